From an optimization exercise on the open Yosys and OpenROAD flow, aimed at small area and a short achievable clock period; shortcuts taken in it are not production practice. Where RTL was checked, it was by simulation tests only, not by an equivalence proof against the original. Runs are listed by start time; runs that overlapped did not see each other's results, and the first one shown may already differ from the original design. The series may have gaps, and a smaller design here may also do less where the tests do not look. Function not checked in runs 2 to 6, 8 to 13, 15, 16 and 28 to 31: the RTL went through the layout flow alone.

$ cat flow/config.mk
export PLATFORM = sky130hd
export DESIGN_NAME = FPUFMAPipe
export DESIGN_NICKNAME = FPUFMAPipe
export VERILOG_FILES = /design/flow/design.v
export SDC_FILE = /design/flow/constraint.sdc
export NUM_CORES = 8
export LEC_CHECK = 0
export CAP_MARGIN = 20
export CORE_MARGIN = 2
export CORE_UTILIZATION = 45
export SLEW_MARGIN = 20
$ cat flow/constraint.sdc
create_clock -name core_clock -period 16.0 [get_ports {clock}]
set_input_delay 3.2000 -clock core_clock [delete_from_list [all_inputs] [get_ports {clock}]]
set_output_delay 3.2000 -clock core_clock [all_outputs]
set_load 0.01 [all_outputs]
$ cat flow/design.v
module FPUFMAPipe(
  input         clock,
                reset,
                io_in_valid,
                io_in_bits_ren3,
                io_in_bits_swap23,
  input  [2:0]  io_in_bits_rm,
  input  [1:0]  io_in_bits_fmaCmd,
  input  [64:0] io_in_bits_in1,
                io_in_bits_in2,
                io_in_bits_in3,
  output        io_out_valid,
  output [64:0] io_out_bits_data,
  output [4:0]  io_out_bits_exc
);
  wire [64:0] _fma_io_out;	 
  wire [4:0]  _fma_io_exceptionFlags;	 
  wire        _fma_io_validout;	 
  reg         valid;	 
  reg  [2:0]  in_rm;	 
  reg  [1:0]  in_fmaCmd;	 
  reg  [64:0] in_in1;	 
  reg  [64:0] in_in2;	 
  reg  [64:0] in_in3;	 
  reg         io_out_v;	 
  reg  [64:0] io_out_b_data;	 
  reg  [4:0]  io_out_b_exc;	 
  always @(posedge clock) begin
    valid <= io_in_valid;	 
    if (io_in_valid) begin
      in_rm <= io_in_bits_rm;	 
      in_fmaCmd <= io_in_bits_fmaCmd;	 
      in_in1 <= io_in_bits_in1;	 
      if (io_in_bits_swap23)
        in_in2 <= 65'h8000000000000000;	 
      else
        in_in2 <= io_in_bits_in2;	 
      if (io_in_bits_ren3 | io_in_bits_swap23)	 
        in_in3 <= io_in_bits_in3;	 
      else	 
        in_in3 <= (io_in_bits_in1 ^ io_in_bits_in2) & 65'h10000000000000000;	 
    end
    if (_fma_io_validout) begin	 
      io_out_b_data <= ({65{_fma_io_out[63:61] != 3'h7}} | 65'h1EFEFFFFFFFFFFFFF) & _fma_io_out;	 
      io_out_b_exc <= _fma_io_exceptionFlags;	 
    end
    if (reset)
      io_out_v <= 1'h0;	 
    else
      io_out_v <= _fma_io_validout;	 
  end  
  MulAddRecFNPipe fma (	 
    .clock             (clock),
    .reset             (reset),
    .io_validin        (valid),	 
    .io_op             (in_fmaCmd),	 
    .io_a              (in_in1),	 
    .io_b              (in_in2),	 
    .io_c              (in_in3),	 
    .io_roundingMode   (in_rm),	 
    .io_out            (_fma_io_out),
    .io_exceptionFlags (_fma_io_exceptionFlags),
    .io_validout       (_fma_io_validout)
  );
  assign io_out_valid = io_out_v;	 
  assign io_out_bits_data = io_out_b_data;	 
  assign io_out_bits_exc = io_out_b_exc;	 
endmodule
module MulAddRecFNPipe(
  input         clock,
                reset,
                io_validin,
  input  [1:0]  io_op,
  input  [64:0] io_a,
                io_b,
                io_c,
  input  [2:0]  io_roundingMode,
  output [64:0] io_out,
  output [4:0]  io_exceptionFlags,
  output        io_validout
);
  wire         _mulAddRecFNToRaw_postMul_io_invalidExc;	 
  wire         _mulAddRecFNToRaw_postMul_io_rawOut_isNaN;	 
  wire         _mulAddRecFNToRaw_postMul_io_rawOut_isInf;	 
  wire         _mulAddRecFNToRaw_postMul_io_rawOut_isZero;	 
  wire         _mulAddRecFNToRaw_postMul_io_rawOut_sign;	 
  wire [12:0]  _mulAddRecFNToRaw_postMul_io_rawOut_sExp;	 
  wire [55:0]  _mulAddRecFNToRaw_postMul_io_rawOut_sig;	 
  wire [52:0]  _mulAddRecFNToRaw_preMul_io_mulAddA;	 
  wire [52:0]  _mulAddRecFNToRaw_preMul_io_mulAddB;	 
  wire [105:0] _mulAddRecFNToRaw_preMul_io_mulAddC;	 
  wire         _mulAddRecFNToRaw_preMul_io_toPostMul_isSigNaNAny;	 
  wire         _mulAddRecFNToRaw_preMul_io_toPostMul_isNaNAOrB;	 
  wire         _mulAddRecFNToRaw_preMul_io_toPostMul_isInfA;	 
  wire         _mulAddRecFNToRaw_preMul_io_toPostMul_isZeroA;	 
  wire         _mulAddRecFNToRaw_preMul_io_toPostMul_isInfB;	 
  wire         _mulAddRecFNToRaw_preMul_io_toPostMul_isZeroB;	 
  wire         _mulAddRecFNToRaw_preMul_io_toPostMul_signProd;	 
  wire         _mulAddRecFNToRaw_preMul_io_toPostMul_isNaNC;	 
  wire         _mulAddRecFNToRaw_preMul_io_toPostMul_isInfC;	 
  wire         _mulAddRecFNToRaw_preMul_io_toPostMul_isZeroC;	 
  wire [12:0]  _mulAddRecFNToRaw_preMul_io_toPostMul_sExpSum;	 
  wire         _mulAddRecFNToRaw_preMul_io_toPostMul_doSubMags;	 
  wire         _mulAddRecFNToRaw_preMul_io_toPostMul_CIsDominant;	 
  wire [5:0]   _mulAddRecFNToRaw_preMul_io_toPostMul_CDom_CAlignDist;	 
  wire [54:0]  _mulAddRecFNToRaw_preMul_io_toPostMul_highAlignedSigC;	 
  wire         _mulAddRecFNToRaw_preMul_io_toPostMul_bit0AlignedSigC;	 
  reg          mulAddRecFNToRaw_postMul_io_fromPreMul_b_isSigNaNAny;	 
  reg          mulAddRecFNToRaw_postMul_io_fromPreMul_b_isNaNAOrB;	 
  reg          mulAddRecFNToRaw_postMul_io_fromPreMul_b_isInfA;	 
  reg          mulAddRecFNToRaw_postMul_io_fromPreMul_b_isZeroA;	 
  reg          mulAddRecFNToRaw_postMul_io_fromPreMul_b_isInfB;	 
  reg          mulAddRecFNToRaw_postMul_io_fromPreMul_b_isZeroB;	 
  reg          mulAddRecFNToRaw_postMul_io_fromPreMul_b_signProd;	 
  reg          mulAddRecFNToRaw_postMul_io_fromPreMul_b_isNaNC;	 
  reg          mulAddRecFNToRaw_postMul_io_fromPreMul_b_isInfC;	 
  reg          mulAddRecFNToRaw_postMul_io_fromPreMul_b_isZeroC;	 
  reg  [12:0]  mulAddRecFNToRaw_postMul_io_fromPreMul_b_sExpSum;	 
  reg          mulAddRecFNToRaw_postMul_io_fromPreMul_b_doSubMags;	 
  reg          mulAddRecFNToRaw_postMul_io_fromPreMul_b_CIsDominant;	 
  reg  [5:0]   mulAddRecFNToRaw_postMul_io_fromPreMul_b_CDom_CAlignDist;	 
  reg  [54:0]  mulAddRecFNToRaw_postMul_io_fromPreMul_b_highAlignedSigC;	 
  reg          mulAddRecFNToRaw_postMul_io_fromPreMul_b_bit0AlignedSigC;	 
  reg  [106:0] mulAddRecFNToRaw_postMul_io_mulAddResult_b;	 
  reg  [2:0]   mulAddRecFNToRaw_postMul_io_roundingMode_b;	 
  reg  [2:0]   roundingMode_stage0_b;	 
  reg          valid_stage0_v;	 
  reg          roundRawFNToRecFN_io_invalidExc_b;	 
  reg          roundRawFNToRecFN_io_in_b_isNaN;	 
  reg          roundRawFNToRecFN_io_in_b_isInf;	 
  reg          roundRawFNToRecFN_io_in_b_isZero;	 
  reg          roundRawFNToRecFN_io_in_b_sign;	 
  reg  [12:0]  roundRawFNToRecFN_io_in_b_sExp;	 
  reg  [55:0]  roundRawFNToRecFN_io_in_b_sig;	 
  reg  [2:0]   roundRawFNToRecFN_io_roundingMode_b;	 
  reg          roundRawFNToRecFN_io_detectTininess_b;	 
  reg          io_validout_v;	 
  always @(posedge clock) begin
    if (io_validin) begin
      mulAddRecFNToRaw_postMul_io_fromPreMul_b_isSigNaNAny <= _mulAddRecFNToRaw_preMul_io_toPostMul_isSigNaNAny;	 
      mulAddRecFNToRaw_postMul_io_fromPreMul_b_isNaNAOrB <= _mulAddRecFNToRaw_preMul_io_toPostMul_isNaNAOrB;	 
      mulAddRecFNToRaw_postMul_io_fromPreMul_b_isInfA <= _mulAddRecFNToRaw_preMul_io_toPostMul_isInfA;	 
      mulAddRecFNToRaw_postMul_io_fromPreMul_b_isZeroA <= _mulAddRecFNToRaw_preMul_io_toPostMul_isZeroA;	 
      mulAddRecFNToRaw_postMul_io_fromPreMul_b_isInfB <= _mulAddRecFNToRaw_preMul_io_toPostMul_isInfB;	 
      mulAddRecFNToRaw_postMul_io_fromPreMul_b_isZeroB <= _mulAddRecFNToRaw_preMul_io_toPostMul_isZeroB;	 
      mulAddRecFNToRaw_postMul_io_fromPreMul_b_signProd <= _mulAddRecFNToRaw_preMul_io_toPostMul_signProd;	 
      mulAddRecFNToRaw_postMul_io_fromPreMul_b_isNaNC <= _mulAddRecFNToRaw_preMul_io_toPostMul_isNaNC;	 
      mulAddRecFNToRaw_postMul_io_fromPreMul_b_isInfC <= _mulAddRecFNToRaw_preMul_io_toPostMul_isInfC;	 
      mulAddRecFNToRaw_postMul_io_fromPreMul_b_isZeroC <= _mulAddRecFNToRaw_preMul_io_toPostMul_isZeroC;	 
      mulAddRecFNToRaw_postMul_io_fromPreMul_b_sExpSum <= _mulAddRecFNToRaw_preMul_io_toPostMul_sExpSum;	 
      mulAddRecFNToRaw_postMul_io_fromPreMul_b_doSubMags <= _mulAddRecFNToRaw_preMul_io_toPostMul_doSubMags;	 
      mulAddRecFNToRaw_postMul_io_fromPreMul_b_CIsDominant <= _mulAddRecFNToRaw_preMul_io_toPostMul_CIsDominant;	 
      mulAddRecFNToRaw_postMul_io_fromPreMul_b_CDom_CAlignDist <= _mulAddRecFNToRaw_preMul_io_toPostMul_CDom_CAlignDist;	 
      mulAddRecFNToRaw_postMul_io_fromPreMul_b_highAlignedSigC <= _mulAddRecFNToRaw_preMul_io_toPostMul_highAlignedSigC;	 
      mulAddRecFNToRaw_postMul_io_fromPreMul_b_bit0AlignedSigC <= _mulAddRecFNToRaw_preMul_io_toPostMul_bit0AlignedSigC;	 
      mulAddRecFNToRaw_postMul_io_mulAddResult_b <= {1'h0, {53'h0, _mulAddRecFNToRaw_preMul_io_mulAddA} * {53'h0, _mulAddRecFNToRaw_preMul_io_mulAddB}} + {1'h0, _mulAddRecFNToRaw_preMul_io_mulAddC};	 
      mulAddRecFNToRaw_postMul_io_roundingMode_b <= io_roundingMode;	 
      roundingMode_stage0_b <= io_roundingMode;	 
    end
    if (valid_stage0_v) begin	 
      roundRawFNToRecFN_io_invalidExc_b <= _mulAddRecFNToRaw_postMul_io_invalidExc;	 
      roundRawFNToRecFN_io_in_b_isNaN <= _mulAddRecFNToRaw_postMul_io_rawOut_isNaN;	 
      roundRawFNToRecFN_io_in_b_isInf <= _mulAddRecFNToRaw_postMul_io_rawOut_isInf;	 
      roundRawFNToRecFN_io_in_b_isZero <= _mulAddRecFNToRaw_postMul_io_rawOut_isZero;	 
      roundRawFNToRecFN_io_in_b_sign <= _mulAddRecFNToRaw_postMul_io_rawOut_sign;	 
      roundRawFNToRecFN_io_in_b_sExp <= _mulAddRecFNToRaw_postMul_io_rawOut_sExp;	 
      roundRawFNToRecFN_io_in_b_sig <= _mulAddRecFNToRaw_postMul_io_rawOut_sig;	 
      roundRawFNToRecFN_io_roundingMode_b <= roundingMode_stage0_b;	 
    end
    roundRawFNToRecFN_io_detectTininess_b <= valid_stage0_v | roundRawFNToRecFN_io_detectTininess_b;	 
    if (reset) begin
      valid_stage0_v <= 1'h0;	 
      io_validout_v <= 1'h0;	 
    end
    else begin
      valid_stage0_v <= io_validin;	 
      io_validout_v <= valid_stage0_v;	 
    end
  end  
  MulAddRecFNToRaw_preMul_52 mulAddRecFNToRaw_preMul (	 
    .io_op                        (io_op),
    .io_a                         (io_a),
    .io_b                         (io_b),
    .io_c                         (io_c),
    .io_mulAddA                   (_mulAddRecFNToRaw_preMul_io_mulAddA),
    .io_mulAddB                   (_mulAddRecFNToRaw_preMul_io_mulAddB),
    .io_mulAddC                   (_mulAddRecFNToRaw_preMul_io_mulAddC),
    .io_toPostMul_isSigNaNAny     (_mulAddRecFNToRaw_preMul_io_toPostMul_isSigNaNAny),
    .io_toPostMul_isNaNAOrB       (_mulAddRecFNToRaw_preMul_io_toPostMul_isNaNAOrB),
    .io_toPostMul_isInfA          (_mulAddRecFNToRaw_preMul_io_toPostMul_isInfA),
    .io_toPostMul_isZeroA         (_mulAddRecFNToRaw_preMul_io_toPostMul_isZeroA),
    .io_toPostMul_isInfB          (_mulAddRecFNToRaw_preMul_io_toPostMul_isInfB),
    .io_toPostMul_isZeroB         (_mulAddRecFNToRaw_preMul_io_toPostMul_isZeroB),
    .io_toPostMul_signProd        (_mulAddRecFNToRaw_preMul_io_toPostMul_signProd),
    .io_toPostMul_isNaNC          (_mulAddRecFNToRaw_preMul_io_toPostMul_isNaNC),
    .io_toPostMul_isInfC          (_mulAddRecFNToRaw_preMul_io_toPostMul_isInfC),
    .io_toPostMul_isZeroC         (_mulAddRecFNToRaw_preMul_io_toPostMul_isZeroC),
    .io_toPostMul_sExpSum         (_mulAddRecFNToRaw_preMul_io_toPostMul_sExpSum),
    .io_toPostMul_doSubMags       (_mulAddRecFNToRaw_preMul_io_toPostMul_doSubMags),
    .io_toPostMul_CIsDominant     (_mulAddRecFNToRaw_preMul_io_toPostMul_CIsDominant),
    .io_toPostMul_CDom_CAlignDist (_mulAddRecFNToRaw_preMul_io_toPostMul_CDom_CAlignDist),
    .io_toPostMul_highAlignedSigC (_mulAddRecFNToRaw_preMul_io_toPostMul_highAlignedSigC),
    .io_toPostMul_bit0AlignedSigC (_mulAddRecFNToRaw_preMul_io_toPostMul_bit0AlignedSigC)
  );
  MulAddRecFNToRaw_postMul_52 mulAddRecFNToRaw_postMul (	 
    .io_fromPreMul_isSigNaNAny     (mulAddRecFNToRaw_postMul_io_fromPreMul_b_isSigNaNAny),	 
    .io_fromPreMul_isNaNAOrB       (mulAddRecFNToRaw_postMul_io_fromPreMul_b_isNaNAOrB),	 
    .io_fromPreMul_isInfA          (mulAddRecFNToRaw_postMul_io_fromPreMul_b_isInfA),	 
    .io_fromPreMul_isZeroA         (mulAddRecFNToRaw_postMul_io_fromPreMul_b_isZeroA),	 
    .io_fromPreMul_isInfB          (mulAddRecFNToRaw_postMul_io_fromPreMul_b_isInfB),	 
    .io_fromPreMul_isZeroB         (mulAddRecFNToRaw_postMul_io_fromPreMul_b_isZeroB),	 
    .io_fromPreMul_signProd        (mulAddRecFNToRaw_postMul_io_fromPreMul_b_signProd),	 
    .io_fromPreMul_isNaNC          (mulAddRecFNToRaw_postMul_io_fromPreMul_b_isNaNC),	 
    .io_fromPreMul_isInfC          (mulAddRecFNToRaw_postMul_io_fromPreMul_b_isInfC),	 
    .io_fromPreMul_isZeroC         (mulAddRecFNToRaw_postMul_io_fromPreMul_b_isZeroC),	 
    .io_fromPreMul_sExpSum         (mulAddRecFNToRaw_postMul_io_fromPreMul_b_sExpSum),	 
    .io_fromPreMul_doSubMags       (mulAddRecFNToRaw_postMul_io_fromPreMul_b_doSubMags),	 
    .io_fromPreMul_CIsDominant     (mulAddRecFNToRaw_postMul_io_fromPreMul_b_CIsDominant),	 
    .io_fromPreMul_CDom_CAlignDist (mulAddRecFNToRaw_postMul_io_fromPreMul_b_CDom_CAlignDist),	 
    .io_fromPreMul_highAlignedSigC (mulAddRecFNToRaw_postMul_io_fromPreMul_b_highAlignedSigC),	 
    .io_fromPreMul_bit0AlignedSigC (mulAddRecFNToRaw_postMul_io_fromPreMul_b_bit0AlignedSigC),	 
    .io_mulAddResult               (mulAddRecFNToRaw_postMul_io_mulAddResult_b),	 
    .io_roundingMode               (mulAddRecFNToRaw_postMul_io_roundingMode_b),	 
    .io_invalidExc                 (_mulAddRecFNToRaw_postMul_io_invalidExc),
    .io_rawOut_isNaN               (_mulAddRecFNToRaw_postMul_io_rawOut_isNaN),
    .io_rawOut_isInf               (_mulAddRecFNToRaw_postMul_io_rawOut_isInf),
    .io_rawOut_isZero              (_mulAddRecFNToRaw_postMul_io_rawOut_isZero),
    .io_rawOut_sign                (_mulAddRecFNToRaw_postMul_io_rawOut_sign),
    .io_rawOut_sExp                (_mulAddRecFNToRaw_postMul_io_rawOut_sExp),
    .io_rawOut_sig                 (_mulAddRecFNToRaw_postMul_io_rawOut_sig)
  );
  RoundRawFNToRecFN_52 roundRawFNToRecFN (	 
    .io_invalidExc     (roundRawFNToRecFN_io_invalidExc_b),	 
    .io_in_isNaN       (roundRawFNToRecFN_io_in_b_isNaN),	 
    .io_in_isInf       (roundRawFNToRecFN_io_in_b_isInf),	 
    .io_in_isZero      (roundRawFNToRecFN_io_in_b_isZero),	 
    .io_in_sign        (roundRawFNToRecFN_io_in_b_sign),	 
    .io_in_sExp        (roundRawFNToRecFN_io_in_b_sExp),	 
    .io_in_sig         (roundRawFNToRecFN_io_in_b_sig),	 
    .io_roundingMode   (roundRawFNToRecFN_io_roundingMode_b),	 
    .io_detectTininess (roundRawFNToRecFN_io_detectTininess_b),	 
    .io_out            (io_out),
    .io_exceptionFlags (io_exceptionFlags)
  );
  assign io_validout = io_validout_v;	 
endmodule
module MulAddRecFNToRaw_preMul_52(
  input  [1:0]   io_op,
  input  [64:0]  io_a,
                 io_b,
                 io_c,
  output [52:0]  io_mulAddA,
                 io_mulAddB,
  output [105:0] io_mulAddC,
  output         io_toPostMul_isSigNaNAny,
                 io_toPostMul_isNaNAOrB,
                 io_toPostMul_isInfA,
                 io_toPostMul_isZeroA,
                 io_toPostMul_isInfB,
                 io_toPostMul_isZeroB,
                 io_toPostMul_signProd,
                 io_toPostMul_isNaNC,
                 io_toPostMul_isInfC,
                 io_toPostMul_isZeroC,
  output [12:0]  io_toPostMul_sExpSum,
  output         io_toPostMul_doSubMags,
                 io_toPostMul_CIsDominant,
  output [5:0]   io_toPostMul_CDom_CAlignDist,
  output [54:0]  io_toPostMul_highAlignedSigC,
  output         io_toPostMul_bit0AlignedSigC
);
  wire         rawA_isNaN = (&(io_a[63:62])) & io_a[61];	 
  wire         rawB_isNaN = (&(io_b[63:62])) & io_b[61];	 
  wire         rawC_isNaN = (&(io_c[63:62])) & io_c[61];	 
  wire         signProd = io_a[64] ^ io_b[64] ^ io_op[1];	 
  wire [13:0]  _sExpAlignedProd_T_2 = {2'h0, io_a[63:52]} + {2'h0, io_b[63:52]} - 14'h7C8;	 
  wire         doSubMags = signProd ^ io_c[64] ^ io_op[0];	 
  wire [13:0]  _sNatCAlignDist_T_1 = _sExpAlignedProd_T_2 - {2'h0, io_c[63:52]};	 
  wire         isMinCAlign = ~(|(io_a[63:61])) | ~(|(io_b[63:61])) | $signed(_sNatCAlignDist_T_1) < 14'sh0;	 
  wire         CIsDominant = (|(io_c[63:61])) & (isMinCAlign | _sNatCAlignDist_T_1[12:0] < 13'h36);	 
  wire [7:0]   CAlignDist = isMinCAlign ? 8'h0 : _sNatCAlignDist_T_1[12:0] < 13'hA1 ? _sNatCAlignDist_T_1[7:0] : 8'hA1;	 
  wire [164:0] mainAlignedSigC = $signed($signed({doSubMags ? {1'h1, ~(|(io_c[63:61])), ~(io_c[51:0])} : {1'h0, |(io_c[63:61]), io_c[51:0]}, {111{doSubMags}}}) >>> CAlignDist);	 
  wire [64:0]  reduced4CExtra_shift = $signed(65'sh10000000000000000 >>> CAlignDist[7:2]);	 
  wire [12:0]  _GEN = {|(io_c[51:48]), |(io_c[47:44]), |(io_c[43:40]), |(io_c[39:36]), |(io_c[35:32]), |(io_c[31:28]), |(io_c[27:24]), |(io_c[23:20]), |(io_c[19:16]), |(io_c[15:12]), |(io_c[11:8]), |(io_c[7:4]), |(io_c[3:0])} & {reduced4CExtra_shift[24], reduced4CExtra_shift[25], reduced4CExtra_shift[26], reduced4CExtra_shift[27], reduced4CExtra_shift[28], reduced4CExtra_shift[29], reduced4CExtra_shift[30], reduced4CExtra_shift[31], reduced4CExtra_shift[32], reduced4CExtra_shift[33], reduced4CExtra_shift[34], reduced4CExtra_shift[35], reduced4CExtra_shift[36]};	 
  assign io_mulAddA = {|(io_a[63:61]), io_a[51:0]};	 
  assign io_mulAddB = {|(io_b[63:61]), io_b[51:0]};	 
  assign io_mulAddC = mainAlignedSigC[108:3];	 
  assign io_toPostMul_isSigNaNAny = rawA_isNaN & ~(io_a[51]) | rawB_isNaN & ~(io_b[51]) | rawC_isNaN & ~(io_c[51]);	 
  assign io_toPostMul_isNaNAOrB = rawA_isNaN | rawB_isNaN;	 
  assign io_toPostMul_isInfA = (&(io_a[63:62])) & ~(io_a[61]);	 
  assign io_toPostMul_isZeroA = ~(|(io_a[63:61]));	 
  assign io_toPostMul_isInfB = (&(io_b[63:62])) & ~(io_b[61]);	 
  assign io_toPostMul_isZeroB = ~(|(io_b[63:61]));	 
  assign io_toPostMul_signProd = signProd;	 
  assign io_toPostMul_isNaNC = rawC_isNaN;	 
  assign io_toPostMul_isInfC = (&(io_c[63:62])) & ~(io_c[61]);	 
  assign io_toPostMul_isZeroC = ~(|(io_c[63:61]));	 
  assign io_toPostMul_sExpSum = CIsDominant ? {1'h0, io_c[63:52]} : _sExpAlignedProd_T_2[12:0] - 13'h35;	 
  assign io_toPostMul_doSubMags = doSubMags;	 
  assign io_toPostMul_CIsDominant = CIsDominant;	 
  assign io_toPostMul_CDom_CAlignDist = CAlignDist[5:0];	 
  assign io_toPostMul_highAlignedSigC = mainAlignedSigC[163:109];	 
  assign io_toPostMul_bit0AlignedSigC = doSubMags ? (&(mainAlignedSigC[2:0])) & ~(|_GEN) : (|(mainAlignedSigC[2:0])) | (|_GEN);	 
endmodule
module MulAddRecFNToRaw_postMul_52(
  input          io_fromPreMul_isSigNaNAny,
                 io_fromPreMul_isNaNAOrB,
                 io_fromPreMul_isInfA,
                 io_fromPreMul_isZeroA,
                 io_fromPreMul_isInfB,
                 io_fromPreMul_isZeroB,
                 io_fromPreMul_signProd,
                 io_fromPreMul_isNaNC,
                 io_fromPreMul_isInfC,
                 io_fromPreMul_isZeroC,
  input  [12:0]  io_fromPreMul_sExpSum,
  input          io_fromPreMul_doSubMags,
                 io_fromPreMul_CIsDominant,
  input  [5:0]   io_fromPreMul_CDom_CAlignDist,
  input  [54:0]  io_fromPreMul_highAlignedSigC,
  input          io_fromPreMul_bit0AlignedSigC,
  input  [106:0] io_mulAddResult,
  input  [2:0]   io_roundingMode,
  output         io_invalidExc,
                 io_rawOut_isNaN,
                 io_rawOut_isInf,
                 io_rawOut_isZero,
                 io_rawOut_sign,
  output [12:0]  io_rawOut_sExp,
  output [55:0]  io_rawOut_sig
);
  wire         roundingMode_min = io_roundingMode == 3'h2;	 
  wire         CDom_sign = io_fromPreMul_signProd ^ io_fromPreMul_doSubMags;	 
  wire [54:0]  _sigSum_T_3 = io_mulAddResult[106] ? io_fromPreMul_highAlignedSigC + 55'h1 : io_fromPreMul_highAlignedSigC;	 
  wire [107:0] CDom_absSigSum = io_fromPreMul_doSubMags ? ~{_sigSum_T_3, io_mulAddResult[105:53]} : {1'h0, io_fromPreMul_highAlignedSigC[54:53], _sigSum_T_3[52:0], io_mulAddResult[105:54]};	 
  wire [170:0] _CDom_mainSig_T = {63'h0, CDom_absSigSum} << io_fromPreMul_CDom_CAlignDist;	 
  wire [16:0]  CDom_reduced4SigExtra_shift = $signed(17'sh10000 >>> ~(io_fromPreMul_CDom_CAlignDist[5:2]));	 
  wire [108:0] notCDom_absSigSum = _sigSum_T_3[2] ? ~{_sigSum_T_3[1:0], io_mulAddResult[105:0], io_fromPreMul_bit0AlignedSigC} : {_sigSum_T_3[1:0], io_mulAddResult[105:0], io_fromPreMul_bit0AlignedSigC} + {108'h0, io_fromPreMul_doSubMags};	 
  wire [5:0]   notCDom_normDistReduced2 =
    notCDom_absSigSum[108]
      ? 6'h0
      : (|(notCDom_absSigSum[107:106]))
          ? 6'h1
          : (|(notCDom_absSigSum[105:104]))
              ? 6'h2
              : (|(notCDom_absSigSum[103:102])) ? 6'h3 : (|(notCDom_absSigSum[101:100])) ? 6'h4 : (|(notCDom_absSigSum[99:98])) ? 6'h5 : (|(notCDom_absSigSum[97:96])) ? 6'h6 : (|(notCDom_absSigSum[95:94])) ? 6'h7 : (|(notCDom_absSigSum[93:92])) ? 6'h8 : (|(notCDom_absSigSum[91:90])) ? 6'h9 : (|(notCDom_absSigSum[89:88])) ? 6'hA : (|(notCDom_absSigSum[87:86])) ? 6'hB : (|(notCDom_absSigSum[85:84])) ? 6'hC : (|(notCDom_absSigSum[83:82])) ? 6'hD : (|(notCDom_absSigSum[81:80])) ? 6'hE : (|(notCDom_absSigSum[79:78])) ? 6'hF : (|(notCDom_absSigSum[77:76])) ? 6'h10 : (|(notCDom_absSigSum[75:74])) ? 6'h11 : (|(notCDom_absSigSum[73:72])) ? 6'h12 : (|(notCDom_absSigSum[71:70])) ? 6'h13 : (|(notCDom_absSigSum[69:68])) ? 6'h14 : (|(notCDom_absSigSum[67:66])) ? 6'h15 : (|(notCDom_absSigSum[65:64])) ? 6'h16 : (|(notCDom_absSigSum[63:62])) ? 6'h17 : (|(notCDom_absSigSum[61:60])) ? 6'h18 : (|(notCDom_absSigSum[59:58])) ? 6'h19 : (|(notCDom_absSigSum[57:56])) ? 6'h1A : (|(notCDom_absSigSum[55:54])) ? 6'h1B : (|(notCDom_absSigSum[53:52])) ? 6'h1C : (|(notCDom_absSigSum[51:50])) ? 6'h1D : (|(notCDom_absSigSum[49:48])) ? 6'h1E : (|(notCDom_absSigSum[47:46])) ? 6'h1F : (|(notCDom_absSigSum[45:44])) ? 6'h20 : (|(notCDom_absSigSum[43:42])) ? 6'h21 : (|(notCDom_absSigSum[41:40])) ? 6'h22 : (|(notCDom_absSigSum[39:38])) ? 6'h23 : (|(notCDom_absSigSum[37:36])) ? 6'h24 : (|(notCDom_absSigSum[35:34])) ? 6'h25 : (|(notCDom_absSigSum[33:32])) ? 6'h26 : (|(notCDom_absSigSum[31:30])) ? 6'h27 : (|(notCDom_absSigSum[29:28])) ? 6'h28 : (|(notCDom_absSigSum[27:26])) ? 6'h29 : (|(notCDom_absSigSum[25:24])) ? 6'h2A : (|(notCDom_absSigSum[23:22])) ? 6'h2B : (|(notCDom_absSigSum[21:20])) ? 6'h2C : (|(notCDom_absSigSum[19:18])) ? 6'h2D : (|(notCDom_absSigSum[17:16])) ? 6'h2E : (|(notCDom_absSigSum[15:14])) ? 6'h2F : (|(notCDom_absSigSum[13:12])) ? 6'h30 : (|(notCDom_absSigSum[11:10])) ? 6'h31 : (|(notCDom_absSigSum[9:8])) ? 6'h32 : (|(notCDom_absSigSum[7:6])) ? 6'h33 : (|(notCDom_absSigSum[5:4])) ? 6'h34 : (|(notCDom_absSigSum[3:2])) ? 6'h35 : 6'h36;	 
  wire [235:0] _notCDom_mainSig_T = {127'h0, notCDom_absSigSum} << {229'h0, notCDom_normDistReduced2, 1'h0};	 
  wire [32:0]  notCDom_reduced4SigExtra_shift = $signed(33'sh100000000 >>> ~(notCDom_normDistReduced2[5:1]));	 
  wire         notCDom_completeCancellation = _notCDom_mainSig_T[109:108] == 2'h0;	 
  wire         notNaN_isInfProd = io_fromPreMul_isInfA | io_fromPreMul_isInfB;	 
  wire         notNaN_isInfOut = notNaN_isInfProd | io_fromPreMul_isInfC;	 
  wire         notNaN_addZeros = (io_fromPreMul_isZeroA | io_fromPreMul_isZeroB) & io_fromPreMul_isZeroC;	 
  assign io_invalidExc = io_fromPreMul_isSigNaNAny | io_fromPreMul_isInfA & io_fromPreMul_isZeroB | io_fromPreMul_isZeroA & io_fromPreMul_isInfB | ~io_fromPreMul_isNaNAOrB & notNaN_isInfProd & io_fromPreMul_isInfC & io_fromPreMul_doSubMags;	 
  assign io_rawOut_isNaN = io_fromPreMul_isNaNAOrB | io_fromPreMul_isNaNC;	 
  assign io_rawOut_isInf = notNaN_isInfOut;	 
  assign io_rawOut_isZero = notNaN_addZeros | ~io_fromPreMul_CIsDominant & notCDom_completeCancellation;	 
  assign io_rawOut_sign = notNaN_isInfProd & io_fromPreMul_signProd | io_fromPreMul_isInfC & CDom_sign | notNaN_addZeros & ~roundingMode_min & io_fromPreMul_signProd & CDom_sign | notNaN_addZeros & roundingMode_min & (io_fromPreMul_signProd | CDom_sign) | ~notNaN_isInfOut & ~notNaN_addZeros & (io_fromPreMul_CIsDominant ? CDom_sign : notCDom_completeCancellation ? roundingMode_min : io_fromPreMul_signProd ^ _sigSum_T_3[2]);	 
  assign io_rawOut_sExp = io_fromPreMul_CIsDominant ? io_fromPreMul_sExpSum - {12'h0, io_fromPreMul_doSubMags} : io_fromPreMul_sExpSum - {6'h0, notCDom_normDistReduced2, 1'h0};	 
  assign io_rawOut_sig =
    io_fromPreMul_CIsDominant
      ? {_CDom_mainSig_T[107:53], (|(_CDom_mainSig_T[52:50])) | (|({|(CDom_absSigSum[49:46]), |(CDom_absSigSum[45:42]), |(CDom_absSigSum[41:38]), |(CDom_absSigSum[37:34]), |(CDom_absSigSum[33:30]), |(CDom_absSigSum[29:26]), |(CDom_absSigSum[25:22]), |(CDom_absSigSum[21:18]), |(CDom_absSigSum[17:14]), |(CDom_absSigSum[13:10]), |(CDom_absSigSum[9:6]), |(CDom_absSigSum[5:2]), |(CDom_absSigSum[1:0])} & {CDom_reduced4SigExtra_shift[1], CDom_reduced4SigExtra_shift[2], CDom_reduced4SigExtra_shift[3], CDom_reduced4SigExtra_shift[4], CDom_reduced4SigExtra_shift[5], CDom_reduced4SigExtra_shift[6], CDom_reduced4SigExtra_shift[7], CDom_reduced4SigExtra_shift[8], CDom_reduced4SigExtra_shift[9], CDom_reduced4SigExtra_shift[10], CDom_reduced4SigExtra_shift[11], CDom_reduced4SigExtra_shift[12], CDom_reduced4SigExtra_shift[13]})) | (io_fromPreMul_doSubMags ? io_mulAddResult[52:0] != 53'h1FFFFFFFFFFFFF : (|(io_mulAddResult[53:0])))}
      : {_notCDom_mainSig_T[109:55], (|(_notCDom_mainSig_T[54:52])) | (|({|{|(notCDom_absSigSum[51:50]), |(notCDom_absSigSum[49:48])}, |{|(notCDom_absSigSum[47:46]), |(notCDom_absSigSum[45:44])}, |{|(notCDom_absSigSum[43:42]), |(notCDom_absSigSum[41:40])}, |{|(notCDom_absSigSum[39:38]), |(notCDom_absSigSum[37:36])}, |{|(notCDom_absSigSum[35:34]), |(notCDom_absSigSum[33:32])}, |{|(notCDom_absSigSum[31:30]), |(notCDom_absSigSum[29:28])}, |{|(notCDom_absSigSum[27:26]), |(notCDom_absSigSum[25:24])}, |{|(notCDom_absSigSum[23:22]), |(notCDom_absSigSum[21:20])}, |{|(notCDom_absSigSum[19:18]), |(notCDom_absSigSum[17:16])}, |{|(notCDom_absSigSum[15:14]), |(notCDom_absSigSum[13:12])}, |{|(notCDom_absSigSum[11:10]), |(notCDom_absSigSum[9:8])}, |{|(notCDom_absSigSum[7:6]), |(notCDom_absSigSum[5:4])}, |{|(notCDom_absSigSum[3:2]), |(notCDom_absSigSum[1:0])}} & {notCDom_reduced4SigExtra_shift[1], notCDom_reduced4SigExtra_shift[2], notCDom_reduced4SigExtra_shift[3], notCDom_reduced4SigExtra_shift[4], notCDom_reduced4SigExtra_shift[5], notCDom_reduced4SigExtra_shift[6], notCDom_reduced4SigExtra_shift[7], notCDom_reduced4SigExtra_shift[8], notCDom_reduced4SigExtra_shift[9], notCDom_reduced4SigExtra_shift[10], notCDom_reduced4SigExtra_shift[11], notCDom_reduced4SigExtra_shift[12], notCDom_reduced4SigExtra_shift[13]}))};	 
endmodule
module RoundAnyRawFNToRecFN_106(
  input         io_invalidExc,
                io_in_isNaN,
                io_in_isInf,
                io_in_isZero,
                io_in_sign,
  input  [12:0] io_in_sExp,
  input  [55:0] io_in_sig,
  input  [2:0]  io_roundingMode,
  input         io_detectTininess,
  output [64:0] io_out,
  output [4:0]  io_exceptionFlags
);
  wire        roundingMode_near_even = io_roundingMode == 3'h0;	 
  wire        roundingMode_odd = io_roundingMode == 3'h6;	 
  wire        roundMagUp = io_roundingMode == 3'h2 & io_in_sign | io_roundingMode == 3'h3 & ~io_in_sign;	 
  wire [11:0] _roundMask_T_1 = ~(io_in_sExp[11:0]);	 
  wire [64:0] roundMask_shift = $signed(65'sh10000000000000000 >>> _roundMask_T_1[5:0]);	 
  wire [64:0] roundMask_shift_1 = $signed(65'sh10000000000000000 >>> _roundMask_T_1[5:0]);	 
  wire [53:0] _roundMask_T_129 = (_roundMask_T_1[11] ? (_roundMask_T_1[10] ? {~(_roundMask_T_1[9] | _roundMask_T_1[8] | _roundMask_T_1[7] | _roundMask_T_1[6] ? 51'h0 : ~{roundMask_shift[13], roundMask_shift[14], roundMask_shift[15], roundMask_shift[16], roundMask_shift[17], roundMask_shift[18], roundMask_shift[19], roundMask_shift[20], roundMask_shift[21], roundMask_shift[22], roundMask_shift[23], roundMask_shift[24], roundMask_shift[25], roundMask_shift[26], roundMask_shift[27], roundMask_shift[28], roundMask_shift[29], roundMask_shift[30], roundMask_shift[31], roundMask_shift[32], roundMask_shift[33], roundMask_shift[34], roundMask_shift[35], roundMask_shift[36], roundMask_shift[37], roundMask_shift[38], roundMask_shift[39], roundMask_shift[40], roundMask_shift[41], roundMask_shift[42], roundMask_shift[43], roundMask_shift[44], roundMask_shift[45], roundMask_shift[46], roundMask_shift[47], roundMask_shift[48], roundMask_shift[49], roundMask_shift[50], roundMask_shift[51], roundMask_shift[52], roundMask_shift[53], roundMask_shift[54], roundMask_shift[55], roundMask_shift[56], roundMask_shift[57], roundMask_shift[58], roundMask_shift[59], roundMask_shift[60], roundMask_shift[61], roundMask_shift[62], roundMask_shift[63]}), 3'h7} : {51'h0, _roundMask_T_1[9] & _roundMask_T_1[8] & _roundMask_T_1[7] & _roundMask_T_1[6] ? {roundMask_shift_1[0], roundMask_shift_1[1], roundMask_shift_1[2]} : 3'h0}) : 54'h0) | {53'h0, io_in_sig[55]};	 
  wire [54:0] _GEN = {_roundMask_T_129, 1'h1};	 
  wire [54:0] _roundedSig_T_14 = {1'h1, ~_roundMask_T_129} & _GEN;	 
  wire [54:0] _GEN_0 = io_in_sig[55:1] & _roundedSig_T_14;	 
  wire [54:0] _GEN_1 = io_in_sig[54:0] & _GEN;	 
  wire        anyRound = (|_GEN_0) | (|_GEN_1);	 
  wire        _overflow_roundMagUp_T = roundingMode_near_even | io_roundingMode == 3'h4;	 
  wire [54:0] roundedSig = _overflow_roundMagUp_T & (|_GEN_0) | roundMagUp & anyRound ? {1'h0, io_in_sig[55:2] | _roundMask_T_129} + 55'h1 & ~(roundingMode_near_even & (|_GEN_0) & ~(|_GEN_1) ? {_roundMask_T_129, 1'h1} : 55'h0) : {1'h0, io_in_sig[55:2] & ~_roundMask_T_129} | (roundingMode_odd & anyRound ? _roundedSig_T_14 : 55'h0);	 
  wire [13:0] sRoundedExp = {io_in_sExp[12], io_in_sExp} + {12'h0, roundedSig[54:53]};	 
  wire        common_totalUnderflow = $signed(sRoundedExp) < 14'sh3CE;	 
  wire        isNaNOut = io_invalidExc | io_in_isNaN;	 
  wire        commonCase = ~isNaNOut & ~io_in_isInf & ~io_in_isZero;	 
  wire        overflow = commonCase & $signed(sRoundedExp[13:10]) > 4'sh2;	 
  wire        overflow_roundMagUp = _overflow_roundMagUp_T | roundMagUp;	 
  wire        pegMinNonzeroMagOut = commonCase & common_totalUnderflow & (roundMagUp | roundingMode_odd);	 
  wire        pegMaxFiniteMagOut = overflow & ~overflow_roundMagUp;	 
  wire        notNaN_isInfOut = io_in_isInf | overflow & overflow_roundMagUp;	 
  assign io_out = {~isNaNOut & io_in_sign, sRoundedExp[11:0] & ~(io_in_isZero | common_totalUnderflow ? 12'hE00 : 12'h0) & ~(pegMinNonzeroMagOut ? 12'hC31 : 12'h0) & {1'h1, ~pegMaxFiniteMagOut, 10'h3FF} & {2'h3, ~notNaN_isInfOut, 9'h1FF} | (pegMinNonzeroMagOut ? 12'h3CE : 12'h0) | (pegMaxFiniteMagOut ? 12'hBFF : 12'h0) | (notNaN_isInfOut ? 12'hC00 : 12'h0) | (isNaNOut ? 12'hE00 : 12'h0), (isNaNOut | io_in_isZero | common_totalUnderflow ? {isNaNOut, 51'h0} : io_in_sig[55] ? roundedSig[52:1] : roundedSig[51:0]) | {52{pegMaxFiniteMagOut}}};	 
  assign io_exceptionFlags = {io_invalidExc, 1'h0, overflow, commonCase & (common_totalUnderflow | anyRound & io_in_sExp[12:11] != 2'h1 & (io_in_sig[55] ? _roundMask_T_129[1] : _roundMask_T_129[0]) & ~(io_detectTininess & ~(io_in_sig[55] ? _roundMask_T_129[2] : _roundMask_T_129[1]) & (io_in_sig[55] ? roundedSig[54] : roundedSig[53]) & (|_GEN_0) & (_overflow_roundMagUp_T & (io_in_sig[55] ? io_in_sig[2] : io_in_sig[1]) | roundMagUp & (io_in_sig[55] & io_in_sig[2] | (|(io_in_sig[1:0])))))), overflow | commonCase & (common_totalUnderflow | anyRound)};	 
endmodule
module RoundRawFNToRecFN_52(
  input         io_invalidExc,
                io_in_isNaN,
                io_in_isInf,
                io_in_isZero,
                io_in_sign,
  input  [12:0] io_in_sExp,
  input  [55:0] io_in_sig,
  input  [2:0]  io_roundingMode,
  input         io_detectTininess,
  output [64:0] io_out,
  output [4:0]  io_exceptionFlags
);
  RoundAnyRawFNToRecFN_106 roundAnyRawFNToRecFN (	 
    .io_invalidExc     (io_invalidExc),
    .io_in_isNaN       (io_in_isNaN),
    .io_in_isInf       (io_in_isInf),
    .io_in_isZero      (io_in_isZero),
    .io_in_sign        (io_in_sign),
    .io_in_sExp        (io_in_sExp),
    .io_in_sig         (io_in_sig),
    .io_roundingMode   (io_roundingMode),
    .io_detectTininess (io_detectTininess),
    .io_out            (io_out),
    .io_exceptionFlags (io_exceptionFlags)
  );
endmodule
$ cat flow/run.sh
#!/bin/bash
# synth_recipe.tcl (not shown) runs the flow's synth.tcl, then flattens the netlist and writes it again
# the make line also repeats each setting of config.mk as NAME=value (left out here)
make -C /OpenROAD-flow-scripts/flow DESIGN_CONFIG=/design/flow/config.mk WORK_HOME=/design/flow/orfs CLKGATE_MAP_FILE= SYNTH_SCRIPT=/design/flow/synth_recipe.tcl finish
==> results of run 1 <==
==> routing by layer <==
layer / GRT usage / wire (um)
met2: 0.561 / 259000
met3: 0.0491 / 41200
met4: 0.138 / 26600
met5: 0 / 69
met1: 0.456 / 226000
==> cells in the final DEF, fill, tap and decap left out, drive strengths merged, types with 272 or more instances in the layout <==
cell type,Yosys,layout
inv,2769,2776
nand2,3009,3009
and2,747,747
fa,2713,2713
buf,182,942
ha,514,514
mux2i,538,538
edfxtp,543,543
nor2,765,765
o21ai,652,652
clkdlybuf4s50,0,272
a21oi,661,661
==> sequential cells by signal, summed over array words and instances, names as in the netlist, 4 cells and up <==
name,flops
fma.roundRawFNToRecFN_io_in_b_sExp,13
in_in3,65
fma.mulAddRecFNToRaw_postMul_io_fromPreMul_b_sExpSum,13
fma.mulAddRecFNToRaw_postMul_io_fromPreMul_b_highAlignedSigC,55
io_out_b_data,65
fma.mulAddRecFNToRaw_postMul_io_fromPreMul_b_CDom_CAlignDist,6
fma.mulAddRecFNToRaw_postMul_io_mulAddResult_b,107
io_out_b_exc,4
in_in2,65
fma.roundRawFNToRecFN_io_in_b_sig,56
in_in1,65
==> layout make-up <==
class                      instances  area, um^2  area share
tap                             4180        5230      0.0332
multi-input combinational      12300      113000       0.717
sequential                       548       16400       0.104
clock inverter                    39         427     0.00271
antenna                            6        15.0   0.0000952
timing repair buffer            1214       10200      0.0646
inverter                        2772       10400      0.0661
clock buffer                      88        2010      0.0127
==> worst max-delay path by stage <==
stage	startpoint	end	slack, ns	cells after the start
final	in_in1[53]$_DFFE_PP_	flip-flop	0.47	67
after floorplan	in_in2[53]$_SDFFCE_PP0P_	flip-flop	0.64	63
after global routing	in_in1[53]$_DFFE_PP_	flip-flop	-0.07	71
after detailed placement	in_in1[53]$_DFFE_PP_	flip-flop	-0.56	67
after CTS	in_in1[53]$_DFFE_PP_	flip-flop	0.03	67
after global placement	in_in2[53]$_SDFFCE_PP0P_	flip-flop	-0.36	67
==> timing repair <==
action,in CTS,in global routing
pin swaps,9,64
buffers inserted,4,12
resized for setup,34,145
hold buffers,0,0
endpoints found under the setup margin,19,34
==> logic make-up after synthesis <==
logic type,Yosys count,share of synthesized area
simple gates,5614,0.178
buf+inv,3989,0.105
fa+ha+maj,3227,0.423
compound gates,2419,0.107
mux,694,0.0503
flops,548,0.114
xor+xnor,363,0.0221
other cells,1,0.0000261
==> stage by stage <==
| stage | cells | TNS, ns |
|---|---|---|
| finish | 21200 | 0 |
| floorplan | 16900 | 0 |
| global placement | 21000 | -2.25 |
| detailed placement | 21000 | -4.16 |
| CTS | 21100 | 0 |
| global route | 21200 | -0.353 |
==> summary.txt, run 1 <==
* Status: no timing/DRC/antenna violations
* GRT Resource Usage Total at 0.342
* Via Count at 123000
* Crit path max fanout at 6
* Nets at 20400
* P&R area growth vs syn at 9.78%
* Worst EP required at 16.52 ns
* H-tree depth at 3
* Mapped Cells at approximately 17000
* Crit end category: flip-flop
* Hold Path Stages at 0
* Placement Cell Area at 154000 um^2
* Final Cell Area at about 160000 um^2
* Primary FF master, synth: edfxtp_1
* Starting Density at 0.452
* CTS tree: done
* Worst path slowest cell: fa_1
* Synth warn at 2
* Synthesized Nets at 20300
* DR vias/cell at roughly 5.8
* Crit path max-delay family: adder cells
* Pin count of the biggest net entering global routing at about 160
* 1st-pass router iterations at 6
* Critical path class: flip-flop to flip-flop
* Worst r2r path cells at 67
* Worst-Margin Slew at 1.29 ns
* Max cap viols at 0
* Clock transition at path regs at 0.06 ns
* Worst path bufs/invs at 13
* Largest stage delay, worst path at roughly 0.60 ns
* EDFF count, synth at 543
* Layout filler cell count at 30900
* Slew Viols, Final at 0
* Post-place setup slack at -0.555 ns
* Top Ports at 276
* Post-DRT Antenna Nets at 0
* Synth top cells by count: nand2_1, inv_1, fa_1
* Post-synth cell types at 109
* Share of cells above drive strength 1 at 0.0857
* Syn_area_per_cell at 8.52 um^2
* Top post-synthesis cells by area: fa_1, edfxtp_1, nand2_1
* Post-synth ARST share at 0
* Synth area leader: fa_1
* WL final at 554000 um
* Die X at 569 um
* Seq/Total Area, Yosys at 0.114
* Fin util at 0.496
* 1st-iter DRT viols at 12000
* Vias in the first global route at 125000
* Max-slew headroom at 0.119
* Final HPWL DP at 454000 um
* HP Start: in_rm[0]$_DFFE_PP_
* Initial antenna violation count at 26
* CTS Buffer Depth at 4
* WL/cell at 26.2 um
* First-pass GRT wire length at approximately 830000 um
* Most common cell in the netlist: nand2_1
* Period utilization at 0.971
* # port buffers at 274
* Final worst path period need at 15.53 ns
* Share of the synthesized area in the top cell type at 0.378
* Row Count at 207
* Synth Register Bits at 548
* Gr ovfl total at 0
* CTS root buf: clkbuf_16
* Clk_skew at roughly 0.064 ns
* CP most frequent cell: fa_1
* Core area at 318000 um^2
* Die Y at 569 um
* Reg2Reg Setup Slack at approximately 0.47 ns
* Peak Freq at 64.4 MHz
* Hold Crit Endpoint: fma.roundingMode_stage0_b[0]$_DFFE_PP_
* WHS at 0.414 ns
* Die Area at approximately 320000 um^2
* Cell Area, Synth at around 140000 um^2
* Cts bufs inserted at 76
* Hold Fails Final Rpt at 0
* CP Data Arrival Time at between 15 and 20 ns
* Setup violators final at 0
* Worst-skew pair later-pin latency at 0.82 ns
* Critical Path Start Type: flip-flop
* Hold Crit Class: flip-flop to flip-flop
* Worst R2R Start: in_in1[53]$_DFFE_PP_
* Clock Sinks at 548
* DR DRC count at 0
* Final WS setup at 0.468 ns
* GP Congestion at approximately 1.1
Power of run 1 is left out: the tool's default activity adds up to more than one toggle a clock period on the data nets, which glitch-free logic cannot reach.
## Run 2: large edit since run 1, in outline
flow/design.v: 429 -> 6372 lines; modules unchanged: 0
  FPUFMAPipe: edited, 68 -> 225 lines
  fma_booth_tree: new, 5008 lines, shown in part
  fma_cpa: new, 903 lines, not shown
  fma_lzc_pairs: new, 198 lines
  fma_round: new, 38 lines
  removed: MulAddRecFNPipe, MulAddRecFNToRaw_preMul_52, MulAddRecFNToRaw_postMul_52, RoundAnyRawFNToRecFN_106, RoundRawFNToRecFN_52
==> module FPUFMAPipe as of run 2 <==
module FPUFMAPipe(
  input         clock,
                reset,
                io_in_valid,
                io_in_bits_ren3,
                io_in_bits_swap23,
  input  [2:0]  io_in_bits_rm,
  input  [1:0]  io_in_bits_fmaCmd,
  input  [64:0] io_in_bits_in1,
                io_in_bits_in2,
                io_in_bits_in3,
  output        io_out_valid,
  output [64:0] io_out_bits_data,
  output [4:0]  io_out_bits_exc
);
  wire [64:0] a = io_in_bits_in1;
  wire [64:0] b = io_in_bits_swap23 ? 65'h08000000000000000 : io_in_bits_in2;
  wire [64:0] c = (io_in_bits_ren3 | io_in_bits_swap23) ? io_in_bits_in3
                  : {io_in_bits_in1[64] ^ io_in_bits_in2[64], 64'h0};
  wire zA = ~(|a[63:61]);
  wire zB = ~(|b[63:61]);
  wire zC = ~(|c[63:61]);
  wire nanA = (&a[63:62]) & a[61];
  wire nanB = (&b[63:62]) & b[61];
  wire nanC = (&c[63:62]) & c[61];
  wire infA = (&a[63:62]) & ~a[61];
  wire infB = (&b[63:62]) & ~b[61];
  wire infC = (&c[63:62]) & ~c[61];
  wire signProd = a[64] ^ b[64] ^ io_in_bits_fmaCmd[1];
  wire doSub    = signProd ^ c[64] ^ io_in_bits_fmaCmd[0];
  wire [13:0] sExpAlignedProd = {2'h0, a[63:52]} + {2'h0, b[63:52]} - 14'h7C8;
  wire [13:0] sNat = sExpAlignedProd - {2'h0, c[63:52]};
  wire [12:0] sExpProd = sExpAlignedProd[12:0] - 13'h35;
  wire isSigNaNAny = nanA & ~a[51] | nanB & ~b[51] | nanC & ~c[51];
  wire isNaNAOrB   = nanA | nanB;
  wire isInfProd   = infA | infB;
  wire invalidExc  = isSigNaNAny | infA & zB | zA & infB | ~isNaNAOrB & isInfProd & infC & doSub;
  wire outIsNaN    = isNaNAOrB | nanC;
  wire isInfOut    = isInfProd | infC;
  wire addZeros    = (zA | zB) & zC;
  wire rmMin       = io_in_bits_rm == 3'h2;
  wire CDomSign    = signProd ^ doSub;
  wire signK       = isInfProd & signProd | infC & CDomSign
                     | addZeros & ~rmMin & signProd & CDomSign
                     | addZeros & rmMin & (signProd | CDomSign);
  wire signEn      = ~isInfOut & ~addZeros;
  wire [54:0] yB = {1'b0, ~zB, b[51:0], 1'b0};    
  wire [26:0] bOne, bTwo;
  wire [25:0] bNeg;
  genvar gi;
  generate
    for (gi = 0; gi < 27; gi = gi + 1) begin : booth
      wire y0 = yB[2*gi];        
      wire y1 = yB[2*gi+1];      
      wire y2 = yB[2*gi+2];      
      assign bOne[gi] = y1 ^ y0;
      assign bTwo[gi] = y2 & ~y1 & ~y0 | ~y2 & y1 & y0;
      if (gi < 26) begin : n
        assign bNeg[gi] = y2;
      end
    end
  endgenerate
  wire [52:0] sigCx = {~zC, c[51:0]} ^ {53{doSub}};
  reg         v0;
  reg  [52:0] e0_sigA;
  reg  [26:0] e0_one, e0_two;
  reg  [25:0] e0_neg;
  reg  [52:0] e0_sigCx;
  reg         e0_doSub, e0_zAB, e0_zC, e0_signProd;
  reg  [13:0] e0_sNat;
  reg  [12:0] e0_sExpProd;
  reg  [11:0] e0_expC;
  reg         e0_invalid, e0_isNaN, e0_isInf, e0_addZeros, e0_signK, e0_signEn;
  reg  [2:0]  e0_rm;
  always @(posedge clock) begin
    v0 <= io_in_valid;
    e0_sigA <= {~zA, a[51:0]};
    e0_one <= bOne;
    e0_two <= bTwo;
    e0_neg <= bNeg;
    e0_sigCx <= sigCx;
    e0_doSub <= doSub;
    e0_zAB <= zA | zB;
    e0_zC <= zC;
    e0_signProd <= signProd;
    e0_sNat <= sNat;
    e0_sExpProd <= sExpProd;
    e0_expC <= c[63:52];
    e0_invalid <= invalidExc;
    e0_isNaN <= outIsNaN;
    e0_isInf <= isInfOut;
    e0_addZeros <= addZeros;
    e0_signK <= signK;
    e0_signEn <= signEn;
    e0_rm <= io_in_bits_rm;
  end
  wire isMinCAlign = e0_zAB | e0_sNat[13];
  wire CIsDom = ~e0_zC & (isMinCAlign | e0_sNat[12:0] < 13'h36);
  wire [7:0] CAlignDist = isMinCAlign ? 8'h0 : e0_sNat[12:0] < 13'hA1 ? e0_sNat[7:0] : 8'hA1;
  wire [12:0] sExpSum = CIsDom ? {1'h0, e0_expC} : e0_sExpProd;
  wire [164:0] mainAlignedSigC = $signed({e0_doSub, e0_sigCx, {111{e0_doSub}}}) >>> CAlignDist;
  wire [64:0] reduced4CExtra_shift = $signed(65'sh10000000000000000 >>> CAlignDist[7:2]);
  wire [51:0] cFrac = e0_sigCx[51:0] ^ {52{e0_doSub}};
  wire [12:0] cGen = {|(cFrac[51:48]), |(cFrac[47:44]), |(cFrac[43:40]), |(cFrac[39:36]), |(cFrac[35:32]),
                      |(cFrac[31:28]), |(cFrac[27:24]), |(cFrac[23:20]), |(cFrac[19:16]), |(cFrac[15:12]),
                      |(cFrac[11:8]), |(cFrac[7:4]), |(cFrac[3:0])}
                   & {reduced4CExtra_shift[24], reduced4CExtra_shift[25], reduced4CExtra_shift[26],
                      reduced4CExtra_shift[27], reduced4CExtra_shift[28], reduced4CExtra_shift[29],
                      reduced4CExtra_shift[30], reduced4CExtra_shift[31], reduced4CExtra_shift[32],
                      reduced4CExtra_shift[33], reduced4CExtra_shift[34], reduced4CExtra_shift[35],
                      reduced4CExtra_shift[36]};
  wire bit0AlignedSigC = e0_doSub ? (&(mainAlignedSigC[2:0])) & ~(|cGen)
                                  : (|(mainAlignedSigC[2:0])) | (|cGen);
  wire [106:0] tr0, tr1;
  fma_booth_tree tree (
    .a(e0_sigA), .one(e0_one), .two(e0_two), .neg(e0_neg),
    .cadd(mainAlignedSigC[108:3]), .r0(tr0), .r1(tr1));
  reg          v1;
  reg  [106:0] e1_r0, e1_r1;
  reg  [54:0]  e1_high;
  reg          e1_bit0, e1_doSub, e1_CIsDom, e1_signProd;
  reg  [5:0]   e1_CAlignDist;
  reg  [12:0]  e1_sExpSum;
  reg          e1_invalid, e1_isNaN, e1_isInf, e1_addZeros, e1_signK, e1_signEn;
  reg  [2:0]   e1_rm;
  always @(posedge clock) begin
    if (reset) v1 <= 1'b0; else v1 <= v0;
    e1_r0 <= tr0;
    e1_r1 <= tr1;
    e1_high <= mainAlignedSigC[163:109];
    e1_bit0 <= bit0AlignedSigC;
    e1_doSub <= e0_doSub;
    e1_CIsDom <= CIsDom;
    e1_signProd <= e0_signProd;
    e1_CAlignDist <= CAlignDist[5:0];
    e1_sExpSum <= sExpSum;
    e1_invalid <= e0_invalid;
    e1_isNaN <= e0_isNaN;
    e1_isInf <= e0_isInf;
    e1_addZeros <= e0_addZeros;
    e1_signK <= e0_signK;
    e1_signEn <= e0_signEn;
    e1_rm <= e0_rm;
  end
  wire [105:0] sum0, sum1;
  wire c105_0, c105_1;
  fma_cpa cpa (.x(e1_r0[105:0]), .y(e1_r1[105:0]), .sum0(sum0), .sum1(sum1),
               .cout0(c105_0), .cout1(c105_1));
  wire m106 = e1_r0[106] ^ e1_r1[106];
  wire mAR106_0 = m106 ^ c105_0;
  wire mAR106_1 = m106 ^ c105_1;
  wire [54:0] T3 = e1_high + {54'h0, mAR106_0};
  wire [1:0]  T3_1 = e1_high[1:0] + {1'b0, mAR106_1};
  wire [161:0] sigSum = {T3, sum0, e1_bit0};
  wire [107:0] CDom_absSigSum = e1_doSub ? ~sigSum[161:54] : {1'h0, e1_high[54:53], sigSum[159:55]};
  wire CDom_extraSticky = e1_doSub ? sum0[52:0] != 53'h1FFFFFFFFFFFFF : (|(sum0[53:0]));
  wire nSign = T3[2];
  wire [108:0] Y = sigSum[108:0];
  wire [108:0] Yp = e1_doSub ? (e1_bit0 ? {T3_1, sum1, 1'b0} : {T3[1:0], sum0, 1'b1}) : Y;
  wire [108:0] notCDom_abs = nSign ? ~Y : Yp;
  wire [109:0] X = e1_CIsDom ? {CDom_absSigSum, 2'b00} : {1'b0, notCDom_abs};
  wire [5:0] nd;
  wire lzAny;
  fma_lzc_pairs lzc (.x({1'b0, notCDom_abs}), .nd(nd), .any(lzAny));
  wire complCanc = ~lzAny & ~(|notCDom_abs[1:0]);
  wire [6:0] sh = e1_CIsDom ? {1'b0, e1_CAlignDist} : {nd, 1'b0};
  wire e1_rmMin = e1_rm == 3'h2;
  wire rawSign = e1_signK | e1_signEn & (e1_CIsDom ? e1_signProd ^ e1_doSub
                                          : complCanc ? e1_rmMin : e1_signProd ^ nSign);
  wire rawIsZero = e1_addZeros | ~e1_CIsDom & complCanc;
  reg          v2;
  reg  [109:0] e2_X;
  reg  [6:0]   e2_sh;
  reg  [12:0]  e2_sExpSum;
  reg          e2_CIsDom, e2_doSub, e2_extraSticky;
  reg          e2_invalid, e2_isNaN, e2_isInf, e2_isZero, e2_sign;
  reg  [2:0]   e2_rm;
  always @(posedge clock) begin
    if (reset) v2 <= 1'b0; else v2 <= v1;
    e2_X <= X;
    e2_sh <= sh;
    e2_sExpSum <= e1_sExpSum;
    e2_CIsDom <= e1_CIsDom;
    e2_doSub <= e1_doSub;
    e2_extraSticky <= e1_CIsDom & CDom_extraSticky;
    e2_invalid <= e1_invalid;
    e2_isNaN <= e1_isNaN;
    e2_isInf <= e1_isInf;
    e2_isZero <= rawIsZero;
    e2_sign <= rawSign;
    e2_rm <= e1_rm;
  end
  wire [109:0] Xs = e2_X << e2_sh;
  wire [12:0] grp = {|(e2_X[51:48]), |(e2_X[47:44]), |(e2_X[43:40]), |(e2_X[39:36]), |(e2_X[35:32]),
                     |(e2_X[31:28]), |(e2_X[27:24]), |(e2_X[23:20]), |(e2_X[19:16]), |(e2_X[15:12]),
                     |(e2_X[11:8]), |(e2_X[7:4]), |(e2_X[3:0])};
  wire [4:0] shq = e2_sh[6:2];
  reg grpSticky;
  integer k;
  always @(*) begin
    grpSticky = 1'b0;
    for (k = 0; k < 13; k = k + 1)
      if ({27'h0, shq} + k <= 12) grpSticky = grpSticky | grp[k];
  end
  wire sticky = (|(Xs[54:52])) | grpSticky | e2_extraSticky;
  wire [55:0] rawSig = {Xs[109:55], sticky};
  wire [12:0] rawExp = e2_sExpSum - (e2_CIsDom ? {12'h0, e2_doSub} : {6'h0, e2_sh});
  wire [64:0] rOut;
  wire [4:0]  rExc;
  fma_round rnd (
    .io_invalidExc(e2_invalid), .io_in_isNaN(e2_isNaN), .io_in_isInf(e2_isInf),
    .io_in_isZero(e2_isZero), .io_in_sign(e2_sign), .io_in_sExp(rawExp), .io_in_sig(rawSig),
    .io_roundingMode(e2_rm), .io_out(rOut), .io_exceptionFlags(rExc));
  reg         v3;
  reg  [64:0] e3_data;
  reg  [4:0]  e3_exc;
  always @(posedge clock) begin
    if (reset) v3 <= 1'b0; else v3 <= v2;
    e3_data <= ({65{rOut[63:61] != 3'h7}} | 65'h1EFEFFFFFFFFFFFFF) & rOut;
    e3_exc <= rExc;
  end
  assign io_out_valid = v3;
  assign io_out_bits_data = e3_data;
  assign io_out_bits_exc = e3_exc;
endmodule
==> module fma_booth_tree as of run 2, first 20 of 5008 lines <==
module fma_booth_tree(
  input [52:0] a,
  input [26:0] one,
  input [26:0] two,
  input [25:0] neg,
  input [105:0] cadd,
  output [106:0] r0,
  output [106:0] r1
);
  wire pp_0_0, pp_0_1, pp_0_2, pp_0_3, pp_0_4, pp_0_5, pp_0_6, pp_0_7, pp_0_8, pp_0_9, pp_0_10, pp_0_11, pp_0_12, pp_0_13, pp_0_14, pp_0_15;
  wire pp_0_16, pp_0_17, pp_0_18, pp_0_19, pp_0_20, pp_0_21, pp_0_22, pp_0_23, pp_0_24, pp_0_25, pp_0_26, pp_0_27, pp_0_28, pp_0_29, pp_0_30, pp_0_31;
  wire pp_0_32, pp_0_33, pp_0_34, pp_0_35, pp_0_36, pp_0_37, pp_0_38, pp_0_39, pp_0_40, pp_0_41, pp_0_42, pp_0_43, pp_0_44, pp_0_45, pp_0_46, pp_0_47;
  wire pp_0_48, pp_0_49, pp_0_50, pp_0_51, pp_0_52, pp_0_53, nneg_0, pp_1_0, pp_1_1, pp_1_2, pp_1_3, pp_1_4, pp_1_5, pp_1_6, pp_1_7, pp_1_8;
  wire pp_1_9, pp_1_10, pp_1_11, pp_1_12, pp_1_13, pp_1_14, pp_1_15, pp_1_16, pp_1_17, pp_1_18, pp_1_19, pp_1_20, pp_1_21, pp_1_22, pp_1_23, pp_1_24;
  wire pp_1_25, pp_1_26, pp_1_27, pp_1_28, pp_1_29, pp_1_30, pp_1_31, pp_1_32, pp_1_33, pp_1_34, pp_1_35, pp_1_36, pp_1_37, pp_1_38, pp_1_39, pp_1_40;
  wire pp_1_41, pp_1_42, pp_1_43, pp_1_44, pp_1_45, pp_1_46, pp_1_47, pp_1_48, pp_1_49, pp_1_50, pp_1_51, pp_1_52, pp_1_53, nneg_1, pp_2_0, pp_2_1;
  wire pp_2_2, pp_2_3, pp_2_4, pp_2_5, pp_2_6, pp_2_7, pp_2_8, pp_2_9, pp_2_10, pp_2_11, pp_2_12, pp_2_13, pp_2_14, pp_2_15, pp_2_16, pp_2_17;
  wire pp_2_18, pp_2_19, pp_2_20, pp_2_21, pp_2_22, pp_2_23, pp_2_24, pp_2_25, pp_2_26, pp_2_27, pp_2_28, pp_2_29, pp_2_30, pp_2_31, pp_2_32, pp_2_33;
  wire pp_2_34, pp_2_35, pp_2_36, pp_2_37, pp_2_38, pp_2_39, pp_2_40, pp_2_41, pp_2_42, pp_2_43, pp_2_44, pp_2_45, pp_2_46, pp_2_47, pp_2_48, pp_2_49;
  wire pp_2_50, pp_2_51, pp_2_52, pp_2_53, nneg_2, pp_3_0, pp_3_1, pp_3_2, pp_3_3, pp_3_4, pp_3_5, pp_3_6, pp_3_7, pp_3_8, pp_3_9, pp_3_10;
==> module fma_lzc_pairs as of run 2 <==
module fma_lzc_pairs(
  input [109:0] x,
  output [5:0] nd,
  output any
);
  wire [63:0] v;
  assign v[0] = x[109] | x[108];
  assign v[1] = x[107] | x[106];
  assign v[2] = x[105] | x[104];
  assign v[3] = x[103] | x[102];
  assign v[4] = x[101] | x[100];
  assign v[5] = x[99] | x[98];
  assign v[6] = x[97] | x[96];
  assign v[7] = x[95] | x[94];
  assign v[8] = x[93] | x[92];
  assign v[9] = x[91] | x[90];
  assign v[10] = x[89] | x[88];
  assign v[11] = x[87] | x[86];
  assign v[12] = x[85] | x[84];
  assign v[13] = x[83] | x[82];
  assign v[14] = x[81] | x[80];
  assign v[15] = x[79] | x[78];
  assign v[16] = x[77] | x[76];
  assign v[17] = x[75] | x[74];
  assign v[18] = x[73] | x[72];
  assign v[19] = x[71] | x[70];
  assign v[20] = x[69] | x[68];
  assign v[21] = x[67] | x[66];
  assign v[22] = x[65] | x[64];
  assign v[23] = x[63] | x[62];
  assign v[24] = x[61] | x[60];
  assign v[25] = x[59] | x[58];
  assign v[26] = x[57] | x[56];
  assign v[27] = x[55] | x[54];
  assign v[28] = x[53] | x[52];
  assign v[29] = x[51] | x[50];
  assign v[30] = x[49] | x[48];
  assign v[31] = x[47] | x[46];
  assign v[32] = x[45] | x[44];
  assign v[33] = x[43] | x[42];
  assign v[34] = x[41] | x[40];
  assign v[35] = x[39] | x[38];
  assign v[36] = x[37] | x[36];
  assign v[37] = x[35] | x[34];
  assign v[38] = x[33] | x[32];
  assign v[39] = x[31] | x[30];
  assign v[40] = x[29] | x[28];
  assign v[41] = x[27] | x[26];
  assign v[42] = x[25] | x[24];
  assign v[43] = x[23] | x[22];
  assign v[44] = x[21] | x[20];
  assign v[45] = x[19] | x[18];
  assign v[46] = x[17] | x[16];
  assign v[47] = x[15] | x[14];
  assign v[48] = x[13] | x[12];
  assign v[49] = x[11] | x[10];
  assign v[50] = x[9] | x[8];
  assign v[51] = x[7] | x[6];
  assign v[52] = x[5] | x[4];
  assign v[53] = x[3] | x[2];
  assign v[54] = 1'b1;
  assign v[55] = 1'b1;
  assign v[56] = 1'b1;
  assign v[57] = 1'b1;
  assign v[58] = 1'b1;
  assign v[59] = 1'b1;
  assign v[60] = 1'b1;
  assign v[61] = 1'b1;
  assign v[62] = 1'b1;
  assign v[63] = 1'b1;
  wire z0_2_v = v[0] | v[1];
  wire z2_2_v = v[2] | v[3];
  wire z0_4_v = z0_2_v | z2_2_v;
  wire z0_4_c0 = z0_2_v ? ~v[0] : ~v[2];
  wire z4_2_v = v[4] | v[5];
  wire z6_2_v = v[6] | v[7];
  wire z4_4_v = z4_2_v | z6_2_v;
  wire z4_4_c0 = z4_2_v ? ~v[4] : ~v[6];
  wire z0_8_v = z0_4_v | z4_4_v;
  wire z0_8_c0 = z0_4_v ? ~z0_2_v : ~z4_2_v;
  wire z0_8_c1 = z0_4_v ? z0_4_c0 : z4_4_c0;
  wire z8_2_v = v[8] | v[9];
  wire z10_2_v = v[10] | v[11];
  wire z8_4_v = z8_2_v | z10_2_v;
  wire z8_4_c0 = z8_2_v ? ~v[8] : ~v[10];
  wire z12_2_v = v[12] | v[13];
  wire z14_2_v = v[14] | v[15];
  wire z12_4_v = z12_2_v | z14_2_v;
  wire z12_4_c0 = z12_2_v ? ~v[12] : ~v[14];
  wire z8_8_v = z8_4_v | z12_4_v;
  wire z8_8_c0 = z8_4_v ? ~z8_2_v : ~z12_2_v;
  wire z8_8_c1 = z8_4_v ? z8_4_c0 : z12_4_c0;
  wire z0_16_v = z0_8_v | z8_8_v;
  wire z0_16_c0 = z0_8_v ? ~z0_4_v : ~z8_4_v;
  wire z0_16_c1 = z0_8_v ? z0_8_c0 : z8_8_c0;
  wire z0_16_c2 = z0_8_v ? z0_8_c1 : z8_8_c1;
  wire z16_2_v = v[16] | v[17];
  wire z18_2_v = v[18] | v[19];
  wire z16_4_v = z16_2_v | z18_2_v;
  wire z16_4_c0 = z16_2_v ? ~v[16] : ~v[18];
  wire z20_2_v = v[20] | v[21];
  wire z22_2_v = v[22] | v[23];
  wire z20_4_v = z20_2_v | z22_2_v;
  wire z20_4_c0 = z20_2_v ? ~v[20] : ~v[22];
  wire z16_8_v = z16_4_v | z20_4_v;
  wire z16_8_c0 = z16_4_v ? ~z16_2_v : ~z20_2_v;
  wire z16_8_c1 = z16_4_v ? z16_4_c0 : z20_4_c0;
  wire z24_2_v = v[24] | v[25];
  wire z26_2_v = v[26] | v[27];
  wire z24_4_v = z24_2_v | z26_2_v;
  wire z24_4_c0 = z24_2_v ? ~v[24] : ~v[26];
  wire z28_2_v = v[28] | v[29];
  wire z30_2_v = v[30] | v[31];
  wire z28_4_v = z28_2_v | z30_2_v;
  wire z28_4_c0 = z28_2_v ? ~v[28] : ~v[30];
  wire z24_8_v = z24_4_v | z28_4_v;
  wire z24_8_c0 = z24_4_v ? ~z24_2_v : ~z28_2_v;
  wire z24_8_c1 = z24_4_v ? z24_4_c0 : z28_4_c0;
  wire z16_16_v = z16_8_v | z24_8_v;
  wire z16_16_c0 = z16_8_v ? ~z16_4_v : ~z24_4_v;
  wire z16_16_c1 = z16_8_v ? z16_8_c0 : z24_8_c0;
  wire z16_16_c2 = z16_8_v ? z16_8_c1 : z24_8_c1;
  wire z0_32_v = z0_16_v | z16_16_v;
  wire z0_32_c0 = z0_16_v ? ~z0_8_v : ~z16_8_v;
  wire z0_32_c1 = z0_16_v ? z0_16_c0 : z16_16_c0;
  wire z0_32_c2 = z0_16_v ? z0_16_c1 : z16_16_c1;
  wire z0_32_c3 = z0_16_v ? z0_16_c2 : z16_16_c2;
  wire z32_2_v = v[32] | v[33];
  wire z34_2_v = v[34] | v[35];
  wire z32_4_v = z32_2_v | z34_2_v;
  wire z32_4_c0 = z32_2_v ? ~v[32] : ~v[34];
  wire z36_2_v = v[36] | v[37];
  wire z38_2_v = v[38] | v[39];
  wire z36_4_v = z36_2_v | z38_2_v;
  wire z36_4_c0 = z36_2_v ? ~v[36] : ~v[38];
  wire z32_8_v = z32_4_v | z36_4_v;
  wire z32_8_c0 = z32_4_v ? ~z32_2_v : ~z36_2_v;
  wire z32_8_c1 = z32_4_v ? z32_4_c0 : z36_4_c0;
  wire z40_2_v = v[40] | v[41];
  wire z42_2_v = v[42] | v[43];
  wire z40_4_v = z40_2_v | z42_2_v;
  wire z40_4_c0 = z40_2_v ? ~v[40] : ~v[42];
  wire z44_2_v = v[44] | v[45];
  wire z46_2_v = v[46] | v[47];
  wire z44_4_v = z44_2_v | z46_2_v;
  wire z44_4_c0 = z44_2_v ? ~v[44] : ~v[46];
  wire z40_8_v = z40_4_v | z44_4_v;
  wire z40_8_c0 = z40_4_v ? ~z40_2_v : ~z44_2_v;
  wire z40_8_c1 = z40_4_v ? z40_4_c0 : z44_4_c0;
  wire z32_16_v = z32_8_v | z40_8_v;
  wire z32_16_c0 = z32_8_v ? ~z32_4_v : ~z40_4_v;
  wire z32_16_c1 = z32_8_v ? z32_8_c0 : z40_8_c0;
  wire z32_16_c2 = z32_8_v ? z32_8_c1 : z40_8_c1;
  wire z48_2_v = v[48] | v[49];
  wire z50_2_v = v[50] | v[51];
  wire z48_4_v = z48_2_v | z50_2_v;
  wire z48_4_c0 = z48_2_v ? ~v[48] : ~v[50];
  wire z52_2_v = v[52] | v[53];
  wire z54_2_v = v[54] | v[55];
  wire z52_4_v = z52_2_v | z54_2_v;
  wire z52_4_c0 = z52_2_v ? ~v[52] : ~v[54];
  wire z48_8_v = z48_4_v | z52_4_v;
  wire z48_8_c0 = z48_4_v ? ~z48_2_v : ~z52_2_v;
  wire z48_8_c1 = z48_4_v ? z48_4_c0 : z52_4_c0;
  wire z56_2_v = v[56] | v[57];
  wire z58_2_v = v[58] | v[59];
  wire z56_4_v = z56_2_v | z58_2_v;
  wire z56_4_c0 = z56_2_v ? ~v[56] : ~v[58];
  wire z60_2_v = v[60] | v[61];
  wire z62_2_v = v[62] | v[63];
  wire z60_4_v = z60_2_v | z62_2_v;
  wire z60_4_c0 = z60_2_v ? ~v[60] : ~v[62];
  wire z56_8_v = z56_4_v | z60_4_v;
  wire z56_8_c0 = z56_4_v ? ~z56_2_v : ~z60_2_v;
  wire z56_8_c1 = z56_4_v ? z56_4_c0 : z60_4_c0;
  wire z48_16_v = z48_8_v | z56_8_v;
  wire z48_16_c0 = z48_8_v ? ~z48_4_v : ~z56_4_v;
  wire z48_16_c1 = z48_8_v ? z48_8_c0 : z56_8_c0;
  wire z48_16_c2 = z48_8_v ? z48_8_c1 : z56_8_c1;
  wire z32_32_v = z32_16_v | z48_16_v;
  wire z32_32_c0 = z32_16_v ? ~z32_8_v : ~z48_8_v;
  wire z32_32_c1 = z32_16_v ? z32_16_c0 : z48_16_c0;
  wire z32_32_c2 = z32_16_v ? z32_16_c1 : z48_16_c1;
  wire z32_32_c3 = z32_16_v ? z32_16_c2 : z48_16_c2;
  wire z0_64_v = z0_32_v | z32_32_v;
  wire z0_64_c0 = z0_32_v ? ~z0_16_v : ~z32_16_v;
  wire z0_64_c1 = z0_32_v ? z0_32_c0 : z32_32_c0;
  wire z0_64_c2 = z0_32_v ? z0_32_c1 : z32_32_c1;
  wire z0_64_c3 = z0_32_v ? z0_32_c2 : z32_32_c2;
  wire z0_64_c4 = z0_32_v ? z0_32_c3 : z32_32_c3;
  assign nd[5] = ~z0_32_v;
  assign nd[4] = z0_64_c0;
  assign nd[3] = z0_64_c1;
  assign nd[2] = z0_64_c2;
  assign nd[1] = z0_64_c3;
  assign nd[0] = z0_64_c4;
  assign any = |v[53:0];
endmodule
==> module fma_round as of run 2 <==
module fma_round(
  input         io_invalidExc,
                io_in_isNaN,
                io_in_isInf,
                io_in_isZero,
                io_in_sign,
  input  [12:0] io_in_sExp,
  input  [55:0] io_in_sig,
  input  [2:0]  io_roundingMode,
  output [64:0] io_out,
  output [4:0]  io_exceptionFlags
);
  wire        roundingMode_near_even = io_roundingMode == 3'h0;
  wire        roundingMode_odd = io_roundingMode == 3'h6;
  wire        roundMagUp = io_roundingMode == 3'h2 & io_in_sign | io_roundingMode == 3'h3 & ~io_in_sign;
  wire [11:0] _roundMask_T_1 = ~(io_in_sExp[11:0]);
  wire [64:0] roundMask_shift = $signed(65'sh10000000000000000 >>> _roundMask_T_1[5:0]);
  wire [64:0] roundMask_shift_1 = $signed(65'sh10000000000000000 >>> _roundMask_T_1[5:0]);
  wire [53:0] _roundMask_T_129 = (_roundMask_T_1[11] ? (_roundMask_T_1[10] ? {~(_roundMask_T_1[9] | _roundMask_T_1[8] | _roundMask_T_1[7] | _roundMask_T_1[6] ? 51'h0 : ~{roundMask_shift[13], roundMask_shift[14], roundMask_shift[15], roundMask_shift[16], roundMask_shift[17], roundMask_shift[18], roundMask_shift[19], roundMask_shift[20], roundMask_shift[21], roundMask_shift[22], roundMask_shift[23], roundMask_shift[24], roundMask_shift[25], roundMask_shift[26], roundMask_shift[27], roundMask_shift[28], roundMask_shift[29], roundMask_shift[30], roundMask_shift[31], roundMask_shift[32], roundMask_shift[33], roundMask_shift[34], roundMask_shift[35], roundMask_shift[36], roundMask_shift[37], roundMask_shift[38], roundMask_shift[39], roundMask_shift[40], roundMask_shift[41], roundMask_shift[42], roundMask_shift[43], roundMask_shift[44], roundMask_shift[45], roundMask_shift[46], roundMask_shift[47], roundMask_shift[48], roundMask_shift[49], roundMask_shift[50], roundMask_shift[51], roundMask_shift[52], roundMask_shift[53], roundMask_shift[54], roundMask_shift[55], roundMask_shift[56], roundMask_shift[57], roundMask_shift[58], roundMask_shift[59], roundMask_shift[60], roundMask_shift[61], roundMask_shift[62], roundMask_shift[63]}), 3'h7} : {51'h0, _roundMask_T_1[9] & _roundMask_T_1[8] & _roundMask_T_1[7] & _roundMask_T_1[6] ? {roundMask_shift_1[0], roundMask_shift_1[1], roundMask_shift_1[2]} : 3'h0}) : 54'h0) | {53'h0, io_in_sig[55]};
  wire [54:0] _GEN = {_roundMask_T_129, 1'h1};
  wire [54:0] _roundedSig_T_14 = {1'h1, ~_roundMask_T_129} & _GEN;
  wire [54:0] _GEN_0 = io_in_sig[55:1] & _roundedSig_T_14;
  wire [54:0] _GEN_1 = io_in_sig[54:0] & _GEN;
  wire        anyRound = (|_GEN_0) | (|_GEN_1);
  wire        _overflow_roundMagUp_T = roundingMode_near_even | io_roundingMode == 3'h4;
  wire [54:0] roundedSig = _overflow_roundMagUp_T & (|_GEN_0) | roundMagUp & anyRound ? {1'h0, io_in_sig[55:2] | _roundMask_T_129} + 55'h1 & ~(roundingMode_near_even & (|_GEN_0) & ~(|_GEN_1) ? {_roundMask_T_129, 1'h1} : 55'h0) : {1'h0, io_in_sig[55:2] & ~_roundMask_T_129} | (roundingMode_odd & anyRound ? _roundedSig_T_14 : 55'h0);
  wire [13:0] sRoundedExp = {io_in_sExp[12], io_in_sExp} + {12'h0, roundedSig[54:53]};
  wire        common_totalUnderflow = $signed(sRoundedExp) < 14'sh3CE;
  wire        isNaNOut = io_invalidExc | io_in_isNaN;
  wire        commonCase = ~isNaNOut & ~io_in_isInf & ~io_in_isZero;
  wire        overflow = commonCase & $signed(sRoundedExp[13:10]) > 4'sh2;
  wire        overflow_roundMagUp = _overflow_roundMagUp_T | roundMagUp;
  wire        pegMinNonzeroMagOut = commonCase & common_totalUnderflow & (roundMagUp | roundingMode_odd);
  wire        pegMaxFiniteMagOut = overflow & ~overflow_roundMagUp;
  wire        notNaN_isInfOut = io_in_isInf | overflow & overflow_roundMagUp;
  assign io_out = {~isNaNOut & io_in_sign, sRoundedExp[11:0] & ~(io_in_isZero | common_totalUnderflow ? 12'hE00 : 12'h0) & ~(pegMinNonzeroMagOut ? 12'hC31 : 12'h0) & {1'h1, ~pegMaxFiniteMagOut, 10'h3FF} & {2'h3, ~notNaN_isInfOut, 9'h1FF} | (pegMinNonzeroMagOut ? 12'h3CE : 12'h0) | (pegMaxFiniteMagOut ? 12'hBFF : 12'h0) | (notNaN_isInfOut ? 12'hC00 : 12'h0) | (isNaNOut ? 12'hE00 : 12'h0), (isNaNOut | io_in_isZero | common_totalUnderflow ? {isNaNOut, 51'h0} : io_in_sig[55] ? roundedSig[52:1] : roundedSig[51:0]) | {52{pegMaxFiniteMagOut}}};
  assign io_exceptionFlags = {io_invalidExc, 1'h0, overflow, commonCase & (common_totalUnderflow | anyRound & io_in_sExp[12:11] != 2'h1 & (io_in_sig[55] ? _roundMask_T_129[1] : _roundMask_T_129[0]) & ~(1'b1 & ~(io_in_sig[55] ? _roundMask_T_129[2] : _roundMask_T_129[1]) & (io_in_sig[55] ? roundedSig[54] : roundedSig[53]) & (|_GEN_0) & (_overflow_roundMagUp_T & (io_in_sig[55] ? io_in_sig[2] : io_in_sig[1]) | roundMagUp & (io_in_sig[55] & io_in_sig[2] | (|(io_in_sig[1:0])))))), overflow | commonCase & (common_totalUnderflow | anyRound)};
endmodule
==> summary.txt, run 2 <==
* Largest register by flop count: e2_X
* Gr ovfl total at 0
* Largest stage delay, worst path at 0.92 ns
* Final HPWL DP at 467000 um
* Share of the synthesized area in the top cell type at 0.242
* Non-filler cells, final at 16400
* Synth warn at 1
* WL final at approximately 650000 um
* Max-slew headroom at 0.107
* GRT Resource Usage Total at 0.484
* Syn_area_per_cell at 8.71 um^2
* Hold Path Stages at 0
* Setup TNS at 0 ns
* CP most frequent cell: mux2_2
* Synth Register Bits at 753
* Pin count of the biggest net entering global routing at 79
* Peak Freq at 81.5 MHz
* Commonest non-fill, non-tap cell in the layout: a22oi_1
* Cts bufs inserted at slightly above 90
* Post-place setup slack at approximately 3.9 ns
* Post-synth ARST share at 0
* Via Count at 116000
* Critical path class: flip-flop to flip-flop
* DR vias/cell at 7.11
* DR DRC count at 0
* Endpoint of the worst register-to-register path: e3_data[16]$_DFF_P_
* CP Data Arrival Time at about 13 ns
* Top Ports at 276
* Crit path max fanout at 31
* Worst EP required at 16.70 ns
* P&R area growth vs syn at 7.47%
* Synth area leader: fa_1
* Worst r2r path cells at 32
* Clk_skew at 0.0631 ns
* Synthesized Nets at 15300
* Reg area at 15300 um^2
* Core area at around 260000 um^2
* Die Area at 264000 um^2
* Share of cells above drive strength 1 at 0.0830
* GP Congestion at between 1 and 1.5
* Setup violators final at 0
* Layout filler cell count at 24500
* Placed cell count at 16200
* Critical Path Start Type: flip-flop
* CTS tree: done
* Vias in the first global route at 117000
* Die Y at 514 um
* Post-DRT Antenna Nets at 0
* Hold Fails Final Rpt at 0
* # resized after CTS at 0
* WL/cell at between 40 and 50 um
* Crit end category: flip-flop
* Hold Crit Endpoint: e2_sExpSum[11]$_DFF_P_
* Worst path slowest cell: a21oi_1
* Worst R2R Start: e2_sh[0]$_SDFF_PN0_
* First-pass GRT wire length at 909000 um
* Post-CTS setup buffer count at 0
* Seq/Total Area, Yosys at 0.129
* Final WS setup at 3.72 ns
* Die X at 514 um
* CTS Buffer Depth at 3
* Row Count at 187
* Initial antenna violation count at 46
* Footprint of the multi-input gates at 92200 um^2
* 1st-iter DRT viols at ~18000
* Period utilization at 0.767
* Worst-skew pair later-pin latency at 0.80 ns
* Nets at approximately 15000
* Clock Sinks at 753
* Mapped Cells at 13400
* CTS Hold Bufs at 0
* Top post-synthesis cells by area: fa_1, dfxtp_1, a22oi_1
* Final worst path period need at 12.28 ns
* Synth top cells by count: a22oi_1, fa_1, inv_1
* 1st-pass router iterations at 13
* Primary FF master, synth: dfxtp_1
* Slew Viols, Final at 0
* Status: no timing/DRC/antenna violations
* Biggest regs: e2_X (110), e1_r0 (107), e1_r1 (107)
* EDFF count, synth at 0
* RSZ-0062 raised after global routing: no
* CTS root buf: clkbuf_16
* Worst-Margin Slew at 1.34 ns
* Max FFs per register at 110
* Most frequent cells in the layout: a22oi_1, fa_1, inv_1
* Hold Crit Class: flip-flop to flip-flop
* Cell Area, Synth at 117000 um^2
* Reg2Reg Setup Slack at 3.72 ns
* H-tree depth at 3
* Most common cell in the netlist: a22oi_1
* Clock transition at path regs at 0.06 ns
* HP Start: e1_sExpSum[11]$_DFF_P_
* # port buffers at 274
* Post-synth cell types at 111
* Starting Density at 0.451
* Max cap viols at 0
## run 2: cell types whose count changed after synthesis, sizes merged, moves of 95 or more
cell    before   now
xor2       111   876
o21ai      652   398
nand2     3009   737
nor2b      172    77
edfxtp     543     0
ha         514   269
nor2       765   572
a22oi       55  1419
fa        2713  1412
dfxtp        5   753
and2       747    68
inv       2769  1293
a21oi      661   507
xnor2      252   916
## run 2: worst max path at each step
stage,slack [ns],cells after the start,endpoint,from
global placement,3.65,35,e3_data[16]$_DFF_P_,e2_sh[0]$_SDFF_PN0_
detailed placement,3.85,32,e3_data[16]$_DFF_P_,e2_sh[0]$_SDFF_PN0_
CTS,3.90,32,e3_data[16]$_DFF_P_,e2_sh[0]$_SDFF_PN0_
floorplan,6.13,39,e3_data[9]$_DFF_P_,e2_sh[1]$_DFF_P_
global route,3.11,32,e3_data[16]$_DFF_P_,e2_sh[0]$_SDFF_PN0_
finish,3.72,32,e3_data[16]$_DFF_P_,e2_sh[0]$_SDFF_PN0_
## run 2: critical path, delay by kind of cell, from the launching register on
family | cells | cell delay [ns]
xor+xnor | 1 | 0.21
compound gates | 11 | 4.08
fa+ha+maj | 4 | 1.15
mux | 3 | 0.80
flops | 1 | 0.65
buf+inv | 3 | 0.68
simple gates | 10 | 4.59
## run 2: cell type report
class / count / share of cell area
clock inverters: 50 / 0.00498
diodes: 20 / 0.000399
multi-input cells: 10100 / 0.734
well taps: 3402 / 0.0339
flip-flops and latches: 753 / 0.122
repair buffers: 655 / 0.0448
clock buffers: 121 / 0.0204
inverters: 1299 / 0.0388
## run 2: kinds of logic after synthesis
group	after synthesis	share of synthesized area
AOI/OAI and AO/OA	3520	0.212
buffers and inverters	2608	0.0853
and+or+nand+nor	2412	0.101
xor gates and xnor gates	1792	0.134
adders and majority gates	1682	0.271
DFF	753	0.129
muxes	650	0.0668
other	1	0.0000321
## run 2: per-stage QoR
stage	instance area, um^2	hold WS (ns)	util
finish	126000	0.285	0.485
global route	126000	0.283	0.485
CTS	125000	0.281	0.484
detailed placement	122000	0.312	0.472
global placement	122000	0.311	0.472
floorplan	117000	0.310	-
## run 2: per-layer routing
metal  part of all wire  GRT usage  vias to the layer above
met5             0.0010     0.0126                        -
met4               0.12      0.434                       48
met3               0.13      0.190                     3656
met2               0.42      0.723                    10400
met1               0.33      0.530                    56800
li1                   -          -                    45500
Power of run 2 is left out for the same reason.
==> inputs of run 3 (changes only) <==
--- a/flow/design.v
+++ b/flow/design.v
@@ -28,9 +28,12 @@
   wire infC = (&c[63:62]) & ~c[61];
   wire signProd = a[64] ^ b[64] ^ io_in_bits_fmaCmd[1];
   wire doSub    = signProd ^ c[64] ^ io_in_bits_fmaCmd[0];
-  wire [13:0] sExpAlignedProd = {2'h0, a[63:52]} + {2'h0, b[63:52]} - 14'h7C8;
-  wire [13:0] sNat = sExpAlignedProd - {2'h0, c[63:52]};
-  wire [12:0] sExpProd = sExpAlignedProd[12:0] - 13'h35;
+  wire [13:0] sNat = {2'h0, a[63:52]} + {2'h0, b[63:52]} + {2'h3, ~c[63:52]} + 14'h3839;
+  wire [12:0] sExpProd = {1'h0, a[63:52]} + {1'h0, b[63:52]} + 13'h1803;
+  wire isMinCAlign = zA | zB | sNat[13];
+  wire bigCAlign = ~isMinCAlign & (sNat[12:0] > 13'hA0);
+  wire CIsDom = ~zC & (isMinCAlign | sNat[12:0] < 13'h36);
+  wire [12:0] sExpSum = CIsDom ? {1'h0, c[63:52]} : sExpProd;
   wire isSigNaNAny = nanA & ~a[51] | nanB & ~b[51] | nanC & ~c[51];
   wire isNaNAOrB   = nanA | nanB;
   wire isInfProd   = infA | infB;
@@ -66,10 +69,9 @@
   reg  [26:0] e0_one, e0_two;
   reg  [25:0] e0_neg;
   reg  [52:0] e0_sigCx;
-  reg         e0_doSub, e0_zAB, e0_zC, e0_signProd;
-  reg  [13:0] e0_sNat;
-  reg  [12:0] e0_sExpProd;
-  reg  [11:0] e0_expC;
+  reg         e0_doSub, e0_signProd, e0_isMin, e0_big, e0_CIsDom;
+  reg  [7:0]  e0_u;
+  reg  [12:0] e0_sExpSum;
   reg         e0_invalid, e0_isNaN, e0_isInf, e0_addZeros, e0_signK, e0_signEn;
   reg  [2:0]  e0_rm;
   always @(posedge clock) begin
@@ -80,12 +82,12 @@
     e0_neg <= bNeg;
     e0_sigCx <= sigCx;
     e0_doSub <= doSub;
-    e0_zAB <= zA | zB;
-    e0_zC <= zC;
     e0_signProd <= signProd;
-    e0_sNat <= sNat;
-    e0_sExpProd <= sExpProd;
-    e0_expC <= c[63:52];
+    e0_isMin <= isMinCAlign;
+    e0_big <= bigCAlign;
+    e0_CIsDom <= CIsDom;
+    e0_u <= sNat[7:0];
+    e0_sExpSum <= sExpSum;
     e0_invalid <= invalidExc;
     e0_isNaN <= outIsNaN;
     e0_isInf <= isInfOut;
@@ -94,11 +96,11 @@
     e0_signEn <= signEn;
     e0_rm <= io_in_bits_rm;
   end
-  wire isMinCAlign = e0_zAB | e0_sNat[13];
-  wire CIsDom = ~e0_zC & (isMinCAlign | e0_sNat[12:0] < 13'h36);
-  wire [7:0] CAlignDist = isMinCAlign ? 8'h0 : e0_sNat[12:0] < 13'hA1 ? e0_sNat[7:0] : 8'hA1;
-  wire [12:0] sExpSum = CIsDom ? {1'h0, e0_expC} : e0_sExpProd;
-  wire [164:0] mainAlignedSigC = $signed({e0_doSub, e0_sigCx, {111{e0_doSub}}}) >>> CAlignDist;
+  wire [7:0] CAlignDist = e0_isMin ? 8'h0 : e0_big ? 8'hA1 : e0_u;
+  wire [164:0] shC = $signed({e0_doSub, e0_sigCx, {111{e0_doSub}}}) >>> e0_u;
+  wire [105:0] cadd = (e0_isMin | e0_big) ? {106{e0_doSub}} : shC[108:3];
+  wire [54:0] highC = e0_isMin ? {e0_sigCx, e0_doSub, e0_doSub} : e0_big ? {55{e0_doSub}} : shC[163:109];
+  wire [2:0] lowC = e0_isMin ? {3{e0_doSub}} : e0_big ? e0_sigCx[52:50] : shC[2:0];
   wire [64:0] reduced4CExtra_shift = $signed(65'sh10000000000000000 >>> CAlignDist[7:2]);
   wire [51:0] cFrac = e0_sigCx[51:0] ^ {52{e0_doSub}};
   wire [12:0] cGen = {|(cFrac[51:48]), |(cFrac[47:44]), |(cFrac[43:40]), |(cFrac[39:36]), |(cFrac[35:32]),
@@ -109,12 +111,11 @@
                       reduced4CExtra_shift[30], reduced4CExtra_shift[31], reduced4CExtra_shift[32],
                       reduced4CExtra_shift[33], reduced4CExtra_shift[34], reduced4CExtra_shift[35],
                       reduced4CExtra_shift[36]};
-  wire bit0AlignedSigC = e0_doSub ? (&(mainAlignedSigC[2:0])) & ~(|cGen)
-                                  : (|(mainAlignedSigC[2:0])) | (|cGen);
+  wire bit0AlignedSigC = e0_doSub ? (&lowC) & ~(|cGen) : (|lowC) | (|cGen);
   wire [106:0] tr0, tr1;
   fma_booth_tree tree (
     .a(e0_sigA), .one(e0_one), .two(e0_two), .neg(e0_neg),
-    .cadd(mainAlignedSigC[108:3]), .r0(tr0), .r1(tr1));
+    .cadd(cadd), .r0(tr0), .r1(tr1));
   reg          v1;
   reg  [106:0] e1_r0, e1_r1;
   reg  [54:0]  e1_high;
@@ -127,13 +128,13 @@
     if (reset) v1 <= 1'b0; else v1 <= v0;
     e1_r0 <= tr0;
     e1_r1 <= tr1;
-    e1_high <= mainAlignedSigC[163:109];
+    e1_high <= highC;
     e1_bit0 <= bit0AlignedSigC;
     e1_doSub <= e0_doSub;
-    e1_CIsDom <= CIsDom;
+    e1_CIsDom <= e0_CIsDom;
     e1_signProd <= e0_signProd;
     e1_CAlignDist <= CAlignDist[5:0];
-    e1_sExpSum <= sExpSum;
+    e1_sExpSum <= e0_sExpSum;
     e1_invalid <= e0_invalid;
     e1_isNaN <= e0_isNaN;
     e1_isInf <= e0_isInf;
@@ -159,10 +160,12 @@
   wire [108:0] Yp = e1_doSub ? (e1_bit0 ? {T3_1, sum1, 1'b0} : {T3[1:0], sum0, 1'b1}) : Y;
   wire [108:0] notCDom_abs = nSign ? ~Y : Yp;
   wire [109:0] X = e1_CIsDom ? {CDom_absSigSum, 2'b00} : {1'b0, notCDom_abs};
-  wire [5:0] nd;
-  wire lzAny;
-  fma_lzc_pairs lzc (.x({1'b0, notCDom_abs}), .nd(nd), .any(lzAny));
-  wire complCanc = ~lzAny & ~(|notCDom_abs[1:0]);
+  wire [5:0] ndPos, ndNeg;
+  wire anyPos, anyNeg;
+  fma_lzc_pairs lzcP (.x({1'b0, Yp}), .nd(ndPos), .any(anyPos));
+  fma_lzc_pairs lzcN (.x({1'b0, ~Y}), .nd(ndNeg), .any(anyNeg));
+  wire [5:0] nd = nSign ? ndNeg : ndPos;
+  wire complCanc = nSign ? ~anyNeg & ~(|notCDom_abs[1:0]) : ~anyPos & ~(|Yp[1:0]);
   wire [6:0] sh = e1_CIsDom ? {1'b0, e1_CAlignDist} : {nd, 1'b0};
   wire e1_rmMin = e1_rm == 3'h2;
   wire rawSign = e1_signK | e1_signEn & (e1_CIsDom ? e1_signProd ^ e1_doSub
@@ -6349,24 +6352,40 @@
   wire        roundMagUp = io_roundingMode == 3'h2 & io_in_sign | io_roundingMode == 3'h3 & ~io_in_sign;
   wire [11:0] _roundMask_T_1 = ~(io_in_sExp[11:0]);
   wire [64:0] roundMask_shift = $signed(65'sh10000000000000000 >>> _roundMask_T_1[5:0]);
-  wire [64:0] roundMask_shift_1 = $signed(65'sh10000000000000000 >>> _roundMask_T_1[5:0]);
-  wire [53:0] _roundMask_T_129 = (_roundMask_T_1[11] ? (_roundMask_T_1[10] ? {~(_roundMask_T_1[9] | _roundMask_T_1[8] | _roundMask_T_1[7] | _roundMask_T_1[6] ? 51'h0 : ~{roundMask_shift[13], roundMask_shift[14], roundMask_shift[15], roundMask_shift[16], roundMask_shift[17], roundMask_shift[18], roundMask_shift[19], roundMask_shift[20], roundMask_shift[21], roundMask_shift[22], roundMask_shift[23], roundMask_shift[24], roundMask_shift[25], roundMask_shift[26], roundMask_shift[27], roundMask_shift[28], roundMask_shift[29], roundMask_shift[30], roundMask_shift[31], roundMask_shift[32], roundMask_shift[33], roundMask_shift[34], roundMask_shift[35], roundMask_shift[36], roundMask_shift[37], roundMask_shift[38], roundMask_shift[39], roundMask_shift[40], roundMask_shift[41], roundMask_shift[42], roundMask_shift[43], roundMask_shift[44], roundMask_shift[45], roundMask_shift[46], roundMask_shift[47], roundMask_shift[48], roundMask_shift[49], roundMask_shift[50], roundMask_shift[51], roundMask_shift[52], roundMask_shift[53], roundMask_shift[54], roundMask_shift[55], roundMask_shift[56], roundMask_shift[57], roundMask_shift[58], roundMask_shift[59], roundMask_shift[60], roundMask_shift[61], roundMask_shift[62], roundMask_shift[63]}), 3'h7} : {51'h0, _roundMask_T_1[9] & _roundMask_T_1[8] & _roundMask_T_1[7] & _roundMask_T_1[6] ? {roundMask_shift_1[0], roundMask_shift_1[1], roundMask_shift_1[2]} : 3'h0}) : 54'h0) | {53'h0, io_in_sig[55]};
-  wire [54:0] _GEN = {_roundMask_T_129, 1'h1};
-  wire [54:0] _roundedSig_T_14 = {1'h1, ~_roundMask_T_129} & _GEN;
-  wire [54:0] _GEN_0 = io_in_sig[55:1] & _roundedSig_T_14;
+  wire [53:0] roundMaskE = _roundMask_T_1[11] ? (_roundMask_T_1[10] ? {~(_roundMask_T_1[9] | _roundMask_T_1[8] | _roundMask_T_1[7] | _roundMask_T_1[6] ? 51'h0 : ~{roundMask_shift[13], roundMask_shift[14], roundMask_shift[15], roundMask_shift[16], roundMask_shift[17], roundMask_shift[18], roundMask_shift[19], roundMask_shift[20], roundMask_shift[21], roundMask_shift[22], roundMask_shift[23], roundMask_shift[24], roundMask_shift[25], roundMask_shift[26], roundMask_shift[27], roundMask_shift[28], roundMask_shift[29], roundMask_shift[30], roundMask_shift[31], roundMask_shift[32], roundMask_shift[33], roundMask_shift[34], roundMask_shift[35], roundMask_shift[36], roundMask_shift[37], roundMask_shift[38], roundMask_shift[39], roundMask_shift[40], roundMask_shift[41], roundMask_shift[42], roundMask_shift[43], roundMask_shift[44], roundMask_shift[45], roundMask_shift[46], roundMask_shift[47], roundMask_shift[48], roundMask_shift[49], roundMask_shift[50], roundMask_shift[51], roundMask_shift[52], roundMask_shift[53], roundMask_shift[54], roundMask_shift[55], roundMask_shift[56], roundMask_shift[57], roundMask_shift[58], roundMask_shift[59], roundMask_shift[60], roundMask_shift[61], roundMask_shift[62], roundMask_shift[63]}), 3'h7} : {51'h0, _roundMask_T_1[9] & _roundMask_T_1[8] & _roundMask_T_1[7] & _roundMask_T_1[6] ? {roundMask_shift[0], roundMask_shift[1], roundMask_shift[2]} : 3'h0}) : 54'h0;
+  wire [53:0] roundMask = roundMaskE | {53'h0, io_in_sig[55]};
+  wire [54:0] _GEN = {roundMask, 1'h1};
+  wire [54:0] roundPosMask = {1'h1, ~roundMask} & _GEN;
+  wire [54:0] _GEN_0 = io_in_sig[55:1] & roundPosMask;
   wire [54:0] _GEN_1 = io_in_sig[54:0] & _GEN;
-  wire        anyRound = (|_GEN_0) | (|_GEN_1);
+  wire        roundPosBit = |_GEN_0;
+  wire        anyRoundExtra = |_GEN_1;
+  wire        anyRound = roundPosBit | anyRoundExtra;
   wire        _overflow_roundMagUp_T = roundingMode_near_even | io_roundingMode == 3'h4;
-  wire [54:0] roundedSig = _overflow_roundMagUp_T & (|_GEN_0) | roundMagUp & anyRound ? {1'h0, io_in_sig[55:2] | _roundMask_T_129} + 55'h1 & ~(roundingMode_near_even & (|_GEN_0) & ~(|_GEN_1) ? {_roundMask_T_129, 1'h1} : 55'h0) : {1'h0, io_in_sig[55:2] & ~_roundMask_T_129} | (roundingMode_odd & anyRound ? _roundedSig_T_14 : 55'h0);
-  wire [13:0] sRoundedExp = {io_in_sExp[12], io_in_sExp} + {12'h0, roundedSig[54:53]};
-  wire        common_totalUnderflow = $signed(sRoundedExp) < 14'sh3CE;
+  wire        roundIncr = _overflow_roundMagUp_T & roundPosBit | roundMagUp & anyRound;
+  wire [54:0] incSig = {1'h0, io_in_sig[55:2] | roundMask} + 55'h1;
+  wire [54:0] roundedSig = roundIncr
+    ? incSig & ~(roundingMode_near_even & roundPosBit & ~anyRoundExtra ? _GEN : 55'h0)
+    : {1'h0, io_in_sig[55:2] & ~roundMask} | (roundingMode_odd & anyRound ? roundPosMask : 55'h0);
+  wire [13:0] sExpX = {io_in_sExp[12], io_in_sExp};
+  wire [13:0] sExpP1 = sExpX + 14'h1;
+  wire [13:0] sExpP2 = sExpX + 14'h2;
+  wire uf0 = $signed(sExpX) < 14'sh3CE;
+  wire uf1 = $signed(sExpP1) < 14'sh3CE;
+  wire uf2 = $signed(sExpP2) < 14'sh3CE;
+  wire of0 = $signed(sExpX[13:10]) > 4'sh2;
+  wire of1 = $signed(sExpP1[13:10]) > 4'sh2;
+  wire of2 = $signed(sExpP2[13:10]) > 4'sh2;
+  wire [13:0] sRoundedExp = roundedSig[54] ? sExpP2 : roundedSig[53] ? sExpP1 : sExpX;
+  wire        common_totalUnderflow = roundedSig[54] ? uf2 : roundedSig[53] ? uf1 : uf0;
+  wire        expOverflow = roundedSig[54] ? of2 : roundedSig[53] ? of1 : of0;
   wire        isNaNOut = io_invalidExc | io_in_isNaN;
   wire        commonCase = ~isNaNOut & ~io_in_isInf & ~io_in_isZero;
-  wire        overflow = commonCase & $signed(sRoundedExp[13:10]) > 4'sh2;
+  wire        overflow = commonCase & expOverflow;
   wire        overflow_roundMagUp = _overflow_roundMagUp_T | roundMagUp;
   wire        pegMinNonzeroMagOut = commonCase & common_totalUnderflow & (roundMagUp | roundingMode_odd);
   wire        pegMaxFiniteMagOut = overflow & ~overflow_roundMagUp;
   wire        notNaN_isInfOut = io_in_isInf | overflow & overflow_roundMagUp;
   assign io_out = {~isNaNOut & io_in_sign, sRoundedExp[11:0] & ~(io_in_isZero | common_totalUnderflow ? 12'hE00 : 12'h0) & ~(pegMinNonzeroMagOut ? 12'hC31 : 12'h0) & {1'h1, ~pegMaxFiniteMagOut, 10'h3FF} & {2'h3, ~notNaN_isInfOut, 9'h1FF} | (pegMinNonzeroMagOut ? 12'h3CE : 12'h0) | (pegMaxFiniteMagOut ? 12'hBFF : 12'h0) | (notNaN_isInfOut ? 12'hC00 : 12'h0) | (isNaNOut ? 12'hE00 : 12'h0), (isNaNOut | io_in_isZero | common_totalUnderflow ? {isNaNOut, 51'h0} : io_in_sig[55] ? roundedSig[52:1] : roundedSig[51:0]) | {52{pegMaxFiniteMagOut}}};
-  assign io_exceptionFlags = {io_invalidExc, 1'h0, overflow, commonCase & (common_totalUnderflow | anyRound & io_in_sExp[12:11] != 2'h1 & (io_in_sig[55] ? _roundMask_T_129[1] : _roundMask_T_129[0]) & ~(1'b1 & ~(io_in_sig[55] ? _roundMask_T_129[2] : _roundMask_T_129[1]) & (io_in_sig[55] ? roundedSig[54] : roundedSig[53]) & (|_GEN_0) & (_overflow_roundMagUp_T & (io_in_sig[55] ? io_in_sig[2] : io_in_sig[1]) | roundMagUp & (io_in_sig[55] & io_in_sig[2] | (|(io_in_sig[1:0])))))), overflow | commonCase & (common_totalUnderflow | anyRound)};
+  assign io_exceptionFlags = {io_invalidExc, 1'h0, overflow, commonCase & (common_totalUnderflow | anyRound & io_in_sExp[12:11] != 2'h1 & (io_in_sig[55] ? roundMask[1] : roundMask[0]) & ~(~(io_in_sig[55] ? roundMask[2] : roundMask[1]) & (io_in_sig[55] ? roundedSig[54] : roundedSig[53]) & roundPosBit & (_overflow_roundMagUp_T & (io_in_sig[55] ? io_in_sig[2] : io_in_sig[1]) | roundMagUp & (io_in_sig[55] & io_in_sig[2] | (|(io_in_sig[1:0])))))), overflow | commonCase & (common_totalUnderflow | anyRound)};
 endmodule
==> flow/flow/run.sh (new file) <==
#!/bin/bash
# The standard layout (standard synthesis, floorplan, placement, CTS, routing),
# with ORFS's setup repair asked to leave extra setup slack so that it upsizes and
# buffers the slowest paths. The make output goes to flow.log, and ORFS keeps each
# step's full log under orfs/logs/.
set -uo pipefail
bash standard.sh SETUP_SLACK_MARGIN=9 finish > flow.log 2>&1
==> flow/standard.sh (new file) <==
#!/bin/bash
# synth_recipe.tcl (not shown) runs the flow's synth.tcl, then flattens the netlist and writes it again
# the make line also repeats each setting of config.mk as NAME=value (left out here)
make -C /OpenROAD-flow-scripts/flow DESIGN_CONFIG=/design/flow/config.mk WORK_HOME=/design/flow/orfs CLKGATE_MAP_FILE= SYNTH_SCRIPT=/design/flow/synth_recipe.tcl "${@:-finish}"
removed: flow/run.sh
==> summary.txt, run 3 <==
* Placed cell count at 16800
* Largest stage delay, worst path at ~0.65 ns
* Pin count of the biggest net entering global routing at 125
* Worst-Margin Slew at 1.36 ns
* Cell Area, Synth at 120000 um^2
* Gr ovfl total at 0
* Clock transition at path regs at 0.06 ns
* Synth warn at 1
* # port buffers at between 200 and 300
* Synthesized Nets at 15900
* Synth Register Bits at 736
* Mapped Cells at approximately 14000
* RSZ-0062 raised after global routing: yes
* Worst-skew pair later-pin latency at 0.89 ns
* CP most frequent cell: a32oi_1
* Final worst path period need at 7.07 ns
* Fin util at 0.491
* Max FFs per register at 110
* Setup violators final at 0
* HP Start: e0_rm[1]$_DFF_P_
* CTS root buf: clkbuf_16
* Post-synth ARST share at 0
* Layout filler cell count at 25200
* Hold Crit Class: flip-flop to flip-flop
* CTS Hold Bufs at 0
* Die Area at 270000 um^2
* Via Count at between 100k and 150k
* Footprint of the multi-input gates at around 96000 um^2
* Clock Sinks at 736
* Hold Crit Endpoint: e1_rm[1]$_DFF_P_
* CTS Buffer Depth at 4
* Share of the synthesized area in the top cell type at 0.238
* Post-synthesis mux area share at 0.0670
* Worst path slowest cell: a21boi_0
* Starting Density at 0.452
* Seq/Total Area, Yosys at 0.123
* Most common cell in the netlist: fa_1
* Hold Fails Final Rpt at 0
* Crit end category: flip-flop
* H-tree depth at 3
* Nets at 15400
* Die X at 520 um
* Critical path class: flip-flop to flip-flop
* Top Ports at 276
* WL final at approximately 670000 um
* First-pass GRT wire length at 925000 um
* Period utilization at 0.442
* Status: no timing/DRC/antenna violations
* Largest register by flop count: e2_X
* 1st-pass router iterations at 12
* Row Count at 189
* P&R area growth vs syn at 8.64%
* Worst r2r path cells at 17
* Share of cells above drive strength 1 at 0.101
* Worst R2R Start: e2_sh[1]$_DFF_P_
* Cts bufs inserted at 94
* Setup TNS at 0 ns
* Crit path max fanout at 44
* Slew Viols, Final at 0
* Most frequent cells in the layout: fa_1, a22oi_1, inv_1
* DR DRC count at 0
* Final HPWL DP at 469000 um
* Critical Path Start Type: flip-flop
* Top post-synthesis cells by area: fa_1, dfxtp_1, a22oi_1
* Initial antenna violation count at roughly 40
* CP Data Arrival Time at 7.83 ns
* WL/cell at 39.2 um
* Compound-Gate Fraction of Synth Area at 0.220
* Largest family of logic cells by synthesized area: adder cells
* Reg area at between 15000 and 20000 um^2
* Synth Area in Simple Gates at 0.104
* Hold Path Stages at 0
* DR vias/cell at 7.15
* Commonest non-fill, non-tap cell in the layout: fa_1
* 1st-iter DRT viols at a little over 20000
* Post-synth cell types at 115
* EDFF count, synth at 0
* Endpoint of the worst register-to-register path: e3_data[17]$_DFF_P_
* XOR/XNOR share of the synthesized area at 0.132
* Post-DRT Antenna Nets at 0
* Biggest regs: e2_X (110), e1_r0 (107), e1_r1 (107)
* Clk_skew at 0.118 ns
* Max cap viols at 0
* Reg2Reg Setup Slack at 8.93 ns
* Worst EP required at 16.76 ns
* Syn_area_per_cell at 8.56 um^2
* Primary FF master, synth: dfxtp_1
* Synth top cells by count: fa_1, a22oi_1, inv_1
* CTS tree: done
* Peak Freq at ~140 MHz
* Vias in the first global route at 120000
* GRT Resource Usage Total at 0.478
* Adder-Cell Fraction of Synth Area at 0.268
* GP Congestion at 1.09
* Core area at 265000 um^2
* Max-slew headroom at 0.0912
* Die Y at 520 um
* WHS at 0.314 ns
* Non-filler cells, final at between 15000 and 20000
* Synth area leader: fa_1
* CP cell instances: buf_4, nand2_2, o22ai_1, o21ai_0, a32oi_1, nand4_1, a211oi_1, a31oi_1, or4_1, or2_4, a21boi_4, buf_12, a21oi_1, a32oi_1, a21boi_0, and2_1, o31ai_2
==> run 3: changes by cell type in the layout (fill, tap and decap cells not counted), sizes merged, moves of 72 or more <==
cell | previous run | this run
a21o | 74 | 146
a21oi | 507 | 656
mux2i | 449 | 303
nand2 | 737 | 843
nor2 | 572 | 662
o21ai | 398 | 631
==> run 3: final cells by class <==
type | count | area share
Multi-Input combinational cell | 10600 | 0.736
Sequential cell | 736 | 0.115
Timing Repair Buffer | 727 | 0.0507
Inverter | 1341 | 0.0387
Tap cell | 3533 | 0.0340
Clock buffer | 117 | 0.0201
Clock inverter | 51 | 0.00449
Antenna cell | 40 | 0.000769
==> run 3: logic make-up after synthesis <==
logic type	after synthesis
xor gates and xnor gates	1803
muxes	590
buffers and inverters	2700
DFF	736
and+or+nand+nor	2603
adders and majority gates	1708
AOI/OAI and AO/OA	3855
other	1
==> run 3: layer usage <==
| metal | track usage | wire (um) | up-vias |
|---|---|---|---|
| li1 | - | - | 47400 |
| met2 | 0.708 | 280000 | 11500 |
| met3 | 0.185 | 92300 | 3868 |
| met5 | 0.00860 | 365 | - |
| met4 | 0.416 | 76600 | 28 |
| met1 | 0.535 | 221000 | 59500 |
==> run 3: worst max path at each step <==
stage	startpoint	to	slack [ns]	depth (start not counted)
after floorplan	io_in_bits_swap23	e0_sExpSum[4]$_DFF_P_	8.30	28
after global placement	e2_sh[0]$_SDFF_PN0_	e3_data[6]$_DFF_P_	6.95	21
after detailed placement	e2_sh[0]$_SDFF_PN0_	e3_data[6]$_DFF_P_	7.11	21
after CTS	io_in_bits_swap23	e0_sExpSum[1]$_DFF_P_	9.00	25
after global routing	e1_r1[0]$_DFF_P_	e2_X[97]$_DFF_P_	8.88	33
final	e2_sh[1]$_DFF_P_	e3_data[17]$_DFF_P_	8.93	17
==> run 3: repair_timing <==
| action | 4_1_cts | 5_1_grt |
|---|---|---|
| pin swaps | 18 | 27 |
| cloned | 5 | 5 |
| setup buffers | 33 | 33 |
| gates resized for setup | 144 | 85 |
| setup endpoints to repair | 179 | 116 |
==> run 3: worst max-delay path, delay by kind of cell (launching register included) <==
kind	cells	cell delay, ns
AO/OA/AOI/OAI	10	3.31
flip-flops	1	0.56
buffers and inverters	2	0.88
AND/OR/NAND/NOR	5	2.23
==> run 3: per-stage QoR <==
| stage | setup WS, ns | area, um^2 |
|---|---|---|
| after global placement | 6.95 | 125000 |
| after detailed placement | 7.11 | 125000 |
| after floorplan | 8.30 | 120000 |
| after global routing | 8.88 | 130000 |
| after CTS | 9.00 | 129000 |
| final | 8.93 | 130000 |
Power of run 3 is left out for the same reason.
--- run 4: outline of the changes from run 3 ---
flow/design.v: 6391 -> 5046 lines; modules unchanged: 3
  FPUFMAPipe: edited, 228 -> 257 lines
  fma_booth_tree: edited, 5008 -> 3606 lines, shown in part
  fma_add: new, 28 lines
==> module FPUFMAPipe, changes in run 4 <==
@@ -28,12 +28,21 @@
   wire infC = (&c[63:62]) & ~c[61];
   wire signProd = a[64] ^ b[64] ^ io_in_bits_fmaCmd[1];
   wire doSub    = signProd ^ c[64] ^ io_in_bits_fmaCmd[0];
-  wire [13:0] sNat = {2'h0, a[63:52]} + {2'h0, b[63:52]} + {2'h3, ~c[63:52]} + 14'h3839;
-  wire [12:0] sExpProd = {1'h0, a[63:52]} + {1'h0, b[63:52]} + 13'h1803;
-  wire isMinCAlign = zA | zB | sNat[13];
-  wire bigCAlign = ~isMinCAlign & (sNat[12:0] > 13'hA0);
-  wire CIsDom = ~zC & (isMinCAlign | sNat[12:0] < 13'h36);
-  wire [12:0] sExpSum = CIsDom ? {1'h0, c[63:52]} : sExpProd;
+  wire [13:0] ex = {2'h0, a[63:52]};
+  wire [13:0] ey = {2'h0, b[63:52]};
+  wire [13:0] ez = {2'h3, ~c[63:52]};
+  wire [13:0] k1 = 14'h3839;
+  wire [13:0] s1 = ex ^ ey ^ ez;
+  wire [13:0] c1 = {(ex[12:0] & ey[12:0]) | (ex[12:0] & ez[12:0]) | (ey[12:0] & ez[12:0]), 1'b0};
+  wire [13:0] s2 = s1 ^ c1 ^ k1;
+  wire [13:0] c2 = {(s1[12:0] & c1[12:0]) | (s1[12:0] & k1[12:0]) | (c1[12:0] & k1[12:0]), 1'b0};
+  wire [13:0] sNat;
+  fma_add #(14) addNat (.a(s2), .b(c2), .cin(1'b0), .s(sNat));
+  wire [12:0] k2 = 13'h1803;
+  wire [12:0] s3 = ex[12:0] ^ ey[12:0] ^ k2;
+  wire [12:0] c3 = {(ex[11:0] & ey[11:0]) | (ex[11:0] & k2[11:0]) | (ey[11:0] & k2[11:0]), 1'b0};
+  wire [12:0] sExpProd;
+  fma_add #(13) addProd (.a(s3), .b(c3), .cin(1'b0), .s(sExpProd));
   wire isSigNaNAny = nanA & ~a[51] | nanB & ~b[51] | nanC & ~c[51];
   wire isNaNAOrB   = nanA | nanB;
   wire isInfProd   = infA | infB;
@@ -69,9 +78,10 @@
   reg  [26:0] e0_one, e0_two;
   reg  [25:0] e0_neg;
   reg  [52:0] e0_sigCx;
-  reg         e0_doSub, e0_signProd, e0_isMin, e0_big, e0_CIsDom;
-  reg  [7:0]  e0_u;
-  reg  [12:0] e0_sExpSum;
+  reg         e0_doSub, e0_signProd, e0_zAB, e0_zC;
+  reg  [13:0] e0_sNat;
+  reg  [12:0] e0_sExpProd;
+  reg  [11:0] e0_expC;
   reg         e0_invalid, e0_isNaN, e0_isInf, e0_addZeros, e0_signK, e0_signEn;
   reg  [2:0]  e0_rm;
   always @(posedge clock) begin
@@ -83,11 +93,11 @@
     e0_sigCx <= sigCx;
     e0_doSub <= doSub;
     e0_signProd <= signProd;
-    e0_isMin <= isMinCAlign;
-    e0_big <= bigCAlign;
-    e0_CIsDom <= CIsDom;
-    e0_u <= sNat[7:0];
-    e0_sExpSum <= sExpSum;
+    e0_zAB <= zA | zB;
+    e0_zC <= zC;
+    e0_sNat <= sNat;
+    e0_sExpProd <= sExpProd;
+    e0_expC <= c[63:52];
     e0_invalid <= invalidExc;
     e0_isNaN <= outIsNaN;
     e0_isInf <= isInfOut;
@@ -96,6 +106,11 @@
     e0_signEn <= signEn;
     e0_rm <= io_in_bits_rm;
   end
+  wire e0_isMin = e0_zAB | e0_sNat[13];
+  wire e0_big = ~e0_isMin & (e0_sNat[12:0] > 13'hA0);
+  wire e0_CIsDom = ~e0_zC & (e0_isMin | e0_sNat[12:0] < 13'h36);
+  wire [12:0] e0_sExpSum = e0_CIsDom ? {1'h0, e0_expC} : e0_sExpProd;
+  wire [7:0] e0_u = e0_sNat[7:0];
   wire [7:0] CAlignDist = e0_isMin ? 8'h0 : e0_big ? 8'hA1 : e0_u;
   wire [164:0] shC = $signed({e0_doSub, e0_sigCx, {111{e0_doSub}}}) >>> e0_u;
   wire [105:0] cadd = (e0_isMin | e0_big) ? {106{e0_doSub}} : shC[108:3];
@@ -150,8 +165,16 @@
   wire m106 = e1_r0[106] ^ e1_r1[106];
   wire mAR106_0 = m106 ^ c105_0;
   wire mAR106_1 = m106 ^ c105_1;
-  wire [54:0] T3 = e1_high + {54'h0, mAR106_0};
-  wire [1:0]  T3_1 = e1_high[1:0] + {1'b0, mAR106_1};
+  wire [54:0] hiOnes;
+  assign hiOnes[0] = 1'b1;
+  genvar hi;
+  generate
+    for (hi = 1; hi < 55; hi = hi + 1) begin : hio
+      assign hiOnes[hi] = &e1_high[hi-1:0];
+    end
+  endgenerate
+  wire [54:0] T3 = e1_high ^ (hiOnes & {55{mAR106_0}});
+  wire [1:0]  T3_1 = e1_high[1:0] ^ (hiOnes[1:0] & {2{mAR106_1}});
   wire [161:0] sigSum = {T3, sum0, e1_bit0};
   wire [107:0] CDom_absSigSum = e1_doSub ? ~sigSum[161:54] : {1'h0, e1_high[54:53], sigSum[159:55]};
   wire CDom_extraSticky = e1_doSub ? sum0[52:0] != 53'h1FFFFFFFFFFFFF : (|(sum0[53:0]));
@@ -182,7 +205,7 @@
     if (reset) v2 <= 1'b0; else v2 <= v1;
     e2_X <= X;
     e2_sh <= sh;
-    e2_sExpSum <= e1_sExpSum;
+    e2_sExpSum <= e1_sExpSum - {12'h0, e1_CIsDom & e1_doSub};
     e2_CIsDom <= e1_CIsDom;
     e2_doSub <= e1_doSub;
     e2_extraSticky <= e1_CIsDom & CDom_extraSticky;
@@ -193,7 +216,13 @@
     e2_sign <= rawSign;
     e2_rm <= e1_rm;
   end
-  wire [109:0] Xs = e2_X << e2_sh;
+  wire [109:0] xs6 = e2_sh[6] ? {e2_X[45:0], 64'h0} : e2_X;
+  wire [109:0] xs5 = e2_sh[5] ? {xs6[77:0], 32'h0} : xs6;
+  wire [109:0] xs4 = e2_sh[4] ? {xs5[93:0], 16'h0} : xs5;
+  wire [109:0] xs3 = e2_sh[3] ? {xs4[101:0], 8'h0} : xs4;
+  wire [109:0] xs2 = e2_sh[2] ? {xs3[105:0], 4'h0} : xs3;
+  wire [109:0] xs1 = e2_sh[1] ? {xs2[107:0], 2'h0} : xs2;
+  wire [109:0] Xs  = e2_sh[0] ? {xs1[108:0], 1'h0} : xs1;
   wire [12:0] grp = {|(e2_X[51:48]), |(e2_X[47:44]), |(e2_X[43:40]), |(e2_X[39:36]), |(e2_X[35:32]),
                      |(e2_X[31:28]), |(e2_X[27:24]), |(e2_X[23:20]), |(e2_X[19:16]), |(e2_X[15:12]),
                      |(e2_X[11:8]), |(e2_X[7:4]), |(e2_X[3:0])};
@@ -207,7 +236,7 @@
   end
   wire sticky = (|(Xs[54:52])) | grpSticky | e2_extraSticky;
   wire [55:0] rawSig = {Xs[109:55], sticky};
-  wire [12:0] rawExp = e2_sExpSum - (e2_CIsDom ? {12'h0, e2_doSub} : {6'h0, e2_sh});
+  wire [12:0] rawExp = e2_sExpSum - {6'h0, e2_sh & {7{~e2_CIsDom}}};
   wire [64:0] rOut;
   wire [4:0]  rExc;
   fma_round rnd (
==> module fma_booth_tree, changes in run 4, first 37 of 4417 lines <==
@@ -1777,3014 +1777,1612 @@
   assign c2 = neg[0] & pp_0_0;
   assign s3 = pp_0_1 ^ c2;
   assign c4 = pp_0_1 & c2;
-  assign s5 = neg[1] ^ pp_0_2 ^ pp_1_0;
-  assign c6 = (neg[1] & pp_0_2) | (neg[1] & pp_1_0) | (pp_0_2 & pp_1_0);
+  assign {c6, s5} = {1'b0, neg[1]} + {1'b0, pp_0_2} + {1'b0, pp_1_0};
   assign s7 = s5 ^ c4;
   assign c8 = s5 & c4;
-  assign s9 = pp_0_3 ^ pp_1_1 ^ c6;
-  assign c10 = (pp_0_3 & pp_1_1) | (pp_0_3 & c6) | (pp_1_1 & c6);
+  assign {c10, s9} = {1'b0, pp_0_3} + {1'b0, pp_1_1} + {1'b0, c6};
   assign s11 = c8 ^ s9;
   assign c12 = c8 & s9;
-  assign s13 = neg[2] ^ pp_0_4 ^ pp_1_2;
-  assign c14 = (neg[2] & pp_0_4) | (neg[2] & pp_1_2) | (pp_0_4 & pp_1_2);
-  assign s15 = pp_2_0 ^ s13 ^ c10;
-  assign c16 = (pp_2_0 & s13) | (pp_2_0 & c10) | (s13 & c10);
+  assign {c14, s13} = {1'b0, neg[2]} + {1'b0, pp_0_4} + {1'b0, pp_1_2};
+  assign {c16, s15} = {1'b0, pp_2_0} + {1'b0, s13} + {1'b0, c10};
   assign s17 = c12 ^ s15;
   assign c18 = c12 & s15;
-  assign s19 = pp_0_5 ^ pp_1_3 ^ pp_2_1;
-  assign c20 = (pp_0_5 & pp_1_3) | (pp_0_5 & pp_2_1) | (pp_1_3 & pp_2_1);
-  assign s21 = c14 ^ s19 ^ c16;
-  assign c22 = (c14 & s19) | (c14 & c16) | (s19 & c16);
+  assign {c20, s19} = {1'b0, pp_0_5} + {1'b0, pp_1_3} + {1'b0, pp_2_1};
+  assign {c22, s21} = {1'b0, c14} + {1'b0, s19} + {1'b0, c16};
   assign s23 = cadd[5] ^ c18;
   assign c24 = cadd[5] & c18;
-  assign s25 = neg[3] ^ pp_0_6 ^ pp_1_4;
-  assign c26 = (neg[3] & pp_0_6) | (neg[3] & pp_1_4) | (pp_0_6 & pp_1_4);
-  assign s27 = pp_2_2 ^ pp_3_0 ^ c20;
-  assign c28 = (pp_2_2 & pp_3_0) | (pp_2_2 & c20) | (pp_3_0 & c20);
-  assign s29 = s25 ^ s27 ^ cadd[6];
-  assign c30 = (s25 & s27) | (s25 & cadd[6]) | (s27 & cadd[6]);
+  assign {c26, s25} = {1'b0, neg[3]} + {1'b0, pp_0_6} + {1'b0, pp_1_4};
==> module fma_add as of run 4 <==
module fma_add #(parameter W = 14) (
  input  [W-1:0] a,
  input  [W-1:0] b,
  input          cin,
  output [W-1:0] s
);
  localparam L = $clog2(W);
  wire [W-1:0] g [0:L];
  wire [W-1:0] p [0:L];
  assign g[0] = (a & b) | ({{(W-1){1'b0}}, cin} & (a ^ b));
  assign p[0] = a ^ b;
  genvar l, i;
  generate
    for (l = 0; l < L; l = l + 1) begin : lev
      for (i = 0; i < W; i = i + 1) begin : bit_
        if ((i >> l) & 1) begin : comb
          localparam integer J = ((i >> l) << l) - 1;
          assign g[l+1][i] = g[l][i] | (p[l][i] & g[l][J]);
          assign p[l+1][i] = p[l][i] & p[l][J];
        end else begin : pass
          assign g[l+1][i] = g[l][i];
          assign p[l+1][i] = p[l][i];
        end
      end
    end
  endgenerate
  assign s = (a ^ b) ^ {g[L][W-2:0], cin};
endmodule
--- a/flow/flow/run.sh
+++ b/flow/flow/run.sh
@@ -4,4 +4,4 @@
 # buffers the slowest paths. The make output goes to flow.log, and ORFS keeps each
 # step's full log under orfs/logs/.
 set -uo pipefail
-bash standard.sh SETUP_SLACK_MARGIN=9 finish > flow.log 2>&1
+bash standard.sh SETUP_SLACK_MARGIN=10.5 finish > flow.log 2>&1
--- a/flow/config.mk
+++ b/flow/config.mk
@@ -5,7 +5,8 @@
 export SDC_FILE = /design/flow/constraint.sdc
 export NUM_CORES = 8
 export LEC_CHECK = 0
+export ABC_AREA = 1
 export CAP_MARGIN = 20
 export CORE_MARGIN = 2
-export CORE_UTILIZATION = 45
+export CORE_UTILIZATION = 55
 export SLEW_MARGIN = 20
==> summary.txt, run 4 <==
* Status: stopped before the end
* Fail Step: global routing (5_1_grt)
* Stop Error: [ERROR GRT-0232] Routing congestion too high. Check the congestion heatmap in the GUI.
* Synth Register Bits at around 750
* Synth area leader: fa_1
* Die X at 453 um
* Post-synth cell types at a little under 70
* Pin count of the biggest net entering global routing at 105
* # port buffers at 274
* Cts bufs inserted at slightly below 90
* Final HPWL DP at roughly 400000 um
* Clock Sinks at 752
* EDFF count, synth at 0
* Synthesized Nets at 16500
* CTS root buf: clkbuf_16
* Top Ports at 276
* Die Y at 453 um
* Primary FF master, synth: dfxtp_1
* Mapped Cells at approximately 15000
* Top post-synthesis cells by area: fa_1, dfxtp_1, xor2_1
* Starting Density at 0.554
* Syn_area_per_cell at about 7.6 um^2
* Seq/Total Area, Yosys at 0.136
* Post-synth ARST share at 0
* CTS Buffer Depth at 3
* GP Congestion at 1.12
* Cell Area, Synth at 111000 um^2
* Synth warn at 3
* Synth top cells by count: nand2_1, xor2_1, o22ai_1
* Row Count at about 160
* H-tree depth at 3
* Most common cell in the netlist: nand2_1
* Share of the synthesized area in the top cell type at 0.258
==> run 4: worst max path at each step <==
stage / end / slack (ns) / depth (start not counted)
floorplan: e0_sNat[12]$_DFF_P_ / 9.95 / 17
global placement: e3_data[61]$_DFF_P_ / 7.95 / 33
detailed placement: e3_data[63]$_DFF_P_ / 7.88 / 33
CTS: e2_X[45]$_DFF_P_ / 10.43 / 25
==> run 4: kinds of logic after synthesis <==
kind of cell | Yosys count | share of synthesized area
compound gates | 2974 | 0.159
mux | 117 | 0.0106
xor+xnor | 1661 | 0.131
flops | 752 | 0.136
buf+inv | 2606 | 0.0909
other cells | 1 | 0.0000338
simple gates | 4722 | 0.182
fa+ha+maj | 1713 | 0.290
==> run 4: timing repair <==
item / in CTS
resized for setup: 875
hold buffers: 0
endpoints found under the setup margin: 328
gates cloned: 63
setup buffers: 67
pin swaps: 40
==> run 4: stage by stage <==
stage	setup slack, ns	instances	hold slack (ns)	util	area (um^2)
detailed placement	7.88	16700	0.312	0.574	115000
floorplan	9.95	14500	0.310	-	111000
global placement	7.95	16700	0.313	0.574	115000
CTS	10.43	16900	0.326	0.616	123000
## Run 5: large edit since run 4, in outline
flow/design.v: 5046 -> 4958 lines; modules unchanged: 5
  fma_booth_tree: edited, 3606 -> 3518 lines, shown in part
==> module fma_booth_tree as of run 5, first 20 of 3518 lines <==
module fma_booth_tree(
  input [52:0] a,
  input [26:0] one,
  input [26:0] two,
  input [25:0] neg,
  input [105:0] cadd,
  output [106:0] r0,
  output [106:0] r1
);
  wire pp_0_0, pp_0_1, pp_0_2, pp_0_3, pp_0_4, pp_0_5, pp_0_6, pp_0_7, pp_0_8, pp_0_9, pp_0_10, pp_0_11, pp_0_12, pp_0_13, pp_0_14, pp_0_15;
  wire pp_0_16, pp_0_17, pp_0_18, pp_0_19, pp_0_20, pp_0_21, pp_0_22, pp_0_23, pp_0_24, pp_0_25, pp_0_26, pp_0_27, pp_0_28, pp_0_29, pp_0_30, pp_0_31;
  wire pp_0_32, pp_0_33, pp_0_34, pp_0_35, pp_0_36, pp_0_37, pp_0_38, pp_0_39, pp_0_40, pp_0_41, pp_0_42, pp_0_43, pp_0_44, pp_0_45, pp_0_46, pp_0_47;
  wire pp_0_48, pp_0_49, pp_0_50, pp_0_51, pp_0_52, pp_0_53, nneg_0, pp_1_0, pp_1_1, pp_1_2, pp_1_3, pp_1_4, pp_1_5, pp_1_6, pp_1_7, pp_1_8;
  wire pp_1_9, pp_1_10, pp_1_11, pp_1_12, pp_1_13, pp_1_14, pp_1_15, pp_1_16, pp_1_17, pp_1_18, pp_1_19, pp_1_20, pp_1_21, pp_1_22, pp_1_23, pp_1_24;
  wire pp_1_25, pp_1_26, pp_1_27, pp_1_28, pp_1_29, pp_1_30, pp_1_31, pp_1_32, pp_1_33, pp_1_34, pp_1_35, pp_1_36, pp_1_37, pp_1_38, pp_1_39, pp_1_40;
  wire pp_1_41, pp_1_42, pp_1_43, pp_1_44, pp_1_45, pp_1_46, pp_1_47, pp_1_48, pp_1_49, pp_1_50, pp_1_51, pp_1_52, pp_1_53, nneg_1, pp_2_0, pp_2_1;
  wire pp_2_2, pp_2_3, pp_2_4, pp_2_5, pp_2_6, pp_2_7, pp_2_8, pp_2_9, pp_2_10, pp_2_11, pp_2_12, pp_2_13, pp_2_14, pp_2_15, pp_2_16, pp_2_17;
  wire pp_2_18, pp_2_19, pp_2_20, pp_2_21, pp_2_22, pp_2_23, pp_2_24, pp_2_25, pp_2_26, pp_2_27, pp_2_28, pp_2_29, pp_2_30, pp_2_31, pp_2_32, pp_2_33;
  wire pp_2_34, pp_2_35, pp_2_36, pp_2_37, pp_2_38, pp_2_39, pp_2_40, pp_2_41, pp_2_42, pp_2_43, pp_2_44, pp_2_45, pp_2_46, pp_2_47, pp_2_48, pp_2_49;
  wire pp_2_50, pp_2_51, pp_2_52, pp_2_53, nneg_2, pp_3_0, pp_3_1, pp_3_2, pp_3_3, pp_3_4, pp_3_5, pp_3_6, pp_3_7, pp_3_8, pp_3_9, pp_3_10;
--- a/flow/config.mk
+++ b/flow/config.mk
@@ -7,6 +7,7 @@
 export LEC_CHECK = 0
 export ABC_AREA = 1
 export CAP_MARGIN = 20
+export CELL_PAD_IN_SITES_DETAIL_PLACEMENT = 1
 export CORE_MARGIN = 2
-export CORE_UTILIZATION = 55
+export CORE_UTILIZATION = 45
 export SLEW_MARGIN = 20
==> summary.txt, run 5 <==
* Worst path slowest cell: fa_1
* Placement Cell Area at 116000 um^2
* Die Area at approximately 250000 um^2
* Max FFs per register at 110
* Worst-Margin Slew at 1.21 ns
* Critical path class: flip-flop to flip-flop
* Starting Density at 0.452
* First-pass GRT wire length at 857000 um
* Clock Sinks at 752
* Critical path origin: e0_sNat[0]$_DFF_P_
* GRT Resource Usage Total at 0.469
* Die Y at 501 um
* Nets at around 16000
* Synth Register Bits at 752
* Post-synth ARST share at 0
* Footprint of the multi-input gates at 87700 um^2
* Crit path max fanout at 27
* # port buffers at 274
* Setup violators final at 0
* Largest stage delay, worst path at roughly 0.71 ns
* Setup TNS at 0 ns
* Peak Freq at between 150 and 200 MHz
* Top Ports at 276
* Initial antenna violation count at 32
* CP cell instances: clkbuf_16, o21ai_0, inv_1, nand2_1, o21ai_1, mux2i_1, nand2_1, o21ai_0, nand2_1, o21ai_0, nand2_1, nand2_1, a21oi_4, fa_1, fa_1, fa_1, fa_1, inv_1
* Share of cells above drive strength 1 at 0.0900
* 1st-iter DRT viols at ~17000
* CTS Hold Bufs at 0
* Worst EP required at 16.65 ns
* Hold Crit Class: flip-flop to flip-flop
* 1st-pass router iterations at 15
* Commonest non-fill, non-tap cell in the layout: nand2_1
* Row Count at 182
* Via Count at approximately 120k
* Die X at about 500 um
* CTS Buffer Depth at 3
* Top post-synthesis cells by area: fa_1, dfxtp_1, xor2_1
* Layout filler cell count at 29700
* Period utilization at 0.355
* Mapped Cells at 14600
* Reg area at 15100 um^2
* Final worst path period need at 5.68 ns
* Crit path max-delay family: adder cells
* Slew Viols, Final at 0
* Synth warn at 3
* Core area at 246000 um^2
* Seq/Total Area, Yosys at 0.135
* Share of the synthesized area in the top cell type at 0.258
* Max cap viols at 0
* Max-slew headroom at 0.195
* Post-DRT Antenna Nets at 0
* Pin count of the biggest net entering global routing at 110
* Critical Path Start Type: flip-flop
* Most frequent cells in the layout: nand2_1, xor2_1, inv_1
* Synth area leader: fa_1
* Largest register by flop count: e2_X
* RSZ-0062 raised after global routing: yes
* H-tree depth at 3
* Final HPWL DP at 426000 um
* HP Start: e0_addZeros$_DFF_P_
* WL/cell at roughly 35 um
* CP Data Arrival Time at around 6.3 ns
* Post-synth cell types at 73
* Worst-skew pair later-pin latency at 0.84 ns
* WL final at a little over 600000 um
* Final Cell Area at about 130000 um^2
* Gr ovfl total at 0
* Cell Area, Synth at between 100000 and 150000 um^2
* Biggest regs: e2_X (110), e1_r0 (107), e1_r1 (107)
* Syn_area_per_cell at 7.60 um^2
* EDFF count, synth at 0
* Vias in the first global route at 122000
* CP most frequent cell: nand2_1
* Primary FF master, synth: dfxtp_1
* GP Congestion at 1.07
* Cts bufs inserted at 94
* Synthesized Nets at 16600
* DR vias/cell at 6.79
* CTS root buf: clkbuf_16
* Most common cell in the netlist: nand2_1
* Synth top cells by count: nand2_1, xor2_1, inv_1
* Worst R2R Start: e0_sNat[0]$_DFF_P_
* Status: no timing/DRC/antenna violations
* P&R area growth vs syn at 13.1%
* Crit end category: flip-flop
* Clk_skew at 0.0921 ns
* Clock transition at path regs at 0.07 ns
* Hold Fails Final Rpt at 0
* Worst path bufs/invs at 3
* CTS tree: done
* DR DRC count at 0
run 5: cell count changes after synthesis, moves of 23 or more:
| cell | delta |
|---|---|
| inv_1 | +181 |
| nand2_1 | -125 |
| clkbuf_1 | +71 |
| xor2_1 | +69 |
| nor2_1 | +51 |
| xnor2_1 | -51 |
| a31oi_1 | +46 |
| buf_1 | -44 |
| o21ai_0 | -35 |
| o22ai_1 | -34 |
| o211ai_1 | -25 |
| nand3_1 | -24 |
| nor3_1 | +24 |
| nand4_1 | +23 |
run 5: stage by stage:
stage | worst slack (ns) | hold WS [ns] | cells | utilization
2_1_floorplan | 9.96 | 0.310 | 14600 | -
3_3_place_gp | 7.84 | 0.312 | 17300 | 0.472
3_5_place_dp | 7.76 | 0.315 | 17300 | 0.472
4_1_cts | 10.50 | 0.330 | 17600 | 0.499
5_1_grt | 10.33 | 0.335 | 17700 | 0.511
6_report | 10.32 | 0.327 | 17700 | 0.512
run 5: worst paths after layout:
kind,end,slack (ns),depth (start not counted)
max reg2reg,e1_r0[38]$_DFF_P_,10.32,18
min,e1_addZeros$_DFF_P_,0.33,0
min reg2reg,e1_addZeros$_DFF_P_,0.33,0
max,e1_r0[38]$_DFF_P_,10.32,18
run 5: cells by family after synthesis:
| family | share of synthesized area |
|---|---|
| DFF | 0.135 |
| muxes | 0.0106 |
| adders and majority gates | 0.288 |
| xor gates and xnor gates | 0.132 |
| and+or+nand+nor | 0.179 |
| buffers and inverters | 0.0964 |
| AOI/OAI and AO/OA | 0.158 |
| other | 0.0000337 |
run 5: area by class of cell:
type | count | area share
flip-flops and latches | 752 | 0.120
clock inverters | 52 | 0.00536
repair buffers | 750 | 0.0679
clock buffers | 122 | 0.0206
well taps | 3220 | 0.0320
inverters | 1698 | 0.0556
diodes | 24 | 0.000477
repair inverters | 9 | 0.000517
multi-input cells | 11100 | 0.697
run 5: worst register-to-register path, stage by stage (launching register included):
cell       delay [ns]
dfxtp_4          0.44
clkbuf_16        0.25
o21ai_0          0.14
inv_1            0.12
nand2_1          0.09
o21ai_1          0.27
mux2i_1          0.19
nand2_1          0.13
o21ai_0          0.23
nand2_1          0.12
o21ai_0          0.17
nand2_1          0.12
nand2_1          0.23
a21oi_4          0.63
fa_1             0.58
fa_1             0.48
fa_1             0.52
fa_1             0.71
inv_1            0.08
run 5: metal layers:
layer  part of all wire  global-route usage
met4               0.11               0.384
met5             0.0015             0.00560
met2               0.41               0.682
met3               0.15               0.206
met1               0.34               0.530
run 5: what timing repair did:
item                       CTS  global route
pin swaps                   39            76
buffers inserted            80            76
gates resized for setup    596           557
setup endpoints to repair  424           302
cloned                      26            23
Power of run 5 is left out for the same reason.
==> inputs of run 6 (changes only) <==
--- a/flow/config.mk
+++ b/flow/config.mk
@@ -7,7 +7,6 @@
 export LEC_CHECK = 0
 export ABC_AREA = 1
 export CAP_MARGIN = 20
-export CELL_PAD_IN_SITES_DETAIL_PLACEMENT = 1
 export CORE_MARGIN = 2
-export CORE_UTILIZATION = 45
+export CORE_UTILIZATION = 38
 export SLEW_MARGIN = 20
==> summary.txt, run 6 <==
* Status: no timing/DRC/antenna violations
* Slew Viols, Final at 0
* Most common cell in the netlist: nand2_1
* Pin count of the biggest net entering global routing at 110
* Clk_skew at 0.0923 ns
* Synth top cells by count: nand2_1, xor2_1, inv_1
* Primary FF master, synth: dfxtp_1
* # port buffers at 274
* Reg area at 15100 um^2
* Clock transition at path regs at 0.06 ns
* RSZ-0062 raised after global routing: yes
* Peak Freq at 178 MHz
* Final HPWL DP at 417000 um
* Hold Crit Class: flip-flop to flip-flop
* First-pass GRT wire length at 824000 um
* Worst path slowest cell: fa_1
* Clock Sinks at 752
* Metal-1 WL at about 210000 um
* Crit path max fanout at 27
* GP Congestion at 1.05
* Worst-skew pair later-pin latency at 0.91 ns
* Max-slew headroom at 0.134
* Top sig layer: met5
* 1st-iter DRT viols at 17200
* Biggest regs: e2_X (110), e1_r0 (107), e1_r1 (107)
* Worst EP required at 16.75 ns
* Metal2 WL at 241000 um
* CTS Hold Bufs at 0
* EDFF count, synth at 0
* Max cap viols at 0
* Fin util at 0.433
* CP most frequent cell: fa_1
* Gr ovfl total at 0
* Die Y at ~550 um
* Worst-Margin Slew at 1.28 ns
* Seq/Total Area, Yosys at 0.135
* Setup violators final at 0
* Row Count at 198
* Critical Path Start Type: flip-flop
* CTS root buf: clkbuf_16
* Starting Density at 0.382
* Mapped Cells at 14600
* Core area at slightly below 300000 um^2
* Period utilization at 0.350
* Critical path class: flip-flop to flip-flop
* Synth Register Bits at 752
* H-tree depth at 3
* WL/cell at 32.2 um
* Post-DRT Antenna Nets at 0
* Worst R2R Start: e0_sNat[0]$_DFF_P_
* Cell Area, Synth at 111000 um^2
* Largest register by flop count: e2_X
* Die X at 545 um
* Top Ports at 276
* Share of cells above drive strength 1 at 0.0899
* WL final at roughly 600000 um
* CP cell instances: clkbuf_16, o21ai_0, mux2i_1, o21ai_2, o21ai_0, mux2i_1, mux2i_2, o21ai_4, inv_1, fa_1, fa_1, fa_1, fa_1, inv_1
* GRT Resource Usage Total at 0.382
* Largest stage delay, worst path at around 0.74 ns
* Worst r2r path cells at 14
* Met3 WL at slightly above 80000 um
* Vias in the first global route at 112000
* Commonest non-fill, non-tap cell in the layout: nand2_1
* Hold Fails Final Rpt at 0
* Top post-synthesis cells by area: fa_1, dfxtp_1, xor2_1
* Footprint of the multi-input gates at 87800 um^2
* DR vias/cell at approximately 6.3
* Layout filler cell count at 29600
* Die Area at between 200000 and 300000 um^2
* Via Count at 115000
* CTS Buffer Depth at 4
* Final worst path period need at 5.61 ns
* Nets at 16300
* Hold Path Stages at 0
* 1st-pass router iterations at 12
* Share of the synthesized area in the top cell type at 0.258
* DR DRC count at 0
* Setup TNS at 0 ns
* Synth area leader: fa_1
* Syn_area_per_cell at between 7 and 8 um^2
* Initial antenna violation count at 30
* Most frequent cells in the layout: nand2_1, xor2_1, inv_1
* Critical path origin: e0_sNat[0]$_DFF_P_
* Synth warn at 3
* P&R area growth vs syn at 13.4%
* Synthesized Nets at ~17000
* CTS tree: done
* Cts bufs inserted at 97
* Max FFs per register at 110
* Post-synth ARST share at 0
* CP Data Arrival Time at 6.35 ns
* Post-synth cell types at between 70 and 80
* Crit end category: flip-flop
* HP Start: e1_invalid$_DFF_P_
## run 6: cell counts after synthesis
No cell type changed its count.
## run 6: final timing paths
check | slack [ns] | end
worst max register to register | 10.39 | e1_r0[37]$_DFF_P_
worst min register to register | 0.32 | e2_invalid$_DFF_P_
worst min-delay path | 0.32 | e2_invalid$_DFF_P_
worst max-delay path | 10.39 | e1_r0[37]$_DFF_P_
## run 6: cells by family (layout without fill, tap and decap cells)
group / Yosys count / count (layout) / synth area share
xor gates and xnor gates: 1680 / 1680 / 0.132
buffers and inverters: 2793 / 2623 / 0.0964
other: 1 / 28 / 0.0000337
muxes: 118 / 118 / 0.0106
AOI/OAI and AO/OA: 2954 / 2955 / 0.158
adders and majority gates: 1705 / 1705 / 0.288
DFF: 752 / 752 / 0.135
and+or+nand+nor: 4643 / 4655 / 0.179
## run 6: area by class of cell
type,count,area share
repair buffers,744,0.0647
clock inverters,59,0.00575
inverters,1698,0.0537
diodes,27,0.000536
multi-input cells,11100,0.696
clock buffers,116,0.0204
well taps,3900,0.0387
flip-flops and latches,752,0.120
repair inverters,6,0.000307
## run 6: per-layer routing
layer,vias up,GRT usage
met2,9516,0.552
met4,33,0.319
li1,48000,-
met1,54800,0.441
met3,2857,0.150
met5,-,0.0146
## run 6: what timing repair did
| action | 4_1_cts | 5_1_grt |
|---|---|---|
| setup buffers | 103 | 55 |
| setup endpoints to repair | 430 | 280 |
| pin swaps | 45 | 68 |
| resized for setup | 521 | 532 |
| gates cloned | 24 | 14 |
## run 6: per-stage QoR
step                setup WS [ns]  hold WS (ns)  cells  instance area (um^2)
floorplan                    9.96         0.310  14600                111000
global placement             7.69         0.310  18000                117000
detailed placement           7.81         0.312  18000                117000
CTS                         10.50         0.324  18300                124000
global route                10.42         0.326  18400                126000
finish                      10.39         0.321  18400                126000
## run 6: worst max-delay path, delay by kind of cell (launching register included)
family,cells,cell delay [ns]
adder cells (fa/ha/maj),4,2.27
AO/OA/AOI/OAI,4,1.27
multiplexers,3,0.89
buffers and inverters,3,0.59
flip-flops,1,0.40
Power of run 6 is left out for the same reason.
==> inputs of run 7 (changes only) <==
--- a/flow/design.v
+++ b/flow/design.v
@@ -37,12 +37,12 @@
   wire [13:0] s2 = s1 ^ c1 ^ k1;
   wire [13:0] c2 = {(s1[12:0] & c1[12:0]) | (s1[12:0] & k1[12:0]) | (c1[12:0] & k1[12:0]), 1'b0};
   wire [13:0] sNat;
-  fma_add #(14) addNat (.a(s2), .b(c2), .cin(1'b0), .s(sNat));
+  fma_add #(14, 4) addNat (.a(s2), .b(c2), .cin(1'b0), .s(sNat));
   wire [12:0] k2 = 13'h1803;
   wire [12:0] s3 = ex[12:0] ^ ey[12:0] ^ k2;
   wire [12:0] c3 = {(ex[11:0] & ey[11:0]) | (ex[11:0] & k2[11:0]) | (ey[11:0] & k2[11:0]), 1'b0};
   wire [12:0] sExpProd;
-  fma_add #(13) addProd (.a(s3), .b(c3), .cin(1'b0), .s(sExpProd));
+  fma_add #(13, 4) addProd (.a(s3), .b(c3), .cin(1'b0), .s(sExpProd));
   wire isSigNaNAny = nanA & ~a[51] | nanB & ~b[51] | nanC & ~c[51];
   wire isNaNAOrB   = nanA | nanB;
   wire isInfProd   = infA | infB;
@@ -4928,13 +4928,12 @@
   assign io_out = {~isNaNOut & io_in_sign, sRoundedExp[11:0] & ~(io_in_isZero | common_totalUnderflow ? 12'hE00 : 12'h0) & ~(pegMinNonzeroMagOut ? 12'hC31 : 12'h0) & {1'h1, ~pegMaxFiniteMagOut, 10'h3FF} & {2'h3, ~notNaN_isInfOut, 9'h1FF} | (pegMinNonzeroMagOut ? 12'h3CE : 12'h0) | (pegMaxFiniteMagOut ? 12'hBFF : 12'h0) | (notNaN_isInfOut ? 12'hC00 : 12'h0) | (isNaNOut ? 12'hE00 : 12'h0), (isNaNOut | io_in_isZero | common_totalUnderflow ? {isNaNOut, 51'h0} : io_in_sig[55] ? roundedSig[52:1] : roundedSig[51:0]) | {52{pegMaxFiniteMagOut}}};
   assign io_exceptionFlags = {io_invalidExc, 1'h0, overflow, commonCase & (common_totalUnderflow | anyRound & io_in_sExp[12:11] != 2'h1 & (io_in_sig[55] ? roundMask[1] : roundMask[0]) & ~(~(io_in_sig[55] ? roundMask[2] : roundMask[1]) & (io_in_sig[55] ? roundedSig[54] : roundedSig[53]) & roundPosBit & (_overflow_roundMagUp_T & (io_in_sig[55] ? io_in_sig[2] : io_in_sig[1]) | roundMagUp & (io_in_sig[55] & io_in_sig[2] | (|(io_in_sig[1:0])))))), overflow | commonCase & (common_totalUnderflow | anyRound)};
 endmodule
-module fma_add #(parameter W = 14) (
+module fma_add #(parameter W = 14, parameter L = 4) (
   input  [W-1:0] a,
   input  [W-1:0] b,
   input          cin,
   output [W-1:0] s
 );
-  localparam L = $clog2(W);
   wire [W-1:0] g [0:L];
   wire [W-1:0] p [0:L];
   assign g[0] = (a & b) | ({{(W-1){1'b0}}, cin} & (a ^ b));
==> summary.txt, run 7 <==
* Status: no timing/DRC/antenna violations
* Cell Area, Synth at 111000 um^2
* Final HPWL DP at 417000 um
* 1st-iter DRT viols at 17200
* Initial antenna violation count at 30
* Synth area leader: fa_1
* Setup violators final at 0
* Synth warn at 3
* Period utilization at 0.350
* WL/cell at about 32 um
* Max-slew headroom at 0.134
* Die X at about 550 um
* RSZ-0062 raised after global routing: yes
* # port buffers at between 200 and 300
* Reg2Reg Setup Slack at around 10 ns
* Post-DRT Antenna Nets at 0
* CTS root buf: clkbuf_16
* Clk_skew at between 0.09 and 0.1 ns
* Most frequent cells in the layout: nand2_1, xor2_1, inv_1
* Top post-synthesis cells by area: fa_1, dfxtp_1, xor2_1
* Syn_area_per_cell at roughly 7.6 um^2
* Die Area at a little under 300000 um^2
* Post-synth cell types at 73
* Synth Register Bits at ~750
* Synthesized Nets at 16600
* Worst-skew pair later-pin latency at 0.91 ns
* Final worst path period need at 5.61 ns
* GP Congestion at 1.05
* Most common cell in the netlist: nand2_1
* CTS tree: done
* Biggest regs: e2_X (110), e1_r0 (107), e1_r1 (107)
* CP Data Arrival Time at 6.35 ns
* Worst-Margin Slew at between 1 and 1.5 ns
* Largest register by flop count: e2_X
* Max cap viols at 0
* Seq/Total Area, Yosys at 0.135
* Max FFs per register at 110
* Synth top cells by count: nand2_1, xor2_1, inv_1
* Clock Sinks at 752
* Pin count of the biggest net entering global routing at 110
* DR vias/cell at 6.26
* Reg area at between 15000 and 20000 um^2
* CTS Buffer Depth at 4
* Nets at roughly 16000
* Slew Viols, Final at 0
* Top Ports at 276
* Non-filler cells, final at roughly 18000
* Critical Path Start Type: flip-flop
* Worst EP required at 16.75 ns
* Footprint of the multi-input gates at 87800 um^2
* Critical path class: flip-flop to flip-flop
* Hold Crit Class: flip-flop to flip-flop
* CTS Hold Bufs at 0
* Post-synth ARST share at 0
* Post-place setup slack at 7.81 ns
* Critical path origin: e0_sNat[0]$_DFF_P_
* P&R area growth vs syn at 13.4%
* Primary FF master, synth: dfxtp_1
* Worst Setup EP: e1_r0[37]$_DFF_P_
* Hold Fails Final Rpt at 0
* Worst r2r path cells at 14
* Share of the synthesized area in the top cell type at 0.258
* GRT Resource Usage Total at 0.382
* Row Count at 198
* Clock transition at path regs at 0.06 ns
* Setup TNS at 0 ns
* WL final at 593000 um
* DR DRC count at 0
* Gr ovfl total at 0
* First-pass GRT wire length at about 820000 um
* 1st-pass router iterations at 12
* Core area at 291000 um^2
* EDFF count, synth at 0
* Peak Freq at 178 MHz
* Crit path max fanout at 27
* Cts bufs inserted at 97
* Via Count at 115000
* Vias in the first global route at around 110k
* Placed cell count at 18000
* Final Cell Area at 126000 um^2
* Starting Density at 0.382
* Worst R2R Start: e0_sNat[0]$_DFF_P_
* Endpoint of the worst register-to-register path: e1_r0[37]$_DFF_P_
* Layout filler cell count at 29600
* Crit end category: flip-flop
* Mapped Cells at 14600
* H-tree depth at 3
* Die Y at between 500 and 600 um
* Commonest non-fill, non-tap cell in the layout: nand2_1
* Placement Cell Area at 117000 um^2
* Share of cells above drive strength 1 at 0.0899
* Final WS setup at 10.39 ns
==> run 7: final cells by class <==
type	instances	share of cell area
multi-input cells	11100	0.696
flip-flops and latches	752	0.120
repair buffers	744	0.0647
inverters	1698	0.0537
well taps	3900	0.0387
clock buffers	116	0.0204
clock inverters	59	0.00575
diodes	27	0.000536
repair inverters	6	0.000307
==> run 7: what timing repair did <==
item                       in CTS  in global routing
setup buffers                 103                 55
pin swaps                      45                 68
gates resized for setup       521                532
gates cloned                   24                 14
setup endpoints to repair     430                280
==> run 7: per-layer routing <==
layer	share of wire	wire, um	GRT usage	vias to the layer above
li1	-	-	-	48000
met1	0.35	207000	0.441	54800
met2	0.41	241000	0.552	9516
met3	0.14	80500	0.150	2857
met4	0.11	63900	0.319	33
met5	0.0013	758	0.0146	-
==> run 7: worst min path at each step <==
stage,start,to,depth (start not counted)
CTS,e1_invalid$_DFF_P_,e2_invalid$_DFF_P_,0
detailed placement,e0_rm[0]$_DFF_P_,e1_rm[0]$_DFF_P_,0
floorplan,e0_addZeros$_DFF_P_,e1_addZeros$_DFF_P_,0
global route,e0_isInf$_DFF_P_,e1_isInf$_DFF_P_,0
global placement,e0_rm[0]$_DFF_P_,e1_rm[0]$_DFF_P_,0
finish,e1_invalid$_DFF_P_,e2_invalid$_DFF_P_,0
==> run 7: logic make-up (layout without fill, tap and decap cells) <==
kind of cell,after synthesis,after routing,synth area share
simple gates,4643,4655,0.179
compound gates,2954,2955,0.158
buf+inv,2793,2623,0.0964
fa+ha+maj,1705,1705,0.288
xor+xnor,1680,1680,0.132
flops,752,752,0.135
mux,118,118,0.0106
other cells,1,28,0.0000337
==> run 7: per-stage QoR <==
| step | hold WS (ns) | util |
|---|---|---|
| 2_1_floorplan | 0.310 | - |
| 3_3_place_gp | 0.310 | 0.402 |
| 3_5_place_dp | 0.312 | 0.402 |
| 4_1_cts | 0.324 | 0.425 |
| 5_1_grt | 0.326 | 0.433 |
| 6_report | 0.321 | 0.433 |
==> run 7: critical path, stage by stage, from the launching register on <==
cell and delay (ns):
dfxtp_4 0.40, clkbuf_16 0.21, o21ai_0 0.38, mux2i_1 0.28
o21ai_2 0.30, o21ai_0 0.17, mux2i_1 0.36, mux2i_2 0.25
o21ai_4 0.42, inv_1 0.30, fa_1 0.55, fa_1 0.46
fa_1 0.52, fa_1 0.74, inv_1 0.08
Power of run 7 is left out for the same reason.
==> inputs of run 8 (changes only) <==
--- a/flow/design.v
+++ b/flow/design.v
@@ -117,10 +117,14 @@
   wire [54:0] highC = e0_isMin ? {e0_sigCx, e0_doSub, e0_doSub} : e0_big ? {55{e0_doSub}} : shC[163:109];
   wire [2:0] lowC = e0_isMin ? {3{e0_doSub}} : e0_big ? e0_sigCx[52:50] : shC[2:0];
   wire [64:0] reduced4CExtra_shift = $signed(65'sh10000000000000000 >>> CAlignDist[7:2]);
-  wire [51:0] cFrac = e0_sigCx[51:0] ^ {52{e0_doSub}};
-  wire [12:0] cGen = {|(cFrac[51:48]), |(cFrac[47:44]), |(cFrac[43:40]), |(cFrac[39:36]), |(cFrac[35:32]),
-                      |(cFrac[31:28]), |(cFrac[27:24]), |(cFrac[23:20]), |(cFrac[19:16]), |(cFrac[15:12]),
-                      |(cFrac[11:8]), |(cFrac[7:4]), |(cFrac[3:0])}
+  wire [12:0] cGrp;
+  genvar cg;
+  generate
+    for (cg = 0; cg < 13; cg = cg + 1) begin : cgrp
+      assign cGrp[cg] = e0_doSub ? ~(&e0_sigCx[4*cg+3:4*cg]) : (|e0_sigCx[4*cg+3:4*cg]);
+    end
+  endgenerate
+  wire [12:0] cGen = cGrp
                    & {reduced4CExtra_shift[24], reduced4CExtra_shift[25], reduced4CExtra_shift[26],
                       reduced4CExtra_shift[27], reduced4CExtra_shift[28], reduced4CExtra_shift[29],
                       reduced4CExtra_shift[30], reduced4CExtra_shift[31], reduced4CExtra_shift[32],
--- a/flow/flow/run.sh
+++ b/flow/flow/run.sh
@@ -4,4 +4,4 @@
 # buffers the slowest paths. The make output goes to flow.log, and ORFS keeps each
 # step's full log under orfs/logs/.
 set -uo pipefail
-bash standard.sh SETUP_SLACK_MARGIN=10.5 finish > flow.log 2>&1
+bash standard.sh SETUP_SLACK_MARGIN=10.8 finish > flow.log 2>&1
==> summary.txt, run 8 <==
* Clock Sinks at 752
* Hold Fails Final Rpt at 0
* Crit end category: flip-flop
* # port buffers at 274
* Initial antenna violation count at 44
* Peak Freq at between 150 and 200 MHz
* Final HPWL DP at between 400000 and 500000 um
* WL final at approximately 640000 um
* Cts bufs inserted at 99
* CTS root buf: clkbuf_16
* Synth top cells by count: nand2_1, xor2_1, inv_1
* Synth warn at 3
* Post-DRT Antenna Nets at 0
* Final worst path period need at 5.35 ns
* Vias in the first global route at 112000
* Gr ovfl total at 0
* Placement Cell Area at 117000 um^2
* Post-synth ARST share at 0
* Die Area at between 200000 and 300000 um^2
* Syn_area_per_cell at 7.65 um^2
* Commonest non-fill, non-tap cell in the layout: nand2_1
* 1st-iter DRT viols at 18800
* Die X at around 540 um
* Cell Area, Synth at ~110000 um^2
* Die Y at 543 um
* Top Ports at 276
* Max-slew headroom at 0.158
* Synth Register Bits at 752
* Core area at a little under 300000 um^2
* Biggest regs: e2_X (110), e1_r0 (107), e1_r1 (107)
* P&R area growth vs syn at 19.2%
* Final WS setup at 10.65 ns
* Crit path max fanout at 8
* Met3 WL at 94000 um
* Slew Viols, Final at 0
* Worst-skew pair later-pin latency at 0.91 ns
* Top post-synthesis cells by area: fa_1, dfxtp_1, xor2_1
* Top sig layer: met5
* Final Cell Area at 132000 um^2
* Metal2 WL at roughly 250000 um
* CTS Hold Bufs at 0
* CTS Buffer Depth at 4
* Share of cells above drive strength 1 at 0.123
* Critical Path Start Type: input port
* Setup violators final at 0
* First-pass GRT wire length at approximately 850000 um
* RSZ-0062 raised after global routing: yes
* Fin util at 0.454
* CP Data Arrival Time at 6.18 ns
* Hold Crit Class: flip-flop to flip-flop
* Starting Density at 0.381
* Critical path class: input port to flip-flop
* Clk_skew at around 0.097 ns
* CTS tree: done
* Metal-1 WL at 213000 um
* Pin count of the biggest net entering global routing at 95
* Post-place setup slack at between 7 and 8 ns
* Via Count at approximately 120k
* Nets at 16400
* EDFF count, synth at 0
* Seq/Total Area, Yosys at 0.136
* Max FFs per register at 110
* Post-synth cell types at 72
* Period utilization at 0.335
* Worst-Margin Slew at ~1.2 ns
* Synth area leader: fa_1
* Most common cell in the netlist: nand2_1
* Largest register by flop count: e2_X
* DR DRC count at 0
* Row Count at 198
* GP Congestion at 1.07
* Synthesized Nets at 16400
* Clock transition at path regs at 0.06 ns
* GRT Resource Usage Total at 0.403
* Primary FF master, synth: dfxtp_1
* Setup TNS at 0 ns
* H-tree depth at 3
* Max cap viols at 0
* Most frequent cells in the layout: nand2_1, xor2_1, inv_1
* Share of the synthesized area in the top cell type at 0.260
* 1st-pass router iterations at 15
* Mapped Cells at around 14000
* Status: no timing/DRC/antenna violations
* Worst EP required at 16.83 ns
* WL/cell at 34.7 um
* DR vias/cell at 6.42
-- run 8: cell types whose count changed after synthesis, sizes merged, moves of 23 or more --
cell	delta
o21ai	-47
nand2	-94
nor3	-23
inv	-38
a31oi	-28
nand3	-24
-- run 8: what timing repair did --
action	CTS	global route
gates resized for setup	993	809
cloned	57	66
setup buffers	123	155
pin swaps	114	208
hold endpoints to repair	0	0
endpoints found under the setup margin	425	289
-- run 8: worst paths after layout --
path                      start                  to  slack, ns  cells after the start
min reg2reg    e0_rm[0]$_DFF_P_    e1_rm[0]$_DFF_P_       0.33                      0
max reg2reg  e0_sNat[0]$_DFF_P_   e1_r0[71]$_DFF_P_      10.72                     20
max           io_in_bits_swap23  e0_sNat[8]$_DFF_P_      10.65                     18
min            e0_rm[0]$_DFF_P_    e1_rm[0]$_DFF_P_       0.33                      0
-- run 8: area by class of cell --
class	instances	area, um^2
timing repair inverter	20	179
clock buffer	124	2730
antenna	40	100
clock inverter	51	614
sequential	752	15200
multi-input combinational	11000	88600
fill	28900	158000
timing repair buffer	953	12300
inverter	1660	7140
tap	3900	4880
-- run 8: logic make-up after synthesis --
| group | synth area share |
|---|---|
| and+or+nand+nor | 0.175 |
| buffers and inverters | 0.0958 |
| xor gates and xnor gates | 0.134 |
| adders and majority gates | 0.290 |
| muxes | 0.0110 |
| DFF | 0.136 |
| other | 0.0000339 |
| AOI/OAI and AO/OA | 0.157 |
-- run 8: stage by stage --
| step | hold slack, ns | instances |
|---|---|---|
| after global routing | 0.329 | 18400 |
| after floorplan | 0.310 | 14400 |
| final | 0.326 | 18500 |
| after global placement | 0.311 | 17800 |
| after CTS | 0.327 | 18200 |
| after detailed placement | 0.314 | 17800 |
-- run 8: layer usage --
layer / up-vias / global-route usage
met5: - / 0.00942
met4: 63 / 0.363
met3: 3522 / 0.164
met2: 10200 / 0.576
met1: 56800 / 0.458
li1: 47900 / -
-- run 8: critical path: stages --
cell and delay, ns:
buf_12 0.11, buf_16 0.14, nor2_4 0.13, buf_12 0.15, nor2_4 0.05, fa_1 0.50
inv_2 0.05, ha_4 0.27, ha_4 0.19, a21o_1 0.16, a21oi_2 0.17, o21ai_2 0.08
a21oi_2 0.14, inv_1 0.06, a21oi_2 0.16, buf_4 0.14, fa_2 0.42, inv_1 0.06
Power of run 8 is not shown: the default activity estimate is doubtful for this run.
==> inputs of run 9 (changes only) <==
--- a/flow/design.v
+++ b/flow/design.v
@@ -207,7 +207,7 @@
   reg  [2:0]   e2_rm;
   always @(posedge clock) begin
     if (reset) v2 <= 1'b0; else v2 <= v1;
-    e2_X <= X;
+    e2_X <= sh[6] ? {X[45:0], 64'h0} : X;    
     e2_sh <= sh;
     e2_sExpSum <= e1_sExpSum - {12'h0, e1_CIsDom & e1_doSub};
     e2_CIsDom <= e1_CIsDom;
@@ -220,8 +220,7 @@
     e2_sign <= rawSign;
     e2_rm <= e1_rm;
   end
-  wire [109:0] xs6 = e2_sh[6] ? {e2_X[45:0], 64'h0} : e2_X;
-  wire [109:0] xs5 = e2_sh[5] ? {xs6[77:0], 32'h0} : xs6;
+  wire [109:0] xs5 = e2_sh[5] ? {e2_X[77:0], 32'h0} : e2_X;
   wire [109:0] xs4 = e2_sh[4] ? {xs5[93:0], 16'h0} : xs5;
   wire [109:0] xs3 = e2_sh[3] ? {xs4[101:0], 8'h0} : xs4;
   wire [109:0] xs2 = e2_sh[2] ? {xs3[105:0], 4'h0} : xs3;
@@ -230,7 +229,7 @@
   wire [12:0] grp = {|(e2_X[51:48]), |(e2_X[47:44]), |(e2_X[43:40]), |(e2_X[39:36]), |(e2_X[35:32]),
                      |(e2_X[31:28]), |(e2_X[27:24]), |(e2_X[23:20]), |(e2_X[19:16]), |(e2_X[15:12]),
                      |(e2_X[11:8]), |(e2_X[7:4]), |(e2_X[3:0])};
-  wire [4:0] shq = e2_sh[6:2];
+  wire [4:0] shq = {1'b0, e2_sh[5:2]};
   reg grpSticky;
   integer k;
   always @(*) begin
==> summary.txt, run 9 <==
* Status: no timing/DRC/antenna violations
* Largest register by flop count: e2_X
* Reg2Reg Setup Slack at 10.62 ns
* Critical Path Start Type: flip-flop
* Most common cell in the netlist: nand2_1
* Hold Crit Endpoint: e1_rm[0]$_DFF_P_
* Hold Path Stages at 0
* Worst EP required at ~17 ns
* P&R area growth vs syn at 20.1%
* XOR/XNOR share of the synthesized area at 0.133
* Die X at 547 um
* Compound-Gate Fraction of Synth Area at 0.159
* Core area at between 200000 and 300000 um^2
* RSZ-0062 raised after global routing: yes
* Synth area leader: fa_1
* Starting Density at 0.381
* Seq/Total Area, Yosys at 0.134
* Setup violators final at 0
* CP cell instances: clkinv_1, buf_12, o22ai_1, xor2_1, fa_1, fa_2, fa_2, fa_1, fa_2, fa_2, fa_2, inv_1
* Share of cells above drive strength 1 at 0.139
* CTS tree: done
* Gr ovfl total at 0
* Most frequent cells in the layout: nand2_1, xor2_1, inv_1
* Worst-Margin Slew at 1.13 ns
* Clock transition at path regs at 0.06 ns
* Via Count at around 120k
* CTS root buf: clkbuf_16
* Share of the synthesized area in the top cell type at 0.257
* Largest family of logic cells by synthesized area: adder cells
* Worst r2r path cells at 12
* Top post-synthesis cells by area: fa_1, dfxtp_1, xor2_1
* Final worst path period need at 5.38 ns
* Synthesized Nets at 16700
* Initial antenna violation count at 41
* Syn_area_per_cell at 7.58 um^2
* # port buffers at 274
* H-tree depth at 3
* Synth top cells by count: nand2_1, xor2_1, inv_1
* Biggest regs: e2_X (110), e1_r0 (107), e1_r1 (107)
* Cell Area, Synth at 112000 um^2
* HP Start: e0_rm[0]$_DFF_P_
* Crit path max fanout at 52
* Hold Crit Class: flip-flop to flip-flop
* Synth Register Bits at 752
* Post-DRT Antenna Nets at 0
* Die Area at approximately 300000 um^2
* WHS at 0.325 ns
* CP Data Arrival Time at 6.11 ns
* Post-synth ARST share at 0
* Synth warn at 3
* Final Cell Area at 134000 um^2
* GP Congestion at 1.06
* EDFF count, synth at 0
* Period utilization at 0.336
* Adder-Cell Fraction of Synth Area at 0.287
* Max cap viols at 0
* DR DRC count at 0
* Hold Fails Final Rpt at 0
* Max-slew headroom at 0.241
* Largest stage delay, worst path at 0.66 ns
* Mapped Cells at 14800
* Top Ports at between 200 and 300
* 1st-iter DRT viols at 17900
* Critical path class: flip-flop to flip-flop
* Primary FF master, synth: dfxtp_1
* CP most frequent cell: fa_2
* Worst path bufs/invs at 3
* Worst path slowest cell: fa_2
* Commonest non-fill, non-tap cell in the layout: nand2_1
* DR vias/cell at approximately 6.3
* First-pass GRT wire length at about 820000 um
* GRT Resource Usage Total at 0.378
* Die Y at 547 um
* Worst-skew pair later-pin latency at 0.91 ns
* WL final at 617000 um
* Post-synth cell types at 76
* Peak Freq at around 190 MHz
* Final HPWL DP at 408000 um
* Clock Sinks at about 750
* Vias in the first global route at 111000
* Slew Viols, Final at 0
* Post-synthesis mux area share at 0.00841
* 1st-pass router iterations at 17
* Setup TNS at 0 ns
* Pin count of the biggest net entering global routing at 79
* Crit end category: flip-flop
* Crit path max-delay family: adder cells
* Row Count at about 200
* WL/cell at 32.8 um
* Placement Cell Area at between 100000 and 150000 um^2
* CTS Buffer Depth at 4
* Synth Area in Simple Gates at 0.181
* Max FFs per register at 110
* Cts bufs inserted at 97
* Endpoint of the worst register-to-register path: e1_r0[39]$_DFF_P_
* Clk_skew at 0.117 ns
* Nets at 16700
* Worst R2R Start: e0_two[3]$_DFF_P_
==> run 9: cell count changes after synthesis, sizes merged, moves of 28 or more <==
| cell | change |
|---|---|
| o21ai | +30 |
| o221ai | -31 |
| a31oi | +32 |
| inv | +44 |
| a22oi | -31 |
| nor3 | +30 |
| nand2 | +237 |
| nor2 | +42 |
| mux2i | -28 |
| nand3 | -134 |
==> run 9: worst register-to-register path: cells and delay by family (launching register included) <==
kind,cells,cell delay [ns]
buf+inv,3,0.56
fa+ha+maj,7,3.72
xor+xnor,1,0.21
compound gates,1,0.25
flops,1,0.52
==> run 9: metal layers <==
metal | vias up | share of wire | global-route usage
met5 | - | 0.0028 | 0.0112
met4 | 75 | 0.11 | 0.312
met3 | 3414 | 0.15 | 0.166
met2 | 10300 | 0.39 | 0.538
met1 | 56300 | 0.34 | 0.436
li1 | 48700 | - | -
==> run 9: area by class of cell <==
type	count	area [um^2]
flip-flops and latches	752	15200
clock buffers	126	2700
repair buffers	1010	13400
inverters	1704	7110
clock inverters	50	638
diodes	28	70.1
multi-input cells	11200	90300
fillers	29000	159000
repair inverters	10	82.6
well taps	3919	4900
==> run 9: kinds of logic after synthesis <==
group / after synthesis
and+or+nand+nor: 4717
AOI/OAI and AO/OA: 2994
buffers and inverters: 2808
adders and majority gates: 1706
xor gates and xnor gates: 1697
DFF: 752
muxes: 94
other: 1
==> run 9: worst max path at each step <==
stage	startpoint	endpoint	cells past startpoint
floorplan	io_in_bits_ren3	e0_sNat[12]$_DFF_P_	17
global placement	e2_sh[0]$_SDFF_PN0_	e3_data[21]$_DFF_P_	28
detailed placement	e2_sh[0]$_SDFF_PN0_	e3_data[20]$_DFF_P_	28
CTS	e0_sNat[0]$_DFF_P_	e1_r0[34]$_DFF_P_	17
global route	io_in_bits_swap23	e0_sNat[11]$_DFF_P_	18
finish	e0_two[3]$_DFF_P_	e1_r0[39]$_DFF_P_	12
==> run 9: per-stage QoR <==
stage | instances | util | setup WS [ns]
6_report | 18800 | 0.458 | 10.62
5_1_grt | 18800 | 0.458 | 10.60
4_1_cts | 18500 | 0.434 | 10.66
3_5_place_dp | 18200 | 0.401 | 7.56
3_3_place_gp | 18200 | 0.401 | 7.74
2_1_floorplan | 14800 | - | 9.94
==> run 9: timing repair <==
| action | CTS | global route |
|---|---|---|
| cloned | 54 | 75 |
| pin swaps | 111 | 253 |
| hold endpoints to repair | 0 | 0 |
| setup buffers | 111 | 222 |
| hold buffers | 0 | 0 |
| gates resized for setup | 1163 | 922 |
| endpoints found under the setup margin | 387 | 326 |
Power of run 9 is not shown: default switching activity piles up to over one toggle a cycle in this logic, so the estimate is an artifact.
==> inputs of run 10 (changes only) <==
--- a/flow/design.v
+++ b/flow/design.v
@@ -36,13 +36,7 @@
   wire [13:0] c1 = {(ex[12:0] & ey[12:0]) | (ex[12:0] & ez[12:0]) | (ey[12:0] & ez[12:0]), 1'b0};
   wire [13:0] s2 = s1 ^ c1 ^ k1;
   wire [13:0] c2 = {(s1[12:0] & c1[12:0]) | (s1[12:0] & k1[12:0]) | (c1[12:0] & k1[12:0]), 1'b0};
-  wire [13:0] sNat;
-  fma_add #(14, 4) addNat (.a(s2), .b(c2), .cin(1'b0), .s(sNat));
-  wire [12:0] k2 = 13'h1803;
-  wire [12:0] s3 = ex[12:0] ^ ey[12:0] ^ k2;
-  wire [12:0] c3 = {(ex[11:0] & ey[11:0]) | (ex[11:0] & k2[11:0]) | (ey[11:0] & k2[11:0]), 1'b0};
-  wire [12:0] sExpProd;
-  fma_add #(13, 4) addProd (.a(s3), .b(c3), .cin(1'b0), .s(sExpProd));
+  wire [8:0] sNatLo = {1'b0, s2[7:0]} + {1'b0, c2[7:0]};
   wire isSigNaNAny = nanA & ~a[51] | nanB & ~b[51] | nanC & ~c[51];
   wire isNaNAOrB   = nanA | nanB;
   wire isInfProd   = infA | infB;
@@ -79,8 +73,8 @@
   reg  [25:0] e0_neg;
   reg  [52:0] e0_sigCx;
   reg         e0_doSub, e0_signProd, e0_zAB, e0_zC;
-  reg  [13:0] e0_sNat;
-  reg  [12:0] e0_sExpProd;
+  reg  [8:0]  e0_sNatLo;
+  reg  [5:0]  e0_sNatS, e0_sNatC;
   reg  [11:0] e0_expC;
   reg         e0_invalid, e0_isNaN, e0_isInf, e0_addZeros, e0_signK, e0_signEn;
   reg  [2:0]  e0_rm;
@@ -95,8 +89,9 @@
     e0_signProd <= signProd;
     e0_zAB <= zA | zB;
     e0_zC <= zC;
-    e0_sNat <= sNat;
-    e0_sExpProd <= sExpProd;
+    e0_sNatLo <= sNatLo;
+    e0_sNatS <= s2[13:8];
+    e0_sNatC <= c2[13:8];
     e0_expC <= c[63:52];
     e0_invalid <= invalidExc;
     e0_isNaN <= outIsNaN;
@@ -106,6 +101,11 @@
     e0_signEn <= signEn;
     e0_rm <= io_in_bits_rm;
   end
+  wire [5:0] sNatHi;
+  fma_add #(6, 3) addNatHi (.a(e0_sNatS), .b(e0_sNatC), .cin(e0_sNatLo[8]), .s(sNatHi));
+  wire [13:0] e0_sNat = {sNatHi, e0_sNatLo[7:0]};
+  wire [12:0] e0_sExpProd;
+  fma_add #(13, 4) addProd (.a(e0_sNat[12:0]), .b({1'b0, e0_expC} + 13'h1FCB), .cin(1'b0), .s(e0_sExpProd));
   wire e0_isMin = e0_zAB | e0_sNat[13];
   wire e0_big = ~e0_isMin & (e0_sNat[12:0] > 13'hA0);
   wire e0_CIsDom = ~e0_zC & (e0_isMin | e0_sNat[12:0] < 13'h36);
==> summary.txt, run 10 <==
* Status: no timing/DRC/antenna violations
* Biggest regs: e2_X (110), e1_r0 (107), e1_r1 (107)
* GRT Resource Usage Total at 0.380
* Gr ovfl total at 0
* RSZ-0062 raised after global routing: yes
* Synthesized Nets at ~17000
* Clk_skew at 0.0913 ns
* Critical Path Start Type: flip-flop
* Fin util at 0.449
* Die X at 546 um
* Most common cell in the netlist: nand2_1
* Via Count at 117000
* Mapped Cells at 14600
* Seq/Total Area, Yosys at 0.133
* CP Data Arrival Time at 6.66 ns
* CP cell instances: buf_4, inv_2, buf_6, o21ai_0, mux2i_1, o21ai_0, o21ai_0, nand2_4, o211ai_1, fa_2, fa_2, fa_2, fa_2, inv_4
* Post-synth cell types at 85
* Worst path slowest cell: o21ai_0
* Die Area at 298000 um^2
* 1st-pass router iterations at 11
* Syn_area_per_cell at 7.62 um^2
* Final worst path period need at 5.94 ns
* Largest register by flop count: e2_X
* Worst R2R Start: e0_sNatLo[2]$_DFF_P_
* DR DRC count at 0
* Endpoint of the worst register-to-register path: e1_r0[68]$_DFF_P_
* Max cap viols at 0
* Final Cell Area at 132000 um^2
* Share of the synthesized area in the top cell type at 0.258
* HP Start: e0_invalid$_DFF_P_
* Placement Cell Area at approximately 120000 um^2
* Post-synth ARST share at 0
* Initial antenna violation count at 27
* Share of cells above drive strength 1 at 0.152
* GP Congestion at around 1.1
* Crit path max fanout at 54
* Hold Fails Final Rpt at 0
* Crit end category: flip-flop
* Max-slew headroom at 0.121
* Clock transition at path regs at about 0.07 ns
* # port buffers at 274
* CP most frequent cell: fa_2
* First-pass GRT wire length at approximately 820000 um
* CTS tree: done
* Slew Viols, Final at 0
* Setup TNS at 0 ns
* CTS Buffer Depth at 4
* WL final at 592000 um
* P&R area growth vs syn at 17.8%
* Top post-synthesis cells by area: fa_1, dfxtp_1, xor2_1
* Crit path max-delay family: compound AO/OA/AOI/OAI gates
* Synth Register Bits at 744
* WL/cell at approximately 32 um
* Commonest non-fill, non-tap cell in the layout: nand2_1
* Row Count at 199
* Vias in the first global route at 112000
* CTS Hold Bufs at 0
* Hold Path Stages at 0
* Period utilization at 0.371
* Nets at ~17000
* Synth area leader: fa_1
* Worst-skew pair later-pin latency at 0.92 ns
* Layout filler cell count at 29100
* Cell Area, Synth at 112000 um^2
* EDFF count, synth at 0
* Pin count of the biggest net entering global routing at 111
* Core area at between 200000 and 300000 um^2
* Hold Crit Endpoint: e1_invalid$_DFF_P_
* Max FFs per register at 110
* Post-DRT Antenna Nets at 0
* Setup violators final at 0
* 1st-iter DRT viols at 17200
* Hold Crit Class: flip-flop to flip-flop
* Most frequent cells in the layout: nand2_1, xor2_1, o22ai_1
* Worst r2r path cells at 14
* Worst-Margin Slew at approximately 1.3 ns
* Worst EP required at roughly 17 ns
* Die Y at 546 um
* Worst path bufs/invs at 4
* Reg2Reg Setup Slack at 10.06 ns
* Starting Density at 0.381
* Synth top cells by count: nand2_1, xor2_1, fa_1
* CTS root buf: clkbuf_16
* Top Ports at 276
* Synth warn at 3
* H-tree depth at 3
* Critical path class: flip-flop to flip-flop
* Clock Sinks at about 740
* Cts bufs inserted at 98
* Peak Freq at 168 MHz
* DR vias/cell at 6.25
* Largest stage delay, worst path at 0.63 ns
* Primary FF master, synth: dfxtp_1
* Final HPWL DP at about 410000 um
[run 10: worst max-delay path by stage]
| stage | from | end | cells after the start |
|---|---|---|---|
| finish | e0_sNatLo[2]$_DFF_P_ | e1_r0[68]$_DFF_P_ | 14 |
| global placement | e2_sh[0]$_SDFF_PN0_ | e3_data[60]$_DFF_P_ | 36 |
| floorplan | io_in_bits_swap23 | e0_sNatLo[7]$_DFF_P_ | 13 |
| detailed placement | e2_sh[0]$_SDFF_PN0_ | e3_data[58]$_DFF_P_ | 36 |
| CTS | e0_sNatLo[8]$_DFF_P_ | e1_r0[66]$_DFF_P_ | 23 |
| global route | e0_sNatLo[8]$_DFF_P_ | e1_r0[66]$_DFF_P_ | 23 |
[run 10: layout make-up]
class                           instances  area, um^2  area share
Inverter                             1618        6480      0.0492
Clock buffer                          123        2670      0.0203
Clock inverter                         52         697     0.00530
Antenna cell                           21        52.6    0.000400
Timing Repair inverter                 15         204     0.00155
Timing Repair Buffer                  942       10500      0.0795
Sequential cell                       744       15000       0.114
Tap cell                             3919        4900      0.0373
Multi-Input combinational cell      11200       91100       0.693
[run 10: metrics by stage]
step	worst slack [ns]	instances	hold WS, ns
after global routing	10.04	18600	0.314
after detailed placement	8.20	18000	0.312
final	10.06	18600	0.313
after CTS	10.21	18500	0.313
after floorplan	10.47	14600	0.310
after global placement	7.71	18000	0.310
[run 10: kinds of logic (layout without fill, tap and decap cells)]
family / Yosys count / after routing / share of synthesized area
flip-flops: 744 / 744 / 0.133
buffers and inverters: 2715 / 2750 / 0.0952
multiplexers: 87 / 87 / 0.00780
AND/OR/NAND/NOR: 4788 / 4813 / 0.186
other: 1 / 22 / 0.0000336
XOR/XNOR: 1701 / 1701 / 0.134
adder cells (fa/ha/maj): 1695 / 1695 / 0.287
AO/OA/AOI/OAI: 2918 / 2918 / 0.158
[run 10: routing by layer]
| metal | track usage | vias to the layer above | share of wire |
|---|---|---|---|
| li1 | - | 48300 | - |
| met1 | 0.430 | 55500 | 0.34 |
| met2 | 0.553 | 9669 | 0.41 |
| met3 | 0.155 | 3141 | 0.14 |
| met4 | 0.328 | 18 | 0.11 |
| met5 | 0.00849 | - | 0.00069 |
[run 10: timing repair]
| item | in CTS | in global routing |
|---|---|---|
| pin swaps | 354 | 291 |
| setup buffers | 221 | 155 |
| gates resized for setup | 1184 | 554 |
| cloned | 55 | 15 |
| setup endpoints to repair | 443 | 365 |
Power of run 10 is left out for the same reason.
==> inputs of run 11 (changes only) <==
--- a/flow/design.v
+++ b/flow/design.v
@@ -136,7 +136,9 @@
     .a(e0_sigA), .one(e0_one), .two(e0_two), .neg(e0_neg),
     .cadd(cadd), .r0(tr0), .r1(tr1));
   reg          v1;
-  reg  [106:0] e1_r0, e1_r1;
+  reg  [106:0] e1_r0n, e1_r1n;    
+  wire [106:0] e1_r0 = ~e1_r0n;
+  wire [106:0] e1_r1 = ~e1_r1n;
   reg  [54:0]  e1_high;
   reg          e1_bit0, e1_doSub, e1_CIsDom, e1_signProd;
   reg  [5:0]   e1_CAlignDist;
@@ -145,8 +147,8 @@
   reg  [2:0]   e1_rm;
   always @(posedge clock) begin
     if (reset) v1 <= 1'b0; else v1 <= v0;
-    e1_r0 <= tr0;
-    e1_r1 <= tr1;
+    e1_r0n <= ~tr0;
+    e1_r1n <= ~tr1;
     e1_high <= highC;
     e1_bit0 <= bit0AlignedSigC;
     e1_doSub <= e0_doSub;
--- a/flow/config.mk
+++ b/flow/config.mk
@@ -9,4 +9,5 @@
 export CAP_MARGIN = 20
 export CORE_MARGIN = 2
 export CORE_UTILIZATION = 38
+export CTS_BUF_LIST = sky130_fd_sc_hd__clkbuf_4 sky130_fd_sc_hd__clkbuf_8
 export SLEW_MARGIN = 20
==> summary.txt, run 11 <==
* Status: no timing/DRC/antenna violations
* Clock Sinks at about 740
* Post-synth cell types at 69
* Max cap viols at 0
* WL/cell at 33.1 um
* 1st-iter DRT viols at roughly 17000
* CP most frequent cell: fa_2
* Adder-Cell Fraction of Synth Area at 0.287
* 1st-pass router iterations at 11
* Worst r2r path cells at 23
* Global routing's busiest layer: met2
* Final Cell Area at approximately 130000 um^2
* Initial antenna violation count at 38
* Worst-skew pair later-pin latency at about 1.1 ns
* Synthesized Nets at 16700
* CTS root buf: clkbuf_8
* CP Data Arrival Time at between 7 and 8 ns
* Final HPWL DP at 446000 um
* Endpoint of the worst register-to-register path: e1_r0n[34]$_DFF_P_
* Commonest non-fill, non-tap cell in the layout: nand2_1
* Vias in the first global route at ~110k
* Grt met3 use at 0.170
* GRT Resource Usage Total at 0.403
* Critical Path Start Type: flip-flop
* DR vias/cell at 6.22
* Worst EP required at about 17 ns
* P&R area growth vs syn at 17.5%
* Die X at ~550 um
* Met1 GRT Util at 0.482
* Final worst path period need at 6.22 ns
* Max FFs per register at 110
* Synth Area in Simple Gates at 0.187
* Via Count at 118000
* Share of the synthesized area in the top cell type at 0.258
* DR DRC count at 0
* Period utilization at 0.389
* Worst path slowest cell: o21ai_4
* Post-place setup slack at 7.97 ns
* Post-synthesis mux area share at 0.00737
* Max-slew headroom at 0.0880
* CTS Hold Bufs at 0
* Worst-Margin Slew at approximately 1.4 ns
* Hold Fails Final Rpt at 0
* Row Count at 198
* Compound-Gate Fraction of Synth Area at 0.159
* Synth area leader: fa_1
* GR Layer Usage met2 at 0.580
* Top post-synthesis cells by area: fa_1, dfxtp_1, xor2_1
* Peak Freq at around 160 MHz
* Crit end category: flip-flop
* CTS tree: done
* Post-synth ARST share at 0
* Largest stage delay, worst path at between 0.5 and 0.6 ns
* Setup violators final at 0
* Die Y at between 500 and 600 um
* RSZ-0062 raised after global routing: yes
* Placed cell count at 18200
* Syn_area_per_cell at about 7.5 um^2
* Core area at 291000 um^2
* Slew Viols, Final at 0
* Top Ports at 276
* Most frequent cells in the layout: nand2_1, xor2_1, o22ai_1
* Seq/Total Area, Yosys at 0.134
* Hold Crit Endpoint: e1_invalid$_DFF_P_
* Cts bufs inserted at ~150
* Post-DRT Antenna Nets at 0
* Critical path class: flip-flop to flip-flop
* Synth top cells by count: nand2_1, xor2_1, inv_1
* Biggest regs: e2_X (110), e1_r0n (107), e1_r1n (107)
* EDFF count, synth at 0
* Cell Area, Synth at 111000 um^2
* GP Congestion at about 1.1
* Largest family of logic cells by synthesized area: adder cells
* Nets at 16800
* CTS Buffer Depth at 4
* Final WS setup at 9.78 ns
* Clk_skew at about 0.14 ns
* Setup TNS at 0 ns
* XOR/XNOR share of the synthesized area at 0.131
* H-tree depth at 4
* Die Area at 298000 um^2
* Placement Cell Area at between 100000 and 150000 um^2
* Starting Density at 0.382
* Hold Crit Class: flip-flop to flip-flop
* Synth Register Bits at 744
* Largest register by flop count: e2_X
* Synth warn at 3
* Most common cell in the netlist: nand2_1
* Crit path max fanout at 4
* Hold Path Stages at 0
* Non-filler cells, final at 19000
* Reg2Reg Setup Slack at 9.78 ns
* Worst R2R Start: e0_sNatS[0]$_DFF_P_
* Clock transition at path regs at 0.06 ns
* Share of cells above drive strength 1 at 0.146
* First-pass GRT wire length at between 800000 and 900000 um
* Primary FF master, synth: dfxtp_1
* # port buffers at approximately 270
* Mapped Cells at 14800
* Gr ovfl total at 0
* WL final at 627000 um
* HP Start: e0_invalid$_DFF_P_
* CP cell instances: fa_2, fa_2, inv_2, nor2_2, a211oi_2, fa_1, inv_1, or4_4, nor3_4, nand2_2, buf_12, inv_16, nand2_8, buf_12, buf_12, buf_8, buf_6, o21ai_4, inv_2, fa_2, fa_2, fa_2, fa_2
* Pin count of the biggest net entering global routing at 111
## run 11: cell types whose count changed after synthesis, sizes merged, moves of 20 or more
cell / delta
nand2: +87
nor2: +59
inv: +29
o21ai: +73
nand4: -27
nor3: +20
xor2: -28
o221ai: -21
nand3: +34
## run 11: layer usage
layer	routed length (um)	vias up	share of wire
li1	-	49100	-
met1	224000	56600	0.36
met2	253000	9535	0.40
met5	531	-	0.00085
met4	59700	40	0.095
met3	90500	2766	0.14
## run 11: logic make-up (layout without fill, tap and decap cells)
kind of cell,after synthesis,in the layout
AND/OR/NAND/NOR,4942,4959
AO/OA/AOI/OAI,2972,2972
buffers and inverters,2740,2937
adder cells (fa/ha/maj),1695,1695
XOR/XNOR,1665,1665
flip-flops,744,744
multiplexers,82,82
other,1,20
## run 11: repair_timing
item | in CTS | in global routing
buffers inserted | 250 | 163
setup endpoints to repair | 455 | 366
gates cloned | 42 | 8
pin swaps | 328 | 315
resized for setup | 972 | 507
## run 11: cell type report
cell class              count  area [um^2]
diodes                     19         47.5
multi-input cells       11400        90600
well taps                3900         4880
repair buffers           1025        10500
flip-flops and latches    744        15000
fillers                 29400       160000
inverters                1643         6440
repair inverters            5         77.6
clock inverters            54          672
clock buffers             210         2700
## run 11: worst max-delay path by stage
stage	startpoint	to	slack [ns]	cells after the start
after floorplan	io_in_bits_ren3	e0_sNatLo[7]$_DFF_P_	10.48	13
after global placement	e2_sh[5]$_DFF_P_	e3_data[3]$_DFF_P_	8.03	32
after detailed placement	e2_sh[5]$_DFF_P_	e3_data[47]$_DFF_P_	7.97	32
after CTS	e0_sNatS[0]$_DFF_P_	e1_r0n[66]$_DFF_P_	9.95	19
after global routing	e0_sNatS[0]$_DFF_P_	e1_r0n[34]$_DFF_P_	9.73	23
final	e0_sNatS[0]$_DFF_P_	e1_r0n[34]$_DFF_P_	9.78	23
## run 11: metrics by stage
step,utilization,hold WS [ns]
after floorplan,-,0.310
after global placement,0.403,0.311
after detailed placement,0.403,0.314
after CTS,0.438,0.328
after global routing,0.449,0.332
final,0.449,0.327
## run 11: critical path, delay by kind of cell, from the launching register on
| kind | cells | cell delay [ns] |
|---|---|---|
| AO/OA/AOI/OAI | 2 | 0.74 |
| adder cells (fa/ha/maj) | 7 | 2.93 |
| buffers and inverters | 9 | 1.03 |
| flip-flops | 1 | 0.32 |
| AND/OR/NAND/NOR | 5 | 0.99 |
Power of run 11 is left out for the same reason.
==> inputs of run 12 (changes only) <==
--- a/flow/design.v
+++ b/flow/design.v
@@ -36,7 +36,13 @@
   wire [13:0] c1 = {(ex[12:0] & ey[12:0]) | (ex[12:0] & ez[12:0]) | (ey[12:0] & ez[12:0]), 1'b0};
   wire [13:0] s2 = s1 ^ c1 ^ k1;
   wire [13:0] c2 = {(s1[12:0] & c1[12:0]) | (s1[12:0] & k1[12:0]) | (c1[12:0] & k1[12:0]), 1'b0};
-  wire [8:0] sNatLo = {1'b0, s2[7:0]} + {1'b0, c2[7:0]};
+  wire [13:0] sNat;
+  fma_add #(14, 4) addNat (.a(s2), .b(c2), .cin(1'b0), .s(sNat));
+  wire [12:0] k2 = 13'h1803;
+  wire [12:0] s3 = ex[12:0] ^ ey[12:0] ^ k2;
+  wire [12:0] c3 = {(ex[11:0] & ey[11:0]) | (ex[11:0] & k2[11:0]) | (ey[11:0] & k2[11:0]), 1'b0};
+  wire [12:0] sExpProd;
+  fma_add #(13, 4) addProd (.a(s3), .b(c3), .cin(1'b0), .s(sExpProd));
   wire isSigNaNAny = nanA & ~a[51] | nanB & ~b[51] | nanC & ~c[51];
   wire isNaNAOrB   = nanA | nanB;
   wire isInfProd   = infA | infB;
@@ -73,8 +79,8 @@
   reg  [25:0] e0_neg;
   reg  [52:0] e0_sigCx;
   reg         e0_doSub, e0_signProd, e0_zAB, e0_zC;
-  reg  [8:0]  e0_sNatLo;
-  reg  [5:0]  e0_sNatS, e0_sNatC;
+  reg  [13:0] e0_sNat;
+  reg  [12:0] e0_sExpProd;
   reg  [11:0] e0_expC;
   reg         e0_invalid, e0_isNaN, e0_isInf, e0_addZeros, e0_signK, e0_signEn;
   reg  [2:0]  e0_rm;
@@ -89,9 +95,8 @@
     e0_signProd <= signProd;
     e0_zAB <= zA | zB;
     e0_zC <= zC;
-    e0_sNatLo <= sNatLo;
-    e0_sNatS <= s2[13:8];
-    e0_sNatC <= c2[13:8];
+    e0_sNat <= sNat;
+    e0_sExpProd <= sExpProd;
     e0_expC <= c[63:52];
     e0_invalid <= invalidExc;
     e0_isNaN <= outIsNaN;
@@ -101,11 +106,6 @@
     e0_signEn <= signEn;
     e0_rm <= io_in_bits_rm;
   end
-  wire [5:0] sNatHi;
-  fma_add #(6, 3) addNatHi (.a(e0_sNatS), .b(e0_sNatC), .cin(e0_sNatLo[8]), .s(sNatHi));
-  wire [13:0] e0_sNat = {sNatHi, e0_sNatLo[7:0]};
-  wire [12:0] e0_sExpProd;
-  fma_add #(13, 4) addProd (.a(e0_sNat[12:0]), .b({1'b0, e0_expC} + 13'h1FCB), .cin(1'b0), .s(e0_sExpProd));
   wire e0_isMin = e0_zAB | e0_sNat[13];
   wire e0_big = ~e0_isMin & (e0_sNat[12:0] > 13'hA0);
   wire e0_CIsDom = ~e0_zC & (e0_isMin | e0_sNat[12:0] < 13'h36);
@@ -136,9 +136,7 @@
     .a(e0_sigA), .one(e0_one), .two(e0_two), .neg(e0_neg),
     .cadd(cadd), .r0(tr0), .r1(tr1));
   reg          v1;
-  reg  [106:0] e1_r0n, e1_r1n;    
-  wire [106:0] e1_r0 = ~e1_r0n;
-  wire [106:0] e1_r1 = ~e1_r1n;
+  reg  [106:0] e1_r0, e1_r1;
   reg  [54:0]  e1_high;
   reg          e1_bit0, e1_doSub, e1_CIsDom, e1_signProd;
   reg  [5:0]   e1_CAlignDist;
@@ -147,8 +145,8 @@
   reg  [2:0]   e1_rm;
   always @(posedge clock) begin
     if (reset) v1 <= 1'b0; else v1 <= v0;
-    e1_r0n <= ~tr0;
-    e1_r1n <= ~tr1;
+    e1_r0 <= tr0;
+    e1_r1 <= tr1;
     e1_high <= highC;
     e1_bit0 <= bit0AlignedSigC;
     e1_doSub <= e0_doSub;
@@ -166,8 +164,9 @@
   end
   wire [105:0] sum0, sum1;
   wire c105_0, c105_1;
+  wire sumIsM1;    
   fma_cpa cpa (.x(e1_r0[105:0]), .y(e1_r1[105:0]), .sum0(sum0), .sum1(sum1),
-               .cout0(c105_0), .cout1(c105_1));
+               .cout0(c105_0), .cout1(c105_1), .pall(sumIsM1));
   wire m106 = e1_r0[106] ^ e1_r1[106];
   wire mAR106_0 = m106 ^ c105_0;
   wire mAR106_1 = m106 ^ c105_1;
@@ -194,7 +193,9 @@
   fma_lzc_pairs lzcP (.x({1'b0, Yp}), .nd(ndPos), .any(anyPos));
   fma_lzc_pairs lzcN (.x({1'b0, ~Y}), .nd(ndNeg), .any(anyNeg));
   wire [5:0] nd = nSign ? ndNeg : ndPos;
-  wire complCanc = nSign ? ~anyNeg & ~(|notCDom_abs[1:0]) : ~anyPos & ~(|Yp[1:0]);
+  wire t3IsM1 = (e1_high[1:0] == 2'h3) & ~m106 | (e1_high[1:0] == 2'h2) & m106;
+  wire signM1 = e1_high[2] ^ (e1_high[1] & e1_high[0] & m106);
+  wire complCanc = e1_bit0 & sumIsM1 & t3IsM1 & (signM1 | e1_doSub);
   wire [6:0] sh = e1_CIsDom ? {1'b0, e1_CAlignDist} : {nd, 1'b0};
   wire e1_rmMin = e1_rm == 3'h2;
   wire rawSign = e1_signK | e1_signEn & (e1_CIsDom ? e1_signProd ^ e1_doSub
@@ -3784,7 +3785,8 @@
   output [105:0] sum0,
   output [105:0] sum1,
   output cout0,
-  output cout1
+  output cout1,
+  output pall
 );
   wire [105:0] g0 = x & y;
   wire [105:0] p0 = x ^ y;
@@ -4680,6 +4682,7 @@
   assign sum1[105] = p0[105] ^ (G6_104 | P6_104);
   assign cout0 = G6_105;
   assign cout1 = G6_105 | P6_105;
+  assign pall = P6_105;
 endmodule
 module fma_lzc_pairs(
   input [109:0] x,
--- a/flow/config.mk
+++ b/flow/config.mk
@@ -9,5 +9,4 @@
 export CAP_MARGIN = 20
 export CORE_MARGIN = 2
 export CORE_UTILIZATION = 38
-export CTS_BUF_LIST = sky130_fd_sc_hd__clkbuf_4 sky130_fd_sc_hd__clkbuf_8
 export SLEW_MARGIN = 20
==> summary.txt, run 12 <==
* Via Count at 119000
* Synthesized Nets at 16800
* Die Y at 547 um
* Worst-Margin Slew at approximately 1.4 ns
* Syn_area_per_cell at 7.53 um^2
* Max cap viols at 0
* Commonest non-fill, non-tap cell in the layout: nand2_1
* Hold Crit Class: flip-flop to flip-flop
* Final HPWL DP at about 420000 um
* CTS tree: done
* EDFF count, synth at 0
* First-pass GRT wire length at between 800000 and 900000 um
* Critical path class: flip-flop to flip-flop
* Setup TNS at 0 ns
* Pin count of the biggest net entering global routing at 73
* Layout filler cell count at 29300
* Seq/Total Area, Yosys at 0.134
* Clk_skew at 0.0958 ns
* DR vias/cell at about 6.3
* Biggest regs: e2_X (110), e1_r0 (107), e1_r1 (107)
* Vias in the first global route at 113000
* GP Congestion at 1.06
* Die X at 547 um
* Synth Register Bits at 752
* Clock transition at path regs at around 0.06 ns
* Row Count at 199
* P&R area growth vs syn at 19.9%
* Reg area at 15200 um^2
* Slew Viols, Final at 0
* Hold Fails Final Rpt at 0
* Gr ovfl total at 0
* Core area at 294000 um^2
* CP most frequent cell: nand2_1
* Max-slew headroom at 0.0788
* WL final at 622000 um
* Primary FF master, synth: dfxtp_1
* Worst path slowest cell: fa_2
* Crit path max-delay family: adder cells
* CP Data Arrival Time at 6.09 ns
* Reg2Reg Setup Slack at 10.62 ns
* Cell Area, Synth at 112000 um^2
* Max FFs per register at 110
* Post-synth cell types at 78
* Critical Path Start Type: flip-flop
* Synth top cells by count: nand2_1, xor2_1, inv_1
* Worst-skew pair later-pin latency at 0.92 ns
* Mapped Cells at 14900
* Worst EP required at 16.71 ns
* CP cell instances: buf_12, clkbuf_16, nand2_1, o21ai_1, mux2i_1, nand2_1, nand2_1, nand2_1, o21ai_1, o21ai_1, mux2i_2, nand2_1, a31oi_4, fa_2, fa_2, fa_1, fa_2, inv_1
* Period utilization at 0.336
* Post-place setup slack at 7.96 ns
* Initial antenna violation count at 27
* Share of the synthesized area in the top cell type at 0.256
* RSZ-0062 raised after global routing: yes
* Synth warn at 3
* Most frequent cells in the layout: nand2_1, xor2_1, inv_1
* 1st-pass router iterations at 31
* 1st-iter DRT viols at 19100
* Setup violators final at 0
* Status: no timing/DRC/antenna violations
* GRT Resource Usage Total at 0.388
* Top post-synthesis cells by area: fa_1, dfxtp_1, xor2_1
* Top Ports at 276
* Crit path max fanout at 27
* Crit end category: flip-flop
* Share of cells above drive strength 1 at 0.132
* Final WS setup at 10.62 ns
* Largest register by flop count: e2_X
* # port buffers at 274
* Most common cell in the netlist: nand2_1
* CTS root buf: clkbuf_16
* CTS Buffer Depth at 4
* Synth area leader: fa_1
* Cts bufs inserted at 99
* Footprint of the multi-input gates at 89900 um^2
* Final worst path period need at 5.38 ns
* Post-DRT Antenna Nets at 0
* Post-synth ARST share at 0
* WL/cell at about 33 um
* Starting Density at 0.382
* Largest stage delay, worst path at 0.75 ns
* Nets at 16800
* Worst path bufs/invs at 3
* Clock Sinks at 752
* H-tree depth at 3
* Die Area at between 200000 and 300000 um^2
* DR DRC count at 0
* Peak Freq at 186 MHz
==> run 12: cell types whose count changed after synthesis, sizes merged, moves of 32 or more <==
cell	before	now
a22oi	42	7
buf	255	288
clkbuf	842	810
inv	1569	1698
nand2	2819	2616
nand3	949	1035
o21ai	801	846
o221ai	54	22
==> run 12: layer usage <==
| layer | global-route usage | vias up | share of wire |
|---|---|---|---|
| met5 | 0.0215 | - | 0.0023 |
| met4 | 0.314 | 40 | 0.11 |
| met3 | 0.162 | 3279 | 0.15 |
| met2 | 0.560 | 10000 | 0.40 |
| met1 | 0.446 | 56900 | 0.34 |
| li1 | - | 49100 | - |
==> run 12: layout make-up <==
class / count / area share
Sequential cell: 752 / 0.113
Timing Repair inverter: 16 / 0.00110
Tap cell: 3919 / 0.0365
Antenna cell: 83 / 0.00154
Inverter: 1772 / 0.0551
Timing Repair Buffer: 991 / 0.0990
Multi-Input combinational cell: 11300 / 0.668
Clock buffer: 132 / 0.0211
Clock inverter: 45 / 0.00444
==> run 12: final timing paths <==
kind | from | endpoint | depth (start not counted)
min reg2reg | e0_rm[2]$_DFF_P_ | e1_rm[2]$_DFF_P_ | 0
max | e0_sNat[0]$_DFF_P_ | e1_r0[47]$_DFF_P_ | 18
min | e0_rm[2]$_DFF_P_ | e1_rm[2]$_DFF_P_ | 0
max reg2reg | e0_sNat[0]$_DFF_P_ | e1_r0[47]$_DFF_P_ | 18
==> run 12: timing repair <==
action | 4_1_cts | 5_1_grt
cloned | 56 | 73
setup buffers | 114 | 188
hold buffers | 0 | 0
setup endpoints to repair | 436 | 331
resized for setup | 1137 | 920
pin swaps | 102 | 255
==> run 12: worst reg2reg max path: stages, from the launching register on <==
cell,delay (ns)
dfxtp_4,0.35
buf_12,0.15
clkbuf_16,0.21
nand2_1,0.07
o21ai_1,0.10
mux2i_1,0.28
nand2_1,0.10
nand2_1,0.22
nand2_1,0.10
o21ai_1,0.17
o21ai_1,0.18
mux2i_2,0.28
nand2_1,0.13
a31oi_4,0.59
fa_2,0.63
fa_2,0.36
fa_1,0.48
fa_2,0.75
inv_1,0.08
==> run 12: cells by family (layout without fill, tap and decap cells) <==
logic type / after synthesis / in the layout / share of synthesized area
AND/OR/NAND/NOR: 4851 / 4864 / 0.186
multiplexers: 108 / 108 / 0.00964
buffers and inverters: 2871 / 2956 / 0.0995
adder cells (fa/ha/maj): 1706 / 1706 / 0.286
other: 1 / 84 / 0.0000334
XOR/XNOR: 1657 / 1657 / 0.130
flip-flops: 752 / 752 / 0.134
AO/OA/AOI/OAI: 2942 / 2942 / 0.155
==> run 12: through the flow <==
stage          area [um^2]  instances   util  hold slack (ns)
2_1_floorplan       112000      14900      -            0.310
3_3_place_gp        118000      18300  0.401            0.312
3_5_place_dp        118000      18300  0.402            0.312
4_1_cts             128000      18600  0.434            0.326
5_1_grt             134000      19000  0.458            0.330
6_report            134000      19000  0.458            0.325
Power of run 12 is left out for the same reason.
==> inputs of run 13 (changes only) <==
--- a/flow/design.v
+++ b/flow/design.v
@@ -136,7 +136,9 @@
     .a(e0_sigA), .one(e0_one), .two(e0_two), .neg(e0_neg),
     .cadd(cadd), .r0(tr0), .r1(tr1));
   reg          v1;
-  reg  [106:0] e1_r0, e1_r1;
+  reg  [106:0] e1_r0n, e1_r1n;    
+  wire [106:0] e1_r0 = ~e1_r0n;
+  wire [106:0] e1_r1 = ~e1_r1n;
   reg  [54:0]  e1_high;
   reg          e1_bit0, e1_doSub, e1_CIsDom, e1_signProd;
   reg  [5:0]   e1_CAlignDist;
@@ -145,8 +147,8 @@
   reg  [2:0]   e1_rm;
   always @(posedge clock) begin
     if (reset) v1 <= 1'b0; else v1 <= v0;
-    e1_r0 <= tr0;
-    e1_r1 <= tr1;
+    e1_r0n <= ~tr0;
+    e1_r1n <= ~tr1;
     e1_high <= highC;
     e1_bit0 <= bit0AlignedSigC;
     e1_doSub <= e0_doSub;
==> summary.txt, run 13 <==
* Starting Density at 0.381
* Metal2 WL at 244000 um
* RSZ-0062 raised after global routing: yes
* Max-slew headroom at 0.0990
* DR DRC count at 0
* Hold Crit Endpoint: e1_rm[1]$_DFF_P_
* 1st-pass router iterations at 17
* Synthesized Nets at 16700
* Mapped Cells at roughly 15000
* Clock Sinks at 752
* Period utilization at 0.343
* Pin count of the biggest net entering global routing at 88
* Max FFs per register at 110
* First-pass GRT wire length at 824000 um
* CTS tree: done
* Core area at 294000 um^2
* Hold Fails Final Rpt at 0
* Post-DRT Antenna Nets at 0
* WL/cell at 32.1 um
* GP Congestion at 1.07
* Die Area at 299000 um^2
* Vias in the first global route at 112000
* Crit end category: flip-flop
* GRT Resource Usage Total at 0.380
* Initial antenna violation count at 34
* Post-synth ARST share at 0
* Placed cell count at 18200
* Status: no timing/DRC/antenna violations
* Gr ovfl total at 0
* CTS root buf: clkbuf_16
* Final HPWL DP at 414000 um
* Commonest non-fill, non-tap cell in the layout: nand2_1
* Seq/Total Area, Yosys at 0.134
* Layout filler cell count at just under 30000
* Worst EP required at 16.67 ns
* Row Count at 199
* Most frequent cells in the layout: nand2_1, xor2_1, inv_1
* Slew Viols, Final at 0
* 1st-iter DRT viols at ~17000
* Worst R2R Start: e0_sNat[0]$_DFF_P_
* Hold Crit Class: flip-flop to flip-flop
* Metal-1 WL at between 200000 and 250000 um
* Via Count at 117000
* Largest register by flop count: e2_X
* Final worst path period need at 5.49 ns
* Clock transition at path regs at approximately 0.06 ns
* Crit path max fanout at 7
* Syn_area_per_cell at roughly 7.6 um^2
* Biggest regs: e2_X (110), e1_r0n (107), e1_r1n (107)
* Post-place setup slack at between 8 and 9 ns
* Worst r2r path cells at 15
* Top Ports at 276
* Peak Freq at 182 MHz
* Most common cell in the netlist: nand2_1
* Cell Area, Synth at 112000 um^2
* Critical path class: flip-flop to flip-flop
* WL final at 604000 um
* HP Start: e0_rm[1]$_DFF_P_
* Critical Path Start Type: flip-flop
* Endpoint of the worst register-to-register path: e1_r0n[31]$_DFF_P_
* Nets at 16600
* Primary FF master, synth: dfxtp_1
* Reg2Reg Setup Slack at 10.51 ns
* H-tree depth at 3
* CP Data Arrival Time at 6.16 ns
* Clk_skew at between 0.08 and 0.09 ns
* Top sig layer: met5
* # port buffers at 274
* Die X at 547 um
* Non-filler cells, final at 18800
* Synth Register Bits at approximately 750
* CTS Hold Bufs at 0
* Synth top cells by count: nand2_1, xor2_1, inv_1
* Share of the synthesized area in the top cell type at 0.257
* Cts bufs inserted at 99
* Hold Path Stages at 0
* Setup TNS at 0 ns
* Top post-synthesis cells by area: fa_1, dfxtp_1, xor2_1
* WHS at between 0.3 and 0.4 ns
* EDFF count, synth at 0
* Setup violators final at 0
* Die Y at 547 um
* P&R area growth vs syn at 18.5%
* Synth area leader: fa_1
* Worst-Margin Slew at 1.35 ns
* Final WS setup at ~11 ns
* Max cap viols at 0
* Post-synth cell types at 78
* Synth warn at 3
* DR vias/cell at 6.23
* Met3 WL at between 80000 and 90000 um
* Worst-skew pair later-pin latency at around 0.90 ns
* CTS Buffer Depth at 4
* Share of cells above drive strength 1 at 0.133
==> run 13: cell count changes in the layout (fill, tap and decap cells not counted), sizes merged, moves of 31 or more <==
cell,previous run,this run
nor2,844,883
inv,1700,1641
clkbuf,200,165
diode,83,52
o21ai,846,726
nand3,1036,993
nand2,2624,2581
==> run 13: how the worst max path moves through the flow <==
stage,from,to,cells past startpoint
4_1_cts,e0_sNat[0]$_DFF_P_,e1_r0n[21]$_DFF_P_,19
5_1_grt,io_in_bits_swap23,e0_sNat[12]$_DFF_P_,19
3_3_place_gp,e2_sh[0]$_SDFF_PN0_,e3_data[61]$_DFF_P_,35
6_report,e0_sNat[0]$_DFF_P_,e1_r0n[31]$_DFF_P_,15
3_5_place_dp,e2_sh[0]$_SDFF_PN0_,e3_data[61]$_DFF_P_,35
2_1_floorplan,io_in_bits_ren3,e0_sNat[12]$_DFF_P_,17
==> run 13: logic make-up after synthesis <==
family / Yosys count / share of synthesized area
buffers and inverters: 2811 / 0.0982
other: 1 / 0.0000335
muxes: 106 / 0.00948
xor gates and xnor gates: 1638 / 0.128
adders and majority gates: 1706 / 0.287
AOI/OAI and AO/OA: 2940 / 0.158
DFF: 752 / 0.134
and+or+nand+nor: 4792 / 0.184
==> run 13: repair_timing <==
item                       in CTS  in global routing
resized for setup            1064                872
setup endpoints to repair     438                375
pin swaps                     119                213
gates cloned                   52                 46
setup buffers                 132                161
==> run 13: critical path: stages (launching register included) <==
cell and delay, ns:
dfxtp_4 0.35, buf_12 0.20, buf_12 0.17, clkbuf_16 0.17
o21ai_1 0.11, mux2i_2 0.28, mux2i_2 0.17, mux2i_1 0.24
o21ai_2 0.14, mux2i_1 0.26, a21oi_2 0.11, o31ai_4 1.04
fa_1 0.61, fa_2 0.36, fa_2 0.55, fa_2 0.48
==> run 13: final cells by class <==
cell class,instances,area (um^2),area share
Multi-Input combinational cell,11200,90100,0.679
Timing Repair Buffer,936,11700,0.0883
Inverter,1721,7170,0.0541
Clock buffer,121,2660,0.0201
Tap cell,3919,4900,0.0370
Sequential cell,752,15200,0.114
Antenna cell,52,130,0.000981
Timing Repair inverter,12,95.1,0.000717
Clock inverter,57,647,0.00488
==> run 13: routing by layer <==
metal / GRT usage / vias to the layer above
met1: 0.440 / 55900
met5: 0.0179 / -
met3: 0.159 / 2931
met2: 0.551 / 9577
li1: - / 48600
met4: 0.300 / 50
==> run 13: per-stage QoR <==
| stage | utilization | area, um^2 |
|---|---|---|
| after floorplan | - | 112000 |
| after global placement | 0.401 | 118000 |
| after detailed placement | 0.401 | 118000 |
| after CTS | 0.432 | 127000 |
| after global routing | 0.452 | 133000 |
| final | 0.452 | 133000 |
Power of run 13 is left out for the same reason.
==> inputs of run 14 (changes only) <==
--- a/flow/design.v
+++ b/flow/design.v
@@ -136,9 +136,7 @@
     .a(e0_sigA), .one(e0_one), .two(e0_two), .neg(e0_neg),
     .cadd(cadd), .r0(tr0), .r1(tr1));
   reg          v1;
-  reg  [106:0] e1_r0n, e1_r1n;    
-  wire [106:0] e1_r0 = ~e1_r0n;
-  wire [106:0] e1_r1 = ~e1_r1n;
+  reg  [106:0] e1_r0, e1_r1;
   reg  [54:0]  e1_high;
   reg          e1_bit0, e1_doSub, e1_CIsDom, e1_signProd;
   reg  [5:0]   e1_CAlignDist;
@@ -147,8 +145,8 @@
   reg  [2:0]   e1_rm;
   always @(posedge clock) begin
     if (reset) v1 <= 1'b0; else v1 <= v0;
-    e1_r0n <= ~tr0;
-    e1_r1n <= ~tr1;
+    e1_r0 <= tr0;
+    e1_r1 <= tr1;
     e1_high <= highC;
     e1_bit0 <= bit0AlignedSigC;
     e1_doSub <= e0_doSub;
@@ -212,7 +210,7 @@
   reg  [2:0]   e2_rm;
   always @(posedge clock) begin
     if (reset) v2 <= 1'b0; else v2 <= v1;
-    e2_X <= sh[6] ? {X[45:0], 64'h0} : X;    
+    e2_X <= X;
     e2_sh <= sh;
     e2_sExpSum <= e1_sExpSum - {12'h0, e1_CIsDom & e1_doSub};
     e2_CIsDom <= e1_CIsDom;
@@ -225,7 +223,8 @@
     e2_sign <= rawSign;
     e2_rm <= e1_rm;
   end
-  wire [109:0] xs5 = e2_sh[5] ? {e2_X[77:0], 32'h0} : e2_X;
+  wire [109:0] xs6 = e2_sh[6] ? {e2_X[45:0], 64'h0} : e2_X;
+  wire [109:0] xs5 = e2_sh[5] ? {xs6[77:0], 32'h0} : xs6;
   wire [109:0] xs4 = e2_sh[4] ? {xs5[93:0], 16'h0} : xs5;
   wire [109:0] xs3 = e2_sh[3] ? {xs4[101:0], 8'h0} : xs4;
   wire [109:0] xs2 = e2_sh[2] ? {xs3[105:0], 4'h0} : xs3;
@@ -234,7 +233,7 @@
   wire [12:0] grp = {|(e2_X[51:48]), |(e2_X[47:44]), |(e2_X[43:40]), |(e2_X[39:36]), |(e2_X[35:32]),
                      |(e2_X[31:28]), |(e2_X[27:24]), |(e2_X[23:20]), |(e2_X[19:16]), |(e2_X[15:12]),
                      |(e2_X[11:8]), |(e2_X[7:4]), |(e2_X[3:0])};
-  wire [4:0] shq = {1'b0, e2_sh[5:2]};
+  wire [4:0] shq = e2_sh[6:2];
   reg grpSticky;
   integer k;
   always @(*) begin
==> summary.txt, run 14 <==
* Status: stopped before the end
* Top post-synthesis cells by area: fa_1, dfxtp_1, xor2_1
* Share of the synthesized area in the top cell type at 0.259
* Synthesized Nets at ~16000
* CTS Buffer Depth at 4
* Seq/Total Area, Yosys at 0.136
* Syn_area_per_cell at roughly 7.6 um^2
* Mapped Cells at 14600
* Primary FF master, synth: dfxtp_1
* # port buffers at 274
* Placement Cell Area at 117000 um^2
* Fail Step: global routing (5_1_grt)
* Post-synth cell types at 72
* Synth area leader: fa_1
* H-tree depth at 3
* CTS root buf: clkbuf_16
* Pin count of the biggest net entering global routing at 90
* Die Y at 544 um
* CTS Hold Bufs at 0
* Clock Sinks at 752
* GP Congestion at 1.04
* Die X at around 540 um
* EDFF count, synth at 0
* Final HPWL DP at between 400000 and 500000 um
* Post-synth ARST share at 0
* Top Ports at 276
* Synth top cells by count: nand2_1, xor2_1, inv_1
* Stop Error: [ERROR GRT-0232] Routing congestion too high. Check the congestion heatmap in the GUI.
* Row Count at 198
* Cell Area, Synth at 111000 um^2
* Starting Density at 0.382
* Synth Register Bits at 752
* Synth warn at 3
* Cts bufs inserted at 96
* Most common cell in the netlist: nand2_1
run 14: changes by cell type after synthesis, moves of 24 or more:
| cell | change |
|---|---|
| or2_2 | -26 |
| o21ai_2 | -26 |
| buf_6 | -24 |
| inv_1 | -83 |
| o21ai_1 | +25 |
| nand2_2 | -35 |
| xor2_1 | +52 |
| nor2_1 | -68 |
| a21oi_1 | +29 |
| nand2_1 | -184 |
| clkbuf_1 | +52 |
| o21ai_0 | +31 |
| nand3_1 | +138 |
run 14: logic make-up after synthesis:
| group | count (synthesis) | share of synthesized area |
|---|---|---|
| AOI/OAI and AO/OA | 2969 | 0.160 |
| other | 1 | 0.0000338 |
| buffers and inverters | 2759 | 0.0951 |
| muxes | 101 | 0.00911 |
| adders and majority gates | 1705 | 0.289 |
| and+or+nand+nor | 4606 | 0.178 |
| xor gates and xnor gates | 1691 | 0.133 |
| DFF | 752 | 0.136 |
run 14: worst min path at each step:
| stage | startpoint | end |
|---|---|---|
| floorplan | e0_addZeros$_DFF_P_ | e1_addZeros$_DFF_P_ |
| global placement | e0_rm[2]$_DFF_P_ | e1_rm[2]$_DFF_P_ |
| detailed placement | e1_isNaN$_DFF_P_ | e2_isNaN$_DFF_P_ |
| CTS | e1_isNaN$_DFF_P_ | e2_isNaN$_DFF_P_ |
run 14: timing repair:
action,4_1_cts
buffers inserted,154
pin swaps,138
endpoints found under the setup margin,435
resized for setup,1214
gates cloned,69
run 14: stage by stage:
step / worst slack (ns) / hold WS [ns] / instances / util
3_3_place_gp: 8.36 / 0.310 / 18000 / 0.403
2_1_floorplan: 9.96 / 0.310 / 14600 / -
3_5_place_dp: 8.27 / 0.312 / 18000 / 0.403
4_1_cts: 10.58 / 0.326 / 18400 / 0.441
==> inputs of run 15 (changes only) <==
--- a/flow/design.v
+++ b/flow/design.v
@@ -164,9 +164,8 @@
   end
   wire [105:0] sum0, sum1;
   wire c105_0, c105_1;
-  wire sumIsM1;    
   fma_cpa cpa (.x(e1_r0[105:0]), .y(e1_r1[105:0]), .sum0(sum0), .sum1(sum1),
-               .cout0(c105_0), .cout1(c105_1), .pall(sumIsM1));
+               .cout0(c105_0), .cout1(c105_1));
   wire m106 = e1_r0[106] ^ e1_r1[106];
   wire mAR106_0 = m106 ^ c105_0;
   wire mAR106_1 = m106 ^ c105_1;
@@ -193,9 +192,7 @@
   fma_lzc_pairs lzcP (.x({1'b0, Yp}), .nd(ndPos), .any(anyPos));
   fma_lzc_pairs lzcN (.x({1'b0, ~Y}), .nd(ndNeg), .any(anyNeg));
   wire [5:0] nd = nSign ? ndNeg : ndPos;
-  wire t3IsM1 = (e1_high[1:0] == 2'h3) & ~m106 | (e1_high[1:0] == 2'h2) & m106;
-  wire signM1 = e1_high[2] ^ (e1_high[1] & e1_high[0] & m106);
-  wire complCanc = e1_bit0 & sumIsM1 & t3IsM1 & (signM1 | e1_doSub);
+  wire complCanc = nSign ? ~anyNeg & ~(|notCDom_abs[1:0]) : ~anyPos & ~(|Yp[1:0]);
   wire [6:0] sh = e1_CIsDom ? {1'b0, e1_CAlignDist} : {nd, 1'b0};
   wire e1_rmMin = e1_rm == 3'h2;
   wire rawSign = e1_signK | e1_signEn & (e1_CIsDom ? e1_signProd ^ e1_doSub
@@ -3786,8 +3783,7 @@
   output [105:0] sum0,
   output [105:0] sum1,
   output cout0,
-  output cout1,
-  output pall
+  output cout1
 );
   wire [105:0] g0 = x & y;
   wire [105:0] p0 = x ^ y;
@@ -4683,7 +4679,6 @@
   assign sum1[105] = p0[105] ^ (G6_104 | P6_104);
   assign cout0 = G6_105;
   assign cout1 = G6_105 | P6_105;
-  assign pall = P6_105;
 endmodule
 module fma_lzc_pairs(
   input [109:0] x,
--- a/flow/flow/run.sh
+++ b/flow/flow/run.sh
@@ -4,4 +4,4 @@
 # buffers the slowest paths. The make output goes to flow.log, and ORFS keeps each
 # step's full log under orfs/logs/.
 set -uo pipefail
-bash standard.sh SETUP_SLACK_MARGIN=10.8 finish > flow.log 2>&1
+bash standard.sh SETUP_SLACK_MARGIN=10.65 finish > flow.log 2>&1
==> summary.txt, run 15 <==
* Cts bufs inserted at a little over 100
* Max FFs per register at 110
* Core area at 290000 um^2
* Worst r2r path cells at 12
* Hold Fails Final Rpt at 0
* Compound-Gate Fraction of Synth Area at 0.157
* Top Ports at 276
* 1st-pass router iterations at 13
* # port buffers at 274
* Crit path max fanout at 15
* Synth area leader: fa_1
* Hold Crit Class: flip-flop to flip-flop
* Most common cell in the netlist: nand2_1
* Clock transition at path regs at 0.06 ns
* Pin count of the biggest net entering global routing at 98
* Gr ovfl total at 0
* Biggest regs: e2_X (110), e1_r0 (107), e1_r1 (107)
* Slew Viols, Final at 0
* Adder-Cell Fraction of Synth Area at 0.290
* Synth top cells by count: nand2_1, xor2_1, inv_1
* Synth Register Bits at around 750
* Largest register by flop count: e2_X
* Largest stage delay, worst path at 0.66 ns
* Peak Freq at 181 MHz
* Post-synth cell types at 72
* Crit end category: flip-flop
* Final worst path period need at 5.54 ns
* CP Data Arrival Time at 6.28 ns
* Metal-1 WL at about 210000 um
* CTS tree: done
* Worst-skew pair later-pin latency at 0.89 ns
* Share of the synthesized area in the top cell type at 0.260
* 1st-iter DRT viols at approximately 17000
* Post-DRT Antenna Nets at 0
* Die Y at 543 um
* Die Area at approximately 300000 um^2
* Met3 WL at 87200 um
* Commonest non-fill, non-tap cell in the layout: nand2_1
* CP cell instances: inv_4, buf_12, o22ai_1, xor2_1, fa_1, fa_1, fa_1, fa_1, fa_1, fa_1, fa_1, inv_1
* HP Start: e0_isNaN$_DFF_P_
* Final HPWL DP at 434000 um
* Critical path origin: e0_sigA[52]$_DFF_P_
* Die X at 543 um
* Critical path class: flip-flop to flip-flop
* DR vias/cell at 6.30
* Initial antenna violation count at 44
* Largest family of logic cells by synthesized area: adder cells
* Syn_area_per_cell at 7.65 um^2
* Hold Path Stages at 0
* Period utilization at 0.346
* Setup violators final at 0
* Crit path depth at 12
* Crit path max-delay family: adder cells
* Via Count at 115000
* Post-synthesis mux area share at 0.0110
* Row Count at 198
* Clock Sinks at 752
* Vias in the first global route at between 100k and 150k
* Clk_skew at 0.0927 ns
* Top sig layer: met5
* Status: no timing/DRC/antenna violations
* Max-slew headroom at 0.164
* CTS root buf: clkbuf_16
* Synth Area in Simple Gates at 0.175
* Seq/Total Area, Yosys at 0.136
* Most frequent cells in the layout: nand2_1, xor2_1, inv_1
* Max cap viols at 0
* Synth warn at 3
* Post-synth ARST share at 0
* Nets at around 16000
* Layout filler cell count at 29400
* Metal2 WL at between 200000 and 250000 um
* P&R area growth vs syn at 15.3%
* Top post-synthesis cells by area: fa_1, dfxtp_1, xor2_1
* XOR/XNOR share of the synthesized area at 0.134
* Worst path slowest cell: fa_1
* Footprint of the multi-input gates at 87400 um^2
* Setup TNS at 0 ns
* RSZ-0062 raised after global routing: yes
* H-tree depth at 3
* Critical Path Start Type: flip-flop
* Share of cells above drive strength 1 at 0.0941
* Worst-Margin Slew at 1.24 ns
* Worst EP required at 16.74 ns
* Primary FF master, synth: dfxtp_1
* Mapped Cells at roughly 14000
* Starting Density at 0.381
* DR DRC count at 0
* WL final at ~620000 um
* CTS Buffer Depth at 4
* WL/cell at 33.7 um
* CP most frequent cell: fa_1
* Reg area at 15100 um^2
* Worst R2R Start: e0_sigA[52]$_DFF_P_
* CTS Hold Bufs at 0
* GRT Resource Usage Total at 0.398
* Synthesized Nets at between 15000 and 20000
* First-pass GRT wire length at 840000 um
* Cell Area, Synth at roughly 110000 um^2
* Worst path bufs/invs at 3
* EDFF count, synth at 0
* GP Congestion at 1.08
run 15: cell families after synthesis:
group / after synthesis
simple gates: 4531
other cells: 1
buf+inv: 2746
mux: 122
xor+xnor: 1688
fa+ha+maj: 1705
flops: 752
compound gates: 2901
run 15: layout make-up:
| type | count | area share |
|---|---|---|
| antenna | 35 | 0.000687 |
| multi-input combinational | 11000 | 0.686 |
| sequential | 752 | 0.119 |
| clock inverter | 57 | 0.00611 |
| clock buffer | 127 | 0.0217 |
| inverter | 1660 | 0.0538 |
| tap | 3900 | 0.0383 |
| timing repair buffer | 770 | 0.0746 |
| timing repair inverter | 8 | 0.000540 |
run 15: worst paths after layout:
kind	to	slack (ns)
setup / recovery	e1_r0[69]$_DFF_P_	10.46
hold / removal	e1_isNaN$_DFF_P_	0.32
setup reg to reg	e1_r0[69]$_DFF_P_	10.46
hold reg to reg	e1_isNaN$_DFF_P_	0.32
run 15: what timing repair did:
item                                   CTS  global route
buffers inserted                        70            81
gates cloned                            30            35
pin swaps                               58            95
endpoints found under the hold margin    0             0
setup endpoints to repair              424           255
resized for setup                      676           668
run 15: stage by stage:
| step | hold WS (ns) | util | cells | cell area, um^2 | setup slack, ns |
|---|---|---|---|---|---|
| after global placement | 0.311 | 0.402 | 17800 | 117000 | 8.13 |
| after CTS | 0.326 | 0.426 | 18100 | 124000 | 10.57 |
| after detailed placement | 0.312 | 0.402 | 17800 | 117000 | 8.17 |
| after global routing | 0.322 | 0.439 | 18300 | 127000 | 10.40 |
| after floorplan | 0.310 | - | 14400 | 111000 | 9.96 |
| final | 0.321 | 0.440 | 18300 | 128000 | 10.46 |
run 15: per-layer routing:
layer,vias up,GRT usage
met5,-,0.00438
met4,16,0.343
met3,3002,0.160
met2,9490,0.573
met1,55200,0.458
li1,47500,-
Power of run 15 is left out for the same reason.
==> inputs of run 16 (changes only) <==
--- a/flow/design.v
+++ b/flow/design.v
@@ -192,6 +192,10 @@
   fma_lzc_pairs lzcP (.x({1'b0, Yp}), .nd(ndPos), .any(anyPos));
   fma_lzc_pairs lzcN (.x({1'b0, ~Y}), .nd(ndNeg), .any(anyNeg));
   wire [5:0] nd = nSign ? ndNeg : ndPos;
+  wire [12:0] expBase = e1_sExpSum - {12'h0, e1_CIsDom & e1_doSub};
+  wire [12:0] expPos = expBase - {6'h0, ndPos, 1'b0};
+  wire [12:0] expNeg = expBase - {6'h0, ndNeg, 1'b0};
+  wire [12:0] rawExpS2 = e1_CIsDom ? expBase : nSign ? expNeg : expPos;
   wire complCanc = nSign ? ~anyNeg & ~(|notCDom_abs[1:0]) : ~anyPos & ~(|Yp[1:0]);
   wire [6:0] sh = e1_CIsDom ? {1'b0, e1_CAlignDist} : {nd, 1'b0};
   wire e1_rmMin = e1_rm == 3'h2;
@@ -201,7 +205,7 @@
   reg          v2;
   reg  [109:0] e2_X;
   reg  [6:0]   e2_sh;
-  reg  [12:0]  e2_sExpSum;
+  reg  [12:0]  e2_rawExp;
   reg          e2_CIsDom, e2_doSub, e2_extraSticky;
   reg          e2_invalid, e2_isNaN, e2_isInf, e2_isZero, e2_sign;
   reg  [2:0]   e2_rm;
@@ -209,7 +213,7 @@
     if (reset) v2 <= 1'b0; else v2 <= v1;
     e2_X <= X;
     e2_sh <= sh;
-    e2_sExpSum <= e1_sExpSum - {12'h0, e1_CIsDom & e1_doSub};
+    e2_rawExp <= rawExpS2;
     e2_CIsDom <= e1_CIsDom;
     e2_doSub <= e1_doSub;
     e2_extraSticky <= e1_CIsDom & CDom_extraSticky;
@@ -240,7 +244,7 @@
   end
   wire sticky = (|(Xs[54:52])) | grpSticky | e2_extraSticky;
   wire [55:0] rawSig = {Xs[109:55], sticky};
-  wire [12:0] rawExp = e2_sExpSum - {6'h0, e2_sh & {7{~e2_CIsDom}}};
+  wire [12:0] rawExp = e2_rawExp;
   wire [64:0] rOut;
   wire [4:0]  rExc;
   fma_round rnd (
==> summary.txt, run 16 <==
* Status: no timing/DRC/antenna violations
* Nets at around 16000
* Most frequent cells in the layout: nand2_1, xor2_1, inv_1
* Worst EP required at 16.80 ns
* Worst r2r path cells at 40
* Critical path origin: e1_r0[18]$_DFF_P_
* Clock Sinks at around 750
* Syn_area_per_cell at ~7.6 um^2
* Peak Freq at 173 MHz
* Synth Register Bits at 751
* Max-slew headroom at 0.147
* Metal2 WL at 240000 um
* Synthesized Nets at about 16000
* Die Area at 296000 um^2
* WL/cell at 32.8 um
* Pin count of the biggest net entering global routing at 82
* Share of cells above drive strength 1 at 0.117
* Final HPWL DP at 417000 um
* GRT Resource Usage Total at 0.387
* Biggest regs: e2_X (110), e1_r0 (107), e1_r1 (107)
* Top sig layer: met5
* Worst-Margin Slew at 1.27 ns
* Worst path slowest cell: dfxtp_1
* WL final at 602000 um
* CTS tree: done
* Setup TNS at 0 ns
* Crit path max-delay family: simple AND/OR/NAND/NOR gates
* Starting Density at 0.381
* Via Count at between 100k and 150k
* Hold Crit Class: flip-flop to flip-flop
* Crit end category: flip-flop
* Met3 WL at 88100 um
* Mapped Cells at around 15000
* Worst Setup EP: e2_rawExp[12]$_DFF_P_
* DR DRC count at 0
* Largest register by flop count: e2_X
* H-tree depth at 3
* Vias in the first global route at 110000
* Worst path bufs/invs at 7
* Post-synth cell types at 70
* Setup violators final at 0
* CTS root buf: clkbuf_16
* # port buffers at 274
* Post-DRT Antenna Nets at 0
* Worst-skew pair later-pin latency at approximately 0.91 ns
* Hold Fails Final Rpt at 0
* Layout filler cell count at about 29000
* Seq/Total Area, Yosys at 0.136
* Reg2Reg Setup Slack at 10.22 ns
* Final WS setup at 10.22 ns
* Die Y at 544 um
* Largest stage delay, worst path at between 0.3 and 0.4 ns
* P&R area growth vs syn at 17.1%
* Critical Path Start Type: flip-flop
* Top Ports at 276
* Core area at 290000 um^2
* Slew Viols, Final at 0
* 1st-iter DRT viols at 17900
* Final worst path period need at 5.78 ns
* Synth area leader: fa_1
* Crit path depth at 40
* Cell Area, Synth at 111000 um^2
* DR vias/cell at 6.29
* Top post-synthesis cells by area: fa_1, dfxtp_1, xor2_1
* Metal-1 WL at 206000 um
* Period utilization at 0.361
* CTS Hold Bufs at 0
* Clock transition at path regs at 0.06 ns
* Post-synth ARST share at 0
* RSZ-0062 raised after global routing: yes
* Critical path class: flip-flop to flip-flop
* Max cap viols at 0
* EDFF count, synth at 0
* Post-place setup slack at roughly 8.3 ns
* GP Congestion at between 1 and 1.5
* Footprint of the multi-input gates at 88900 um^2
* Share of the synthesized area in the top cell type at 0.259
* Synth top cells by count: nand2_1, xor2_1, inv_1
* Worst R2R Start: e1_r0[18]$_DFF_P_
* Endpoint of the worst register-to-register path: e2_rawExp[12]$_DFF_P_
* Cts bufs inserted at 99
* Primary FF master, synth: dfxtp_1
* Row Count at 198
* CP Data Arrival Time at 6.58 ns
* Clk_skew at about 0.11 ns
* Reg area at 15200 um^2
* Max FFs per register at 110
* Most common cell in the netlist: nand2_1
* 1st-pass router iterations at 12
* Gr ovfl total at 0
* Die X at 544 um
* Commonest non-fill, non-tap cell in the layout: nand2_1
* First-pass GRT wire length at 819000 um
* Synth warn at 3
* Crit path max fanout at 5
* Initial antenna violation count at 36
* CTS Buffer Depth at 4
[run 16: cell types whose count changed in the layout (fill, tap and decap cells not counted), sizes merged, moves of 16 or more]
cell,previous run,this run
inv,1613,1585
buf,450,516
o21a,1,19
a21oi,362,378
nand3,1080,1196
nand2,2332,2316
o22ai,1443,1412
nor3,82,105
a22oi,32,13
nor2,808,739
o21ai,715,772
mux2i,122,89
xor2,1638,1618
[run 16: worst register-to-register path: cells and delay by family, from the launching register on]
family	cells	cell delay [ns]
DFF	1	0.32
and+or+nand+nor	23	3.03
adders and majority gates	3	0.67
xor gates and xnor gates	3	0.47
AOI/OAI and AO/OA	4	0.46
buffers and inverters	7	0.76
[run 16: repair_timing]
action	CTS	global route
gates resized for setup	1006	683
gates cloned	31	33
setup endpoints to repair	393	235
buffers inserted	102	120
pin swaps	110	184
[run 16: cells by family after synthesis]
logic type	after synthesis	synth area share
and+or+nand+nor	4587	0.179
AOI/OAI and AO/OA	2952	0.159
buffers and inverters	2750	0.0958
adders and majority gates	1704	0.290
xor gates and xnor gates	1671	0.132
DFF	751	0.136
muxes	89	0.00804
other	1	0.0000339
[run 16: worst min path at each step]
stage          slack (ns)             endpoint                 from  depth (start not counted)
2_1_floorplan        0.31  e1_addZeros$_DFF_P_  e0_addZeros$_DFF_P_                          0
4_1_cts              0.33     e1_rm[1]$_DFF_P_     e0_rm[1]$_DFF_P_                          0
3_3_place_gp         0.31     e1_rm[1]$_DFF_P_     e0_rm[1]$_DFF_P_                          0
5_1_grt              0.33  e1_addZeros$_DFF_P_  e0_addZeros$_DFF_P_                          0
6_report             0.33     e1_rm[1]$_DFF_P_     e0_rm[1]$_DFF_P_                          0
3_5_place_dp         0.31  e1_addZeros$_DFF_P_  e0_addZeros$_DFF_P_                          0
[run 16: area by class of cell]
class,instances,area share
repair inverters,11,0.000743
multi-input cells,11000,0.685
clock inverters,55,0.00551
inverters,1652,0.0532
well taps,3900,0.0376
diodes,31,0.000598
clock buffers,125,0.0210
flip-flops and latches,751,0.117
repair buffers,835,0.0793
[run 16: routing by layer]
layer	GRT usage	up-vias
met5	0.00925	-
met4	0.335	32
met3	0.164	2927
met2	0.548	9850
met1	0.445	54900
li1	-	47900
[run 16: stage by stage]
step / cells / cell area, um^2 / util / hold slack [ns]
floorplan: 14500 / 111000 / - / 0.310
finish: 18400 / 130000 / 0.447 / 0.326
detailed placement: 17900 / 117000 / 0.403 / 0.314
CTS: 18200 / 126000 / 0.432 / 0.328
global placement: 17900 / 117000 / 0.402 / 0.311
global route: 18300 / 130000 / 0.447 / 0.335
Power of run 16 is left out for the same reason.
==> inputs of run 17 (changes only) <==
==> flow/design.v: back to that of run 14 <==
==> flow/flow/run.sh (replaced) <==
#!/bin/bash
# The standard layout (standard synthesis, floorplan, placement, CTS, routing), with
# two changes to how ORFS repairs timing: the setup repair is asked to leave extra setup
# slack, and gate resizing may pick any drive strength (MATCH_CELL_FOOTPRINT=0) instead of
# only cells of the same width. The make output goes to flow.log, and ORFS keeps each
# step's full log under orfs/logs/.
set -uo pipefail
bash standard.sh SETUP_SLACK_MARGIN=10.65 MATCH_CELL_FOOTPRINT=0 finish > flow.log 2>&1
==> summary.txt, run 17 <==
* Status: no timing/DRC/antenna violations
* Final WS setup at 10.47 ns
* Initial antenna violation count at 40
* H-tree depth at 3
* Top Ports at 276
* Peak Freq at 181 MHz
* Clk_skew at slightly above 0.09 ns
* Die Y at 544 um
* Most frequent cells in the layout: nand2_1, xor2_1, inv_1
* Max FFs per register at 110
* Largest register by flop count: e2_X
* Synth area leader: fa_1
* Final HPWL DP at roughly 420000 um
* Critical Path Start Type: flip-flop
* Most common cell in the netlist: nand2_1
* P&R area growth vs syn at 16.0%
* Clock Sinks at 752
* Synth Register Bits at about 750
* Period utilization at 0.346
* Die Area at 296000 um^2
* Final worst path period need at 5.53 ns
* Row Count at a little under 200
* Critical path class: flip-flop to flip-flop
* Share of the synthesized area in the top cell type at 0.259
* # port buffers at 274
* Post-DRT Antenna Nets at 0
* Layout filler cell count at 29500
* EDFF count, synth at 0
* Mapped Cells at between 10000 and 15000
* CTS Buffer Depth at 4
* Share of cells above drive strength 1 at 0.104
* CTS tree: done
* Reg area at roughly 15000 um^2
* Starting Density at 0.382
* Crit end category: flip-flop
* Final Cell Area at between 100000 and 150000 um^2
* Die X at between 500 and 600 um
* HP Start: e0_signEn$_DFF_P_
* WHS at 0.325 ns
* GP Congestion at between 1 and 1.5
* CTS root buf: clkbuf_16
* Hold Fails Final Rpt at 0
* Syn_area_per_cell at 7.61 um^2
* Post-synth cell types at just over 70
* Synth top cells by count: nand2_1, xor2_1, inv_1
* Worst EP required at 16.65 ns
* DR DRC count at 0
* Footprint of the multi-input gates at 87800 um^2
* Synth warn at 3
* Commonest non-fill, non-tap cell in the layout: nand2_1
* Clock transition at path regs at around 0.060 ns
* Worst-Margin Slew at 1.30 ns
* Max-slew headroom at 0.132
* Hold Crit Class: flip-flop to flip-flop
* Setup TNS at 0 ns
* Slew Viols, Final at 0
* Cell Area, Synth at 111000 um^2
* Crit path max fanout at 29
* 1st-iter DRT viols at 18200
* First-pass GRT wire length at around 840000 um
* RSZ-0062 raised after global routing: yes
* CP Data Arrival Time at 6.19 ns
* DR vias/cell at 6.36
* Post-synth ARST share at 0
* Seq/Total Area, Yosys at 0.136
* Critical path origin: e0_neg[22]$_DFF_P_
* Biggest regs: e2_X (110), e1_r0 (107), e1_r1 (107)
* Worst R2R Start: e0_neg[22]$_DFF_P_
* Core area at 291000 um^2
* Primary FF master, synth: dfxtp_1
* Worst-skew pair later-pin latency at between 0.8 and 0.9 ns
* WL/cell at 33.1 um
* Gr ovfl total at 0
* Via Count at 117000
* Setup violators final at 0
* Vias in the first global route at 113000
* Placement Cell Area at between 100000 and 150000 um^2
* Post-place setup slack at 8.06 ns
* WL final at 612000 um
* GRT Resource Usage Total at 0.393
* 1st-pass router iterations at 23
* Top post-synthesis cells by area: fa_1, dfxtp_1, xor2_1
* Pin count of the biggest net entering global routing at between 80 and 90
* Nets at 16400
* Cts bufs inserted at 98
* Max cap viols at 0
* Synthesized Nets at 16500
run 17: changes by cell type after synthesis, sizes merged, moves of 13 or more:
cell	previous run	this run
nand3	1196	1120
nor2	735	780
nand2	2312	2350
o22ai	1412	1442
xor2	1618	1635
o21ai	772	757
a22oi	13	27
clkbuf	844	857
run 17: final timing paths:
path / endpoint / slack, ns / depth (start not counted)
max reg2reg: e1_r0[51]$_DFF_P_ / 10.47 / 12
min reg2reg: e1_signEn$_DFF_P_ / 0.32 / 0
min: e1_signEn$_DFF_P_ / 0.32 / 0
max: e1_r0[51]$_DFF_P_ / 10.47 / 12
run 17: metal layers:
layer,GRT usage,share of wire,up-vias
li1,-,-,48100
met1,0.453,0.34,55900
met2,0.569,0.41,10200
met3,0.153,0.14,3223
met4,0.331,0.11,50
met5,0.0135,0.0015,-
run 17: critical path, cell delays in order (launching register included):
cell	delay, ns
dfxtp_1	0.32
buf_6	0.36
inv_6	0.19
buf_12	0.25
xor2_1	0.24
fa_1	0.54
fa_1	0.56
fa_2	0.61
fa_1	0.46
fa_1	0.47
fa_1	0.53
fa_1	0.60
inv_1	0.16
run 17: cell families after synthesis:
| kind of cell | after synthesis | synth area share |
|---|---|---|
| xor+xnor | 1691 | 0.133 |
| mux | 101 | 0.00911 |
| simple gates | 4606 | 0.178 |
| compound gates | 2969 | 0.160 |
| other cells | 1 | 0.0000338 |
| fa+ha+maj | 1705 | 0.289 |
| buf+inv | 2759 | 0.0951 |
| flops | 752 | 0.136 |
run 17: repair_timing:
action | in CTS | in global routing
hold endpoints to repair | 0 | 0
buffers inserted | 98 | 115
cloned | 36 | 45
endpoints found under the setup margin | 434 | 312
hold buffers | 0 | 0
gates resized for setup | 925 | 595
pin swaps | 68 | 111
run 17: cell type report:
class	instances	area share
clock buffer	119	0.0208
antenna	25	0.000486
tap	3900	0.0379
multi-input combinational	11100	0.682
timing repair buffer	870	0.0816
timing repair inverter	8	0.000437
sequential	752	0.118
inverter	1660	0.0530
clock inverter	57	0.00600
run 17: through the flow:
stage / std cells / util
global route: 18500 / 0.443
CTS: 18300 / 0.429
global placement: 18000 / 0.403
finish: 18500 / 0.443
floorplan: 14600 / -
detailed placement: 18000 / 0.403
Power of run 17 is left out for the same reason.
==> inputs of run 18 (changes only) <==
==> flow/flow/run.sh (replaced) <==
#!/bin/bash
# The standard layout (standard synthesis, floorplan, placement, CTS, routing), with
# two changes: the setup repair is asked to leave extra setup slack, and the buffers
# that every input and output port gets are sky130_fd_sc_hd__buf_4 cells. The make output
# goes to flow.log, and ORFS keeps each step's full log under orfs/logs/.
set -uo pipefail
bash standard.sh SETUP_SLACK_MARGIN=10.65 "BUFFER_PORTS_ARGS=-buffer_cell sky130_fd_sc_hd__buf_4" finish > flow.log 2>&1
==> summary.txt, run 18 <==
* Primary FF master, synth: dfxtp_1
* Clk_skew at 0.0904 ns
* Row Count at 198
* Worst EP required at 16.71 ns
* Critical path class: flip-flop to flip-flop
* GRT Resource Usage Total at 0.390
* EDFF count, synth at 0
* Crit end category: flip-flop
* CTS Buffer Depth at 4
* Die Area at 296000 um^2
* HP Start: e0_addZeros$_DFF_P_
* Clock Sinks at 752
* Setup TNS at 0 ns
* Synth area leader: fa_1
* Endpoint of the worst register-to-register path: e1_r0[65]$_DFF_P_
* Top Ports at roughly 280
* CP Data Arrival Time at 6.34 ns
* GP Congestion at 1.06
* Post-synth cell types at slightly above 70
* Mapped Cells at 14600
* WL final at 614000 um
* Worst-Margin Slew at 1.39 ns
* Core area at 291000 um^2
* Starting Density at 0.382
* Hold Crit Endpoint: e1_addZeros$_DFF_P_
* Top post-synthesis cells by area: fa_1, dfxtp_1, xor2_1
* 1st-iter DRT viols at 18100
* Worst r2r path cells at 13
* CTS Hold Bufs at 0
* Most common cell in the netlist: nand2_1
* Max FFs per register at 110
* Max cap viols at 0
* H-tree depth at 3
* Synth Register Bits at 752
* Synth top cells by count: nand2_1, xor2_1, inv_1
* Die Y at 544 um
* Post-synth ARST share at 0
* Largest register by flop count: e2_X
* Hold Fails Final Rpt at 0
* DR vias/cell at 6.35
* Via Count at ~120k
* Cell Area, Synth at 111000 um^2
* Cts bufs inserted at 95
* Final worst path period need at 5.63 ns
* Final HPWL DP at 424000 um
* Seq/Total Area, Yosys at 0.136
* Worst-skew pair later-pin latency at ~0.90 ns
* First-pass GRT wire length at ~830000 um
* Critical Path Start Type: flip-flop
* Hold Crit Class: flip-flop to flip-flop
* WHS at 0.321 ns
* Setup violators final at 0
* Share of cells above drive strength 1 at 0.121
* Fin util at 0.440
* Worst R2R Start: e0_sigA[52]$_DFF_P_
* Vias in the first global route at 112000
* Status: no timing/DRC/antenna violations
* 1st-pass router iterations at 15
* Die X at between 500 and 600 um
* CTS tree: done
* CTS root buf: clkbuf_16
* RSZ-0062 raised after global routing: yes
* WL/cell at 33.3 um
* Hold Path Stages at 0
* Period utilization at 0.352
* # port buffers at 274
* Slew Viols, Final at 0
* Synthesized Nets at between 15000 and 20000
* Share of the synthesized area in the top cell type at 0.259
* Post-DRT Antenna Nets at 0
* Most frequent cells in the layout: nand2_1, xor2_1, inv_1
* Non-filler cells, final at approximately 18000
* DR DRC count at 0
* P&R area growth vs syn at 15.3%
* Synth warn at 3
* Max-slew headroom at 0.0712
* Pin count of the biggest net entering global routing at ~100
* Commonest non-fill, non-tap cell in the layout: nand2_1
* Gr ovfl total at 0
* Biggest regs: e2_X (110), e1_r0 (107), e1_r1 (107)
* Crit path max fanout at 15
* Placed cell count at 18000
* Reg2Reg Setup Slack at 10.37 ns
* Clock transition at path regs at approximately 0.070 ns
* Peak Freq at 178 MHz
* Syn_area_per_cell at 7.61 um^2
* Initial antenna violation count at 28
* Nets at 16400
==> run 18: cell counts after synthesis <==
No cell type changed its count.
==> run 18: repair_timing <==
| item | in CTS | in global routing |
|---|---|---|
| endpoints found under the setup margin | 429 | 320 |
| cloned | 30 | 49 |
| pin swaps | 59 | 109 |
| resized for setup | 769 | 645 |
| buffers inserted | 75 | 128 |
==> run 18: worst max-delay path by stage <==
stage,start,endpoint,depth (start not counted)
finish,e0_sigA[52]$_DFF_P_,e1_r0[65]$_DFF_P_,13
global route,e0_sigA[52]$_DFF_P_,e1_r0[65]$_DFF_P_,13
CTS,e0_sNat[2]$_DFF_P_,e1_r0[80]$_DFF_P_,18
detailed placement,e2_sh[0]$_SDFF_PN0_,e3_data[61]$_DFF_P_,35
global placement,e2_sh[0]$_SDFF_PN0_,e3_data[60]$_DFF_P_,35
floorplan,io_in_bits_ren3,e0_sNat[12]$_DFF_P_,17
==> run 18: worst max-delay path, cell delays in order (launching register included) <==
cell,delay (ns)
dfxtp_2,0.34
buf_12,0.20
nand2_1,0.14
xor2_2,0.96
ha_1,0.30
inv_1,0.08
fa_1,0.53
inv_1,0.05
fa_1,0.50
fa_1,0.46
fa_1,0.64
fa_2,0.51
fa_1,0.59
inv_1,0.06
==> run 18: metrics by stage <==
step	worst slack, ns	area (um^2)
global placement	8.19	116000
detailed placement	8.22	116000
finish	10.37	128000
CTS	10.54	124000
floorplan	9.96	111000
global route	10.45	128000
==> run 18: cells by family after synthesis <==
| kind of cell | share of synthesized area |
|---|---|
| other | 0.0000338 |
| flip-flops | 0.136 |
| XOR/XNOR | 0.133 |
| AND/OR/NAND/NOR | 0.178 |
| adder cells (fa/ha/maj) | 0.289 |
| AO/OA/AOI/OAI | 0.160 |
| multiplexers | 0.00911 |
| buffers and inverters | 0.0951 |
==> run 18: final cells by class <==
cell class / instances / area [um^2]
fill: 29500 / 163000
antenna: 27 / 67.6
timing repair buffer: 846 / 9730
multi-input combinational: 11100 / 87700
timing repair inverter: 14 / 123
clock buffer: 117 / 2600
clock inverter: 56 / 801
tap: 3900 / 4880
sequential: 752 / 15200
inverter: 1660 / 6910
==> run 18: per-layer routing <==
layer | vias to the layer above | track usage | part of all wire
met5 | - | 0.0214 | 0.0015
met4 | 37 | 0.328 | 0.11
met3 | 3112 | 0.144 | 0.14
met2 | 10100 | 0.566 | 0.40
met1 | 55900 | 0.455 | 0.34
li1 | 48100 | - | -
Power of run 18 is left out for the same reason.
==> inputs of run 19 (changes only) <==
==> flow/flow/run.sh (replaced) <==
#!/bin/bash
# The standard layout (standard synthesis, floorplan, placement, CTS, routing),
# with ORFS's setup repair asked to leave extra setup slack so that it upsizes and
# buffers the slowest paths. The make output goes to flow.log, and ORFS keeps each
# step's full log under orfs/logs/.
set -uo pipefail
bash standard.sh SETUP_SLACK_MARGIN=10.65 finish > flow.log 2>&1
==> summary.txt, run 19 <==
* RSZ-0062 raised after global routing: yes
* DR vias/cell at 6.36
* Hold Path Stages at 0
* Critical path class: flip-flop to flip-flop
* Clock Sinks at 752
* Endpoint of the worst register-to-register path: e1_r0[80]$_DFF_P_
* Row Count at 198
* Synth Register Bits at around 750
* Seq/Total Area, Yosys at 0.136
* Post-DRT Antenna Nets at 0
* CTS Hold Bufs at 0
* Synth top cells by count: nand2_1, xor2_1, inv_1
* Via Count at about 120k
* Footprint of the multi-input gates at between 80000 and 90000 um^2
* 1st-iter DRT viols at 17800
* Nets at 16400
* Final HPWL DP at 425000 um
* Cts bufs inserted at 95
* Post-synth ARST share at 0
* Layout filler cell count at 29400
* Gr ovfl total at 0
* Synth warn at 3
* Crit end category: flip-flop
* H-tree depth at 3
* Slew Viols, Final at 0
* Syn_area_per_cell at 7.61 um^2
* EDFF count, synth at 0
* Top post-synthesis cells by area: fa_1, dfxtp_1, xor2_1
* Post-synth cell types at 72
* Worst EP required at 16.71 ns
* Primary FF master, synth: dfxtp_1
* HP Start: e0_isNaN$_DFF_P_
* Top Ports at between 200 and 300
* GRT Resource Usage Total at 0.391
* Reg area at 15200 um^2
* Pin count of the biggest net entering global routing at 90
* Share of cells above drive strength 1 at 0.108
* Initial antenna violation count at 33
* Status: no timing/DRC/antenna violations
* Commonest non-fill, non-tap cell in the layout: nand2_1
* Synthesized Nets at around 16000
* # port buffers at 274
* Final worst path period need at 5.41 ns
* Largest register by flop count: e2_X
* Share of the synthesized area in the top cell type at 0.259
* Worst R2R Start: e0_sNat[2]$_DFF_P_
* Cell Area, Synth at 111000 um^2
* CTS tree: done
* Core area at 291000 um^2
* CTS Buffer Depth at 4
* Mapped Cells at 14600
* 1st-pass router iterations at 14
* Clock transition at path regs at 0.06 ns
* Worst r2r path cells at 18
* CP Data Arrival Time at 6.11 ns
* Max cap viols at 0
* Die Y at 544 um
* Crit path max fanout at 12
* Worst-Margin Slew at 1.35 ns
* Hold Crit Endpoint: e1_isNaN$_DFF_P_
* Setup TNS at 0 ns
* Vias in the first global route at roughly 110k
* Worst-skew pair later-pin latency at 0.89 ns
* Biggest regs: e2_X (110), e1_r0 (107), e1_r1 (107)
* Die Area at 296000 um^2
* Max FFs per register at 110
* CTS root buf: clkbuf_16
* Max-slew headroom at 0.0995
* Reg2Reg Setup Slack at 10.59 ns
* Hold Crit Class: flip-flop to flip-flop
* Period utilization at 0.338
* Synth area leader: fa_1
* Critical Path Start Type: flip-flop
* WL final at between 600000 and 700000 um
* DR DRC count at 0
* Setup violators final at 0
* P&R area growth vs syn at 16.3%
* Clk_skew at between 0.07 and 0.08 ns
* Starting Density at 0.382
* First-pass GRT wire length at 834000 um
* GP Congestion at around 1.1
* WL/cell at around 33 um
* Die X at 544 um
* Peak Freq at approximately 190 MHz
* Hold Fails Final Rpt at 0
* Most common cell in the netlist: nand2_1
* Most frequent cells in the layout: nand2_1, xor2_1, inv_1
## run 19: cells by family after synthesis
kind of cell    count (synthesis)  synth area share
xor+xnor                     1691             0.133
other cells                     1         0.0000338
fa+ha+maj                    1705             0.289
mux                           101           0.00911
buf+inv                      2759            0.0951
simple gates                 4606             0.178
compound gates               2969             0.160
flops                         752             0.136
## run 19: how the worst max path moves through the flow
stage	start	end	slack, ns	depth (start not counted)
after global placement	e2_sh[0]$_SDFF_PN0_	e3_data[61]$_DFF_P_	8.31	35
after CTS	e0_sNat[0]$_DFF_P_	e1_r0[83]$_DFF_P_	10.58	17
after global routing	io_in_bits_swap23	e0_sNat[12]$_DFF_P_	10.46	18
final	e0_sNat[2]$_DFF_P_	e1_r0[80]$_DFF_P_	10.59	18
after floorplan	io_in_bits_ren3	e0_sNat[12]$_DFF_P_	9.96	17
after detailed placement	e2_sh[0]$_SDFF_PN0_	e3_data[61]$_DFF_P_	8.34	35
## run 19: cell type report
type	instances	share of cell area
Timing Repair inverter	7	0.000417
Inverter	1660	0.0530
Tap cell	3900	0.0378
Timing Repair Buffer	887	0.0822
Sequential cell	752	0.118
Clock buffer	111	0.0198
Multi-Input combinational cell	11100	0.682
Antenna cell	22	0.000427
Clock inverter	55	0.00632
## run 19: critical path: stages (launching register included)
cell	delay, ns
dfxtp_4	0.41
buf_12	0.17
inv_4	0.08
buf_12	0.16
nand4_1	0.10
a21oi_2	0.08
o21a_1	0.20
nand2_1	0.10
buf_12	0.16
clkinvlp_4	0.16
buf_12	0.20
nand2_8	0.13
clkinv_8	0.12
a211oi_4	0.82
fa_1	0.59
fa_1	0.47
fa_1	0.53
fa_1	0.59
inv_1	0.09
## run 19: metal layers
layer / track usage / share of wire
met1: 0.447 / 0.34
met2: 0.568 / 0.40
met3: 0.153 / 0.14
met4: 0.336 / 0.11
met5: 0.0235 / 0.0016
## run 19: through the flow
| step | hold slack, ns | utilization | setup slack (ns) | cell area, um^2 | instances |
|---|---|---|---|---|---|
| after floorplan | 0.310 | - | 9.96 | 111000 | 14600 |
| after global placement | 0.310 | 0.403 | 8.31 | 117000 | 18000 |
| after detailed placement | 0.312 | 0.403 | 8.34 | 117000 | 18000 |
| after CTS | 0.326 | 0.428 | 10.58 | 124000 | 18300 |
| after global routing | 0.333 | 0.444 | 10.46 | 129000 | 18500 |
| final | 0.325 | 0.444 | 10.59 | 129000 | 18500 |
## run 19: repair_timing
action | in CTS | in global routing
gates cloned | 23 | 47
setup endpoints to repair | 376 | 305
resized for setup | 777 | 648
setup buffers | 82 | 153
pin swaps | 73 | 130
Power of run 19 is left out for the same reason.
==> inputs of run 20 (changes only) <==
==> flow/flow/run.sh (replaced) <==
#!/bin/bash
# The standard layout (standard synthesis, floorplan, placement, CTS, routing), with
# two changes: the setup repair is asked to leave extra setup slack, and the buffers
# that every input and output port gets are sky130_fd_sc_hd__buf_2 cells (smaller and
# faster than the delay cells buffer_ports picks by default). The make output goes to
# flow.log, and ORFS keeps each step's full log under orfs/logs/.
set -uo pipefail
bash standard.sh SETUP_SLACK_MARGIN=10.65 "BUFFER_PORTS_ARGS=-buffer_cell sky130_fd_sc_hd__buf_2" finish > flow.log 2>&1
==> summary.txt, run 20 <==
* Clock Sinks at approximately 750
* Crit end category: flip-flop
* Layout filler cell count at 29500
* Placed cell count at 18000
* Synth warn at 3
* Slew Viols, Final at 0
* Setup violators final at 0
* Mapped Cells at 14600
* Peak Freq at 183 MHz
* 1st-iter DRT viols at 18000
* Final HPWL DP at around 420000 um
* Cell Area, Synth at 111000 um^2
* GP Congestion at 1.06
* WHS at 0.323 ns
* Worst-skew pair later-pin latency at 0.93 ns
* Max FFs per register at 110
* WL/cell at 33.2 um
* Synth Register Bits at 752
* Synth top cells by count: nand2_1, xor2_1, inv_1
* Share of the synthesized area in the top cell type at 0.259
* Max-slew headroom at 0.157
* Hold Fails Final Rpt at 0
* Hold Crit Class: flip-flop to flip-flop
* Pin count of the biggest net entering global routing at 100
* Via Count at 118000
* Largest stage delay, worst path at just under 0.7 ns
* Biggest regs: e2_X (110), e1_r0 (107), e1_r1 (107)
* CTS Hold Bufs at 0
* EDFF count, synth at 0
* Worst r2r path cells at 17
* Critical Path Start Type: flip-flop
* Final WS setup at roughly 11 ns
* Period utilization at 0.342
* CTS root buf: clkbuf_16
* Clk_skew at 0.122 ns
* Crit path max fanout at 14
* Die Area at 296000 um^2
* CP Data Arrival Time at 6.19 ns
* Gr ovfl total at 0
* CTS tree: done
* Row Count at 198
* 1st-pass router iterations at 11
* Seq/Total Area, Yosys at 0.136
* Hold Path Stages at 0
* Synthesized Nets at ~16000
* Setup TNS at 0 ns
* DR vias/cell at 6.37
* Syn_area_per_cell at around 7.6 um^2
* Die Y at 544 um
* Commonest non-fill, non-tap cell in the layout: nand2_1
* RSZ-0062 raised after global routing: yes
* Worst EP required at 16.71 ns
* Non-filler cells, final at between 15000 and 20000
* Synth area leader: fa_1
* H-tree depth at 3
* Worst R2R Start: e0_sNat[1]$_DFF_P_
* Status: no timing/DRC/antenna violations
* WL final at roughly 610000 um
* Max cap viols at 0
* Post-place setup slack at 8.15 ns
* Final worst path period need at approximately 5.5 ns
* Worst path slowest cell: fa_2
* Nets at between 15000 and 20000
* Top Ports at 276
* HP Start: e0_isInf$_DFF_P_
* Die X at around 540 um
* GRT Resource Usage Total at 0.392
* Reg2Reg Setup Slack at 10.52 ns
* P&R area growth vs syn at 15.0%
* DR DRC count at 0
* Endpoint of the worst register-to-register path: e1_r0[70]$_DFF_P_
* Core area at 291000 um^2
* Cts bufs inserted at just under 100
* Critical path class: flip-flop to flip-flop
* Crit path max-delay family: adder cells
* Most common cell in the netlist: nand2_1
* Primary FF master, synth: dfxtp_1
* Hold Crit Endpoint: e1_isInf$_DFF_P_
* First-pass GRT wire length at 834000 um
* Post-synth cell types at 72
* Initial antenna violation count at 37
* CTS Buffer Depth at 4
* Share of cells above drive strength 1 at 0.125
* CP most frequent cell: nand2_1
* Starting Density at 0.382
* Largest register by flop count: e2_X
* Worst path bufs/invs at 4
* Vias in the first global route at 112000
* Clock transition at path regs at 0.06 ns
* Worst-Margin Slew at around 1.3 ns
* CP cell instances: buf_12, inv_6, buf_12, or2_2, o21a_1, nand2_1, o21ai_1, mux2i_1, o21ai_0, nand2_1, nand2_1, a31oi_4, fa_1, fa_1, fa_2, fa_2, inv_1
* Top post-synthesis cells by area: fa_1, dfxtp_1, xor2_1
* Most frequent cells in the layout: nand2_1, xor2_1, inv_1
* Post-synth ARST share at 0
* # port buffers at around 270
* Post-DRT Antenna Nets at 0
## run 20: worst max path at each step
stage                   startpoint                   to  slack, ns  cells after the start
6_report        e0_sNat[1]$_DFF_P_    e1_r0[70]$_DFF_P_      10.52                     17
5_1_grt         e0_two[12]$_DFF_P_    e1_r0[70]$_DFF_P_      10.51                     15
4_1_cts         e0_sNat[1]$_DFF_P_    e1_r0[68]$_DFF_P_      10.50                     16
3_5_place_dp   e2_sh[0]$_SDFF_PN0_  e3_data[52]$_DFF_P_       8.15                     33
3_3_place_gp   e2_sh[0]$_SDFF_PN0_  e3_data[51]$_DFF_P_       8.32                     33
2_1_floorplan      io_in_bits_ren3  e0_sNat[12]$_DFF_P_       9.96                     17
## run 20: area by class of cell
class | instances | area [um^2] | area share
timing repair buffer | 840 | 8970 | 0.0703
timing repair inverter | 11 | 100 | 0.000784
inverter | 1660 | 6950 | 0.0544
clock buffer | 118 | 2640 | 0.0207
clock inverter | 60 | 772 | 0.00605
antenna | 23 | 57.6 | 0.000451
multi-input combinational | 11100 | 88100 | 0.690
sequential | 752 | 15200 | 0.119
tap | 3900 | 4880 | 0.0382
## run 20: cells by family (layout without fill, tap and decap cells)
logic type / Yosys count / count (layout) / share of synthesized area
AO/OA/AOI/OAI: 2969 / 2969 / 0.160
XOR/XNOR: 1691 / 1691 / 0.133
AND/OR/NAND/NOR: 4606 / 4618 / 0.178
adder cells (fa/ha/maj): 1705 / 1705 / 0.289
flip-flops: 752 / 752 / 0.136
buffers and inverters: 2759 / 2689 / 0.0951
multiplexers: 101 / 101 / 0.00911
other: 1 / 24 / 0.0000338
## run 20: per-stage QoR
step	instance area [um^2]	util
after floorplan	111000	-
after CTS	123000	0.424
after global routing	128000	0.439
after global placement	116000	0.398
after detailed placement	116000	0.398
final	128000	0.439
## run 20: worst reg2reg max path: cells and delay by family (launching register included)
| family | cells | cell delay [ns] |
|---|---|---|
| DFF | 1 | 0.39 |
| buffers and inverters | 4 | 0.48 |
| AOI/OAI and AO/OA | 4 | 1.22 |
| muxes | 1 | 0.24 |
| adders and majority gates | 4 | 2.31 |
| and+or+nand+nor | 4 | 0.66 |
## run 20: per-layer routing
| metal | GRT usage | vias up | routed length, um |
|---|---|---|---|
| li1 | - | 48000 | - |
| met1 | 0.452 | 56200 | 209000 |
| met2 | 0.565 | 10200 | 246000 |
| met3 | 0.158 | 3104 | 87400 |
| met4 | 0.333 | 55 | 68600 |
| met5 | 0.00990 | - | 1120 |
## run 20: what timing repair did
| item | 4_1_cts | 5_1_grt |
|---|---|---|
| cloned | 25 | 46 |
| pin swaps | 75 | 146 |
| gates resized for setup | 810 | 711 |
| endpoints found under the setup margin | 386 | 293 |
| buffers inserted | 75 | 121 |
Power of run 20 is left out for the same reason.
==> inputs of run 21 (changes only) <==
--- a/flow/flow/run.sh
+++ b/flow/flow/run.sh
@@ -5,4 +5,4 @@
 # faster than the delay cells buffer_ports picks by default). The make output goes to
 # flow.log, and ORFS keeps each step's full log under orfs/logs/.
 set -uo pipefail
-bash standard.sh SETUP_SLACK_MARGIN=10.65 "BUFFER_PORTS_ARGS=-buffer_cell sky130_fd_sc_hd__buf_2" finish > flow.log 2>&1
+bash standard.sh SETUP_SLACK_MARGIN=10.65 MATCH_CELL_FOOTPRINT=0 "BUFFER_PORTS_ARGS=-buffer_cell sky130_fd_sc_hd__buf_2" finish > flow.log 2>&1
==> summary.txt, run 21 <==
* Status: no timing/DRC/antenna violations
* Compound-Gate Fraction of Synth Area at 0.160
* Hold Fails Final Rpt at 0
* Via Count at 118000
* 1st-iter DRT viols at 18000
* DR DRC count at 0
* XOR/XNOR share of the synthesized area at 0.133
* Core area at 291000 um^2
* Crit end category: flip-flop
* Synthesized Nets at 16500
* RSZ-0062 raised after global routing: yes
* GP Congestion at 1.07
* Seq/Total Area, Yosys at 0.136
* First-pass GRT wire length at 848000 um
* Cts bufs inserted at 95
* # port buffers at 274
* Final Cell Area at roughly 130000 um^2
* WL final at 625000 um
* Hold Crit Class: flip-flop to flip-flop
* Placement Cell Area at 116000 um^2
* Adder-Cell Fraction of Synth Area at 0.289
* Largest register by flop count: e2_X
* CP Data Arrival Time at 6.17 ns
* Final worst path period need at between 5 and 6 ns
* Commonest non-fill, non-tap cell in the layout: nand2_1
* Worst EP required at approximately 17 ns
* Clock Sinks at around 750
* Worst-skew pair later-pin latency at 0.89 ns
* CTS root buf: clkbuf_16
* CP most frequent cell: o21ai_0
* Row Count at 198
* Synth area leader: fa_1
* Syn_area_per_cell at about 7.6 um^2
* Share of the synthesized area in the top cell type at 0.259
* Post-DRT Antenna Nets at 0
* CTS Buffer Depth at 4
* Setup TNS at 0 ns
* Initial antenna violation count at 49
* GRT Resource Usage Total at 0.400
* Most common cell in the netlist: nand2_1
* WL/cell at 33.7 um
* 1st-pass router iterations at 17
* Crit path max fanout at 25
* Synth Register Bits at 752
* Synth warn at 3
* Gr ovfl total at 0
* Biggest regs: e2_X (110), e1_r0 (107), e1_r1 (107)
* Die Y at 544 um
* Period utilization at 0.342
* Max cap viols at 0
* Die X at approximately 540 um
* Vias in the first global route at 113000
* H-tree depth at 3
* Synth top cells by count: nand2_1, xor2_1, inv_1
* Clock transition at path regs at 0.06 ns
* Worst path bufs/invs at 4
* Pin count of the biggest net entering global routing at 94
* Post-synth ARST share at 0
* Post-synthesis mux area share at 0.00911
* Starting Density at 0.382
* Max-slew headroom at 0.0976
* Final HPWL DP at between 400000 and 500000 um
* Worst path slowest cell: fa_2
* Layout filler cell count at roughly 29000
* Worst-Margin Slew at 1.35 ns
* Slew Viols, Final at 0
* Most frequent cells in the layout: nand2_1, xor2_1, inv_1
* CTS Hold Bufs at 0
* Peak Freq at 182 MHz
* P&R area growth vs syn at 16.1%
* Critical Path Start Type: flip-flop
* CP cell instances: inv_1, buf_6, o21ai_0, o21ai_0, a21oi_1, inv_1, o21ai_0, nand2_1, o21ai_0, nand2_1, nand2_1, a31oi_4, fa_1, fa_1, fa_2, fa_2, inv_1
* Share of cells above drive strength 1 at 0.133
* Die Area at slightly below 300000 um^2
* Largest stage delay, worst path at 0.71 ns
* Post-synth cell types at 72
* CTS tree: done
* Setup violators final at 0
* Top Ports at 276
* Cell Area, Synth at 111000 um^2
* Crit path max-delay family: adder cells
* EDFF count, synth at 0
* Max FFs per register at 110
* Synth Area in Simple Gates at 0.178
* Clk_skew at between 0.08 and 0.09 ns
* Primary FF master, synth: dfxtp_1
* Largest family of logic cells by synthesized area: adder cells
* Top post-synthesis cells by area: fa_1, dfxtp_1, xor2_1
* Mapped Cells at approximately 15000
* DR vias/cell at between 6 and 7
* Nets at 16500
* Critical path class: flip-flop to flip-flop
==> run 21: cell types whose count changed in the layout (fill, tap and decap cells not counted), moves of 9 or more <==
| cell | delta |
|---|---|
| buf_8 | -13 |
| buf_12 | +24 |
| nor2_4 | +16 |
| o21ai_0 | -10 |
| nand2_2 | +10 |
| nor2_1 | -13 |
| clkbuf_16 | +9 |
| dfxtp_1 | +9 |
| buf_4 | +83 |
| nand2_1 | -13 |
| dfxtp_4 | -9 |
| buf_6 | +13 |
| o21ai_2 | +14 |
==> run 21: final timing paths <==
check                         from           endpoint  slack [ns]  cells after the start
setup / recovery  e0_doSub$_DFF_P_  e1_r0[70]$_DFF_P_       10.52                     17
hold / removal    e0_rm[1]$_DFF_P_   e1_rm[1]$_DFF_P_        0.32                      0
setup reg to reg  e0_doSub$_DFF_P_  e1_r0[70]$_DFF_P_       10.52                     17
hold reg to reg   e0_rm[1]$_DFF_P_   e1_rm[1]$_DFF_P_        0.32                      0
==> run 21: area by class of cell <==
cell class | instances | area, um^2 | area share
multi-input combinational | 11100 | 88300 | 0.685
sequential | 752 | 15200 | 0.118
timing repair buffer | 954 | 10200 | 0.0792
inverter | 1660 | 6920 | 0.0537
tap | 3900 | 4880 | 0.0379
clock buffer | 120 | 2650 | 0.0206
clock inverter | 51 | 572 | 0.00444
antenna | 29 | 72.6 | 0.000563
timing repair inverter | 7 | 55.1 | 0.000427
==> run 21: layer usage <==
layer	global-route usage	share of wire
met4	0.338	0.12
met3	0.160	0.14
met2	0.582	0.40
met1	0.454	0.34
met5	0.0286	0.0028
==> run 21: stage by stage <==
step	worst slack [ns]	std cells	util	hold slack, ns
CTS	10.59	18300	0.426	0.321
finish	10.52	18600	0.443	0.322
floorplan	9.98	14600	-	0.310
detailed placement	8.12	18000	0.398	0.312
global route	10.51	18500	0.443	0.333
global placement	8.04	18000	0.398	0.310
==> run 21: cells by family (layout without fill, tap and decap cells) <==
kind of cell / Yosys count / after routing
fa+ha+maj: 1705 / 1705
mux: 101 / 101
compound gates: 2969 / 2969
xor+xnor: 1691 / 1691
buf+inv: 2759 / 2792
flops: 752 / 752
other cells: 1 / 30
simple gates: 4606 / 4618
==> run 21: worst register-to-register path, stage by stage, from the launching register on <==
cell,delay (ns)
dfxtp_4,0.41
inv_1,0.10
buf_6,0.27
o21ai_0,0.19
o21ai_0,0.26
a21oi_1,0.11
inv_1,0.07
o21ai_0,0.18
nand2_1,0.13
o21ai_0,0.26
nand2_1,0.17
nand2_1,0.10
a31oi_4,0.67
fa_1,0.59
fa_1,0.48
fa_2,0.50
fa_2,0.71
inv_1,0.08
==> run 21: timing repair <==
item / 4_1_cts / 5_1_grt
buffers inserted: 118 / 174
endpoints found under the setup margin: 433 / 243
gates resized for setup: 1051 / 706
pin swaps: 74 / 167
gates cloned: 36 / 38
Power of run 21 is left out for the same reason.
==> inputs of run 22 (changes only) <==
--- a/flow/design.v
+++ b/flow/design.v
@@ -136,7 +136,9 @@
     .a(e0_sigA), .one(e0_one), .two(e0_two), .neg(e0_neg),
     .cadd(cadd), .r0(tr0), .r1(tr1));
   reg          v1;
-  reg  [106:0] e1_r0, e1_r1;
+  reg  [106:0] e1_r0n, e1_r1n;    
+  wire [106:0] e1_r0 = ~e1_r0n;
+  wire [106:0] e1_r1 = ~e1_r1n;
   reg  [54:0]  e1_high;
   reg          e1_bit0, e1_doSub, e1_CIsDom, e1_signProd;
   reg  [5:0]   e1_CAlignDist;
@@ -145,8 +147,8 @@
   reg  [2:0]   e1_rm;
   always @(posedge clock) begin
     if (reset) v1 <= 1'b0; else v1 <= v0;
-    e1_r0 <= tr0;
-    e1_r1 <= tr1;
+    e1_r0n <= ~tr0;
+    e1_r1n <= ~tr1;
     e1_high <= highC;
     e1_bit0 <= bit0AlignedSigC;
     e1_doSub <= e0_doSub;
--- a/flow/flow/run.sh
+++ b/flow/flow/run.sh
@@ -5,4 +5,4 @@
 # faster than the delay cells buffer_ports picks by default). The make output goes to
 # flow.log, and ORFS keeps each step's full log under orfs/logs/.
 set -uo pipefail
-bash standard.sh SETUP_SLACK_MARGIN=10.65 MATCH_CELL_FOOTPRINT=0 "BUFFER_PORTS_ARGS=-buffer_cell sky130_fd_sc_hd__buf_2" finish > flow.log 2>&1
+bash standard.sh SETUP_SLACK_MARGIN=10.8 "BUFFER_PORTS_ARGS=-buffer_cell sky130_fd_sc_hd__buf_2" finish > flow.log 2>&1
==> summary.txt, run 22 <==
* Via Count at 117000
* Clk_skew at between 0.1 and 0.15 ns
* Synth Register Bits at ~750
* Max-slew headroom at 0.0787
* Worst EP required at about 17 ns
* Synth top cells by count: nand2_1, xor2_1, inv_1
* Worst-Margin Slew at between 1 and 1.5 ns
* Final HPWL DP at 411000 um
* Period utilization at 0.333
* Commonest non-fill, non-tap cell in the layout: nand2_1
* Crit path depth at 18
* Critical Path Start Type: input port
* H-tree depth at 3
* Top Ports at roughly 280
* Hold Path Stages at 0
* Most common cell in the netlist: nand2_1
* Slew Viols, Final at 0
* Mapped Cells at 14800
* Worst-skew pair later-pin latency at 0.96 ns
* DR DRC count at 0
* Nets at 16600
* Crit path max fanout at 5
* Biggest regs: e2_X (110), e1_r0n (107), e1_r1n (107)
* GP Congestion at 1.08
* WL final at around 600000 um
* Die Y at 546 um
* 1st-pass router iterations at 11
* DR vias/cell at 6.27
* Setup violators final at 0
* Crit path max-delay family: compound AO/OA/AOI/OAI gates
* Post-synth cell types at 73
* Final worst path period need at 5.33 ns
* Pin count of the biggest net entering global routing at 75
* Crit end category: flip-flop
* CP Data Arrival Time at ~6.1 ns
* Synth warn at 3
* Share of the synthesized area in the top cell type at 0.257
* Initial antenna violation count at 24
* Clock Sinks at 752
* Peak Freq at 188 MHz
* Primary FF master, synth: dfxtp_1
* RSZ-0062 raised after global routing: yes
* Critical path class: input port to flip-flop
* Hold Crit Class: flip-flop to flip-flop
* Synthesized Nets at 16700
* Max cap viols at 0
* Status: no timing/DRC/antenna violations
* Post-synth ARST share at 0
* Worst path slowest cell: fa_1
* Hold Fails Final Rpt at 0
* Largest stage delay, worst path at roughly 0.53 ns
* Die X at 546 um
* CTS Buffer Depth at 4
* # port buffers at approximately 270
* CP cell instances: buf_16, buf_16, clkinv_16, nand2_8, fa_1, inv_2, ha_4, ha_4, a21o_1, a21oi_2, o21ai_2, a21oi_2, inv_1, a21oi_2, o21ai_2, a21oi_2, o21bai_2, xor2_1
* Vias in the first global route at 111000
* Most frequent cells in the layout: nand2_1, xor2_1, inv_1
* First-pass GRT wire length at about 820000 um
* 1st-iter DRT viols at 17800
* EDFF count, synth at 0
* Largest register by flop count: e2_X
* Syn_area_per_cell at roughly 7.6 um^2
* Row Count at approximately 200
* Post-DRT Antenna Nets at 0
* Cts bufs inserted at 102
* Worst r2r path cells at 16
* Gr ovfl total at 0
* GRT Resource Usage Total at 0.378
* Starting Density at 0.381
* CTS tree: done
* CP most frequent cell: a21oi_2
* Setup TNS at 0 ns
* Max FFs per register at 110
* Core area at 293000 um^2
* P&R area growth vs syn at 17.0%
* Die Area at 299000 um^2
* CTS Hold Bufs at 0
* Share of cells above drive strength 1 at 0.135
* Top post-synthesis cells by area: fa_1, dfxtp_1, xor2_1
* Worst path bufs/invs at 5
* CTS root buf: clkbuf_16
* Cell Area, Synth at 112000 um^2
* Synth area leader: fa_1
* Clock transition at path regs at 0.07 ns
* WL/cell at 32.0 um
* Seq/Total Area, Yosys at 0.135
-- run 22: timing repair --
item                                    in CTS  in global routing
buffers inserted                           112                158
gates cloned                                48                 45
resized for setup                          968                809
pin swaps                                   83                171
endpoints found under the setup margin     437                343
-- run 22: logic make-up after synthesis --
| group | Yosys count | synth area share |
|---|---|---|
| buffers and inverters | 2781 | 0.0959 |
| other | 1 | 0.0000335 |
| muxes | 111 | 0.00994 |
| DFF | 752 | 0.135 |
| and+or+nand+nor | 4739 | 0.181 |
| AOI/OAI and AO/OA | 2979 | 0.159 |
| adders and majority gates | 1705 | 0.287 |
| xor gates and xnor gates | 1690 | 0.132 |
-- run 22: cell type report --
class	count	area, um^2
Timing Repair inverter	11	103
Multi-Input combinational cell	11200	89300
Sequential cell	752	15200
Antenna cell	18	45.0
Clock buffer	121	2710
Tap cell	3919	4900
Clock inverter	58	867
Fill cell	29400	163000
Timing Repair Buffer	925	10500
Inverter	1682	7150
-- run 22: per-stage QoR --
| stage | util | hold WS [ns] | setup slack (ns) | cell area, um^2 | cells |
|---|---|---|---|---|---|
| floorplan | - | 0.310 | 9.94 | 112000 | 14800 |
| global placement | 0.397 | 0.310 | 8.02 | 116000 | 18200 |
| detailed placement | 0.397 | 0.313 | 8.01 | 116000 | 18200 |
| CTS | 0.428 | 0.327 | 10.68 | 126000 | 18500 |
| global route | 0.446 | 0.330 | 10.50 | 131000 | 18700 |
| finish | 0.446 | 0.327 | 10.67 | 131000 | 18700 |
-- run 22: worst register-to-register path: stages (launching register included) --
cell     delay [ns]
dfxtp_4        0.35
buf_12         0.15
buf_16         0.16
o21ai_0        0.36
mux2i_2        0.18
buf_4          0.18
mux2i_4        0.22
nand2_1        0.08
o21ai_0        0.12
o21ai_1        0.18
o21ai_1        0.49
a21oi_1        0.16
buf_4          0.25
fa_1           0.55
fa_1           0.46
fa_1           0.54
fa_1           0.68
-- run 22: per-layer routing --
layer,track usage,part of all wire
met1,0.439,0.34
met2,0.547,0.40
met3,0.155,0.15
met4,0.304,0.11
met5,0.00801,0.0014
-- run 22: path summary, 6_finish.rpt --
path                            from                  end  slack, ns
setup / recovery   io_in_bits_swap23  e0_sNat[12]$_DFF_P_      10.67
hold / removal      e0_rm[1]$_DFF_P_     e1_rm[1]$_DFF_P_       0.33
setup reg to reg  e0_sNat[0]$_DFF_P_   e1_r0n[39]$_DFF_P_      10.72
hold reg to reg     e0_rm[1]$_DFF_P_     e1_rm[1]$_DFF_P_       0.33
Power of run 22 is not shown: the default activity estimate is doubtful for this run.
==> inputs of run 23 (changes only) <==
--- a/flow/flow/run.sh
+++ b/flow/flow/run.sh
@@ -5,4 +5,4 @@
 # faster than the delay cells buffer_ports picks by default). The make output goes to
 # flow.log, and ORFS keeps each step's full log under orfs/logs/.
 set -uo pipefail
-bash standard.sh SETUP_SLACK_MARGIN=10.8 "BUFFER_PORTS_ARGS=-buffer_cell sky130_fd_sc_hd__buf_2" finish > flow.log 2>&1
+bash standard.sh SETUP_SLACK_MARGIN=10.65 "BUFFER_PORTS_ARGS=-buffer_cell sky130_fd_sc_hd__buf_2" finish > flow.log 2>&1
==> summary.txt, run 23 <==
* RSZ-0062 raised after global routing: yes
* WL/cell at 31.7 um
* Gr ovfl total at 0
* Layout filler cell count at 29900
* Non-filler cells, final at 18600
* Critical path class: flip-flop to flip-flop
* Hold Fails Final Rpt at 0
* Pin count of the biggest net entering global routing at 99
* Biggest regs: e2_X (110), e1_r0n (107), e1_r1n (107)
* Cell Area, Synth at between 100000 and 150000 um^2
* Synthesized Nets at approximately 17000
* Max FFs per register at 110
* Mapped Cells at 14800
* Initial antenna violation count at 31
* Starting Density at 0.381
* Share of cells above drive strength 1 at 0.116
* P&R area growth vs syn at 13.8%
* Core area at ~290000 um^2
* Final worst path period need at 5.44 ns
* Peak Freq at 184 MHz
* Footprint of the multi-input gates at between 80000 and 90000 um^2
* Post-synth ARST share at 0
* Max cap viols at 0
* Nets at about 16000
* Worst r2r path cells at 11
* First-pass GRT wire length at just over 800000 um
* Setup TNS at 0 ns
* Worst-Margin Slew at 1.33 ns
* CTS tree: done
* Largest register by flop count: e2_X
* Syn_area_per_cell at 7.58 um^2
* H-tree depth at 3
* Share of the synthesized area in the top cell type at 0.257
* Most common cell in the netlist: nand2_1
* Max-slew headroom at 0.107
* Worst EP required at 16.72 ns
* Cts bufs inserted at 102
* Post-synth cell types at 73
* Row Count at 199
* Synth warn at 3
* GRT Resource Usage Total at 0.377
* Seq/Total Area, Yosys at 0.135
* Status: no timing/DRC/antenna violations
* Final HPWL DP at 412000 um
* Slew Viols, Final at 0
* Via Count at between 100k and 150k
* CTS root buf: clkbuf_16
* Clk_skew at around 0.11 ns
* DR DRC count at 0
* GP Congestion at 1.07
* Top Ports at about 280
* Synth Register Bits at between 700 and 800
* Synth top cells by count: nand2_1, xor2_1, inv_1
* Period utilization at 0.340
* WHS at 0.321 ns
* Hold Path Stages at 0
* # port buffers at about 270
* WL final at 589000 um
* Reg area at 15200 um^2
* Crit end category: flip-flop
* EDFF count, synth at 0
* Commonest non-fill, non-tap cell in the layout: nand2_1
* Critical Path Start Type: flip-flop
* Die X at 546 um
* Synth area leader: fa_1
* Worst-skew pair later-pin latency at 0.92 ns
* Die Y at between 500 and 600 um
* DR vias/cell at 6.22
* Die Area at 299000 um^2
* CTS Buffer Depth at 4
* Placed cell count at around 18000
* Hold Crit Class: flip-flop to flip-flop
* 1st-pass router iterations at 11
* Post-DRT Antenna Nets at 0
* 1st-iter DRT viols at 16200
* Clock transition at path regs at 0.06 ns
* CP Data Arrival Time at between 6 and 7 ns
* Setup violators final at 0
* Clock Sinks at 752
* Crit path max fanout at 36
* Primary FF master, synth: dfxtp_1
* Top post-synthesis cells by area: fa_1, dfxtp_1, xor2_1
* Most frequent cells in the layout: nand2_1, xor2_1, inv_1
* CTS Hold Bufs at 0
* Vias in the first global route at between 100k and 150k
run 23: cell families (layout without fill, tap and decap cells):
| kind of cell | after synthesis | after routing | share of synthesized area |
|---|---|---|---|
| and+or+nand+nor | 4739 | 4750 | 0.181 |
| AOI/OAI and AO/OA | 2979 | 2979 | 0.159 |
| buffers and inverters | 2781 | 2646 | 0.0959 |
| adders and majority gates | 1705 | 1705 | 0.287 |
| xor gates and xnor gates | 1690 | 1690 | 0.132 |
| DFF | 752 | 752 | 0.135 |
| muxes | 111 | 111 | 0.00994 |
| other | 1 | 21 | 0.0000335 |
run 23: cell type report:
cell class,instances,share of cell area
multi-input cells,11200,0.695
flip-flops and latches,752,0.119
repair buffers,775,0.0622
inverters,1682,0.0550
well taps,3919,0.0385
clock buffers,124,0.0221
clock inverters,58,0.00694
repair inverters,7,0.000502
diodes,20,0.000393
run 23: final timing paths:
check | end | start | slack (ns)
worst max-delay path | e1_r0n[63]$_DFF_P_ | e0_neg[18]$_DFF_P_ | 10.56
worst min-delay path | e2_isNaN$_DFF_P_ | e1_isNaN$_DFF_P_ | 0.32
worst max register to register | e1_r0n[63]$_DFF_P_ | e0_neg[18]$_DFF_P_ | 10.56
worst min register to register | e2_isNaN$_DFF_P_ | e1_isNaN$_DFF_P_ | 0.32
run 23: critical path, stage by stage, from the launching register on:
cell,delay (ns)
dfxtp_1,0.31
buf_4,0.41
inv_6,0.20
buf_16,0.25
xor2_1,0.26
fa_1,0.44
fa_1,0.68
fa_1,0.50
fa_1,0.48
fa_1,0.49
fa_1,0.53
fa_1,0.68
run 23: through the flow:
step | util | setup slack [ns] | area [um^2]
2_1_floorplan | - | 9.94 | 112000
3_3_place_gp | 0.397 | 8.36 | 116000
3_5_place_dp | 0.397 | 8.36 | 116000
4_1_cts | 0.421 | 10.58 | 124000
5_1_grt | 0.434 | 10.47 | 127000
6_report | 0.434 | 10.56 | 127000
run 23: what timing repair did:
item                       in CTS  in global routing
gates cloned                   27                 27
pin swaps                      45                106
setup endpoints to repair     427                332
resized for setup             686                633
setup buffers                  67                 94
run 23: metal layers:
metal	wire length, um	global-route usage
met1	204000	0.442
met2	238000	0.542
met3	83100	0.148
met4	63900	0.308
met5	862	0.0163
Power of run 23 is not shown: the default activity estimate is doubtful for this run.
==> inputs of run 24 (changes only) <==
--- a/flow/design.v
+++ b/flow/design.v
@@ -74,10 +74,11 @@
   endgenerate
   wire [52:0] sigCx = {~zC, c[51:0]} ^ {53{doSub}};
   reg         v0;
-  reg  [52:0] e0_sigA;
-  reg  [26:0] e0_one, e0_two;
+  reg  [52:0] e0_sigAn;            
+  reg  [26:0] e0_onen, e0_twon;
   reg  [25:0] e0_neg;
-  reg  [52:0] e0_sigCx;
+  reg  [52:0] e0_sigCxn;           
+  wire [52:0] e0_sigCx = ~e0_sigCxn;
   reg         e0_doSub, e0_signProd, e0_zAB, e0_zC;
   reg  [13:0] e0_sNat;
   reg  [12:0] e0_sExpProd;
@@ -86,11 +87,11 @@
   reg  [2:0]  e0_rm;
   always @(posedge clock) begin
     v0 <= io_in_valid;
-    e0_sigA <= {~zA, a[51:0]};
-    e0_one <= bOne;
-    e0_two <= bTwo;
+    e0_sigAn <= ~{~zA, a[51:0]};
+    e0_onen <= ~bOne;
+    e0_twon <= ~bTwo;
     e0_neg <= bNeg;
-    e0_sigCx <= sigCx;
+    e0_sigCxn <= ~sigCx;
     e0_doSub <= doSub;
     e0_signProd <= signProd;
     e0_zAB <= zA | zB;
@@ -133,7 +134,7 @@
   wire bit0AlignedSigC = e0_doSub ? (&lowC) & ~(|cGen) : (|lowC) | (|cGen);
   wire [106:0] tr0, tr1;
   fma_booth_tree tree (
-    .a(e0_sigA), .one(e0_one), .two(e0_two), .neg(e0_neg),
+    .a(~e0_sigAn), .one(~e0_onen), .two(~e0_twon), .neg(e0_neg),
     .cadd(cadd), .r0(tr0), .r1(tr1));
   reg          v1;
   reg  [106:0] e1_r0n, e1_r1n;    
@@ -164,11 +165,15 @@
     e1_signEn <= e0_signEn;
     e1_rm <= e0_rm;
   end
-  wire [105:0] sum0, sum1;
-  wire c105_0, c105_1;
+  wire [105:0] sum0n, sum1n;
+  wire c105_0n, c105_1n;
   wire sumIsM1;    
-  fma_cpa cpa (.x(e1_r0[105:0]), .y(e1_r1[105:0]), .sum0(sum0), .sum1(sum1),
-               .cout0(c105_0), .cout1(c105_1), .pall(sumIsM1));
+  fma_cpa cpa (.x(e1_r0n[105:0]), .y(e1_r1n[105:0]), .sum0(sum0n), .sum1(sum1n),
+               .cout0(c105_0n), .cout1(c105_1n), .pall(sumIsM1));
+  wire [105:0] sum0 = ~sum1n;
+  wire [105:0] sum1 = ~sum0n;
+  wire c105_0 = ~c105_1n;
+  wire c105_1 = ~c105_0n;
   wire m106 = e1_r0[106] ^ e1_r1[106];
   wire mAR106_0 = m106 ^ c105_0;
   wire mAR106_1 = m106 ^ c105_1;
==> summary.txt, run 24 <==
* Clk_skew at around 0.11 ns
* Top post-synthesis cells by area: fa_1, dfxtp_1, xor2_1
* DR vias/cell at ~6.3
* Worst-skew pair later-pin latency at roughly 0.90 ns
* P&R area growth vs syn at 13.5%
* DR DRC count at 0
* CP Data Arrival Time at 6.15 ns
* 1st-iter DRT viols at between 15000 and 20000
* Synth Register Bits at 752
* # port buffers at 274
* Hold Fails Final Rpt at 0
* Core area at about 290000 um^2
* Status: no timing/DRC/antenna violations
* CTS tree: done
* Mapped Cells at 14800
* Starting Density at 0.383
* Syn_area_per_cell at between 7 and 8 um^2
* Max FFs per register at between 100 and 150
* Clock transition at path regs at 0.06 ns
* First-pass GRT wire length at 818000 um
* Row Count at 198
* Compound-Gate Fraction of Synth Area at 0.159
* 1st-pass router iterations at 12
* Share of the synthesized area in the top cell type at 0.257
* Footprint of the multi-input gates at between 80000 and 90000 um^2
* Vias in the first global route at between 100k and 150k
* Post-synthesis mux area share at 0.00655
* Clock Sinks at 752
* Period utilization at 0.340
* WL final at 592000 um
* Seq/Total Area, Yosys at 0.135
* Setup TNS at 0 ns
* Gr ovfl total at 0
* Biggest regs: e2_X (110), e1_r0n (107), e1_r1n (107)
* WL/cell at 32.1 um
* Cell Area, Synth at 112000 um^2
* Primary FF master, synth: dfxtp_1
* Most frequent cells in the layout: nand2_1, xor2_1, o22ai_1
* Synthesized Nets at 16700
* Commonest non-fill, non-tap cell in the layout: nand2_1
* Final worst path period need at 5.44 ns
* Peak Freq at 184 MHz
* Crit path max fanout at 32
* Post-synth ARST share at 0
* Layout filler cell count at 29500
* Synth top cells by count: nand2_1, xor2_1, o22ai_1
* Endpoint of the worst register-to-register path: e1_r0n[47]$_DFF_P_
* Largest family of logic cells by synthesized area: adder cells
* Hold Crit Class: flip-flop to flip-flop
* Adder-Cell Fraction of Synth Area at 0.288
* Hold Crit Endpoint: e2_isNaN$_DFF_P_
* Synth Area in Simple Gates at 0.192
* GRT Resource Usage Total at 0.376
* HP Start: e1_isNaN$_DFF_P_
* Reg2Reg Setup Slack at 10.56 ns
* Crit end category: flip-flop
* Critical Path Start Type: flip-flop
* Worst r2r path cells at 11
* EDFF count, synth at 0
* Largest register by flop count: e2_X
* Worst R2R Start: e0_neg[10]$_DFF_P_
* CTS Buffer Depth at 4
* Die X at approximately 550 um
* Top Ports at 276
* Share of cells above drive strength 1 at 0.122
* Via Count at ~120k
* Reg area at 15400 um^2
* Post-DRT Antenna Nets at 0
* Die Y at 546 um
* XOR/XNOR share of the synthesized area at 0.133
* Slew Viols, Final at 0
* Cts bufs inserted at 93
* Pin count of the biggest net entering global routing at 86
* Synth warn at 3
* Worst EP required at 16.70 ns
* Setup violators final at 0
* Post-synth cell types at 71
* Synth area leader: fa_1
* Initial antenna violation count at 24
* Max cap viols at 0
* Hold Path Stages at 0
* CTS root buf: clkbuf_16
* GP Congestion at 1.05
* Worst-Margin Slew at 1.13 ns
* CTS Hold Bufs at 0
* Max-slew headroom at 0.242
* Die Area at 298000 um^2
* H-tree depth at 3
* Final HPWL DP at 399000 um
* Most common cell in the netlist: nand2_1
* Nets at roughly 16000
* RSZ-0062 raised after global routing: yes
* Critical path class: flip-flop to flip-flop
-- run 24: cell count changes in the layout (fill, tap and decap cells not counted), moves of 20 or more --
cell,previous run,this run
inv_1,1483,1189
nand2_1,2306,2551
dfxtp_1,708,619
dfxtp_2,20,72
nand2_2,69,114
dfxtp_4,24,61
o21ai_1,108,135
mux2i_1,86,60
buf_4,251,273
clkinv_1,38,16
nand4_1,147,125
a22oi_1,37,58
o31ai_1,26,6
-- run 24: metrics by stage --
| stage | hold slack [ns] | std cells | util | setup WS (ns) | instance area [um^2] |
|---|---|---|---|---|---|
| after global routing | 0.332 | 18500 | 0.434 | 10.49 | 127000 |
| after CTS | 0.327 | 18300 | 0.421 | 10.59 | 123000 |
| after global placement | 0.311 | 18000 | 0.396 | 8.10 | 115000 |
| after detailed placement | 0.312 | 18000 | 0.396 | 8.18 | 115000 |
| after floorplan | 0.310 | 14800 | - | 9.95 | 112000 |
| final | 0.327 | 18500 | 0.434 | 10.56 | 127000 |
-- run 24: how the worst max path moves through the flow --
stage                   startpoint             endpoint  slack, ns  cells past startpoint
5_1_grt          io_in_bits_swap23  e0_sNat[12]$_DFF_P_      10.49                     18
6_report        e0_neg[10]$_DFF_P_   e1_r0n[47]$_DFF_P_      10.56                     11
3_5_place_dp   e2_sh[0]$_SDFF_PN0_  e3_data[61]$_DFF_P_       8.18                     36
3_3_place_gp   e2_sh[0]$_SDFF_PN0_  e3_data[61]$_DFF_P_       8.10                     36
4_1_cts         e0_sNat[0]$_DFF_P_   e1_r0n[23]$_DFF_P_      10.59                     18
2_1_floorplan    io_in_bits_swap23  e0_sNat[12]$_DFF_P_       9.95                     17
-- run 24: per-layer routing --
layer  vias up  global-route usage  wire length [um]
met5         -              0.0160              1370
met1     55600               0.451            207000
met4        34               0.294             60500
met3      2969               0.147             86300
met2     10200               0.535            237000
li1      48400                   -                 -
-- run 24: layout make-up --
cell class,instances,area share
antenna,22,0.000435
clock buffer,117,0.0205
clock inverter,49,0.00482
inverter,1285,0.0398
multi-input combinational,11500,0.707
sequential,752,0.121
tap,3900,0.0385
timing repair buffer,824,0.0672
timing repair inverter,4,0.000247
-- run 24: kinds of logic (layout without fill, tap and decap cells) --
| kind of cell | Yosys count | count (layout) |
|---|---|---|
| mux | 73 | 73 |
| compound gates | 2968 | 2968 |
| fa+ha+maj | 1704 | 1704 |
| other cells | 1 | 23 |
| xor+xnor | 1695 | 1695 |
| simple gates | 5058 | 5070 |
| flops | 752 | 752 |
| buf+inv | 2511 | 2279 |
-- run 24: what timing repair did --
item / CTS / global route
gates cloned: 32 / 26
endpoints found under the setup margin: 381 / 297
pin swaps: 58 / 120
gates resized for setup: 652 / 619
buffers inserted: 114 / 127
-- run 24: critical path, cell delays in order, from the launching register on --
cell and delay (ns):
dfxtp_1 0.30, buf_4 0.47, inv_8 0.21, buf_12 0.25, xor2_1 0.27, fa_1 0.59
fa_1 0.48, fa_1 0.61, fa_1 0.46, fa_1 0.47, fa_1 0.53, fa_1 0.55
Power of run 24 is not shown: default switching activity piles up to over one toggle a cycle in this logic, so the estimate is an artifact.
==> inputs of run 25 (changes only) <==
--- a/flow/flow/run.sh
+++ b/flow/flow/run.sh
@@ -5,4 +5,4 @@
 # faster than the delay cells buffer_ports picks by default). The make output goes to
 # flow.log, and ORFS keeps each step's full log under orfs/logs/.
 set -uo pipefail
-bash standard.sh SETUP_SLACK_MARGIN=10.65 "BUFFER_PORTS_ARGS=-buffer_cell sky130_fd_sc_hd__buf_2" finish > flow.log 2>&1
+bash standard.sh SETUP_SLACK_MARGIN=10.6 "BUFFER_PORTS_ARGS=-buffer_cell sky130_fd_sc_hd__buf_2" finish > flow.log 2>&1
==> summary.txt, run 25 <==
* Top Ports at 276
* CTS Buffer Depth at 4
* CP Data Arrival Time at 6.33 ns
* Hold Path Stages at 0
* Initial antenna violation count at 32
* Worst-skew pair later-pin latency at 0.93 ns
* Synth top cells by count: nand2_1, xor2_1, o22ai_1
* Mapped Cells at 14800
* Top post-synthesis cells by area: fa_1, dfxtp_1, xor2_1
* Share of cells above drive strength 1 at 0.106
* CTS root buf: clkbuf_16
* Final HPWL DP at 389000 um
* Synth Register Bits at roughly 750
* Die Area at around 300000 um^2
* Max cap viols at 0
* Row Count at 198
* Hold Crit Endpoint: e1_addZeros$_DFF_P_
* Most common cell in the netlist: nand2_1
* EDFF count, synth at 0
* Endpoint of the worst register-to-register path: e1_r0n[52]$_DFF_P_
* Synthesized Nets at approximately 17000
* Max-slew headroom at 0.162
* GP Congestion at 1.07
* Period utilization at 0.349
* Pin count of the biggest net entering global routing at 88
* # port buffers at 274
* Hold Crit Class: flip-flop to flip-flop
* Via Count at 117000
* Critical path class: flip-flop to flip-flop
* Fin util at 0.427
* Worst EP required at between 15 and 20 ns
* Synth area leader: fa_1
* Hold Fails Final Rpt at 0
* Worst-Margin Slew at 1.24 ns
* Vias in the first global route at ~110k
* Post-synth cell types at 71
* Die Y at 546 um
* Post-DRT Antenna Nets at 0
* Synth warn at 3
* 1st-pass router iterations at 11
* HP Start: e0_addZeros$_DFF_P_
* Worst path slowest cell: fa_1
* Cts bufs inserted at between 90 and 100
* Critical Path Start Type: flip-flop
* Max FFs per register at 110
* Syn_area_per_cell at about 7.6 um^2
* Seq/Total Area, Yosys at 0.135
* 1st-iter DRT viols at between 15000 and 20000
* Post-synth ARST share at 0
* CP cell instances: buf_6, o22ai_1, xor2_1, fa_1, fa_1, fa_2, fa_1, fa_1, fa_1, fa_1
* Commonest non-fill, non-tap cell in the layout: nand2_1
* Core area at just under 300000 um^2
* CP most frequent cell: fa_1
* Largest register by flop count: e2_X
* CTS tree: done
* Final worst path period need at ~5.6 ns
* Largest stage delay, worst path at ~0.73 ns
* Setup TNS at 0 ns
* Worst R2R Start: e0_sigAn[22]$_DFF_P_
* P&R area growth vs syn at 11.6%
* GRT Resource Usage Total at 0.369
* Layout filler cell count at 29700
* CTS Hold Bufs at 0
* Share of the synthesized area in the top cell type at 0.257
* RSZ-0062 raised after global routing: yes
* Primary FF master, synth: dfxtp_1
* Biggest regs: e2_X (110), e1_r0n (107), e1_r1n (107)
* WL final at between 500000 and 600000 um
* Gr ovfl total at 0
* Starting Density at 0.383
* Slew Viols, Final at 0
* Clk_skew at 0.135 ns
* Worst r2r path cells at 10
* Crit end category: flip-flop
* Setup violators final at 0
* WL/cell at 31.7 um
* Clock transition at path regs at 0.07 ns
* Crit path max fanout at 54
* H-tree depth at 3
* Reg2Reg Setup Slack at roughly 10 ns
* Most frequent cells in the layout: nand2_1, xor2_1, o22ai_1
* Nets at 16300
* Die X at ~550 um
* Status: no timing/DRC/antenna violations
* DR vias/cell at 6.40
* First-pass GRT wire length at 804000 um
* Peak Freq at 179 MHz
* DR DRC count at 0
* Cell Area, Synth at 112000 um^2
* Clock Sinks at around 750
run 25: cell counts after synthesis:
Identical to the previous run, type by type.
run 25: stage by stage:
| step | hold slack, ns | worst slack [ns] | cell area (um^2) | std cells |
|---|---|---|---|---|
| floorplan | 0.310 | 9.95 | 112000 | 14800 |
| global placement | 0.310 | 8.92 | 115000 | 18000 |
| detailed placement | 0.312 | 8.97 | 115000 | 18000 |
| CTS | 0.328 | 10.60 | 121000 | 18200 |
| global route | 0.332 | 10.46 | 124000 | 18300 |
| finish | 0.327 | 10.41 | 124000 | 18400 |
run 25: worst max path at each step:
stage / endpoint / startpoint
4_1_cts: e3_data[61]$_DFF_P_ / e2_sh[0]$_SDFF_PN0_
5_1_grt: e1_r0n[30]$_DFF_P_ / e0_sNat[0]$_DFF_P_
2_1_floorplan: e0_sNat[12]$_DFF_P_ / io_in_bits_swap23
3_3_place_gp: e3_data[48]$_DFF_P_ / e2_sh[0]$_SDFF_PN0_
6_report: e1_r0n[52]$_DFF_P_ / e0_sigAn[22]$_DFF_P_
3_5_place_dp: e3_data[61]$_DFF_P_ / e2_sh[0]$_SDFF_PN0_
run 25: layer usage:
layer / track usage / wire [um] / share of wire
met4: 0.295 / 62900 / 0.11
met2: 0.517 / 230000 / 0.39
met3: 0.153 / 87900 / 0.15
met1: 0.440 / 201000 / 0.35
met5: 0.00577 / 419 / 0.00072
run 25: final cells by class:
type | count | area (um^2) | share of cell area
Timing Repair inverter | 2 | 16.3 | 0.000131
Multi-Input combinational cell | 11500 | 89000 | 0.715
Tap cell | 3900 | 4880 | 0.0392
Timing Repair Buffer | 710 | 6990 | 0.0561
Sequential cell | 752 | 15400 | 0.123
Clock buffer | 117 | 2530 | 0.0203
Clock inverter | 44 | 579 | 0.00465
Antenna cell | 29 | 72.6 | 0.000583
Inverter | 1285 | 5030 | 0.0404
run 25: what timing repair did:
action                                 4_1_cts  5_1_grt
cloned                                      21       21
resized for setup                          471      536
endpoints found under the hold margin        0        0
buffers inserted                            57       94
pin swaps                                   28       72
setup endpoints to repair                  341      307
run 25: cell families (layout without fill, tap and decap cells):
logic type               Yosys count  after routing  share of synthesized area
other                              1             30                  0.0000336
buffers and inverters           2511           2158                     0.0864
adder cells (fa/ha/maj)         1704           1704                      0.288
XOR/XNOR                        1695           1695                      0.133
multiplexers                      73             73                    0.00655
flip-flops                       752            752                      0.135
AND/OR/NAND/NOR                 5058           5070                      0.192
AO/OA/AOI/OAI                   2968           2968                      0.159
run 25: worst max-delay path, delay by kind of cell, from the launching register on:
| kind | cells | cell delay, ns |
|---|---|---|
| adder cells (fa/ha/maj) | 7 | 3.98 |
| buffers and inverters | 1 | 0.60 |
| flip-flops | 1 | 0.33 |
| XOR/XNOR | 1 | 0.22 |
| AO/OA/AOI/OAI | 1 | 0.19 |
Power of run 25 is left out for the same reason.
==> inputs of run 26 (changes only) <==
--- a/flow/flow/run.sh
+++ b/flow/flow/run.sh
@@ -5,4 +5,4 @@
 # faster than the delay cells buffer_ports picks by default). The make output goes to
 # flow.log, and ORFS keeps each step's full log under orfs/logs/.
 set -uo pipefail
-bash standard.sh SETUP_SLACK_MARGIN=10.6 "BUFFER_PORTS_ARGS=-buffer_cell sky130_fd_sc_hd__buf_2" finish > flow.log 2>&1
+bash standard.sh SETUP_SLACK_MARGIN=10.65 "BUFFER_PORTS_ARGS=-buffer_cell sky130_fd_sc_hd__buf_2" finish > flow.log 2>&1
--- a/flow/config.mk
+++ b/flow/config.mk
@@ -8,5 +8,5 @@
 export ABC_AREA = 1
 export CAP_MARGIN = 20
 export CORE_MARGIN = 2
-export CORE_UTILIZATION = 38
+export CORE_UTILIZATION = 35
 export SLEW_MARGIN = 20
==> summary.txt, run 26 <==
* Status: no timing/DRC/antenna violations
* Final worst path period need at 5.44 ns
* Most common cell in the netlist: nand2_1
* Row Count at 207
* Most frequent cells in the layout: nand2_1, xor2_1, o22ai_1
* Worst r2r path cells at 10
* Syn_area_per_cell at 7.56 um^2
* WL/cell at between 30 and 40 um
* Synth top cells by count: nand2_1, xor2_1, o22ai_1
* Critical Path Start Type: flip-flop
* Placement Cell Area at approximately 120000 um^2
* Final Cell Area at 126000 um^2
* CP most frequent cell: fa_1
* Non-filler cells, final at 18700
* WL final at roughly 600000 um
* Core area at 318000 um^2
* Share of the synthesized area in the top cell type at 0.257
* Clock Sinks at 752
* GRT Resource Usage Total at 0.343
* Post-synth cell types at 71
* Hold Path Stages at 0
* Share of cells above drive strength 1 at 0.117
* # port buffers at roughly 270
* Worst-Margin Slew at 1.15 ns
* Crit end category: flip-flop
* RSZ-0062 raised after global routing: yes
* Top post-synthesis cells by area: fa_1, dfxtp_1, xor2_1
* Crit path max fanout at 53
* Via Count at roughly 120k
* Biggest regs: e2_X (110), e1_r0n (107), e1_r1n (107)
* Post-DRT Antenna Nets at 0
* Largest stage delay, worst path at 0.70 ns
* CTS Buffer Depth at 4
* Vias in the first global route at 112000
* CP cell instances: buf_4, o22ai_1, xor2_1, fa_1, fa_1, fa_1, fa_1, fa_1, fa_1, fa_2
* Critical path class: flip-flop to flip-flop
* Post-place setup slack at 8.05 ns
* Setup violators final at 0
* Synth warn at 3
* Layout filler cell count at ~33000
* Placed cell count at 18200
* CP Data Arrival Time at 6.21 ns
* Synth area leader: fa_1
* Die X at approximately 570 um
* GP Congestion at around 1.1
* CTS root buf: clkbuf_16
* Reg area at 15300 um^2
* Slew Viols, Final at 0
* Initial antenna violation count at 24
* Top Ports at 276
* Final WS setup at between 10 and 15 ns
* Synthesized Nets at approximately 17000
* Final HPWL DP at a little under 400000 um
* Seq/Total Area, Yosys at 0.135
* Hold Crit Class: flip-flop to flip-flop
* CTS tree: done
* DR vias/cell at 6.26
* Nets at 16300
* Primary FF master, synth: dfxtp_1
* Post-synth ARST share at 0
* Mapped Cells at around 15000
* Die Y at 569 um
* First-pass GRT wire length at 809000 um
* Footprint of the multi-input gates at around 90000 um^2
* P&R area growth vs syn at 13.1%
* Max FFs per register at 110
* Die Area at 323000 um^2
* Cell Area, Synth at ~110000 um^2
* Gr ovfl total at 0
* Cts bufs inserted at 99
* H-tree depth at 3
* EDFF count, synth at 0
* Clk_skew at between 0.09 and 0.1 ns
* Period utilization at 0.340
* DR DRC count at 0
* Worst-skew pair later-pin latency at 0.94 ns
* Starting Density at 0.351
* Commonest non-fill, non-tap cell in the layout: nand2_1
* Hold Fails Final Rpt at 0
* Synth Register Bits at around 750
* 1st-pass router iterations at 13
* Reg2Reg Setup Slack at 10.56 ns
* Worst EP required at 16.77 ns
* Setup TNS at 0 ns
* 1st-iter DRT viols at ~19000
* Clock transition at path regs at 0.07 ns
* Max cap viols at 0
* Pin count of the biggest net entering global routing at 86
* Largest register by flop count: e2_X
* Worst path slowest cell: fa_2
* Peak Freq at 184 MHz
* Max-slew headroom at 0.224
-- run 26: cell counts after synthesis --
Identical to the previous run, type by type.
-- run 26: final cells by class --
cell class / count / share of cell area
Multi-Input combinational cell: 11500 / 0.709
Timing Repair inverter: 2 / 0.000119
Inverter: 1285 / 0.0401
Clock buffer: 128 / 0.0218
Sequential cell: 752 / 0.122
Antenna cell: 13 / 0.000258
Clock inverter: 50 / 0.00480
Timing Repair Buffer: 759 / 0.0605
Tap cell: 4180 / 0.0414
-- run 26: path summary, 6_finish.rpt --
| check | end | from |
|---|---|---|
| setup / recovery | e1_r0n[54]$_DFF_P_ | e0_onen[0]$_DFF_P_ |
| hold / removal | e1_signProd$_DFF_P_ | e0_signProd$_DFF_P_ |
| hold reg to reg | e1_signProd$_DFF_P_ | e0_signProd$_DFF_P_ |
| setup reg to reg | e1_r0n[54]$_DFF_P_ | e0_onen[0]$_DFF_P_ |
-- run 26: metrics by stage --
stage	hold WS [ns]	utilization
global route	0.330	0.397
detailed placement	0.313	0.364
finish	0.327	0.397
floorplan	0.310	-
CTS	0.328	0.385
global placement	0.312	0.364
-- run 26: worst max-delay path: cells and delay by family (launching register included) --
kind            cells  cell delay (ns)
compound gates      1             0.26
flops               1             0.31
fa+ha+maj           7             3.79
xor+xnor            1             0.23
buf+inv             1             0.64
-- run 26: per-layer routing --
layer	up-vias	track usage	routed length (um)
met5	-	0.00759	631
met4	30	0.256	58300
met3	2872	0.139	89300
met2	10200	0.487	232000
met1	55600	0.414	206000
li1	48400	-	-
-- run 26: cells by family after synthesis --
group	Yosys count	share of synthesized area
AND/OR/NAND/NOR	5058	0.192
AO/OA/AOI/OAI	2968	0.159
adder cells (fa/ha/maj)	1704	0.288
multiplexers	73	0.00655
XOR/XNOR	1695	0.133
buffers and inverters	2511	0.0864
flip-flops	752	0.135
other	1	0.0000336
-- run 26: timing repair --
item | in CTS | in global routing
hold buffers | 0 | 0
setup buffers | 73 | 118
resized for setup | 584 | 594
endpoints found under the setup margin | 387 | 305
cloned | 27 | 25
pin swaps | 45 | 76
Power of run 26 is left out for the same reason.
==> inputs of run 27 (changes only) <==
--- a/flow/flow/run.sh
+++ b/flow/flow/run.sh
@@ -5,4 +5,4 @@
 # faster than the delay cells buffer_ports picks by default). The make output goes to
 # flow.log, and ORFS keeps each step's full log under orfs/logs/.
 set -uo pipefail
-bash standard.sh SETUP_SLACK_MARGIN=10.65 "BUFFER_PORTS_ARGS=-buffer_cell sky130_fd_sc_hd__buf_2" finish > flow.log 2>&1
+bash standard.sh SETUP_SLACK_MARGIN=10.7 "BUFFER_PORTS_ARGS=-buffer_cell sky130_fd_sc_hd__buf_2" finish > flow.log 2>&1
--- a/flow/config.mk
+++ b/flow/config.mk
@@ -8,5 +8,5 @@
 export ABC_AREA = 1
 export CAP_MARGIN = 20
 export CORE_MARGIN = 2
-export CORE_UTILIZATION = 35
+export CORE_UTILIZATION = 38
 export SLEW_MARGIN = 20
==> summary.txt, run 27 <==
* Setup violators final at 0
* Reg2Reg Setup Slack at 10.60 ns
* Hold Fails Final Rpt at 0
* Syn_area_per_cell at 7.56 um^2
* Worst path bufs/invs at 0
* Max FFs per register at 110
* Row Count at 198
* WL final at 590000 um
* Vias in the first global route at about 110k
* Clock transition at path regs at 0.06 ns
* Post-DRT Antenna Nets at 0
* Synth top cells by count: nand2_1, xor2_1, o22ai_1
* Setup TNS at 0 ns
* CTS root buf: clkbuf_16
* Worst-Margin Slew at 1.08 ns
* P&R area growth vs syn at 13.3%
* First-pass GRT wire length at 814000 um
* Synthesized Nets at ~17000
* Synth warn at 3
* DR vias/cell at around 6.4
* WHS at roughly 0.31 ns
* Top Ports at 276
* Post-synth ARST share at 0
* Most common cell in the netlist: nand2_1
* CTS Buffer Depth at 4
* Crit path max-delay family: adder cells
* DR DRC count at 0
* 1st-pass router iterations at 15
* H-tree depth at 3
* Most frequent cells in the layout: nand2_1, xor2_1, o22ai_1
* Cts bufs inserted at 96
* Die X at 546 um
* GP Congestion at ~1.1
* HP Start: e0_rm[1]$_DFF_P_
* Via Count at 118000
* Pin count of the biggest net entering global routing at between 80 and 90
* GRT Resource Usage Total at 0.373
* Clock Sinks at ~750
* WL/cell at roughly 32 um
* Worst path slowest cell: dfxtp_4
* Worst r2r path cells at 9
* Primary FF master, synth: dfxtp_1
* Biggest regs: e2_X (110), e1_r0n (107), e1_r1n (107)
* Critical Path Start Type: flip-flop
* Status: no timing/DRC/antenna violations
* CTS Hold Bufs at 0
* Commonest non-fill, non-tap cell in the layout: nand2_1
* Core area at 292000 um^2
* Peak Freq at 185 MHz
* Final worst path period need at roughly 5.4 ns
* Worst R2R Start: e0_onen[17]$_DFF_P_
* CTS tree: done
* Initial antenna violation count at 31
* Synth area leader: fa_1
* Period utilization at 0.337
* Layout filler cell count at 29400
* Largest register by flop count: e2_X
* Post-synth cell types at 71
* # port buffers at ~270
* Crit path max fanout at 28
* Mapped Cells at 14800
* CP cell instances: o22ai_1, xor2_1, fa_1, fa_1, fa_2, fa_1, fa_1, fa_1, fa_1
* Top post-synthesis cells by area: fa_1, dfxtp_1, xor2_1
* Worst EP required at around 17 ns
* Share of cells above drive strength 1 at 0.114
* Max cap viols at 0
* Cell Area, Synth at approximately 110000 um^2
* Die Area at 298000 um^2
* Hold Path Stages at 0
* Die Y at 546 um
* Hold Crit Endpoint: e1_rm[1]$_DFF_P_
* Max-slew headroom at 0.270
* Gr ovfl total at 0
* Worst-skew pair later-pin latency at just over 0.9 ns
* Starting Density at 0.383
* Share of the synthesized area in the top cell type at 0.257
* Endpoint of the worst register-to-register path: e1_r0n[52]$_DFF_P_
* 1st-iter DRT viols at approximately 20000
* Critical path class: flip-flop to flip-flop
* Clk_skew at 0.103 ns
* CP most frequent cell: fa_1
* Crit end category: flip-flop
* Largest stage delay, worst path at 0.89 ns
* Seq/Total Area, Yosys at 0.135
* Slew Viols, Final at 0
* Nets at about 16000
* Synth Register Bits at 752
* EDFF count, synth at 0
* RSZ-0062 raised after global routing: yes
* Final HPWL DP at 389000 um
* Hold Crit Class: flip-flop to flip-flop
* CP Data Arrival Time at 6.13 ns
## run 27: changes by cell type in the layout (fill, tap and decap cells not counted), moves of 21 or more
cell	change
nand2_1	+41
buf_12	+21
ha_1	+24
buf_6	-22
nand2_2	-37
buf_8	+24
dfxtp_2	-22
## run 27: cells by family (layout without fill, tap and decap cells)
logic type	Yosys count	in the layout	share of synthesized area
flops	752	752	0.135
mux	73	73	0.00655
simple gates	5058	5068	0.192
fa+ha+maj	1704	1704	0.288
xor+xnor	1695	1695	0.133
compound gates	2968	2968	0.159
buf+inv	2511	2261	0.0864
other cells	1	22	0.0000336
## run 27: repair_timing
action | CTS | global route
setup endpoints to repair | 377 | 344
cloned | 26 | 27
gates resized for setup | 635 | 569
setup buffers | 93 | 137
pin swaps | 35 | 85
## run 27: layout make-up
| cell class | count | area (um^2) | share of cell area |
|---|---|---|---|
| Timing Repair Buffer | 801 | 8680 | 0.0687 |
| Sequential cell | 752 | 15400 | 0.122 |
| Inverter | 1285 | 5090 | 0.0403 |
| Antenna cell | 21 | 52.6 | 0.000416 |
| Tap cell | 3900 | 4880 | 0.0386 |
| Timing Repair inverter | 3 | 21.3 | 0.000168 |
| Multi-Input combinational cell | 11500 | 89200 | 0.705 |
| Clock buffer | 120 | 2600 | 0.0206 |
| Clock inverter | 52 | 515 | 0.00408 |
## run 27: worst max-delay path by stage
stage	cells past startpoint	slack (ns)	to	from
4_1_cts	18	10.66	e1_r0n[32]$_DFF_P_	e0_sNat[1]$_DFF_P_
3_5_place_dp	31	8.88	e3_data[61]$_DFF_P_	e2_sh[6]$_SDFF_PP0_
6_report	9	10.60	e1_r0n[52]$_DFF_P_	e0_onen[17]$_DFF_P_
3_3_place_gp	35	8.96	e3_data[61]$_DFF_P_	e2_sh[0]$_SDFF_PN0_
2_1_floorplan	17	9.95	e0_sNat[12]$_DFF_P_	io_in_bits_swap23
5_1_grt	17	10.53	e0_sNat[12]$_DFF_P_	io_in_bits_swap23
## run 27: per-stage QoR
step,area (um^2),setup slack [ns],util,cells
after detailed placement,115000,8.88,0.396,18000
after global routing,126000,10.53,0.433,18400
after CTS,122000,10.66,0.420,18300
final,126000,10.60,0.434,18400
after floorplan,112000,9.95,-,14800
after global placement,115000,8.96,0.396,18000
## run 27: layer usage
metal / track usage / vias to the layer above / part of all wire
li1: - / 48400 / -
met4: 0.302 / 36 / 0.11
met3: 0.156 / 3167 / 0.15
met1: 0.443 / 55600 / 0.34
met5: 0.0133 / - / 0.0013
met2: 0.524 / 10700 / 0.39
Power of run 27 is left out for the same reason.
==> inputs of run 28 (changes only) <==
--- a/flow/design.v
+++ b/flow/design.v
@@ -114,7 +114,8 @@
   wire [7:0] e0_u = e0_sNat[7:0];
   wire [7:0] CAlignDist = e0_isMin ? 8'h0 : e0_big ? 8'hA1 : e0_u;
   wire [164:0] shC = $signed({e0_doSub, e0_sigCx, {111{e0_doSub}}}) >>> e0_u;
-  wire [105:0] cadd = (e0_isMin | e0_big) ? {106{e0_doSub}} : shC[108:3];
+  wire caddFill = e0_zAB | (|e0_sNat[13:8]);
+  wire [105:0] cadd = caddFill ? {106{e0_doSub}} : shC[108:3];
   wire [54:0] highC = e0_isMin ? {e0_sigCx, e0_doSub, e0_doSub} : e0_big ? {55{e0_doSub}} : shC[163:109];
   wire [2:0] lowC = e0_isMin ? {3{e0_doSub}} : e0_big ? e0_sigCx[52:50] : shC[2:0];
   wire [64:0] reduced4CExtra_shift = $signed(65'sh10000000000000000 >>> CAlignDist[7:2]);
==> summary.txt, run 28 <==
* Synthesized Nets at 16900
* Setup violators final at 0
* WL/cell at 33.3 um
* Worst-skew pair later-pin latency at 0.90 ns
* Most frequent cells in the layout: nand2_1, xor2_1, o22ai_1
* EDFF count, synth at 0
* GP Congestion at 1.06
* Max-slew headroom at 0.149
* CP most frequent cell: fa_1
* Max cap viols at 0
* Largest stage delay, worst path at 0.76 ns
* Clock transition at path regs at 0.07 ns
* Max FFs per register at 110
* Worst EP required at approximately 17 ns
* Post-synth cell types at 70
* 1st-iter DRT viols at 19100
* Hold Fails Final Rpt at 0
* Status: no timing/DRC/antenna violations
* Nets at 16600
* Die Area at around 300000 um^2
* Peak Freq at 185 MHz
* Share of cells above drive strength 1 at 0.116
* Share of the synthesized area in the top cell type at 0.255
* Synth top cells by count: nand2_1, xor2_1, o22ai_1
* DR DRC count at 0
* # port buffers at 274
* Via Count at 120000
* CTS Hold Bufs at 0
* Largest register by flop count: e2_X
* CP Data Arrival Time at 6.14 ns
* GRT Resource Usage Total at 0.391
* Gr ovfl total at 0
* Clock Sinks at 752
* Syn_area_per_cell at 7.51 um^2
* Hold Crit Class: flip-flop to flip-flop
* HP Start: e1_invalid$_DFF_P_
* Crit end category: flip-flop
* DR vias/cell at ~6.4
* Slew Viols, Final at 0
* CTS root buf: clkbuf_16
* Post-synth ARST share at 0
* CTS tree: done
* Commonest non-fill, non-tap cell in the layout: nand2_1
* CP cell instances: clkbuf_8, inv_16, buf_16, xor2_1, fa_1, fa_1, fa_1, fa_1, fa_1, fa_1, fa_1
* Final HPWL DP at approximately 420000 um
* Top Ports at approximately 280
* P&R area growth vs syn at 13.7%
* RSZ-0062 raised after global routing: yes
* Row Count at 200
* Period utilization at 0.338
* Mapped Cells at 15000
* CTS Buffer Depth at 4
* Cts bufs inserted at 96
* Critical path origin: e0_neg[14]$_DFF_P_
* Cell Area, Synth at 113000 um^2
* Setup TNS at 0 ns
* Final worst path period need at 5.41 ns
* 1st-pass router iterations at 12
* Worst-Margin Slew at approximately 1.3 ns
* Starting Density at 0.381
* Top post-synthesis cells by area: fa_1, dfxtp_1, xor2_1
* Pin count of the biggest net entering global routing at 95
* Synth Register Bits at 752
* Crit path max fanout at 19
* Worst R2R Start: e0_neg[14]$_DFF_P_
* H-tree depth at 3
* Synth area leader: fa_1
* Post-DRT Antenna Nets at 0
* Critical path class: flip-flop to flip-flop
* Die Y at 549 um
* First-pass GRT wire length at 849000 um
* Vias in the first global route at 114000
* Initial antenna violation count at 36
* Synth warn at 3
* Worst path slowest cell: fa_1
* WL final at 624000 um
* Die X at about 550 um
* Seq/Total Area, Yosys at 0.134
* Critical Path Start Type: flip-flop
* Core area at 296000 um^2
* Biggest regs: e2_X (110), e1_r0n (107), e1_r1n (107)
* Primary FF master, synth: dfxtp_1
* Clk_skew at 0.116 ns
* Most common cell in the netlist: nand2_1
[run 28: cell type report]
class / count / area, um^2
Sequential cell: 752 / 15400
Timing Repair inverter: 3 / 17.5
Clock buffer: 116 / 2640
Inverter: 1252 / 5020
Timing Repair Buffer: 831 / 9170
Clock inverter: 56 / 802
Multi-Input combinational cell: 11800 / 90200
Antenna cell: 27 / 67.6
Tap cell: 3939 / 4930
Fill cell: 29900 / 168000
[run 28: stage by stage]
step | instances | setup WS (ns) | hold WS [ns] | util | instance area, um^2
after floorplan | 15000 | 9.96 | 0.310 | - | 113000
after CTS | 18500 | 10.67 | 0.324 | 0.419 | 124000
after global routing | 18700 | 10.49 | 0.330 | 0.433 | 128000
after global placement | 18300 | 8.63 | 0.310 | 0.394 | 117000
after detailed placement | 18300 | 8.74 | 0.312 | 0.394 | 117000
final | 18700 | 10.59 | 0.320 | 0.433 | 128000
[run 28: logic make-up (layout without fill, tap and decap cells)]
| logic type | Yosys count | in the layout | share of synthesized area |
|---|---|---|---|
| xor+xnor | 1696 | 1696 | 0.132 |
| buf+inv | 2509 | 2258 | 0.0858 |
| simple gates | 5340 | 5354 | 0.201 |
| fa+ha+maj | 1704 | 1704 | 0.285 |
| other cells | 1 | 28 | 0.0000333 |
| mux | 70 | 70 | 0.00621 |
| compound gates | 2945 | 2945 | 0.157 |
| flops | 752 | 752 | 0.134 |
[run 28: final timing paths]
kind                              to  slack, ns  cells after the start
setup / recovery  e1_r0n[51]$_DFF_P_      10.59                     11
hold / removal    e2_invalid$_DFF_P_       0.32                      0
setup reg to reg  e1_r0n[51]$_DFF_P_      10.59                     11
hold reg to reg   e2_invalid$_DFF_P_       0.32                      0
[run 28: repair_timing]
item | 4_1_cts | 5_1_grt
cloned | 31 | 39
gates resized for setup | 724 | 555
endpoints found under the hold margin | 0 | 0
pin swaps | 44 | 84
endpoints found under the setup margin | 380 | 265
buffers inserted | 75 | 146
[run 28: per-layer routing]
| layer | wire, um | vias up | track usage |
|---|---|---|---|
| met5 | 1150 | - | 0.0123 |
| li1 | - | 49300 | - |
| met2 | 252000 | 10400 | 0.565 |
| met3 | 90200 | 3259 | 0.157 |
| met1 | 213000 | 56900 | 0.457 |
| met4 | 68200 | 44 | 0.308 |
[run 28: worst max-delay path: cells and delay by family, from the launching register on]
family                     cells  cell delay [ns]
adders and majority gates      7             3.91
DFF                            1             0.30
xor gates and xnor gates       1             0.24
buffers and inverters          3             0.77
Power of run 28 is left out for the same reason.
==> inputs of run 29 (changes only) <==
--- a/flow/design.v
+++ b/flow/design.v
@@ -36,13 +36,7 @@
   wire [13:0] c1 = {(ex[12:0] & ey[12:0]) | (ex[12:0] & ez[12:0]) | (ey[12:0] & ez[12:0]), 1'b0};
   wire [13:0] s2 = s1 ^ c1 ^ k1;
   wire [13:0] c2 = {(s1[12:0] & c1[12:0]) | (s1[12:0] & k1[12:0]) | (c1[12:0] & k1[12:0]), 1'b0};
-  wire [13:0] sNat;
-  fma_add #(14, 4) addNat (.a(s2), .b(c2), .cin(1'b0), .s(sNat));
-  wire [12:0] k2 = 13'h1803;
-  wire [12:0] s3 = ex[12:0] ^ ey[12:0] ^ k2;
-  wire [12:0] c3 = {(ex[11:0] & ey[11:0]) | (ex[11:0] & k2[11:0]) | (ey[11:0] & k2[11:0]), 1'b0};
-  wire [12:0] sExpProd;
-  fma_add #(13, 4) addProd (.a(s3), .b(c3), .cin(1'b0), .s(sExpProd));
+  wire [8:0] sNatLo = {1'b0, s2[7:0]} + {1'b0, c2[7:0]};
   wire isSigNaNAny = nanA & ~a[51] | nanB & ~b[51] | nanC & ~c[51];
   wire isNaNAOrB   = nanA | nanB;
   wire isInfProd   = infA | infB;
@@ -80,8 +74,8 @@
   reg  [52:0] e0_sigCxn;           
   wire [52:0] e0_sigCx = ~e0_sigCxn;
   reg         e0_doSub, e0_signProd, e0_zAB, e0_zC;
-  reg  [13:0] e0_sNat;
-  reg  [12:0] e0_sExpProd;
+  reg  [8:0]  e0_sNatLo;
+  reg  [5:0]  e0_sNatS, e0_sNatC;
   reg  [11:0] e0_expC;
   reg         e0_invalid, e0_isNaN, e0_isInf, e0_addZeros, e0_signK, e0_signEn;
   reg  [2:0]  e0_rm;
@@ -96,8 +90,9 @@
     e0_signProd <= signProd;
     e0_zAB <= zA | zB;
     e0_zC <= zC;
-    e0_sNat <= sNat;
-    e0_sExpProd <= sExpProd;
+    e0_sNatLo <= sNatLo;
+    e0_sNatS <= s2[13:8];
+    e0_sNatC <= c2[13:8];
     e0_expC <= c[63:52];
     e0_invalid <= invalidExc;
     e0_isNaN <= outIsNaN;
@@ -107,6 +102,11 @@
     e0_signEn <= signEn;
     e0_rm <= io_in_bits_rm;
   end
+  wire [5:0] sNatHi;
+  fma_add #(6, 3) addNatHi (.a(e0_sNatS), .b(e0_sNatC), .cin(e0_sNatLo[8]), .s(sNatHi));
+  wire [13:0] e0_sNat = {sNatHi, e0_sNatLo[7:0]};
+  wire [12:0] e0_sExpProd;
+  fma_add #(13, 4) addProd (.a(e0_sNat[12:0]), .b({1'b0, e0_expC} + 13'h1FCB), .cin(1'b0), .s(e0_sExpProd));
   wire e0_isMin = e0_zAB | e0_sNat[13];
   wire e0_big = ~e0_isMin & (e0_sNat[12:0] > 13'hA0);
   wire e0_CIsDom = ~e0_zC & (e0_isMin | e0_sNat[12:0] < 13'h36);
==> summary.txt, run 29 <==
* Share of the synthesized area in the top cell type at 0.259
* Met3 WL at 87500 um
* Share of cells above drive strength 1 at 0.142
* CTS root buf: clkbuf_16
* Max FFs per register at 110
* P&R area growth vs syn at 13.9%
* Die X at between 500 and 600 um
* DR DRC count at 0
* HP Start: e1_isNaN$_DFF_P_
* Vias in the first global route at 113000
* Post-DRT Antenna Nets at 0
* Pin count of the biggest net entering global routing at 75
* 1st-iter DRT viols at 18500
* Via Count at 118000
* Gr ovfl total at 0
* Cell Area, Synth at 111000 um^2
* Peak Freq at 165 MHz
* Reg area at 15200 um^2
* Worst r2r path cells at 20
* Die Area at just under 300000 um^2
* WL/cell at ~33 um
* Nets at 16300
* Biggest regs: e2_X (110), e1_r0n (107), e1_r1n (107)
* Initial antenna violation count at 34
* Top Ports at 276
* Worst EP required at 16.70 ns
* Commonest non-fill, non-tap cell in the layout: nand2_1
* Metal-1 WL at approximately 210000 um
* 1st-pass router iterations at 13
* Top sig layer: met5
* Clock transition at path regs at 0.06 ns
* GRT Resource Usage Total at 0.390
* Setup TNS at 0 ns
* WL final at approximately 600000 um
* Footprint of the multi-input gates at 90600 um^2
* Most frequent cells in the layout: nand2_1, xor2_1, o22ai_1
* Core area at around 300000 um^2
* Primary FF master, synth: dfxtp_1
* Most common cell in the netlist: nand2_1
* Setup violators final at 0
* Period utilization at 0.378
* # port buffers at 274
* Hold Path Stages at 0
* Syn_area_per_cell at 7.59 um^2
* EDFF count, synth at 0
* Worst-Margin Slew at 1.34 ns
* Die Y at ~550 um
* Layout filler cell count at roughly 30000
* Synthesized Nets at 16600
* RSZ-0062 raised after global routing: yes
* Slew Viols, Final at 0
* Metal2 WL at 241000 um
* First-pass GRT wire length at around 840000 um
* Synth top cells by count: nand2_1, xor2_1, o22ai_1
* Synth area leader: fa_1
* Worst R2R Start: e0_sNatLo[8]$_DFF_P_
* Critical Path Start Type: flip-flop
* Post-synth ARST share at 0
* Hold Crit Class: flip-flop to flip-flop
* Crit end category: flip-flop
* Hold Crit Endpoint: e2_isNaN$_DFF_P_
* Worst-skew pair later-pin latency at between 0.8 and 0.9 ns
* Endpoint of the worst register-to-register path: e1_r0n[25]$_DFF_P_
* Starting Density at 0.382
* Post-synth cell types at 74
* Clk_skew at 0.0715 ns
* Seq/Total Area, Yosys at 0.134
* CTS Buffer Depth at 4
* GP Congestion at between 1 and 1.5
* Cts bufs inserted at 95
* Critical path class: flip-flop to flip-flop
* Hold Fails Final Rpt at 0
* DR vias/cell at roughly 6.4
* H-tree depth at 3
* Mapped Cells at approximately 15000
* Top post-synthesis cells by area: fa_1, dfxtp_1, xor2_1
* Crit path max fanout at 7
* Clock Sinks at 744
* CTS tree: done
* Final HPWL DP at roughly 420000 um
* CTS Hold Bufs at 0
* Synth Register Bits at 744
* Max cap viols at 0
* Reg2Reg Setup Slack at 9.95 ns
* Status: no timing/DRC/antenna violations
* Final worst path period need at 6.05 ns
* CP Data Arrival Time at 6.75 ns
* Largest register by flop count: e2_X
* Synth warn at 3
* Max-slew headroom at 0.102
* Row Count at about 200
run 29: layer usage:
layer,track usage,vias to the layer above
li1,-,48300
met1,0.469,56100
met2,0.549,10500
met3,0.149,3043
met4,0.321,35
met5,0.0155,-
run 29: cell families (layout without fill, tap and decap cells):
group	after synthesis	after routing	synth area share
other cells	1	26	0.0000337
mux	73	73	0.00656
fa+ha+maj	1693	1693	0.287
flops	744	744	0.134
xor+xnor	1717	1717	0.135
compound gates	2952	2952	0.160
simple gates	4989	5011	0.191
buf+inv	2497	2317	0.0866
run 29: cell type report:
type / instances / area share
multi-input combinational: 11400 / 0.715
timing repair inverter: 2 / 0.0000789
timing repair buffer: 882 / 0.0627
clock inverter: 50 / 0.00406
sequential: 744 / 0.120
antenna: 25 / 0.000493
inverter: 1263 / 0.0388
tap: 3900 / 0.0385
clock buffer: 120 / 0.0209
run 29: what timing repair did:
| action | in CTS | in global routing |
|---|---|---|
| resized for setup | 747 | 594 |
| pin swaps | 204 | 262 |
| cloned | 29 | 16 |
| endpoints found under the setup margin | 384 | 352 |
| buffers inserted | 128 | 161 |
| hold endpoints to repair | 0 | 0 |
run 29: worst max-delay path by stage:
stage,end,slack [ns],depth (start not counted),startpoint
after floorplan,e0_sNatLo[7]$_DFF_P_,10.27,14,io_in_bits_swap23
after global placement,e3_data[55]$_DFF_P_,8.08,33,e2_sh[0]$_SDFF_PN0_
after detailed placement,e2_sh[3]$_DFF_P_,8.21,36,e1_r1n[0]$_DFF_P_
after CTS,e1_r0n[49]$_DFF_P_,10.08,19,e0_sNatLo[8]$_DFF_P_
after global routing,e1_r0n[23]$_DFF_P_,9.93,20,e0_sNatLo[8]$_DFF_P_
final,e1_r0n[25]$_DFF_P_,9.95,20,e0_sNatLo[8]$_DFF_P_
run 29: per-stage QoR:
| step | utilization | std cells | setup slack, ns | hold WS (ns) | cell area, um^2 |
|---|---|---|---|---|---|
| finish | 0.435 | 18400 | 9.95 | 0.313 | 127000 |
| global route | 0.435 | 18400 | 9.93 | 0.325 | 127000 |
| CTS | 0.422 | 18200 | 10.08 | 0.315 | 123000 |
| detailed placement | 0.396 | 17900 | 8.21 | 0.312 | 115000 |
| global placement | 0.396 | 17900 | 8.08 | 0.311 | 115000 |
| floorplan | - | 14700 | 10.27 | 0.310 | 111000 |
run 29: worst max-delay path, stage by stage (launching register included):
cell and delay (ns):
dfxtp_2 0.33, fa_2 0.19, inv_2 0.04, fa_2 0.37
nor2_2 0.10, a211oi_2 0.05, fa_1 0.56, nand2_2 0.08
nor4_4 0.25, nand2_4 0.12, nor2_4 0.17, buf_12 0.17
clkinvlp_4 0.13, buf_8 0.16, buf_6 0.13, buf_4 0.13
o211ai_1 0.76, fa_2 0.66, fa_2 0.36, fa_2 0.60
fa_2 0.51
Power of run 29 is left out for the same reason.
==> inputs of run 30 (changes only) <==
--- a/flow/flow/run.sh
+++ b/flow/flow/run.sh
@@ -5,4 +5,4 @@
 # faster than the delay cells buffer_ports picks by default). The make output goes to
 # flow.log, and ORFS keeps each step's full log under orfs/logs/.
 set -uo pipefail
-bash standard.sh SETUP_SLACK_MARGIN=10.7 "BUFFER_PORTS_ARGS=-buffer_cell sky130_fd_sc_hd__buf_2" finish > flow.log 2>&1
+bash standard.sh SETUP_SLACK_MARGIN=10.75 "BUFFER_PORTS_ARGS=-buffer_cell sky130_fd_sc_hd__buf_2" finish > flow.log 2>&1
==> summary.txt, run 30 <==
* Met1 GRT Util at 0.461
* Largest register by flop count: e2_X
* Global routing's busiest layer: met2
* Status: no timing/DRC/antenna violations
* Post-synth cell types at 74
* Max FFs per register at 110
* Worst EP required at 16.69 ns
* GRT Resource Usage Total at 0.385
* 1st-iter DRT viols at 19100
* CTS root buf: clkbuf_16
* CTS tree: done
* Clock transition at path regs at around 0.060 ns
* RSZ-0062 raised after global routing: yes
* Clock Sinks at 744
* Critical Path Start Type: flip-flop
* 1st-pass router iterations at 11
* Via Count at 118000
* Gr ovfl total at 0
* Die Y at roughly 550 um
* Slew Viols, Final at 0
* GP Congestion at 1.08
* Pin count of the biggest net entering global routing at 83
* Grt met3 use at 0.151
* Vias in the first global route at approximately 110k
* Reg area at 15200 um^2
* GR Layer Usage met2 at 0.546
* Final WS setup at roughly 10 ns
* Post-place setup slack at 8.40 ns
* Post-DRT Antenna Nets at 0
* P&R area growth vs syn at 14.1%
* Crit path max fanout at 4
* Footprint of the multi-input gates at ~90000 um^2
* DR DRC count at 0
* Seq/Total Area, Yosys at 0.134
* Hold Fails Final Rpt at 0
* Critical path class: flip-flop to flip-flop
* Row Count at 198
* Post-synth ARST share at 0
* Crit end category: flip-flop
* Setup TNS at 0 ns
* Max-slew headroom at 0.0905
* Period utilization at 0.375
* Top post-synthesis cells by area: fa_1, dfxtp_1, xor2_1
* Largest stage delay, worst path at 0.88 ns
* Initial antenna violation count at 24
* Worst-Margin Slew at 1.36 ns
* Clk_skew at 0.0620 ns
* CP cell instances: fa_2, inv_2, fa_2, nor2_2, a211oi_2, fa_1, nand2_2, nor4_4, nand2_4, nor2_4, buf_12, clkinvlp_4, buf_4, buf_8, o211ai_1, fa_2, fa_2, fa_2, fa_2
* WL final at 601000 um
* Cell Area, Synth at around 110000 um^2
* Synth warn at 3
* WL/cell at roughly 33 um
* Peak Freq at roughly 170 MHz
* First-pass GRT wire length at 831000 um
* Commonest non-fill, non-tap cell in the layout: nand2_1
* Most common cell in the netlist: nand2_1
* CTS Buffer Depth at 4
* Mapped Cells at 14700
* Biggest regs: e2_X (110), e1_r0n (107), e1_r1n (107)
* Die Area at 297000 um^2
* Synth area leader: fa_1
* CTS Hold Bufs at 0
* CP most frequent cell: fa_2
* Die X at 545 um
* Share of cells above drive strength 1 at 0.137
* Nets at roughly 16000
* EDFF count, synth at 0
* Share of the synthesized area in the top cell type at 0.259
* Cts bufs inserted at 96
* Synth top cells by count: nand2_1, xor2_1, o22ai_1
* Synthesized Nets at 16600
* Final worst path period need at 6.00 ns
* DR vias/cell at between 6 and 7
* Worst path slowest cell: o211ai_1
* Max cap viols at 0
* Most frequent cells in the layout: nand2_1, xor2_1, o22ai_1
* Final HPWL DP at 411000 um
* Top Ports at about 280
* Synth Register Bits at 744
* Core area at approximately 290000 um^2
* Setup violators final at 0
* H-tree depth at 3
* Worst-skew pair later-pin latency at 0.88 ns
* CP Data Arrival Time at roughly 6.7 ns
* Hold Crit Class: flip-flop to flip-flop
* Starting Density at 0.382
* Syn_area_per_cell at 7.59 um^2
* Layout filler cell count at around 30000
* # port buffers at 274
* Primary FF master, synth: dfxtp_1
==> run 30: cell counts after synthesis <==
Identical to the previous run, type by type.
==> run 30: area by class of cell <==
class / instances / share of cell area
diodes: 16 / 0.000315
clock buffers: 124 / 0.0212
clock inverters: 46 / 0.00418
inverters: 1263 / 0.0388
multi-input cells: 11400 / 0.712
flip-flops and latches: 744 / 0.119
well taps: 3900 / 0.0384
repair buffers: 865 / 0.0656
repair inverters: 1 / 0.0000394
==> run 30: worst max-delay path: cells and delay by family (launching register included) <==
family / cells / cell delay (ns)
AOI/OAI and AO/OA: 2 / 0.93
DFF: 1 / 0.33
buffers and inverters: 5 / 0.54
and+or+nand+nor: 5 / 0.71
adders and majority gates: 7 / 3.28
==> run 30: worst paths after layout <==
path / start / end / slack (ns) / depth (start not counted)
worst max-delay path: e0_sNatC[0]$_DFF_P_ / e1_r0n[25]$_DFF_P_ / 10.0 / 19
worst min-delay path: e0_rm[0]$_DFF_P_ / e1_rm[0]$_DFF_P_ / 0.33 / 0
worst max register to register: e0_sNatC[0]$_DFF_P_ / e1_r0n[25]$_DFF_P_ / 10.0 / 19
worst min register to register: e0_rm[0]$_DFF_P_ / e1_rm[0]$_DFF_P_ / 0.33 / 0
==> run 30: logic make-up (layout without fill, tap and decap cells) <==
kind of cell / Yosys count / in the layout / share of synthesized area
compound gates: 2952 / 2952 / 0.160
xor+xnor: 1717 / 1717 / 0.135
fa+ha+maj: 1693 / 1693 / 0.287
buf+inv: 2497 / 2299 / 0.0866
flops: 744 / 744 / 0.134
mux: 73 / 73 / 0.00656
other cells: 1 / 17 / 0.0000337
simple gates: 4989 / 5011 / 0.191
==> run 30: repair_timing <==
item / CTS / global route
pin swaps: 209 / 246
buffers inserted: 113 / 151
gates cloned: 31 / 22
resized for setup: 822 / 558
setup endpoints to repair: 382 / 340
==> run 30: per-stage QoR <==
step / instances / util / hold WS, ns / area [um^2]
floorplan: 14700 / - / 0.310 / 111000
global placement: 17900 / 0.395 / 0.311 / 115000
detailed placement: 17900 / 0.396 / 0.313 / 115000
CTS: 18200 / 0.423 / 0.327 / 123000
global route: 18400 / 0.436 / 0.331 / 127000
finish: 18400 / 0.436 / 0.325 / 127000
==> run 30: layer usage <==
layer | up-vias | share of wire
met4 | 35 | 0.11
met2 | 10400 | 0.40
li1 | 48300 | -
met1 | 55900 | 0.35
met5 | - | 0.0010
met3 | 3121 | 0.15
Power of run 30 is left out for the same reason.
==> inputs of run 31 (changes only) <==
--- a/flow/flow/run.sh
+++ b/flow/flow/run.sh
@@ -5,4 +5,4 @@
 # faster than the delay cells buffer_ports picks by default). The make output goes to
 # flow.log, and ORFS keeps each step's full log under orfs/logs/.
 set -uo pipefail
-bash standard.sh SETUP_SLACK_MARGIN=10.75 "BUFFER_PORTS_ARGS=-buffer_cell sky130_fd_sc_hd__buf_2" finish > flow.log 2>&1
+bash standard.sh SETUP_SLACK_MARGIN=10.65 "BUFFER_PORTS_ARGS=-buffer_cell sky130_fd_sc_hd__buf_2" finish > flow.log 2>&1
==> summary.txt, run 31 <==
* Max cap viols at 0
* GP Congestion at 1.06
* Crit end category: flip-flop
* Worst-skew pair later-pin latency at a little under 0.9 ns
* Die Y at 545 um
* Synthesized Nets at about 17000
* CP Data Arrival Time at a little under 7 ns
* Primary FF master, synth: dfxtp_1
* CTS root buf: clkbuf_16
* Post-synth ARST share at 0
* CP cell instances: fa_2, inv_2, fa_2, nor2_2, a211oi_2, fa_1, nand2_2, nor4_4, nand2_4, buf_4, buf_12, nor2_4, buf_6, clkinv_4, buf_12, o211ai_1, fa_2, fa_2, fa_2, fa_2
* Die X at roughly 550 um
* 1st-pass router iterations at 12
* Final worst path period need at 6.10 ns
* Worst path bufs/invs at 6
* DR vias/cell at 6.39
* H-tree depth at 3
* Share of cells above drive strength 1 at 0.134
* Clock transition at path regs at 0.06 ns
* Row Count at about 200
* Synth area leader: fa_1
* Final WS setup at 9.90 ns
* Layout filler cell count at ~30000
* Most frequent cells in the layout: nand2_1, xor2_1, o22ai_1
* Core area at 291000 um^2
* # port buffers at 274
* Post-synth cell types at 74
* Worst path slowest cell: o211ai_1
* GRT Resource Usage Total at 0.388
* Slew Viols, Final at 0
* Mapped Cells at 14700
* Hold Crit Class: flip-flop to flip-flop
* Largest register by flop count: e2_X
* Cell Area, Synth at 111000 um^2
* Pin count of the biggest net entering global routing at 85
* Nets at 16300
* EDFF count, synth at 0
* Cts bufs inserted at 93
* CTS tree: done
* Clock Sinks at 744
* WL final at 602000 um
* Period utilization at 0.381
* Crit path max fanout at 4
* Largest stage delay, worst path at 1.00 ns
* Peak Freq at 164 MHz
* CTS Buffer Depth at 4
* Status: no timing/DRC/antenna violations
* Synth warn at 3
* Initial antenna violation count at 33
* DR DRC count at 0
* Max-slew headroom at 0.0756
* RSZ-0062 raised after global routing: yes
* Crit path max-delay family: adder cells
* Biggest regs: e2_X (110), e1_r0n (107), e1_r1n (107)
* 1st-iter DRT viols at ~18000
* CP most frequent cell: fa_2
* First-pass GRT wire length at between 800000 and 900000 um
* Vias in the first global route at 113000
* Via Count at around 120k
* Post-place setup slack at 8.14 ns
* Die Area at 297000 um^2
* Top Ports at around 280
* Seq/Total Area, Yosys at 0.134
* P&R area growth vs syn at 12.9%
* Setup TNS at 0 ns
* Synth top cells by count: nand2_1, xor2_1, o22ai_1
* Worst-Margin Slew at 1.38 ns
* Final HPWL DP at 418000 um
* Fin util at 0.432
* WL/cell at 32.8 um
* Clk_skew at 0.0811 ns
* Share of the synthesized area in the top cell type at 0.259
* Max FFs per register at 110
* Critical path class: flip-flop to flip-flop
* Syn_area_per_cell at ~7.6 um^2
* Most common cell in the netlist: nand2_1
* Top post-synthesis cells by area: fa_1, dfxtp_1, xor2_1
* Worst EP required at 16.69 ns
* Commonest non-fill, non-tap cell in the layout: nand2_1
* Synth Register Bits at 744
* Gr ovfl total at 0
* Post-DRT Antenna Nets at 0
* Starting Density at 0.382
* Critical Path Start Type: flip-flop
* Hold Fails Final Rpt at 0
* Setup violators final at 0
run 31: final cells by class:
cell class / count / area [um^2] / share of cell area
diodes: 16 / 40.0 / 0.000318
clock buffers: 119 / 2580 / 0.0205
clock inverters: 46 / 577 / 0.00459
inverters: 1263 / 4900 / 0.0390
multi-input cells: 11400 / 90200 / 0.717
flip-flops and latches: 744 / 15100 / 0.120
well taps: 3900 / 4880 / 0.0388
repair buffers: 834 / 7450 / 0.0592
repair inverters: 1 / 5.00 / 0.0000398
run 31: cells by family after synthesis:
kind of cell,Yosys count,share of synthesized area
and+or+nand+nor,4989,0.191
buffers and inverters,2497,0.0866
adders and majority gates,1693,0.287
other,1,0.0000337
xor gates and xnor gates,1717,0.135
AOI/OAI and AO/OA,2952,0.160
DFF,744,0.134
muxes,73,0.00656
run 31: layer usage:
metal	wire length [um]	up-vias	GRT usage
met2	241000	10200	0.553
li1	-	48200	-
met1	212000	55900	0.464
met4	61100	42	0.307
met3	87000	3019	0.152
met5	483	-	0.00545
run 31: worst paths after layout:
check / from / end / slack (ns) / depth (start not counted)
worst min register to register: e0_isInf$_DFF_P_ / e1_isInf$_DFF_P_ / 0.33 / 0
worst max register to register: e0_sNatLo[8]$_DFF_P_ / e1_r0n[79]$_DFF_P_ / 9.90 / 20
worst max-delay path: e0_sNatLo[8]$_DFF_P_ / e1_r0n[79]$_DFF_P_ / 9.90 / 20
worst min-delay path: e0_isInf$_DFF_P_ / e1_isInf$_DFF_P_ / 0.33 / 0
run 31: repair_timing:
item / CTS / global route
pin swaps: 246 / 261
cloned: 33 / 9
hold endpoints to repair: 0 / 0
resized for setup: 740 / 472
hold buffers: 0 / 0
setup buffers: 132 / 109
setup endpoints to repair: 371 / 328
run 31: worst register-to-register path, stage by stage (launching register included):
cell and delay [ns]:
dfxtp_2 0.33, fa_2 0.20, inv_2 0.04, fa_2 0.35, nor2_2 0.13, a211oi_2 0.05
fa_1 0.53, nand2_2 0.08, nor4_4 0.35, nand2_4 0.12, buf_4 0.17, buf_12 0.13
nor2_4 0.08, buf_6 0.17, clkinv_4 0.07, buf_12 0.12, o211ai_1 1.00, fa_2 0.68
fa_2 0.36, fa_2 0.57, fa_2 0.44
run 31: through the flow:
step	hold WS, ns	area [um^2]	std cells
finish	0.326	126000	18400
global route	0.331	126000	18400
CTS	0.327	123000	18200
detailed placement	0.312	115000	17900
global placement	0.311	115000	17900
floorplan	0.310	111000	14700
Power of run 31 is left out for the same reason.

[re-timing with driven ports]
The flow's constraints put no driver on any port. The routed layouts listed below were extracted and timed again, unchanged, in two steps.
Step 1 sets driving cells, clkbuf_16 on the clock port and buf_2 on the other inputs (assumed; they add their load-dependent delay and slew).
Step 2 times the ports against the registers' clock, not the clock port: input delays grow and output delays shrink by t, the midpoint of the rising clock arrivals with the driver on.
a / b / c = ideal / step 1 / step 2; a / b = the first two.
run	t, ns	setup WS [ns]	worst setup path at the end	worst register clock-pin slew, ns	worst data-port slew with drivers (ns)
run 1	0.893	0.468 / 0.468 / 0.468	register to register	0.07 / 0.07	0.10
run 2	0.878	3.725 / 3.725 / 3.725	register to register	0.07 / 0.07	0.12
run 3	0.948	8.928 / 8.928 / 7.994	input to register	0.08 / 0.08	0.60
run 5	0.891	10.317 / 10.317 / 9.683	input to register	0.08 / 0.08	0.14
run 6	0.974	10.394 / 10.394 / 9.692	input to register	0.09 / 0.09	0.19
run 7	0.974	10.394 / 10.394 / 9.692	input to register	0.09 / 0.09	0.19
run 8	0.972	10.647 / 10.691 / 9.719	input to register	0.07 / 0.07	0.21
run 9	0.966	10.618 / 10.618 / 9.787	input to register	0.08 / 0.08	0.08
run 10	0.986	10.061 / 10.061 / 9.967	input to register	0.09 / 0.09	0.09
run 11	1.134	9.775 / 9.775 / 9.775	register to register	0.08 / 0.08	0.12
run 12	0.960	10.624 / 10.624 / 9.719	input to register	0.08 / 0.08	0.09
run 13	0.962	10.509 / 10.509 / 9.742	input to register	0.08 / 0.08	0.07
run 15	0.957	10.465 / 10.465 / 9.649	input to register	0.09 / 0.09	0.19
run 16	0.949	10.218 / 10.218 / 9.768	input to register	0.09 / 0.09	0.12
run 17	0.947	10.468 / 10.355 / 9.408	input to register	0.08 / 0.08	0.49
run 18	0.957	10.371 / 10.371 / 9.465	input to register	0.09 / 0.09	0.50
run 19	0.963	10.595 / 10.595 / 9.689	input to register	0.09 / 0.09	0.12
run 20	0.991	10.523 / 10.523 / 9.712	input to register	0.09 / 0.09	0.14
run 21	0.956	10.520 / 10.449 / 9.493	input to register	0.08 / 0.08	0.46
run 22	0.984	10.670 / 10.693 / 9.709	input to register	0.09 / 0.09	0.22
run 23	0.959	10.562 / 10.562 / 9.724	input to register	0.07 / 0.07	0.28
run 24	0.956	10.558 / 10.558 / 9.716	input to register	0.08 / 0.08	0.08
run 25	0.990	10.414 / 10.414 / 9.766	input to register	0.07 / 0.07	0.09
run 26	0.996	10.562 / 10.562 / 9.693	input to register	0.08 / 0.08	0.09
run 27	0.978	10.602 / 10.602 / 9.779	input to register	0.08 / 0.08	0.08
run 28	0.956	10.592 / 10.592 / 9.719	input to register	0.09 / 0.09	0.11
run 29	0.943	9.950 / 9.950 / 9.950	register to register	0.08 / 0.08	0.13
run 30	0.965	10.000 / 10.000 / 9.988	input to register	0.08 / 0.08	0.10
run 31	0.964	9.905 / 9.905 / 9.905	register to register	0.08 / 0.08	0.14
After both steps setup and hold are still met in every run listed. For run 17, which loses most, drivers alone change the setup slack by -0.113 ns; drivers and shift together by -1.060 ns.
